What follows belongs to an exercise in optimizing a design on an open flow for small area, a short achievable clock period and few clock cycles per item; a production flow would make more cautious choices.
At most, simulation tests tie the RTL to the original design; equivalence was not proved.
Runs are listed by start time; runs that overlapped did not see each other's results, and the first one shown may already differ from the original design.
Some runs may be left out. An edit can pass the tests and still lose a function that they never use.
For runs 9, 12 to 17, 19 to 22, 26, 35, 43, 45, 46, 50, 53, 54, 56 and 57, only the layout was checked, not whether the RTL still works.

**design/flow/design.v**
```verilog
module Mul (input clk,
            input reset,
            input signed [10:0] A,
            input signed [10:0] B,
            output signed [20:0] out);
    assign out = A * B;
endmodule
module CrossProduct (input clk,
                     input reset,
                     input start_flg,
                     input signed [10:0] Ax,
                     input signed [10:0] Bx,
                     input signed [10:0] Ay,
                     input signed [10:0] By,
                     output cmp_flg,
                     output reg A_bigger_B_flg);
    reg signed [10:0] Mul_A;
    reg signed [10:0] Mul_B;
    reg signed [20:0] tmp;
    wire signed [20:0] Mul_O;
    reg [1:0]timer;
    assign cmp_flg = (timer == 2'd3);
    Mul M0(
    .clk(clk),
    .reset(reset),
    .A(Mul_A),
    .B(Mul_B),
    .out(Mul_O));
    always @(posedge clk or posedge reset) begin
        if (reset) begin
            timer <= 2'd0;
        end
        else if(!start_flg) begin
            timer <= 2'd0;
        end
        else if (start_flg) begin
            timer <= timer + 2'd1;
        end
        else begin
            timer <= 2'd0;
        end
    end
    always @(posedge clk or posedge reset) begin
        if (reset) begin
            Mul_A <= 11'b0;
            Mul_B <= 11'b0;
        end
        else if(!start_flg) begin
            Mul_A <= 11'b0;
            Mul_B <= 11'b0;
        end
        else if (start_flg) begin
            case(timer)
                2'd0: begin
                    Mul_A <= Bx;
                    Mul_B <= Ay;
                end
                2'd1: begin
                    Mul_A <= Ax;
                    Mul_B <= By;
                end
                2'd2: begin
                    Mul_A <= 11'd0;
                    Mul_B <= 11'd0;
                end
                default: begin
                    Mul_A <= 11'd0;
                    Mul_B <= 11'd0;
                end
            endcase
        end
        else begin
            Mul_A <= 11'd0;
            Mul_B <= 11'd0;
        end
    end
    always @(posedge clk or posedge reset) begin
        if (reset) begin
            tmp <= 21'd0;
        end
        else if(!start_flg) begin
            tmp <= 21'd0;
        end
        else if (start_flg) begin
            case(timer)
                2'd0: begin
                    tmp <= 21'd0;
                end
                2'd1: begin
                    tmp <= Mul_O;
                end
                2'd2: begin
                    tmp <= tmp;
                end
                default: begin
                    tmp <= 21'd0;
                end
            endcase
        end
        else begin
            tmp <= 21'd0;
        end
    end
    wire [20:0] div = $signed(tmp) - $signed(Mul_O);
    wire cmp = !div[20];
    always @(posedge clk or posedge reset) begin
        if (reset) begin
            A_bigger_B_flg <= 1'd0;
        end
        else if(!start_flg) begin
            A_bigger_B_flg <= 1'd0;
        end
        else if (start_flg) begin
            if (timer == 2'd2) begin
                A_bigger_B_flg <= cmp;
            end
            else begin
                A_bigger_B_flg <= A_bigger_B_flg;
            end
        end
        else begin
            A_bigger_B_flg <= A_bigger_B_flg;
        end
    end
endmodule
module geofence (clk,
                 reset,
                 X,
                 Y,
                 valid,
                 is_inside);
    input clk;
    input reset;
    input [9:0] X;
    input [9:0] Y;
    output valid;
    output is_inside;
    localparam FALSE = 1'd0;
    localparam TRUE  = !FALSE;
    localparam STORE_NODE      = 3'd0;
    localparam STORE_FENCE     = 3'd1;
    localparam CACULATE_VECTOR = 3'd2;
    localparam FENCE_BUILD     = 3'd3;
    localparam ORDER_CHANGE    = 3'd4;
    localparam CACULATE_NODE   = 3'd5;
    localparam DETECT_NODE     = 3'd6;
    localparam CACULATE_OVER   = 3'd7;
    reg [2:0] cur_state, next_state;
    reg [2:0] node_ptr, node_ptr2;
    reg signed [10:0] cmp_node_x, cmp_node_y;
    reg signed [10:0] fence_node_x [5:0];
    reg signed [10:0] fence_node_y [5:0];
    reg p_n_flg, cross_start_flg;
    wire cross_cmp_flg, A_bigger_B_flg;
    reg signed [10:0] Ax, Bx, Ay, By;
    reg is_inside_tmp;
    integer i;
    assign is_inside = is_inside_tmp;
    assign valid = (cur_state == CACULATE_OVER) ? TRUE : FALSE;
    CrossProduct C0(
    .clk(clk),
    .reset(reset),
    .start_flg(cross_start_flg),
    .Ax(Ax),
    .Bx(Bx),
    .Ay(Ay),
    .By(By),
    .cmp_flg(cross_cmp_flg),
    .A_bigger_B_flg(A_bigger_B_flg));
    wire STORE_FENCE_flg     = (node_ptr == 3'd5) ? TRUE : FALSE;
    wire CACULATE_VECTOR_flg = (node_ptr == 3'd0) ? TRUE : FALSE;
    wire FENCE_BUILD_flg     = (cross_cmp_flg) ? TRUE : FALSE;
    wire ORDER_CHANGE_flg    = (node_ptr == 3'd4 && node_ptr2 == 3'd5) ? TRUE : FALSE;
    wire CACULATE_NODE_flg   = (cross_cmp_flg) ? TRUE : FALSE;
    wire DETECT_NODE_flg     = ((node_ptr != 0 && A_bigger_B_flg != p_n_flg) || (node_ptr == 3'd5)) ? TRUE : FALSE;
    always @(posedge clk or posedge reset) begin
        if (reset) begin
            cur_state <= STORE_NODE;
        end
        else begin
            cur_state <= next_state;
        end
    end
    always @(*) begin
        case(cur_state)
            STORE_NODE : begin
                next_state = STORE_FENCE;
            end
            STORE_FENCE : begin
                next_state = (STORE_FENCE_flg) ? CACULATE_VECTOR : STORE_FENCE;
            end
            CACULATE_VECTOR : begin
                next_state = (CACULATE_VECTOR_flg) ? FENCE_BUILD : CACULATE_VECTOR;
            end
            FENCE_BUILD : begin
                next_state = (FENCE_BUILD_flg) ? ORDER_CHANGE : FENCE_BUILD;
            end
            ORDER_CHANGE : begin
                next_state = (ORDER_CHANGE_flg) ? CACULATE_NODE : FENCE_BUILD;
            end
            CACULATE_NODE : begin
                next_state = (CACULATE_NODE_flg) ? DETECT_NODE : CACULATE_NODE;
            end
            DETECT_NODE : begin
                next_state = (DETECT_NODE_flg) ? CACULATE_OVER : CACULATE_NODE;
            end
            CACULATE_OVER : begin
                next_state = STORE_NODE;
            end
        endcase
    end
    always @(posedge clk or posedge reset) begin
        if (reset) begin
            cmp_node_x <= 11'd0;
            cmp_node_y <= 11'd0;
        end
        else begin
            case(cur_state)
                STORE_NODE : begin
                    cmp_node_x <= $signed({1'b0, X});
                    cmp_node_y <= $signed({1'b0, Y});
                end
                CACULATE_VECTOR : begin
                    if (node_ptr == 3'd5) begin
                        cmp_node_x <= cmp_node_x - $signed({1'b0, fence_node_x[0]});
                        cmp_node_y <= cmp_node_y - $signed({1'b0, fence_node_y[0]});
                    end
                end
                default: begin
                    cmp_node_x <= cmp_node_x;
                    cmp_node_y <= cmp_node_y;
                end
            endcase
        end
    end
    always @(posedge clk or posedge reset) begin
        if (reset) begin
            for(i = 0; i<6; i = i+1) begin
                fence_node_x[i] <= 11'd0;
                fence_node_y[i] <= 11'd0;
            end
        end
        else begin
            case(cur_state)
                STORE_FENCE : begin
                    fence_node_x[node_ptr] <= $signed({1'b0, X});
                    fence_node_y[node_ptr] <= $signed({1'b0, Y});
                end
                CACULATE_VECTOR : begin
                    fence_node_x[node_ptr] <= fence_node_x[node_ptr] - $signed({1'b0, fence_node_x[0]});
                    fence_node_y[node_ptr] <= fence_node_y[node_ptr] - $signed({1'b0, fence_node_y[0]});
                end
                ORDER_CHANGE : begin
                    if (!A_bigger_B_flg) begin  
                        fence_node_x[node_ptr]  <= fence_node_x[node_ptr2];
                        fence_node_x[node_ptr2] <= fence_node_x[node_ptr];
                        fence_node_y[node_ptr]  <= fence_node_y[node_ptr2];
                        fence_node_y[node_ptr2] <= fence_node_y[node_ptr];
                    end
                end
                default: begin
                    for(i = 0; i<6; i = i+1) begin
                        fence_node_x[i] <= fence_node_x[i] ;
                        fence_node_y[i] <= fence_node_y[i] ;
                    end
                end
            endcase
        end
    end
    always @(posedge clk or posedge reset) begin
        if (reset) begin
            node_ptr <= 3'd0;
        end
        else begin
            case(cur_state)
                STORE_NODE : begin
                    node_ptr <= 3'd0;
                end
                STORE_FENCE : begin
                    if (node_ptr == 3'd5) begin
                        node_ptr <= 3'd5;
                    end
                    else begin
                        node_ptr <= node_ptr + 3'd1;
                    end
                end
                CACULATE_VECTOR : begin
                    if (node_ptr == 3'd0) begin
                        node_ptr <= 3'd1;
                    end
                    else begin
                        node_ptr <= node_ptr - 3'd1;
                    end
                end
                ORDER_CHANGE : begin
                    if (node_ptr == 3'd4 && node_ptr2 == 3'd5) begin
                        node_ptr <= 3'd0;
                    end
                    else if (node_ptr2 == 3'd5) begin
                        node_ptr <= node_ptr + 3'd1;
                    end
                    else begin
                        node_ptr <= node_ptr;
                    end
                end
                DETECT_NODE : begin
                    if (node_ptr == 3'd5) begin
                        node_ptr <= 3'd0;
                    end
                    else begin
                        node_ptr <= node_ptr + 3'd1;
                    end
                end
                default: begin
                    node_ptr <= node_ptr;
                end
            endcase
        end
    end
    always @(posedge clk or posedge reset) begin
        if (reset) begin
            node_ptr2 <= 3'd1;
        end
        else begin
            case(cur_state)
                STORE_NODE : begin
                    node_ptr2 <= 3'd1;
                end
                CACULATE_VECTOR : begin
                    node_ptr2 <= 3'd2;
                end
                ORDER_CHANGE : begin
                    if (node_ptr2 == 3'd5 && node_ptr == 3'd4) begin
                        node_ptr2 <= 3'd1;
                    end
                    else if (node_ptr2 == 3'd5) begin
                        node_ptr2 <= node_ptr + 3'd2;
                    end
                    else begin
                        node_ptr2 <= node_ptr2 + 3'd1;
                    end
                end
                DETECT_NODE : begin
                    if (node_ptr2 == 3'd5) begin
                        node_ptr2 <= 3'd0;
                    end
                    else begin
                        node_ptr2 <= node_ptr2 + 3'd1;
                    end
                end
                default: begin
                    node_ptr2 <= node_ptr2;
                end
            endcase
        end
    end
    always @(*) begin
        case(cur_state)
            FENCE_BUILD : begin
                Ax              = fence_node_x[node_ptr];
                Bx              = fence_node_x[node_ptr2];
                Ay              = fence_node_y[node_ptr];
                By              = fence_node_y[node_ptr2];
                cross_start_flg = 1'b1;
            end
            CACULATE_NODE : begin
                Ax              = cmp_node_x - fence_node_x[node_ptr];
                Bx              = fence_node_x[node_ptr] - fence_node_x[node_ptr2];
                Ay              = cmp_node_y - fence_node_y[node_ptr];
                By              = fence_node_y[node_ptr] - fence_node_y[node_ptr2];
                cross_start_flg = 1'b1;
            end
            default: begin
                Ax              = 11'd0;
                Bx              = 11'd0;
                Ay              = 11'd0;
                By              = 11'd0;
                cross_start_flg = 1'd0;
            end
        endcase
    end
    always @(posedge clk or posedge reset) begin
        if (reset) begin
            p_n_flg <= FALSE;
        end
        else begin
            case(cur_state)
                STORE_NODE : begin
                    p_n_flg <= FALSE;
                end
                CACULATE_NODE : begin
                    p_n_flg <= p_n_flg;
                end
                DETECT_NODE : begin
                    if (node_ptr == 3'd0) begin
                        p_n_flg <= A_bigger_B_flg;
                    end
                    else begin
                        p_n_flg <= p_n_flg;
                    end
                end
                default: begin
                    p_n_flg <= FALSE;
                end
            endcase
        end
    end
    always @(posedge clk or posedge reset) begin
        if (reset) begin
            is_inside_tmp <= FALSE;
        end
        else begin
            case(cur_state)
                STORE_NODE : begin
                    is_inside_tmp <= FALSE;
                end
                DETECT_NODE : begin
                    if(node_ptr == 3'd5 && A_bigger_B_flg == p_n_flg) begin
                        is_inside_tmp <= TRUE;
                    end
                    else begin
                        is_inside_tmp <= FALSE;
                    end
                end
                CACULATE_OVER : begin
                    is_inside_tmp <= is_inside_tmp;
                end
                default: begin
                    is_inside_tmp <= FALSE;
                end
            endcase
        end
    end
endmodule
```
**design/flow/run.sh**
```bash
#!/bin/bash
# synth_recipe.tcl (not shown) runs the flow's synth.tcl, then flattens the netlist and writes it again
# the make line also repeats each setting of config.mk as NAME=value (left out here)
make -C /OpenROAD-flow-scripts/flow DESIGN_CONFIG=/design/flow/config.mk WORK_HOME=/design/flow/orfs CLKGATE_MAP_FILE= SYNTH_SCRIPT=/design/flow/synth_recipe.tcl finish
```
**design/flow/config.mk**
```make
export PLATFORM = sky130hd
export DESIGN_NAME = geofence
export DESIGN_NICKNAME = geofence
export VERILOG_FILES = /design/flow/design.v
export SDC_FILE = /design/flow/constraint.sdc
export NUM_CORES = 4
export LEC_CHECK = 0
export CAP_MARGIN = 20
export CORE_MARGIN = 2
export CORE_UTILIZATION = 40
export SLEW_MARGIN = 20
```
**design/flow/constraint.sdc**
```tcl
create_clock -name core_clock -period 7.5 [get_ports {clk}]
set_input_delay 1.5000 -clock core_clock [delete_from_list [all_inputs] [get_ports {clk}]]
set_output_delay 1.5000 -clock core_clock [all_outputs]
set_load 0.01 [all_outputs]
```
==> reports/results.tsv, run 1 <==
metric	value	unit
fin_crit	6590	ps
syn_area	21300	um^2
syn_nets	2902	
gp_congestion	0.926	
avgSynthCellArea	8.18	um^2
cp_top_family	adder cells	
yosysMostFrequentCell	nor2_1	
ys_top_cells_by_count	321 x nor2_1, 250 x nand2_1, 224 x inv_1	
startpoint	C0.Mul_A[4]	
maxCapViolCount	0	
dp_hpwl	51300	um
io_buffers	23	
grt_pass1_wl	117000	um
pin_count	24	
cts_tree	yes	
netlist.area_leader.share	0.247	
die_width	235	um
ys_ff_latch	211	
core	52600	um^2
cts.reportedPaths.clkPinSlew	60	ps
busiest_layer	met2	
n_fill_cell	5171	
ys.flop_type	dfrtp_1	
slew_viol_final	0	
insertion_delay	610	ps
viasPerCell	6.08	
area_growth	8.68	%
grt_max_degree	174	
synth_warnings	4	
clkSinkCount	211	
cp.arrival	7120	ps
path_depth	26	
period_share	0.878	
cts_setup_buffers	0	
critPathMaxStageDelay	600	ps
antenna_found_initial	2	
initial_utilization	0.405	
final_net_count	2844	
clock-root-buffer	clkbuf_16	
grtUsageTotal	0.280	
setup_viol_count_final	0	
cp.required	8030	ps
relSlewSlack	0.287	
grt_util_met2	0.442	
start_kind	flop	
grt_pass1_vias	19500	
syn_inst	2600	
skew	22.2	ps
hold_path.class	flop to flop	
cp_common_cell	fa_1	
ant_nets	0	
cp_num_buf_inv	3	
r2r_start	C0.Mul_A[4]	
layout-drive-gt1-share	0.0714	
met3_usage	0.0435	
die_h	235	um
cts-buffers-inserted	27	
htreeDepth	1	
finalHoldViolCount	0	
ys_seq_area_frac	0.248	
antenna_cells	0	
synth_area_leaders	dfrtp_1 25%, fa_1 11%, ha_1 9.4%	
route.detailed.drc	0	
synthArstFlopShare	1.00	
regArea	5280	um^2
worstMarginPinSlew	1070	ps
synth_edf_count	0	
rr_endpoint	C0.A_bigger_B_flg	
endpoint_kind	flop	
cts_hold_buf	0	
routed_wl	76200	um
rsz0062_at_grt	false	
clockBufferDepth	3	
grt_use_met1	0.375	
synth_top_area_cell	dfrtp_1	
status	no timing/DRC/antenna violations	
wl_per_cell	23.4	um
first_pass_iters	6	
rows	84	
cp-endpoint	C0.A_bigger_B_flg	
worstPathMaxFanout	11	
ys_types	77	
slowest_stage	dfrtp_1	
overflow	0	
multi_input_area	14500	um^2
fin_setup_tns	0	ps
cts-resized-gates	0	
ff2ff_setup_slack	910	ps
crit_type	flop to flop	
num_vias	19800	
max_freq	152	MHz
dr.first_iter.drc_count	2195	
fp.dieArea	55000	um^2
reg2reg_depth	26	
## stage by stage
step	hold WS (ps)	cell area (um^2)	std cells	util	setup WS [ps]
after floorplan	450	21300	2600	-	236
after global routing	506	23100	3251	0.440	301
final	480	23100	3251	0.440	912
after CTS	484	23100	3250	0.439	897
after detailed placement	472	22200	3200	0.422	925
after global placement	464	22200	3200	0.422	970
## metal layers
metal,vias up,part of all wire
met5,-,0
met4,0,0.054
met3,200,0.084
met2,870,0.44
met1,9684,0.42
li1,8997,-
## worst register-to-register path, stage by stage (launching register included)
cell and delay [ps]:
dfrtp_1 600, nand2_1 150, fa_1 490, fa_1 450, fa_1 480, inv_1 50, fa_1 540, inv_1 50
fa_1 470, inv_1 40, ha_1 330, o21ai_0 180, nand2b_1 80, a21oi_1 140, a21oi_1 90, a41o_1 320
o22a_1 210, xnor2_1 140, ha_1 300, o211ai_1 100, nand2_1 70, a21oi_1 60, o21ai_0 220, mux2i_1 220
o22ai_1 120, or4b_1 520, nand3_1 100
## logic make-up (layout without fill, tap and decap cells)
group,after synthesis,count (layout),synth area share
xor+xnor,77,77,0.0317
fa+ha+maj,280,280,0.207
simple gates,778,778,0.161
flops,211,211,0.248
mux,39,39,0.0191
buf+inv,395,358,0.0740
compound gates,820,820,0.258
## flip-flops by register name, indices dropped and copies added, names as in the netlist, 2 cells and up
signal        count
fence_node_x     66
fence_node_y     66
C0.tmp           21
C0.Mul_A         11
C0.Mul_B         11
cmp_node_x       11
cmp_node_y       11
cur_state         3
node_ptr2         3
node_ptr          3
C0.timer          2
## worst min-delay path by stage
| stage | startpoint | endpoint | slack, ps | cells past startpoint |
|---|---|---|---|---|
| floorplan | cmp_node_x[0] | cmp_node_x[0] | 450 | 2 |
| CTS | C0.tmp[0] | C0.tmp[0] | 480 | 2 |
| detailed placement | C0.tmp[0] | C0.tmp[0] | 470 | 2 |
| finish | C0.tmp[0] | C0.tmp[0] | 480 | 2 |
| global route | cmp_node_y[0] | cmp_node_y[0] | 510 | 2 |
| global placement | cmp_node_y[0] | cmp_node_y[0] | 460 | 2 |
## final cells by class
type / count / share of cell area
tap: 688 / 0.0372
timing repair buffer: 77 / 0.0289
inverter: 231 / 0.0378
multi-input combinational: 1994 / 0.628
clock inverter: 16 / 0.00709
clock buffer: 34 / 0.0325
sequential: 211 / 0.229
## layout by cell type, fill, tap and decap left out, drive strengths merged, types with 68 or more instances in the layout
cell type    n
nor2       323
nand2      250
inv        234
o21ai      228
dfrtp      210
a21oi      164
ha         159
fa         121
a31oi      111
a22oi       79
and2        68
Testbench counts, summed over its fixed seeds: cycles 269,580, tests 3,200.
Power of run 1 is left out: the tool's default activity adds up to more than one toggle a clock period on the data nets, which glitch-free logic cannot reach.
==> run 2, diff against run 1 <==
==> design/flow/design.v (replaced) <==
module Mul (input signed [10:0] A,
            input signed [10:0] B,
            output signed [20:0] out);
    assign out = A * B;
endmodule
module CrossProduct (input signed [10:0] ax,
                     input signed [10:0] ay,
                     input signed [10:0] bx,
                     input signed [10:0] by,
                     output pos);
    wire signed [21:0] d = Mul(ay, bx) - Mul(ax, by);
    assign pos = d[21];
    function signed [21:0] Mul(input signed [10:0] a, input signed [10:0] b);
        Mul = a * b;
    endfunction
endmodule
module geofence (clk,
                 reset,
                 X,
                 Y,
                 valid,
                 is_inside);
    input clk;
    input reset;
    input [9:0] X;
    input [9:0] Y;
    output valid;
    output is_inside;
    reg [3:0] cnt;
    reg [9:0] px, py;
    reg signed [10:0] ux, uy, sx, sy, ex, ey;
    reg ins;
    wire cs, ce;
    CrossProduct C0 (.ax(sx), .ay(sy), .bx(ux), .by(uy), .pos(cs));
    CrossProduct C1 (.ax(ex), .ay(ey), .bx(ux), .by(uy), .pos(ce));
    assign valid = (cnt == 4'd8);
    assign is_inside = ins;
    always @(posedge clk or posedge reset) begin
        if (reset)
            cnt <= 4'd0;
        else if (cnt == 4'd8)
            cnt <= 4'd0;
        else
            cnt <= cnt + 4'd1;
    end
    always @(posedge clk) begin
        if (cnt == 4'd0) begin
            px <= X;
            py <= Y;
        end
        ux <= $signed({1'b0, X}) - $signed({1'b0, px});
        uy <= $signed({1'b0, Y}) - $signed({1'b0, py});
        if (cnt == 4'd2 || (cnt >= 4'd3 && cnt <= 4'd7 && !cs && !ce)) begin
            sx <= ux;
            sy <= uy;
        end
        if (cnt == 4'd2 || (cnt >= 4'd3 && cnt <= 4'd7 && cs && ce)) begin
            ex <= ux;
            ey <= uy;
        end
        if (cnt == 4'd2)
            ins <= 1'b0;
        else if (cnt >= 4'd3 && cnt <= 4'd7 && !cs && ce)
            ins <= 1'b1;
    end
endmodule
==> run 2 against run 1 <==
  * First-iteration DRC count fell by 71%
  * Still clean
  * Non-clock buffer count is 15 lower
  * Setup slack lost 570 ps
  * Final area up 0.96%
  * Register-to-register slack worse by 570 ps
  * Worst hold slack got worse by 10 ps
  * Die area grew 3.2%
  * Synthesized cell count down 15%
  * Flip-flop and latch count shrank 120
  * Fmax down 8.0%
==> reports/results.tsv, run 2 <==
metric	value	unit
antenna_cells	0	
pin_count	24	
period_share	0.955	
wl_per_cell	16.8	um
relSlewSlack	0.392	
final_cell_mix	635 x inv_1, 528 x fa_1, 281 x and2_1	
skew	7.59	ps
syn_inst	2202	
n_fill_cell	5269	
num_vias	13700	
clockBufferDepth	2	
syn_area	21900	um^2
initial_utilization	0.406	
io_buffers	23	
synthAdderAreaFrac	0.585	
crit_type	flop to flop	
ys_ff_latch	91	
core	54000	um^2
viasPerCell	4.75	
clock-root-buffer	clkbuf_16	
ant_nets	0	
cts.reportedPaths.clkPinSlew	60	ps
worstPathMaxFanout	22	
ys_seq_area_frac	0.113	
cp.required	7560	ps
synthArstFlopShare	0.0440	
rsz0062_at_grt	false	
ys_types	43	
routed_wl	48600	um
start_kind	flop	
hold_path.class	flop to flop	
fp.dieArea	56800	um^2
endpoint_kind	flop	
final_net_count	2919	
grtUsageTotal	0.186	
cts-buffers-inserted	9	
htreeDepth	3	
clkSinkCount	91	
maxCapViolCount	0	
worstMarginPinSlew	911	ps
grt_pass1_wl	82800	um
syn_nets	2933	
gp_congestion	0.839	
setup_viol_count_final	0	
finalHoldViolCount	0	
synth_compound_area_frac	0.0211	
synth_area_leaders	fa_1 48%, inv_1 11%, ha_1 10%	
synth_top_area_cell	fa_1	
cp.arrival	7220	ps
muxShareOfSynthArea	0.000456	
ys.flop_type	edfxtp_1	
die_width	238	um
max_freq	140	MHz
cts_tree	yes	
rows	85	
layout-drive-gt1-share	0.0264	
yosysMostFrequentCell	inv_1	
synthSimpleGateAreaFrac	0.133	
dr.first_iter.drc_count	631	
fin_setup_tns	0	ps
die_h	238	um
synth_xor_area_frac	0.0227	
fin_crit	7160	ps
cts_hold_buf	0	
synth_top_family_by_area	adder cells	
first_pass_iters	5	
avgSynthCellArea	9.97	um^2
antenna_found_initial	1	
fin_cells	2889	
synth_warnings	2	
dp_cells	2872	
synth_edf_count	64	
area_growth	6.31	%
grt_max_degree	27	
dp_hpwl	40700	um
overflow	0	
status	no timing/DRC/antenna violations	
slew_viol_final	0	
insertion_delay	350	ps
route.detailed.drc	0	
final_common_cell	inv_1	
netlist.area_leader.share	0.483	
grt_pass1_vias	16000	
ys_top_cells_by_count	635 x inv_1, 530 x fa_1, 281 x and2_1	
==> run 2: cell count changes in the layout (fill, tap and decap cells not counted), moves of 40 or more <==
cell      change
nand2_1      -72
a22oi_1      -79
o21ai_0     -154
dfrtp_1     -206
a222oi_1     -43
o211ai_1     -40
nor2_1      -290
and2_1      +214
a31oi_1     -103
fa_1        +407
edfxtp_1     +64
a21oi_1     -151
inv_1       +412
==> run 2: layout make-up <==
type | instances | area (um^2) | area share
Sequential cell | 91 | 2480 | 0.106
Clock buffer | 12 | 236 | 0.0101
Inverter | 636 | 2390 | 0.102
Multi-Input combinational cell | 1388 | 16800 | 0.718
Tap cell | 696 | 871 | 0.0373
Clock inverter | 4 | 42.5 | 0.00182
Timing Repair Buffer | 62 | 548 | 0.0235
==> run 2: what timing repair did <==
item / in CTS / in global routing
setup buffers: 0 / 1
resized for setup: 0 / 4
endpoints found under the setup margin: 0 / 44
==> run 2: through the flow <==
stage	hold slack [ps]	utilization	setup WS [ps]	area (um^2)
detailed placement	459	0.426	154	23000
finish	470	0.432	338	23300
global placement	454	0.426	331	23000
floorplan	454	-	239	21900
CTS	473	0.432	137	23300
global route	502	0.432	31.3	23300
==> run 2: per-layer routing <==
metal,wire [um],global-route usage,vias to the layer above
met3,1970,0.0170,57
li1,-,-,6224
met5,0,0,-
met2,24100,0.320,304
met4,1120,0.0420,0
met1,21400,0.257,7142
==> run 2: path summary, 6_finish.rpt <==
path,depth (start not counted),endpoint,slack [ps],start
max reg2reg,22,sy[2],340,uy[2]
max in group asynchronous,2,cnt[0],6010,reset
min in group asynchronous,2,cnt[3],1340,reset
min,1,ins,470,ins
min reg2reg,1,ins,470,ins
max,22,sy[2],340,uy[2]
==> run 2: worst max-delay path, stage by stage (launching register included) <==
cell      delay [ps]
dfxtp_1          750
buf_4            300
and2_1           170
fa_1             460
fa_1             470
fa_1             510
inv_1             50
fa_1             560
fa_1             450
fa_1             500
inv_1             50
fa_1             480
inv_1             40
ha_1             290
a21o_1           160
a21oi_1          220
o211ai_1         140
a221oi_1         310
o31ai_1          130
xnor2_1          360
nand3b_1         140
nand2_1          140
buf_12           180
Testbench counts for the RTL of run 2, summed over its fixed seeds: cycles 28,800, tests 3,200.
Power of run 2 is left out for the same reason.
==> run 3: too many edits to list; what changed since run 2 <==
design/flow/design.v: 66 -> 760 lines; modules unchanged: 1
  CrossProduct: edited, 11 -> 699 lines, shown in part
  geofence: edited, 50 -> 56 lines
==> module CrossProduct, changes in run 3, first 28 of 709 lines <==
@@ -1,11 +1,699 @@
-module CrossProduct (input signed [10:0] ax,
-                     input signed [10:0] ay,
-                     input signed [10:0] bx,
-                     input signed [10:0] by,
+module CrossProduct (input [10:0] ax,
+                     input [10:0] ay,
+                     input [10:0] bx,
+                     input [10:0] by,
                      output pos);
-    wire signed [21:0] d = Mul(ay, bx) - Mul(ax, by);
-    assign pos = d[21];
-    function signed [21:0] Mul(input signed [10:0] a, input signed [10:0] b);
-        Mul = a * b;
-    endfunction
+    wire [9:0] ma = ax[9:0], mb = by[9:0], mc = ay[9:0], md = bx[9:0];
+    wire n1 = ax[10] ^ by[10];    
+    wire n2 = ay[10] ^ bx[10];    
+    wire gt;
+    assign pos = n1 ? (n2 & ~gt) : (n2 | gt);
+    wire p1, q2, p3, q4, p5, q6, p7, q8, p9, q10, p11, q12, p13, q14, p15, q16;
+    wire p17, q18, p19, q20, p21, q22, p23, q24, p25, q26, p27, q28, p29, q30, p31, q32;
+    wire p33, q34, p35, q36, p37, q38, p39, q40, p41, q42, p43, q44, p45, q46, p47, q48;
+    wire p49, q50, p51, q52, p53, q54, p55, q56, p57, q58, p59, q60, p61, q62, p63, q64;
+    wire p65, q66, p67, q68, p69, q70, p71, q72, p73, q74, p75, q76, p77, q78, p79, q80;
+    wire p81, q82, p83, q84, p85, q86, p87, q88, p89, q90, p91, q92, p93, q94, p95, q96;
+    wire p97, q98, p99, q100, p101, q102, p103, q104, p105, q106, p107, q108, p109, q110, p111, q112;
+    wire p113, q114, p115, q116, p117, q118, p119, q120, p121, q122, p123, q124, p125, q126, p127, q128;
==> module geofence as of run 3 <==
module geofence (clk,
                 reset,
                 X,
                 Y,
                 valid,
                 is_inside);
    input clk;
    input reset;
    input [9:0] X;
    input [9:0] Y;
    output valid;
    output is_inside;
    reg [3:0] cnt;
    reg [9:0] px, py;
    reg [10:0] ux, uy, sx, sy, ex, ey;    
    reg ins, vld;
    wire cs, ce;
    CrossProduct C0 (.ax(sx), .ay(sy), .bx(ux), .by(uy), .pos(cs));
    CrossProduct C1 (.ax(ex), .ay(ey), .bx(ux), .by(uy), .pos(ce));
    assign valid = vld;
    assign is_inside = ins;
    always @(posedge clk or posedge reset) begin
        if (reset) begin
            cnt <= 4'd0;
            vld <= 1'b0;
        end else begin
            cnt <= (cnt == 4'd8) ? 4'd0 : cnt + 4'd1;
            vld <= (cnt == 4'd7);
        end
    end
    wire [10:0] dx = {1'b0, X} - {1'b0, px};
    wire [10:0] dy = {1'b0, Y} - {1'b0, py};
    wire [9:0] nx = px - X;
    wire [9:0] ny = py - Y;
    wire place = cnt >= 4'd3 && cnt <= 4'd7;
    always @(posedge clk) begin
        if (cnt == 4'd0) begin
            px <= X;
            py <= Y;
        end
        ux <= {dx[10], dx[10] ? nx : dx[9:0]};
        uy <= {dy[10], dy[10] ? ny : dy[9:0]};
        if (cnt == 4'd2 || (place && !cs && !ce)) begin
            sx <= ux;
            sy <= uy;
        end
        if (cnt == 4'd2 || (place && cs && ce)) begin
            ex <= ux;
            ey <= uy;
        end
        if (cnt == 4'd2)
            ins <= 1'b0;
        else if (place && !cs && ce)
            ins <= 1'b1;
    end
endmodule
==> run 3 against run 2 <==
  * First-iteration DRC count fell by 5.4%
  * Critical path depth fell by 2
  * Count of clock-buffer cells in the layout fell by 3
  * Via count fell by 23%
==> reports/results.tsv, run 3 <==
metric	value	unit
status	no timing/DRC/antenna violations	
initial_utilization	0.404	
pin_count	24	
dr.first_iter.drc_count	597	
start_kind	flop	
dp_hpwl	29800	um
pre_cts_ws	380	ps
relSlewSlack	0.339	
cts-buffers-inserted	9	
setup_viol_count_final	0	
finalHoldViolCount	0	
area_growth	7.48	%
clkSinkCount	92	
cts_tree	yes	
rsz0062_at_grt	false	
top_layer	met5	
synthArstFlopShare	0.0543	
synth_warnings	1	
final_cell_mix	376 x inv_1, 326 x fa_1, 235 x nand2_1	
clock-root-buffer	clkbuf_16	
synth_area_leaders	fa_1 42%, edfxtp_1 12%, inv_1 9.1%	
cts_hold_buf	0	
worstPathMaxFanout	22	
clockBufferDepth	2	
maxCapViolCount	0	
grt_max_degree	23	
final_net_count	2048	
wl_per_cell	17.8	um
cp.arrival	7150	ps
insertion_delay	350	ps
yosysMostFrequentCell	inv_1	
final_common_cell	inv_1	
wl_met1	16500	um
fin_setup_tns	0	ps
synth_top_area_cell	fa_1	
ys_seq_area_frac	0.161	
ys_ff_latch	92	
design_area	16700	um^2
viasPerCell	4.96	
syn_inst	1637	
cts.reportedPaths.clkPinSlew	70	ps
route.detailed.drc	0	
endpoint_kind	flop	
worst_slack	374	ps
wl_met2	18500	um
rows	72	
cts-resized-gates	0	
worstMarginPinSlew	990	ps
layout-drive-gt1-share	0.0370	
dpl_cell_area	16400	um^2
avgSynthCellArea	9.49	um^2
period_share	0.950	
core	38500	um^2
antenna_found_initial	1	
grt_pass1_wl	62000	um
fp.dieArea	40400	um^2
die_h	201	um
crit_type	flop to flop	
ant_nets	0	
netlist.area_leader.share	0.420	
num_vias	10600	
syn_area	15500	um^2
routed_wl	38000	um
grt_pass1_vias	11400	
ys_top_cells_by_count	376 x inv_1, 326 x fa_1, 235 x nand2_1	
syn_nets	2068	
cp.required	7530	ps
ys.flop_type	edfxtp_1	
fin_crit	7130	ps
die_width	201	um
synth_edf_count	64	
slew_viol_final	0	
grtUsageTotal	0.197	
cts_setup_buffers	0	
skew	11.5	ps
wl_met3	2030	um
ys_types	55	
hold_path.class	flop to flop	
max_freq	140	MHz
overflow	0	
first_pass_iters	5	
htreeDepth	3	
antenna_cells	0	
io_buffers	23	
gp_congestion	0.849	
run 3: changes by cell type in the layout (fill, tap and decap cells not counted), sizes merged, moves of 10 or more:
cell,delta
a21oi,+21
and2,-86
fa,-204
ha,-96
inv,-258
mux2i,+11
nand2,+57
nand2b,-10
nor2b,-12
xnor2,-39
run 3: cell families (layout without fill, tap and decap cells):
kind of cell	Yosys count	in the layout	share of synthesized area
adders and majority gates	414	414	0.490
AOI/OAI and AO/OA	135	135	0.0567
DFF	92	92	0.161
buffers and inverters	463	448	0.112
muxes	14	14	0.00918
xor gates and xnor gates	18	18	0.0102
and+or+nand+nor	501	501	0.160
run 3: metrics by stage:
step	hold WS [ps]	cells	util
after floorplan	444	1637	-
after global placement	473	2124	0.425
after detailed placement	481	2124	0.425
after CTS	490	2140	0.434
after global routing	508	2140	0.434
final	485	2140	0.434
run 3: metal layers:
metal / vias to the layer above / GRT usage
li1: 4818 / -
met1: 5427 / 0.268
met4: 2 / 0.0587
met2: 308 / 0.329
met3: 59 / 0.0276
met5: - / 0
run 3: critical path, cell delays in order (launching register included):
cell and delay, ps:
edfxtp_1 530, and2_1 240, fa_1 510, fa_1 540, fa_1 560, inv_1 60
fa_1 500, fa_1 540, inv_1 50, fa_1 500, fa_1 570, nand2_1 60
maj3_1 360, o211ai_1 90, a21oi_1 80, o2111ai_1 380, a21oi_1 150, mux2i_1 310
inv_1 120, o41ai_4 320, buf_4 330
run 3: final cells by class:
class | instances | area, um^2
well taps | 518 | 648
clock inverters | 7 | 100
repair buffers | 56 | 490
multi-input cells | 1082 | 11300
inverters | 376 | 1410
fillers | 3741 | 21800
flip-flops and latches | 92 | 2510
clock buffers | 9 | 225
run 3: final timing paths:
kind                       cells past startpoint    from  slack (ps)  endpoint
max                                           20   ex[0]         370     ex[0]
min                                            1  cnt[0]         480    cnt[0]
max reg2reg                                   20   ex[0]         370     ex[0]
min reg2reg                                    1  cnt[0]         480    cnt[0]
max in group asynchronous                      2   reset        5980    cnt[1]
min in group asynchronous                      2   reset        1350       vld
Testbench counts for the RTL of run 3, summed over its fixed seeds: cycles 28,800, tests 3,200.
Power of run 3 is left out for the same reason.
--- run 4: outline of the changes from run 3 ---
design/flow/design.v: 760 -> 590 lines; modules unchanged: 1
  FA: new, 4 lines
  HA: new, 4 lines
  CrossProduct: edited, 699 -> 526 lines, shown in part
  removed: Mul
==> module FA as of run 4 <==
module FA (input a, input b, input c, output s, output co);
    assign s = a ^ b ^ c;
    assign co = (a & b) | (c & (a ^ b));
endmodule
==> module HA as of run 4 <==
module HA (input a, input b, output s, output co);
    assign s = a ^ b;
    assign co = a & b;
endmodule
==> module CrossProduct as of run 4, first 24 of 526 lines <==
module CrossProduct (input [10:0] ax,
                     input [10:0] ay,
                     input [10:0] bx,
                     input [10:0] by,
                     output pos);
    wire [9:0] ma = ax[9:0], mb = by[9:0], mc = ay[9:0], md = bx[9:0];
    wire n1 = ax[10] ^ by[10];    
    wire n2 = ay[10] ^ bx[10];    
    wire gt;
    assign pos = n1 ? (n2 & ~gt) : (n2 | gt);
    wire p1, q2, p3, q4, p5, q6, p7, q8, p9, q10, p11, q12, p13, q14, p15, q16;
    wire p17, q18, p19, q20, p21, q22, p23, q24, p25, q26, p27, q28, p29, q30, p31, q32;
    wire p33, q34, p35, q36, p37, q38, p39, q40, p41, q42, p43, q44, p45, q46, p47, q48;
    wire p49, q50, p51, q52, p53, q54, p55, q56, p57, q58, p59, q60, p61, q62, p63, q64;
    wire p65, q66, p67, q68, p69, q70, p71, q72, p73, q74, p75, q76, p77, q78, p79, q80;
    wire p81, q82, p83, q84, p85, q86, p87, q88, p89, q90, p91, q92, p93, q94, p95, q96;
    wire p97, q98, p99, q100, p101, q102, p103, q104, p105, q106, p107, q108, p109, q110, p111, q112;
    wire p113, q114, p115, q116, p117, q118, p119, q120, p121, q122, p123, q124, p125, q126, p127, q128;
    wire p129, q130, p131, q132, p133, q134, p135, q136, p137, q138, p139, q140, p141, q142, p143, q144;
    wire p145, q146, p147, q148, p149, q150, p151, q152, p153, q154, p155, q156, p157, q158, p159, q160;
    wire p161, q162, p163, q164, p165, q166, p167, q168, p169, q170, p171, q172, p173, q174, p175, q176;
    wire p177, q178, p179, q180, p181, q182, p183, q184, p185, q186, p187, q188, p189, q190, p191, q192;
    wire p193, q194, p195, q196, p197, q198, p199, q200, s201, c202, s203, c204, s205, c206, s207, c208;
    wire s209, c210, s211, c212, s213, c214, s215, c216, s217, c218, s219, c220, s221, c222, s223, c224;
--- a/design/flow/config.mk
+++ b/design/flow/config.mk
@@ -9,3 +9,5 @@
 export CORE_MARGIN = 2
 export CORE_UTILIZATION = 40
 export SLEW_MARGIN = 20
+export SYNTH_HIERARCHICAL = 1
+export SYNTH_MINIMUM_KEEP_SIZE = 0
==> run 4 against run 3 <==
  * First-iteration DRC count grew 13%
  * Area after synthesis shrank 7.1%
  * Non-clock buffer count is the same
  * Die area shrank 7.0%
  * Worst hold slack gained 9.0 ps
  * Critical path depth shrank 3
==> reports/results.tsv, run 4 <==
metric	value	unit
synth_edf_count	64	
grtUsageTotal	0.211	
cts_setup_buffers	0	
cts_tree	yes	
fp.dieArea	37600	um^2
syn_nets	1768	
initial_utilization	0.405	
grt_pass1_vias	10700	
area_growth	7.61	%
die_width	194	um
skew	7.51	ps
start_kind	flop	
worstPathMaxFanout	22	
viasPerCell	5.33	
ys_seq_area_frac	0.174	
status	no timing/DRC/antenna violations	
hold_path.class	flop to flop	
clock-root-buffer	clkbuf_16	
synth_top_area_cell	fa_1	
rows	69	
final_cell_mix	326 x fa_1, 215 x nand2_1, 203 x and2_1	
setup_viol_count_final	0	
synthAdderAreaFrac	0.529	
synthSimpleGateAreaFrac	0.160	
avgSynthCellArea	10.8	um^2
cts_hold_buf	0	
syn_area	14400	um^2
cts-resized-gates	0	
finalHoldViolCount	0	
cp.required	7530	ps
cp.arrival	6630	ps
clockBufferDepth	2	
final_common_cell	fa_1	
fin_setup_tns	0	ps
period_share	0.880	
worstMarginPinSlew	866	ps
antenna_found_initial	1	
final_net_count	1780	
insertion_delay	350	ps
cts.reportedPaths.clkPinSlew	70	ps
first_pass_iters	5	
relSlewSlack	0.422	
grt_pass1_wl	60900	um
endpoint_kind	flop	
maxCapViolCount	0	
clkSinkCount	92	
cts-buffers-inserted	9	
rsz0062_at_grt	false	
syn_inst	1337	
synth_warnings	7	
synth_area_leaders	fa_1 45%, edfxtp_1 13%, and2_1 8.8%	
hp-start	cnt[0]	
max_freq	152	MHz
crit_type	flop to flop	
grt_max_degree	23	
io_buffers	23	
synthArstFlopShare	0.0543	
ys.flop_type	edfxtp_1	
pin_count	24	
r2r_start	ux[9]	
synth_compound_area_frac	0.0644	
slew_viol_final	0	
die_h	194	um
ant_nets	0	
yosysMostFrequentCell	fa_1	
num_vias	9666	
dr.first_iter.drc_count	676	
routed_wl	37700	um
htreeDepth	3	
antenna_cells	0	
core	35600	um^2
dp_hpwl	29000	um
ff2ff_setup_slack	900	ps
gp_congestion	0.833	
layout-drive-gt1-share	0.0443	
netlist.area_leader.share	0.453	
ys_types	50	
ys_ff_latch	92	
startpoint	ux[9]	
wl_per_cell	20.7	um
overflow	0	
synth_top_family_by_area	adder cells	
fin_crit	6600	ps
synth_xor_area_frac	0.0128	
ys_top_cells_by_count	326 x fa_1, 215 x nand2_1, 203 x and2_1	
muxShareOfSynthArea	0.0118	
route.detailed.drc	0	
==> run 4: worst paths after layout <==
check | endpoint | depth (start not counted)
worst max-delay path | ex[10] | 17
worst min-delay path | cnt[0] | 1
worst max register to register | ex[10] | 17
worst min register to register | cnt[0] | 1
max in group asynchronous | cnt[1] | 2
min in group asynchronous | cnt[3] | 2
==> run 4: worst max-delay path, cell delays in order, from the launching register on <==
cell and delay (ps):
dfxtp_1 630, nand2_1 140, fa_1 540, fa_1 530, fa_1 530, fa_1 530, fa_1 520, fa_1 530
fa_1 540, a31oi_1 190, nor2_1 70, nor2_1 180, o221ai_1 210, a21oi_2 240, mux2i_1 290, o211ai_1 150
a21oi_2 150, buf_4 300
==> run 4: per-layer routing <==
layer  part of all wire  wire (um)  GRT usage  vias to the layer above
li1                   -          -          -                     4260
met1               0.43      16200      0.296                     5032
met2               0.46      17400      0.336                      308
met3              0.074       2800     0.0390                       66
met4              0.034       1270     0.0648                        0
met5                  0          0          0                        -
==> run 4: layout make-up <==
cell class	count	area (um^2)
clock buffers	9	225
clock inverters	7	57.6
fillers	3345	20100
inverters	119	447
multi-input cells	1071	11200
flip-flops and latches	92	2510
well taps	461	577
repair buffers	56	478
==> run 4: stage by stage <==
step | util | cells | hold WS [ps] | worst slack (ps) | area (um^2)
2_1_floorplan | - | 1337 | 444 | 552 | 14400
3_3_place_gp | 0.428 | 1799 | 470 | 1010 | 15200
3_5_place_dp | 0.428 | 1799 | 477 | 925 | 15200
4_1_cts | 0.436 | 1815 | 493 | 896 | 15500
5_1_grt | 0.436 | 1815 | 536 | 542 | 15500
6_report | 0.436 | 1815 | 494 | 904 | 15500
==> run 4: Yosys stat by module, one instance, submodules excluded <==
module | cells | area [um^2] | flops+latches | copies in the design
geofence | 365 | 4430 | 92 | 1
CrossProduct | 313 | 1620 | 0 | 2
FA | 1 | 20.0 | 0 | 322
HA | 1 | 12.5 | 0 | 24
Testbench counts for the RTL of run 4, summed over its fixed seeds: cycles 28,800, tests 3,200.
Power of run 4 is left out for the same reason.
==> run 5: too many edits to list; what changed since run 4 <==
design/flow/design.v: 590 -> 519 lines; modules unchanged: 2
  BoothEnc: new, 14 lines
  CrossProduct: edited, 526 -> 432 lines, shown in part
  geofence: edited, 56 -> 65 lines
==> module BoothEnc as of run 5 <==
module BoothEnc (input [9:0] m,
                 output [5:0] one,
                 output [5:0] two,
                 output [5:0] neg);
    wire [12:0] b = {2'b00, m, 1'b0};    
    genvar i;
    generate
        for (i = 0; i < 6; i = i + 1) begin : dig
            assign one[i] = b[2*i+1] ^ b[2*i];
            assign two[i] = (b[2*i+2] & ~b[2*i+1] & ~b[2*i]) | (~b[2*i+2] & b[2*i+1] & b[2*i]);
            assign neg[i] = b[2*i+2];
        end
    endgenerate
endmodule
==> module CrossProduct, changes in run 5, first 28 of 932 lines <==
@@ -1,26 +1,32 @@
 module CrossProduct (input [10:0] ax,
                      input [10:0] ay,
-                     input [10:0] bx,
-                     input [10:0] by,
+                     input bx_sign,
+                     input [5:0] bx_one,
+                     input [5:0] bx_two,
+                     input [5:0] bx_neg,
+                     input by_sign,
+                     input [5:0] by_one,
+                     input [5:0] by_two,
+                     input [5:0] by_neg,
                      output pos);
-    wire [9:0] ma = ax[9:0], mb = by[9:0], mc = ay[9:0], md = bx[9:0];
-    wire n1 = ax[10] ^ by[10];    
-    wire n2 = ay[10] ^ bx[10];    
+    wire [9:0] ma = ax[9:0], mc = ay[9:0];
+    wire n1 = ax[10] ^ by_sign;    
+    wire n2 = ay[10] ^ bx_sign;    
     wire gt;
     assign pos = n1 ? (n2 & ~gt) : (n2 | gt);
-    wire p1, q2, p3, q4, p5, q6, p7, q8, p9, q10, p11, q12, p13, q14, p15, q16;
-    wire p17, q18, p19, q20, p21, q22, p23, q24, p25, q26, p27, q28, p29, q30, p31, q32;
-    wire p33, q34, p35, q36, p37, q38, p39, q40, p41, q42, p43, q44, p45, q46, p47, q48;
-    wire p49, q50, p51, q52, p53, q54, p55, q56, p57, q58, p59, q60, p61, q62, p63, q64;
-    wire p65, q66, p67, q68, p69, q70, p71, q72, p73, q74, p75, q76, p77, q78, p79, q80;
-    wire p81, q82, p83, q84, p85, q86, p87, q88, p89, q90, p91, q92, p93, q94, p95, q96;
==> module geofence, changes in run 5 <==
@@ -15,8 +15,17 @@
     reg [10:0] ux, uy, sx, sy, ex, ey;    
     reg ins, vld;
     wire cs, ce;
-    CrossProduct C0 (.ax(sx), .ay(sy), .bx(ux), .by(uy), .pos(cs));
-    CrossProduct C1 (.ax(ex), .ay(ey), .bx(ux), .by(uy), .pos(ce));
+    wire [5:0] ux_one, ux_two, ux_neg, uy_one, uy_two, uy_neg;
+    BoothEnc BX (.m(ux[9:0]), .one(ux_one), .two(ux_two), .neg(ux_neg));
+    BoothEnc BY (.m(uy[9:0]), .one(uy_one), .two(uy_two), .neg(uy_neg));
+    CrossProduct C0 (.ax(sx), .ay(sy),
+                     .bx_sign(ux[10]), .bx_one(ux_one), .bx_two(ux_two), .bx_neg(ux_neg),
+                     .by_sign(uy[10]), .by_one(uy_one), .by_two(uy_two), .by_neg(uy_neg),
+                     .pos(cs));
+    CrossProduct C1 (.ax(ex), .ay(ey),
+                     .bx_sign(ux[10]), .bx_one(ux_one), .bx_two(ux_two), .bx_neg(ux_neg),
+                     .by_sign(uy[10]), .by_one(uy_one), .by_two(uy_two), .by_neg(uy_neg),
+                     .pos(ce));
     assign valid = vld;
     assign is_inside = ins;
     always @(posedge clk or posedge reset) begin
==> run 5 against run 4 <==
  * Critical path depth rose by 1
  * Area after synthesis up 3.5%
  * Global-route usage fell by 0.55 points
  * Setup slack got worse by 360 ps
  * Wire length increased by 0.91%
  * Final cell count up 5.2%
  * Fmax is 5.1% lower
  * Final area rose by 3.0%
  * Critical path type unchanged
  * Largest cell class unchanged
  * Highest routed layer unchanged
==> reports/results.tsv, run 5 <==
metric	value	unit
status	no timing/DRC/antenna violations	
cp_common_cell	fa_1	
core	36700	um^2
hold_path.class	flop to flop	
worstMarginPinSlew	861	ps
regArea	2520	um^2
fin_setup_tns	0	ps
final_common_cell	fa_1	
start_kind	flop	
cp.arrival	6930	ps
cts.reportedPaths.clkPinSlew	70	ps
worstPathMaxFanout	22	
avgSynthCellArea	10.1	um^2
clock-root-buffer	clkbuf_16	
route.detailed.drc	0	
cts-buffers-inserted	9	
maxCapViolCount	0	
die_h	197	um
clkSinkCount	92	
wl_per_cell	19.9	um
relSlewSlack	0.426	
cts_hold_buf	0	
clockBufferDepth	2	
crit_chain	nand2b_1 > o21ai_1 > buf_4 > a22oi_1 > xor2_1 > ha_1 > fa_1 > fa_1 > fa_1 > fa_1 > nor2_1 > or3_4 > or4_4 > a211o_1 > o211ai_1 > nor2_1 > nor3_1 > a21o_1	
critPathMaxStageDelay	730	ps
rsz0062_at_grt	false	
die_width	197	um
antenna_cells	0	
syn_inst	1481	
overflow	0	
area_growth	7.09	%
multi_input_area	11300	um^2
viasPerCell	5.66	
crit_type	flop to flop	
antenna_found_initial	0	
io_buffers	23	
dp_hpwl	29300	um
grt_pass1_wl	62800	um
final_net_count	1775	
syn_area	14900	um^2
rows	70	
syn_nets	1820	
n_fill_cell	3455	
cp_top_family	adder cells	
endpoint_kind	flop	
fin_crit	6950	ps
dr.first_iter.drc_count	916	
cts-resized-gates	0	
grt_max_degree	27	
cts_tree	yes	
grt_pass1_vias	11500	
insertion_delay	360	ps
layout-drive-gt1-share	0.0604	
setup_viol_count_final	0	
ant_nets	0	
routed_wl	38000	um
fp.dieArea	38900	um^2
finalHoldViolCount	0	
period_share	0.927	
cp.required	7480	ps
synth_warnings	7	
skew	8.96	ps
first_pass_iters	7	
slew_viol_final	0	
cts_setup_buffers	0	
htreeDepth	3	
grtUsageTotal	0.206	
initial_utilization	0.407	
pin_count	24	
slowest_stage	a21o_1	
max_freq	144	MHz
gp_congestion	0.857	
cp_num_buf_inv	1	
final_cell_mix	220 x fa_1, 188 x a22oi_1, 184 x xnor2_1	
num_vias	10800	
[run 5: changes by cell type in the layout (fill, tap and decap cells not counted), sizes merged, moves of 8 or more]
| cell | delta |
|---|---|
| a22oi | +184 |
| and2 | -180 |
| xnor2 | +178 |
| nand2 | -138 |
| fa | -106 |
| xor2 | +52 |
| inv | +28 |
| buf | +19 |
| ha | +14 |
| nand2b | +8 |
[run 5: per-layer routing]
layer / track usage / routed length, um
met4: 0.0554 / 831
met1: 0.284 / 16600
met5: 0 / 0
met2: 0.348 / 18500
met3: 0.0179 / 2070
[run 5: final timing paths]
check,start,slack (ps),to,depth (start not counted)
setup reg to reg,ux[5],550,sy[3],18
setup / recovery,ux[5],550,sy[3],18
hold reg to reg,cnt[0],490,cnt[0],1
min in group asynchronous,reset,1350,vld,2
max in group asynchronous,reset,5970,cnt[2],2
hold / removal,cnt[0],490,cnt[0],1
[run 5: per-stage QoR]
stage	utilization	instances	cell area, um^2	hold slack (ps)	setup slack (ps)
floorplan	-	1481	14900	448	729
global placement	0.425	1893	15600	470	799
detailed placement	0.425	1893	15600	479	608
CTS	0.435	1909	16000	490	560
global route	0.435	1909	16000	498	174
finish	0.435	1909	16000	490	547
[run 5: layout make-up]
cell class | instances | area share
Multi-Input combinational cell | 1107 | 0.707
Sequential cell | 92 | 0.157
Timing Repair Buffer | 75 | 0.0396
Tap cell | 468 | 0.0366
Inverter | 151 | 0.0355
Clock buffer | 9 | 0.0141
Clock inverter | 7 | 0.0102
Testbench counts for the RTL of run 5, summed over its fixed seeds: cycles 28,800, tests 3,200.
Power of run 5 is left out for the same reason.
==> run 6, diff against run 5 <==
--- a/design/flow/config.mk
+++ b/design/flow/config.mk
@@ -8,6 +8,7 @@
 export CAP_MARGIN = 20
 export CORE_MARGIN = 2
 export CORE_UTILIZATION = 40
+export SETUP_SLACK_MARGIN = 3.0
 export SLEW_MARGIN = 20
 export SYNTH_HIERARCHICAL = 1
 export SYNTH_MINIMUM_KEEP_SIZE = 0
==> run 6 against run 5 <==
  * Die area is the same
  * Wire length up 5.6%
  * Final area grew 5.5%
  * Final cell count increased by 2.0%
  * Flip-flop and latch count unchanged
  * Worst hold slack improved by 1.3 ps
  * Highest routed layer is now met5
==> reports/results.tsv, run 6 <==
metric	value	unit
hp-start	cnt[0]	
antenna_found_initial	1	
fp.dieArea	38900	um^2
io_buffers	23	
die_width	197	um
num_vias	11200	
ant_nets	0	
slew_viol_final	0	
clkSinkCount	92	
syn_inst	1481	
core	36700	um^2
period_share	0.793	
insertion_delay	340	ps
rsz0062_at_grt	true	
maxCapViolCount	0	
worstPathMaxFanout	22	
worstMarginPinSlew	700	ps
skew	10.3	ps
htreeDepth	3	
startpoint	uy[9]	
fin_setup_tns	0	ps
fin_crit	5950	ps
clockBufferDepth	2	
grt_pass1_wl	65000	um
slowest_stage	fa_2	
final_cell_mix	204 x fa_1, 182 x a22oi_1, 178 x xnor2_1	
crit_type	flop to flop	
cp.arrival	5980	ps
setup_viol_count_final	0	
area_growth	13.0	%
crit_chain	buf_12 > nand3b_1 > o21ai_4 > buf_6 > buf_6 > a22oi_2 > xnor2_1 > fa_1 > fa_2 > fa_2 > fa_2 > fa_1 > nor2_1 > or3_4 > or4_4 > a21oi_2 > o211ai_1 > nor2_2 > o211ai_1 > a21oi_4 > buf_12	
final_common_cell	fa_1	
dp_hpwl	28600	um
route.detailed.drc	0	
grt_pass1_vias	11900	
pin_count	24	
syn_area	14900	um^2
cp.required	7530	ps
finalHoldViolCount	0	
start_kind	flop	
synth_warnings	7	
die_h	197	um
gp_congestion	0.848	
cts_tree	yes	
wl_per_cell	20.6	um
critPathMaxStageDelay	590	ps
routed_wl	40100	um
clock-root-buffer	clkbuf_16	
viasPerCell	5.73	
overflow	0	
cts-buffers-inserted	9	
avgSynthCellArea	10.1	um^2
initial_utilization	0.407	
dr.first_iter.drc_count	1074	
relSlewSlack	0.533	
antenna_cells	0	
rows	70	
grt_max_degree	48	
max_freq	168	MHz
endpoint_kind	flop	
r2r_start	uy[9]	
first_pass_iters	6	
cp_common_cell	fa_2	
cts.reportedPaths.clkPinSlew	70	ps
final_net_count	1813	
syn_nets	1820	
grtUsageTotal	0.214	
hold_path.class	flop to flop	
layout-drive-gt1-share	0.135	
status	no timing/DRC/antenna violations	
## run 6: cell count changes in the layout (fill, tap and decap cells not counted), moves of 5 or more
cell and change:
dfxtp_4 +12, fa_2 +16, nor2_1 -5, a22oi_1 -6
o22ai_1 -5, dfxtp_1 -8, xor2_1 -5, xnor2_1 -6
buf_6 +21, o21ai_1 -5, a22oi_2 +6, xnor2_2 +6
fa_1 -16
## run 6: repair_timing
action	in CTS	in global routing
gates cloned	15	0
endpoints found under the setup margin	45	45
gates resized for setup	105	23
pin swaps	57	21
setup buffers	31	6
hold buffers	0	0
## run 6: layout make-up
class	instances	area [um^2]
Fill cell	3435	19800
Tap cell	468	586
Multi-Input combinational cell	1111	11800
Clock buffer	10	239
Sequential cell	92	2560
Inverter	151	571
Clock inverter	6	63.8
Timing Repair Buffer	109	1060
## run 6: metrics by stage
stage	util	setup WS [ps]	cells	area (um^2)	hold WS [ps]
floorplan	-	1910	1481	15100	448
global placement	0.424	1020	1879	15500	472
detailed placement	0.424	928	1879	15500	476
CTS	0.455	1600	1941	16700	492
global route	0.459	1320	1947	16900	518
finish	0.459	1550	1947	16900	491
## run 6: critical path, delay by kind of cell, from the launching register on
| family | cells | cell delay (ps) |
|---|---|---|
| adders and majority gates | 5 | 2430 |
| and+or+nand+nor | 5 | 1340 |
| AOI/OAI and AO/OA | 6 | 760 |
| buffers and inverters | 4 | 560 |
| DFF | 1 | 350 |
| xor gates and xnor gates | 1 | 210 |
## run 6: final timing paths
check	end	slack (ps)	depth (start not counted)
max in group asynchronous	cnt[2]	5960	2
min in group asynchronous	vld	1360	2
worst max-delay path	ey[8]	1550	21
worst min register to register	cnt[0]	490	1
worst min-delay path	cnt[0]	490	1
worst max register to register	ey[8]	1550	21
## run 6: metal layers
metal	track usage	up-vias	routed length (um)
li1	-	4986	-
met4	0.0699	2	1180
met1	0.287	5633	16400
met2	0.362	472	19400
met3	0.0256	72	3070
met5	0	-	13
Power of run 6 is left out for the same reason.
==> run 7, diff against run 6 <==
==> design/flow/design.v: back to that of run 4 <==
==> run 7 against run 6 <==
  * Still clean on timing, DRC and antenna
  * Count of clock-buffer cells in the layout unchanged
  * Setup slack worse by 210 ps
  * Worst hold slack improved by 11 ps
  * Via count fell by 9.8%
  * Flip-flop and latch count unchanged
  * Critical path depth decreased by 3
  * Non-clock buffer count up 1
  * First-iteration DRC count fell by 47%
  * Clock skew is 2.9 ps lower
  * Global-route usage increased by 0.061 points
  * Wire length fell by 3.7%
  * Register-to-register slack worse by 210 ps
==> reports/results.tsv, run 7 <==
metric	value	unit
skew	7.44	ps
synthAdderAreaFrac	0.529	
synth_top_family_by_area	adder cells	
ys_ff_latch	92	
crit_chain	and2_4 > fa_2 > fa_1 > fa_2 > fa_2 > fa_2 > fa_2 > fa_2 > a31oi_1 > o21ai_1 > a21oi_2 > o31ai_1 > maj3_2 > a21oi_4 > mux2i_2 > o211ai_1 > a21oi_4 > buf_6	
whs	502	ps
grt_pass1_vias	11200	
grtUsageTotal	0.215	
clkSinkCount	92	
start_kind	flop	
overflow	0	
slew_viol_final	0	
muxShareOfSynthArea	0.0118	
yosysMostFrequentCell	fa_1	
synth_warnings	7	
dp_hpwl	28300	um
cts_tree	yes	
ys.flop_type	edfxtp_1	
pin_count	24	
cp.required	7570	ps
grt_pass1_wl	62400	um
grt_util_met2	0.350	
gp_congestion	0.818	
critPathMaxStageDelay	570	ps
synth_xor_area_frac	0.0128	
rsz0062_at_grt	true	
antenna_found_initial	0	
routed_wl	38600	um
fp.dieArea	37600	um^2
avgSynthCellArea	10.8	um^2
grt_use_met1	0.306	
num_vias	10100	
worstMarginPinSlew	735	ps
synthSimpleGateAreaFrac	0.160	
fin_crit	6160	ps
n_fill_cell	3398	
period_share	0.822	
first_pass_iters	5	
cp_num_buf_inv	1	
cts-buffers-inserted	9	
viasPerCell	5.39	
grt_max_degree	23	
final_cell_mix	303 x fa_1, 215 x nand2_1, 200 x and2_1	
ys_seq_area_frac	0.174	
cp_top_family	adder cells	
netlist.area_leader.share	0.453	
insertion_delay	350	ps
final_common_cell	fa_1	
syn_inst	1337	
endpoint_kind	flop	
die_width	194	um
syn_nets	1768	
hold_path.class	flop to flop	
setup_viol_count_final	0	
initial_utilization	0.405	
relSlewSlack	0.508	
rows	69	
wl_per_cell	20.6	um
synth_compound_area_frac	0.0644	
final_net_count	1835	
synth_area_leaders	fa_1 45%, edfxtp_1 13%, and2_1 8.8%	
layout-drive-gt1-share	0.111	
io_buffers	23	
clockBufferDepth	2	
crit_type	flop to flop	
max_freq	162	MHz
worstPathMaxFanout	6	
synth_edf_count	64	
syn_area	14400	um^2
finalHoldViolCount	0	
synthArstFlopShare	0.0543	
maxCapViolCount	0	
cp_common_cell	fa_2	
cts.reportedPaths.clkPinSlew	70	ps
die_h	194	um
ys_top_cells_by_count	326 x fa_1, 215 x nand2_1, 203 x and2_1	
busiest_layer	met2	
status	no timing/DRC/antenna violations	
cp.arrival	6230	ps
fin_setup_tns	0	ps
clock-root-buffer	clkbuf_16	
core	35600	um^2
met3_usage	0.0299	
ant_nets	0	
dr.first_iter.drc_count	571	
htreeDepth	3	
antenna_cells	0	
ys_types	50	
route.detailed.drc	0	
synth_top_area_cell	fa_1	
slowest_stage	fa_2	
area_growth	11.8	%
-- run 7: routing by layer --
layer  routed length (um)  share of wire
met1                17000           0.44
met2                18400           0.48
met3                 2250          0.058
met4                  973          0.025
met5                    0              0
-- run 7: area by class of cell --
cell class,instances,area (um^2),share of cell area
multi-input combinational,1072,11400,0.704
sequential,92,2530,0.157
timing repair buffer,110,911,0.0565
tap,461,577,0.0358
inverter,119,447,0.0277
clock buffer,10,250,0.0155
clock inverter,6,51.3,0.00318
-- run 7: cells by family (layout without fill, tap and decap cells) --
| kind of cell | after synthesis | after routing |
|---|---|---|
| adders and majority gates | 415 | 415 |
| and+or+nand+nor | 468 | 468 |
| DFF | 92 | 92 |
| AOI/OAI and AO/OA | 150 | 151 |
| buffers and inverters | 174 | 245 |
| muxes | 17 | 17 |
| xor gates and xnor gates | 21 | 21 |
-- run 7: worst paths after layout --
path                        start     end  slack (ps)  cells after the start
max                         ex[1]   ex[3]        1340                     18
min                        cnt[0]  cnt[0]         500                      1
max reg2reg                 ex[1]   ex[3]        1340                     18
min reg2reg                cnt[0]  cnt[0]         500                      1
max in group asynchronous   reset  cnt[2]        5910                      2
min in group asynchronous   reset     vld        1400                      2
-- run 7: metrics by stage --
step	cells	util	cell area, um^2	setup slack [ps]
3_5_place_dp	1796	0.430	15300	744
4_1_cts	1860	0.451	16000	1350
3_3_place_gp	1796	0.430	15300	891
6_report	1870	0.453	16100	1340
2_1_floorplan	1337	-	14500	1570
5_1_grt	1870	0.453	16100	1120
-- run 7: per-module statistics from Yosys (local to each module, per instance) --
module	flip-flops and latches	copies in the design
CrossProduct	0	2
FA	0	322
HA	0	24
geofence	92	1
-- run 7: timing repair --
| item | 4_1_cts | 5_1_grt |
|---|---|---|
| buffers inserted | 47 | 10 |
| gates resized for setup | 20 | 4 |
| hold buffers | 0 | 0 |
| setup endpoints to repair | 45 | 45 |
| cloned | 1 | 0 |
| pin swaps | 3 | 4 |
Testbench counts for the RTL of run 7, summed over its fixed seeds: cycles 28,800, tests 3,200.
Power of run 7 is left out for the same reason.
==> run 8, diff against run 7 <==
==> design/flow/design.v: back to that of run 5 <==
--- a/design/flow/config.mk
+++ b/design/flow/config.mk
@@ -5,6 +5,7 @@
 export SDC_FILE = /design/flow/constraint.sdc
 export NUM_CORES = 4
 export LEC_CHECK = 0
+export ABC_CLOCK_PERIOD_IN_PS = 4000
 export CAP_MARGIN = 20
 export CORE_MARGIN = 2
 export CORE_UTILIZATION = 40
==> run 8 against run 7 <==
  * Still clean
  * Register-to-register slack better by 210 ps
  * Non-clock buffer count is 1 lower
  * Area after synthesis is 3.5% higher
  * Clock skew increased by 2.9 ps
  * Via count up 11%
  * Final cell count grew 4.1%
  * Global-route usage down 0.061 points
  * Wire length rose by 3.9%
  * Die area is 3.4% higher
  * Final area grew 4.6%
  * Core utilization increased by 0.62 points
==> reports/results.tsv, run 8 <==
metric	value	unit
status	no timing/DRC/antenna violations	
crit_chain	buf_12 > nand3b_1 > o21ai_4 > buf_6 > buf_6 > a22oi_2 > xnor2_1 > fa_1 > fa_2 > fa_2 > fa_2 > fa_1 > nor2_1 > or3_4 > or4_4 > a21oi_2 > o211ai_1 > nor2_2 > o211ai_1 > a21oi_4 > buf_12	
cp_common_cell	fa_2	
antenna_cells	0	
overflow	0	
rsz0062_at_grt	true	
rr_endpoint	ey[8]	
worstMarginPinSlew	700	ps
reg2reg_depth	21	
syn_nets	1820	
skew	10.3	ps
dr.first_iter.drc_count	1074	
crit_type	flop to flop	
worstPathMaxFanout	22	
start_kind	flop	
syn_inst	1481	
cp.required	7530	ps
whs_endpoint	cnt[0]	
avgSynthCellArea	10.1	um^2
fin_setup_tns	0	ps
synth_warnings	7	
finalHoldViolCount	0	
die_width	197	um
antenna_found_initial	1	
routed_wl	40100	um
top_layer	met5	
num_vias	11200	
cp.arrival	5980	ps
fp.dieArea	38900	um^2
wl_met3	3070	um
wl_per_cell	20.6	um
final_cell_mix	204 x fa_1, 182 x a22oi_1, 178 x xnor2_1	
initial_utilization	0.407	
layout-drive-gt1-share	0.135	
viasPerCell	5.73	
fin_crit	5950	ps
maxCapViolCount	0	
setup_viol_count_final	0	
wl_met2	19400	um
max_freq	168	MHz
htreeDepth	3	
route.detailed.drc	0	
endpoint_kind	flop	
grt_max_degree	48	
clkSinkCount	92	
cts_tree	yes	
ant_nets	0	
grt_pass1_wl	65000	um
hp-start	cnt[0]	
critPathMaxStageDelay	590	ps
insertion_delay	340	ps
fin_cells	1947	
wl_met1	16400	um
dp_hpwl	28600	um
startpoint	uy[9]	
n_fill_cell	3435	
first_pass_iters	6	
pin_count	24	
gp_congestion	0.848	
relSlewSlack	0.533	
core	36700	um^2
final_net_count	1813	
dp_cells	1879	
hold_depth	1	
cts.reportedPaths.clkPinSlew	70	ps
final_common_cell	fa_1	
hold_path.class	flop to flop	
slowest_stage	fa_2	
die_h	197	um
cp_num_buf_inv	4	
clock-root-buffer	clkbuf_16	
grt_pass1_vias	11900	
syn_area	14900	um^2
r2r_start	uy[9]	
period_share	0.793	
clockBufferDepth	2	
io_buffers	23	
grtUsageTotal	0.214	
slew_viol_final	0	
cp_top_family	adder cells	
cts-buffers-inserted	9	
area_growth	13.0	%
rows	70	
ff2ff_setup_slack	1550	ps
## run 8: worst max path at each step
stage,slack [ps],to,cells past startpoint
floorplan,1910,ex[0],18
global placement,1020,sy[0],17
finish,1550,ey[8],21
detailed placement,930,sx[1],17
CTS,1600,ey[8],22
global route,1320,ey[0],19
## run 8: final cells by class
class / instances / area [um^2] / share of cell area
Tap cell: 468 / 586 / 0.0347
Sequential cell: 92 / 2560 / 0.152
Timing Repair Buffer: 109 / 1060 / 0.0631
Clock inverter: 6 / 63.8 / 0.00378
Inverter: 151 / 571 / 0.0338
Multi-Input combinational cell: 1111 / 11800 / 0.699
Clock buffer: 10 / 239 / 0.0142
## run 8: metrics by stage
| stage | worst slack [ps] | utilization | hold WS, ps | cell area, um^2 |
|---|---|---|---|---|
| finish | 1550 | 0.459 | 491 | 16900 |
| global route | 1320 | 0.459 | 518 | 16900 |
| CTS | 1600 | 0.455 | 492 | 16700 |
| detailed placement | 928 | 0.424 | 476 | 15500 |
| global placement | 1020 | 0.424 | 472 | 15500 |
| floorplan | 1910 | - | 448 | 15100 |
## run 8: routing by layer
| metal | track usage | up-vias |
|---|---|---|
| met3 | 0.0256 | 72 |
| met1 | 0.287 | 5633 |
| met5 | 0 | - |
| li1 | - | 4986 |
| met2 | 0.362 | 472 |
| met4 | 0.0699 | 2 |
## run 8: timing repair
item                                    CTS  global route
pin swaps                                57            21
endpoints found under the setup margin   45            45
gates resized for setup                 105            23
hold buffers                              0             0
hold endpoints to repair                  0             0
gates cloned                             15             0
buffers inserted                         31             6
Testbench counts for the RTL of run 8, summed over its fixed seeds: cycles 28,800, tests 3,200.
Power of run 8 is left out for the same reason.
==> run 9, diff against run 8 <==
--- a/design/flow/design.v
+++ b/design/flow/design.v
@@ -469,9 +469,8 @@
     reg [10:0] ux, uy, sx, sy, ex, ey;    
     reg ins, vld;
     wire cs, ce;
-    wire [5:0] ux_one, ux_two, ux_neg, uy_one, uy_two, uy_neg;
-    BoothEnc BX (.m(ux[9:0]), .one(ux_one), .two(ux_two), .neg(ux_neg));
-    BoothEnc BY (.m(uy[9:0]), .one(uy_one), .two(uy_two), .neg(uy_neg));
+    reg [5:0] ux_one, ux_two, ux_neg, uy_one, uy_two, uy_neg;
+    wire [5:0] dx_one, dx_two, dx_neg, dy_one, dy_two, dy_neg;
     CrossProduct C0 (.ax(sx), .ay(sy),
                      .bx_sign(ux[10]), .bx_one(ux_one), .bx_two(ux_two), .bx_neg(ux_neg),
                      .by_sign(uy[10]), .by_one(uy_one), .by_two(uy_two), .by_neg(uy_neg),
@@ -495,14 +494,24 @@
     wire [10:0] dy = {1'b0, Y} - {1'b0, py};
     wire [9:0] nx = px - X;
     wire [9:0] ny = py - Y;
+    wire [9:0] mx = dx[10] ? nx : dx[9:0];
+    wire [9:0] my = dy[10] ? ny : dy[9:0];
     wire place = cnt >= 4'd3 && cnt <= 4'd7;
+    BoothEnc BX (.m(mx), .one(dx_one), .two(dx_two), .neg(dx_neg));
+    BoothEnc BY (.m(my), .one(dy_one), .two(dy_two), .neg(dy_neg));
     always @(posedge clk) begin
         if (cnt == 4'd0) begin
             px <= X;
             py <= Y;
         end
-        ux <= {dx[10], dx[10] ? nx : dx[9:0]};
-        uy <= {dy[10], dy[10] ? ny : dy[9:0]};
+        ux <= {dx[10], mx};
+        uy <= {dy[10], my};
+        ux_one <= dx_one;
+        ux_two <= dx_two;
+        ux_neg <= dx_neg;
+        uy_one <= dy_one;
+        uy_two <= dy_two;
+        uy_neg <= dy_neg;
         if (cnt == 4'd2 || (place && !cs && !ce)) begin
             sx <= ux;
             sy <= uy;
==> run 9 against run 8 <==
  * Synthesized cell count grew 2.2%
  * Die area is 4.2% higher
  * Via count is 5.6% higher
  * Final area grew 9.6%
  * Non-clock buffer count up 64
  * Critical path type unchanged
  * Critical endpoint is now ey[5]
==> reports/results.tsv, run 9 <==
metric	value	unit
grtUsageTotal	0.215	
whs_endpoint	ex[1]	
cts_tree	yes	
hold_path.class	flop to flop	
first_pass_iters	5	
num_vias	11800	
clkSinkCount	124	
slowest_stage	fa_1	
gp_congestion	0.823	
relSlewSlack	0.450	
layout-drive-gt1-share	0.199	
insertion_delay	420	ps
area_growth	18.7	%
max_freq	170	MHz
fin_crit	5900	ps
grt_pass1_vias	12500	
period_share	0.786	
finalHoldViolCount	0	
wl_per_cell	20.4	um
cts.reportedPaths.clkPinSlew	60	ps
slew_viol_final	0	
start_kind	flop	
die_h	201	um
rows	72	
final_net_count	1916	
hp-start	ux[1]	
hold_depth	0	
endpoint_kind	flop	
routed_wl	43100	um
rsz0062_at_grt	true	
rr_endpoint	ey[5]	
io_buffers	23	
antenna_cells	0	
ant_nets	0	
grt_pass1_wl	68300	um
core	38600	um^2
final_common_cell	fa_1	
r2r_start	ex[7]	
die_width	201	um
route.detailed.drc	0	
clockBufferDepth	2	
reg2reg_depth	18	
ff2ff_setup_slack	1600	ps
startpoint	ex[7]	
crit_chain	buf_6 > a22oi_2 > xnor2_1 > fa_1 > fa_2 > fa_1 > fa_1 > fa_1 > nor2_1 > or3_4 > or4_4 > o2111ai_1 > o211ai_1 > nor2_2 > o211ai_1 > buf_4 > a21oi_4 > buf_6	
status	no timing/DRC/antenna violations	
dr.first_iter.drc_count	933	
dp_hpwl	30400	um
worstPathMaxFanout	4	
pin_count	24	
clock-root-buffer	clkbuf_16	
final_cell_mix	198 x fa_1, 177 x xnor2_1, 152 x a22oi_1	
whs	428	ps
avgSynthCellArea	10.3	um^2
maxCapViolCount	0	
cts_hold_buf	0	
overflow	0	
skew	14.6	ps
crit_type	flop to flop	
cp.arrival	6040	ps
cts-buffers-inserted	17	
grt_max_degree	27	
worstMarginPinSlew	802	ps
initial_utilization	0.404	
antenna_found_initial	0	
fp.dieArea	40500	um^2
fin_setup_tns	0	ps
viasPerCell	5.59	
setup_viol_count_final	0	
synth_warnings	7	
htreeDepth	4	
cp.required	7640	ps
critPathMaxStageDelay	580	ps
syn_inst	1513	
syn_nets	1852	
cp_common_cell	fa_1	
syn_area	15600	um^2
## run 9: metal layers
metal | GRT usage | vias to the layer above | part of all wire | wire, um
li1 | - | 5245 | - | -
met5 | 0 | - | 0 | 0
met3 | 0.0431 | 75 | 0.070 | 3030
met2 | 0.355 | 467 | 0.48 | 20600
met1 | 0.288 | 6003 | 0.42 | 18200
met4 | 0.0622 | 0 | 0.030 | 1270
## run 9: worst max-delay path, delay by kind of cell, from the launching register on
| family | cells | cell delay [ps] |
|---|---|---|
| compound gates | 5 | 810 |
| buf+inv | 3 | 570 |
| xor+xnor | 1 | 160 |
| fa+ha+maj | 5 | 2420 |
| flops | 1 | 540 |
| simple gates | 4 | 1130 |
## run 9: worst max-delay path by stage
| stage | endpoint | slack [ps] | cells past startpoint |
|---|---|---|---|
| global placement | ex[9] | 1130 | 15 |
| CTS | ex[9] | 1750 | 17 |
| floorplan | ex[0] | 2090 | 16 |
| finish | ey[5] | 1600 | 18 |
| global route | ey[5] | 1490 | 18 |
| detailed placement | ex[0] | 910 | 15 |
## run 9: final cells by class
type                    instances  area (um^2)
fillers                      3535        20100
multi-input cells            1110        11800
flip-flops and latches        124         3220
repair buffers                173         1620
well taps                     518          648
inverters                     151          586
clock buffers                  17          425
clock inverters                15          163
## run 9: what timing repair did
action | CTS | global route
cloned | 4 | 1
setup buffers | 101 | 18
pin swaps | 25 | 73
endpoints found under the setup margin | 45 | 51
hold endpoints to repair | 0 | 0
gates resized for setup | 78 | 74
## run 9: per-stage QoR
step | setup slack [ps] | area [um^2] | instances | util
floorplan | 2090 | 15800 | 1513 | -
global placement | 1130 | 16200 | 1952 | 0.420
detailed placement | 905 | 16200 | 1952 | 0.420
CTS | 1750 | 17900 | 2089 | 0.465
global route | 1490 | 18500 | 2108 | 0.479
finish | 1600 | 18500 | 2108 | 0.479
Power of run 9 is left out for the same reason.
==> run 10, diff against run 9 <==
==> design/flow/design.v: back to that of run 4 <==
==> design/flow/config.mk (replaced) <==
export PLATFORM = sky130hd
export DESIGN_NAME = geofence
export DESIGN_NICKNAME = geofence
export VERILOG_FILES = /design/flow/design.v
export SDC_FILE = /design/flow/constraint.sdc
export NUM_CORES = 4
export LEC_CHECK = 0
export CAP_MARGIN = 20
export CORE_MARGIN = 2
export CORE_UTILIZATION = 40
export SETUP_SLACK_MARGIN = 2.0
export SLEW_MARGIN = 20
export SYNTH_HIERARCHICAL = 1
export SYNTH_MINIMUM_KEEP_SIZE = 0
==> run 10 against run 9 <==
  * Still clean on timing, DRC and antenna
  * Final cell count down 9.6%
  * Register-to-register slack worse by 260 ps
  * Non-clock buffer count down 28
  * Final area down 11%
  * Critical path type unchanged
==> reports/results.tsv, run 10 <==
metric	value	unit
status	no timing/DRC/antenna violations	
rows	69	
critPathMaxStageDelay	540	ps
area_growth	14.3	%
muxShareOfSynthArea	0.0118	
clockBufferDepth	2	
slowest_stage	fa_2	
n_fill_cell	3317	
endpoint_kind	flop	
ant_nets	0	
worstMarginPinSlew	599	ps
dp_hpwl	28100	um
slew_viol_final	0	
syn_inst	1337	
cts_hold_buf	0	
initial_utilization	0.405	
antenna_found_initial	0	
first_pass_iters	6	
die_width	194	um
relSlewSlack	0.598	
r2r_start	ex[0]	
routed_wl	39400	um
synth_area_leaders	fa_1 45%, edfxtp_1 13%, and2_1 8.8%	
crit_type	flop to flop	
ys_types	50	
skew	12.8	ps
setup_viol_count_final	0	
startpoint	ex[0]	
cp.arrival	6220	ps
grt_pass1_wl	62700	um
yosysMostFrequentCell	fa_1	
synth_edf_count	64	
crit_chain	and2_4 > fa_2 > fa_2 > fa_2 > fa_2 > fa_2 > fa_2 > fa_1 > a31oi_1 > nor2_1 > nor2_1 > o221ai_1 > a21oi_2 > mux2i_1 > o211ai_1 > buf_4 > a21oi_4 > buf_12	
viasPerCell	5.34	
max_freq	162	MHz
ff2ff_setup_slack	1340	ps
cts.reportedPaths.clkPinSlew	70	ps
syn_nets	1768	
wl_per_cell	20.7	um
cts-buffers-inserted	9	
worstPathMaxFanout	11	
start_kind	flop	
die_h	194	um
io_buffers	23	
ys.flop_type	edfxtp_1	
cp_common_cell	fa_2	
route.detailed.drc	0	
ys_top_cells_by_count	326 x fa_1, 215 x nand2_1, 203 x and2_1	
synth_top_area_cell	fa_1	
synthArstFlopShare	0.0543	
hold_path.class	flop to flop	
grt_pass1_vias	11200	
cts_tree	yes	
synth_compound_area_frac	0.0644	
synth_xor_area_frac	0.0128	
maxCapViolCount	0	
final_cell_mix	299 x fa_1, 215 x nand2_1, 196 x and2_1	
netlist.area_leader.share	0.453	
hp-start	cnt[0]	
cp.required	7560	ps
layout-drive-gt1-share	0.136	
fp.dieArea	37600	um^2
ys_seq_area_frac	0.174	
fin_crit	6160	ps
synth_top_family_by_area	adder cells	
avgSynthCellArea	10.8	um^2
synthAdderAreaFrac	0.529	
syn_area	14400	um^2
clock-root-buffer	clkbuf_16	
overflow	0	
clkSinkCount	92	
synthSimpleGateAreaFrac	0.160	
gp_congestion	0.843	
antenna_cells	0	
fin_setup_tns	0	ps
finalHoldViolCount	0	
grtUsageTotal	0.218	
synth_warnings	7	
core	35600	um^2
ys_ff_latch	92	
num_vias	10200	
period_share	0.821	
rsz0062_at_grt	true	
final_common_cell	fa_1	
pin_count	24	
htreeDepth	3	
dr.first_iter.drc_count	661	
insertion_delay	350	ps
final_net_count	1871	
grt_max_degree	23	
-- run 10: kinds of logic after synthesis --
| group | count (synthesis) |
|---|---|
| AO/OA/AOI/OAI | 150 |
| flip-flops | 92 |
| multiplexers | 17 |
| AND/OR/NAND/NOR | 468 |
| adder cells (fa/ha/maj) | 415 |
| buffers and inverters | 174 |
| XOR/XNOR | 21 |
-- run 10: metrics by stage --
step	worst slack [ps]	instance area [um^2]	util	hold WS, ps	instances
global route	1180	16500	0.463	520	1906
CTS	1380	16100	0.454	490	1873
floorplan	1570	14500	-	444	1337
global placement	834	15300	0.429	473	1790
detailed placement	794	15300	0.429	482	1790
finish	1340	16500	0.463	511	1906
-- run 10: repair_timing --
item | CTS | global route
cloned | 1 | 1
endpoints found under the setup margin | 45 | 45
resized for setup | 24 | 15
pin swaps | 9 | 14
buffers inserted | 66 | 32
hold endpoints to repair | 0 | 0
-- run 10: cell type report --
| class | instances | area, um^2 | area share |
|---|---|---|---|
| clock buffers | 10 | 229 | 0.0139 |
| clock inverters | 6 | 63.8 | 0.00387 |
| inverters | 119 | 447 | 0.0271 |
| multi-input cells | 1073 | 11400 | 0.690 |
| flip-flops and latches | 92 | 2530 | 0.154 |
| well taps | 461 | 577 | 0.0350 |
| repair buffers | 145 | 1260 | 0.0765 |
-- run 10: routing by layer --
layer  up-vias  part of all wire  track usage
li1       4457                 -            -
met1      5295              0.42        0.295
met2       355              0.48        0.356
met3        67             0.074       0.0433
met4         0             0.022       0.0648
met5         -                 0            0
-- run 10: worst max-delay path, delay by kind of cell, from the launching register on --
family	cells	cell delay, ps
fa+ha+maj	7	3410
simple gates	3	450
compound gates	5	920
buf+inv	2	330
mux	1	280
flops	1	480
-- run 10: path summary, 6_finish.rpt --
path | to | cells after the start
setup / recovery | ex[8] | 18
hold / removal | cnt[0] | 1
setup reg to reg | ex[8] | 18
hold reg to reg | cnt[0] | 1
max in group asynchronous | cnt[0] | 2
min in group asynchronous | vld | 2
-- run 10: Yosys stat by module, one instance, submodules excluded --
module        cells inside  flops+latches  times used
geofence               365             92           1
HA                       1              0          24
FA                       1              0         322
CrossProduct           313              0           2
Testbench counts for the RTL of run 10, summed over its fixed seeds: cycles 28,800, tests 3,200.
Power of run 10 is left out for the same reason.
==> run 11, diff against run 10 <==
==> design/flow/design.v: back to that of run 5 <==
==> run 11 against run 10 <==
  * First-iteration DRC count rose by 31%
  * Final cell count rose by 1.4%
  * Critical path depth did not move
  * Clock skew fell by 3.7 ps
  * Die area rose by 3.4%
  * Register-to-register slack improved by 80 ps
  * Critical endpoint is now ey[8]
  * Largest cell class unchanged
==> reports/results.tsv, run 11 <==
metric	value	unit
status	no timing/DRC/antenna violations	
reg2reg_depth	18	
cp_common_cell	fa_1	
final_net_count	1798	
pin_count	24	
initial_utilization	0.407	
grt_pass1_wl	62400	um
startpoint	uy[3]	
slew_viol_final	0	
antenna_found_initial	0	
worstPathMaxFanout	22	
grtUsageTotal	0.204	
relSlewSlack	0.523	
gp_congestion	0.833	
grt_max_degree	49	
setup_viol_count_final	0	
slowest_stage	fa_1	
cts.reportedPaths.clkPinSlew	70	ps
io_buffers	23	
clock-root-buffer	clkbuf_16	
wl_met1	16400	um
synth_warnings	7	
wl_per_cell	19.8	um
n_fill_cell	3448	
crit_chain	buf_8 > o22ai_2 > buf_6 > a22oi_1 > xnor2_1 > fa_1 > fa_1 > fa_1 > fa_1 > fa_1 > o22ai_1 > or4_4 > o2111ai_1 > o211ai_1 > nor2_4 > o211ai_1 > a21oi_4 > buf_12	
core	36700	um^2
critPathMaxStageDelay	580	ps
syn_nets	1820	
endpoint_kind	flop	
cp_top_family	adder cells	
syn_area	14900	um^2
path_depth	18	
period_share	0.811	
route.detailed.drc	0	
die_h	197	um
overflow	0	
cts_tree	yes	
final_common_cell	fa_1	
top_layer	met4	
maxCapViolCount	0	
dp_hpwl	29000	um
ff2ff_setup_slack	1420	ps
rr_endpoint	ey[8]	
fin_crit	6080	ps
cp.arrival	6130	ps
cts-buffers-inserted	9	
syn_inst	1481	
htreeDepth	3	
viasPerCell	5.65	
worstMarginPinSlew	705	ps
cp-endpoint	ey[8]	
hold_path.class	flop to flop	
cp.required	7540	ps
final_cell_mix	208 x fa_1, 184 x a22oi_1, 182 x xnor2_1	
clkSinkCount	92	
wl_met2	18600	um
insertion_delay	340	ps
clockBufferDepth	2	
ant_nets	0	
first_pass_iters	6	
cts_hold_buf	0	
fin_setup_tns	0	ps
fp.dieArea	38900	um^2
num_vias	10900	
finalHoldViolCount	0	
routed_wl	38200	um
skew	9.14	ps
layout-drive-gt1-share	0.111	
wl_met3	2450	um
start_kind	flop	
rsz0062_at_grt	true	
avgSynthCellArea	10.1	um^2
dr.first_iter.drc_count	867	
die_width	197	um
area_growth	10.7	%
grt_pass1_vias	11600	
r2r_start	uy[3]	
cp_num_buf_inv	3	
crit_type	flop to flop	
rows	70	
antenna_cells	0	
max_freq	164	MHz
## run 11: metal layers
| metal | global-route usage | vias up |
|---|---|---|
| li1 | - | 4957 |
| met1 | 0.276 | 5532 |
| met2 | 0.343 | 381 |
| met3 | 0.0271 | 46 |
| met4 | 0.0574 | 0 |
| met5 | 0 | - |
## run 11: area by class of cell
cell class                      count  area, um^2  area share
Inverter                          151         571      0.0345
Clock buffer                       10         229      0.0139
Multi-Input combinational cell   1110       11600       0.703
Clock inverter                      6         111     0.00674
Timing Repair Buffer               95         863      0.0523
Tap cell                          468         586      0.0354
Sequential cell                    92        2540       0.154
## run 11: through the flow
step                      instance area [um^2]  instances  setup slack (ps)  utilization  hold slack [ps]
after floorplan                          15100       1481              1910            -              448
after global placement                   15600       1887               844        0.425              470
after detailed placement                 15600       1887               747        0.425              476
after CTS                                16300       1925              1470        0.445              486
after global routing                     16500       1932              1200        0.450              509
final                                    16500       1932              1420        0.450              485
## run 11: worst min-delay path by stage
stage	cells after the start	slack [ps]	to	from
after floorplan	1	450	cnt[0]	cnt[0]
after global placement	1	470	cnt[0]	cnt[0]
after detailed placement	1	480	cnt[0]	cnt[0]
after CTS	1	490	cnt[0]	cnt[0]
after global routing	0	510	ey[4]	uy[4]
final	1	490	cnt[0]	cnt[0]
## run 11: repair_timing
| item | 4_1_cts | 5_1_grt |
|---|---|---|
| setup buffers | 18 | 7 |
| cloned | 4 | 0 |
| endpoints found under the setup margin | 45 | 45 |
| resized for setup | 50 | 31 |
| pin swaps | 26 | 40 |
Testbench counts for the RTL of run 11, summed over its fixed seeds: cycles 28,800, tests 3,200.
Power of run 11 is left out for the same reason.
==> run 12, diff against run 11 <==
--- a/design/flow/design.v
+++ b/design/flow/design.v
@@ -466,17 +466,22 @@
     output is_inside;
     reg [3:0] cnt;
     reg [9:0] px, py;
-    reg [10:0] ux, uy, sx, sy, ex, ey;    
+    reg [10:0] ux, uy, upx, upy, sx, sy, ex, ey;    
+    reg sel_s, sel_e;
     reg ins, vld;
+    wire [10:0] scx = sel_s ? upx : sx;
+    wire [10:0] scy = sel_s ? upy : sy;
+    wire [10:0] ecx = sel_e ? upx : ex;
+    wire [10:0] ecy = sel_e ? upy : ey;
     wire cs, ce;
     wire [5:0] ux_one, ux_two, ux_neg, uy_one, uy_two, uy_neg;
     BoothEnc BX (.m(ux[9:0]), .one(ux_one), .two(ux_two), .neg(ux_neg));
     BoothEnc BY (.m(uy[9:0]), .one(uy_one), .two(uy_two), .neg(uy_neg));
-    CrossProduct C0 (.ax(sx), .ay(sy),
+    CrossProduct C0 (.ax(scx), .ay(scy),
                      .bx_sign(ux[10]), .bx_one(ux_one), .bx_two(ux_two), .bx_neg(ux_neg),
                      .by_sign(uy[10]), .by_one(uy_one), .by_two(uy_two), .by_neg(uy_neg),
                      .pos(cs));
-    CrossProduct C1 (.ax(ex), .ay(ey),
+    CrossProduct C1 (.ax(ecx), .ay(ecy),
                      .bx_sign(ux[10]), .bx_one(ux_one), .bx_two(ux_two), .bx_neg(ux_neg),
                      .by_sign(uy[10]), .by_one(uy_one), .by_two(uy_two), .by_neg(uy_neg),
                      .pos(ce));
@@ -503,14 +508,14 @@
         end
         ux <= {dx[10], dx[10] ? nx : dx[9:0]};
         uy <= {dy[10], dy[10] ? ny : dy[9:0]};
-        if (cnt == 4'd2 || (place && !cs && !ce)) begin
-            sx <= ux;
-            sy <= uy;
-        end
-        if (cnt == 4'd2 || (place && cs && ce)) begin
-            ex <= ux;
-            ey <= uy;
-        end
+        upx <= ux;
+        upy <= uy;
+        sx <= scx;
+        sy <= scy;
+        ex <= ecx;
+        ey <= ecy;
+        sel_s <= cnt == 4'd2 || (place && !cs && !ce);
+        sel_e <= cnt == 4'd2 || (place && cs && ce);
         if (cnt == 4'd2)
             ins <= 1'b0;
         else if (place && !cs && ce)
==> run 12 against run 11 <==
  * Still clean
  * Global-route usage increased by 0.91 points
  * Setup slack improved by 510 ps
  * Final area up 10%
  * First-iteration DRC count is 3.1% higher
  * Sequential share of layout area is 1.2 points lower
  * Fmax grew 9.2%
  * Critical path type unchanged
  * Critical endpoint is now sel_e
==> reports/results.tsv, run 12 <==
metric	value	unit
status	no timing/DRC/antenna violations	
routed_wl	42900	um
maxCapViolCount	0	
final_cell_mix	195 x fa_1, 175 x xnor2_1, 157 x a22oi_1	
dp_hpwl	29600	um
worstPathMaxFanout	6	
slowest_stage	fa_1	
dr.first_iter.drc_count	894	
final_net_count	1920	
synth_warnings	7	
syn_nets	1892	
wl_per_cell	20.3	um
avgSynthCellArea	9.96	um^2
num_vias	11700	
syn_inst	1553	
gp_congestion	0.854	
die_h	201	um
initial_utilization	0.403	
route.detailed.drc	0	
fp.dieArea	40300	um^2
layout-drive-gt1-share	0.200	
cp_common_cell	fa_1	
rsz0062_at_grt	true	
insertion_delay	410	ps
grtUsageTotal	0.213	
core	38400	um^2
antenna_cells	0	
final_common_cell	fa_1	
finalHoldViolCount	0	
ant_nets	0	
clockBufferDepth	2	
cp.arrival	5900	ps
crit_type	flop to flop	
fin_setup_tns	0	ps
viasPerCell	5.52	
grt_pass1_wl	67700	um
io_buffers	23	
skew	7.45	ps
overflow	0	
htreeDepth	4	
area_growth	17.9	%
worstMarginPinSlew	880	ps
rows	72	
slew_viol_final	0	
cp_top_family	adder cells	
critPathMaxStageDelay	580	ps
relSlewSlack	0.404	
first_pass_iters	8	
endpoint_kind	flop	
clkSinkCount	116	
period_share	0.742	
syn_area	15500	um^2
start_kind	flop	
pin_count	24	
hold_path.class	flop to flop	
worst_slack	1930	ps
cts.reportedPaths.clkPinSlew	50	ps
grt_max_degree	48	
max_freq	180	MHz
cp.required	7830	ps
cp_num_buf_inv	3	
pre_cts_ws	1220	ps
die_width	201	um
cts_tree	yes	
clock-root-buffer	clkbuf_16	
grt_pass1_vias	12300	
fin_crit	5570	ps
cts-buffers-inserted	17	
setup_viol_count_final	0	
antenna_found_initial	0	
crit_chain	buf_12 > buf_6 > mux2_4 > buf_4 > a22oi_1 > xnor2_1 > fa_1 > fa_1 > fa_1 > fa_1 > fa_1 > o22ai_1 > or4_4 > a21oi_2 > o211ai_1 > nor2_2 > o211ai_1 > a21oi_1	
[run 12: cell types whose count changed in the layout (fill, tap and decap cells not counted), sizes merged, moves of 3 or more]
cell    change
dfxtp      +68
buf        +46
mux2       +46
edfxtp     -44
clkbuf     +11
clkinv      +4
a21o        -3
[run 12: worst register-to-register path, delay by kind of cell, from the launching register on]
kind | cells | cell delay, ps
adders and majority gates | 5 | 2560
and+or+nand+nor | 2 | 750
buffers and inverters | 3 | 440
AOI/OAI and AO/OA | 6 | 830
xor gates and xnor gates | 1 | 180
DFF | 1 | 370
muxes | 1 | 360
[run 12: worst paths after layout]
check                      startpoint       to  slack (ps)  cells past startpoint
max                             sel_e    sel_e        1930                     18
min                            uy[10]  upy[10]         400                      0
max reg2reg                     sel_e    sel_e        1930                     18
min reg2reg                    uy[10]  upy[10]         400                      0
max in group asynchronous       reset   cnt[3]        6040                      2
min in group asynchronous       reset   cnt[0]        1300                      2
[run 12: layout make-up]
class,count,area [um^2]
Timing Repair Buffer,142,1310
Multi-Input combinational cell,1153,12500
Fill cell,3531,20100
Sequential cell,116,2590
Tap cell,518,648
Inverter,151,567
Clock buffer,20,478
Clock inverter,12,198
[run 12: metrics by stage]
step / cell area, um^2 / utilization / hold WS, ps / std cells
global placement: 16100 / 0.419 / 381 / 1993
global route: 18200 / 0.475 / 409 / 2112
detailed placement: 16100 / 0.419 / 387 / 1993
finish: 18200 / 0.475 / 403 / 2112
floorplan: 15500 / - / 352 / 1553
CTS: 17800 / 0.465 / 397 / 2096
[run 12: metal layers]
layer  track usage  vias up  routed length, um
met5             0        -                  0
met4        0.0587        0                833
met3        0.0300       62               3160
met2         0.364      438              21100
met1         0.283     5879              17900
li1              -     5283                  -
[run 12: timing repair]
| action | 4_1_cts | 5_1_grt |
|---|---|---|
| setup endpoints to repair | 3 | 3 |
| cloned | 5 | 3 |
| gates resized for setup | 113 | 65 |
| hold endpoints to repair | 0 | 0 |
| buffers inserted | 66 | 13 |
| pin swaps | 87 | 63 |
| hold buffers | 0 | 0 |
Power of run 12 is left out for the same reason.
==> run 13, diff against run 12 <==
--- a/design/flow/config.mk
+++ b/design/flow/config.mk
@@ -8,7 +8,7 @@
 export CAP_MARGIN = 20
 export CORE_MARGIN = 2
 export CORE_UTILIZATION = 40
-export SETUP_SLACK_MARGIN = 2.0
+export SETUP_SLACK_MARGIN = 3.0
 export SLEW_MARGIN = 20
 export SYNTH_HIERARCHICAL = 1
 export SYNTH_MINIMUM_KEEP_SIZE = 0
==> run 13 against run 12 <==
  * Still clean on timing, DRC and antenna
  * Sequential share of layout area is 0.18 points higher
  * Flip-flop and latch count unchanged
  * Final cell count is essentially flat
  * Clock skew up 7.5 ps
  * Core utilization is 0.49 points lower
  * Worst hold slack worse by 18 ps
  * Wire length shrank 0.27%
  * Critical path type unchanged
  * Critical endpoint is now ins
==> reports/results.tsv, run 13 <==
metric	value	unit
status	no timing/DRC/antenna violations	
grt_max_degree	48	
antenna_found_initial	0	
syn_area	15500	um^2
pin_count	24	
syn_nets	1892	
max_freq	179	MHz
cts_hold_buf	0	
initial_utilization	0.403	
die_h	201	um
cp_num_buf_inv	2	
overflow	0	
grt_pass1_wl	68300	um
reg2reg_depth	18	
slowest_stage	fa_1	
crit_chain	buf_12 > buf_12 > mux2_4 > a22oi_1 > xor2_1 > fa_1 > fa_1 > fa_1 > fa_1 > fa_1 > o22ai_1 > or4_4 > a211o_1 > o211ai_1 > nor2_2 > nor3_2 > a21oi_1 > nor2_1	
path_depth	18	
grtUsageTotal	0.215	
first_pass_iters	6	
layout-drive-gt1-share	0.191	
worstPathMaxFanout	12	
core	38400	um^2
dr.first_iter.drc_count	1067	
setup_viol_count_final	0	
fp.dieArea	40300	um^2
worstMarginPinSlew	721	ps
relSlewSlack	0.517	
endpoint_kind	flop	
rsz0062_at_grt	true	
hold_depth	0	
period_share	0.745	
wl_per_cell	20.3	um
insertion_delay	420	ps
fin_setup_tns	0	ps
num_vias	11900	
cp.arrival	5950	ps
start_kind	flop	
area_growth	16.7	%
clock-root-buffer	clkbuf_16	
cp.required	7860	ps
cts-buffers-inserted	17	
multi_input_area	12400	um^2
clkSinkCount	116	
cts_tree	yes	
die_width	201	um
maxCapViolCount	0	
final_common_cell	fa_1	
critPathMaxStageDelay	580	ps
dp_hpwl	29900	um
whs	385	ps
skew	14.9	ps
ff2ff_setup_slack	1910	ps
gp_congestion	0.872	
cp_top_family	adder cells	
regArea	2590	um^2
antenna_cells	0	
routed_wl	42800	um
avgSynthCellArea	9.96	um^2
rows	72	
n_fill_cell	3592	
clockBufferDepth	2	
io_buffers	23	
grt_pass1_vias	12600	
route.detailed.drc	0	
finalHoldViolCount	0	
synth_warnings	7	
hold_path.class	flop to flop	
final_cell_mix	199 x fa_1, 178 x xnor2_1, 156 x a22oi_1	
syn_inst	1553	
ant_nets	0	
crit_type	flop to flop	
cts.reportedPaths.clkPinSlew	60	ps
viasPerCell	5.62	
fin_crit	5590	ps
htreeDepth	4	
slew_viol_final	0	
cp_common_cell	fa_1	
final_net_count	1919	
run 13: cell type report:
| type | count | area share |
|---|---|---|
| Clock inverter | 13 | 0.00818 |
| Timing Repair Buffer | 136 | 0.0686 |
| Multi-Input combinational cell | 1158 | 0.687 |
| Inverter | 151 | 0.0314 |
| Sequential cell | 116 | 0.144 |
| Tap cell | 518 | 0.0359 |
| Clock buffer | 19 | 0.0257 |
run 13: worst paths after layout:
check / startpoint / to
max: sel_s / ins
min: uy[8] / upy[8]
max reg2reg: sel_s / ins
min reg2reg: uy[8] / upy[8]
max in group asynchronous: reset / cnt[1]
min in group asynchronous: reset / vld
run 13: layer usage:
layer	track usage	routed length, um
met4	0.0677	1350
met1	0.283	17800
met2	0.357	20700
met3	0.0433	2980
met5	0	0
run 13: repair_timing:
action | 4_1_cts | 5_1_grt
setup buffers | 58 | 16
pin swaps | 41 | 21
gates resized for setup | 87 | 35
gates cloned | 7 | 3
endpoints found under the setup margin | 3 | 3
run 13: per-stage QoR:
| step | cells | util | setup WS, ps | instance area [um^2] |
|---|---|---|---|---|
| after floorplan | 1553 | - | 2250 | 15800 |
| after CTS | 2092 | 0.462 | 2010 | 17700 |
| after detailed placement | 1995 | 0.422 | 1040 | 16200 |
| final | 2111 | 0.470 | 1910 | 18100 |
| after global placement | 1995 | 0.422 | 1160 | 16200 |
| after global routing | 2111 | 0.470 | 1740 | 18100 |
Power of run 13 is left out for the same reason.
==> run 14, diff against run 13 <==
--- a/design/flow/design.v
+++ b/design/flow/design.v
@@ -20,6 +20,22 @@
     assign s = a ^ b;
     assign co = a & b;
 endmodule
+module GPI (input a, input b, output ng, output np);
+    assign ng = ~(a & b);
+    assign np = ~(a | b);
+endmodule
+module MGI (input gh, input ph, input gl, input pl, output g, output p);
+    assign g = ~(gh & (ph | gl));
+    assign p = ~(ph | pl);
+endmodule
+module MGP (input gh, input ph, input gl, input pl, output g, output p);
+    assign g = ~(gh | (ph & gl));
+    assign p = ~(ph & pl);
+endmodule
+module INV2 (input g, input p, output gn, output pn);
+    assign gn = ~g;
+    assign pn = ~p;
+endmodule
 module CrossProduct (input [10:0] ax,
                      input [10:0] ay,
                      input bx_sign,
@@ -67,7 +83,7 @@
     wire g449, t450, g451, t452, g453, t454, g455, t456, g457, t458, g459, t460, g461, t462, g463, t464;
     wire g465, t466, g467, t468, G469, P470, G471, P472, G473, P474, G475, P476, G477, P478, G479, P480;
     wire G481, P482, G483, P484, G485, P486, G487, P488, G489, P490, G491, P492, G493, P494, G495, P496;
-    wire G497, P498, G499, P500, G501, P502, G503, P504, G505, P506;
+    wire G497, P498, G499, P500, G501, P502, G503, P504, G505, P506, G507, P508, G509, P510;
     assign pp1 = ((by_one[0] & ma[0])) ^ by_neg[0];
     assign pp2 = ((by_one[0] & ma[1]) | (by_two[0] & ma[0])) ^ by_neg[0];
     assign pp3 = ((by_one[0] & ma[2]) | (by_two[0] & ma[1])) ^ by_neg[0];
@@ -372,85 +388,49 @@
     FA fs425 (.a(s383), .b(c340), .c(c382), .s(s425), .co(c426));
     assign s427 = ~(s385 ^ c384);
     assign c428 = s385 | c384;
-    assign g429 = s387 & 1'b1;
-    assign t430 = s387 | 1'b1;
-    assign g431 = s389 & c388;
-    assign t432 = s389 | c388;
-    assign g433 = s391 & c390;
-    assign t434 = s391 | c390;
-    assign g435 = s393 & c392;
-    assign t436 = s393 | c392;
-    assign g437 = s395 & c394;
-    assign t438 = s395 | c394;
-    assign g439 = s397 & c396;
-    assign t440 = s397 | c396;
-    assign g441 = s399 & c398;
-    assign t442 = s399 | c398;
-    assign g443 = s401 & c400;
-    assign t444 = s401 | c400;
-    assign g445 = s403 & c402;
-    assign t446 = s403 | c402;
-    assign g447 = s405 & c404;
-    assign t448 = s405 | c404;
-    assign g449 = s407 & c406;
-    assign t450 = s407 | c406;
-    assign g451 = s409 & c408;
-    assign t452 = s409 | c408;
-    assign g453 = s411 & c410;
-    assign t454 = s411 | c410;
-    assign g455 = s413 & c412;
-    assign t456 = s413 | c412;
-    assign g457 = s415 & c414;
-    assign t458 = s415 | c414;
-    assign g459 = s417 & c416;
-    assign t460 = s417 | c416;
-    assign g461 = s419 & c418;
-    assign t462 = s419 | c418;
-    assign g463 = s421 & c420;
-    assign t464 = s421 | c420;
-    assign g465 = s423 & c422;
-    assign t466 = s423 | c422;
-    assign g467 = s425 & c424;
-    assign t468 = s425 | c424;
-    assign G469 = g431 | (t432 & g429);
-    assign P470 = t432 & t430;
-    assign G471 = g433 | (t434 & G469);
-    assign P472 = t434 & P470;
-    assign G473 = g437 | (t438 & g435);
-    assign P474 = t438 & t436;
-    assign G475 = G473 | (P474 & G471);
-    assign P476 = P474 & P472;
-    assign G477 = g441 | (t442 & g439);
-    assign P478 = t442 & t440;
-    assign G479 = g443 | (t444 & G477);
-    assign P480 = t444 & P478;
-    assign G481 = g447 | (t448 & g445);
-    assign P482 = t448 & t446;
-    assign G483 = G481 | (P482 & G479);
-    assign P484 = P482 & P480;
-    assign G485 = G483 | (P484 & G475);
-    assign P486 = P484 & P476;
-    assign G487 = g451 | (t452 & g449);
-    assign P488 = t452 & t450;
-    assign G489 = g453 | (t454 & G487);
-    assign P490 = t454 & P488;
-    assign G491 = g457 | (t458 & g455);
-    assign P492 = t458 & t456;
-    assign G493 = G491 | (P492 & G489);
-    assign P494 = P492 & P490;
-    assign G495 = g461 | (t462 & g459);
-    assign P496 = t462 & t460;
-    assign G497 = g463 | (t464 & G495);
-    assign P498 = t464 & P496;
-    assign G499 = g467 | (t468 & g465);
-    assign P500 = t468 & t466;
-    assign G501 = G499 | (P500 & G497);
-    assign P502 = P500 & P498;
-    assign G503 = G501 | (P502 & G493);
-    assign P504 = P502 & P494;
-    assign G505 = G503 | (P504 & G485);
-    assign P506 = P504 & P486;
-    assign gt = ~(s427 ^ c426 ^ G505);
+    assign g429 = ~s387;
+    assign t430 = 1'b0;
+    GPI ug431 (.a(s389), .b(c388), .ng(g431), .np(t432));
+    GPI ug433 (.a(s391), .b(c390), .ng(g433), .np(t434));
+    GPI ug435 (.a(s393), .b(c392), .ng(g435), .np(t436));
+    GPI ug437 (.a(s395), .b(c394), .ng(g437), .np(t438));
+    GPI ug439 (.a(s397), .b(c396), .ng(g439), .np(t440));
+    GPI ug441 (.a(s399), .b(c398), .ng(g441), .np(t442));
+    GPI ug443 (.a(s401), .b(c400), .ng(g443), .np(t444));
+    GPI ug445 (.a(s403), .b(c402), .ng(g445), .np(t446));
+    GPI ug447 (.a(s405), .b(c404), .ng(g447), .np(t448));
+    GPI ug449 (.a(s407), .b(c406), .ng(g449), .np(t450));
+    GPI ug451 (.a(s409), .b(c408), .ng(g451), .np(t452));
+    GPI ug453 (.a(s411), .b(c410), .ng(g453), .np(t454));
+    GPI ug455 (.a(s413), .b(c412), .ng(g455), .np(t456));
+    GPI ug457 (.a(s415), .b(c414), .ng(g457), .np(t458));
+    GPI ug459 (.a(s417), .b(c416), .ng(g459), .np(t460));
+    GPI ug461 (.a(s419), .b(c418), .ng(g461), .np(t462));
+    GPI ug463 (.a(s421), .b(c420), .ng(g463), .np(t464));
+    GPI ug465 (.a(s423), .b(c422), .ng(g465), .np(t466));
+    GPI ug467 (.a(s425), .b(c424), .ng(g467), .np(t468));
+    MGI mG469 (.gh(g467), .ph(t468), .gl(g465), .pl(t466), .g(G469), .p(P470));
+    MGI mG471 (.gh(g463), .ph(t464), .gl(g461), .pl(t462), .g(G471), .p(P472));
+    MGI mG473 (.gh(g459), .ph(t460), .gl(g457), .pl(t458), .g(G473), .p(P474));
+    MGI mG475 (.gh(g455), .ph(t456), .gl(g453), .pl(t454), .g(G475), .p(P476));
+    MGI mG477 (.gh(g451), .ph(t452), .gl(g449), .pl(t450), .g(G477), .p(P478));
+    MGI mG479 (.gh(g447), .ph(t448), .gl(g445), .pl(t446), .g(G479), .p(P480));
+    MGI mG481 (.gh(g443), .ph(t444), .gl(g441), .pl(t442), .g(G481), .p(P482));
+    MGI mG483 (.gh(g439), .ph(t440), .gl(g437), .pl(t438), .g(G483), .p(P484));
+    MGI mG485 (.gh(g435), .ph(t436), .gl(g433), .pl(t434), .g(G485), .p(P486));
+    MGI mG487 (.gh(g431), .ph(t432), .gl(g429), .pl(t430), .g(G487), .p(P488));
+    MGP mG489 (.gh(G469), .ph(P470), .gl(G471), .pl(P472), .g(G489), .p(P490));
+    MGP mG491 (.gh(G473), .ph(P474), .gl(G475), .pl(P476), .g(G491), .p(P492));
+    MGP mG493 (.gh(G477), .ph(P478), .gl(G479), .pl(P480), .g(G493), .p(P494));
+    MGP mG495 (.gh(G481), .ph(P482), .gl(G483), .pl(P484), .g(G495), .p(P496));
+    MGP mG497 (.gh(G485), .ph(P486), .gl(G487), .pl(P488), .g(G497), .p(P498));
+    MGI mG499 (.gh(G489), .ph(P490), .gl(G491), .pl(P492), .g(G499), .p(P500));
+    MGI mG501 (.gh(G493), .ph(P494), .gl(G495), .pl(P496), .g(G501), .p(P502));
+    INV2 iG503 (.g(G497), .p(P498), .gn(G503), .pn(P504));
+    MGP mG505 (.gh(G499), .ph(P500), .gl(G501), .pl(P502), .g(G505), .p(P506));
+    INV2 iG507 (.g(G503), .p(P504), .gn(G507), .pn(P508));
+    MGI mG509 (.gh(G505), .ph(P506), .gl(G507), .pl(P508), .g(G509), .p(P510));
+    assign gt = ~(s427 ^ c426 ^ G509);
 endmodule
 module geofence (clk,
                  reset,
--- a/design/flow/config.mk
+++ b/design/flow/config.mk
@@ -8,7 +8,7 @@
 export CAP_MARGIN = 20
 export CORE_MARGIN = 2
 export CORE_UTILIZATION = 40
-export SETUP_SLACK_MARGIN = 3.0
+export SETUP_SLACK_MARGIN = 1.0
 export SLEW_MARGIN = 20
 export SYNTH_HIERARCHICAL = 1
 export SYNTH_MINIMUM_KEEP_SIZE = 0
==> run 14 against run 13 <==
  * Still clean
  * Setup slack got worse by 590 ps
  * First-iteration DRC count fell by 33%
  * Final cell count fell by 1.1%
  * Register-to-register slack got worse by 590 ps
  * Flip-flop and latch count did not move
  * Fmax fell by 9.5%
  * Worst hold slack improved by 2.5 ps
  * Largest cell class unchanged
  * Highest routed layer unchanged
==> reports/results.tsv, run 14 <==
metric	value	unit
status	no timing/DRC/antenna violations	
gp_congestion	0.849	
grtUsageTotal	0.199	
final_cell_mix	220 x fa_1, 185 x xnor2_1, 182 x a22oi_1	
r2r_start	ux[5]	
setup_viol_count_final	0	
fin_setup_tns	0	ps
io_buffers	23	
cp.required	7810	ps
htreeDepth	4	
fp.dieArea	41100	um^2
max_freq	162	MHz
final_common_cell	fa_1	
num_vias	11200	
syn_nets	1950	
die_h	203	um
grt_max_degree	28	
reg2reg_depth	23	
clockBufferDepth	2	
core	38800	um^2
finalHoldViolCount	0	
pin_count	24	
syn_inst	1611	
cp.arrival	6490	ps
relSlewSlack	0.476	
fin_crit	6170	ps
grt_pass1_vias	12000	
worstPathMaxFanout	20	
ant_nets	0	
antenna_cells	0	
wl_per_cell	18.6	um
slowest_stage	fa_1	
cp_num_buf_inv	2	
layout-drive-gt1-share	0.108	
maxCapViolCount	0	
cp_top_family	adder cells	
rsz0062_at_grt	true	
critPathMaxStageDelay	570	ps
routed_wl	38800	um
die_width	203	um
synth_warnings	7	
start_kind	flop	
cts_setup_buffers	0	
rows	72	
crit_type	flop to flop	
cts_hold_buf	0	
whs_endpoint	upx[8]	
hold_path.class	flop to flop	
viasPerCell	5.34	
crit_chain	buf_4 > nand3b_1 > o21ai_1 > buf_4 > a22oi_1 > xnor2_1 > ha_1 > fa_1 > fa_1 > fa_1 > fa_1 > nor2_1 > nor2_1 > nand2_1 > nor2_1 > nand2_1 > o21ai_2 > xor2_1 > xnor2_1 > mux2i_1 > nor3_1 > a21oi_1 > nor2_1	
dr.first_iter.drc_count	717	
first_pass_iters	6	
cts.reportedPaths.clkPinSlew	60	ps
cts_tree	yes	
area_growth	6.79	%
rr_endpoint	ins	
hold_depth	0	
ff2ff_setup_slack	1330	ps
route.detailed.drc	0	
syn_area	15800	um^2
final_net_count	1895	
dp_hpwl	29300	um
avgSynthCellArea	9.80	um^2
path_depth	23	
period_share	0.823	
skew	14.0	ps
cts-buffers-inserted	17	
antenna_found_initial	0	
slew_viol_final	0	
worstMarginPinSlew	786	ps
initial_utilization	0.407	
clock-root-buffer	clkbuf_16	
grt_pass1_wl	64600	um
hp-start	ux[8]	
overflow	0	
clkSinkCount	116	
insertion_delay	420	ps
endpoint_kind	flop	
## run 14: repair_timing
item                       in CTS  in global routing
setup endpoints to repair       0                  3
resized for setup               0                 14
hold endpoints to repair        0                  0
## run 14: per-stage QoR
| step | std cells | hold slack [ps] | instance area [um^2] | utilization | setup slack (ps) |
|---|---|---|---|---|---|
| final | 2087 | 387 | 16900 | 0.434 | 1330 |
| after global placement | 2055 | 376 | 16200 | 0.418 | 1070 |
| after detailed placement | 2055 | 381 | 16200 | 0.418 | 1060 |
| after global routing | 2087 | 394 | 16900 | 0.434 | 994 |
| after CTS | 2087 | 389 | 16800 | 0.433 | 1020 |
| after floorplan | 1611 | 352 | 15800 | - | 1820 |
## run 14: how the worst max path moves through the flow
stage                     slack [ps]  start  end
final                           1330  ux[5]  ins
after global routing             990  uy[7]  ins
after CTS                       1020  sel_s  ins
after detailed placement        1060  sel_s  ins
after global placement          1070  sel_s  ins
after floorplan                 1820  sel_s  ins
## run 14: metal layers
layer,vias up,share of wire,wire (um),GRT usage
li1,5167,-,-,-
met1,5583,0.45,17300,0.268
met2,334,0.48,18500,0.328
met3,69,0.047,1810,0.0247
met4,0,0.029,1120,0.0735
met5,-,0,0,0
## run 14: area by class of cell
class | instances | area (um^2)
clock inverters | 13 | 169
clock buffers | 19 | 443
flip-flops and latches | 116 | 2570
repair buffers | 61 | 519
well taps | 518 | 648
fillers | 3728 | 22000
multi-input cells | 1193 | 11900
inverters | 167 | 627
## run 14: worst reg2reg max path, delay by kind of cell (launching register included)
kind / cells / cell delay [ps]
muxes: 1 / 260
buffers and inverters: 2 / 690
xor gates and xnor gates: 3 / 530
and+or+nand+nor: 8 / 970
DFF: 1 / 550
AOI/OAI and AO/OA: 4 / 650
adders and majority gates: 5 / 2420
Power of run 14 is left out for the same reason.
==> run 15, diff against run 14 <==
--- a/design/flow/config.mk
+++ b/design/flow/config.mk
@@ -8,7 +8,6 @@
 export CAP_MARGIN = 20
 export CORE_MARGIN = 2
 export CORE_UTILIZATION = 40
-export SETUP_SLACK_MARGIN = 1.0
 export SLEW_MARGIN = 20
 export SYNTH_HIERARCHICAL = 1
 export SYNTH_MINIMUM_KEEP_SIZE = 0
==> run 15 against run 14 <==
  * Area after synthesis stayed put
  * Synthesized cell count unchanged
  * Die area stayed put
  * Setup slack worse by 370 ps
  * Core utilization down 0.11 points
  * Global-route usage did not move
  * Count of clock-buffer cells in the layout unchanged
  * Final area is 0.24% lower
  * Critical endpoint unchanged
==> reports/results.tsv, run 15 <==
metric	value	unit
status	no timing/DRC/antenna violations	
pin_count	24	
insertion_delay	420	ps
reg2reg_depth	20	
avgSynthCellArea	9.80	um^2
r2r_start	sel_s	
initial_utilization	0.407	
cts-resized-gates	0	
overflow	0	
num_vias	11200	
final_common_cell	fa_1	
syn_area	15800	um^2
rows	72	
final_cell_mix	220 x fa_1, 186 x xnor2_1, 182 x a22oi_1	
routed_wl	38800	um
cts.reportedPaths.clkPinSlew	60	ps
antenna_found_initial	0	
die_h	203	um
grt_max_degree	28	
clock-root-buffer	clkbuf_16	
slew_viol_final	0	
worstMarginPinSlew	938	ps
cts_setup_buffers	0	
core	38800	um^2
relSlewSlack	0.370	
start_kind	flop	
whs_endpoint	upx[8]	
area_growth	6.53	%
cp_common_cell	fa_1	
cts_tree	yes	
first_pass_iters	6	
setup_viol_count_final	0	
syn_inst	1611	
gp_congestion	0.849	
clockBufferDepth	2	
wl_per_cell	18.6	um
n_fill_cell	3730	
grtUsageTotal	0.199	
finalHoldViolCount	0	
layout-drive-gt1-share	0.104	
period_share	0.873	
fin_setup_tns	0	ps
rr_endpoint	ins	
synth_warnings	7	
maxCapViolCount	0	
fp.dieArea	41100	um^2
antenna_cells	0	
max_freq	153	MHz
dp_hpwl	29300	um
htreeDepth	4	
crit_type	flop to flop	
worstPathMaxFanout	17	
grt_pass1_vias	12000	
syn_nets	1950	
slowest_stage	dfxtp_1	
fin_crit	6550	ps
hold_depth	0	
cp.required	7810	ps
route.detailed.drc	0	
critPathMaxStageDelay	840	ps
io_buffers	23	
rsz0062_at_grt	false	
hp-start	ux[8]	
grt_pass1_wl	64600	um
cts-buffers-inserted	17	
endpoint_kind	flop	
cp.arrival	6860	ps
cts_hold_buf	0	
dr.first_iter.drc_count	724	
crit_chain	mux2_2 > a22oi_1 > xnor2_1 > fa_1 > fa_1 > fa_1 > fa_1 > fa_1 > nor2_1 > nor2_1 > nand2_1 > nor2_1 > nand2_1 > o21ai_2 > xor2_1 > xnor2_1 > mux2i_1 > nor3_1 > a21oi_1 > nor2_1	
hold_path.class	flop to flop	
ff2ff_setup_slack	950	ps
die_width	203	um
clkSinkCount	116	
final_net_count	1895	
skew	13.5	ps
viasPerCell	5.34	
ant_nets	0	
==> run 15: cell type report <==
cell class,count,area (um^2),share of cell area
Multi-Input combinational cell,1193,11900,0.705
Sequential cell,116,2550,0.152
Tap cell,518,648,0.0385
Inverter,167,627,0.0373
Timing Repair Buffer,61,515,0.0306
Clock buffer,19,443,0.0263
Clock inverter,13,169,0.0100
==> run 15: critical path, delay by kind of cell, from the launching register on <==
kind / cells / cell delay [ps]
multiplexers: 2 / 800
adder cells (fa/ha/maj): 5 / 2630
flip-flops: 1 / 840
AO/OA/AOI/OAI: 3 / 720
AND/OR/NAND/NOR: 7 / 890
XOR/XNOR: 3 / 550
==> run 15: metrics by stage <==
step / instances / area (um^2) / utilization / hold slack, ps / setup slack, ps
6_report: 2087 / 16800 / 0.433 / 387 / 953
4_1_cts: 2087 / 16800 / 0.433 / 389 / 1020
3_3_place_gp: 2055 / 16200 / 0.418 / 376 / 1070
3_5_place_dp: 2055 / 16200 / 0.418 / 381 / 1060
2_1_floorplan: 1611 / 15800 / - / 352 / 1820
5_1_grt: 2087 / 16800 / 0.433 / 394 / 585
==> run 15: metal layers <==
| metal | part of all wire | global-route usage |
|---|---|---|
| met3 | 0.053 | 0.0247 |
| met5 | 0 | 0 |
| met1 | 0.44 | 0.268 |
| met2 | 0.47 | 0.328 |
| met4 | 0.032 | 0.0735 |
==> run 15: worst max path at each step <==
stage / startpoint / to / cells past startpoint
after floorplan: sel_s / ins / 22
after global placement: sel_s / ins / 20
after detailed placement: sel_s / ins / 20
after CTS: sel_s / ins / 20
after global routing: ux[9] / ins / 21
final: sel_s / ins / 20
Power of run 15 is left out for the same reason.
==> run 16, diff against run 15 <==
--- a/design/flow/config.mk
+++ b/design/flow/config.mk
@@ -8,6 +8,7 @@
 export CAP_MARGIN = 20
 export CORE_MARGIN = 2
 export CORE_UTILIZATION = 40
+export SETUP_SLACK_MARGIN = 3.0
 export SLEW_MARGIN = 20
 export SYNTH_HIERARCHICAL = 1
 export SYNTH_MINIMUM_KEEP_SIZE = 0
==> run 16 against run 15 <==
  * Still clean
  * Non-clock buffer count grew 97
  * Core utilization grew 5.2 points
  * Count of clock-buffer cells in the layout is the same
  * Setup slack gained 830 ps
  * Register-to-register slack gained 830 ps
  * Die area is the same
  * Flip-flop and latch count is the same
  * Wire length grew 9.0%
==> reports/results.tsv, run 16 <==
metric	value	unit
status	no timing/DRC/antenna violations	
antenna_cells	0	
period_share	0.763	
cts_hold_buf	0	
fin_util	0.485	
die_h	203	um
core	38800	um^2
dr.first_iter.drc_count	944	
clkSinkCount	116	
syn_inst	1611	
syn_nets	1950	
setup_viol_count_final	0	
io_buffers	23	
skew	11.6	ps
design_area	18800	um^2
insertion_delay	420	ps
layout-drive-gt1-share	0.238	
grt_pass1_vias	12700	
worstMarginPinSlew	721	ps
viasPerCell	5.44	
dp_cells	2052	
endpoint_kind	flop	
grt_max_degree	45	
routed_wl	42300	um
crit_chain	buf_12 > nand3b_1 > o21ai_4 > buf_6 > a22oi_2 > xor2_1 > fa_1 > fa_1 > fa_1 > fa_1 > fa_1 > nor2_2 > nor2_2 > nand2_2 > nor2_4 > nand2_1 > o21ai_2 > xor2_1 > xnor2_1 > mux2i_1 > nor3_1 > a21oi_1 > nor2_1	
dp_hpwl	29100	um
critPathMaxStageDelay	590	ps
antenna_found_initial	0	
hold_path.class	flop to flop	
pin_count	24	
dpl_cell_area	16600	um^2
avgSynthCellArea	9.80	um^2
grtUsageTotal	0.213	
fin_setup_tns	0	ps
cp_common_cell	fa_1	
fp.dieArea	41100	um^2
ff2ff_setup_slack	1780	ps
final_common_cell	fa_1	
initial_utilization	0.407	
cts.reportedPaths.clkPinSlew	60	ps
route.detailed.drc	0	
crit_type	flop to flop	
ant_nets	0	
synth_warnings	7	
final_net_count	2000	
fin_crit	5720	ps
cp.arrival	6040	ps
slowest_stage	fa_1	
clock-root-buffer	clkbuf_16	
max_freq	175	MHz
cts-buffers-inserted	17	
htreeDepth	4	
cp.required	7820	ps
grt_pass1_wl	68500	um
wl_per_cell	19.3	um
gp_congestion	0.834	
relSlewSlack	0.518	
cp_num_buf_inv	2	
die_width	203	um
overflow	0	
rsz0062_at_grt	true	
cp_top_family	adder cells	
start_kind	flop	
syn_area	15800	um^2
rows	72	
num_vias	11900	
n_fill_cell	3519	
area_growth	19.3	%
cts_tree	yes	
final_cell_mix	198 x fa_1, 177 x xnor2_1, 167 x inv_1	
maxCapViolCount	0	
finalHoldViolCount	0	
fin_cells	2192	
first_pass_iters	5	
slew_viol_final	0	
clockBufferDepth	2	
worstPathMaxFanout	15	
-- run 16: repair_timing --
item                       CTS  global route
setup endpoints to repair    3             3
cloned                      14             1
gates resized for setup     82            29
setup buffers               69            24
pin swaps                   23            21
-- run 16: path summary, 6_finish.rpt --
path                       startpoint       to  cells past startpoint
min reg2reg                    uy[10]  upy[10]                      0
max                             ux[5]      ins                     23
min in group asynchronous       reset      vld                      2
max in group asynchronous       reset   cnt[3]                      2
max reg2reg                     ux[5]      ins                     23
min                            uy[10]  upy[10]                      0
-- run 16: routing by layer --
metal	wire (um)	track usage	vias to the layer above
li1	-	-	5388
met1	17600	0.279	6046
met2	20700	0.358	425
met3	2950	0.0414	64
met4	952	0.0589	0
met5	0	0	-
-- run 16: cell type report --
type | instances | area, um^2 | share of cell area
repair buffers | 158 | 1640 | 0.0870
clock inverters | 13 | 124 | 0.00657
well taps | 518 | 648 | 0.0344
clock buffers | 19 | 454 | 0.0241
multi-input cells | 1201 | 12800 | 0.677
inverters | 167 | 627 | 0.0333
flip-flops and latches | 116 | 2590 | 0.137
-- run 16: worst register-to-register path, delay by kind of cell (launching register included) --
kind            cells  cell delay, ps
simple gates        8             820
fa+ha+maj           5            2560
buf+inv             2             370
flops               1             400
compound gates      4             620
mux                 1             270
xor+xnor            3             580
-- run 16: per-stage QoR --
step | setup WS [ps] | hold WS, ps
floorplan | 2300 | 352
global placement | 1050 | 394
detailed placement | 943 | 393
CTS | 1720 | 403
global route | 1510 | 410
finish | 1780 | 399
Power of run 16 is left out for the same reason.
==> run 17, diff against run 16 <==
--- a/design/flow/config.mk
+++ b/design/flow/config.mk
@@ -8,7 +8,7 @@
 export CAP_MARGIN = 20
 export CORE_MARGIN = 2
 export CORE_UTILIZATION = 40
-export SETUP_SLACK_MARGIN = 3.0
+export SETUP_SLACK_MARGIN = 2.0
 export SLEW_MARGIN = 20
 export SYNTH_HIERARCHICAL = 1
 export SYNTH_MINIMUM_KEEP_SIZE = 0
==> run 17 against run 16 <==
  * Die area unchanged
  * Synthesized cell count unchanged
  * Still clean
  * Worst hold slack worse by 9.3 ps
  * Clock skew up 2.7 ps
  * Core utilization down 1.3 points
  * Final cell count down 0.87%
  * Register-to-register slack worse by 60 ps
  * Critical path depth down 1
  * Final area down 2.7%
  * Count of clock-buffer cells in the layout down 1
  * Area after synthesis unchanged
  * Flip-flop and latch count unchanged
  * Critical path type unchanged
==> reports/results.tsv, run 17 <==
metric	value	unit
clock-root-buffer	clkbuf_16	
setup_viol_count_final	0	
endpoint_kind	flop	
fin_crit	5780	ps
crit_type	flop to flop	
worstPathMaxFanout	7	
viasPerCell	5.49	
first_pass_iters	6	
die_h	203	um
wl_per_cell	19.7	um
relSlewSlack	0.521	
finalHoldViolCount	0	
antenna_found_initial	0	
grt_max_degree	27	
grtUsageTotal	0.209	
final_cell_mix	211 x fa_1, 178 x xnor2_1, 167 x inv_1	
avgSynthCellArea	9.80	um^2
overflow	0	
antenna_cells	0	
die_width	203	um
whs	389	ps
reg2reg_depth	22	
core	38800	um^2
fp.dieArea	41100	um^2
grt_pass1_wl	67200	um
htreeDepth	4	
final_common_cell	fa_1	
max_freq	173	MHz
maxCapViolCount	0	
insertion_delay	420	ps
gp_congestion	0.857	
synth_warnings	7	
whs_endpoint	upy[8]	
wl_met1	18000	um
pin_count	24	
cp.required	7810	ps
fin_util	0.472	
routed_wl	42700	um
initial_utilization	0.407	
status	no timing/DRC/antenna violations	
grt_pass1_vias	12400	
r2r_start	sel_s	
hold_depth	0	
skew	14.3	ps
ff2ff_setup_slack	1720	ps
cts.reportedPaths.clkPinSlew	60	ps
route.detailed.drc	0	
hp-start	uy[8]	
syn_nets	1950	
n_fill_cell	3550	
io_buffers	23	
cp.arrival	6090	ps
rsz0062_at_grt	true	
rr_endpoint	ins	
slew_viol_final	0	
ant_nets	0	
period_share	0.770	
cts_tree	yes	
layout-drive-gt1-share	0.211	
cts-buffers-inserted	17	
regArea	2590	um^2
start_kind	flop	
fin_setup_tns	0	ps
top_layer	met4	
syn_area	15800	um^2
syn_inst	1611	
clkSinkCount	116	
worstMarginPinSlew	717	ps
dr.first_iter.drc_count	1036	
wl_met2	20100	um
multi_input_area	12600	um^2
area_growth	16.1	%
startpoint	sel_s	
num_vias	11900	
dp_hpwl	28600	um
rows	72	
clockBufferDepth	2	
hold_path.class	flop to flop	
wl_met3	3470	um
final_net_count	1981	
run 17: layout make-up:
| type | count | area share |
|---|---|---|
| repair buffers | 139 | 0.0729 |
| clock buffers | 18 | 0.0234 |
| flip-flops and latches | 116 | 0.141 |
| multi-input cells | 1201 | 0.686 |
| inverters | 167 | 0.0342 |
| clock inverters | 14 | 0.00696 |
| well taps | 518 | 0.0353 |
run 17: how the worst max path moves through the flow:
| stage | slack [ps] | depth (start not counted) | end |
|---|---|---|---|
| global route | 1460 | 20 | sel_e |
| detailed placement | 770 | 21 | ins |
| floorplan | 2010 | 21 | sel_e |
| global placement | 680 | 19 | sel_e |
| finish | 1720 | 22 | ins |
| CTS | 1740 | 23 | ins |
run 17: metal layers:
layer  vias up  GRT usage
li1       5356          -
met1      5929      0.274
met2       556      0.342
met3        98     0.0491
met4         0     0.0631
met5         -          0
run 17: critical path, stage by stage (launching register included):
cell and delay, ps:
dfxtp_4 410, buf_6 120, buf_12 130, mux2_4 370, a22oi_1 230, xnor2_1 180
fa_1 500, fa_2 610, fa_2 450, fa_1 470, fa_1 510, nor2_2 160
o21ai_2 70, a21oi_2 130, o21ai_2 70, a21oi_2 190, o21ai_4 120, xor2_2 170
xnor2_2 200, mux2i_2 290, nor3_2 70, a21oi_1 150, nor2_1 50
run 17: timing repair:
item | CTS | global route
pin swaps | 77 | 44
resized for setup | 134 | 50
endpoints found under the setup margin | 3 | 3
gates cloned | 11 | 4
setup buffers | 68 | 6
hold buffers | 0 | 0
run 17: stage by stage:
stage          cell area, um^2  setup slack [ps]  cells
2_1_floorplan            15800              2010   1611
3_3_place_gp             16200               682   2051
3_5_place_dp             16200               772   2052
4_1_cts                  18000              1740   2163
5_1_grt                  18300              1460   2173
6_report                 18300              1720   2173
Power of run 17 is left out for the same reason.
==> run 18, diff against run 17 <==
--- a/design/flow/design.v
+++ b/design/flow/design.v
@@ -36,6 +36,9 @@
     assign gn = ~g;
     assign pn = ~p;
 endmodule
+module CSEL (input s, input a, input b, output y);
+    assign y = s ? a : b;
+endmodule
 module CrossProduct (input [10:0] ax,
                      input [10:0] ay,
                      input bx_sign,
@@ -50,8 +53,9 @@
     wire [9:0] ma = ax[9:0], mc = ay[9:0];
     wire n1 = ax[10] ^ by_sign;    
     wire n2 = ay[10] ^ bx_sign;    
-    wire gt;
-    assign pos = n1 ? (n2 & ~gt) : (n2 | gt);
+    wire x, pa, pb;
+    assign pa = n1 ? (n2 & ~x) : (n2 | x);
+    assign pb = n1 ? (n2 & x) : (n2 | ~x);
     wire pp1, pp2, pp3, pp4, pp5, pp6, pp7, pp8, pp9, pp10, pp11, ns12, nc13, pp14, pp15, pp16;
     wire pp17, pp18, pp19, pp20, pp21, pp22, pp23, pp24, ns25, nc26, pp27, pp28, pp29, pp30, pp31, pp32;
     wire pp33, pp34, pp35, pp36, pp37, ns38, nc39, pp40, pp41, pp42, pp43, pp44, pp45, pp46, pp47, pp48;
@@ -430,7 +434,8 @@
     MGP mG505 (.gh(G499), .ph(P500), .gl(G501), .pl(P502), .g(G505), .p(P506));
     INV2 iG507 (.g(G503), .p(P504), .gn(G507), .pn(P508));
     MGI mG509 (.gh(G505), .ph(P506), .gl(G507), .pl(P508), .g(G509), .p(P510));
-    assign gt = ~(s427 ^ c426 ^ G509);
+    assign x = s427 ^ c426;
+    CSEL usel (.s(G509), .a(pa), .b(pb), .y(pos));
 endmodule
 module geofence (clk,
                  reset,
@@ -446,22 +451,17 @@
     output is_inside;
     reg [3:0] cnt;
     reg [9:0] px, py;
-    reg [10:0] ux, uy, upx, upy, sx, sy, ex, ey;    
-    reg sel_s, sel_e;
+    reg [10:0] ux, uy, sx, sy, ex, ey;    
     reg ins, vld;
-    wire [10:0] scx = sel_s ? upx : sx;
-    wire [10:0] scy = sel_s ? upy : sy;
-    wire [10:0] ecx = sel_e ? upx : ex;
-    wire [10:0] ecy = sel_e ? upy : ey;
     wire cs, ce;
     wire [5:0] ux_one, ux_two, ux_neg, uy_one, uy_two, uy_neg;
     BoothEnc BX (.m(ux[9:0]), .one(ux_one), .two(ux_two), .neg(ux_neg));
     BoothEnc BY (.m(uy[9:0]), .one(uy_one), .two(uy_two), .neg(uy_neg));
-    CrossProduct C0 (.ax(scx), .ay(scy),
+    CrossProduct C0 (.ax(sx), .ay(sy),
                      .bx_sign(ux[10]), .bx_one(ux_one), .bx_two(ux_two), .bx_neg(ux_neg),
                      .by_sign(uy[10]), .by_one(uy_one), .by_two(uy_two), .by_neg(uy_neg),
                      .pos(cs));
-    CrossProduct C1 (.ax(ecx), .ay(ecy),
+    CrossProduct C1 (.ax(ex), .ay(ey),
                      .bx_sign(ux[10]), .bx_one(ux_one), .bx_two(ux_two), .bx_neg(ux_neg),
                      .by_sign(uy[10]), .by_one(uy_one), .by_two(uy_two), .by_neg(uy_neg),
                      .pos(ce));
@@ -488,14 +488,14 @@
         end
         ux <= {dx[10], dx[10] ? nx : dx[9:0]};
         uy <= {dy[10], dy[10] ? ny : dy[9:0]};
-        upx <= ux;
-        upy <= uy;
-        sx <= scx;
-        sy <= scy;
-        ex <= ecx;
-        ey <= ecy;
-        sel_s <= cnt == 4'd2 || (place && !cs && !ce);
-        sel_e <= cnt == 4'd2 || (place && cs && ce);
+        if (cnt == 4'd2 || (place && !cs && !ce)) begin
+            sx <= ux;
+            sy <= uy;
+        end
+        if (cnt == 4'd2 || (place && cs && ce)) begin
+            ex <= ux;
+            ey <= uy;
+        end
         if (cnt == 4'd2)
             ins <= 1'b0;
         else if (place && !cs && ce)
--- a/design/flow/config.mk
+++ b/design/flow/config.mk
@@ -8,7 +8,7 @@
 export CAP_MARGIN = 20
 export CORE_MARGIN = 2
 export CORE_UTILIZATION = 40
-export SETUP_SLACK_MARGIN = 2.0
+export SETUP_SLACK_MARGIN = 1.0
 export SLEW_MARGIN = 20
 export SYNTH_HIERARCHICAL = 1
 export SYNTH_MINIMUM_KEEP_SIZE = 0
==> run 18 against run 17 <==
  * Still clean on timing, DRC and antenna
  * Final cell count down 7.8%
  * Count of clock-buffer cells in the layout down 6
  * Clock skew down 2.9 ps
  * Die area down 3.2%
  * Core utilization down 4.3 points
  * Register-to-register slack worse by 460 ps
  * First-iteration DRC count down 22%
  * Synthesized cell count down 4.5%
  * Flip-flop and latch count down 24
  * Setup slack worse by 460 ps
  * Critical path type unchanged
  * Largest cell class unchanged
==> reports/results.tsv, run 18 <==
metric	value	unit
worstPathMaxFanout	22	
grt_max_degree	49	
crit_chain	buf_6 > nand3b_1 > o21ai_4 > buf_4 > a22oi_1 > xnor2_1 > fa_1 > fa_1 > fa_1 > fa_1 > fa_1 > nor2_1 > nor2_1 > nand2_1 > nor2_1 > nand2_1 > o21ai_2 > mux2_4 > o211ai_1 > a21oi_2 > buf_4	
avgSynthCellArea	9.93	um^2
wl_met2	18500	um
final_common_cell	fa_1	
insertion_delay	340	ps
grtUsageTotal	0.199	
route.detailed.drc	0	
dr.first_iter.drc_count	803	
fin_crit	6240	ps
cp_num_buf_inv	3	
clockBufferDepth	2	
ant_nets	0	
slowest_stage	fa_1	
viasPerCell	5.41	
pin_count	24	
wl_met1	15800	um
gp_congestion	0.856	
setup_viol_count_final	0	
critPathMaxStageDelay	590	ps
syn_area	15300	um^2
status	no timing/DRC/antenna violations	
period_share	0.831	
relSlewSlack	0.524	
syn_nets	1878	
first_pass_iters	5	
dpl_cell_area	15700	um^2
cts_tree	yes	
clock-root-buffer	clkbuf_16	
cp_top_family	adder cells	
layout-drive-gt1-share	0.0837	
core	37700	um^2
area_growth	5.85	%
reg2reg_depth	21	
design_area	16200	um^2
wl_per_cell	18.8	um
path_depth	21	
skew	11.4	ps
cts_hold_buf	0	
clkSinkCount	92	
final_cell_mix	220 x fa_1, 182 x xnor2_1, 182 x a22oi_1	
endpoint_kind	flop	
hold_path.class	flop to flop	
rsz0062_at_grt	false	
antenna_cells	0	
cp.arrival	6250	ps
syn_inst	1539	
overflow	0	
slew_viol_final	0	
crit_type	flop to flop	
fp.dieArea	39800	um^2
hold_depth	1	
wl_met3	2560	um
die_h	199	um
dp_hpwl	28800	um
rows	71	
die_width	199	um
io_buffers	23	
grt_pass1_vias	11400	
antenna_found_initial	0	
final_net_count	1827	
fin_cells	2004	
maxCapViolCount	0	
htreeDepth	3	
grt_pass1_wl	61200	um
top_layer	met4	
num_vias	10800	
worstMarginPinSlew	713	ps
finalHoldViolCount	0	
max_freq	160	MHz
start_kind	flop	
synth_warnings	7	
fin_setup_tns	0	ps
n_fill_cell	3709	
cp_common_cell	fa_1	
cp.required	7520	ps
routed_wl	37600	um
dp_cells	1982	
cts-buffers-inserted	9	
cts.reportedPaths.clkPinSlew	60	ps
initial_utilization	0.406	
## run 18: routing by layer
layer / global-route usage / vias up
li1: - / 4950
met2: 0.336 / 387
met4: 0.0516 / 0
met5: 0 / -
met3: 0.0295 / 55
met1: 0.267 / 5457
## run 18: worst reg2reg max path: cells and delay by family (launching register included)
kind / cells / cell delay [ps]
fa+ha+maj: 5 / 2710
xor+xnor: 1 / 210
compound gates: 5 / 810
mux: 1 / 240
simple gates: 6 / 770
flops: 1 / 400
buf+inv: 3 / 770
## run 18: repair_timing
item,CTS,global route
resized for setup,6,14
buffers inserted,0,5
setup endpoints to repair,44,44
endpoints found under the hold margin,0,0
## run 18: layout make-up
cell class                      count  area [um^2]  area share
Timing Repair Buffer               69          591      0.0365
Sequential cell                    92         2530       0.156
Inverter                          167          627      0.0388
Clock buffer                       12          258      0.0159
Tap cell                          511          639      0.0395
Multi-Input combinational cell   1149        11500       0.710
Clock inverter                      4         46.3     0.00286
## run 18: per-stage QoR
stage	util	worst slack, ps	hold WS (ps)
finish	0.429	1260	487
global route	0.429	1000	530
CTS	0.426	1020	487
detailed placement	0.418	757	475
global placement	0.418	861	472
floorplan	-	1450	448
## run 18: worst paths after layout
path	startpoint	to	slack, ps
worst max-delay path	uy[5]	ey[3]	1260
worst min register to register	cnt[0]	cnt[0]	490
min in group asynchronous	reset	cnt[1]	1370
max in group asynchronous	reset	cnt[2]	5950
worst max register to register	uy[5]	ey[3]	1260
worst min-delay path	cnt[0]	cnt[0]	490
Testbench counts for the RTL of run 18, summed over its fixed seeds: cycles 28,800, tests 3,200.
Power of run 18 is left out for the same reason.
==> run 19, diff against run 18 <==
--- a/design/flow/design.v
+++ b/design/flow/design.v
@@ -451,17 +451,22 @@
     output is_inside;
     reg [3:0] cnt;
     reg [9:0] px, py;
-    reg [10:0] ux, uy, sx, sy, ex, ey;    
+    reg [10:0] ux, uy, upx, upy, sx, sy, ex, ey;    
+    reg sel_s, sel_e;
     reg ins, vld;
+    wire [10:0] scx = sel_s ? upx : sx;
+    wire [10:0] scy = sel_s ? upy : sy;
+    wire [10:0] ecx = sel_e ? upx : ex;
+    wire [10:0] ecy = sel_e ? upy : ey;
     wire cs, ce;
     wire [5:0] ux_one, ux_two, ux_neg, uy_one, uy_two, uy_neg;
     BoothEnc BX (.m(ux[9:0]), .one(ux_one), .two(ux_two), .neg(ux_neg));
     BoothEnc BY (.m(uy[9:0]), .one(uy_one), .two(uy_two), .neg(uy_neg));
-    CrossProduct C0 (.ax(sx), .ay(sy),
+    CrossProduct C0 (.ax(scx), .ay(scy),
                      .bx_sign(ux[10]), .bx_one(ux_one), .bx_two(ux_two), .bx_neg(ux_neg),
                      .by_sign(uy[10]), .by_one(uy_one), .by_two(uy_two), .by_neg(uy_neg),
                      .pos(cs));
-    CrossProduct C1 (.ax(ex), .ay(ey),
+    CrossProduct C1 (.ax(ecx), .ay(ecy),
                      .bx_sign(ux[10]), .bx_one(ux_one), .bx_two(ux_two), .bx_neg(ux_neg),
                      .by_sign(uy[10]), .by_one(uy_one), .by_two(uy_two), .by_neg(uy_neg),
                      .pos(ce));
@@ -488,14 +493,14 @@
         end
         ux <= {dx[10], dx[10] ? nx : dx[9:0]};
         uy <= {dy[10], dy[10] ? ny : dy[9:0]};
-        if (cnt == 4'd2 || (place && !cs && !ce)) begin
-            sx <= ux;
-            sy <= uy;
-        end
-        if (cnt == 4'd2 || (place && cs && ce)) begin
-            ex <= ux;
-            ey <= uy;
-        end
+        upx <= ux;
+        upy <= uy;
+        sx <= scx;
+        sy <= scy;
+        ex <= ecx;
+        ey <= ecy;
+        sel_s <= cnt == 4'd2 || (place && !cs && !ce);
+        sel_e <= cnt == 4'd2 || (place && cs && ce);
         if (cnt == 4'd2)
             ins <= 1'b0;
         else if (place && !cs && ce)
==> run 19 against run 18 <==
  * Still clean
  * Count of clock-buffer cells in the layout grew 9
  * Worst hold slack lost 90 ps
  * Register-to-register slack gained 90 ps
  * Wire length grew 1.2%
  * Critical path depth is the same
==> reports/results.tsv, run 19 <==
metric	value	unit
status	no timing/DRC/antenna violations	
insertion_delay	420	ps
maxCapViolCount	0	
hold_path.class	flop to flop	
dr.first_iter.drc_count	742	
clock-root-buffer	clkbuf_16	
routed_wl	38100	um
syn_nets	1950	
antenna_found_initial	0	
area_growth	6.36	%
final_common_cell	fa_1	
route.detailed.drc	0	
antenna_cells	0	
r2r_start	uy[7]	
worstPathMaxFanout	20	
cts.reportedPaths.clkPinSlew	60	ps
crit_chain	buf_4 > nand2b_1 > o21ai_1 > buf_4 > a22oi_1 > xnor2_1 > fa_1 > fa_1 > fa_1 > fa_1 > fa_1 > nor2_1 > nor2_1 > nand2_1 > nor2_1 > nand2_1 > o21ai_2 > mux2_4 > nor3_1 > a21oi_1 > nor2_1	
layout-drive-gt1-share	0.108	
start_kind	flop	
pin_count	24	
grt_max_degree	48	
rows	72	
htreeDepth	4	
cp_top_family	adder cells	
rsz0062_at_grt	false	
syn_area	15800	um^2
fp.dieArea	41200	um^2
regArea	2560	um^2
cp-endpoint	ins	
die_h	203	um
dp_hpwl	29600	um
overflow	0	
n_fill_cell	3728	
fin_crit	6140	ps
cp.arrival	6510	ps
gp_congestion	0.856	
syn_inst	1611	
cp.required	7860	ps
grt_pass1_vias	11900	
first_pass_iters	5	
path_depth	21	
crit_type	flop to flop	
cp_common_cell	fa_1	
startpoint	uy[7]	
fin_setup_tns	0	ps
num_vias	11200	
clkSinkCount	116	
endpoint_kind	flop	
wl_per_cell	18.3	um
finalHoldViolCount	0	
cts-resized-gates	1	
worstMarginPinSlew	758	ps
setup_viol_count_final	0	
clockBufferDepth	2	
cp_num_buf_inv	2	
synth_warnings	7	
grtUsageTotal	0.195	
slew_viol_final	0	
skew	7.57	ps
multi_input_area	11900	um^2
final_cell_mix	220 x fa_1, 182 x xnor2_1, 182 x a22oi_1	
initial_utilization	0.408	
critPathMaxStageDelay	600	ps
cts-buffers-inserted	17	
max_freq	163	MHz
slowest_stage	fa_1	
reg2reg_depth	21	
ant_nets	0	
viasPerCell	5.39	
die_width	203	um
cts_hold_buf	0	
core	38800	um^2
relSlewSlack	0.494	
ff2ff_setup_slack	1360	ps
cts_tree	yes	
cts_setup_buffers	0	
grt_pass1_wl	63300	um
avgSynthCellArea	9.83	um^2
rr_endpoint	ins	
period_share	0.819	
io_buffers	23	
final_net_count	1894	
==> run 19: worst min-delay path by stage <==
stage	from	endpoint	slack, ps	cells after the start
2_1_floorplan	ux[0]	upx[0]	350	0
3_3_place_gp	uy[10]	upy[10]	390	0
3_5_place_dp	uy[10]	upy[10]	390	0
4_1_cts	uy[10]	upy[10]	400	0
5_1_grt	uy[10]	upy[10]	410	0
6_report	uy[10]	upy[10]	400	0
==> run 19: layout make-up <==
class | instances | share of cell area
Clock inverter | 11 | 0.00594
Sequential cell | 116 | 0.152
Inverter | 167 | 0.0372
Clock buffer | 21 | 0.0273
Timing Repair Buffer | 60 | 0.0304
Multi-Input combinational cell | 1193 | 0.709
Tap cell | 518 | 0.0385
==> run 19: routing by layer <==
layer,vias up,global-route usage,share of wire
met5,-,0,0
met4,0,0.0558,0.021
met3,60,0.0313,0.052
met2,366,0.325,0.49
met1,5643,0.261,0.44
li1,5167,-,-
==> run 19: stage by stage <==
| step | util | hold slack, ps | setup slack (ps) | cell area [um^2] | instances |
|---|---|---|---|---|---|
| 2_1_floorplan | - | 352 | 2000 | 15800 | 1611 |
| 6_report | 0.434 | 398 | 1360 | 16800 | 2086 |
| 3_5_place_dp | 0.419 | 393 | 973 | 16300 | 2054 |
| 4_1_cts | 0.433 | 399 | 1130 | 16800 | 2086 |
| 3_3_place_gp | 0.418 | 389 | 1070 | 16200 | 2054 |
| 5_1_grt | 0.434 | 412 | 1060 | 16800 | 2086 |
Power of run 19 is left out for the same reason.
==> run 20, diff against run 19 <==
--- a/design/flow/design.v
+++ b/design/flow/design.v
@@ -459,9 +459,8 @@
     wire [10:0] ecx = sel_e ? upx : ex;
     wire [10:0] ecy = sel_e ? upy : ey;
     wire cs, ce;
-    wire [5:0] ux_one, ux_two, ux_neg, uy_one, uy_two, uy_neg;
-    BoothEnc BX (.m(ux[9:0]), .one(ux_one), .two(ux_two), .neg(ux_neg));
-    BoothEnc BY (.m(uy[9:0]), .one(uy_one), .two(uy_two), .neg(uy_neg));
+    reg [5:0] ux_one, ux_two, ux_neg, uy_one, uy_two, uy_neg;
+    wire [5:0] dx_one, dx_two, dx_neg, dy_one, dy_two, dy_neg;
     CrossProduct C0 (.ax(scx), .ay(scy),
                      .bx_sign(ux[10]), .bx_one(ux_one), .bx_two(ux_two), .bx_neg(ux_neg),
                      .by_sign(uy[10]), .by_one(uy_one), .by_two(uy_two), .by_neg(uy_neg),
@@ -485,14 +484,24 @@
     wire [10:0] dy = {1'b0, Y} - {1'b0, py};
     wire [9:0] nx = px - X;
     wire [9:0] ny = py - Y;
+    wire [9:0] mx = dx[10] ? nx : dx[9:0];
+    wire [9:0] my = dy[10] ? ny : dy[9:0];
     wire place = cnt >= 4'd3 && cnt <= 4'd7;
+    BoothEnc BX (.m(mx), .one(dx_one), .two(dx_two), .neg(dx_neg));
+    BoothEnc BY (.m(my), .one(dy_one), .two(dy_two), .neg(dy_neg));
     always @(posedge clk) begin
         if (cnt == 4'd0) begin
             px <= X;
             py <= Y;
         end
-        ux <= {dx[10], dx[10] ? nx : dx[9:0]};
-        uy <= {dy[10], dy[10] ? ny : dy[9:0]};
+        ux <= {dx[10], mx};
+        uy <= {dy[10], my};
+        ux_one <= dx_one;
+        ux_two <= dx_two;
+        ux_neg <= dx_neg;
+        uy_one <= dy_one;
+        uy_two <= dy_two;
+        uy_neg <= dy_neg;
         upx <= ux;
         upy <= uy;
         sx <= scx;
==> run 20 against run 19 <==
  * Synthesized cell count grew 2.0%
  * Clock skew increased by 6.8 ps
  * Wire length increased by 5.4%
  * Count of clock-buffer cells in the layout decreased by 1
  * Critical path type unchanged
  * Global-route usage about the same
  * Core utilization shrank 0.63 points
  * Still clean on timing, DRC and antenna
  * Critical endpoint is now sel_e
  * Sequential share of layout area is 3.1 points higher
  * Via count grew 0.64%
==> reports/results.tsv, run 20 <==
metric	value	unit
antenna_found_initial	0	
dr.first_iter.drc_count	981	
skew	14.4	ps
routed_wl	40200	um
cts_setup_buffers	0	
num_vias	11300	
initial_utilization	0.404	
grt_pass1_vias	11700	
pin_count	24	
finalHoldViolCount	0	
critPathMaxStageDelay	820	ps
die_h	207	um
dpl_cell_area	16800	um^2
worstPathMaxFanout	16	
worstMarginPinSlew	1170	ps
final_common_cell	fa_1	
slew_viol_final	0	
start_kind	flop	
avgSynthCellArea	10.0	um^2
gp_congestion	0.868	
fp.dieArea	42800	um^2
clock-root-buffer	clkbuf_16	
synth_warnings	7	
hp-start	uy[7]	
crit_type	flop to flop	
multi_input_area	11900	um^2
area_growth	5.71	%
status	no timing/DRC/antenna violations	
rsz0062_at_grt	false	
crit_chain	buf_4 > mux2_2 > a22oi_1 > xor2_1 > fa_1 > fa_1 > fa_1 > fa_1 > fa_1 > nor2_1 > nor2_1 > nand2_1 > nor2_1 > nand2_1 > o21ai_2 > mux2_4 > o211ai_1 > a21oi_1	
ff2ff_setup_slack	1360	ps
relSlewSlack	0.222	
max_freq	163	MHz
ant_nets	0	
whs_endpoint	upy[7]	
grt_max_degree	27	
io_buffers	23	
regArea	3190	um^2
viasPerCell	5.35	
final_net_count	1909	
setup_viol_count_final	0	
cts_tree	yes	
cp.arrival	6420	ps
cts-buffers-inserted	17	
syn_area	16500	um^2
antenna_cells	0	
wl_per_cell	19.0	um
fin_crit	6140	ps
die_width	207	um
first_pass_iters	6	
insertion_delay	420	ps
route.detailed.drc	0	
htreeDepth	4	
period_share	0.818	
rr_endpoint	sel_e	
overflow	0	
cp.required	7780	ps
hold_depth	0	
layout-drive-gt1-share	0.0903	
endpoint_kind	flop	
reg2reg_depth	18	
maxCapViolCount	0	
n_fill_cell	3899	
grtUsageTotal	0.195	
fin_setup_tns	0	ps
syn_nets	1982	
cp_common_cell	fa_1	
final_cell_mix	220 x fa_1, 182 x xnor2_1, 182 x a22oi_1	
design_area	17400	um^2
clockBufferDepth	2	
grt_pass1_wl	64200	um
hold_path.class	flop to flop	
core	40700	um^2
slowest_stage	dfxtp_1	
rows	74	
cts.reportedPaths.clkPinSlew	60	ps
dp_hpwl	30100	um
syn_inst	1643	
clkSinkCount	148	
r2r_start	sel_e	
run 20: through the flow:
| stage | worst slack (ps) | hold WS [ps] | utilization | std cells |
|---|---|---|---|---|
| 3_3_place_gp | 1370 | 310 | 0.412 | 2083 |
| 4_1_cts | 1240 | 326 | 0.427 | 2115 |
| 5_1_grt | 1080 | 328 | 0.427 | 2115 |
| 6_report | 1360 | 325 | 0.427 | 2115 |
| 3_5_place_dp | 1260 | 312 | 0.412 | 2083 |
| 2_1_floorplan | 2000 | 310 | - | 1643 |
run 20: cell type report:
class,count,area share
Multi-Input combinational cell,1193,0.684
Sequential cell,148,0.183
Tap cell,532,0.0382
Inverter,167,0.0360
Clock buffer,20,0.0269
Timing Repair Buffer,43,0.0218
Clock inverter,12,0.00956
run 20: worst max path at each step:
| stage | to | depth (start not counted) | start | slack (ps) |
|---|---|---|---|---|
| 5_1_grt | sel_e | 18 | sel_e | 1080 |
| 3_5_place_dp | ins | 18 | sel_s | 1260 |
| 3_3_place_gp | ins | 18 | sel_s | 1370 |
| 4_1_cts | ins | 18 | sel_s | 1240 |
| 6_report | sel_e | 18 | sel_e | 1360 |
| 2_1_floorplan | ins | 20 | sel_s | 2000 |
run 20: routing by layer:
layer	vias to the layer above	part of all wire	GRT usage	wire, um
met5	-	0	0	0
met4	0	0.025	0.0603	1010
met3	59	0.068	0.0272	2720
met2	428	0.47	0.320	19000
met1	5595	0.43	0.266	17400
li1	5226	-	-	-
run 20: timing repair:
action,in CTS,in global routing
resized for setup,0,1
hold endpoints to repair,0,0
hold buffers,0,0
endpoints found under the setup margin,0,2
run 20: worst max-delay path, delay by kind of cell, from the launching register on:
kind / cells / cell delay, ps
and+or+nand+nor: 5 / 630
xor gates and xnor gates: 1 / 220
DFF: 1 / 820
muxes: 2 / 810
AOI/OAI and AO/OA: 4 / 680
buffers and inverters: 1 / 290
adders and majority gates: 5 / 2540
Power of run 20 is left out for the same reason.
==> run 21, diff against run 20 <==
--- a/design/flow/design.v
+++ b/design/flow/design.v
@@ -451,21 +451,16 @@
     output is_inside;
     reg [3:0] cnt;
     reg [9:0] px, py;
-    reg [10:0] ux, uy, upx, upy, sx, sy, ex, ey;    
-    reg sel_s, sel_e;
+    reg [10:0] ux, uy, sx, sy, ex, ey;    
     reg ins, vld;
-    wire [10:0] scx = sel_s ? upx : sx;
-    wire [10:0] scy = sel_s ? upy : sy;
-    wire [10:0] ecx = sel_e ? upx : ex;
-    wire [10:0] ecy = sel_e ? upy : ey;
     wire cs, ce;
     reg [5:0] ux_one, ux_two, ux_neg, uy_one, uy_two, uy_neg;
     wire [5:0] dx_one, dx_two, dx_neg, dy_one, dy_two, dy_neg;
-    CrossProduct C0 (.ax(scx), .ay(scy),
+    CrossProduct C0 (.ax(sx), .ay(sy),
                      .bx_sign(ux[10]), .bx_one(ux_one), .bx_two(ux_two), .bx_neg(ux_neg),
                      .by_sign(uy[10]), .by_one(uy_one), .by_two(uy_two), .by_neg(uy_neg),
                      .pos(cs));
-    CrossProduct C1 (.ax(ecx), .ay(ecy),
+    CrossProduct C1 (.ax(ex), .ay(ey),
                      .bx_sign(ux[10]), .bx_one(ux_one), .bx_two(ux_two), .bx_neg(ux_neg),
                      .by_sign(uy[10]), .by_one(uy_one), .by_two(uy_two), .by_neg(uy_neg),
                      .pos(ce));
@@ -502,14 +497,14 @@
         uy_one <= dy_one;
         uy_two <= dy_two;
         uy_neg <= dy_neg;
-        upx <= ux;
-        upy <= uy;
-        sx <= scx;
-        sy <= scy;
-        ex <= ecx;
-        ey <= ecy;
-        sel_s <= cnt == 4'd2 || (place && !cs && !ce);
-        sel_e <= cnt == 4'd2 || (place && cs && ce);
+        if (cnt == 4'd2 || (place && !cs && !ce)) begin
+            sx <= ux;
+            sy <= uy;
+        end
+        if (cnt == 4'd2 || (place && cs && ce)) begin
+            ex <= ux;
+            ey <= uy;
+        end
         if (cnt == 4'd2)
             ins <= 1'b0;
         else if (place && !cs && ce)
--- a/design/flow/config.mk
+++ b/design/flow/config.mk
@@ -8,7 +8,7 @@
 export CAP_MARGIN = 20
 export CORE_MARGIN = 2
 export CORE_UTILIZATION = 40
-export SETUP_SLACK_MARGIN = 1.0
+export SETUP_SLACK_MARGIN = 2.0
 export SLEW_MARGIN = 20
 export SYNTH_HIERARCHICAL = 1
 export SYNTH_MINIMUM_KEEP_SIZE = 0
==> run 21 against run 20 <==
  * Critical path depth grew 1
  * Count of clock-buffer cells in the layout shrank 3
  * Sequential share of layout area shrank 0.60 points
  * Global-route usage grew 0.17 points
  * Via count grew 1.3%
  * Final area grew 4.5%
  * First-iteration DRC count shrank 15%
  * Final cell count grew 0.99%
  * Non-clock buffer count grew 93
  * Setup slack gained 580 ps
  * Critical path type unchanged
==> reports/results.tsv, run 21 <==
metric	value	unit
first_pass_iters	5	
core	39500	um^2
pin_count	24	
wl_per_cell	18.7	um
grtUsageTotal	0.197	
antenna_cells	0	
slew_viol_final	0	
reg2reg_depth	19	
routed_wl	39800	um
die_width	204	um
syn_nets	1910	
cts_tree	yes	
dr.first_iter.drc_count	835	
setup_viol_count_final	0	
clock-root-buffer	clkbuf_16	
grt_pass1_vias	12000	
grt_pass1_wl	64000	um
final_common_cell	fa_1	
endpoint_kind	flop	
cp.arrival	5730	ps
start_kind	flop	
finalHoldViolCount	0	
crit_chain	buf_6 > a22oi_2 > xnor2_2 > fa_1 > fa_1 > fa_1 > fa_1 > fa_2 > nor2_2 > nor2_2 > nand2_2 > nor2_4 > nand2_2 > o21ai_4 > mux2_4 > o211ai_1 > a21oi_2 > buf_6 > clkbuf_16	
antenna_found_initial	0	
cp_top_family	adder cells	
hold_path.class	flop to flop	
hold_depth	0	
status	no timing/DRC/antenna violations	
insertion_delay	410	ps
clkSinkCount	124	
layout-drive-gt1-share	0.188	
fin_setup_tns	0	ps
ant_nets	0	
fp.dieArea	41400	um^2
path_depth	19	
viasPerCell	5.36	
cts_hold_buf	0	
overflow	0	
cp_num_buf_inv	3	
crit_type	flop to flop	
cp_common_cell	fa_1	
relSlewSlack	0.381	
final_net_count	1937	
syn_inst	1571	
fin_crit	5560	ps
final_cell_mix	213 x fa_1, 175 x xnor2_1, 160 x inv_1	
slowest_stage	fa_2	
max_freq	180	MHz
num_vias	11500	
skew	7.37	ps
grt_max_degree	27	
worstPathMaxFanout	11	
die_h	204	um
syn_area	15900	um^2
synth_warnings	7	
rows	73	
cp.required	7670	ps
period_share	0.741	
avgSynthCellArea	10.1	um^2
initial_utilization	0.403	
critPathMaxStageDelay	580	ps
worstMarginPinSlew	927	ps
io_buffers	23	
area_growth	14.2	%
cts.reportedPaths.clkPinSlew	60	ps
gp_congestion	0.859	
dp_hpwl	29500	um
n_fill_cell	3690	
maxCapViolCount	0	
clockBufferDepth	2	
rsz0062_at_grt	true	
htreeDepth	4	
cts-buffers-inserted	17	
route.detailed.drc	0	
-- run 21: final timing paths --
kind	from	end	slack, ps
worst max-delay path	ex[6]	ey[9]	1940
worst min-delay path	ux[0]	ex[0]	440
worst max register to register	ex[6]	ey[9]	1940
worst min register to register	ux[0]	ex[0]	440
max in group asynchronous	reset	cnt[2]	6060
min in group asynchronous	reset	vld	1280
-- run 21: per-layer routing --
metal,track usage,share of wire,vias to the layer above
met3,0.0313,0.063,50
met1,0.259,0.42,5780
met2,0.342,0.50,392
met4,0.0391,0.017,0
li1,-,-,5231
met5,0,0,-
-- run 21: area by class of cell --
cell class / instances / area, um^2 / share of cell area
Sequential cell: 124 / 3220 / 0.177
Clock buffer: 17 / 425 / 0.0234
Tap cell: 525 / 657 / 0.0361
Multi-Input combinational cell: 1152 / 11800 / 0.651
Inverter: 167 / 649 / 0.0357
Timing Repair Buffer: 136 / 1190 / 0.0652
Clock inverter: 15 / 211 / 0.0116
-- run 21: metrics by stage --
stage | instances | hold WS (ps) | utilization | cell area (um^2) | worst slack (ps)
floorplan | 1571 | 404 | - | 15900 | 2010
global placement | 2014 | 425 | 0.411 | 16300 | 1000
detailed placement | 2014 | 425 | 0.411 | 16300 | 944
CTS | 2112 | 435 | 0.446 | 17600 | 1900
global route | 2136 | 447 | 0.460 | 18200 | 1790
finish | 2136 | 436 | 0.460 | 18200 | 1940
-- run 21: timing repair --
action | CTS | global route
gates cloned | 3 | 1
hold endpoints to repair | 0 | 0
buffers inserted | 63 | 23
pin swaps | 12 | 101
endpoints found under the setup margin | 45 | 45
gates resized for setup | 69 | 83
Power of run 21 is left out for the same reason.
==> run 22, diff against run 21 <==
--- a/design/flow/config.mk
+++ b/design/flow/config.mk
@@ -8,7 +8,7 @@
 export CAP_MARGIN = 20
 export CORE_MARGIN = 2
 export CORE_UTILIZATION = 40
-export SETUP_SLACK_MARGIN = 2.0
+export SETUP_SLACK_MARGIN = 1.0
 export SLEW_MARGIN = 20
 export SYNTH_HIERARCHICAL = 1
 export SYNTH_MINIMUM_KEEP_SIZE = 0
==> run 22 against run 21 <==
  * Still clean on timing, DRC and antenna
  * Sequential share of layout area up 0.90 points
  * Critical path depth down 2
  * Flip-flop and latch count unchanged
  * Die area unchanged
  * First-iteration DRC count up 15%
  * Non-clock buffer count down 91
  * Final cell count down 4.4%
  * Synthesized cell count unchanged
  * Count of clock-buffer cells in the layout up 2
  * Clock skew down 1.4 ps
  * Setup slack worse by 570 ps
  * Via count down 4.8%
  * Largest cell class unchanged
==> reports/results.tsv, run 22 <==
metric	value	unit
worstMarginPinSlew	1080	ps
viasPerCell	5.34	
dp_cells	2010	
fp.dieArea	41400	um^2
rsz0062_at_grt	false	
worst_slack	1380	ps
pin_count	24	
wl_met3	2050	um
cts_hold_buf	0	
die_width	204	um
max_freq	163	MHz
layout-drive-gt1-share	0.0732	
htreeDepth	4	
initial_utilization	0.403	
crit_type	flop to flop	
setup_viol_count_final	0	
worstPathMaxFanout	22	
maxCapViolCount	0	
core	39500	um^2
final_net_count	1843	
clockBufferDepth	2	
fin_cells	2042	
grt_pass1_wl	61600	um
dp_hpwl	29100	um
syn_nets	1910	
io_buffers	23	
skew	5.93	ps
grt_max_degree	27	
start_kind	flop	
n_fill_cell	3773	
wl_met1	16300	um
final_common_cell	fa_1	
dr.first_iter.drc_count	960	
wl_met2	18400	um
clkSinkCount	124	
synth_warnings	7	
first_pass_iters	6	
grtUsageTotal	0.189	
fin_util	0.429	
finalHoldViolCount	0	
rows	73	
cp.arrival	6210	ps
fin_crit	6120	ps
slew_viol_final	0	
clock-root-buffer	clkbuf_16	
overflow	0	
endpoint_kind	flop	
cts.reportedPaths.clkPinSlew	60	ps
num_vias	10900	
pre_cts_ws	964	ps
cts-buffers-inserted	17	
fin_setup_tns	0	ps
status	no timing/DRC/antenna violations	
ant_nets	0	
hold_path.class	flop to flop	
cp.required	7580	ps
avgSynthCellArea	10.1	um^2
insertion_delay	420	ps
routed_wl	37400	um
area_growth	6.58	%
period_share	0.817	
gp_congestion	0.821	
final_cell_mix	220 x fa_1, 182 x xnor2_1, 182 x a22oi_1	
syn_inst	1571	
route.detailed.drc	0	
wl_per_cell	18.3	um
top_layer	met4	
relSlewSlack	0.278	
grt_pass1_vias	11400	
cts_tree	yes	
antenna_found_initial	0	
syn_area	15900	um^2
die_h	204	um
antenna_cells	0	
[run 22: metal layers]
layer  up-vias  global-route usage
met5         -                   0
met4         0              0.0433
met3        51              0.0224
met2       383               0.324
met1      5445               0.257
li1       5027                   -
[run 22: final timing paths]
kind                            from      to  slack, ps  depth (start not counted)
max in group asynchronous      reset  cnt[2]       6050                          2
setup reg to reg           uy_neg[3]  ex[10]       1380                         17
hold / removal                 uy[8]   sy[8]        430                          0
min in group asynchronous      reset     vld       1280                          2
setup / recovery           uy_neg[3]  ex[10]       1380                         17
hold reg to reg                uy[8]   sy[8]        430                          0
[run 22: area by class of cell]
type,count,area (um^2),share of cell area
Clock inverter,13,235,0.0139
Multi-Input combinational cell,1149,11400,0.674
Inverter,167,627,0.0369
Clock buffer,19,464,0.0274
Tap cell,525,657,0.0387
Timing Repair Buffer,45,395,0.0233
Sequential cell,124,3160,0.186
[run 22: metrics by stage]
step                area [um^2]  hold WS [ps]
finish                    17000           426
detailed placement        16300           414
CTS                       17000           427
floorplan                 15900           404
global route              17000           437
global placement          16200           416
[run 22: timing repair]
action,CTS,global route
endpoints found under the setup margin,22,22
endpoints found under the hold margin,0,0
buffers inserted,0,0
gates resized for setup,1,9
[run 22: worst max-delay path: stages (launching register included)]
cell	delay, ps
dfxtp_1	830
buf_4	400
xnor2_1	150
fa_1	590
fa_1	460
fa_1	530
fa_1	520
fa_1	580
nor2_1	70
nor2_1	170
nand2_1	110
nor2_1	180
nand2_1	90
o21ai_2	290
mux2_4	250
o211ai_1	100
a21oi_2	140
buf_4	320
Power of run 22 is left out for the same reason.
==> run 23, diff against run 22 <==
--- a/design/flow/design.v
+++ b/design/flow/design.v
@@ -454,8 +454,9 @@
     reg [10:0] ux, uy, sx, sy, ex, ey;    
     reg ins, vld;
     wire cs, ce;
-    reg [5:0] ux_one, ux_two, ux_neg, uy_one, uy_two, uy_neg;
-    wire [5:0] dx_one, dx_two, dx_neg, dy_one, dy_two, dy_neg;
+    wire [5:0] ux_one, ux_two, ux_neg, uy_one, uy_two, uy_neg;
+    BoothEnc BX (.m(ux[9:0]), .one(ux_one), .two(ux_two), .neg(ux_neg));
+    BoothEnc BY (.m(uy[9:0]), .one(uy_one), .two(uy_two), .neg(uy_neg));
     CrossProduct C0 (.ax(sx), .ay(sy),
                      .bx_sign(ux[10]), .bx_one(ux_one), .bx_two(ux_two), .bx_neg(ux_neg),
                      .by_sign(uy[10]), .by_one(uy_one), .by_two(uy_two), .by_neg(uy_neg),
@@ -479,24 +480,14 @@
     wire [10:0] dy = {1'b0, Y} - {1'b0, py};
     wire [9:0] nx = px - X;
     wire [9:0] ny = py - Y;
-    wire [9:0] mx = dx[10] ? nx : dx[9:0];
-    wire [9:0] my = dy[10] ? ny : dy[9:0];
     wire place = cnt >= 4'd3 && cnt <= 4'd7;
-    BoothEnc BX (.m(mx), .one(dx_one), .two(dx_two), .neg(dx_neg));
-    BoothEnc BY (.m(my), .one(dy_one), .two(dy_two), .neg(dy_neg));
     always @(posedge clk) begin
         if (cnt == 4'd0) begin
             px <= X;
             py <= Y;
         end
-        ux <= {dx[10], mx};
-        uy <= {dy[10], my};
-        ux_one <= dx_one;
-        ux_two <= dx_two;
-        ux_neg <= dx_neg;
-        uy_one <= dy_one;
-        uy_two <= dy_two;
-        uy_neg <= dy_neg;
+        ux <= {dx[10], dx[10] ? nx : dx[9:0]};
+        uy <= {dy[10], dy[10] ? ny : dy[9:0]};
         if (cnt == 4'd2 || (place && !cs && !ce)) begin
             sx <= ux;
             sy <= uy;
--- a/design/flow/config.mk
+++ b/design/flow/config.mk
@@ -8,7 +8,7 @@
 export CAP_MARGIN = 20
 export CORE_MARGIN = 2
 export CORE_UTILIZATION = 40
-export SETUP_SLACK_MARGIN = 1.0
+export SETUP_SLACK_MARGIN = 2.0
 export SLEW_MARGIN = 20
 export SYNTH_HIERARCHICAL = 1
 export SYNTH_MINIMUM_KEEP_SIZE = 0
==> run 23 against run 22 <==
  * Still clean on timing, DRC and antenna
  * Flip-flop and latch count is 32 lower
  * Die area down 3.9%
  * Fmax grew 6.6%
  * Setup slack better by 380 ps
  * Final cell count rose by 0.73%
  * Global-route usage increased by 1.6 points
  * Via count up 2.1%
  * Synthesized cell count shrank 2.0%
  * First-iteration DRC count shrank 9.1%
  * Final area increased by 1.0%
  * Critical path type unchanged
==> reports/results.tsv, run 23 <==
metric	value	unit
rsz0062_at_grt	true	
first_pass_iters	5	
status	no timing/DRC/antenna violations	
insertion_delay	340	ps
synth_warnings	7	
worstPathMaxFanout	6	
relSlewSlack	0.545	
gp_congestion	0.843	
start_kind	flop	
overflow	0	
grtUsageTotal	0.205	
antenna_found_initial	1	
cts-buffers-inserted	9	
worstMarginPinSlew	680	ps
grt_max_degree	49	
rows	71	
fin_crit	5750	ps
syn_area	15300	um^2
design_area	17100	um^2
slew_viol_final	0	
period_share	0.766	
grt_pass1_wl	63000	um
multi_input_area	11900	um^2
antenna_cells	0	
syn_inst	1539	
max_freq	174	MHz
final_net_count	1880	
num_vias	11100	
syn_nets	1878	
final_cell_mix	203 x fa_1, 176 x xnor2_1, 170 x a22oi_1	
grt_pass1_vias	11600	
area_growth	12.2	%
route.detailed.drc	0	
cts.reportedPaths.clkPinSlew	70	ps
clkSinkCount	92	
avgSynthCellArea	9.93	um^2
crit_type	flop to flop	
routed_wl	39000	um
setup_viol_count_final	0	
cp.arrival	5800	ps
skew	7.77	ps
n_fill_cell	3558	
clock-root-buffer	clkbuf_16	
dpl_cell_area	15700	um^2
maxCapViolCount	0	
dp_hpwl	28300	um
fin_util	0.455	
ant_nets	0	
fin_cells	2057	
final_common_cell	fa_1	
viasPerCell	5.41	
die_h	199	um
finalHoldViolCount	0	
die_width	199	um
layout-drive-gt1-share	0.163	
core	37700	um^2
cts_tree	yes	
io_buffers	23	
hold_path.class	flop to flop	
pin_count	24	
fin_setup_tns	0	ps
htreeDepth	3	
dr.first_iter.drc_count	873	
wl_per_cell	19.0	um
clockBufferDepth	2	
dp_cells	1980	
endpoint_kind	flop	
fp.dieArea	39800	um^2
initial_utilization	0.406	
cp.required	7550	ps
regArea	2550	um^2
## run 23: routing by layer
| layer | up-vias | routed length (um) | global-route usage |
|---|---|---|---|
| met5 | - | 0 | 0 |
| met4 | 0 | 912 | 0.0546 |
| met3 | 67 | 2470 | 0.0327 |
| met2 | 396 | 19100 | 0.346 |
| met1 | 5600 | 16500 | 0.274 |
| li1 | 5074 | - | - |
## run 23: worst paths after layout
path | startpoint | end | slack [ps] | depth (start not counted)
setup / recovery | uy[5] | ey[6] | 1750 | 23
min in group asynchronous | reset | cnt[1] | 1360 | 2
hold reg to reg | cnt[0] | cnt[0] | 500 | 1
hold / removal | cnt[0] | cnt[0] | 500 | 1
max in group asynchronous | reset | vld | 5960 | 2
setup reg to reg | uy[5] | ey[6] | 1750 | 23
## run 23: critical path: stages (launching register included)
cell and delay [ps]:
dfxtp_4 360, buf_12 140, buf_4 130, o21ai_4 230, buf_6 170, a22oi_1 80, xnor2_1 180, fa_1 600
fa_2 480, fa_1 560, fa_1 440, fa_1 530, nor2_1 70, nor2_2 150, nand2_1 80, nor2_2 150
buf_4 140, a21oi_4 50, o21ai_4 90, mux2_4 210, o211ai_1 90, buf_4 170, a21oi_4 200, buf_6 160
## run 23: cell type report
type	instances	share of cell area
Timing Repair Buffer	118	0.0657
Sequential cell	92	0.149
Tap cell	511	0.0373
Inverter	167	0.0370
Clock buffer	12	0.0156
Multi-Input combinational cell	1153	0.694
Clock inverter	4	0.00168
## run 23: metrics by stage
stage | setup slack, ps | hold slack, ps
5_1_grt | 1560 | 526
6_report | 1750 | 496
2_1_floorplan | 2090 | 448
3_5_place_dp | 975 | 487
4_1_cts | 1760 | 501
3_3_place_gp | 994 | 468
## run 23: timing repair
action / CTS / global route
setup endpoints to repair: 45 / 45
gates cloned: 11 / 0
setup buffers: 45 / 5
hold buffers: 0 / 0
resized for setup: 107 / 39
pin swaps: 107 / 48
Testbench counts for the RTL of run 23, summed over its fixed seeds: cycles 28,800, tests 3,200.
Power of run 23 is left out for the same reason.
==> run 24, diff against run 23 <==
--- a/design/flow/config.mk
+++ b/design/flow/config.mk
@@ -8,6 +8,7 @@
 export CAP_MARGIN = 20
 export CORE_MARGIN = 2
 export CORE_UTILIZATION = 40
+export PLACE_DENSITY = 0.8
 export SETUP_SLACK_MARGIN = 2.0
 export SLEW_MARGIN = 20
 export SYNTH_HIERARCHICAL = 1
==> run 24 against run 23 <==
  * Register-to-register slack got worse by 200 ps
  * Core utilization rose by 0.52 points
  * Fmax fell by 3.4%
  * Die area did not move
  * Setup slack got worse by 200 ps
  * Synthesized cell count did not move
  * Clock skew rose by 10 ps
  * Non-clock buffer count rose by 13
==> reports/results.tsv, run 24 <==
metric	value	unit
syn_area	15300	um^2
slowest_stage	fa_1	
grt_pass1_wl	63500	um
fp.dieArea	39800	um^2
synth_warnings	7	
skew	17.8	ps
fin_crit	5950	ps
antenna_cells	0	
crit_type	flop to flop	
cp_common_cell	fa_1	
htreeDepth	3	
max_freq	168	MHz
rsz0062_at_grt	true	
worstPathMaxFanout	6	
ant_nets	0	
cp.arrival	6010	ps
final_common_cell	fa_1	
start_kind	flop	
cp.required	7560	ps
cts.reportedPaths.clkPinSlew	70	ps
whs_endpoint	cnt[0]	
clkSinkCount	92	
die_h	199	um
gp_congestion	0.887	
reg2reg_depth	24	
ff2ff_setup_slack	1550	ps
maxCapViolCount	0	
final_cell_mix	198 x fa_1, 174 x xnor2_1, 171 x a22oi_1	
relSlewSlack	0.531	
insertion_delay	350	ps
core	37700	um^2
cp_top_family	adder cells	
rows	71	
dr.first_iter.drc_count	1457	
critPathMaxStageDelay	530	ps
num_vias	11900	
rr_endpoint	ey[5]	
period_share	0.793	
grtUsageTotal	0.203	
layout-drive-gt1-share	0.176	
syn_inst	1539	
syn_nets	1878	
finalHoldViolCount	0	
endpoint_kind	flop	
avgSynthCellArea	9.93	um^2
fin_setup_tns	0	ps
setup_viol_count_final	0	
dp_hpwl	27100	um
clock-root-buffer	clkbuf_16	
pin_count	24	
worstMarginPinSlew	701	ps
hold_path.class	flop to flop	
clockBufferDepth	2	
route.detailed.drc	0	
die_width	199	um
hold_depth	1	
initial_utilization	0.406	
cts-buffers-inserted	9	
grt_pass1_vias	12300	
first_pass_iters	6	
cp_num_buf_inv	6	
wl_per_cell	19.7	um
antenna_found_initial	0	
cts_hold_buf	0	
crit_chain	buf_4 > nand2b_1 > o21ai_4 > buf_6 > buf_4 > a22oi_1 > xnor2_1 > fa_1 > fa_1 > fa_1 > fa_1 > fa_1 > nor2_2 > nor2_2 > buf_4 > a21oi_2 > o21ai_2 > a21oi_2 > o21ai_4 > mux2_4 > o211ai_1 > buf_4 > a21oi_4 > buf_6	
hp-start	cnt[0]	
io_buffers	23	
cts_tree	yes	
routed_wl	40800	um
viasPerCell	5.76	
overflow	0	
final_net_count	1893	
status	no timing/DRC/antenna violations	
grt_max_degree	49	
slew_viol_final	0	
r2r_start	uy[5]	
area_growth	13.5	%
-- run 24: cell count changes in the layout (fill, tap and decap cells not counted), moves of 3 or more --
cell     change
nor2_1       -3
nand2_2      -3
fa_1         -5
buf_4        +5
nor2_2       +4
fa_2         +5
buf_6        +4
nand2_1      +3
-- run 24: layer usage --
metal | share of wire | GRT usage
met5 | 0 | 0
met4 | 0.057 | 0.0914
met3 | 0.11 | 0.0331
met2 | 0.48 | 0.344
met1 | 0.36 | 0.254
-- run 24: stage by stage --
stage | setup WS (ps) | hold WS (ps) | instance area (um^2) | util | cells
3_5_place_dp | 722 | 480 | 15700 | 0.417 | 1975
2_1_floorplan | 2090 | 448 | 15300 | - | 1539
6_report | 1550 | 489 | 17300 | 0.460 | 2070
5_1_grt | 1450 | 506 | 17300 | 0.460 | 2070
3_3_place_gp | 192 | 469 | 15700 | 0.416 | 1974
4_1_cts | 1740 | 493 | 16800 | 0.446 | 2041
-- run 24: worst max path at each step --
stage / start / end / slack (ps) / cells after the start
after CTS: uy[5] / ey[7] / 1740 / 22
after global routing: uy[3] / sx[8] / 1450 / 22
final: uy[5] / ey[5] / 1550 / 24
after global placement: uy[5] / ey[3] / 190 / 18
after floorplan: uy[7] / sx[0] / 2090 / 19
after detailed placement: uy[5] / ex[1] / 720 / 20
-- run 24: what timing repair did --
item / 4_1_cts / 5_1_grt
setup endpoints to repair: 45 / 45
buffers inserted: 36 / 28
cloned: 14 / 1
pin swaps: 82 / 90
hold endpoints to repair: 0 / 0
gates resized for setup: 94 / 73
-- run 24: area by class of cell --
class | count | area [um^2]
clock buffers | 10 | 239
clock inverters | 6 | 70.1
fillers | 3344 | 20300
inverters | 167 | 638
multi-input cells | 1153 | 11900
flip-flops and latches | 92 | 2550
well taps | 511 | 639
repair buffers | 131 | 1270
Power of run 24 is left out for the same reason.
==> run 25, diff against run 24 <==
--- a/design/flow/config.mk
+++ b/design/flow/config.mk
@@ -7,8 +7,7 @@
 export LEC_CHECK = 0
 export CAP_MARGIN = 20
 export CORE_MARGIN = 2
-export CORE_UTILIZATION = 40
-export PLACE_DENSITY = 0.8
+export CORE_UTILIZATION = 60
 export SETUP_SLACK_MARGIN = 2.0
 export SLEW_MARGIN = 20
 export SYNTH_HIERARCHICAL = 1
==> run 25 against run 24 <==
  * Critical path type unchanged
  * Final cell count down 8.3%
  * Non-clock buffer count up 10
  * Worst hold slack worse by 1.2 ps
  * Register-to-register slack better by 180 ps
  * Fmax up 3.1%
  * Critical path depth down 3
  * Via count down 5.5%
  * First-iteration DRC count down 43%
  * Sequential share of layout area up 0.15 points
  * Setup slack better by 180 ps
==> reports/results.tsv, run 25 <==
metric	value	unit
finalHoldViolCount	0	
htreeDepth	3	
first_pass_iters	5	
max_freq	173	MHz
maxCapViolCount	0	
antenna_cells	0	
grt_pass1_vias	11400	
cp_num_buf_inv	3	
grtUsageTotal	0.296	
fin_setup_tns	0	ps
endpoint_kind	flop	
avgSynthCellArea	9.93	um^2
start_kind	flop	
pre_cts_ws	706	ps
startpoint	uy[7]	
syn_inst	1539	
fin_cells	1899	
die_h	164	um
syn_nets	1878	
clock-root-buffer	clkbuf_16	
synth_warnings	7	
rr_endpoint	sx[5]	
layout-drive-gt1-share	0.194	
slew_viol_final	0	
r2r_start	uy[7]	
rows	58	
clockBufferDepth	2	
antenna_found_initial	0	
ff2ff_setup_slack	1730	ps
num_vias	11300	
syn_area	15300	um^2
cts-buffers-inserted	9	
dp_hpwl	27700	um
pin_count	24	
grt_pass1_wl	60700	um
worstMarginPinSlew	699	ps
status	no timing/DRC/antenna violations	
reg2reg_depth	21	
clkSinkCount	92	
die_width	164	um
setup_viol_count_final	0	
crit_chain	nand2b_1 > o21ai_2 > buf_4 > buf_4 > a22oi_2 > xnor2_2 > fa_2 > fa_2 > fa_2 > fa_2 > fa_1 > nor2_2 > nor2_1 > nand2_1 > nor2_2 > nand2_2 > o21ai_4 > mux2_4 > nor3_4 > buf_4 > a21o_4	
dp_cells	1803	
critPathMaxStageDelay	610	ps
gp_congestion	0.895	
n_fill_cell	1913	
route.detailed.drc	0	
slowest_stage	fa_2	
cp.required	7550	ps
final_common_cell	fa_1	
crit_type	flop to flop	
cts.reportedPaths.clkPinSlew	60	ps
overflow	0	
fp.dieArea	26800	um^2
cp_common_cell	fa_2	
cp-endpoint	sx[5]	
cp.arrival	5820	ps
initial_utilization	0.609	
insertion_delay	340	ps
fin_crit	5770	ps
fin_util	0.686	
rsz0062_at_grt	true	
skew	11.2	ps
ant_nets	0	
period_share	0.769	
final_cell_mix	193 x fa_1, 172 x xnor2_1, 165 x inv_1	
worst_slack	1730	ps
viasPerCell	5.93	
core	25100	um^2
area_growth	12.8	%
final_net_count	1903	
routed_wl	38400	um
cp_top_family	adder cells	
dr.first_iter.drc_count	832	
cts_tree	yes	
grt_max_degree	49	
wl_per_cell	20.2	um
relSlewSlack	0.533	
io_buffers	23	
hold_path.class	flop to flop	
worstPathMaxFanout	8	
path_depth	21	
-- run 25: how the worst min path moves through the flow --
stage | startpoint | end | cells past startpoint
after floorplan | cnt[0] | cnt[0] | 1
after global placement | cnt[0] | cnt[0] | 1
after detailed placement | cnt[0] | cnt[0] | 1
after CTS | cnt[0] | cnt[0] | 1
after global routing | ux[4] | sx[4] | 0
final | cnt[0] | cnt[0] | 1
-- run 25: repair_timing --
item,in CTS,in global routing
setup endpoints to repair,45,45
gates cloned,8,0
pin swaps,113,61
hold buffers,0,0
hold endpoints to repair,0,0
gates resized for setup,107,82
buffers inserted,63,9
-- run 25: per-layer routing --
layer | GRT usage | wire, um
met2 | 0.499 | 18900
met4 | 0.0778 | 922
met5 | 0 | 0
met3 | 0.0467 | 3010
met1 | 0.399 | 15600
-- run 25: final cells by class --
class                   count  area, um^2  area share
multi-input cells        1153       12100       0.700
flip-flops and latches     92        2560       0.148
repair buffers            141        1300      0.0753
inverters                 167         634      0.0368
well taps                 330         413      0.0240
clock buffers              12         246      0.0143
clock inverters             4        25.0     0.00145
-- run 25: stage by stage --
stage | hold WS (ps) | area [um^2]
global placement | 472 | 15500
floorplan | 448 | 15300
CTS | 483 | 16800
finish | 488 | 17200
global route | 496 | 17200
detailed placement | 470 | 15500
Power of run 25 is left out for the same reason.
==> run 26, diff against run 25 <==
--- a/design/flow/design.v
+++ b/design/flow/design.v
@@ -478,16 +478,26 @@
     end
     wire [10:0] dx = {1'b0, X} - {1'b0, px};
     wire [10:0] dy = {1'b0, Y} - {1'b0, py};
-    wire [9:0] nx = px - X;
-    wire [9:0] ny = py - Y;
+    wire [9:0] lx, ly;    
+    assign lx[0] = 1'b0;
+    assign ly[0] = 1'b0;
+    genvar j;
+    generate
+        for (j = 1; j < 10; j = j + 1) begin : neg
+            assign lx[j] = lx[j-1] | dx[j-1];
+            assign ly[j] = ly[j-1] | dy[j-1];
+        end
+    endgenerate
+    wire [9:0] mx = dx[9:0] ^ ({10{dx[10]}} & lx);
+    wire [9:0] my = dy[9:0] ^ ({10{dy[10]}} & ly);
     wire place = cnt >= 4'd3 && cnt <= 4'd7;
     always @(posedge clk) begin
         if (cnt == 4'd0) begin
             px <= X;
             py <= Y;
         end
-        ux <= {dx[10], dx[10] ? nx : dx[9:0]};
-        uy <= {dy[10], dy[10] ? ny : dy[9:0]};
+        ux <= {dx[10], mx};
+        uy <= {dy[10], my};
         if (cnt == 4'd2 || (place && !cs && !ce)) begin
             sx <= ux;
             sy <= uy;
--- a/design/flow/config.mk
+++ b/design/flow/config.mk
@@ -7,7 +7,7 @@
 export LEC_CHECK = 0
 export CAP_MARGIN = 20
 export CORE_MARGIN = 2
-export CORE_UTILIZATION = 60
+export CORE_UTILIZATION = 40
 export SETUP_SLACK_MARGIN = 2.0
 export SLEW_MARGIN = 20
 export SYNTH_HIERARCHICAL = 1
==> run 26 against run 25 <==
  * Critical path depth stayed put
  * Worst hold slack better by 3.7 ps
  * Wire length is 0.30% lower
  * Clock skew is 0.50 ps higher
  * Global-route usage is 9.0 points lower
  * Largest cell class unchanged
  * Highest routed layer unchanged
==> reports/results.tsv, run 26 <==
metric	value	unit
cts.reportedPaths.clkPinSlew	70	ps
syn_area	14900	um^2
skew	11.7	ps
dr.first_iter.drc_count	875	
status	no timing/DRC/antenna violations	
cts-buffers-inserted	9	
maxCapViolCount	0	
cp.required	7570	ps
crit_type	flop to flop	
die_width	197	um
final_cell_mix	189 x fa_1, 186 x xnor2_1, 163 x a22oi_1	
rsz0062_at_grt	true	
start_kind	flop	
die_h	197	um
relSlewSlack	0.516	
worstPathMaxFanout	10	
grt_pass1_wl	61800	um
syn_inst	1472	
ff2ff_setup_slack	1700	ps
route.detailed.drc	0	
clock-root-buffer	clkbuf_16	
fin_setup_tns	0	ps
core	36600	um^2
grt_max_degree	49	
dp_hpwl	27100	um
rows	70	
max_freq	173	MHz
final_common_cell	fa_1	
clkSinkCount	92	
wl_met2	18500	um
ant_nets	0	
routed_wl	38300	um
pin_count	24	
setup_viol_count_final	0	
syn_nets	1791	
finalHoldViolCount	0	
pre_cts_ws	488	ps
area_growth	15.6	%
overflow	0	
hold_depth	1	
initial_utilization	0.406	
fin_crit	5800	ps
grt_pass1_vias	11400	
slew_viol_final	0	
endpoint_kind	flop	
hold_path.class	flop to flop	
wl_per_cell	19.3	um
final_net_count	1831	
gp_congestion	0.815	
cts_tree	yes	
wl_met1	15800	um
htreeDepth	3	
reg2reg_depth	21	
insertion_delay	350	ps
cp.arrival	5860	ps
worstMarginPinSlew	725	ps
wl_met3	2730	um
fp.dieArea	38700	um^2
grtUsageTotal	0.206	
antenna_found_initial	0	
layout-drive-gt1-share	0.220	
viasPerCell	5.48	
period_share	0.773	
clockBufferDepth	2	
top_layer	met4	
antenna_cells	0	
worst_slack	1700	ps
avgSynthCellArea	10.1	um^2
num_vias	10900	
synth_warnings	7	
first_pass_iters	6	
io_buffers	23	
-- run 26: path summary, 6_finish.rpt --
check,start,end
max,ux[3],ex[4]
min,cnt[0],cnt[0]
max reg2reg,ux[3],ex[4]
min reg2reg,cnt[0],cnt[0]
max in group asynchronous,reset,cnt[2]
min in group asynchronous,reset,cnt[3]
-- run 26: cell type report --
type / instances / area, um^2
tap: 468 / 586
timing repair buffer: 143 / 1400
sequential: 92 / 2540
multi-input combinational: 1117 / 11800
clock inverter: 7 / 98.8
fill: 3364 / 19400
clock buffer: 9 / 225
inverter: 149 / 571
-- run 26: repair_timing --
action                                  4_1_cts  5_1_grt
hold buffers                                  0        0
gates cloned                                 13        2
gates resized for setup                     136       55
pin swaps                                    94       77
endpoints found under the setup margin       45       45
buffers inserted                             59       10
-- run 26: layer usage --
metal / vias to the layer above / track usage
li1: 4907 / -
met1: 5416 / 0.281
met2: 478 / 0.343
met3: 85 / 0.0279
met4: 0 / 0.0596
met5: - / 0
-- run 26: worst max-delay path, stage by stage (launching register included) --
cell and delay [ps]:
dfxtp_4 430, buf_4 170, xor2_4 250, buf_6 240
a22oi_2 110, xor2_1 180, fa_1 560, fa_2 440
fa_1 560, fa_1 440, fa_1 480, nor2_2 160
nor2_4 60, a21oi_2 180, o21ai_4 100, a21oi_4 180
o21ai_4 100, mux2_4 230, o211ai_1 90, buf_4 180
a21oi_4 210, clkbuf_16 180
-- run 26: stage by stage --
step	std cells	hold WS, ps	util	cell area (um^2)
5_1_grt	1985	517	0.469	17200
2_1_floorplan	1472	448	-	14900
6_report	1985	491	0.469	17200
3_3_place_gp	1885	475	0.419	15400
4_1_cts	1973	494	0.460	16800
3_5_place_dp	1885	483	0.419	15400
Power of run 26 is left out for the same reason.
==> run 27, diff against run 26 <==
--- a/design/flow/design.v
+++ b/design/flow/design.v
@@ -478,26 +478,16 @@
     end
     wire [10:0] dx = {1'b0, X} - {1'b0, px};
     wire [10:0] dy = {1'b0, Y} - {1'b0, py};
-    wire [9:0] lx, ly;    
-    assign lx[0] = 1'b0;
-    assign ly[0] = 1'b0;
-    genvar j;
-    generate
-        for (j = 1; j < 10; j = j + 1) begin : neg
-            assign lx[j] = lx[j-1] | dx[j-1];
-            assign ly[j] = ly[j-1] | dy[j-1];
-        end
-    endgenerate
-    wire [9:0] mx = dx[9:0] ^ ({10{dx[10]}} & lx);
-    wire [9:0] my = dy[9:0] ^ ({10{dy[10]}} & ly);
+    wire [9:0] nx = px - X;
+    wire [9:0] ny = py - Y;
     wire place = cnt >= 4'd3 && cnt <= 4'd7;
     always @(posedge clk) begin
         if (cnt == 4'd0) begin
             px <= X;
             py <= Y;
         end
-        ux <= {dx[10], mx};
-        uy <= {dy[10], my};
+        ux <= {dx[10], dx[10] ? nx : dx[9:0]};
+        uy <= {dy[10], dy[10] ? ny : dy[9:0]};
         if (cnt == 4'd2 || (place && !cs && !ce)) begin
             sx <= ux;
             sy <= uy;
--- a/design/flow/config.mk
+++ b/design/flow/config.mk
@@ -8,6 +8,7 @@
 export CAP_MARGIN = 20
 export CORE_MARGIN = 2
 export CORE_UTILIZATION = 40
+export CTS_BUF_LIST = sky130_fd_sc_hd__clkbuf_4 sky130_fd_sc_hd__clkbuf_8
 export SETUP_SLACK_MARGIN = 2.0
 export SLEW_MARGIN = 20
 export SYNTH_HIERARCHICAL = 1
==> run 27 against run 26 <==
  * Still clean on timing, DRC and antenna
  * Flip-flop and latch count unchanged
  * Final cell count up 3.9%
  * Die area increased by 2.7%
  * Count of clock-buffer cells in the layout is 2 higher
  * Setup slack better by 93 ps
  * Clock skew grew 4.5 ps
  * Via count increased by 2.5%
  * Area after synthesis rose by 2.8%
  * Synthesized cell count rose by 4.6%
  * Fmax grew 1.6%
==> reports/results.tsv, run 27 <==
metric	value	unit
grt_util_met2	0.344	
insertion_delay	360	ps
worstPathMaxFanout	11	
cts_hold_buf	0	
fp.dieArea	39800	um^2
io_buffers	23	
grt_max_degree	49	
die_width	199	um
busiest_layer	met2	
final_cell_mix	204 x fa_1, 177 x xnor2_1, 176 x a22oi_1	
ant_nets	0	
period_share	0.760	
gp_congestion	0.843	
wl_per_cell	19.0	um
cts-buffers-inserted	9	
max_freq	175	MHz
antenna_cells	0	
dp_hpwl	28300	um
core	37700	um^2
dr.first_iter.drc_count	823	
clockBufferDepth	2	
grt_use_met1	0.269	
rsz0062_at_grt	true	
final_net_count	1885	
route.detailed.drc	0	
final_common_cell	fa_1	
skew	16.2	ps
setup_viol_count_final	0	
start_kind	flop	
fin_setup_tns	0	ps
syn_inst	1539	
viasPerCell	5.41	
endpoint_kind	flop	
clock-root-buffer	clkbuf_8	
overflow	0	
syn_nets	1878	
cp.required	7620	ps
layout-drive-gt1-share	0.162	
top_layer	met4	
pin_count	24	
grtUsageTotal	0.206	
synth_warnings	7	
met3_usage	0.0402	
clkSinkCount	92	
area_growth	11.3	%
worstMarginPinSlew	714	ps
grt_pass1_vias	11600	
htreeDepth	3	
fin_crit	5700	ps
wl_met2	19100	um
wl_met1	16100	um
status	no timing/DRC/antenna violations	
grt_pass1_wl	63100	um
syn_area	15300	um^2
slew_viol_final	0	
num_vias	11200	
maxCapViolCount	0	
cts.reportedPaths.clkPinSlew	100	ps
hold_depth	1	
rows	71	
antenna_found_initial	1	
initial_utilization	0.406	
wl_met3	2860	um
cp.arrival	5820	ps
routed_wl	39200	um
reg2reg_depth	22	
crit_type	flop to flop	
die_h	199	um
finalHoldViolCount	0	
relSlewSlack	0.524	
first_pass_iters	6	
hold_path.class	flop to flop	
avgSynthCellArea	9.93	um^2
cts_tree	yes	
-- run 27: final timing paths --
| path | endpoint | startpoint | slack, ps |
|---|---|---|---|
| worst min register to register | cnt[0] | cnt[0] | 500 |
| worst max register to register | ex[4] | uy[5] | 1800 |
| worst min-delay path | cnt[0] | cnt[0] | 500 |
| min in group asynchronous | cnt[1] | reset | 1330 |
| max in group asynchronous | vld | reset | 6000 |
| worst max-delay path | ex[4] | uy[5] | 1800 |
-- run 27: what timing repair did --
action / in CTS / in global routing
cloned: 11 / 0
buffers inserted: 43 / 12
resized for setup: 95 / 44
pin swaps: 101 / 84
hold endpoints to repair: 0 / 0
setup endpoints to repair: 45 / 45
-- run 27: worst max-delay path: stages, from the launching register on --
cell and delay [ps]:
dfxtp_4 370, buf_12 140, buf_4 140, o21ai_4 190, buf_6 170, a22oi_1 80
xnor2_1 180, fa_1 470, fa_1 550, fa_1 580, fa_2 450, fa_1 530
nor2_1 70, nor2_2 150, nand2_1 80, nor2_2 160, nand2_2 80, o21ai_4 220
mux2_4 340, o211ai_1 100, buf_4 170, a21oi_4 60, buf_12 170
-- run 27: metrics by stage --
step / utilization / setup WS, ps / hold slack [ps] / cell area (um^2) / instances
5_1_grt: 0.452 / 1590 / 527 / 17000 / 2062
4_1_cts: 0.445 / 1810 / 506 / 16800 / 2050
2_1_floorplan: - / 2090 / 448 / 15300 / 1539
3_5_place_dp: 0.418 / 975 / 487 / 15700 / 1980
3_3_place_gp: 0.418 / 994 / 468 / 15700 / 1980
6_report: 0.452 / 1800 / 501 / 17000 / 2062
-- run 27: area by class of cell --
| type | count | area [um^2] |
|---|---|---|
| inverters | 167 | 634 |
| multi-input cells | 1153 | 11800 |
| clock inverters | 5 | 58.8 |
| clock buffers | 11 | 145 |
| flip-flops and latches | 92 | 2550 |
| well taps | 511 | 639 |
| repair buffers | 123 | 1130 |
| fillers | 3579 | 20700 |
Testbench counts for the RTL of run 27, summed over its fixed seeds: cycles 28,800, tests 3,200.
Power of run 27 is left out for the same reason.
==> run 28: too many edits to list; what changed since run 27 <==
design/flow/design.v: 504 -> 581 lines; modules unchanged: 7
  CrossProduct: edited, 398 -> 488 lines, shown in part
  geofence: edited, 65 -> 66 lines, not shown
  removed: BoothEnc
==> module CrossProduct, changes in run 28, first 31 of 859 lines <==
@@ -1,33 +1,27 @@
 module CrossProduct (input [10:0] ax,
                      input [10:0] ay,
-                     input bx_sign,
-                     input [5:0] bx_one,
-                     input [5:0] bx_two,
-                     input [5:0] bx_neg,
-                     input by_sign,
-                     input [5:0] by_one,
-                     input [5:0] by_two,
-                     input [5:0] by_neg,
+                     input [10:0] bx,
+                     input [10:0] by,
                      output pos);
-    wire [9:0] ma = ax[9:0], mc = ay[9:0];
-    wire n1 = ax[10] ^ by_sign;    
-    wire n2 = ay[10] ^ bx_sign;    
+    wire [9:0] ma = ax[9:0], mb = by[9:0], mc = ay[9:0], md = bx[9:0];
+    wire n1 = ax[10] ^ by[10];    
+    wire n2 = ay[10] ^ bx[10];    
     wire x, pa, pb;
     assign pa = n1 ? (n2 & ~x) : (n2 | x);
     assign pb = n1 ? (n2 & x) : (n2 | ~x);
-    wire pp1, pp2, pp3, pp4, pp5, pp6, pp7, pp8, pp9, pp10, pp11, ns12, nc13, pp14, pp15, pp16;
-    wire pp17, pp18, pp19, pp20, pp21, pp22, pp23, pp24, ns25, nc26, pp27, pp28, pp29, pp30, pp31, pp32;
-    wire pp33, pp34, pp35, pp36, pp37, ns38, nc39, pp40, pp41, pp42, pp43, pp44, pp45, pp46, pp47, pp48;
-    wire pp49, pp50, ns51, nc52, pp53, pp54, pp55, pp56, pp57, pp58, pp59, pp60, pp61, pp62, pp63, ns64;
-    wire nc65, pp66, pp67, pp68, pp69, pp70, pp71, pp72, pp73, pp74, pp75, pp76, pp77, pp78, pp79, pp80;
-    wire pp81, pp82, pp83, pp84, pp85, pp86, ns87, nc88, pp89, pp90, pp91, pp92, pp93, pp94, pp95, pp96;
-    wire pp97, pp98, pp99, ns100, nc101, pp102, pp103, pp104, pp105, pp106, pp107, pp108, pp109, pp110, pp111, pp112;
-    wire ns113, nc114, pp115, pp116, pp117, pp118, pp119, pp120, pp121, pp122, pp123, pp124, pp125, ns126, nc127, pp128;
--- a/design/flow/config.mk
+++ b/design/flow/config.mk
@@ -8,7 +8,6 @@
 export CAP_MARGIN = 20
 export CORE_MARGIN = 2
 export CORE_UTILIZATION = 40
-export CTS_BUF_LIST = sky130_fd_sc_hd__clkbuf_4 sky130_fd_sc_hd__clkbuf_8
 export SETUP_SLACK_MARGIN = 2.0
 export SLEW_MARGIN = 20
 export SYNTH_HIERARCHICAL = 1
==> run 28 against run 27 <==
  * Still clean
  * Wire length down 6.5%
  * Flip-flop and latch count unchanged
  * Fmax shrank 2.9%
  * Clock skew is 6.7 ps lower
  * Final cell count fell by 8.7%
  * Count of clock-buffer cells in the layout is 2 lower
  * Die area fell by 6.1%
  * Worst hold slack got worse by 2.8 ps
  * Critical endpoint is now ey[1]
==> reports/results.tsv, run 28 <==
metric	value	unit
status	no timing/DRC/antenna violations	
initial_utilization	0.405	
grt_pass1_wl	60100	um
maxCapViolCount	0	
synth_warnings	7	
grt_pass1_vias	10900	
syn_area	14300	um^2
antenna_cells	0	
dp_hpwl	27000	um
final_cell_mix	306 x fa_1, 260 x nand2_1, 196 x and2_1	
viasPerCell	5.13	
r2r_start	ex[1]	
period_share	0.783	
grt_max_degree	23	
route.detailed.drc	0	
ff2ff_setup_slack	1620	ps
routed_wl	36600	um
endpoint_kind	flop	
clkSinkCount	92	
syn_nets	1739	
fin_setup_tns	0	ps
hold_depth	1	
grt_use_met1	0.285	
wl_per_cell	19.5	um
cp.required	7570	ps
die_h	193	um
cts.reportedPaths.clkPinSlew	70	ps
rsz0062_at_grt	true	
finalHoldViolCount	0	
io_buffers	23	
clockBufferDepth	2	
antenna_found_initial	0	
whs_endpoint	cnt[0]	
n_fill_cell	3293	
dr.first_iter.drc_count	559	
rr_endpoint	ey[1]	
max_freq	170	MHz
crit_type	flop to flop	
layout-drive-gt1-share	0.163	
die_width	193	um
busiest_layer	met2	
whs	499	ps
grt_util_met2	0.346	
pin_count	24	
overflow	0	
final_net_count	1828	
cts_hold_buf	0	
avgSynthCellArea	10.8	um^2
cts_tree	yes	
ant_nets	0	
area_growth	12.4	%
rows	69	
final_common_cell	fa_1	
start_kind	flop	
core	35400	um^2
met3_usage	0.0298	
grtUsageTotal	0.209	
first_pass_iters	4	
syn_inst	1328	
setup_viol_count_final	0	
clock-root-buffer	clkbuf_16	
htreeDepth	3	
worstMarginPinSlew	925	ps
num_vias	9658	
hp-start	cnt[0]	
cts-buffers-inserted	9	
worstPathMaxFanout	5	
relSlewSlack	0.382	
skew	9.45	ps
fp.dieArea	37300	um^2
hold_path.class	flop to flop	
cp.arrival	5950	ps
fin_crit	5880	ps
insertion_delay	350	ps
reg2reg_depth	19	
slew_viol_final	0	
gp_congestion	0.795	
==> run 28: repair_timing <==
action	4_1_cts	5_1_grt
cloned	4	0
endpoints found under the setup margin	45	45
gates resized for setup	32	10
setup buffers	65	3
pin swaps	35	11
endpoints found under the hold margin	0	0
==> run 28: per-stage QoR <==
stage	std cells	utilization	instance area [um^2]	setup slack, ps
3_3_place_gp	1795	0.428	15100	1240
6_report	1883	0.455	16100	1620
5_1_grt	1883	0.455	16100	1430
3_5_place_dp	1795	0.428	15100	1010
2_1_floorplan	1328	-	14400	1840
4_1_cts	1880	0.453	16000	1630
==> run 28: final cells by class <==
type	instances	area [um^2]	share of cell area
tap	461	577	0.0358
clock buffer	9	225	0.0140
clock inverter	7	58.8	0.00365
multi-input combinational	1090	11300	0.705
inverter	109	409	0.0254
timing repair buffer	115	956	0.0594
sequential	92	2530	0.157
==> run 28: layer usage <==
layer / wire length, um / up-vias / part of all wire
met5: 0 / - / 0
met1: 15400 / 4945 / 0.42
met3: 2550 / 79 / 0.070
li1: - / 4285 / -
met4: 1280 / 0 / 0.035
met2: 17400 / 349 / 0.48
==> run 28: critical path, cell delays in order, from the launching register on <==
cell and delay, ps:
edfxtp_1 450, and2_4 180, fa_2 560, fa_2 440, fa_2 550, fa_2 440, fa_2 540, fa_1 430
fa_1 490, nor2_2 150, o21ai_2 70, a21oi_2 180, o21ai_2 90, a21oi_2 130, o21ai_2 70, mux2_4 220
o211ai_1 80, buf_4 170, a21oi_4 160, buf_4 180
==> run 28: how the worst max path moves through the flow <==
| stage | slack [ps] | startpoint | to |
|---|---|---|---|
| 2_1_floorplan | 1840 | ex[1] | ex[0] |
| 3_3_place_gp | 1240 | ey[0] | ex[7] |
| 3_5_place_dp | 1010 | uy[3] | ex[4] |
| 4_1_cts | 1630 | ex[1] | ex[3] |
| 5_1_grt | 1430 | ex[1] | ey[1] |
| 6_report | 1620 | ex[1] | ey[1] |
Testbench counts for the RTL of run 28, summed over its fixed seeds: cycles 28,800, tests 3,200.
Power of run 28 is left out for the same reason.
==> run 29, diff against run 28 <==
==> design/flow/design.v: back to that of run 18 <==
--- a/design/flow/config.mk
+++ b/design/flow/config.mk
@@ -8,7 +8,7 @@
 export CAP_MARGIN = 20
 export CORE_MARGIN = 2
 export CORE_UTILIZATION = 40
-export SETUP_SLACK_MARGIN = 2.0
+export SETUP_SLACK_MARGIN = 2.5
 export SLEW_MARGIN = 20
 export SYNTH_HIERARCHICAL = 1
 export SYNTH_MINIMUM_KEEP_SIZE = 0
==> run 29 against run 28 <==
  * Largest cell class unchanged
  * Count of clock-buffer cells in the layout is 3 higher
  * Clock skew shrank 2.3 ps
  * Register-to-register slack improved by 180 ps
  * Flip-flop and latch count unchanged
  * Area after synthesis is 6.7% higher
  * Synthesized cell count is 16% higher
==> reports/results.tsv, run 29 <==
metric	value	unit
grt_pass1_wl	63000	um
rows	71	
reg2reg_depth	22	
cts_tree	yes	
skew	7.15	ps
synth_warnings	7	
grt_pass1_vias	11600	
hold_path.class	flop to flop	
cp_common_cell	fa_1	
area_growth	14.5	%
die_h	199	um
first_pass_iters	6	
clkSinkCount	92	
maxCapViolCount	0	
syn_inst	1539	
cts.reportedPaths.clkPinSlew	60	ps
overflow	0	
avgSynthCellArea	9.93	um^2
setup_viol_count_final	0	
fp.dieArea	39800	um^2
ff2ff_setup_slack	1800	ps
ant_nets	0	
regArea	2560	um^2
r2r_start	uy[8]	
whs_endpoint	cnt[0]	
rsz0062_at_grt	true	
syn_nets	1878	
routed_wl	39200	um
fin_util	0.464	
final_cell_mix	197 x fa_1, 172 x xnor2_1, 166 x inv_1	
hold_depth	1	
num_vias	11100	
grt_max_degree	49	
syn_area	15300	um^2
initial_utilization	0.406	
crit_type	flop to flop	
fin_crit	5700	ps
die_width	199	um
multi_input_area	12000	um^2
slowest_stage	fa_2	
rr_endpoint	ey[0]	
status	no timing/DRC/antenna violations	
core	37700	um^2
clockBufferDepth	2	
dp_hpwl	28300	um
cp.arrival	5810	ps
worstMarginPinSlew	688	ps
grtUsageTotal	0.205	
startpoint	uy[8]	
dr.first_iter.drc_count	863	
fin_setup_tns	0	ps
cts-buffers-inserted	9	
gp_congestion	0.826	
htreeDepth	3	
endpoint_kind	flop	
io_buffers	23	
n_fill_cell	3539	
antenna_found_initial	0	
start_kind	flop	
finalHoldViolCount	0	
max_freq	175	MHz
final_common_cell	fa_1	
cts_hold_buf	0	
viasPerCell	5.35	
critPathMaxStageDelay	600	ps
pin_count	24	
insertion_delay	340	ps
layout-drive-gt1-share	0.185	
hp-start	cnt[0]	
wl_per_cell	19.0	um
cp.required	7610	ps
crit_chain	nand2b_4 > o21ai_4 > buf_12 > buf_6 > a22oi_2 > xnor2_2 > fa_1 > fa_1 > fa_2 > fa_1 > fa_1 > nor2_2 > nor2_1 > nand2_1 > nor2_4 > nand2_2 > o21ai_4 > mux2_4 > o211ai_1 > buf_4 > a21oi_4 > buf_12	
final_net_count	1894	
relSlewSlack	0.541	
clock-root-buffer	clkbuf_16	
worstPathMaxFanout	11	
antenna_cells	0	
slew_viol_final	0	
period_share	0.760	
route.detailed.drc	0	
## run 29: final cells by class
cell class,instances,area share
inverter,167,0.0361
tap,511,0.0366
timing repair buffer,132,0.0760
clock inverter,4,0.00172
clock buffer,12,0.0147
sequential,92,0.146
multi-input combinational,1153,0.689
## run 29: critical path: cells and delay by family (launching register included)
kind            cells  cell delay [ps]
simple gates        6              610
xor+xnor            1              180
mux                 1              340
fa+ha+maj           5             2630
compound gates      5              710
flops               1              370
buf+inv             4              620
## run 29: worst max-delay path by stage
stage | to
after floorplan | ex[0]
after global placement | ex[0]
after detailed placement | ey[5]
after CTS | ey[8]
after global routing | sx[2]
final | ey[0]
## run 29: repair_timing
action / in CTS / in global routing
setup endpoints to repair: 45 / 45
cloned: 12 / 1
gates resized for setup: 99 / 58
buffers inserted: 47 / 15
pin swaps: 53 / 55
endpoints found under the hold margin: 0 / 0
## run 29: routing by layer
metal  GRT usage  vias up  wire length, um
met3      0.0196       46             2250
met4      0.0565        0              784
met1       0.287     5554            17000
met2       0.339      385            19200
li1            -     5101                -
met5           0        -                0
## run 29: stage by stage
| step | worst slack, ps | instance area, um^2 | cells | hold WS (ps) |
|---|---|---|---|---|
| after floorplan | 2300 | 15400 | 1539 | 444 |
| after global placement | 628 | 15800 | 1980 | 468 |
| after detailed placement | 529 | 15800 | 1980 | 484 |
| after CTS | 1840 | 17100 | 2055 | 492 |
| after global routing | 1590 | 17500 | 2071 | 521 |
| final | 1800 | 17500 | 2071 | 485 |
Testbench counts for the RTL of run 29, summed over its fixed seeds: cycles 28,800, tests 3,200.
Power of run 29 is left out for the same reason.
==> run 30, diff against run 29 <==
==> design/flow/design.v: back to that of run 28 <==
--- a/design/flow/config.mk
+++ b/design/flow/config.mk
@@ -8,7 +8,8 @@
 export CAP_MARGIN = 20
 export CORE_MARGIN = 2
 export CORE_UTILIZATION = 40
-export SETUP_SLACK_MARGIN = 2.5
+export CTS_BUF_LIST = sky130_fd_sc_hd__clkbuf_4 sky130_fd_sc_hd__clkbuf_8
+export SETUP_SLACK_MARGIN = 3.0
 export SLEW_MARGIN = 20
 export SYNTH_HIERARCHICAL = 1
 export SYNTH_MINIMUM_KEEP_SIZE = 0
==> run 30 against run 29 <==
  * Fmax shrank 3.4%
  * Still clean on timing, DRC and antenna
  * Sequential share of layout area increased by 1.2 points
  * Critical endpoint is now ey[1]
  * First-iteration DRC count decreased by 29%
  * Worst hold slack improved by 18 ps
==> reports/results.tsv, run 30 <==
metric	value	unit
rows	69	
pin_count	24	
syn_nets	1739	
die_h	193	um
whs_endpoint	ex[9]	
clkSinkCount	92	
antenna_found_initial	0	
num_vias	9708	
ant_nets	0	
slew_viol_final	0	
period_share	0.786	
dr.first_iter.drc_count	613	
worstPathMaxFanout	11	
start_kind	flop	
maxCapViolCount	0	
viasPerCell	5.14	
rr_endpoint	ey[1]	
crit_type	flop to flop	
hold_depth	0	
synth_warnings	7	
clock-root-buffer	clkbuf_8	
skew	17.8	ps
insertion_delay	390	ps
grt_max_degree	23	
relSlewSlack	0.390	
overflow	0	
fp.dieArea	37300	um^2
ff2ff_setup_slack	1600	ps
avgSynthCellArea	10.8	um^2
clockBufferDepth	2	
dp_hpwl	27200	um
fin_setup_tns	0	ps
final_common_cell	fa_1	
rsz0062_at_grt	true	
fin_crit	5900	ps
final_cell_mix	310 x fa_1, 261 x nand2_1, 196 x and2_1	
status	no timing/DRC/antenna violations	
hp-start	ux[9]	
syn_area	14300	um^2
syn_inst	1328	
grtUsageTotal	0.210	
cts_hold_buf	0	
cts_tree	yes	
htreeDepth	3	
reg2reg_depth	19	
core	35400	um^2
hold_path.class	flop to flop	
grt_pass1_wl	60400	um
layout-drive-gt1-share	0.164	
final_net_count	1835	
antenna_cells	0	
cts.reportedPaths.clkPinSlew	110	ps
area_growth	12.2	%
die_width	193	um
first_pass_iters	5	
endpoint_kind	flop	
worstMarginPinSlew	914	ps
r2r_start	ex[1]	
finalHoldViolCount	0	
routed_wl	36800	um
route.detailed.drc	0	
setup_viol_count_final	0	
cp.arrival	6060	ps
grt_pass1_vias	11000	
gp_congestion	0.802	
wl_per_cell	19.5	um
cp.required	7670	ps
max_freq	170	MHz
cts-buffers-inserted	9	
io_buffers	23	
initial_utilization	0.405	
[run 30: layer usage]
metal | routed length [um] | up-vias | global-route usage
met5 | 0 | - | 0
li1 | - | 4298 | -
met2 | 17700 | 376 | 0.351
met4 | 1230 | 0 | 0.0724
met3 | 2500 | 60 | 0.0356
met1 | 15400 | 4974 | 0.279
[run 30: area by class of cell]
class	instances	area, um^2
fillers	3342	19300
multi-input cells	1090	11300
flip-flops and latches	92	2540
repair buffers	122	1030
well taps	461	577
inverters	109	409
clock buffers	9	124
clock inverters	7	65.1
[run 30: worst max-delay path by stage]
stage / from / to / slack [ps] / cells after the start
floorplan: ex[1] / ex[0] / 1840 / 17
global placement: ux[8] / ey[4] / 1170 / 16
detailed placement: ux[9] / ey[5] / 1120 / 18
CTS: sx[1] / sy[8] / 1620 / 17
global route: sx[1] / sx[6] / 1430 / 18
finish: ex[1] / ey[1] / 1600 / 19
[run 30: critical path, cell delays in order (launching register included)]
cell,delay [ps]
edfxtp_1,460
and2_4,180
fa_2,570
fa_2,450
fa_2,540
fa_2,440
fa_2,540
fa_1,440
fa_1,530
nor2_2,50
nor2_1,120
nand2_1,120
nor2_1,120
nand2_1,70
o21ai_2,170
mux2_4,330
o211ai_1,110
buf_4,190
a21oi_4,70
buf_12,170
[run 30: timing repair]
item | CTS | global route
endpoints found under the setup margin | 45 | 45
gates resized for setup | 31 | 7
setup buffers | 70 | 7
cloned | 4 | 0
pin swaps | 16 | 4
[run 30: metrics by stage]
step	util	instance area [um^2]	hold WS (ps)	worst slack, ps	std cells
after global placement	0.427	15100	482	1170	1793
after CTS	0.452	16000	495	1620	1883
final	0.454	16100	503	1600	1890
after global routing	0.454	16100	513	1430	1890
after floorplan	-	14400	437	1840	1328
after detailed placement	0.427	15100	485	1120	1793
Testbench counts for the RTL of run 30, summed over its fixed seeds: cycles 28,800, tests 3,200.
Power of run 30 is left out for the same reason.
==> run 31, diff against run 30 <==
--- a/design/flow/config.mk
+++ b/design/flow/config.mk
@@ -9,7 +9,7 @@
 export CORE_MARGIN = 2
 export CORE_UTILIZATION = 40
 export CTS_BUF_LIST = sky130_fd_sc_hd__clkbuf_4 sky130_fd_sc_hd__clkbuf_8
-export SETUP_SLACK_MARGIN = 3.0
+export SETUP_SLACK_MARGIN = 2.0
 export SLEW_MARGIN = 20
 export SYNTH_HIERARCHICAL = 1
 export SYNTH_MINIMUM_KEEP_SIZE = 0
==> run 31 against run 30 <==
  * Area after synthesis unchanged
  * Wire length decreased by 0.15%
  * Die area unchanged
  * Final area decreased by 0.24%
  * Fmax increased by 0.29%
  * Core utilization decreased by 0.11 points
  * Synthesized cell count unchanged
  * Critical path depth unchanged
  * Register-to-register slack improved by 20 ps
  * Worst hold slack improved by 3.4 ps
  * Global-route usage decreased by 0.17 points
  * Sequential share of layout area about the same
==> reports/results.tsv, run 31 <==
metric	value	unit
hold_path.class	flop to flop	
ant_nets	0	
syn_nets	1739	
avgSynthCellArea	10.8	um^2
rows	69	
cts.reportedPaths.clkPinSlew	100	ps
layout-drive-gt1-share	0.165	
relSlewSlack	0.366	
gp_congestion	0.795	
overflow	0	
dr.first_iter.drc_count	496	
synth_warnings	7	
regArea	2530	um^2
cp_common_cell	fa_2	
crit_type	flop to flop	
fin_setup_tns	0	ps
cts_tree	yes	
htreeDepth	3	
status	no timing/DRC/antenna violations	
slew_viol_final	0	
multi_input_area	11400	um^2
first_pass_iters	5	
fp.dieArea	37300	um^2
core	35400	um^2
worstMarginPinSlew	950	ps
antenna_cells	0	
cp.required	7620	ps
skew	13.1	ps
n_fill_cell	3302	
fin_crit	5880	ps
route.detailed.drc	0	
maxCapViolCount	0	
grt_pass1_vias	11000	
crit_chain	and2_4 > fa_2 > fa_2 > fa_2 > fa_2 > fa_2 > fa_1 > fa_1 > nor2_2 > o21ai_2 > a21oi_2 > o21ai_2 > a21oi_2 > o21ai_2 > mux2_4 > o211ai_1 > buf_4 > a21oi_4 > buf_6	
final_common_cell	fa_1	
setup_viol_count_final	0	
antenna_found_initial	0	
cts-buffers-inserted	9	
grt_pass1_wl	60100	um
grt_max_degree	23	
syn_area	14300	um^2
pin_count	24	
initial_utilization	0.405	
rsz0062_at_grt	true	
grtUsageTotal	0.209	
routed_wl	36700	um
dp_hpwl	27000	um
period_share	0.784	
clockBufferDepth	2	
area_growth	11.9	%
num_vias	9741	
insertion_delay	390	ps
clkSinkCount	92	
endpoint_kind	flop	
syn_inst	1328	
cp_num_buf_inv	2	
die_width	193	um
wl_per_cell	19.5	um
max_freq	170	MHz
start_kind	flop	
die_h	193	um
cp.arrival	6000	ps
final_net_count	1831	
finalHoldViolCount	0	
viasPerCell	5.16	
worstPathMaxFanout	5	
final_cell_mix	306 x fa_1, 260 x nand2_1, 196 x and2_1	
io_buffers	23	
critPathMaxStageDelay	560	ps
slowest_stage	fa_2	
clock-root-buffer	clkbuf_8	
cp_top_family	adder cells	
-- run 31: changes by cell type in the layout (fill, tap and decap cells not counted), moves of 3 or more --
cell | previous run | this run
buf_4 | 92 | 87
buf_6 | 3 | 6
fa_1 | 310 | 306
fa_2 | 14 | 18
nor2_1 | 78 | 74
nor2_2 | 5 | 9
-- run 31: stage by stage --
stage          setup WS (ps)  area (um^2)  std cells  hold WS [ps]   util
2_1_floorplan           1840        14400       1328           437      -
3_3_place_gp            1240        15100       1795           475  0.428
5_1_grt                 1430        16000       1886           524  0.453
4_1_cts                 1620        16000       1882           501  0.451
3_5_place_dp            1010        15100       1795           488  0.428
6_report                1620        16000       1886           506  0.453
-- run 31: metal layers --
metal | vias up | global-route usage | part of all wire
met5 | - | 0 | 0
li1 | 4296 | - | -
met3 | 77 | 0.0321 | 0.068
met1 | 4996 | 0.283 | 0.42
met4 | 0 | 0.0701 | 0.036
met2 | 372 | 0.343 | 0.47
-- run 31: timing repair --
item | in CTS | in global routing
hold buffers | 0 | 0
endpoints found under the setup margin | 45 | 45
resized for setup | 32 | 13
pin swaps | 35 | 9
cloned | 4 | 0
setup buffers | 67 | 4
-- run 31: worst paths after layout --
check | start | to | slack (ps) | depth (start not counted)
min reg2reg | cnt[0] | cnt[0] | 510 | 1
min | cnt[0] | cnt[0] | 510 | 1
max | ex[1] | ey[1] | 1620 | 19
max in group asynchronous | reset | cnt[1] | 5960 | 2
max reg2reg | ex[1] | ey[1] | 1620 | 19
min in group asynchronous | reset | cnt[3] | 1330 | 2
-- run 31: area by class of cell --
cell class | instances | area share
inverter | 109 | 0.0255
multi-input combinational | 1090 | 0.708
sequential | 92 | 0.158
clock inverter | 7 | 0.00367
timing repair buffer | 118 | 0.0615
clock buffer | 9 | 0.00772
tap | 461 | 0.0360
Power of run 31 is left out for the same reason.
==> run 32, diff against run 31 <==
--- a/design/flow/design.v
+++ b/design/flow/design.v
@@ -29,8 +29,10 @@
                      input [10:0] ay,
                      input [10:0] bx,
                      input [10:0] by,
+                     input [9:0] nax,
+                     input [9:0] nby,
                      output pos);
-    wire [9:0] ma = ax[9:0], mb = by[9:0], mc = ay[9:0], md = bx[9:0];
+    wire [9:0] na = nax, nb = nby, mc = ay[9:0], md = bx[9:0];
     wire n1 = ax[10] ^ by[10];    
     wire n2 = ay[10] ^ bx[10];    
     wire x, pa, pb;
@@ -77,205 +79,205 @@
     wire G609, P610, G611, P612, G613, P614, G615, P616, G617, P618, G619, P620, G621, P622, G623, P624;
     wire G625, P626, G627, P628, G629, P630, G631, P632, G633, P634, G635, P636, G637, P638, G639, P640;
     wire G641, P642, G643, P644, G645, P646;
-    assign p1 = ma[0] & mb[0];
+    assign p1 = ~(na[0] | nb[0]);
     assign q2 = ~(mc[0] & md[0]);
-    assign p3 = ma[0] & mb[1];
+    assign p3 = ~(na[0] | nb[1]);
     assign q4 = ~(mc[0] & md[1]);
-    assign p5 = ma[0] & mb[2];
+    assign p5 = ~(na[0] | nb[2]);
     assign q6 = ~(mc[0] & md[2]);
-    assign p7 = ma[0] & mb[3];
+    assign p7 = ~(na[0] | nb[3]);
     assign q8 = ~(mc[0] & md[3]);
-    assign p9 = ma[0] & mb[4];
+    assign p9 = ~(na[0] | nb[4]);
     assign q10 = ~(mc[0] & md[4]);
-    assign p11 = ma[0] & mb[5];
+    assign p11 = ~(na[0] | nb[5]);
     assign q12 = ~(mc[0] & md[5]);
-    assign p13 = ma[0] & mb[6];
+    assign p13 = ~(na[0] | nb[6]);
     assign q14 = ~(mc[0] & md[6]);
-    assign p15 = ma[0] & mb[7];
+    assign p15 = ~(na[0] | nb[7]);
     assign q16 = ~(mc[0] & md[7]);
-    assign p17 = ma[0] & mb[8];
+    assign p17 = ~(na[0] | nb[8]);
     assign q18 = ~(mc[0] & md[8]);
-    assign p19 = ma[0] & mb[9];
+    assign p19 = ~(na[0] | nb[9]);
     assign q20 = ~(mc[0] & md[9]);
-    assign p21 = ma[1] & mb[0];
+    assign p21 = ~(na[1] | nb[0]);
     assign q22 = ~(mc[1] & md[0]);
-    assign p23 = ma[1] & mb[1];
+    assign p23 = ~(na[1] | nb[1]);
     assign q24 = ~(mc[1] & md[1]);
-    assign p25 = ma[1] & mb[2];
+    assign p25 = ~(na[1] | nb[2]);
     assign q26 = ~(mc[1] & md[2]);
-    assign p27 = ma[1] & mb[3];
+    assign p27 = ~(na[1] | nb[3]);
     assign q28 = ~(mc[1] & md[3]);
-    assign p29 = ma[1] & mb[4];
+    assign p29 = ~(na[1] | nb[4]);
     assign q30 = ~(mc[1] & md[4]);
-    assign p31 = ma[1] & mb[5];
+    assign p31 = ~(na[1] | nb[5]);
     assign q32 = ~(mc[1] & md[5]);
-    assign p33 = ma[1] & mb[6];
+    assign p33 = ~(na[1] | nb[6]);
     assign q34 = ~(mc[1] & md[6]);
-    assign p35 = ma[1] & mb[7];
+    assign p35 = ~(na[1] | nb[7]);
     assign q36 = ~(mc[1] & md[7]);
-    assign p37 = ma[1] & mb[8];
+    assign p37 = ~(na[1] | nb[8]);
     assign q38 = ~(mc[1] & md[8]);
-    assign p39 = ma[1] & mb[9];
+    assign p39 = ~(na[1] | nb[9]);
     assign q40 = ~(mc[1] & md[9]);
-    assign p41 = ma[2] & mb[0];
+    assign p41 = ~(na[2] | nb[0]);
     assign q42 = ~(mc[2] & md[0]);
-    assign p43 = ma[2] & mb[1];
+    assign p43 = ~(na[2] | nb[1]);
     assign q44 = ~(mc[2] & md[1]);
-    assign p45 = ma[2] & mb[2];
+    assign p45 = ~(na[2] | nb[2]);
     assign q46 = ~(mc[2] & md[2]);
-    assign p47 = ma[2] & mb[3];
+    assign p47 = ~(na[2] | nb[3]);
     assign q48 = ~(mc[2] & md[3]);
-    assign p49 = ma[2] & mb[4];
+    assign p49 = ~(na[2] | nb[4]);
     assign q50 = ~(mc[2] & md[4]);
-    assign p51 = ma[2] & mb[5];
+    assign p51 = ~(na[2] | nb[5]);
     assign q52 = ~(mc[2] & md[5]);
-    assign p53 = ma[2] & mb[6];
+    assign p53 = ~(na[2] | nb[6]);
     assign q54 = ~(mc[2] & md[6]);
-    assign p55 = ma[2] & mb[7];
+    assign p55 = ~(na[2] | nb[7]);
     assign q56 = ~(mc[2] & md[7]);
-    assign p57 = ma[2] & mb[8];
+    assign p57 = ~(na[2] | nb[8]);
     assign q58 = ~(mc[2] & md[8]);
-    assign p59 = ma[2] & mb[9];
+    assign p59 = ~(na[2] | nb[9]);
     assign q60 = ~(mc[2] & md[9]);
-    assign p61 = ma[3] & mb[0];
+    assign p61 = ~(na[3] | nb[0]);
     assign q62 = ~(mc[3] & md[0]);
-    assign p63 = ma[3] & mb[1];
+    assign p63 = ~(na[3] | nb[1]);
     assign q64 = ~(mc[3] & md[1]);
-    assign p65 = ma[3] & mb[2];
+    assign p65 = ~(na[3] | nb[2]);
     assign q66 = ~(mc[3] & md[2]);
-    assign p67 = ma[3] & mb[3];
+    assign p67 = ~(na[3] | nb[3]);
     assign q68 = ~(mc[3] & md[3]);
-    assign p69 = ma[3] & mb[4];
+    assign p69 = ~(na[3] | nb[4]);
     assign q70 = ~(mc[3] & md[4]);
-    assign p71 = ma[3] & mb[5];
+    assign p71 = ~(na[3] | nb[5]);
     assign q72 = ~(mc[3] & md[5]);
-    assign p73 = ma[3] & mb[6];
+    assign p73 = ~(na[3] | nb[6]);
     assign q74 = ~(mc[3] & md[6]);
-    assign p75 = ma[3] & mb[7];
+    assign p75 = ~(na[3] | nb[7]);
     assign q76 = ~(mc[3] & md[7]);
-    assign p77 = ma[3] & mb[8];
+    assign p77 = ~(na[3] | nb[8]);
     assign q78 = ~(mc[3] & md[8]);
-    assign p79 = ma[3] & mb[9];
+    assign p79 = ~(na[3] | nb[9]);
     assign q80 = ~(mc[3] & md[9]);
-    assign p81 = ma[4] & mb[0];
+    assign p81 = ~(na[4] | nb[0]);
     assign q82 = ~(mc[4] & md[0]);
-    assign p83 = ma[4] & mb[1];
+    assign p83 = ~(na[4] | nb[1]);
     assign q84 = ~(mc[4] & md[1]);
-    assign p85 = ma[4] & mb[2];
+    assign p85 = ~(na[4] | nb[2]);
     assign q86 = ~(mc[4] & md[2]);
-    assign p87 = ma[4] & mb[3];
+    assign p87 = ~(na[4] | nb[3]);
     assign q88 = ~(mc[4] & md[3]);
-    assign p89 = ma[4] & mb[4];
+    assign p89 = ~(na[4] | nb[4]);
     assign q90 = ~(mc[4] & md[4]);
-    assign p91 = ma[4] & mb[5];
+    assign p91 = ~(na[4] | nb[5]);
     assign q92 = ~(mc[4] & md[5]);
-    assign p93 = ma[4] & mb[6];
+    assign p93 = ~(na[4] | nb[6]);
     assign q94 = ~(mc[4] & md[6]);
-    assign p95 = ma[4] & mb[7];
+    assign p95 = ~(na[4] | nb[7]);
     assign q96 = ~(mc[4] & md[7]);
-    assign p97 = ma[4] & mb[8];
+    assign p97 = ~(na[4] | nb[8]);
     assign q98 = ~(mc[4] & md[8]);
-    assign p99 = ma[4] & mb[9];
+    assign p99 = ~(na[4] | nb[9]);
     assign q100 = ~(mc[4] & md[9]);
-    assign p101 = ma[5] & mb[0];
+    assign p101 = ~(na[5] | nb[0]);
     assign q102 = ~(mc[5] & md[0]);
-    assign p103 = ma[5] & mb[1];
+    assign p103 = ~(na[5] | nb[1]);
     assign q104 = ~(mc[5] & md[1]);
-    assign p105 = ma[5] & mb[2];
+    assign p105 = ~(na[5] | nb[2]);
     assign q106 = ~(mc[5] & md[2]);
-    assign p107 = ma[5] & mb[3];
+    assign p107 = ~(na[5] | nb[3]);
     assign q108 = ~(mc[5] & md[3]);
-    assign p109 = ma[5] & mb[4];
+    assign p109 = ~(na[5] | nb[4]);
     assign q110 = ~(mc[5] & md[4]);
-    assign p111 = ma[5] & mb[5];
+    assign p111 = ~(na[5] | nb[5]);
     assign q112 = ~(mc[5] & md[5]);
-    assign p113 = ma[5] & mb[6];
+    assign p113 = ~(na[5] | nb[6]);
     assign q114 = ~(mc[5] & md[6]);
-    assign p115 = ma[5] & mb[7];
+    assign p115 = ~(na[5] | nb[7]);
     assign q116 = ~(mc[5] & md[7]);
-    assign p117 = ma[5] & mb[8];
+    assign p117 = ~(na[5] | nb[8]);
     assign q118 = ~(mc[5] & md[8]);
-    assign p119 = ma[5] & mb[9];
+    assign p119 = ~(na[5] | nb[9]);
     assign q120 = ~(mc[5] & md[9]);
-    assign p121 = ma[6] & mb[0];
+    assign p121 = ~(na[6] | nb[0]);
     assign q122 = ~(mc[6] & md[0]);
-    assign p123 = ma[6] & mb[1];
+    assign p123 = ~(na[6] | nb[1]);
     assign q124 = ~(mc[6] & md[1]);
-    assign p125 = ma[6] & mb[2];
+    assign p125 = ~(na[6] | nb[2]);
     assign q126 = ~(mc[6] & md[2]);
-    assign p127 = ma[6] & mb[3];
+    assign p127 = ~(na[6] | nb[3]);
     assign q128 = ~(mc[6] & md[3]);
-    assign p129 = ma[6] & mb[4];
+    assign p129 = ~(na[6] | nb[4]);
     assign q130 = ~(mc[6] & md[4]);
-    assign p131 = ma[6] & mb[5];
+    assign p131 = ~(na[6] | nb[5]);
     assign q132 = ~(mc[6] & md[5]);
-    assign p133 = ma[6] & mb[6];
+    assign p133 = ~(na[6] | nb[6]);
     assign q134 = ~(mc[6] & md[6]);
-    assign p135 = ma[6] & mb[7];
+    assign p135 = ~(na[6] | nb[7]);
     assign q136 = ~(mc[6] & md[7]);
-    assign p137 = ma[6] & mb[8];
+    assign p137 = ~(na[6] | nb[8]);
     assign q138 = ~(mc[6] & md[8]);
-    assign p139 = ma[6] & mb[9];
+    assign p139 = ~(na[6] | nb[9]);
     assign q140 = ~(mc[6] & md[9]);
-    assign p141 = ma[7] & mb[0];
+    assign p141 = ~(na[7] | nb[0]);
     assign q142 = ~(mc[7] & md[0]);
-    assign p143 = ma[7] & mb[1];
+    assign p143 = ~(na[7] | nb[1]);
     assign q144 = ~(mc[7] & md[1]);
-    assign p145 = ma[7] & mb[2];
+    assign p145 = ~(na[7] | nb[2]);
     assign q146 = ~(mc[7] & md[2]);
-    assign p147 = ma[7] & mb[3];
+    assign p147 = ~(na[7] | nb[3]);
     assign q148 = ~(mc[7] & md[3]);
-    assign p149 = ma[7] & mb[4];
+    assign p149 = ~(na[7] | nb[4]);
     assign q150 = ~(mc[7] & md[4]);
-    assign p151 = ma[7] & mb[5];
+    assign p151 = ~(na[7] | nb[5]);
     assign q152 = ~(mc[7] & md[5]);
-    assign p153 = ma[7] & mb[6];
+    assign p153 = ~(na[7] | nb[6]);
     assign q154 = ~(mc[7] & md[6]);
-    assign p155 = ma[7] & mb[7];
+    assign p155 = ~(na[7] | nb[7]);
     assign q156 = ~(mc[7] & md[7]);
-    assign p157 = ma[7] & mb[8];
+    assign p157 = ~(na[7] | nb[8]);
     assign q158 = ~(mc[7] & md[8]);
-    assign p159 = ma[7] & mb[9];
+    assign p159 = ~(na[7] | nb[9]);
     assign q160 = ~(mc[7] & md[9]);
-    assign p161 = ma[8] & mb[0];
+    assign p161 = ~(na[8] | nb[0]);
     assign q162 = ~(mc[8] & md[0]);
-    assign p163 = ma[8] & mb[1];
+    assign p163 = ~(na[8] | nb[1]);
     assign q164 = ~(mc[8] & md[1]);
-    assign p165 = ma[8] & mb[2];
+    assign p165 = ~(na[8] | nb[2]);
     assign q166 = ~(mc[8] & md[2]);
-    assign p167 = ma[8] & mb[3];
+    assign p167 = ~(na[8] | nb[3]);
     assign q168 = ~(mc[8] & md[3]);
-    assign p169 = ma[8] & mb[4];
+    assign p169 = ~(na[8] | nb[4]);
     assign q170 = ~(mc[8] & md[4]);
-    assign p171 = ma[8] & mb[5];
+    assign p171 = ~(na[8] | nb[5]);
     assign q172 = ~(mc[8] & md[5]);
-    assign p173 = ma[8] & mb[6];
+    assign p173 = ~(na[8] | nb[6]);
     assign q174 = ~(mc[8] & md[6]);
-    assign p175 = ma[8] & mb[7];
+    assign p175 = ~(na[8] | nb[7]);
     assign q176 = ~(mc[8] & md[7]);
-    assign p177 = ma[8] & mb[8];
+    assign p177 = ~(na[8] | nb[8]);
     assign q178 = ~(mc[8] & md[8]);
-    assign p179 = ma[8] & mb[9];
+    assign p179 = ~(na[8] | nb[9]);
     assign q180 = ~(mc[8] & md[9]);
-    assign p181 = ma[9] & mb[0];
+    assign p181 = ~(na[9] | nb[0]);
     assign q182 = ~(mc[9] & md[0]);
-    assign p183 = ma[9] & mb[1];
+    assign p183 = ~(na[9] | nb[1]);
     assign q184 = ~(mc[9] & md[1]);
-    assign p185 = ma[9] & mb[2];
+    assign p185 = ~(na[9] | nb[2]);
     assign q186 = ~(mc[9] & md[2]);
-    assign p187 = ma[9] & mb[3];
+    assign p187 = ~(na[9] | nb[3]);
     assign q188 = ~(mc[9] & md[3]);
-    assign p189 = ma[9] & mb[4];
+    assign p189 = ~(na[9] | nb[4]);
     assign q190 = ~(mc[9] & md[4]);
-    assign p191 = ma[9] & mb[5];
+    assign p191 = ~(na[9] | nb[5]);
     assign q192 = ~(mc[9] & md[5]);
-    assign p193 = ma[9] & mb[6];
+    assign p193 = ~(na[9] | nb[6]);
     assign q194 = ~(mc[9] & md[6]);
-    assign p195 = ma[9] & mb[7];
+    assign p195 = ~(na[9] | nb[7]);
     assign q196 = ~(mc[9] & md[7]);
-    assign p197 = ma[9] & mb[8];
+    assign p197 = ~(na[9] | nb[8]);
     assign q198 = ~(mc[9] & md[8]);
-    assign p199 = ma[9] & mb[9];
+    assign p199 = ~(na[9] | nb[9]);
     assign q200 = ~(mc[9] & md[9]);
     FA fs201 (.a(p19), .b(q20), .c(p37), .s(s201), .co(c202));
     HA hs203 (.a(p39), .b(q40), .s(s203), .co(c204));
@@ -530,8 +532,9 @@
     reg [10:0] ux, uy, sx, sy, ex, ey;    
     reg ins, vld;
     wire cs, ce;
-    CrossProduct C0 (.ax(sx), .ay(sy), .bx(ux), .by(uy), .pos(cs));
-    CrossProduct C1 (.ax(ex), .ay(ey), .bx(ux), .by(uy), .pos(ce));
+    wire [9:0] nsx = ~sx[9:0], nex = ~ex[9:0], nuy = ~uy[9:0];
+    CrossProduct C0 (.ax(sx), .ay(sy), .bx(ux), .by(uy), .nax(nsx), .nby(nuy), .pos(cs));
+    CrossProduct C1 (.ax(ex), .ay(ey), .bx(ux), .by(uy), .nax(nex), .nby(nuy), .pos(ce));
     assign valid = vld;
     assign is_inside = ins;
     always @(posedge clk or posedge reset) begin
==> run 32 against run 31 <==
  * Wire length down 5.1%
  * Setup slack worse by 45 ps
  * Synthesized cell count up 5.3%
==> reports/results.tsv, run 32 <==
metric	value	unit
grt_max_degree	23	
die_width	193	um
antenna_found_initial	0	
final_net_count	1863	
maxCapViolCount	0	
endpoint_kind	flop	
clkSinkCount	92	
design_area	15800	um^2
grtUsageTotal	0.205	
fin_crit	5930	ps
layout-drive-gt1-share	0.167	
viasPerCell	5.10	
dpl_cell_area	14800	um^2
antenna_cells	0	
clockBufferDepth	2	
initial_utilization	0.404	
area_growth	10.6	%
cts-buffers-inserted	9	
slowest_stage	fa_2	
route.detailed.drc	0	
finalHoldViolCount	0	
die_h	193	um
num_vias	9791	
setup_viol_count_final	0	
critPathMaxStageDelay	550	ps
relSlewSlack	0.558	
cts_hold_buf	0	
cp.arrival	6030	ps
fin_setup_tns	0	ps
ant_nets	0	
reg2reg_depth	21	
hold_path.class	flop to flop	
fp.dieArea	37200	um^2
gp_congestion	0.829	
hp-start	uy[8]	
cp_common_cell	fa_1	
startpoint	uy[8]	
cp_num_buf_inv	4	
cts.reportedPaths.clkPinSlew	100	ps
slew_viol_final	0	
overflow	0	
rr_endpoint	ex[8]	
skew	15.9	ps
syn_area	14300	um^2
cp.required	7600	ps
htreeDepth	3	
syn_nets	1809	
syn_inst	1398	
core	35300	um^2
synth_warnings	7	
start_kind	flop	
crit_type	flop to flop	
worstMarginPinSlew	663	ps
cts_tree	yes	
io_buffers	23	
period_share	0.790	
final_cell_mix	318 x fa_1, 270 x nor2_1, 260 x nand2_1	
ff2ff_setup_slack	1570	ps
insertion_delay	370	ps
whs_endpoint	sy[8]	
status	no timing/DRC/antenna violations	
max_freq	169	MHz
dr.first_iter.drc_count	702	
crit_chain	clkinvlp_4 > buf_6 > nor2_4 > fa_1 > fa_2 > fa_1 > fa_2 > fa_2 > fa_1 > fa_1 > nor2_2 > nor2_1 > nand2_1 > nor2_1 > nand2_1 > o21ai_2 > mux2_4 > o211ai_1 > buf_4 > a21oi_4 > buf_12	
wl_per_cell	18.2	um
dp_hpwl	26400	um
cp_top_family	adder cells	
r2r_start	uy[8]	
path_depth	21	
grt_pass1_wl	57600	um
rsz0062_at_grt	true	
pin_count	24	
routed_wl	34800	um
rows	69	
first_pass_iters	5	
worstPathMaxFanout	6	
grt_pass1_vias	10700	
hold_depth	0	
clock-root-buffer	clkbuf_8	
avgSynthCellArea	10.2	um^2
final_common_cell	fa_1	
[run 32: layer usage]
layer  vias to the layer above  share of wire  track usage
met2                       419           0.48        0.338
met4                         0          0.027       0.0590
met5                         -              0            0
li1                       4359              -            -
met3                        68          0.091       0.0455
met1                      4945           0.40        0.273
[run 32: per-stage QoR]
stage / std cells / hold slack [ps] / worst slack, ps / util
after detailed placement: 1826 / 441 / 1020 / 0.419
after floorplan: 1398 / 426 / 1860 / -
after global routing: 1918 / 479 / 1370 / 0.447
after CTS: 1904 / 468 / 1570 / 0.443
after global placement: 1826 / 431 / 1100 / 0.419
final: 1918 / 478 / 1570 / 0.447
[run 32: final cells by class]
| type | instances | area (um^2) |
|---|---|---|
| clock buffer | 9 | 124 |
| inverter | 139 | 582 |
| tap | 461 | 577 |
| timing repair inverter | 1 | 5.00 |
| fill | 3315 | 19500 |
| sequential | 92 | 2530 |
| timing repair buffer | 119 | 1080 |
| clock inverter | 7 | 51.3 |
| multi-input combinational | 1090 | 10800 |
[run 32: worst max-delay path by stage]
stage	slack (ps)	end
after CTS	1570	ex[0]
final	1570	ex[8]
after detailed placement	1020	ey[7]
after global placement	1100	ey[9]
after floorplan	1860	ex[0]
after global routing	1370	ex[8]
[run 32: what timing repair did]
item / CTS / global route
setup endpoints to repair: 45 / 45
endpoints found under the hold margin: 0 / 0
cloned: 6 / 0
setup buffers: 56 / 14
resized for setup: 38 / 10
pin swaps: 11 / 3
Testbench counts for the RTL of run 32, summed over its fixed seeds: cycles 28,800, tests 3,200.
Power of run 32 is left out for the same reason.
==> run 33, diff against run 32 <==
==> design/flow/design.v: back to that of run 28 <==
--- a/design/flow/config.mk
+++ b/design/flow/config.mk
@@ -13,3 +13,4 @@
 export SLEW_MARGIN = 20
 export SYNTH_HIERARCHICAL = 1
 export SYNTH_MINIMUM_KEEP_SIZE = 0
+export TNS_END_PERCENT = 10
==> run 33 against run 32 <==
  * Still clean
  * Synthesized cell count shrank 5.0%
  * Core utilization grew 0.46 points
  * Final cell count shrank 1.8%
  * Largest cell class unchanged
==> reports/results.tsv, run 33 <==
metric	value	unit
syn_nets	1739	
relSlewSlack	0.432	
antenna_found_initial	0	
maxCapViolCount	0	
final_cell_mix	312 x fa_1, 261 x nand2_1, 196 x and2_1	
grtUsageTotal	0.210	
initial_utilization	0.405	
wl_per_cell	19.7	um
cts_tree	yes	
dp_hpwl	26800	um
final_net_count	1828	
syn_inst	1328	
rr_endpoint	sy[5]	
cp.required	7610	ps
viasPerCell	5.13	
rsz0062_at_grt	true	
fin_setup_tns	0	ps
skew	18.2	ps
worstPathMaxFanout	6	
routed_wl	37100	um
die_h	193	um
grt_pass1_wl	60200	um
num_vias	9651	
worstMarginPinSlew	851	ps
route.detailed.drc	0	
r2r_start	sx[1]	
cts_hold_buf	0	
max_freq	170	MHz
rows	69	
crit_type	flop to flop	
period_share	0.787	
clkSinkCount	92	
cts-buffers-inserted	9	
reg2reg_depth	18	
fp.dieArea	37300	um^2
finalHoldViolCount	0	
pin_count	24	
design_area	16000	um^2
hold_path.class	flop to flop	
cp.arrival	6010	ps
layout-drive-gt1-share	0.158	
htreeDepth	3	
setup_viol_count_final	0	
gp_congestion	0.806	
startpoint	sx[1]	
cp-endpoint	sy[5]	
dr.first_iter.drc_count	566	
slew_viol_final	0	
status	no timing/DRC/antenna violations	
first_pass_iters	5	
insertion_delay	390	ps
overflow	0	
syn_area	14300	um^2
avgSynthCellArea	10.8	um^2
area_growth	11.6	%
grt_max_degree	23	
cts.reportedPaths.clkPinSlew	110	ps
final_common_cell	fa_1	
fin_util	0.452	
endpoint_kind	flop	
core	35400	um^2
synth_warnings	7	
start_kind	flop	
io_buffers	23	
grt_pass1_vias	10900	
clockBufferDepth	2	
dpl_cell_area	15100	um^2
die_width	193	um
ant_nets	0	
clock-root-buffer	clkbuf_8	
ff2ff_setup_slack	1600	ps
fin_crit	5900	ps
antenna_cells	0	
==> run 33: worst min-delay path by stage <==
| stage | slack, ps | depth (start not counted) | from | end |
|---|---|---|---|---|
| floorplan | 440 | 0 | ux[1] | ex[1] |
| global placement | 480 | 1 | cnt[0] | cnt[0] |
| detailed placement | 490 | 1 | cnt[0] | cnt[0] |
| CTS | 510 | 1 | cnt[0] | cnt[0] |
| global route | 540 | 1 | cnt[0] | cnt[0] |
| finish | 510 | 1 | cnt[0] | cnt[0] |
==> run 33: what timing repair did <==
item	CTS	global route
setup buffers	64	8
gates resized for setup	24	4
pin swaps	21	3
endpoints found under the setup margin	45	45
gates cloned	4	0
==> run 33: critical path, cell delays in order, from the launching register on <==
cell	delay, ps
edfxtp_1	460
and2_4	170
fa_1	550
fa_2	440
fa_1	520
fa_2	450
fa_2	540
fa_1	430
fa_1	540
nor2_2	60
nor2_1	120
nand2_1	90
nor2_1	120
nand2_1	80
o21ai_2	200
mux2_4	340
nor3_4	180
buf_4	170
a21o_4	170
==> run 33: through the flow <==
stage | std cells | setup slack (ps) | hold slack [ps]
after global placement | 1791 | 1110 | 476
after floorplan | 1328 | 1840 | 437
after global routing | 1883 | 1410 | 543
after detailed placement | 1791 | 1050 | 490
after CTS | 1875 | 1580 | 507
final | 1883 | 1600 | 512
==> run 33: layout make-up <==
| cell class | instances | area, um^2 |
|---|---|---|
| clock buffers | 9 | 124 |
| clock inverters | 7 | 88.8 |
| fillers | 3307 | 19400 |
| inverters | 109 | 409 |
| multi-input cells | 1090 | 11300 |
| flip-flops and latches | 92 | 2530 |
| well taps | 461 | 577 |
| repair buffers | 115 | 933 |
==> run 33: layer usage <==
metal | vias to the layer above | GRT usage | wire [um]
li1 | 4283 | - | -
met1 | 4970 | 0.279 | 15600
met2 | 340 | 0.354 | 17900
met3 | 58 | 0.0392 | 2570
met4 | 0 | 0.0534 | 913
met5 | - | 0 | 0
Testbench counts for the RTL of run 33, summed over its fixed seeds: cycles 28,800, tests 3,200.
Power of run 33 is left out for the same reason.
==> run 34, diff against run 33 <==
==> design/flow/design.v: back to that of run 32 <==
--- a/design/flow/config.mk
+++ b/design/flow/config.mk
@@ -9,8 +9,7 @@
 export CORE_MARGIN = 2
 export CORE_UTILIZATION = 40
 export CTS_BUF_LIST = sky130_fd_sc_hd__clkbuf_4 sky130_fd_sc_hd__clkbuf_8
-export SETUP_SLACK_MARGIN = 2.0
+export SETUP_SLACK_MARGIN = 1.5
 export SLEW_MARGIN = 20
 export SYNTH_HIERARCHICAL = 1
 export SYNTH_MINIMUM_KEEP_SIZE = 0
-export TNS_END_PERCENT = 10
==> run 34 against run 33 <==
  * Wire length decreased by 7.2%
  * Setup slack got worse by 44 ps
  * Final area decreased by 1.6%
  * Area after synthesis decreased by 0.38%
  * Non-clock buffer count decreased by 3
  * Fmax decreased by 0.75%
  * Die area decreased by 0.38%
  * Global-route usage decreased by 0.76 points
  * Sequential share of layout area increased by 0.21 points
  * Critical path depth increased by 1
  * Worst hold slack got worse by 29 ps
  * First-iteration DRC count increased by 32%
  * Largest cell class unchanged
  * Highest routed layer is now met5
==> reports/results.tsv, run 34 <==
metric	value	unit
initial_utilization	0.404	
clock-root-buffer	clkbuf_8	
wl_per_cell	18.0	um
cp.required	7600	ps
die_width	193	um
layout-drive-gt1-share	0.173	
fin_util	0.446	
cp.arrival	6050	ps
avgSynthCellArea	10.2	um^2
cts-buffers-inserted	9	
finalHoldViolCount	0	
critPathMaxStageDelay	570	ps
slowest_stage	fa_1	
hp-start	uy[2]	
grt_pass1_wl	56900	um
rsz0062_at_grt	true	
r2r_start	ex[4]	
crit_type	flop to flop	
cts_tree	yes	
io_buffers	23	
grt_max_degree	23	
clkSinkCount	92	
relSlewSlack	0.500	
crit_chain	clkinvlp_4 > nor2_2 > fa_1 > fa_1 > fa_1 > fa_1 > fa_1 > fa_1 > nor2_1 > nor2_1 > nand2_1 > nor2_2 > nand2_1 > o21ai_2 > mux2_4 > o211ai_1 > buf_4 > a21oi_4 > clkbuf_16	
start_kind	flop	
grt_util_met2	0.333	
regArea	2530	um^2
cts.reportedPaths.clkPinSlew	110	ps
fin_crit	5940	ps
skew	23.9	ps
multi_input_area	10800	um^2
hold_depth	0	
first_pass_iters	5	
cp_num_buf_inv	3	
antenna_cells	0	
pin_count	24	
worstMarginPinSlew	749	ps
cts_hold_buf	0	
dr.first_iter.drc_count	748	
clockBufferDepth	2	
overflow	0	
antenna_found_initial	1	
status	no timing/DRC/antenna violations	
n_fill_cell	3287	
syn_nets	1809	
ff2ff_setup_slack	1560	ps
cp_top_family	adder cells	
slew_viol_final	0	
die_h	193	um
setup_viol_count_final	0	
num_vias	9709	
reg2reg_depth	19	
gp_congestion	0.855	
fin_setup_tns	0	ps
synth_warnings	7	
worstPathMaxFanout	10	
max_freq	168	MHz
hold_path.class	flop to flop	
grtUsageTotal	0.202	
final_cell_mix	313 x fa_1, 268 x nor2_1, 261 x nand2_1	
pre_cts_ws	844	ps
area_growth	10.3	%
htreeDepth	3	
cp_common_cell	fa_1	
maxCapViolCount	0	
rows	69	
whs_endpoint	sy[2]	
syn_inst	1398	
routed_wl	34400	um
period_share	0.793	
met3_usage	0.0395	
route.detailed.drc	0	
final_net_count	1855	
syn_area	14300	um^2
insertion_delay	380	ps
grt_pass1_vias	10700	
fp.dieArea	37200	um^2
dp_hpwl	26800	um
rr_endpoint	ex[9]	
grt_use_met1	0.269	
core	35300	um^2
final_common_cell	fa_1	
ant_nets	0	
endpoint_kind	flop	
worst_slack	1560	ps
viasPerCell	5.08	
busiest_layer	met2	
==> run 34: cell type report <==
cell class | instances | area share
multi-input cells | 1090 | 0.689
flip-flops and latches | 92 | 0.161
repair buffers | 112 | 0.0639
inverters | 139 | 0.0382
well taps | 461 | 0.0367
clock buffers | 10 | 0.00835
clock inverters | 6 | 0.00294
==> run 34: worst register-to-register path: stages (launching register included) <==
cell and delay (ps):
edfxtp_1 380, clkinvlp_4 280, nor2_2 240, fa_1 460, fa_1 540, fa_1 530, fa_1 530, fa_1 520
fa_1 570, nor2_1 60, nor2_1 110, nand2_1 110, nor2_2 190, nand2_1 90, o21ai_2 180, mux2_4 190
o211ai_1 110, buf_4 180, a21oi_4 200, clkbuf_16 190
==> run 34: worst max-delay path by stage <==
stage | startpoint | to | cells past startpoint
after floorplan | uy[9] | sx[0] | 19
after global placement | ux[9] | sy[6] | 17
after detailed placement | ux[9] | sx[7] | 17
after CTS | uy[8] | ex[2] | 20
after global routing | uy[8] | ey[0] | 21
final | ex[4] | ex[9] | 19
==> run 34: metal layers <==
metal | share of wire | up-vias
li1 | - | 4348
met1 | 0.41 | 4907
met2 | 0.47 | 380
met3 | 0.081 | 72
met4 | 0.031 | 2
met5 | 0.00032 | -
==> run 34: per-stage QoR <==
stage | instances | hold slack [ps] | instance area [um^2]
detailed placement | 1827 | 435 | 14700
floorplan | 1398 | 426 | 14300
finish | 1910 | 483 | 15700
CTS | 1899 | 481 | 15600
global route | 1910 | 487 | 15700
global placement | 1827 | 432 | 14700
==> run 34: timing repair <==
item | 4_1_cts | 5_1_grt
gates resized for setup | 53 | 29
gates cloned | 5 | 0
pin swaps | 33 | 21
endpoints found under the setup margin | 45 | 45
setup buffers | 51 | 11
Testbench counts for the RTL of run 34, summed over its fixed seeds: cycles 28,800, tests 3,200.
Power of run 34 is left out for the same reason.
==> run 35, diff against run 34 <==
--- a/design/flow/design.v
+++ b/design/flow/design.v
@@ -25,16 +25,18 @@
 module CSEL (input s, input a, input b, output y);
     assign y = s ? a : b;
 endmodule
-module CrossProduct (input [10:0] ax,
-                     input [10:0] ay,
-                     input [10:0] bx,
-                     input [10:0] by,
+module CrossProduct (input ax_sign,
                      input [9:0] nax,
+                     input ay_sign,
+                     input [9:0] ay,
+                     input bx_sign,
+                     input [9:0] bx,
+                     input by_sign,
                      input [9:0] nby,
                      output pos);
-    wire [9:0] na = nax, nb = nby, mc = ay[9:0], md = bx[9:0];
-    wire n1 = ax[10] ^ by[10];    
-    wire n2 = ay[10] ^ bx[10];    
+    wire [9:0] na = nax, nb = nby, mc = ay, md = bx;
+    wire n1 = ax_sign ^ by_sign;    
+    wire n2 = ay_sign ^ bx_sign;    
     wire x, pa, pb;
     assign pa = n1 ? (n2 & ~x) : (n2 | x);
     assign pb = n1 ? (n2 & x) : (n2 | ~x);
@@ -529,12 +531,17 @@
     output is_inside;
     reg [3:0] cnt;
     reg [9:0] px, py;
-    reg [10:0] ux, uy, sx, sy, ex, ey;    
+    reg ux_s, uy_s, sx_s, sy_s, ex_s, ey_s;    
+    reg [9:0] ux_m, uy_n;                      
+    reg [9:0] sx_n, sy_m, ex_n, ey_m;          
     reg ins, vld;
     wire cs, ce;
-    wire [9:0] nsx = ~sx[9:0], nex = ~ex[9:0], nuy = ~uy[9:0];
-    CrossProduct C0 (.ax(sx), .ay(sy), .bx(ux), .by(uy), .nax(nsx), .nby(nuy), .pos(cs));
-    CrossProduct C1 (.ax(ex), .ay(ey), .bx(ux), .by(uy), .nax(nex), .nby(nuy), .pos(ce));
+    CrossProduct C0 (.ax_sign(sx_s), .nax(sx_n), .ay_sign(sy_s), .ay(sy_m),
+                     .bx_sign(ux_s), .bx(ux_m), .by_sign(uy_s), .nby(uy_n),
+                     .pos(cs));
+    CrossProduct C1 (.ax_sign(ex_s), .nax(ex_n), .ay_sign(ey_s), .ay(ey_m),
+                     .bx_sign(ux_s), .bx(ux_m), .by_sign(uy_s), .nby(uy_n),
+                     .pos(ce));
     assign valid = vld;
     assign is_inside = ins;
     always @(posedge clk or posedge reset) begin
@@ -566,15 +573,21 @@
             px <= X;
             py <= Y;
         end
-        ux <= {dx[10], mx};
-        uy <= {dy[10], my};
+        ux_s <= dx[10];
+        uy_s <= dy[10];
+        ux_m <= mx;
+        uy_n <= ~my;
         if (cnt == 4'd2 || (place && !cs && !ce)) begin
-            sx <= ux;
-            sy <= uy;
+            sx_s <= ux_s;
+            sy_s <= uy_s;
+            sx_n <= ~ux_m;
+            sy_m <= ~uy_n;
         end
         if (cnt == 4'd2 || (place && cs && ce)) begin
-            ex <= ux;
-            ey <= uy;
+            ex_s <= ux_s;
+            ey_s <= uy_s;
+            ex_n <= ~ux_m;
+            ey_m <= ~uy_n;
         end
         if (cnt == 4'd2)
             ins <= 1'b0;
--- a/design/flow/config.mk
+++ b/design/flow/config.mk
@@ -9,7 +9,7 @@
 export CORE_MARGIN = 2
 export CORE_UTILIZATION = 40
 export CTS_BUF_LIST = sky130_fd_sc_hd__clkbuf_4 sky130_fd_sc_hd__clkbuf_8
-export SETUP_SLACK_MARGIN = 1.5
+export SETUP_SLACK_MARGIN = 2.5
 export SLEW_MARGIN = 20
 export SYNTH_HIERARCHICAL = 1
 export SYNTH_MINIMUM_KEEP_SIZE = 0
==> run 35 against run 34 <==
  * Still clean on timing, DRC and antenna
  * Setup slack got worse by 270 ps
  * Synthesized cell count up 1.6%
  * Final cell count up 0.26%
  * Final area down 0.57%
  * Clock skew shrank 8.8 ps
  * Fmax down 4.3%
  * Count of clock-buffer cells in the layout is the same
  * Flip-flop and latch count unchanged
  * Worst hold slack gained 8.2 ps
  * Critical path depth down 1
  * Global-route usage is essentially flat
  * Critical path type unchanged
  * Largest cell class unchanged
==> reports/results.tsv, run 35 <==
metric	value	unit
status	no timing/DRC/antenna violations	
cts-buffers-inserted	9	
cts_tree	yes	
multi_input_area	10900	um^2
antenna_cells	0	
slowest_stage	edfxtp_1	
skew	15.1	ps
final_net_count	1860	
area_growth	8.95	%
hold_depth	1	
rows	69	
clkSinkCount	92	
route.detailed.drc	0	
rsz0062_at_grt	true	
layout-drive-gt1-share	0.135	
cp_top_family	adder cells	
hold_path.class	flop to flop	
cp_num_buf_inv	2	
insertion_delay	380	ps
syn_nets	1832	
syn_inst	1421	
slew_viol_final	0	
crit_chain	nor2_1 > fa_1 > fa_1 > fa_1 > fa_1 > fa_1 > fa_1 > nand2_1 > o21ai_2 > a21oi_2 > o21ai_2 > a21oi_2 > o21ai_2 > mux2_4 > or3_4 > a21oi_4 > buf_4 > buf_12	
critPathMaxStageDelay	740	ps
fin_cells	1915	
first_pass_iters	5	
worstMarginPinSlew	782	ps
cp_common_cell	fa_1	
wl_per_cell	18.9	um
viasPerCell	5.20	
initial_utilization	0.405	
maxCapViolCount	0	
max_freq	161	MHz
worstPathMaxFanout	11	
grt_max_degree	23	
htreeDepth	3	
ff2ff_setup_slack	1290	ps
reg2reg_depth	18	
crit_type	flop to flop	
dp_hpwl	28500	um
syn_area	14400	um^2
die_h	193	um
setup_viol_count_final	0	
dr.first_iter.drc_count	745	
cts_hold_buf	0	
clock-root-buffer	clkbuf_8	
synth_warnings	7	
die_width	193	um
core	35500	um^2
clockBufferDepth	2	
start_kind	flop	
fp.dieArea	37400	um^2
final_cell_mix	309 x fa_1, 261 x nor2_1, 257 x nand2_1	
path_depth	18	
cts.reportedPaths.clkPinSlew	100	ps
period_share	0.828	
fin_setup_tns	0	ps
cp.required	7600	ps
gp_congestion	0.865	
io_buffers	23	
finalHoldViolCount	0	
endpoint_kind	flop	
fin_crit	6210	ps
final_common_cell	fa_1	
grt_pass1_wl	58400	um
relSlewSlack	0.478	
antenna_found_initial	0	
num_vias	9955	
grtUsageTotal	0.202	
regArea	2530	um^2
n_fill_cell	3353	
dp_cells	1853	
grt_pass1_vias	11000	
pin_count	24	
avgSynthCellArea	10.1	um^2
routed_wl	36100	um
cp.arrival	6310	ps
ant_nets	0	
overflow	0	
[run 35: final cells by class]
cell class / count / share of cell area
Clock buffer: 10 / 0.00880
Tap cell: 461 / 0.0369
Timing Repair Buffer: 102 / 0.0594
Clock inverter: 6 / 0.00448
Sequential cell: 92 / 0.162
Inverter: 132 / 0.0317
Multi-Input combinational cell: 1112 / 0.697
[run 35: metrics by stage]
step                       util  hold WS [ps]  instance area [um^2]  setup slack, ps
final                     0.441           491                 15600             1290
after global routing      0.441           529                 15600             1170
after CTS                 0.436           498                 15500             1320
after detailed placement  0.421           477                 14900             1050
after global placement    0.421           473                 14900             1090
after floorplan               -           448                 14500             1490
[run 35: per-layer routing]
metal  vias to the layer above  share of wire  track usage
li1                       4431              -            -
met1                      5046           0.40        0.262
met2                       396           0.48        0.339
met3                        82          0.076       0.0375
met4                         0          0.038       0.0735
met5                         -              0            0
[run 35: worst reg2reg max path: stages (launching register included)]
cell,delay [ps]
edfxtp_1,740
nor2_1,150
fa_1,580
fa_1,450
fa_1,540
fa_1,520
fa_1,530
fa_1,570
nand2_1,80
o21ai_2,190
a21oi_2,80
o21ai_2,230
a21oi_2,60
o21ai_2,90
mux2_4,320
or3_4,400
a21oi_4,140
buf_4,150
buf_12,130
[run 35: worst paths after layout]
check | start | to
worst max register to register | sx_n[6] | sx_n[9]
worst min register to register | cnt[0] | cnt[0]
worst max-delay path | sx_n[6] | sx_n[9]
worst min-delay path | cnt[0] | cnt[0]
max in group asynchronous | reset | cnt[2]
min in group asynchronous | reset | cnt[1]
[run 35: repair_timing]
action	in CTS	in global routing
pin swaps	0	3
gates resized for setup	32	8
endpoints found under the setup margin	45	45
cloned	3	0
setup buffers	22	21
Power of run 35 is left out for the same reason.
==> run 36, diff against run 35 <==
==> design/flow/design.v: back to that of run 32 <==
==> run 36 against run 35 <==
  * Die area down 0.61%
  * Highest routed layer unchanged
  * Final area up 0.30%
  * Non-clock buffer count unchanged
  * Final cell count down 0.73%
  * Count of clock-buffer cells in the layout down 1
  * Global-route usage up 0.65 points
  * Register-to-register slack better by 270 ps
  * Still clean
  * Via count down 1.1%
  * Synthesized cell count down 1.6%
  * Area after synthesis down 0.62%
  * Core utilization up 0.35 points
  * Fmax up 4.5%
  * Critical endpoint is now ey[1]
==> reports/results.tsv, run 36 <==
metric	value	unit
dp_hpwl	26700	um
rsz0062_at_grt	true	
rows	69	
die_width	193	um
insertion_delay	380	ps
gp_congestion	0.848	
clock-root-buffer	clkbuf_8	
busiest_layer	met2	
area_growth	9.96	%
endpoint_kind	flop	
viasPerCell	5.18	
skew	16.1	ps
route.detailed.drc	0	
fp.dieArea	37200	um^2
fin_setup_tns	0	ps
maxCapViolCount	0	
worstMarginPinSlew	765	ps
syn_nets	1809	
cts-buffers-inserted	9	
grtUsageTotal	0.208	
grt_pass1_vias	10900	
avgSynthCellArea	10.2	um^2
finalHoldViolCount	0	
period_share	0.793	
antenna_cells	0	
fin_crit	5940	ps
n_fill_cell	3323	
clockBufferDepth	2	
hold_path.class	flop to flop	
grt_pass1_wl	58200	um
relSlewSlack	0.489	
routed_wl	35500	um
cp.arrival	6060	ps
initial_utilization	0.404	
final_net_count	1846	
max_freq	168	MHz
grt_max_degree	23	
fin_util	0.444	
slew_viol_final	0	
whs	478	ps
syn_inst	1398	
crit_type	flop to flop	
num_vias	9845	
die_h	193	um
ff2ff_setup_slack	1560	ps
status	no timing/DRC/antenna violations	
cp.required	7610	ps
overflow	0	
syn_area	14300	um^2
final_cell_mix	310 x fa_1, 263 x nor2_1, 260 x nand2_1	
htreeDepth	3	
worstPathMaxFanout	5	
grt_use_met1	0.276	
ant_nets	0	
met3_usage	0.0509	
setup_viol_count_final	0	
wl_per_cell	18.7	um
io_buffers	23	
antenna_found_initial	0	
start_kind	flop	
first_pass_iters	5	
clkSinkCount	92	
dr.first_iter.drc_count	748	
grt_util_met2	0.333	
core	35300	um^2
layout-drive-gt1-share	0.166	
multi_input_area	10900	um^2
cts.reportedPaths.clkPinSlew	100	ps
cts_tree	yes	
pin_count	24	
regArea	2530	um^2
synth_warnings	7	
final_common_cell	fa_1	
-- run 36: changes by cell type in the layout (fill, tap and decap cells not counted), moves of 5 or more --
cell and delta:
clkinvlp_4 +14, nor2b_1 -5, o21a_1 -7, a21oi_1 -11, inv_1 -8, o21ai_0 -7
nor2_2 +8, a21oi_2 +7
-- run 36: cell type report --
type                       count  area share
multi-input combinational   1090       0.693
sequential                    92       0.161
timing repair buffer         102      0.0591
tap                          461      0.0368
inverter                     139      0.0366
clock buffer                   9     0.00789
clock inverter                 7     0.00510
timing repair inverter         1    0.000319
-- run 36: worst paths after layout --
kind,start,to,cells after the start
setup reg to reg,uy[9],ey[1],21
max in group asynchronous,reset,cnt[2],2
min in group asynchronous,reset,cnt[1],2
hold reg to reg,uy[8],ey[8],0
setup / recovery,uy[9],ey[1],21
hold / removal,uy[8],ey[8],0
-- run 36: timing repair --
| action | in CTS | in global routing |
|---|---|---|
| pin swaps | 31 | 5 |
| endpoints found under the setup margin | 45 | 45 |
| resized for setup | 50 | 11 |
| hold buffers | 0 | 0 |
| cloned | 5 | 1 |
| buffers inserted | 46 | 7 |
-- run 36: metal layers --
metal	part of all wire	wire, um
met4	0.031	1090
met3	0.088	3140
met1	0.41	14600
met5	0	0
met2	0.47	16700
-- run 36: critical path, cell delays in order, from the launching register on --
cell and delay, ps:
dfxtp_4 370, clkinvlp_4 180, buf_12 190, nor2_4 80, fa_2 440, fa_2 550
fa_1 420, fa_2 540, fa_2 440, fa_2 550, fa_1 440, nor2_2 130
o21ai_2 70, a21oi_2 120, o21ai_2 70, a21oi_2 130, o21ai_2 90, mux2_4 230
o211ai_1 90, buf_4 180, a21oi_4 190, clkbuf_16 180
-- run 36: stage by stage --
step,cell area [um^2],setup WS [ps],instances
2_1_floorplan,14300,1860,1398
3_3_place_gp,14800,1090,1826
3_5_place_dp,14800,985,1826
4_1_cts,15600,1600,1893
5_1_grt,15700,1380,1901
6_report,15700,1560,1901
Testbench counts for the RTL of run 36, summed over its fixed seeds: cycles 28,800, tests 3,200.
Power of run 36 is left out for the same reason.
==> run 37, diff against run 36 <==
==> design/flow/flow/run.sh (new file) <==
#!/bin/bash
# The standard layout (standard.sh), with one change: the input and output
# ports are buffered with sky130_fd_sc_hd__buf_1 instead of the default port
# buffer cell. standard.sh's full output goes to flow.log; ORFS keeps each
# step's own log under orfs/logs/.
set -o pipefail
export BUFFER_PORTS_ARGS="-buffer_cell sky130_fd_sc_hd__buf_1"
bash standard.sh > flow.log 2>&1
==> design/flow/standard.sh (new file) <==
#!/bin/bash
# synth_recipe.tcl (not shown) runs the flow's synth.tcl, then flattens the netlist and writes it again
# the make line also repeats each setting of config.mk as NAME=value (left out here)
make -C /OpenROAD-flow-scripts/flow DESIGN_CONFIG=/design/flow/config.mk WORK_HOME=/design/flow/orfs CLKGATE_MAP_FILE= SYNTH_SCRIPT=/design/flow/synth_recipe.tcl "${@:-finish}"
removed: design/flow/run.sh
==> run 37 against run 36 <==
  * Still clean on timing, DRC and antenna
  * Area after synthesis did not move
  * Fmax barely moved
  * Final area fell by 0.67%
  * Via count fell by 0.46%
  * Critical path depth fell by 2
  * Die area did not move
  * Worst hold slack improved by 3.6 ps
  * First-iteration DRC count fell by 11%
  * Synthesized cell count did not move
  * Clock skew fell by 2.6 ps
  * Highest routed layer unchanged
==> reports/results.tsv, run 37 <==
metric	value	unit
status	no timing/DRC/antenna violations	
slowest_stage	fa_1	
die_h	193	um
grt_max_degree	23	
cts_tree	yes	
grt_pass1_vias	10800	
antenna_cells	0	
final_cell_mix	311 x fa_1, 265 x nor2_1, 260 x nand2_1	
core	35300	um^2
syn_nets	1809	
htreeDepth	3	
relSlewSlack	0.465	
insertion_delay	380	ps
grt_pass1_wl	57900	um
final_common_cell	fa_1	
route.detailed.drc	0	
n_fill_cell	3274	
pin_count	24	
worstMarginPinSlew	801	ps
first_pass_iters	5	
cts-buffers-inserted	9	
rsz0062_at_grt	true	
dpl_cell_area	14600	um^2
area_growth	9.22	%
avgSynthCellArea	10.2	um^2
antenna_found_initial	0	
cp_common_cell	fa_1	
startpoint	ex[4]	
hp-start	uy[5]	
dr.first_iter.drc_count	663	
endpoint_kind	flop	
setup_viol_count_final	0	
die_width	193	um
cp.arrival	6080	ps
hold_path.class	flop to flop	
clock-root-buffer	clkbuf_8	
fp.dieArea	37200	um^2
fin_crit	5940	ps
slew_viol_final	0	
routed_wl	35000	um
fin_cells	1910	
final_net_count	1855	
start_kind	flop	
worstPathMaxFanout	11	
max_freq	168	MHz
grtUsageTotal	0.206	
maxCapViolCount	0	
critPathMaxStageDelay	560	ps
num_vias	9800	
crit_chain	inv_1 > nor2_1 > fa_1 > fa_1 > fa_1 > fa_1 > fa_1 > fa_1 > nor2_1 > nor2_1 > nand2_1 > nor2_2 > nand2_1 > o21ai_2 > mux2_4 > o211ai_1 > buf_4 > a21oi_4 > buf_12	
wl_per_cell	18.3	um
layout-drive-gt1-share	0.169	
crit_type	flop to flop	
clockBufferDepth	2	
synth_warnings	7	
ant_nets	0	
syn_inst	1398	
cts.reportedPaths.clkPinSlew	100	ps
rows	69	
initial_utilization	0.404	
gp_congestion	0.826	
dp_cells	1828	
clkSinkCount	92	
cp.required	7640	ps
skew	13.5	ps
design_area	15600	um^2
r2r_start	ex[4]	
viasPerCell	5.13	
overflow	0	
period_share	0.792	
fin_setup_tns	0	ps
io_buffers	23	
finalHoldViolCount	0	
dp_hpwl	26600	um
syn_area	14300	um^2
-- run 37: cell count changes in the layout (fill, tap and decap cells not counted), sizes merged --
cell,delta
buf,+33
clkdlybuf4s50,-23
inv,-4
clkinvlp,+3
clkinv,+2
bufinv,-1
clkbuf,-1
-- run 37: final timing paths --
path,slack (ps),end,cells past startpoint
worst max-delay path,1560,ey[9],19
worst min-delay path,480,ey[5],0
worst max register to register,1560,ey[9],19
worst min register to register,480,ey[5],0
max in group asynchronous,6340,cnt[2],2
min in group asynchronous,990,cnt[0],2
-- run 37: final cells by class --
type | instances | area [um^2] | share of cell area
inverters | 139 | 582 | 0.0373
multi-input cells | 1090 | 10900 | 0.697
repair buffers | 111 | 852 | 0.0547
repair inverters | 1 | 5.00 | 0.000321
well taps | 461 | 577 | 0.0370
clock buffers | 9 | 124 | 0.00795
clock inverters | 7 | 57.6 | 0.00369
flip-flops and latches | 92 | 2520 | 0.162
-- run 37: through the flow --
stage                     hold slack [ps]  setup slack (ps)   util
after detailed placement              442              1040  0.415
after floorplan                       426              1860      -
after global placement                431              1080  0.415
after CTS                             488              1620  0.437
final                                 482              1560  0.441
after global routing                  498              1350  0.441
-- run 37: critical path, delay by kind of cell (launching register included) --
family	cells	cell delay, ps
adders and majority gates	6	3210
buffers and inverters	3	740
muxes	1	330
DFF	1	390
and+or+nand+nor	6	650
AOI/OAI and AO/OA	3	360
-- run 37: per-layer routing --
| layer | GRT usage | up-vias | routed length (um) | part of all wire |
|---|---|---|---|---|
| met5 | 0 | - | 0 | 0 |
| met4 | 0.0584 | 0 | 890 | 0.025 |
| li1 | - | 4344 | - | - |
| met2 | 0.343 | 420 | 16900 | 0.48 |
| met3 | 0.0324 | 69 | 2890 | 0.083 |
| met1 | 0.280 | 4967 | 14300 | 0.41 |
-- run 37: what timing repair did --
action | 4_1_cts | 5_1_grt
hold endpoints to repair | 0 | 0
hold buffers | 0 | 0
setup endpoints to repair | 45 | 45
pin swaps | 14 | 7
buffers inserted | 48 | 13
cloned | 5 | 0
gates resized for setup | 43 | 18
Power of run 37 is left out for the same reason.
## Run 38: large edit since run 37, in outline
design/flow/design.v: 584 -> 584 lines; modules unchanged: 8
  CrossProduct: edited, 490 -> 490 lines, shown in part
==> module CrossProduct as of run 38, first 26 of 490 lines <==
module CrossProduct (input [10:0] ax,
                     input [10:0] ay,
                     input [10:0] bx,
                     input [10:0] by,
                     input [9:0] nax,
                     input [9:0] nby,
                     output pos);
    wire [9:0] na = nax, nb = nby, mc = ay[9:0], md = bx[9:0];
    wire n1 = ax[10] ^ by[10];    
    wire n2 = ay[10] ^ bx[10];    
    wire x, pa, pb;
    assign pa = n1 ? (n2 & ~x) : (n2 | x);
    assign pb = n1 ? (n2 & x) : (n2 | ~x);
    wire p1, q2, p3, q4, p5, q6, p7, q8, p9, q10, p11, q12, p13, q14, p15, q16;
    wire p17, q18, p19, q20, p21, q22, p23, q24, p25, q26, p27, q28, p29, q30, p31, q32;
    wire p33, q34, p35, q36, p37, q38, p39, q40, p41, q42, p43, q44, p45, q46, p47, q48;
    wire p49, q50, p51, q52, p53, q54, p55, q56, p57, q58, p59, q60, p61, q62, p63, q64;
    wire p65, q66, p67, q68, p69, q70, p71, q72, p73, q74, p75, q76, p77, q78, p79, q80;
    wire p81, q82, p83, q84, p85, q86, p87, q88, p89, q90, p91, q92, p93, q94, p95, q96;
    wire p97, q98, p99, q100, p101, q102, p103, q104, p105, q106, p107, q108, p109, q110, p111, q112;
    wire p113, q114, p115, q116, p117, q118, p119, q120, p121, q122, p123, q124, p125, q126, p127, q128;
    wire p129, q130, p131, q132, p133, q134, p135, q136, p137, q138, p139, q140, p141, q142, p143, q144;
    wire p145, q146, p147, q148, p149, q150, p151, q152, p153, q154, p155, q156, p157, q158, p159, q160;
    wire p161, q162, p163, q164, p165, q166, p167, q168, p169, q170, p171, q172, p173, q174, p175, q176;
    wire p177, q178, p179, q180, p181, q182, p183, q184, p185, q186, p187, q188, p189, q190, p191, q192;
    wire p193, q194, p195, q196, p197, q198, p199, q200, s201, c202, s203, c204, s205, c206, s207, c208;
removed: design/flow/flow/run.sh
removed: design/flow/standard.sh
==> design/flow/run.sh (new file) <==
#!/bin/bash
# synth_recipe.tcl (not shown) runs the flow's synth.tcl, then flattens the netlist and writes it again
# the make line also repeats each setting of config.mk as NAME=value (left out here)
make -C /OpenROAD-flow-scripts/flow DESIGN_CONFIG=/design/flow/config.mk WORK_HOME=/design/flow/orfs CLKGATE_MAP_FILE= SYNTH_SCRIPT=/design/flow/synth_recipe.tcl finish
==> run 38 against run 37 <==
  * Non-clock buffer count grew 85
  * Area after synthesis is 1.5% lower
  * Wire length up 9.8%
  * Sequential share of layout area decreased by 0.95 points
  * Global-route usage up 1.9 points
  * Final cell count up 2.4%
  * Register-to-register slack improved by 470 ps
  * Worst hold slack better by 7.7 ps
  * Final area is 8.1% higher
  * Critical path depth rose by 1
  * Setup slack better by 470 ps
  * Die area is 1.5% lower
==> reports/results.tsv, run 38 <==
metric	value	unit
cp.required	7650	ps
cp.arrival	5610	ps
cts.reportedPaths.clkPinSlew	110	ps
wl_per_cell	19.6	um
dp_hpwl	25700	um
grt_max_degree	23	
antenna_cells	0	
finalHoldViolCount	0	
viasPerCell	5.14	
r2r_start	uy[3]	
ant_nets	0	
worstMarginPinSlew	657	ps
area_growth	19.9	%
syn_nets	1763	
final_net_count	1901	
clockBufferDepth	2	
fin_setup_tns	0	ps
layout-drive-gt1-share	0.272	
fin_crit	5460	ps
startpoint	uy[3]	
dr.first_iter.drc_count	822	
period_share	0.729	
core	34500	um^2
slew_viol_final	0	
crit_type	flop to flop	
whs	490	ps
grt_pass1_wl	61700	um
route.detailed.drc	0	
rows	68	
clock-root-buffer	clkbuf_8	
final_common_cell	fa_1	
io_buffers	23	
routed_wl	38400	um
worst_slack	2040	ps
setup_viol_count_final	0	
relSlewSlack	0.562	
cts-buffers-inserted	9	
gp_congestion	0.837	
cts_tree	yes	
cts_hold_buf	0	
synth_warnings	7	
grtUsageTotal	0.225	
fp.dieArea	36600	um^2
hold_path.class	flop to flop	
final_cell_mix	297 x fa_1, 240 x nor2_1, 228 x nand2_1	
avgSynthCellArea	10.3	um^2
pin_count	24	
max_freq	183	MHz
clkSinkCount	92	
hp-start	cnt[0]	
maxCapViolCount	0	
n_fill_cell	3125	
die_h	191	um
rsz0062_at_grt	true	
overflow	0	
skew	16.7	ps
worstPathMaxFanout	11	
pre_cts_ws	1500	ps
die_width	191	um
status	no timing/DRC/antenna violations	
syn_inst	1358	
endpoint_kind	flop	
syn_area	14100	um^2
start_kind	flop	
insertion_delay	390	ps
first_pass_iters	7	
htreeDepth	3	
antenna_found_initial	2	
num_vias	10100	
grt_pass1_vias	11100	
initial_utilization	0.407	
[run 38: cell types whose count changed in the layout (fill, tap and decap cells not counted), sizes merged, moves of 17 or more]
cell	previous run	this run
nand2	265	243
inv	126	75
buf	111	173
and2	4	34
clkinvlp	18	35
clkdlybuf4s50	0	23
[run 38: what timing repair did]
| action | 4_1_cts | 5_1_grt |
|---|---|---|
| buffers inserted | 134 | 34 |
| setup endpoints to repair | 45 | 45 |
| pin swaps | 12 | 32 |
| cloned | 12 | 0 |
| gates resized for setup | 81 | 53 |
[run 38: path summary, 6_finish.rpt]
check,endpoint,cells past startpoint,slack (ps)
min in group asynchronous,vld,2,1300
min,cnt[0],1,490
max,ey[5],20,2040
min reg2reg,cnt[0],1,490
max in group asynchronous,cnt[1],2,6030
max reg2reg,ey[5],20,2040
[run 38: per-layer routing]
| metal | vias up | GRT usage | wire length, um |
|---|---|---|---|
| li1 | 4449 | - | - |
| met1 | 5145 | 0.293 | 15600 |
| met2 | 402 | 0.372 | 18500 |
| met3 | 64 | 0.0587 | 3000 |
| met4 | 0 | 0.0615 | 1190 |
| met5 | - | 0 | 0 |
[run 38: layout make-up]
class	instances	area, um^2	area share
timing repair inverter	8	55.1	0.00327
sequential	92	2570	0.152
clock inverter	7	56.3	0.00334
tap	455	569	0.0338
timing repair buffer	196	1880	0.112
multi-input combinational	1092	11100	0.661
inverter	97	462	0.0274
clock buffer	9	124	0.00735
[run 38: through the flow]
stage | instance area, um^2 | std cells | util
floorplan | 14400 | 1358 | -
global placement | 14600 | 1760 | 0.422
detailed placement | 14600 | 1760 | 0.422
CTS | 16400 | 1922 | 0.474
global route | 16800 | 1956 | 0.488
finish | 16800 | 1956 | 0.488
[run 38: worst max-delay path: stages, from the launching register on]
cell and delay [ps]:
dfxtp_4 400, clkinvlp_4 120, buf_4 170, nor2_4 100, fa_1 460, fa_2 410, fa_1 490, fa_1 520
fa_2 440, fa_1 520, nor2_1 50, nor2_1 100, nand2_1 100, nor2_4 130, nand2_1 80, o21ai_2 180
mux2_4 340, o211ai_1 170, buf_4 190, a21oi_4 60, buf_12 190
Testbench counts for the RTL of run 38, summed over its fixed seeds: cycles 28,800, tests 3,200.
Power of run 38 is left out for the same reason.
==> run 39, diff against run 38 <==
--- a/design/flow/config.mk
+++ b/design/flow/config.mk
@@ -9,7 +9,7 @@
 export CORE_MARGIN = 2
 export CORE_UTILIZATION = 40
 export CTS_BUF_LIST = sky130_fd_sc_hd__clkbuf_4 sky130_fd_sc_hd__clkbuf_8
-export SETUP_SLACK_MARGIN = 2.5
+export SETUP_SLACK_MARGIN = 2.0
 export SLEW_MARGIN = 20
 export SYNTH_HIERARCHICAL = 1
 export SYNTH_MINIMUM_KEEP_SIZE = 0
==> run 39 against run 38 <==
  * Still clean
  * Largest cell class unchanged
  * Count of clock-buffer cells in the layout unchanged
  * Flip-flop and latch count unchanged
  * Synthesized cell count unchanged
==> reports/results.tsv, run 39 <==
metric	value	unit
status	no timing/DRC/antenna violations	
ant_nets	0	
syn_nets	1763	
fp.dieArea	36600	um^2
start_kind	flop	
die_width	191	um
whs_endpoint	sy[8]	
route.detailed.drc	0	
cts.reportedPaths.clkPinSlew	90	ps
grt_pass1_vias	10800	
met3_usage	0.0338	
hold_depth	0	
max_freq	179	MHz
viasPerCell	5.14	
r2r_start	uy[5]	
final_cell_mix	319 x fa_1, 255 x nor2_1, 235 x nand2_1	
cts_hold_buf	0	
clkSinkCount	92	
layout-drive-gt1-share	0.214	
reg2reg_depth	20	
rows	68	
synth_warnings	7	
dp_hpwl	25800	um
cts_tree	yes	
rr_endpoint	sy[1]	
routed_wl	34900	um
avgSynthCellArea	10.3	um^2
dr.first_iter.drc_count	525	
initial_utilization	0.407	
crit_type	flop to flop	
endpoint_kind	flop	
insertion_delay	370	ps
clock-root-buffer	clkbuf_8	
finalHoldViolCount	0	
worstPathMaxFanout	6	
htreeDepth	3	
cts-buffers-inserted	9	
worstMarginPinSlew	485	ps
grt_util_met2	0.334	
hold_path.class	flop to flop	
setup_viol_count_final	0	
ff2ff_setup_slack	1910	ps
core	34500	um^2
gp_congestion	0.847	
hp-start	uy[8]	
final_common_cell	fa_1	
fin_crit	5590	ps
maxCapViolCount	0	
num_vias	9799	
area_growth	15.0	%
period_share	0.745	
first_pass_iters	5	
wl_per_cell	18.3	um
n_fill_cell	3279	
final_net_count	1850	
io_buffers	23	
relSlewSlack	0.675	
antenna_found_initial	0	
rsz0062_at_grt	true	
syn_area	14100	um^2
skew	16.1	ps
grt_use_met1	0.271	
pin_count	24	
slew_viol_final	0	
regArea	2560	um^2
grt_pass1_wl	56900	um
clockBufferDepth	2	
fin_setup_tns	0	ps
die_h	191	um
busiest_layer	met2	
grt_max_degree	23	
multi_input_area	11000	um^2
cp.required	7580	ps
grtUsageTotal	0.202	
overflow	0	
cp.arrival	5670	ps
antenna_cells	0	
syn_inst	1358	
-- run 39: area by class of cell --
class / instances / share of cell area
well taps: 455 / 0.0352
flip-flops and latches: 92 / 0.158
clock buffers: 9 / 0.00767
clock inverters: 7 / 0.00465
multi-input cells: 1091 / 0.678
inverters: 97 / 0.0288
repair buffers: 154 / 0.0873
-- run 39: layer usage --
layer | part of all wire | wire [um] | vias up
met4 | 0.022 | 753 | 0
met2 | 0.50 | 17400 | 341
met1 | 0.41 | 14400 | 5063
met5 | 0 | 0 | -
li1 | - | - | 4340
met3 | 0.066 | 2300 | 55
-- run 39: how the worst max path moves through the flow --
stage	cells after the start	start	slack [ps]	to
after floorplan	17	ux[9]	2120	ex[0]
after global placement	17	ux[6]	1310	sy[0]
after detailed placement	17	ux[6]	1250	sy[0]
after CTS	20	uy[5]	2000	ey[9]
after global routing	18	uy[5]	1760	sy[1]
final	20	uy[5]	1910	sy[1]
-- run 39: what timing repair did --
action,CTS,global route
buffers inserted,68,39
gates cloned,2,4
pin swaps,7,27
hold endpoints to repair,0,0
endpoints found under the setup margin,45,45
gates resized for setup,64,77
-- run 39: per-stage QoR --
step | cell area, um^2 | util | worst slack (ps) | cells | hold slack, ps
3_5_place_dp | 14600 | 0.422 | 1250 | 1776 | 443
4_1_cts | 15500 | 0.449 | 2000 | 1862 | 467
2_1_floorplan | 14100 | - | 2120 | 1358 | 426
5_1_grt | 16200 | 0.468 | 1760 | 1905 | 480
6_report | 16200 | 0.468 | 1910 | 1905 | 468
3_3_place_gp | 14600 | 0.422 | 1310 | 1776 | 440
-- run 39: critical path, stage by stage (launching register included) --
cell and delay [ps]:
dfxtp_4 380, clkinvlp_4 140, buf_8 180, buf_4 140, buf_4 150, nor2_1 110
ha_1 260, fa_1 480, fa_1 520, fa_1 400, fa_1 450, fa_1 510
nor2_1 70, nor2_1 170, nand2_2 90, nor2_2 80, nand2_1 70, o21ai_2 210
mux2_4 350, nor3_4 310, a21o_4 230
Power of run 39 is left out for the same reason.
==> run 40, diff against run 39 <==
--- a/design/flow/config.mk
+++ b/design/flow/config.mk
@@ -9,7 +9,7 @@
 export CORE_MARGIN = 2
 export CORE_UTILIZATION = 40
 export CTS_BUF_LIST = sky130_fd_sc_hd__clkbuf_4 sky130_fd_sc_hd__clkbuf_8
-export SETUP_SLACK_MARGIN = 2.0
+export SETUP_SLACK_MARGIN = 1.0
 export SLEW_MARGIN = 20
 export SYNTH_HIERARCHICAL = 1
 export SYNTH_MINIMUM_KEEP_SIZE = 0
==> run 40 against run 39 <==
  * Global-route usage shrank 1.2 points
  * Sequential share of layout area grew 1.2 points
  * Critical path depth shrank 1
  * Flip-flop and latch count is the same
  * Count of clock-buffer cells in the layout grew 1
  * Register-to-register slack lost 590 ps
  * Wire length shrank 9.8%
  * Core utilization shrank 4.0 points
  * Fmax shrank 9.5%
  * Clock skew shrank 1.6 ps
  * Final area shrank 8.5%
==> reports/results.tsv, run 40 <==
metric	value	unit
grtUsageTotal	0.189	
ant_nets	0	
setup_viol_count_final	0	
finalHoldViolCount	0	
worstPathMaxFanout	22	
syn_nets	1763	
max_freq	162	MHz
regArea	2510	um^2
cts_hold_buf	0	
core	34500	um^2
clkSinkCount	92	
maxCapViolCount	0	
grt_pass1_wl	53300	um
worstMarginPinSlew	944	ps
antenna_cells	0	
final_cell_mix	328 x fa_1, 285 x nor2_1, 239 x nand2_1	
pin_count	24	
n_fill_cell	3334	
fin_crit	6170	ps
layout-drive-gt1-share	0.0861	
clockBufferDepth	2	
start_kind	flop	
syn_inst	1358	
final_net_count	1735	
die_h	191	um
gp_congestion	0.815	
cp.required	7540	ps
antenna_found_initial	0	
viasPerCell	5.08	
fin_util	0.428	
synth_warnings	7	
fin_setup_tns	0	ps
grt_max_degree	23	
die_width	191	um
slew_viol_final	0	
skew	14.4	ps
routed_wl	31500	um
initial_utilization	0.407	
multi_input_area	10700	um^2
num_vias	9092	
grt_pass1_vias	10100	
area_growth	5.24	%
endpoint_kind	flop	
cts_tree	yes	
overflow	0	
syn_area	14100	um^2
dp_hpwl	25300	um
relSlewSlack	0.370	
fp.dieArea	36600	um^2
crit_type	flop to flop	
hold_path.class	flop to flop	
cp.arrival	6210	ps
htreeDepth	3	
fin_cells	1790	
io_buffers	23	
cts.reportedPaths.clkPinSlew	90	ps
final_common_cell	fa_1	
dr.first_iter.drc_count	694	
status	no timing/DRC/antenna violations	
insertion_delay	370	ps
first_pass_iters	5	
dp_cells	1774	
rows	68	
period_share	0.823	
avgSynthCellArea	10.3	um^2
route.detailed.drc	0	
rsz0062_at_grt	false	
clock-root-buffer	clkbuf_8	
cts-buffers-inserted	9	
wl_per_cell	17.6	um
[run 40: area by class of cell]
| class | count | share of cell area |
|---|---|---|
| well taps | 455 | 0.0385 |
| flip-flops and latches | 92 | 0.170 |
| repair buffers | 42 | 0.0252 |
| clock buffers | 10 | 0.00931 |
| clock inverters | 6 | 0.00626 |
| multi-input cells | 1088 | 0.726 |
| inverters | 97 | 0.0249 |
[run 40: through the flow]
stage	cell area (um^2)	hold WS [ps]	setup WS, ps
floorplan	14100	426	1650
global placement	14500	428	1280
detailed placement	14500	440	1200
CTS	14800	460	1180
global route	14800	478	1010
finish	14800	466	1330
[run 40: path summary, 6_finish.rpt]
check	end	cells past startpoint	slack [ps]	from
worst min-delay path	ey[9]	0	470	uy[9]
worst min register to register	ey[9]	0	470	uy[9]
worst max-delay path	sy[0]	19	1330	uy[7]
max in group asynchronous	cnt[2]	2	6010	reset
worst max register to register	sy[0]	19	1330	uy[7]
min in group asynchronous	vld	2	1320	reset
[run 40: critical path: stages, from the launching register on]
cell and delay (ps):
dfxtp_1 340, inv_1 380, buf_4 300, nor2_1 90, fa_1 500, fa_1 540, fa_1 430, fa_1 400
fa_1 450, fa_1 520, nor2_1 70, nor2_1 170, nand2_1 100, nor2_1 180, nand2_1 90, o21ai_2 250
mux2_4 340, nor3_1 250, a21o_1 160, buf_4 290
[run 40: per-layer routing]
| metal | vias to the layer above | share of wire | wire (um) | global-route usage |
|---|---|---|---|---|
| met1 | 4651 | 0.42 | 13300 | 0.258 |
| met5 | - | 0 | 0 | 0 |
| li1 | 4096 | - | - | - |
| met4 | 0 | 0.011 | 332 | 0.0343 |
| met2 | 322 | 0.50 | 15600 | 0.324 |
| met3 | 23 | 0.071 | 2230 | 0.0274 |
[run 40: repair_timing]
item                                    CTS  global route
setup buffers                             0             0
endpoints found under the setup margin    0            44
resized for setup                         0             6
Power of run 40 is left out for the same reason.
==> run 41, diff against run 40 <==
--- a/design/flow/config.mk
+++ b/design/flow/config.mk
@@ -9,7 +9,7 @@
 export CORE_MARGIN = 2
 export CORE_UTILIZATION = 40
 export CTS_BUF_LIST = sky130_fd_sc_hd__clkbuf_4 sky130_fd_sc_hd__clkbuf_8
-export SETUP_SLACK_MARGIN = 1.0
+export SETUP_SLACK_MARGIN = 1.75
 export SLEW_MARGIN = 20
 export SYNTH_HIERARCHICAL = 1
 export SYNTH_MINIMUM_KEEP_SIZE = 0
==> run 41 against run 40 <==
  * Setup slack better by 590 ps
  * Sequential share of layout area down 0.73 points
  * Critical path depth down 1
  * Clock skew about the same
  * Flip-flop and latch count unchanged
  * Count of clock-buffer cells in the layout up 1
  * Synthesized cell count unchanged
  * Fmax up 11%
  * Critical path type unchanged
  * Critical endpoint is now sy[10]
==> reports/results.tsv, run 41 <==
metric	value	unit
ff2ff_setup_slack	1920	ps
grt_pass1_wl	54800	um
max_freq	179	MHz
reg2reg_depth	18	
worstMarginPinSlew	506	ps
final_cell_mix	326 x fa_1, 274 x nor2_1, 238 x nand2_1	
cts-buffers-inserted	9	
initial_utilization	0.407	
cts_tree	yes	
fin_setup_tns	0	ps
gp_congestion	0.809	
fp.dieArea	36600	um^2
clockBufferDepth	2	
first_pass_iters	5	
slowest_stage	fa_1	
cp.arrival	5670	ps
whs_endpoint	ey[8]	
rows	68	
viasPerCell	5.15	
fin_util	0.454	
synth_warnings	7	
slew_viol_final	0	
crit_type	flop to flop	
syn_area	14100	um^2
ant_nets	0	
clock-root-buffer	clkbuf_8	
rr_endpoint	sy[10]	
cp.required	7590	ps
top_layer	met4	
critPathMaxStageDelay	570	ps
syn_inst	1358	
hp-start	uy[8]	
area_growth	11.6	%
r2r_start	sy[6]	
htreeDepth	3	
hold_path.class	flop to flop	
status	no timing/DRC/antenna violations	
final_common_cell	fa_1	
wl_met2	16600	um
maxCapViolCount	0	
start_kind	flop	
syn_nets	1763	
wl_met1	14000	um
skew	14.7	ps
dp_hpwl	25700	um
setup_viol_count_final	0	
antenna_cells	0	
core	34500	um^2
grt_max_degree	23	
num_vias	9578	
period_share	0.744	
endpoint_kind	flop	
wl_per_cell	18.1	um
fin_crit	5580	ps
clkSinkCount	92	
die_h	191	um
avgSynthCellArea	10.3	um^2
antenna_found_initial	0	
io_buffers	23	
crit_chain	buf_4 > nand2_1 > fa_1 > fa_1 > fa_1 > fa_1 > fa_1 > fa_1 > nor2_1 > nor2_1 > nand2_1 > nor2_2 > nand2_1 > o21ai_4 > mux2_4 > nor3_4 > a21o_4 > clkbuf_16	
die_width	191	um
insertion_delay	370	ps
whs	482	ps
wl_met3	2210	um
rsz0062_at_grt	true	
relSlewSlack	0.660	
grtUsageTotal	0.195	
hold_depth	0	
final_net_count	1806	
worstPathMaxFanout	6	
cp_common_cell	fa_1	
dr.first_iter.drc_count	560	
overflow	0	
routed_wl	33600	um
pin_count	24	
cts_hold_buf	0	
route.detailed.drc	0	
cts.reportedPaths.clkPinSlew	90	ps
grt_pass1_vias	10500	
finalHoldViolCount	0	
layout-drive-gt1-share	0.164	
## run 41: cell type report
cell class	instances	area [um^2]
repair inverters	2	15.0
clock inverters	5	82.6
fillers	3289	18900
flip-flops and latches	92	2550
repair buffers	111	1080
clock buffers	11	145
well taps	455	569
inverters	97	439
multi-input cells	1088	10800
## run 41: worst max-delay path: cells and delay by family, from the launching register on
kind                       cells  cell delay (ps)
and+or+nand+nor                7              690
AOI/OAI and AO/OA              2              420
adders and majority gates      6             3040
muxes                          1              340
DFF                            1              460
buffers and inverters          2              340
## run 41: worst max path at each step
| stage | startpoint | end | slack [ps] |
|---|---|---|---|
| final | sy[6] | sy[10] | 1920 |
| after global routing | sy[5] | sy[0] | 1720 |
| after CTS | ux[5] | sy[0] | 1750 |
| after detailed placement | ux[7] | sx[1] | 1240 |
| after global placement | ux[4] | sx[5] | 1300 |
| after floorplan | ux[9] | sx[0] | 1990 |
## run 41: metal layers
metal / GRT usage / vias up
li1: - / 4245
met1: 0.255 / 4950
met2: 0.329 / 333
met3: 0.0387 / 50
met4: 0.0553 / 0
met5: 0 / -
## run 41: per-stage QoR
step	instances	instance area, um^2	setup slack, ps
4_1_cts	1814	15100	1750
6_report	1861	15700	1920
3_5_place_dp	1774	14500	1240
3_3_place_gp	1774	14500	1300
2_1_floorplan	1358	14100	1990
5_1_grt	1861	15700	1720
## run 41: repair_timing
| action | CTS | global route |
|---|---|---|
| cloned | 2 | 3 |
| setup buffers | 22 | 44 |
| endpoints found under the setup margin | 45 | 44 |
| resized for setup | 38 | 49 |
| pin swaps | 0 | 5 |
Power of run 41 is left out for the same reason.
==> run 42, diff against run 41 <==
--- a/design/flow/config.mk
+++ b/design/flow/config.mk
@@ -9,7 +9,7 @@
 export CORE_MARGIN = 2
 export CORE_UTILIZATION = 40
 export CTS_BUF_LIST = sky130_fd_sc_hd__clkbuf_4 sky130_fd_sc_hd__clkbuf_8
-export SETUP_SLACK_MARGIN = 1.75
+export SETUP_SLACK_MARGIN = 1.5
 export SLEW_MARGIN = 20
 export SYNTH_HIERARCHICAL = 1
 export SYNTH_MINIMUM_KEEP_SIZE = 0
==> run 42 against run 41 <==
  * Worst hold slack gained 10 ps
  * Global-route usage fell by 0.29 points
  * Clock skew grew 0.77 ps
  * Synthesized cell count unchanged
  * Sequential share of layout area increased by 0.51 points
  * Register-to-register slack lost 150 ps
  * Wire length shrank 3.9%
  * Final area shrank 3.8%
  * Fmax decreased by 2.6%
  * Count of clock-buffer cells in the layout fell by 1
  * Setup slack got worse by 150 ps
  * First-iteration DRC count rose by 7.7%
  * Largest cell class unchanged
==> reports/results.tsv, run 42 <==
metric	value	unit
initial_utilization	0.407	
num_vias	9288	
reg2reg_depth	19	
rr_endpoint	sy[0]	
cp.arrival	5790	ps
clock-root-buffer	clkbuf_8	
insertion_delay	370	ps
antenna_cells	0	
hold_path.class	flop to flop	
fp.dieArea	36600	um^2
fin_setup_tns	0	ps
pin_count	24	
cp.required	7560	ps
syn_area	14100	um^2
area_growth	7.36	%
clkSinkCount	92	
maxCapViolCount	0	
cp_num_buf_inv	4	
startpoint	uy[8]	
synth_warnings	7	
cts-buffers-inserted	9	
grt_pass1_vias	10200	
dp_hpwl	25300	um
crit_type	flop to flop	
clockBufferDepth	2	
grt_max_degree	23	
relSlewSlack	0.584	
final_common_cell	fa_1	
cts.reportedPaths.clkPinSlew	90	ps
setup_viol_count_final	0	
die_width	191	um
finalHoldViolCount	0	
antenna_found_initial	0	
endpoint_kind	flop	
wl_per_cell	17.8	um
rows	68	
slew_viol_final	0	
cp_top_family	adder cells	
rsz0062_at_grt	false	
start_kind	flop	
skew	15.4	ps
design_area	15100	um^2
layout-drive-gt1-share	0.118	
status	no timing/DRC/antenna violations	
grt_pass1_wl	53900	um
dpl_cell_area	14500	um^2
r2r_start	uy[8]	
met3_usage	0.0288	
dr.first_iter.drc_count	603	
crit_chain	clkinvlp_4 > buf_4 > nor2_1 > fa_1 > fa_1 > fa_1 > fa_1 > fa_1 > fa_1 > nor2_1 > nor2_1 > nand2_1 > nor2_2 > nand2_1 > o21ai_2 > mux2_4 > inv_1 > a21o_1 > buf_8	
avgSynthCellArea	10.3	um^2
overflow	0	
final_cell_mix	328 x fa_1, 283 x nor2_1, 239 x nand2_1	
syn_nets	1763	
grtUsageTotal	0.192	
cp_common_cell	fa_1	
final_net_count	1762	
io_buffers	23	
slowest_stage	fa_1	
viasPerCell	5.11	
fin_util	0.437	
busiest_layer	met2	
first_pass_iters	4	
die_h	191	um
ant_nets	0	
path_depth	19	
cp-endpoint	sy[0]	
htreeDepth	3	
critPathMaxStageDelay	540	ps
period_share	0.763	
gp_congestion	0.815	
route.detailed.drc	0	
core	34500	um^2
worstPathMaxFanout	22	
ff2ff_setup_slack	1780	ps
worstMarginPinSlew	620	ps
fin_crit	5720	ps
cts_tree	yes	
grt_use_met1	0.261	
grt_util_met2	0.325	
syn_inst	1358	
max_freq	175	MHz
routed_wl	32300	um
## run 42: area by class of cell
cell class | instances | area (um^2)
Tap cell | 455 | 569
Sequential cell | 92 | 2530
Fill cell | 3311 | 19500
Timing Repair Buffer | 66 | 581
Multi-Input combinational cell | 1088 | 10800
Clock inverter | 6 | 92.6
Clock buffer | 10 | 138
Inverter | 97 | 405
Timing Repair inverter | 3 | 17.5
## run 42: worst register-to-register path: stages, from the launching register on
cell and delay [ps]:
dfxtp_2 420, clkinvlp_4 230, buf_4 250, nor2_1 190, fa_1 450, fa_1 540
fa_1 430, fa_1 390, fa_1 450, fa_1 520, nor2_1 80, nor2_1 170
nand2_1 120, nor2_2 170, nand2_1 80, o21ai_2 210, mux2_4 340, inv_1 70
a21o_1 130, buf_8 210
## run 42: routing by layer
| metal | vias up | routed length [um] | share of wire |
|---|---|---|---|
| met5 | - | 0 | 0 |
| met4 | 0 | 618 | 0.019 |
| met3 | 41 | 2220 | 0.069 |
| li1 | 4151 | - | - |
| met2 | 339 | 15800 | 0.49 |
| met1 | 4757 | 13700 | 0.42 |
## run 42: worst min path at each step
stage | start | end | cells past startpoint
floorplan | uy[0] | ey[0] | 0
global placement | uy[4] | ey[4] | 0
detailed placement | uy[5] | sy[5] | 0
CTS | uy[8] | ey[8] | 0
global route | uy[7] | ey[7] | 0
finish | uy[7] | ey[7] | 0
## run 42: what timing repair did
| action | in CTS | in global routing |
|---|---|---|
| gates cloned | 2 | 1 |
| hold buffers | 0 | 0 |
| buffers inserted | 9 | 15 |
| endpoints found under the setup margin | 44 | 44 |
| gates resized for setup | 15 | 20 |
| hold endpoints to repair | 0 | 0 |
| pin swaps | 0 | 0 |
## run 42: per-stage QoR
step                      setup WS, ps  cells  hold WS [ps]
after floorplan                   1650   1358           426
after global placement            1280   1774           428
after detailed placement          1200   1774           440
after CTS                         1500   1801           466
after global routing              1470   1817           502
final                             1780   1817           492
Power of run 42 is left out for the same reason.
## Run 43: large edit since run 42, in outline
design/flow/design.v: 584 -> 514 lines; modules unchanged: 7
  BoothEnc: new, 14 lines
  CrossProduct: edited, 490 -> 398 lines, shown in part
  geofence: edited, 67 -> 75 lines, not shown
==> module BoothEnc as of run 43 <==
module BoothEnc (input [9:0] m,
                 output [5:0] one,
                 output [5:0] two,
                 output [5:0] neg);
    wire [12:0] b = {2'b00, m, 1'b0};    
    genvar i;
    generate
        for (i = 0; i < 6; i = i + 1) begin : dig
            assign one[i] = b[2*i+1] ^ b[2*i];
            assign two[i] = (b[2*i+2] & ~b[2*i+1] & ~b[2*i]) | (~b[2*i+2] & b[2*i+1] & b[2*i]);
            assign neg[i] = b[2*i+2];
        end
    endgenerate
endmodule
==> module CrossProduct, changes in run 43, first 33 of 863 lines <==
@@ -1,29 +1,33 @@
 module CrossProduct (input [10:0] ax,
                      input [10:0] ay,
-                     input [10:0] bx,
-                     input [10:0] by,
-                     input [9:0] nax,
-                     input [9:0] nby,
+                     input bx_sign,
+                     input [5:0] bx_one,
+                     input [5:0] bx_two,
+                     input [5:0] bx_neg,
+                     input by_sign,
+                     input [5:0] by_one,
+                     input [5:0] by_two,
+                     input [5:0] by_neg,
                      output pos);
-    wire [9:0] na = nax, nb = nby, mc = ay[9:0], md = bx[9:0];
-    wire n1 = ax[10] ^ by[10];    
-    wire n2 = ay[10] ^ bx[10];    
+    wire [9:0] ma = ax[9:0], mc = ay[9:0];
+    wire n1 = ax[10] ^ by_sign;    
+    wire n2 = ay[10] ^ bx_sign;    
     wire x, pa, pb;
     assign pa = n1 ? (n2 & ~x) : (n2 | x);
     assign pb = n1 ? (n2 & x) : (n2 | ~x);
-    wire p1, q2, p3, q4, p5, q6, p7, q8, p9, q10, p11, q12, p13, q14, p15, q16;
-    wire p17, q18, p19, q20, p21, q22, p23, q24, p25, q26, p27, q28, p29, q30, p31, q32;
-    wire p33, q34, p35, q36, p37, q38, p39, q40, p41, q42, p43, q44, p45, q46, p47, q48;
-    wire p49, q50, p51, q52, p53, q54, p55, q56, p57, q58, p59, q60, p61, q62, p63, q64;
-    wire p65, q66, p67, q68, p69, q70, p71, q72, p73, q74, p75, q76, p77, q78, p79, q80;
-    wire p81, q82, p83, q84, p85, q86, p87, q88, p89, q90, p91, q92, p93, q94, p95, q96;
-    wire p97, q98, p99, q100, p101, q102, p103, q104, p105, q106, p107, q108, p109, q110, p111, q112;
-    wire p113, q114, p115, q116, p117, q118, p119, q120, p121, q122, p123, q124, p125, q126, p127, q128;
==> run 43 against run 42 <==
  * Global-route usage up 0.097 points
  * Non-clock buffer count up 46
  * Worst hold slack about the same
  * Synthesized cell count up 4.3%
  * Wire length up 20%
  * Setup slack worse by 38 ps
  * Critical path type unchanged
  * Largest cell class unchanged
==> reports/results.tsv, run 43 <==
metric	value	unit
status	no timing/DRC/antenna violations	
pre_cts_ws	875	ps
relSlewSlack	0.399	
grt_pass1_vias	11100	
antenna_found_initial	0	
grt_use_met1	0.260	
fp.dieArea	41600	um^2
num_vias	10400	
endpoint_kind	flop	
rows	73	
viasPerCell	5.33	
fin_setup_tns	0	ps
setup_viol_count_final	0	
hp-start	cnt[0]	
dp_hpwl	29500	um
final_common_cell	fa_1	
pin_count	24	
fin_cells	1952	
startpoint	uy[1]	
route.detailed.drc	0	
dr.first_iter.drc_count	596	
avgSynthCellArea	11.3	um^2
routed_wl	38700	um
overflow	0	
antenna_cells	0	
period_share	0.768	
die_h	204	um
cp.arrival	5810	ps
worstPathMaxFanout	21	
insertion_delay	350	ps
grt_pass1_wl	61900	um
io_buffers	23	
initial_utilization	0.404	
core	39600	um^2
syn_inst	1416	
rsz0062_at_grt	false	
crit_type	flop to flop	
slew_viol_final	0	
cts_hold_buf	0	
busiest_layer	met2	
clkSinkCount	92	
cts-buffers-inserted	9	
dp_cells	1883	
cp.required	7550	ps
maxCapViolCount	0	
wl_per_cell	19.8	um
syn_area	16000	um^2
syn_nets	1731	
cts_tree	yes	
fin_crit	5760	ps
hold_path.class	flop to flop	
ant_nets	0	
final_cell_mix	224 x fa_1, 213 x xnor2_1, 176 x a22oi_2	
first_pass_iters	5	
max_freq	174	MHz
skew	5.30	ps
clock-root-buffer	clkbuf_8	
gp_congestion	0.871	
finalHoldViolCount	0	
met3_usage	0.0263	
area_growth	7.11	%
start_kind	flop	
cts.reportedPaths.clkPinSlew	80	ps
grt_max_degree	29	
htreeDepth	3	
synth_warnings	7	
layout-drive-gt1-share	0.282	
die_width	204	um
r2r_start	uy[1]	
grt_util_met2	0.320	
worst_slack	1740	ps
clockBufferDepth	2	
worstMarginPinSlew	901	ps
final_net_count	1737	
grtUsageTotal	0.193	
## run 43: stage by stage
step	cell area, um^2	hold slack, ps	utilization
6_report	17100	492	0.432
3_5_place_dp	16200	480	0.408
3_3_place_gp	16200	473	0.408
5_1_grt	17100	537	0.432
2_1_floorplan	16000	448	-
4_1_cts	16800	497	0.425
## run 43: path summary, 6_finish.rpt
check,to,slack [ps],cells after the start
worst max-delay path,sy[3],1740,20
worst min-delay path,cnt[0],490,1
worst max register to register,sy[3],1740,20
worst min register to register,cnt[0],490,1
max in group asynchronous,cnt[3],5980,2
min in group asynchronous,vld,1350,2
## run 43: critical path, cell delays in order (launching register included)
cell	delay [ps]
dfxtp_4	440
buf_12	210
nor2b_4	250
buf_6	200
nand2_1	120
xnor2_2	190
fa_1	520
fa_1	510
fa_1	390
fa_1	450
fa_1	510
nor2_1	70
nor2_1	160
nand2_1	100
nor2_1	220
nand2_1	100
o21ai_2	220
mux2_4	350
inv_1	60
a21o_1	150
buf_6	210
## run 43: layout make-up
class | instances | area [um^2]
clock buffer | 11 | 139
clock inverter | 5 | 52.6
fill | 3840 | 22500
inverter | 93 | 353
multi-input combinational | 1114 | 12400
sequential | 92 | 2540
tap | 525 | 657
timing repair buffer | 112 | 1030
## run 43: what timing repair did
item                                    4_1_cts  5_1_grt
buffers inserted                             30       23
endpoints found under the setup margin       45       44
gates resized for setup                      29       26
pin swaps                                     9        4
## run 43: per-layer routing
metal / share of wire / wire length [um]
met5: 0 / 0
met4: 0.036 / 1400
met3: 0.052 / 2020
met2: 0.48 / 18500
met1: 0.43 / 16800
Power of run 43 is left out for the same reason.
## Run 44: large edit since run 43, in outline
design/flow/design.v: 514 -> 588 lines; modules unchanged: 7
  CrossProduct: edited, 398 -> 490 lines, shown in part
  geofence: edited, 75 -> 71 lines, not shown
  removed: BoothEnc
==> module CrossProduct, changes in run 44, first 32 of 863 lines <==
@@ -1,33 +1,29 @@
 module CrossProduct (input [10:0] ax,
                      input [10:0] ay,
-                     input bx_sign,
-                     input [5:0] bx_one,
-                     input [5:0] bx_two,
-                     input [5:0] bx_neg,
-                     input by_sign,
-                     input [5:0] by_one,
-                     input [5:0] by_two,
-                     input [5:0] by_neg,
+                     input [10:0] bx,
+                     input [10:0] by,
+                     input [9:0] nax,
+                     input [9:0] nby,
                      output pos);
-    wire [9:0] ma = ax[9:0], mc = ay[9:0];
-    wire n1 = ax[10] ^ by_sign;    
-    wire n2 = ay[10] ^ bx_sign;    
+    wire [9:0] na = nax, nb = nby, mc = ay[9:0], md = bx[9:0];
+    wire n1 = ax[10] ^ by[10];    
+    wire n2 = ay[10] ^ bx[10];    
     wire x, pa, pb;
     assign pa = n1 ? (n2 & ~x) : (n2 | x);
     assign pb = n1 ? (n2 & x) : (n2 | ~x);
-    wire pp1, pp2, pp3, pp4, pp5, pp6, pp7, pp8, pp9, pp10, pp11, ns12, nc13, pp14, pp15, pp16;
-    wire pp17, pp18, pp19, pp20, pp21, pp22, pp23, pp24, ns25, nc26, pp27, pp28, pp29, pp30, pp31, pp32;
-    wire pp33, pp34, pp35, pp36, pp37, ns38, nc39, pp40, pp41, pp42, pp43, pp44, pp45, pp46, pp47, pp48;
-    wire pp49, pp50, ns51, nc52, pp53, pp54, pp55, pp56, pp57, pp58, pp59, pp60, pp61, pp62, pp63, ns64;
-    wire nc65, pp66, pp67, pp68, pp69, pp70, pp71, pp72, pp73, pp74, pp75, pp76, pp77, pp78, pp79, pp80;
-    wire pp81, pp82, pp83, pp84, pp85, pp86, ns87, nc88, pp89, pp90, pp91, pp92, pp93, pp94, pp95, pp96;
-    wire pp97, pp98, pp99, ns100, nc101, pp102, pp103, pp104, pp105, pp106, pp107, pp108, pp109, pp110, pp111, pp112;
--- a/design/flow/config.mk
+++ b/design/flow/config.mk
@@ -9,7 +9,7 @@
 export CORE_MARGIN = 2
 export CORE_UTILIZATION = 40
 export CTS_BUF_LIST = sky130_fd_sc_hd__clkbuf_4 sky130_fd_sc_hd__clkbuf_8
-export SETUP_SLACK_MARGIN = 1.5
+export SETUP_SLACK_MARGIN = 1.75
 export SLEW_MARGIN = 20
 export SYNTH_HIERARCHICAL = 1
 export SYNTH_MINIMUM_KEEP_SIZE = 0
==> run 44 against run 43 <==
  * Clock skew is 6.5 ps higher
  * Worst hold slack better by 7.4 ps
  * Largest cell class unchanged
  * Die area is 12% lower
  * Final cell count is 3.1% lower
  * Area after synthesis is 12% lower
  * Non-clock buffer count is 5 higher
  * Register-to-register slack better by 190 ps
==> reports/results.tsv, run 44 <==
metric	value	unit
start_kind	flop	
num_vias	9731	
fin_setup_tns	0	ps
cts_hold_buf	0	
final_cell_mix	326 x fa_1, 279 x nor2_1, 244 x nand2_1	
overflow	0	
dp_hpwl	26100	um
status	no timing/DRC/antenna violations	
relSlewSlack	0.418	
rsz0062_at_grt	true	
finalHoldViolCount	0	
syn_nets	1791	
gp_congestion	0.852	
cp.required	7540	ps
fin_crit	5570	ps
worstPathMaxFanout	9	
grt_pass1_wl	54600	um
crit_type	flop to flop	
antenna_cells	0	
dr.first_iter.drc_count	563	
area_growth	10.8	%
cts-buffers-inserted	9	
grt_pass1_vias	10500	
worstMarginPinSlew	872	ps
endpoint_kind	flop	
max_freq	179	MHz
die_width	192	um
cts_tree	yes	
clockBufferDepth	2	
regArea	2560	um^2
clkSinkCount	92	
synth_warnings	7	
initial_utilization	0.408	
pin_count	24	
period_share	0.743	
maxCapViolCount	0	
clock-root-buffer	clkbuf_8	
final_common_cell	fa_1	
cts.reportedPaths.clkPinSlew	90	ps
htreeDepth	3	
antenna_found_initial	0	
viasPerCell	5.15	
skew	11.8	ps
slew_viol_final	0	
grtUsageTotal	0.193	
rows	68	
io_buffers	23	
die_h	192	um
n_fill_cell	3226	
avgSynthCellArea	10.2	um^2
syn_inst	1386	
ant_nets	0	
cp.arrival	5610	ps
final_net_count	1836	
first_pass_iters	5	
fp.dieArea	36800	um^2
routed_wl	33500	um
layout-drive-gt1-share	0.142	
setup_viol_count_final	0	
wl_per_cell	17.7	um
multi_input_area	10900	um^2
core	34600	um^2
route.detailed.drc	0	
grt_max_degree	23	
insertion_delay	360	ps
syn_area	14100	um^2
hold_path.class	flop to flop	
==> run 44: cell count changes in the layout (fill, tap and decap cells not counted), sizes merged, moves of 15 or more <==
cell      previous run  this run
nand2              133       244
fa                 224       327
nor2                85       284
xnor2              224        23
a22oi              180         0
clkinvlp             1        16
xor2                45        14
and2                20        36
==> run 44: layout make-up <==
class                           instances  area share
Multi-Input combinational cell       1119       0.696
Tap cell                              455      0.0364
Timing Repair Buffer                  117      0.0652
Clock inverter                          3     0.00168
Inverter                               92      0.0259
Sequential cell                        92       0.164
Clock buffer                           13      0.0110
==> run 44: worst paths after layout <==
kind	start	to	slack [ps]	cells past startpoint
worst max-delay path	uyn[3]	sy[4]	1930	18
worst min-delay path	cnt[0]	cnt[0]	500	1
worst max register to register	uyn[3]	sy[4]	1930	18
worst min register to register	cnt[0]	cnt[0]	500	1
max in group asynchronous	reset	cnt[2]	5950	2
min in group asynchronous	reset	cnt[3]	1370	2
==> run 44: critical path, stage by stage (launching register included) <==
cell and delay [ps]:
dfxtp_2 550, buf_4 230, nor2_1 70, fa_1 370
fa_1 470, fa_1 530, fa_1 390, fa_1 500
fa_1 530, nor2_1 80, nor2_2 140, nand2_1 90
nor2_1 120, nand2_1 100, o21ai_4 230, mux2_4 350
nor3_4 190, nand2b_4 150, o21ai_4 150
==> run 44: metal layers <==
metal | GRT usage | routed length [um]
met1 | 0.252 | 13800
met2 | 0.332 | 17000
met3 | 0.0356 | 2180
met4 | 0.0473 | 613
met5 | 0 | 0
==> run 44: stage by stage <==
step / setup WS [ps] / std cells / utilization / hold WS (ps) / area (um^2)
2_1_floorplan: 2120 / 1386 / - / 437 / 14100
3_3_place_gp: 1170 / 1802 / 0.422 / 477 / 14600
3_5_place_dp: 1050 / 1802 / 0.422 / 482 / 14600
4_1_cts: 1750 / 1832 / 0.434 / 496 / 15000
5_1_grt: 1730 / 1891 / 0.452 / 523 / 15600
6_report: 1930 / 1891 / 0.452 / 499 / 15600
==> run 44: timing repair <==
action	4_1_cts	5_1_grt
resized for setup	34	34
buffers inserted	11	59
setup endpoints to repair	45	44
pin swaps	0	2
cloned	3	0
Testbench counts for the RTL of run 44, summed over its fixed seeds: cycles 28,800, tests 3,200.
Power of run 44 is left out for the same reason.
==> run 45, diff against run 44 <==
--- a/design/flow/design.v
+++ b/design/flow/design.v
@@ -22,8 +22,8 @@
     assign gn = ~g;
     assign pn = ~p;
 endmodule
-module CSEL (input s, input a, input b, output y);
-    assign y = s ? a : b;
+module CSELN (input s, input a, input b, output yn);
+    assign yn = ~(s ? a : b);
 endmodule
 module CrossProduct (input [10:0] ax,
                      input [10:0] ay,
@@ -31,7 +31,7 @@
                      input [10:0] by,
                      input [9:0] nax,
                      input [9:0] nby,
-                     output pos);
+                     output npos);
     wire [9:0] na = nax, nb = nby, mc = ay[9:0], md = bx[9:0];
     wire n1 = ax[10] ^ by[10];    
     wire n2 = ay[10] ^ bx[10];    
@@ -513,7 +513,7 @@
     INV2 iG643 (.g(G639), .p(P640), .gn(G643), .pn(P644));
     MGI mG645 (.gh(G641), .ph(P642), .gl(G643), .pl(P644), .g(G645), .p(P646));
     assign x = 1'b1;
-    CSEL usel (.s(G645), .a(pa), .b(pb), .y(pos));
+    CSELN usel (.s(G645), .a(pa), .b(pb), .yn(npos));
 endmodule
 module geofence (clk,
                  reset,
@@ -534,10 +534,11 @@
     reg [9:0] uyn;                        
     wire [10:0] uy = {uys, ~uyn};
     reg ins, vld;
-    wire cs, ce;
+    wire ncs, nce;
+    wire cs = ~ncs, ce = ~nce;
     wire [9:0] nsx = ~sx[9:0], nex = ~ex[9:0], nuy = uyn;
-    CrossProduct C0 (.ax(sx), .ay(sy), .bx(ux), .by(uy), .nax(nsx), .nby(nuy), .pos(cs));
-    CrossProduct C1 (.ax(ex), .ay(ey), .bx(ux), .by(uy), .nax(nex), .nby(nuy), .pos(ce));
+    CrossProduct C0 (.ax(sx), .ay(sy), .bx(ux), .by(uy), .nax(nsx), .nby(nuy), .npos(ncs));
+    CrossProduct C1 (.ax(ex), .ay(ey), .bx(ux), .by(uy), .nax(nex), .nby(nuy), .npos(nce));
     assign valid = vld;
     assign is_inside = ins;
     always @(posedge clk or posedge reset) begin
--- a/design/flow/config.mk
+++ b/design/flow/config.mk
@@ -9,7 +9,7 @@
 export CORE_MARGIN = 2
 export CORE_UTILIZATION = 40
 export CTS_BUF_LIST = sky130_fd_sc_hd__clkbuf_4 sky130_fd_sc_hd__clkbuf_8
-export SETUP_SLACK_MARGIN = 1.75
+export SETUP_SLACK_MARGIN = 1.25
 export SLEW_MARGIN = 20
 export SYNTH_HIERARCHICAL = 1
 export SYNTH_MINIMUM_KEEP_SIZE = 0
==> run 45 against run 44 <==
  * Worst hold slack got worse by 5.9 ps
  * Register-to-register slack got worse by 370 ps
  * Setup slack got worse by 370 ps
  * Still clean on timing, DRC and antenna
  * Non-clock buffer count fell by 71
  * Global-route usage barely moved
  * Final area fell by 4.0%
  * Wire length fell by 2.7%
  * Final cell count fell by 3.3%
  * Via count fell by 3.7%
  * Flip-flop and latch count did not move
  * Sequential share of layout area rose by 0.51 points
==> reports/results.tsv, run 45 <==
metric	value	unit
first_pass_iters	5	
worstPathMaxFanout	22	
fin_crit	5950	ps
num_vias	9373	
clkSinkCount	92	
max_freq	168	MHz
die_width	193	um
whs	493	ps
final_cell_mix	327 x fa_1, 278 x nor2_1, 242 x nand2_1	
dr.first_iter.drc_count	631	
fp.dieArea	37100	um^2
wl_met3	1670	um
area_growth	5.58	%
skew	18.2	ps
wl_per_cell	17.8	um
top_layer	met4	
avgSynthCellArea	10.2	um^2
antenna_found_initial	0	
layout-drive-gt1-share	0.0811	
finalHoldViolCount	0	
route.detailed.drc	0	
ff2ff_setup_slack	1550	ps
antenna_cells	0	
routed_wl	32600	um
cp.required	7560	ps
synth_warnings	7	
wl_met2	16300	um
start_kind	flop	
hold_path.class	flop to flop	
cts_tree	yes	
worstMarginPinSlew	903	ps
overflow	0	
initial_utilization	0.403	
syn_area	14200	um^2
slew_viol_final	0	
cts-buffers-inserted	9	
cts_hold_buf	0	
dp_hpwl	25800	um
final_net_count	1768	
status	no timing/DRC/antenna violations	
grtUsageTotal	0.193	
grt_pass1_wl	54600	um
insertion_delay	380	ps
ant_nets	0	
grt_pass1_vias	10300	
pin_count	24	
die_h	193	um
wl_met1	14100	um
fin_setup_tns	0	ps
clockBufferDepth	2	
crit_type	flop to flop	
clock-root-buffer	clkbuf_8	
rows	69	
relSlewSlack	0.398	
cts.reportedPaths.clkPinSlew	100	ps
final_common_cell	fa_1	
grt_max_degree	25	
cp.arrival	6010	ps
viasPerCell	5.12	
core	35300	um^2
maxCapViolCount	0	
gp_congestion	0.826	
syn_inst	1392	
endpoint_kind	flop	
syn_nets	1797	
setup_viol_count_final	0	
io_buffers	23	
rsz0062_at_grt	false	
htreeDepth	3	
period_share	0.793	
[run 45: cell count changes in the layout (fill, tap and decap cells not counted), sizes merged, moves of 5 or more]
cell	previous run	this run
buf	94	23
inv	78	97
clkinvlp	16	4
a21oi	32	25
nor3	1	7
o21a	0	5
[run 45: critical path, stage by stage, from the launching register on]
cell	delay (ps)
dfxtp_2	690
buf_4	270
nor2_1	80
fa_1	490
fa_1	510
fa_1	420
fa_1	390
fa_1	460
fa_1	520
nor2_1	70
nor2_1	190
nand2_1	110
nor2_1	140
nand2_1	80
o21ai_2	290
mux2i_1	210
nor3_1	220
a21oi_1	70
nor2_2	100
buf_4	310
[run 45: area by class of cell]
class                           count  area [um^2]
Fill cell                        3369        20300
Clock inverter                      6          105
Sequential cell                    92         2530
Timing Repair Buffer               46          410
Inverter                           98          383
Multi-Input combinational cell   1116        10900
Tap cell                          461          577
Clock buffer                       10          138
[run 45: path summary, 6_finish.rpt]
check	from	cells after the start	end
setup / recovery	uyn[4]	19	ex[0]
hold / removal	cnt[0]	1	cnt[0]
setup reg to reg	uyn[4]	19	ex[0]
hold reg to reg	cnt[0]	1	cnt[0]
max in group asynchronous	reset	2	cnt[2]
min in group asynchronous	reset	2	cnt[1]
[run 45: layer usage]
| layer | GRT usage | up-vias |
|---|---|---|
| li1 | - | 4258 |
| met1 | 0.262 | 4822 |
| met2 | 0.328 | 260 |
| met3 | 0.0276 | 33 |
| met4 | 0.0440 | 0 |
| met5 | 0 | - |
[run 45: repair_timing]
| action | in CTS | in global routing |
|---|---|---|
| buffers inserted | 0 | 5 |
| resized for setup | 7 | 17 |
| setup endpoints to repair | 22 | 44 |
| pin swaps | 0 | 0 |
[run 45: through the flow]
stage | setup WS, ps | instance area [um^2] | util | instances
after floorplan | 1760 | 14200 | - | 1392
after global placement | 1240 | 14700 | 0.416 | 1808
after detailed placement | 1210 | 14700 | 0.416 | 1808
after CTS | 1300 | 14900 | 0.423 | 1824
after global routing | 1250 | 15000 | 0.425 | 1829
final | 1550 | 15000 | 0.425 | 1829
Power of run 45 is left out for the same reason.
==> run 46, diff against run 45 <==
--- a/design/flow/config.mk
+++ b/design/flow/config.mk
@@ -9,7 +9,7 @@
 export CORE_MARGIN = 2
 export CORE_UTILIZATION = 40
 export CTS_BUF_LIST = sky130_fd_sc_hd__clkbuf_4 sky130_fd_sc_hd__clkbuf_8
-export SETUP_SLACK_MARGIN = 1.25
+export SETUP_SLACK_MARGIN = 1.5
 export SLEW_MARGIN = 20
 export SYNTH_HIERARCHICAL = 1
 export SYNTH_MINIMUM_KEEP_SIZE = 0
==> run 46 against run 45 <==
  * Largest cell class unchanged
  * Critical endpoint is now sy[1]
  * Area after synthesis did not move
  * Synthesized cell count stayed put
  * Via count increased by 1.6%
==> reports/results.tsv, run 46 <==
metric	value	unit
fin_cells	1863	
syn_nets	1797	
clockBufferDepth	2	
r2r_start	sy[4]	
cp_top_family	adder cells	
final_common_cell	fa_1	
endpoint_kind	flop	
wl_per_cell	17.7	um
n_fill_cell	3343	
grtUsageTotal	0.193	
antenna_cells	0	
rows	69	
cp.required	7580	ps
dr.first_iter.drc_count	627	
die_h	193	um
clkSinkCount	92	
slowest_stage	edfxtp_1	
crit_type	flop to flop	
cts_hold_buf	0	
viasPerCell	5.11	
grt_pass1_wl	54600	um
worstMarginPinSlew	906	ps
whs_endpoint	cnt[0]	
htreeDepth	3	
fin_setup_tns	0	ps
cts.reportedPaths.clkPinSlew	100	ps
pin_count	24	
final_cell_mix	327 x fa_1, 277 x nor2_1, 242 x nand2_1	
regArea	2540	um^2
routed_wl	33000	um
finalHoldViolCount	0	
dp_hpwl	25800	um
hp-start	cnt[0]	
multi_input_area	10900	um^2
relSlewSlack	0.396	
area_growth	7.78	%
syn_area	14200	um^2
initial_utilization	0.403	
setup_viol_count_final	0	
gp_congestion	0.826	
avgSynthCellArea	10.2	um^2
reg2reg_depth	17	
synth_warnings	7	
fp.dieArea	37100	um^2
hold_depth	1	
grt_max_degree	25	
route.detailed.drc	0	
insertion_delay	380	ps
cp.arrival	5790	ps
clock-root-buffer	clkbuf_8	
worstPathMaxFanout	22	
cts-buffers-inserted	9	
grt_pass1_vias	10300	
fin_crit	5710	ps
final_net_count	1802	
cts_tree	yes	
period_share	0.762	
cp_common_cell	fa_1	
hold_path.class	flop to flop	
skew	18.7	ps
cp_num_buf_inv	1	
io_buffers	23	
ff2ff_setup_slack	1790	ps
overflow	0	
status	no timing/DRC/antenna violations	
critPathMaxStageDelay	650	ps
ant_nets	0	
start_kind	flop	
die_width	193	um
num_vias	9519	
antenna_found_initial	0	
layout-drive-gt1-share	0.109	
first_pass_iters	5	
dp_cells	1808	
slew_viol_final	0	
maxCapViolCount	0	
rr_endpoint	sy[1]	
crit_chain	nand2_1 > fa_1 > fa_1 > fa_1 > fa_1 > fa_1 > fa_1 > nor2_1 > nor2_1 > nand2_1 > nor2_1 > nand2_1 > o21ai_2 > mux2i_1 > nor3b_2 > a22o_1 > buf_6	
rsz0062_at_grt	false	
syn_inst	1392	
max_freq	175	MHz
core	35300	um^2
[run 46: routing by layer]
metal	GRT usage	up-vias	share of wire
met3	0.0276	34	0.054
met2	0.328	272	0.50
met4	0.0440	0	0.016
met1	0.262	4885	0.43
li1	-	4328	-
met5	0	-	0
[run 46: what timing repair did]
item                       in CTS  in global routing
setup endpoints to repair      44                 44
resized for setup              14                 26
gates cloned                    0                  0
setup buffers                   0                 39
pin swaps                       0                  0
[run 46: how the worst max path moves through the flow]
stage                      start    end  slack (ps)  cells past startpoint
after floorplan            ux[9]  ex[0]        1760                     18
after global placement    uyn[4]  ex[4]        1240                     19
after global routing       ux[2]  sy[0]        1480                     18
after CTS                 uyn[2]  ex[3]        1510                     18
final                      sy[4]  sy[1]        1790                     17
after detailed placement  uyn[4]  ex[4]        1210                     19
[run 46: metrics by stage]
stage	setup slack, ps	utilization	cell area [um^2]	hold slack, ps
finish	1790	0.434	15300	494
global placement	1240	0.416	14700	474
CTS	1510	0.423	14900	494
floorplan	1760	-	14200	437
global route	1480	0.434	15300	534
detailed placement	1210	0.416	14700	478
[run 46: cell type report]
cell class,instances,area share
Tap cell,461,0.0376
Clock buffer,10,0.00898
Timing Repair Buffer,80,0.0444
Clock inverter,6,0.00686
Multi-Input combinational cell,1116,0.710
Sequential cell,92,0.166
Inverter,98,0.0260
[run 46: worst reg2reg max path: stages (launching register included)]
cell      delay (ps)
edfxtp_1         650
nand2_1          140
fa_1             400
fa_1             530
fa_1             450
fa_1             560
fa_1             450
fa_1             520
nor2_1            70
nor2_1           180
nand2_1          120
nor2_1           180
nand2_1           90
o21ai_2          210
mux2i_1          240
nor3b_2          220
a22o_1           170
buf_6            220
Power of run 46 is left out for the same reason.
==> run 47, diff against run 46 <==
--- a/design/flow/design.v
+++ b/design/flow/design.v
@@ -22,8 +22,8 @@
     assign gn = ~g;
     assign pn = ~p;
 endmodule
-module CSELN (input s, input a, input b, output yn);
-    assign yn = ~(s ? a : b);
+module CSEL (input s, input a, input b, output y);
+    assign y = s ? a : b;
 endmodule
 module CrossProduct (input [10:0] ax,
                      input [10:0] ay,
@@ -31,7 +31,7 @@
                      input [10:0] by,
                      input [9:0] nax,
                      input [9:0] nby,
-                     output npos);
+                     output pos);
     wire [9:0] na = nax, nb = nby, mc = ay[9:0], md = bx[9:0];
     wire n1 = ax[10] ^ by[10];    
     wire n2 = ay[10] ^ bx[10];    
@@ -513,7 +513,7 @@
     INV2 iG643 (.g(G639), .p(P640), .gn(G643), .pn(P644));
     MGI mG645 (.gh(G641), .ph(P642), .gl(G643), .pl(P644), .g(G645), .p(P646));
     assign x = 1'b1;
-    CSELN usel (.s(G645), .a(pa), .b(pb), .yn(npos));
+    CSEL usel (.s(G645), .a(pa), .b(pb), .y(pos));
 endmodule
 module geofence (clk,
                  reset,
@@ -534,11 +534,10 @@
     reg [9:0] uyn;                        
     wire [10:0] uy = {uys, ~uyn};
     reg ins, vld;
-    wire ncs, nce;
-    wire cs = ~ncs, ce = ~nce;
+    wire cs, ce;
     wire [9:0] nsx = ~sx[9:0], nex = ~ex[9:0], nuy = uyn;
-    CrossProduct C0 (.ax(sx), .ay(sy), .bx(ux), .by(uy), .nax(nsx), .nby(nuy), .npos(ncs));
-    CrossProduct C1 (.ax(ex), .ay(ey), .bx(ux), .by(uy), .nax(nex), .nby(nuy), .npos(nce));
+    CrossProduct C0 (.ax(sx), .ay(sy), .bx(ux), .by(uy), .nax(nsx), .nby(nuy), .pos(cs));
+    CrossProduct C1 (.ax(ex), .ay(ey), .bx(ux), .by(uy), .nax(nex), .nby(nuy), .pos(ce));
     assign valid = vld;
     assign is_inside = ins;
     always @(posedge clk or posedge reset) begin
==> run 47 against run 46 <==
  * Final cell count decreased by 1.5%
  * Count of clock-buffer cells in the layout increased by 2
  * Global-route usage decreased by 0.098 points
  * Still clean on timing, DRC and antenna
  * Non-clock buffer count decreased by 19
  * Critical path type unchanged
  * Worst hold slack got worse by 2.3 ps
==> reports/results.tsv, run 47 <==
metric	value	unit
final_cell_mix	327 x fa_1, 284 x nor2_1, 244 x nand2_1	
antenna_cells	0	
htreeDepth	3	
wl_per_cell	17.8	um
worstPathMaxFanout	10	
area_growth	6.54	%
grtUsageTotal	0.192	
cts-buffers-inserted	9	
status	no timing/DRC/antenna violations	
cts.reportedPaths.clkPinSlew	90	ps
worstMarginPinSlew	879	ps
cp.arrival	5750	ps
maxCapViolCount	0	
ant_nets	0	
dp_hpwl	25700	um
antenna_found_initial	0	
hold_path.class	flop to flop	
pin_count	24	
rsz0062_at_grt	false	
final_net_count	1780	
first_pass_iters	7	
insertion_delay	360	ps
grt_pass1_wl	54400	um
synth_warnings	7	
start_kind	flop	
avgSynthCellArea	10.2	um^2
clkSinkCount	92	
layout-drive-gt1-share	0.0942	
grt_max_degree	23	
routed_wl	32700	um
final_common_cell	fa_1	
syn_inst	1386	
initial_utilization	0.408	
route.detailed.drc	0	
core	34600	um^2
setup_viol_count_final	0	
clock-root-buffer	clkbuf_8	
cts_tree	yes	
dr.first_iter.drc_count	627	
cp.required	7530	ps
gp_congestion	0.858	
grt_pass1_vias	10400	
syn_area	14100	um^2
rows	68	
period_share	0.763	
slew_viol_final	0	
num_vias	9549	
max_freq	175	MHz
relSlewSlack	0.414	
fin_crit	5720	ps
finalHoldViolCount	0	
io_buffers	23	
cts_hold_buf	0	
endpoint_kind	flop	
crit_type	flop to flop	
syn_nets	1791	
clockBufferDepth	2	
fin_setup_tns	0	ps
die_width	192	um
viasPerCell	5.20	
skew	14.5	ps
die_h	192	um
overflow	0	
fp.dieArea	36800	um^2
n_fill_cell	3273	
[run 47: critical path, stage by stage, from the launching register on]
cell and delay (ps):
edfxtp_1 380, inv_1 400, nor2_1 120, fa_1 510, fa_1 530, fa_1 420
fa_1 390, fa_1 460, fa_1 510, nor2_1 70, nor2_1 160, nand2_1 100
nor2_1 230, nand2_1 100, o21ai_2 200, mux2_4 340, nand2b_1 140, buf_4 170
o21ai_2 130
[run 47: final cells by class]
cell class,count,area (um^2),share of cell area
Timing Repair Buffer,61,539,0.0359
Clock inverter,4,32.5,0.00216
Tap cell,455,569,0.0379
Sequential cell,92,2540,0.169
Inverter,92,368,0.0245
Multi-Input combinational cell,1119,10800,0.720
Clock buffer,12,153,0.0102
[run 47: path summary, 6_finish.rpt]
kind / cells after the start / endpoint / slack [ps] / start
worst max-delay path: 18 / sx[9] / 1780 / ex[3]
worst min-delay path: 1 / cnt[0] / 490 / cnt[0]
worst max register to register: 18 / sx[9] / 1780 / ex[3]
worst min register to register: 1 / cnt[0] / 490 / cnt[0]
max in group asynchronous: 2 / cnt[2] / 5960 / reset
min in group asynchronous: 2 / cnt[0] / 1350 / reset
[run 47: repair_timing]
item                                    in CTS  in global routing
buffers inserted                             0                 16
endpoints found under the setup margin      44                 44
gates cloned                                 0                  3
pin swaps                                    0                  0
resized for setup                           13                 22
[run 47: through the flow]
stage	worst slack (ps)	instance area, um^2	std cells	utilization	hold slack (ps)
floorplan	1650	14100	1386	-	437
global placement	1230	14600	1800	0.421	474
detailed placement	1100	14600	1800	0.421	476
CTS	1510	14800	1816	0.428	494
global route	1490	15000	1835	0.434	544
finish	1780	15000	1835	0.434	491
[run 47: layer usage]
| metal | global-route usage | up-vias | part of all wire |
|---|---|---|---|
| li1 | - | 4266 | - |
| met1 | 0.259 | 4918 | 0.42 |
| met2 | 0.326 | 321 | 0.50 |
| met3 | 0.0291 | 44 | 0.064 |
| met4 | 0.0441 | 0 | 0.018 |
| met5 | 0 | - | 0 |
Testbench counts for the RTL of run 47, summed over its fixed seeds: cycles 28,800, tests 3,200.
Power of run 47 is left out for the same reason.
==> run 48, diff against run 47 <==
--- a/design/flow/config.mk
+++ b/design/flow/config.mk
@@ -9,7 +9,7 @@
 export CORE_MARGIN = 2
 export CORE_UTILIZATION = 40
 export CTS_BUF_LIST = sky130_fd_sc_hd__clkbuf_4 sky130_fd_sc_hd__clkbuf_8
-export SETUP_SLACK_MARGIN = 1.5
+export SETUP_SLACK_MARGIN = 1.4
 export SLEW_MARGIN = 20
 export SYNTH_HIERARCHICAL = 1
 export SYNTH_MINIMUM_KEEP_SIZE = 0
==> run 48 against run 47 <==
  * Still clean
  * Sequential share of layout area hardly changed
  * Critical path depth stayed put
  * Core utilization hardly changed
  * Die area stayed put
  * Clock skew is 1.1 ps lower
  * Via count is 0.18% higher
  * Area after synthesis stayed put
  * Setup slack worse by 97 ps
  * Wire length is 0.27% lower
  * Final cell count stayed put
  * Worst hold slack worse by 0.73 ps
  * Non-clock buffer count stayed put
  * Critical endpoint is now sy[6]
  * Largest cell class unchanged
  * Highest routed layer unchanged
==> reports/results.tsv, run 48 <==
metric	value	unit
status	no timing/DRC/antenna violations	
setup_viol_count_final	0	
whs	491	ps
first_pass_iters	5	
routed_wl	32600	um
dp_cells	1800	
syn_inst	1386	
clock-root-buffer	clkbuf_8	
cp.required	7540	ps
fin_cells	1835	
area_growth	6.45	%
hp-start	cnt[0]	
pre_cts_ws	1100	ps
cts.reportedPaths.clkPinSlew	90	ps
rsz0062_at_grt	false	
clkSinkCount	92	
insertion_delay	360	ps
finalHoldViolCount	0	
grt_max_degree	23	
die_width	192	um
hold_path.class	flop to flop	
overflow	0	
layout-drive-gt1-share	0.0928	
relSlewSlack	0.412	
maxCapViolCount	0	
antenna_found_initial	0	
gp_congestion	0.858	
worstPathMaxFanout	14	
route.detailed.drc	0	
max_freq	172	MHz
syn_nets	1791	
period_share	0.776	
hold_depth	1	
rr_endpoint	sy[6]	
grtUsageTotal	0.192	
die_h	192	um
dr.first_iter.drc_count	606	
clockBufferDepth	2	
final_common_cell	fa_1	
core	34600	um^2
final_cell_mix	327 x fa_1, 284 x nor2_1, 244 x nand2_1	
fin_setup_tns	0	ps
ant_nets	0	
startpoint	ux[2]	
viasPerCell	5.21	
synth_warnings	7	
endpoint_kind	flop	
cts_hold_buf	0	
final_net_count	1780	
syn_area	14100	um^2
crit_type	flop to flop	
cts-buffers-inserted	9	
rows	68	
io_buffers	23	
num_vias	9566	
worstMarginPinSlew	882	ps
whs_endpoint	cnt[0]	
cp.arrival	5860	ps
grt_pass1_vias	10400	
grt_pass1_wl	54400	um
dp_hpwl	25700	um
antenna_cells	0	
worst_slack	1680	ps
pin_count	24	
start_kind	flop	
wl_per_cell	17.8	um
avgSynthCellArea	10.2	um^2
fin_crit	5820	ps
skew	13.4	ps
ff2ff_setup_slack	1680	ps
slew_viol_final	0	
htreeDepth	3	
initial_utilization	0.408	
cts_tree	yes	
r2r_start	ux[2]	
fp.dieArea	36800	um^2
reg2reg_depth	18	
[run 48: repair_timing]
action	CTS	global route
endpoints found under the setup margin	44	44
gates cloned	0	3
resized for setup	12	19
setup buffers	0	16
[run 48: how the worst max path moves through the flow]
| stage | end | slack, ps | depth (start not counted) |
|---|---|---|---|
| 2_1_floorplan | ex[0] | 1650 | 17 |
| 3_3_place_gp | sy[1] | 1230 | 17 |
| 3_5_place_dp | sy[0] | 1100 | 17 |
| 4_1_cts | sy[0] | 1480 | 18 |
| 5_1_grt | sy[7] | 1410 | 19 |
| 6_report | sy[6] | 1680 | 18 |
[run 48: routing by layer]
layer  vias to the layer above  share of wire  GRT usage
met5                         -              0          0
met4                         0          0.018     0.0441
met3                        45          0.062     0.0291
met2                       335           0.50      0.326
met1                      4923           0.42      0.259
li1                       4263              -          -
[run 48: area by class of cell]
class | count | area, um^2
clock buffer | 12 | 153
clock inverter | 4 | 32.5
inverter | 92 | 368
fill | 3277 | 19600
tap | 455 | 569
sequential | 92 | 2540
timing repair buffer | 61 | 536
multi-input combinational | 1119 | 10800
[run 48: stage by stage]
step,instance area [um^2],utilization
after floorplan,14100,-
after global placement,14600,0.421
after detailed placement,14600,0.421
after CTS,14800,0.427
after global routing,15000,0.434
final,15000,0.434
[run 48: critical path, cell delays in order, from the launching register on]
cell      delay (ps)
dfxtp_2          540
buf_4            290
nand2_1          100
fa_1             540
fa_1             570
fa_1             420
fa_1             390
fa_1             460
fa_1             510
nor2_1            70
nor2_1           160
nand2_1          100
nor2_1           230
nand2_1          100
o21ai_2          190
mux2_4           340
nand2b_1         140
buf_4            170
o21ai_2          140
Power of run 48 is left out for the same reason.
==> run 49, diff against run 48 <==
--- a/design/flow/config.mk
+++ b/design/flow/config.mk
@@ -9,7 +9,7 @@
 export CORE_MARGIN = 2
 export CORE_UTILIZATION = 40
 export CTS_BUF_LIST = sky130_fd_sc_hd__clkbuf_4 sky130_fd_sc_hd__clkbuf_8
-export SETUP_SLACK_MARGIN = 1.4
+export SETUP_SLACK_MARGIN = 1.6
 export SLEW_MARGIN = 20
 export SYNTH_HIERARCHICAL = 1
 export SYNTH_MINIMUM_KEEP_SIZE = 0
==> run 49 against run 48 <==
  * Still clean on timing, DRC and antenna
  * Count of clock-buffer cells in the layout is the same
  * Non-clock buffer count increased by 24
  * Via count grew 0.31%
  * Area after synthesis is the same
  * Fmax rose by 2.8%
  * Die area stayed put
  * Largest cell class unchanged
==> reports/results.tsv, run 49 <==
metric	value	unit
status	no timing/DRC/antenna violations	
die_width	192	um
rsz0062_at_grt	false	
worstPathMaxFanout	14	
worstMarginPinSlew	879	ps
grt_pass1_wl	54400	um
finalHoldViolCount	0	
area_growth	8.36	%
grt_pass1_vias	10400	
initial_utilization	0.408	
maxCapViolCount	0	
layout-drive-gt1-share	0.115	
rows	68	
crit_type	flop to flop	
skew	12.1	ps
antenna_cells	0	
hold_path.class	flop to flop	
antenna_found_initial	0	
syn_nets	1791	
dp_hpwl	25700	um
syn_inst	1386	
route.detailed.drc	0	
start_kind	flop	
routed_wl	32800	um
io_buffers	23	
fin_crit	5660	ps
cts_hold_buf	0	
pin_count	24	
grtUsageTotal	0.192	
core	34600	um^2
slew_viol_final	0	
endpoint_kind	flop	
cts.reportedPaths.clkPinSlew	90	ps
ant_nets	0	
overflow	0	
dr.first_iter.drc_count	677	
final_net_count	1804	
max_freq	177	MHz
period_share	0.755	
first_pass_iters	5	
clkSinkCount	92	
clockBufferDepth	2	
clock-root-buffer	clkbuf_8	
die_h	192	um
fin_setup_tns	0	ps
num_vias	9596	
fp.dieArea	36800	um^2
cp.arrival	5700	ps
setup_viol_count_final	0	
cp.required	7540	ps
htreeDepth	3	
viasPerCell	5.16	
grt_max_degree	23	
cts_tree	yes	
relSlewSlack	0.414	
ff2ff_setup_slack	1840	ps
gp_congestion	0.858	
final_common_cell	fa_1	
cts-buffers-inserted	9	
dpl_cell_area	14600	um^2
synth_warnings	7	
wl_per_cell	17.6	um
design_area	15300	um^2
final_cell_mix	327 x fa_1, 283 x nor2_1, 244 x nand2_1	
syn_area	14100	um^2
insertion_delay	360	ps
avgSynthCellArea	10.2	um^2
==> run 49: layout make-up <==
| cell class | instances | area (um^2) |
|---|---|---|
| clock buffers | 12 | 153 |
| clock inverters | 4 | 32.5 |
| fillers | 3242 | 19300 |
| inverters | 92 | 387 |
| multi-input cells | 1119 | 10800 |
| flip-flops and latches | 92 | 2550 |
| well taps | 455 | 569 |
| repair buffers | 85 | 764 |
==> run 49: critical path, cell delays in order, from the launching register on <==
cell and delay, ps:
dfxtp_4 470, buf_4 260, nand2_1 100, fa_1 530, fa_1 560, fa_1 420, fa_1 390, fa_1 460
fa_1 510, nor2_1 70, nor2_1 160, nand2_1 120, nor2_2 190, nand2_1 80, o21ai_2 190, mux2_4 340
nand2b_2 270, o21ai_2 170
==> run 49: repair_timing <==
item                       in CTS  in global routing
setup endpoints to repair      44                 44
resized for setup              22                 25
cloned                          0                  3
setup buffers                  10                 30
==> run 49: final timing paths <==
| check | startpoint | endpoint | cells after the start |
|---|---|---|---|
| min in group asynchronous | reset | cnt[0] | 2 |
| min | cnt[0] | cnt[0] | 1 |
| max | ux[2] | sy[7] | 17 |
| max reg2reg | ux[2] | sy[7] | 17 |
| max in group asynchronous | reset | cnt[2] | 2 |
| min reg2reg | cnt[0] | cnt[0] | 1 |
==> run 49: layer usage <==
metal,global-route usage,vias up,share of wire
met1,0.260,4919,0.42
met4,0.0429,0,0.017
met2,0.326,326,0.50
met5,0,-,0
li1,-,4306,-
met3,0.0287,45,0.060
==> run 49: stage by stage <==
step           cells  utilization  setup slack, ps  hold slack [ps]
2_1_floorplan   1386            -             1650              437
3_3_place_gp    1800        0.421             1230              474
3_5_place_dp    1800        0.421             1100              476
4_1_cts         1826        0.431             1620              494
5_1_grt         1859        0.442             1580              544
6_report        1859        0.442             1840              491
Power of run 49 is left out for the same reason.
==> run 50, diff against run 49 <==
--- a/design/flow/design.v
+++ b/design/flow/design.v
@@ -29,10 +29,8 @@
                      input [10:0] ay,
                      input [10:0] bx,
                      input [10:0] by,
-                     input [9:0] nax,
-                     input [9:0] nby,
                      output pos);
-    wire [9:0] na = nax, nb = nby, mc = ay[9:0], md = bx[9:0];
+    wire [9:0] na = ax[9:0], nb = by[9:0], mc = ay[9:0], md = bx[9:0];
     wire n1 = ax[10] ^ by[10];    
     wire n2 = ay[10] ^ bx[10];    
     wire x, pa, pb;
@@ -529,15 +527,14 @@
     output is_inside;
     reg [3:0] cnt;
     reg [9:0] px, py;
-    reg [10:0] ux, sx, sy, ex, ey;        
-    reg uys;                              
-    reg [9:0] uyn;                        
-    wire [10:0] uy = {uys, ~uyn};
+    reg [10:0] ux, sx, ex;                
+    reg [10:0] uy, sy, ey;                
     reg ins, vld;
     wire cs, ce;
-    wire [9:0] nsx = ~sx[9:0], nex = ~ex[9:0], nuy = uyn;
-    CrossProduct C0 (.ax(sx), .ay(sy), .bx(ux), .by(uy), .nax(nsx), .nby(nuy), .pos(cs));
-    CrossProduct C1 (.ax(ex), .ay(ey), .bx(ux), .by(uy), .nax(nex), .nby(nuy), .pos(ce));
+    wire [10:0] nsx = {sx[10], ~sx[9:0]}, nex = {ex[10], ~ex[9:0]};
+    wire [10:0] psy = {sy[10], ~sy[9:0]}, pey = {ey[10], ~ey[9:0]};
+    CrossProduct C0 (.ax(nsx), .ay(psy), .bx(ux), .by(uy), .pos(cs));
+    CrossProduct C1 (.ax(nex), .ay(pey), .bx(ux), .by(uy), .pos(ce));
     assign valid = vld;
     assign is_inside = ins;
     always @(posedge clk or posedge reset) begin
@@ -570,8 +567,7 @@
             py <= Y;
         end
         ux <= {dx[10], mx};
-        uys <= dy[10];
-        uyn <= ~my;
+        uy <= {dy[10], ~my};
         if (cnt == 4'd2 || (place && !cs && !ce)) begin
             sx <= ux;
             sy <= uy;
--- a/design/flow/config.mk
+++ b/design/flow/config.mk
@@ -9,7 +9,7 @@
 export CORE_MARGIN = 2
 export CORE_UTILIZATION = 40
 export CTS_BUF_LIST = sky130_fd_sc_hd__clkbuf_4 sky130_fd_sc_hd__clkbuf_8
-export SETUP_SLACK_MARGIN = 1.6
+export SETUP_SLACK_MARGIN = 1.5
 export SLEW_MARGIN = 20
 export SYNTH_HIERARCHICAL = 1
 export SYNTH_MINIMUM_KEEP_SIZE = 0
==> run 50 against run 49 <==
  * Wire length up 7.8%
  * Core utilization up 1.4 points
  * Clock skew up 3.1 ps
  * Worst hold slack about the same
  * Die area up 1.0%
  * Via count up 4.1%
  * Sequential share of layout area down 0.73 points
  * Count of clock-buffer cells in the layout down 2
  * Synthesized cell count up 1.0%
==> reports/results.tsv, run 50 <==
metric	value	unit
clockBufferDepth	2	
rows	69	
num_vias	9990	
grt_pass1_vias	10400	
start_kind	flop	
area_growth	12.8	%
pin_count	24	
cts.reportedPaths.clkPinSlew	100	ps
rsz0062_at_grt	false	
skew	15.2	ps
cts-buffers-inserted	9	
htreeDepth	3	
fin_setup_tns	0	ps
whs	492	ps
syn_nets	1805	
fp.dieArea	37200	um^2
syn_inst	1400	
endpoint_kind	flop	
die_h	193	um
synth_warnings	7	
relSlewSlack	0.502	
grt_pass1_wl	56200	um
routed_wl	35300	um
worstPathMaxFanout	6	
antenna_found_initial	0	
maxCapViolCount	0	
clkSinkCount	92	
dr.first_iter.drc_count	594	
layout-drive-gt1-share	0.185	
max_freq	170	MHz
crit_type	flop to flop	
period_share	0.783	
overflow	0	
status	no timing/DRC/antenna violations	
final_common_cell	fa_1	
dpl_cell_area	14800	um^2
clock-root-buffer	clkbuf_8	
grtUsageTotal	0.198	
final_net_count	1883	
dp_hpwl	27100	um
fin_crit	5870	ps
first_pass_iters	5	
syn_area	14300	um^2
gp_congestion	0.865	
setup_viol_count_final	0	
io_buffers	23	
insertion_delay	370	ps
finalHoldViolCount	0	
cp.required	7600	ps
wl_per_cell	18.2	um
avgSynthCellArea	10.2	um^2
viasPerCell	5.14	
antenna_cells	0	
n_fill_cell	3258	
initial_utilization	0.404	
cts_tree	yes	
slew_viol_final	0	
core	35300	um^2
design_area	16100	um^2
ant_nets	0	
cts_hold_buf	0	
worstMarginPinSlew	746	ps
grt_max_degree	23	
hold_path.class	flop to flop	
route.detailed.drc	0	
final_cell_mix	317 x fa_1, 266 x nor2_1, 232 x nand2_1	
cp.arrival	5980	ps
die_width	193	um
run 50: metrics by stage:
stage | util | setup WS (ps) | std cells
CTS | 0.426 | 1520 | 1842
detailed placement | 0.418 | 1110 | 1826
global route | 0.456 | 1450 | 1944
global placement | 0.418 | 1180 | 1826
floorplan | - | 1640 | 1400
finish | 0.456 | 1630 | 1944
run 50: worst max-delay path, cell delays in order, from the launching register on:
cell	delay (ps)
edfxtp_1	420
clkinvlp_4	220
buf_4	190
nand2_1	90
fa_2	440
fa_1	400
fa_1	490
fa_1	570
fa_1	430
fa_1	510
nor2_1	50
nor2_1	90
nand2_1	90
nor2_4	140
nand2_2	80
o21ai_4	210
mux2_4	330
or3_4	400
a21oi_4	240
clkbuf_16	200
run 50: per-layer routing:
layer  vias up  wire, um  track usage
li1       4483         -            -
met1      5151     15400        0.275
met2       294     17400        0.335
met3        62      1630       0.0200
met4         0       872       0.0505
met5         -         0            0
run 50: path summary, 6_finish.rpt:
kind | start | endpoint | slack, ps | cells after the start
max reg2reg | sy[5] | sx[3] | 1630 | 19
max in group asynchronous | reset | cnt[2] | 6020 | 2
min reg2reg | cnt[0] | cnt[0] | 490 | 1
max | sy[5] | sx[3] | 1630 | 19
min | cnt[0] | cnt[0] | 490 | 1
min in group asynchronous | reset | cnt[0] | 1310 | 2
run 50: what timing repair did:
item | CTS | global route
buffers inserted | 0 | 99
setup endpoints to repair | 44 | 44
gates resized for setup | 31 | 76
pin swaps | 0 | 23
cloned | 0 | 3
run 50: cell type report:
cell class,count,area (um^2),area share
Clock buffer,10,138,0.00856
Clock inverter,6,68.8,0.00428
Inverter,110,541,0.0336
Multi-Input combinational cell,1113,10900,0.679
Sequential cell,92,2560,0.159
Tap cell,461,577,0.0359
Timing Repair Buffer,151,1270,0.0789
Timing Repair inverter,1,7.51,0.000467
Power of run 50 is left out for the same reason.
==> run 51, diff against run 50 <==
--- a/design/flow/design.v
+++ b/design/flow/design.v
@@ -29,8 +29,10 @@
                      input [10:0] ay,
                      input [10:0] bx,
                      input [10:0] by,
+                     input [9:0] nax,
+                     input [9:0] nby,
                      output pos);
-    wire [9:0] na = ax[9:0], nb = by[9:0], mc = ay[9:0], md = bx[9:0];
+    wire [9:0] na = nax, nb = nby, mc = ay[9:0], md = bx[9:0];
     wire n1 = ax[10] ^ by[10];    
     wire n2 = ay[10] ^ bx[10];    
     wire x, pa, pb;
@@ -527,14 +529,15 @@
     output is_inside;
     reg [3:0] cnt;
     reg [9:0] px, py;
-    reg [10:0] ux, sx, ex;                
-    reg [10:0] uy, sy, ey;                
+    reg [10:0] ux, sx, sy, ex, ey;        
+    reg uys;                              
+    reg [9:0] uyn;                        
+    wire [10:0] uy = {uys, ~uyn};
     reg ins, vld;
     wire cs, ce;
-    wire [10:0] nsx = {sx[10], ~sx[9:0]}, nex = {ex[10], ~ex[9:0]};
-    wire [10:0] psy = {sy[10], ~sy[9:0]}, pey = {ey[10], ~ey[9:0]};
-    CrossProduct C0 (.ax(nsx), .ay(psy), .bx(ux), .by(uy), .pos(cs));
-    CrossProduct C1 (.ax(nex), .ay(pey), .bx(ux), .by(uy), .pos(ce));
+    wire [9:0] nsx = ~sx[9:0], nex = ~ex[9:0], nuy = uyn;
+    CrossProduct C0 (.ax(sx), .ay(sy), .bx(ux), .by(uy), .nax(nsx), .nby(nuy), .pos(cs));
+    CrossProduct C1 (.ax(ex), .ay(ey), .bx(ux), .by(uy), .nax(nex), .nby(nuy), .pos(ce));
     assign valid = vld;
     assign is_inside = ins;
     always @(posedge clk or posedge reset) begin
@@ -567,7 +570,8 @@
             py <= Y;
         end
         ux <= {dx[10], mx};
-        uy <= {dy[10], ~my};
+        uys <= dy[10];
+        uyn <= ~my;
         if (cnt == 4'd2 || (place && !cs && !ce)) begin
             sx <= ux;
             sy <= uy;
--- a/design/flow/config.mk
+++ b/design/flow/config.mk
@@ -9,6 +9,7 @@
 export CORE_MARGIN = 2
 export CORE_UTILIZATION = 40
 export CTS_BUF_LIST = sky130_fd_sc_hd__clkbuf_4 sky130_fd_sc_hd__clkbuf_8
+export PLACE_DENSITY = 0.7
 export SETUP_SLACK_MARGIN = 1.5
 export SLEW_MARGIN = 20
 export SYNTH_HIERARCHICAL = 1
==> run 51 against run 50 <==
  * Final cell count shrank 5.3%
  * Area after synthesis down 1.1%
  * Fmax increased by 1.8%
  * Critical endpoint is now ex[1]
==> reports/results.tsv, run 51 <==
metric	value	unit
slew_viol_final	0	
reg2reg_depth	18	
grt_use_met1	0.239	
grt_pass1_wl	53300	um
ff2ff_setup_slack	1730	ps
design_area	15100	um^2
core	34600	um^2
dp_hpwl	25200	um
insertion_delay	370	ps
grtUsageTotal	0.187	
cts_hold_buf	0	
fin_cells	1841	
initial_utilization	0.408	
clkSinkCount	92	
worstMarginPinSlew	859	ps
whs	520	ps
hold_path.class	flop to flop	
antenna_found_initial	1	
max_freq	173	MHz
skew	16.3	ps
maxCapViolCount	0	
final_common_cell	fa_1	
ant_nets	0	
num_vias	9717	
wl_per_cell	17.4	um
grt_pass1_vias	10600	
htreeDepth	3	
dp_cells	1798	
final_cell_mix	327 x fa_1, 284 x nor2_1, 244 x nand2_1	
cts_tree	yes	
syn_area	14100	um^2
syn_inst	1386	
cts-buffers-inserted	9	
worstPathMaxFanout	22	
clock-root-buffer	clkbuf_8	
avgSynthCellArea	10.2	um^2
route.detailed.drc	0	
routed_wl	32100	um
first_pass_iters	5	
crit_type	flop to flop	
cp-endpoint	ex[1]	
final_net_count	1786	
relSlewSlack	0.428	
clockBufferDepth	2	
met3_usage	0.0338	
synth_warnings	7	
overflow	0	
n_fill_cell	3202	
startpoint	uyn[7]	
syn_nets	1791	
die_width	192	um
fin_setup_tns	0	ps
busiest_layer	met2	
viasPerCell	5.28	
fin_crit	5770	ps
io_buffers	23	
grt_max_degree	25	
pin_count	24	
antenna_cells	0	
cts.reportedPaths.clkPinSlew	90	ps
cp.arrival	5810	ps
area_growth	7.14	%
layout-drive-gt1-share	0.0967	
start_kind	flop	
finalHoldViolCount	0	
rsz0062_at_grt	false	
gp_congestion	0.871	
rows	68	
grt_util_met2	0.322	
endpoint_kind	flop	
dr.first_iter.drc_count	709	
fp.dieArea	36800	um^2
cp.required	7540	ps
r2r_start	uyn[7]	
setup_viol_count_final	0	
status	no timing/DRC/antenna violations	
rr_endpoint	ex[1]	
dpl_cell_area	14600	um^2
period_share	0.769	
die_h	192	um
-- run 51: changes by cell type in the layout (fill, tap and decap cells not counted), moves of 8 or more --
cell        previous run  this run
buf_4                118        38
clkinvlp_4            36         6
nor2_1               266       284
nand2_1              232       244
inv_1                 75        86
fa_1                 317       327
fa_2                  10         0
dfxtp_4               14         6
-- run 51: critical path, cell delays in order, from the launching register on --
cell and delay [ps]:
dfxtp_2 530, buf_4 290, nor2_1 100, fa_1 510, fa_1 560, fa_1 460, fa_1 420, fa_1 430
fa_1 550, nor2_1 80, nor2_1 160, nand2_1 100, nor2_1 160, nand2_1 90, o21ai_2 210, mux2_4 210
o211ai_1 100, a21oi_2 160, buf_4 310
-- run 51: timing repair --
action / 4_1_cts / 5_1_grt
resized for setup: 12 / 21
setup buffers: 0 / 24
gates cloned: 0 / 3
setup endpoints to repair: 44 / 44
-- run 51: final cells by class --
| cell class | count | area, um^2 | share of cell area |
|---|---|---|---|
| Timing Repair Buffer | 67 | 609 | 0.0403 |
| Sequential cell | 92 | 2540 | 0.168 |
| Multi-Input combinational cell | 1119 | 10800 | 0.716 |
| Inverter | 92 | 368 | 0.0243 |
| Tap cell | 455 | 569 | 0.0377 |
| Clock inverter | 7 | 82.6 | 0.00546 |
| Clock buffer | 9 | 124 | 0.00819 |
-- run 51: metrics by stage --
stage,util,setup WS [ps]
floorplan,-,1650
global placement,0.421,1360
detailed placement,0.421,1140
CTS,0.428,1510
global route,0.437,1530
finish,0.437,1730
-- run 51: worst min-delay path by stage --
| stage | startpoint | end | cells after the start |
|---|---|---|---|
| floorplan | ux[0] | ex[0] | 0 |
| global placement | cnt[0] | cnt[0] | 1 |
| detailed placement | cnt[0] | cnt[0] | 1 |
| CTS | cnt[0] | cnt[0] | 1 |
| global route | ins | ins | 2 |
| finish | cnt[0] | cnt[0] | 1 |
-- run 51: routing by layer --
| layer | wire length, um | part of all wire |
|---|---|---|
| met4 | 891 | 0.028 |
| met3 | 2750 | 0.086 |
| met1 | 12400 | 0.39 |
| met5 | 12 | 0.00037 |
| met2 | 16000 | 0.50 |
Testbench counts for the RTL of run 51, summed over its fixed seeds: cycles 28,800, tests 3,200.
Power of run 51 is left out for the same reason.
==> run 52, diff against run 51 <==
--- a/design/flow/config.mk
+++ b/design/flow/config.mk
@@ -7,9 +7,8 @@
 export LEC_CHECK = 0
 export CAP_MARGIN = 20
 export CORE_MARGIN = 2
-export CORE_UTILIZATION = 40
+export CORE_UTILIZATION = 50
 export CTS_BUF_LIST = sky130_fd_sc_hd__clkbuf_4 sky130_fd_sc_hd__clkbuf_8
-export PLACE_DENSITY = 0.7
 export SETUP_SLACK_MARGIN = 1.5
 export SLEW_MARGIN = 20
 export SYNTH_HIERARCHICAL = 1
==> run 52 against run 51 <==
  * Still clean
  * Worst hold slack worse by 28 ps
  * Count of clock-buffer cells in the layout stayed put
  * Die area is 20% lower
  * Register-to-register slack hardly changed
  * Non-clock buffer count is 15 lower
  * Setup slack worse by 6.8 ps
  * Critical endpoint is now sy[5]
  * Clock skew is 4.7 ps higher
  * First-iteration DRC count is 5.2% lower
  * Synthesized cell count stayed put
  * Via count is 2.9% lower
  * Largest cell class unchanged
==> reports/results.tsv, run 52 <==
metric	value	unit
wl_per_cell	18.8	um
worstMarginPinSlew	859	ps
area_growth	5.30	%
endpoint_kind	flop	
rsz0062_at_grt	false	
cp_num_buf_inv	1	
pre_cts_ws	1150	ps
regArea	2540	um^2
hp-start	cnt[0]	
insertion_delay	370	ps
syn_nets	1791	
hold_depth	1	
fin_crit	5780	ps
final_common_cell	fa_1	
antenna_found_initial	0	
clockBufferDepth	2	
reg2reg_depth	18	
syn_area	14100	um^2
cts-buffers-inserted	9	
cts_tree	yes	
routed_wl	32900	um
cp.required	7530	ps
route.detailed.drc	0	
overflow	0	
pin_count	24	
initial_utilization	0.508	
cp_top_family	adder cells	
r2r_start	sx[3]	
skew	21.0	ps
core	27800	um^2
critPathMaxStageDelay	530	ps
grt_max_degree	24	
die_width	172	um
max_freq	173	MHz
slew_viol_final	0	
viasPerCell	5.40	
htreeDepth	3	
die_h	172	um
final_cell_mix	327 x fa_1, 283 x nor2_1, 244 x nand2_1	
ant_nets	0	
final_net_count	1771	
setup_viol_count_final	0	
clkSinkCount	92	
multi_input_area	10800	um^2
antenna_cells	0	
fin_setup_tns	0	ps
relSlewSlack	0.427	
first_pass_iters	5	
slowest_stage	fa_1	
n_fill_cell	2535	
avgSynthCellArea	10.2	um^2
ff2ff_setup_slack	1720	ps
period_share	0.770	
maxCapViolCount	0	
clock-root-buffer	clkbuf_8	
cp_common_cell	fa_1	
synth_warnings	7	
grtUsageTotal	0.246	
fp.dieArea	29600	um^2
rows	61	
crit_chain	inv_1 > nor2_1 > fa_1 > fa_1 > fa_1 > fa_1 > fa_1 > fa_1 > nor2_1 > nor2_1 > nand2_1 > nor2_1 > nand2_1 > o21ai_2 > mux2_4 > nor3_4 > nand2b_4 > o21ai_2	
dp_hpwl	26200	um
num_vias	9440	
cp.arrival	5810	ps
hold_path.class	flop to flop	
finalHoldViolCount	0	
grt_pass1_wl	55000	um
start_kind	flop	
status	no timing/DRC/antenna violations	
io_buffers	23	
whs_endpoint	cnt[0]	
worstPathMaxFanout	10	
rr_endpoint	sy[5]	
layout-drive-gt1-share	0.0853	
syn_inst	1386	
cts.reportedPaths.clkPinSlew	110	ps
crit_type	flop to flop	
worst_slack	1720	ps
grt_pass1_vias	10600	
dr.first_iter.drc_count	672	
gp_congestion	0.841	
==> run 52: final cells by class <==
type / count / share of cell area
repair buffers: 52 / 0.0315
inverters: 92 / 0.0237
flip-flops and latches: 92 / 0.171
clock buffers: 9 / 0.00834
well taps: 378 / 0.0318
multi-input cells: 1119 / 0.730
clock inverters: 7 / 0.00379
==> run 52: how the worst max path moves through the flow <==
stage | start | end | slack (ps) | depth (start not counted)
floorplan | ux[9] | ex[0] | 1650 | 17
global placement | ux[2] | sy[0] | 1290 | 18
detailed placement | ux[2] | sx[1] | 1150 | 18
CTS | ux[2] | sy[5] | 1520 | 18
global route | uyn[4] | sx[4] | 1470 | 18
finish | sx[3] | sy[5] | 1720 | 18
==> run 52: routing by layer <==
metal	wire length (um)	GRT usage	part of all wire
met1	13500	0.321	0.41
met4	809	0.0687	0.025
met2	16900	0.435	0.51
met5	0	0	0
met3	1640	0.0284	0.050
==> run 52: timing repair <==
action,in CTS,in global routing
setup endpoints to repair,24,44
hold buffers,0,0
hold endpoints to repair,0,0
cloned,1,2
buffers inserted,0,4
resized for setup,16,19
==> run 52: stage by stage <==
| stage | cell area (um^2) | hold WS [ps] | instances | util |
|---|---|---|---|---|
| after CTS | 14700 | 493 | 1743 | 0.531 |
| after global routing | 14900 | 528 | 1749 | 0.535 |
| final | 14900 | 492 | 1749 | 0.535 |
| after detailed placement | 14500 | 473 | 1726 | 0.523 |
| after floorplan | 14100 | 437 | 1386 | - |
| after global placement | 14500 | 477 | 1726 | 0.523 |
Power of run 52 is left out for the same reason.
==> run 53, diff against run 52 <==
--- a/design/flow/design.v
+++ b/design/flow/design.v
@@ -22,8 +22,8 @@
     assign gn = ~g;
     assign pn = ~p;
 endmodule
-module CSEL (input s, input a, input b, output y);
-    assign y = s ? a : b;
+module CSELN (input s, input a, input b, output yn);
+    assign yn = ~(s ? a : b);
 endmodule
 module CrossProduct (input [10:0] ax,
                      input [10:0] ay,
@@ -31,7 +31,7 @@
                      input [10:0] by,
                      input [9:0] nax,
                      input [9:0] nby,
-                     output pos);
+                     output npos);
     wire [9:0] na = nax, nb = nby, mc = ay[9:0], md = bx[9:0];
     wire n1 = ax[10] ^ by[10];    
     wire n2 = ay[10] ^ bx[10];    
@@ -513,7 +513,7 @@
     INV2 iG643 (.g(G639), .p(P640), .gn(G643), .pn(P644));
     MGI mG645 (.gh(G641), .ph(P642), .gl(G643), .pl(P644), .g(G645), .p(P646));
     assign x = 1'b1;
-    CSEL usel (.s(G645), .a(pa), .b(pb), .y(pos));
+    CSELN usel (.s(G645), .a(pa), .b(pb), .yn(npos));
 endmodule
 module geofence (clk,
                  reset,
@@ -534,10 +534,11 @@
     reg [9:0] uyn;                        
     wire [10:0] uy = {uys, ~uyn};
     reg ins, vld;
-    wire cs, ce;
+    wire ncs, nce;
+    wire cs = ~ncs, ce = ~nce;
     wire [9:0] nsx = ~sx[9:0], nex = ~ex[9:0], nuy = uyn;
-    CrossProduct C0 (.ax(sx), .ay(sy), .bx(ux), .by(uy), .nax(nsx), .nby(nuy), .pos(cs));
-    CrossProduct C1 (.ax(ex), .ay(ey), .bx(ux), .by(uy), .nax(nex), .nby(nuy), .pos(ce));
+    CrossProduct C0 (.ax(sx), .ay(sy), .bx(ux), .by(uy), .nax(nsx), .nby(nuy), .npos(ncs));
+    CrossProduct C1 (.ax(ex), .ay(ey), .bx(ux), .by(uy), .nax(nex), .nby(nuy), .npos(nce));
     assign valid = vld;
     assign is_inside = ins;
     always @(posedge clk or posedge reset) begin
--- a/design/flow/config.mk
+++ b/design/flow/config.mk
@@ -7,9 +7,9 @@
 export LEC_CHECK = 0
 export CAP_MARGIN = 20
 export CORE_MARGIN = 2
-export CORE_UTILIZATION = 50
+export CORE_UTILIZATION = 40
 export CTS_BUF_LIST = sky130_fd_sc_hd__clkbuf_4 sky130_fd_sc_hd__clkbuf_8
-export SETUP_SLACK_MARGIN = 1.5
+export SETUP_SLACK_MARGIN = 1.6
 export SLEW_MARGIN = 20
 export SYNTH_HIERARCHICAL = 1
 export SYNTH_MINIMUM_KEEP_SIZE = 0
==> run 53 against run 52 <==
  * Still clean
  * Final area increased by 4.8%
  * Count of clock-buffer cells in the layout increased by 1
  * Via count grew 1.8%
  * Fmax up 1.9%
  * Non-clock buffer count up 54
  * Clock skew is 2.1 ps lower
  * Core utilization down 9.4 points
  * Synthesized cell count up 0.43%
  * Register-to-register slack improved by 110 ps
  * Die area up 25%
  * Global-route usage is 5.3 points lower
==> reports/results.tsv, run 53 <==
metric	value	unit
reg2reg_depth	17	
dr.first_iter.drc_count	579	
worstPathMaxFanout	22	
grt_pass1_wl	54700	um
synth_warnings	7	
rsz0062_at_grt	false	
fin_cells	1889	
cts-buffers-inserted	9	
grt_max_degree	25	
area_growth	9.52	%
finalHoldViolCount	0	
htreeDepth	3	
overflow	0	
fp.dieArea	37100	um^2
ant_nets	0	
status	no timing/DRC/antenna violations	
hold_path.class	flop to flop	
crit_type	flop to flop	
worstMarginPinSlew	906	ps
final_common_cell	fa_1	
die_width	193	um
routed_wl	33100	um
slowest_stage	edfxtp_1	
slew_viol_final	0	
syn_nets	1797	
skew	18.9	ps
fin_util	0.441	
num_vias	9610	
gp_congestion	0.826	
maxCapViolCount	0	
grtUsageTotal	0.193	
rows	69	
cts.reportedPaths.clkPinSlew	100	ps
max_freq	176	MHz
layout-drive-gt1-share	0.130	
cp.arrival	5760	ps
syn_inst	1392	
n_fill_cell	3327	
io_buffers	23	
endpoint_kind	flop	
fin_setup_tns	0	ps
cp.required	7590	ps
syn_area	14200	um^2
dp_cells	1808	
ff2ff_setup_slack	1830	ps
initial_utilization	0.403	
r2r_start	sy[7]	
wl_per_cell	17.5	um
period_share	0.756	
clockBufferDepth	2	
route.detailed.drc	0	
fin_crit	5670	ps
critPathMaxStageDelay	650	ps
final_cell_mix	327 x fa_1, 276 x nor2_1, 242 x nand2_1	
relSlewSlack	0.396	
insertion_delay	380	ps
die_h	193	um
final_net_count	1828	
first_pass_iters	5	
whs	494	ps
startpoint	sy[7]	
cts_hold_buf	0	
grt_pass1_vias	10300	
setup_viol_count_final	0	
dp_hpwl	25800	um
pin_count	24	
start_kind	flop	
core	35300	um^2
avgSynthCellArea	10.2	um^2
cp_common_cell	fa_1	
viasPerCell	5.09	
clkSinkCount	92	
antenna_cells	0	
cts_tree	yes	
cp-endpoint	sy[1]	
rr_endpoint	sy[1]	
crit_chain	nand2_1 > fa_1 > fa_1 > fa_1 > fa_1 > fa_1 > fa_1 > nor2_1 > nor2_1 > nand2_1 > nor2_1 > nand2_1 > o21ai_2 > mux2i_1 > nor3b_2 > a22o_1 > buf_8	
clock-root-buffer	clkbuf_8	
antenna_found_initial	0	
==> run 53: worst min-delay path by stage <==
stage | startpoint | to | slack, ps | cells after the start
CTS | cnt[0] | cnt[0] | 490 | 1
floorplan | ux[0] | ex[0] | 440 | 0
finish | cnt[0] | cnt[0] | 490 | 1
global placement | cnt[0] | cnt[0] | 470 | 1
global route | cnt[0] | cnt[0] | 530 | 1
detailed placement | cnt[0] | cnt[0] | 480 | 1
==> run 53: cell type report <==
| cell class | count | area (um^2) | share of cell area |
|---|---|---|---|
| timing repair buffer | 106 | 892 | 0.0573 |
| clock buffer | 10 | 138 | 0.00884 |
| sequential | 92 | 2550 | 0.164 |
| tap | 461 | 577 | 0.0370 |
| multi-input combinational | 1116 | 10900 | 0.700 |
| inverter | 98 | 420 | 0.0270 |
| clock inverter | 6 | 105 | 0.00675 |
==> run 53: metrics by stage <==
step                      instance area [um^2]  setup slack [ps]
after CTS                                15100              1610
after detailed placement                 14700              1210
after floorplan                          14200              1760
after global routing                     15600              1590
final                                    15600              1830
after global placement                   14700              1240
==> run 53: routing by layer <==
layer	wire, um	up-vias	GRT usage
li1	-	4377	-
met1	14200	4942	0.262
met2	16500	254	0.328
met3	1730	37	0.0280
met4	573	0	0.0440
met5	0	-	0
==> run 53: what timing repair did <==
| action | 4_1_cts | 5_1_grt |
|---|---|---|
| setup endpoints to repair | 44 | 44 |
| gates cloned | 0 | 0 |
| gates resized for setup | 25 | 28 |
| setup buffers | 11 | 54 |
==> run 53: critical path: cells and delay by family (launching register included) <==
| kind | cells | cell delay, ps |
|---|---|---|
| fa+ha+maj | 6 | 3040 |
| flops | 1 | 650 |
| buf+inv | 1 | 200 |
| simple gates | 7 | 840 |
| compound gates | 2 | 400 |
| mux | 1 | 240 |
Power of run 53 is left out for the same reason.
==> run 54, diff against run 53 <==
--- a/design/flow/config.mk
+++ b/design/flow/config.mk
@@ -9,7 +9,7 @@
 export CORE_MARGIN = 2
 export CORE_UTILIZATION = 40
 export CTS_BUF_LIST = sky130_fd_sc_hd__clkbuf_4 sky130_fd_sc_hd__clkbuf_8
-export SETUP_SLACK_MARGIN = 1.6
+export SETUP_SLACK_MARGIN = 1.75
 export SLEW_MARGIN = 20
 export SYNTH_HIERARCHICAL = 1
 export SYNTH_MINIMUM_KEEP_SIZE = 0
==> run 54 against run 53 <==
  * Setup slack better by 120 ps
  * Critical path depth is 3 higher
  * Sequential share of layout area shrank 0.47 points
  * Via count up 3.6%
  * Still clean on timing, DRC and antenna
  * Global-route usage barely moved
  * Register-to-register slack gained 120 ps
  * First-iteration DRC count is 8.5% lower
  * Flip-flop and latch count unchanged
==> reports/results.tsv, run 54 <==
metric	value	unit
die_h	193	um
hold_path.class	flop to flop	
cts-buffers-inserted	9	
syn_area	14200	um^2
rows	69	
pre_cts_ws	1210	ps
dp_hpwl	25800	um
syn_nets	1797	
worst_slack	1950	ps
cp.arrival	5700	ps
crit_type	flop to flop	
antenna_cells	0	
cts_tree	yes	
insertion_delay	390	ps
clkSinkCount	92	
route.detailed.drc	0	
rsz0062_at_grt	true	
finalHoldViolCount	0	
antenna_found_initial	0	
grtUsageTotal	0.193	
fin_util	0.459	
fin_crit	5550	ps
cp.required	7650	ps
layout-drive-gt1-share	0.179	
ant_nets	0	
synth_warnings	7	
dr.first_iter.drc_count	530	
start_kind	flop	
grt_use_met1	0.260	
viasPerCell	5.15	
grt_max_degree	25	
endpoint_kind	flop	
met3_usage	0.0291	
first_pass_iters	5	
busiest_layer	met2	
cp-endpoint	ey[9]	
final_cell_mix	313 x fa_1, 270 x nor2_1, 237 x nand2_1	
clockBufferDepth	2	
final_common_cell	fa_1	
status	no timing/DRC/antenna violations	
slew_viol_final	0	
r2r_start	ey[4]	
whs	494	ps
grt_pass1_wl	54800	um
startpoint	ey[4]	
syn_inst	1392	
core	35300	um^2
pin_count	24	
max_freq	180	MHz
period_share	0.739	
htreeDepth	3	
fp.dieArea	37100	um^2
clock-root-buffer	clkbuf_8	
reg2reg_depth	20	
cts.reportedPaths.clkPinSlew	100	ps
ff2ff_setup_slack	1950	ps
final_net_count	1871	
grt_util_met2	0.328	
grt_pass1_vias	10400	
area_growth	14.0	%
gp_congestion	0.826	
avgSynthCellArea	10.2	um^2
num_vias	9954	
cts_hold_buf	0	
skew	19.8	ps
worstMarginPinSlew	905	ps
io_buffers	23	
relSlewSlack	0.397	
routed_wl	34900	um
n_fill_cell	3264	
worstPathMaxFanout	11	
initial_utilization	0.403	
setup_viol_count_final	0	
die_width	193	um
fin_setup_tns	0	ps
wl_per_cell	18.0	um
overflow	0	
rr_endpoint	ey[9]	
maxCapViolCount	0	
## run 54: routing by layer
layer  share of wire  vias up
li1                -     4473
met5               0        -
met2            0.49      337
met1            0.42     5089
met3           0.065       55
met4           0.022        0
## run 54: worst max-delay path, cell delays in order, from the launching register on
cell and delay (ps):
edfxtp_1 370, buf_4 170, nand2_1 80, fa_1 420
fa_1 510, fa_1 440, fa_1 580, fa_1 440
fa_1 530, nor2_2 70, nor2_2 170, nand2_2 90
nor2_2 140, nand2_2 80, o21ai_4 280, mux2i_4 320
nor3_1 80, a21oi_1 140, nor2_2 50, buf_4 160
clkbuf_16 170
## run 54: how the worst min path moves through the flow
stage / start / slack (ps) / cells after the start / to
global route: cnt[0] / 530 / 1 / cnt[0]
CTS: cnt[0] / 490 / 1 / cnt[0]
detailed placement: cnt[0] / 480 / 1 / cnt[0]
global placement: cnt[0] / 470 / 1 / cnt[0]
finish: cnt[0] / 490 / 1 / cnt[0]
floorplan: ux[0] / 440 / 0 / ex[0]
## run 54: timing repair
item,4_1_cts,5_1_grt
resized for setup,38,71
buffers inserted,25,78
cloned,0,5
setup endpoints to repair,45,44
pin swaps,0,11
## run 54: final cells by class
type                    instances  area, um^2  area share
multi-input cells            1116       11000       0.677
flip-flops and latches         92        2570       0.159
repair buffers                149        1410      0.0871
well taps                     461         577      0.0356
inverters                      98         435      0.0269
clock buffers                  10         138     0.00850
clock inverters                 6         105     0.00649
## run 54: per-stage QoR
stage	instance area, um^2	cells
3_5_place_dp	14700	1808
5_1_grt	16200	1932
4_1_cts	15200	1849
2_1_floorplan	14200	1392
3_3_place_gp	14700	1808
6_report	16200	1932
Power of run 54 is left out for the same reason.
==> run 55, diff against run 54 <==
--- a/design/flow/design.v
+++ b/design/flow/design.v
@@ -22,8 +22,8 @@
     assign gn = ~g;
     assign pn = ~p;
 endmodule
-module CSELN (input s, input a, input b, output yn);
-    assign yn = ~(s ? a : b);
+module CSEL (input s, input a, input b, output y);
+    assign y = s ? a : b;
 endmodule
 module CrossProduct (input [10:0] ax,
                      input [10:0] ay,
@@ -31,7 +31,7 @@
                      input [10:0] by,
                      input [9:0] nax,
                      input [9:0] nby,
-                     output npos);
+                     output pos);
     wire [9:0] na = nax, nb = nby, mc = ay[9:0], md = bx[9:0];
     wire n1 = ax[10] ^ by[10];    
     wire n2 = ay[10] ^ bx[10];    
@@ -513,7 +513,7 @@
     INV2 iG643 (.g(G639), .p(P640), .gn(G643), .pn(P644));
     MGI mG645 (.gh(G641), .ph(P642), .gl(G643), .pl(P644), .g(G645), .p(P646));
     assign x = 1'b1;
-    CSELN usel (.s(G645), .a(pa), .b(pb), .yn(npos));
+    CSEL usel (.s(G645), .a(pa), .b(pb), .y(pos));
 endmodule
 module geofence (clk,
                  reset,
@@ -534,11 +534,10 @@
     reg [9:0] uyn;                        
     wire [10:0] uy = {uys, ~uyn};
     reg ins, vld;
-    wire ncs, nce;
-    wire cs = ~ncs, ce = ~nce;
+    wire cs, ce;
     wire [9:0] nsx = ~sx[9:0], nex = ~ex[9:0], nuy = uyn;
-    CrossProduct C0 (.ax(sx), .ay(sy), .bx(ux), .by(uy), .nax(nsx), .nby(nuy), .npos(ncs));
-    CrossProduct C1 (.ax(ex), .ay(ey), .bx(ux), .by(uy), .nax(nex), .nby(nuy), .npos(nce));
+    CrossProduct C0 (.ax(sx), .ay(sy), .bx(ux), .by(uy), .nax(nsx), .nby(nuy), .pos(cs));
+    CrossProduct C1 (.ax(ex), .ay(ey), .bx(ux), .by(uy), .nax(nex), .nby(nuy), .pos(ce));
     assign valid = vld;
     assign is_inside = ins;
     always @(posedge clk or posedge reset) begin
==> design/flow/flow/run.sh (new file) <==
#!/bin/bash
# The standard layout (standard.sh), with one change: the input and output
# ports are buffered with sky130_fd_sc_hd__buf_1 instead of the default port
# buffer cell. standard.sh's full output goes to flow.log; ORFS keeps each
# step's own log under orfs/logs/.
set -o pipefail
export BUFFER_PORTS_ARGS="-buffer_cell sky130_fd_sc_hd__buf_1"
bash standard.sh > flow.log 2>&1
==> design/flow/standard.sh (new file) <==
#!/bin/bash
# synth_recipe.tcl (not shown) runs the flow's synth.tcl, then flattens the netlist and writes it again
# the make line also repeats each setting of config.mk as NAME=value (left out here)
make -C /OpenROAD-flow-scripts/flow DESIGN_CONFIG=/design/flow/config.mk WORK_HOME=/design/flow/orfs CLKGATE_MAP_FILE= SYNTH_SCRIPT=/design/flow/synth_recipe.tcl "${@:-finish}"
--- a/design/flow/config.mk
+++ b/design/flow/config.mk
@@ -9,7 +9,7 @@
 export CORE_MARGIN = 2
 export CORE_UTILIZATION = 40
 export CTS_BUF_LIST = sky130_fd_sc_hd__clkbuf_4 sky130_fd_sc_hd__clkbuf_8
-export SETUP_SLACK_MARGIN = 1.75
+export SETUP_SLACK_MARGIN = 1.5
 export SLEW_MARGIN = 20
 export SYNTH_HIERARCHICAL = 1
 export SYNTH_MINIMUM_KEEP_SIZE = 0
removed: design/flow/run.sh
==> run 55 against run 54 <==
  * Still clean on timing, DRC and antenna
  * Register-to-register slack got worse by 210 ps
  * Synthesized cell count fell by 0.43%
  * Critical path depth fell by 2
  * Final cell count fell by 4.6%
  * Core utilization fell by 2.5 points
  * Count of clock-buffer cells in the layout rose by 1
  * First-iteration DRC count rose by 11%
  * Non-clock buffer count fell by 79
  * Wire length fell by 5.7%
  * Area after synthesis fell by 0.72%
==> reports/results.tsv, run 55 <==
metric	value	unit
final_cell_mix	327 x fa_1, 283 x nor2_1, 244 x nand2_1	
crit_chain	clkinvlp_4 > nor2_1 > fa_1 > fa_1 > fa_1 > fa_1 > fa_1 > fa_1 > nor2_1 > nor2_1 > nand2_1 > nor2_1 > nand2_1 > o21ai_4 > mux2_4 > nor3_2 > nand2b_2 > o21ai_2	
period_share	0.767	
syn_nets	1791	
cp_common_cell	fa_1	
clockBufferDepth	2	
relSlewSlack	0.423	
critPathMaxStageDelay	530	ps
fin_crit	5750	ps
antenna_cells	0	
cp_num_buf_inv	1	
antenna_found_initial	0	
slowest_stage	fa_1	
ant_nets	0	
cts-buffers-inserted	9	
area_growth	6.42	%
endpoint_kind	flop	
wl_per_cell	17.8	um
viasPerCell	5.17	
skew	8.58	ps
crit_type	flop to flop	
rows	68	
clock-root-buffer	clkbuf_8	
cts_hold_buf	0	
syn_area	14100	um^2
final_net_count	1789	
setup_viol_count_final	0	
grtUsageTotal	0.194	
hold_path.class	flop to flop	
layout-drive-gt1-share	0.102	
core	34600	um^2
clkSinkCount	92	
die_h	192	um
cts.reportedPaths.clkPinSlew	90	ps
cp.required	7540	ps
first_pass_iters	6	
insertion_delay	360	ps
routed_wl	32900	um
cp.arrival	5790	ps
die_width	192	um
grt_pass1_vias	10400	
maxCapViolCount	0	
avgSynthCellArea	10.2	um^2
final_common_cell	fa_1	
cts_tree	yes	
regArea	2550	um^2
fp.dieArea	36800	um^2
rsz0062_at_grt	false	
overflow	0	
start_kind	flop	
worstPathMaxFanout	10	
syn_inst	1386	
dr.first_iter.drc_count	590	
initial_utilization	0.408	
worstMarginPinSlew	866	ps
grt_max_degree	23	
max_freq	174	MHz
cp_top_family	adder cells	
num_vias	9533	
finalHoldViolCount	0	
htreeDepth	3	
multi_input_area	10800	um^2
fin_setup_tns	0	ps
io_buffers	23	
dp_hpwl	26200	um
n_fill_cell	3292	
gp_congestion	0.844	
route.detailed.drc	0	
pin_count	24	
status	no timing/DRC/antenna violations	
synth_warnings	7	
grt_pass1_wl	54600	um
slew_viol_final	0	
[run 55: path summary, 6_finish.rpt]
path,from,to,slack [ps],cells after the start
setup / recovery,sx[2],sx[10],1750,18
hold / removal,cnt[0],cnt[0],490,1
setup reg to reg,sx[2],sx[10],1750,18
hold reg to reg,cnt[0],cnt[0],490,1
max in group asynchronous,reset,cnt[1],6280,2
min in group asynchronous,reset,vld,1020,2
[run 55: metrics by stage]
| step | instances | util | worst slack, ps | instance area (um^2) | hold slack [ps] |
|---|---|---|---|---|---|
| CTS | 1818 | 0.425 | 1510 | 14700 | 489 |
| finish | 1844 | 0.434 | 1750 | 15000 | 493 |
| global placement | 1802 | 0.418 | 1140 | 14500 | 474 |
| floorplan | 1386 | - | 1650 | 14100 | 437 |
| detailed placement | 1802 | 0.418 | 1090 | 14500 | 476 |
| global route | 1844 | 0.434 | 1480 | 15000 | 528 |
[run 55: area by class of cell]
class,instances,share of cell area
clock buffer,11,0.00966
inverter,92,0.0245
clock inverter,5,0.00550
sequential,92,0.170
multi-input combinational,1119,0.722
timing repair buffer,70,0.0311
tap,455,0.0379
[run 55: what timing repair did]
| action | in CTS | in global routing |
|---|---|---|
| endpoints found under the setup margin | 44 | 44 |
| gates resized for setup | 15 | 26 |
| buffers inserted | 0 | 23 |
| gates cloned | 0 | 3 |
[run 55: metal layers]
| metal | up-vias | wire (um) | part of all wire | GRT usage |
|---|---|---|---|---|
| met5 | - | 0 | 0 | 0 |
| met3 | 37 | 2190 | 0.067 | 0.0311 |
| li1 | 4275 | - | - | - |
| met4 | 0 | 531 | 0.016 | 0.0432 |
| met1 | 4879 | 13600 | 0.41 | 0.258 |
| met2 | 342 | 16600 | 0.50 | 0.333 |
Testbench counts for the RTL of run 55, summed over its fixed seeds: cycles 28,800, tests 3,200.
Power of run 55 is left out for the same reason.
==> run 56, diff against run 55 <==
--- a/design/flow/design.v
+++ b/design/flow/design.v
@@ -529,15 +529,24 @@
     output is_inside;
     reg [3:0] cnt;
     reg [9:0] px, py;
-    reg [10:0] ux, sx, sy, ex, ey;        
-    reg uys;                              
-    reg [9:0] uyn;                        
-    wire [10:0] uy = {uys, ~uyn};
+    reg ux_s, uy_s, upx_s, upy_s, sx_s, sy_s, ex_s, ey_s;
+    reg [9:0] ux_m, upx_m, sx_m, ex_m;    
+    reg [9:0] uy_n, upy_n, sy_n, ey_n;    
+    reg sel_s, sel_e;
     reg ins, vld;
+    wire scx_s = sel_s ? upx_s : sx_s;
+    wire scy_s = sel_s ? upy_s : sy_s;
+    wire ecx_s = sel_e ? upx_s : ex_s;
+    wire ecy_s = sel_e ? upy_s : ey_s;
+    wire [9:0] scx_n = ~(sel_s ? upx_m : sx_m);
+    wire [9:0] scy_m = ~(sel_s ? upy_n : sy_n);
+    wire [9:0] ecx_n = ~(sel_e ? upx_m : ex_m);
+    wire [9:0] ecy_m = ~(sel_e ? upy_n : ey_n);
     wire cs, ce;
-    wire [9:0] nsx = ~sx[9:0], nex = ~ex[9:0], nuy = uyn;
-    CrossProduct C0 (.ax(sx), .ay(sy), .bx(ux), .by(uy), .nax(nsx), .nby(nuy), .pos(cs));
-    CrossProduct C1 (.ax(ex), .ay(ey), .bx(ux), .by(uy), .nax(nex), .nby(nuy), .pos(ce));
+    CrossProduct C0 (.ax({scx_s, 10'd0}), .ay({scy_s, scy_m}), .bx({ux_s, ux_m}), .by({uy_s, 10'd0}),
+                     .nax(scx_n), .nby(uy_n), .pos(cs));
+    CrossProduct C1 (.ax({ecx_s, 10'd0}), .ay({ecy_s, ecy_m}), .bx({ux_s, ux_m}), .by({uy_s, 10'd0}),
+                     .nax(ecx_n), .nby(uy_n), .pos(ce));
     assign valid = vld;
     assign is_inside = ins;
     always @(posedge clk or posedge reset) begin
@@ -569,17 +578,28 @@
             px <= X;
             py <= Y;
         end
-        ux <= {dx[10], mx};
-        uys <= dy[10];
-        uyn <= ~my;
-        if (cnt == 4'd2 || (place && !cs && !ce)) begin
-            sx <= ux;
-            sy <= uy;
+        ux_s <= dx[10];
+        ux_m <= mx;
+        uy_s <= dy[10];
+        uy_n <= ~my;
+        upx_s <= ux_s;
+        upx_m <= ux_m;
+        upy_s <= uy_s;
+        upy_n <= uy_n;
+        if (sel_s) begin
+            sx_s <= upx_s;
+            sx_m <= upx_m;
+            sy_s <= upy_s;
+            sy_n <= upy_n;
         end
-        if (cnt == 4'd2 || (place && cs && ce)) begin
-            ex <= ux;
-            ey <= uy;
+        if (sel_e) begin
+            ex_s <= upx_s;
+            ex_m <= upx_m;
+            ey_s <= upy_s;
+            ey_n <= upy_n;
         end
+        sel_s <= cnt == 4'd2 || (place && !cs && !ce);
+        sel_e <= cnt == 4'd2 || (place && cs && ce);
         if (cnt == 4'd2)
             ins <= 1'b0;
         else if (place && !cs && ce)
==> design/flow/run.sh (new file) <==
#!/bin/bash
# synth_recipe.tcl (not shown) runs the flow's synth.tcl, then flattens the netlist and writes it again
# the make line also repeats each setting of config.mk as NAME=value (left out here)
make -C /OpenROAD-flow-scripts/flow DESIGN_CONFIG=/design/flow/config.mk WORK_HOME=/design/flow/orfs CLKGATE_MAP_FILE= SYNTH_SCRIPT=/design/flow/synth_recipe.tcl finish
removed: design/flow/flow/run.sh
removed: design/flow/standard.sh
==> run 56 against run 55 <==
  * Fmax is 1.6% lower
  * Count of clock-buffer cells in the layout is 7 higher
  * Synthesized cell count is 6.3% higher
  * Largest cell class unchanged
==> reports/results.tsv, run 56 <==
metric	value	unit
num_vias	10300	
cts_hold_buf	0	
dpl_cell_area	15500	um^2
maxCapViolCount	0	
r2r_start	sel_s	
io_buffers	23	
worstPathMaxFanout	9	
grt_max_degree	22	
ant_nets	0	
grt_pass1_vias	11600	
hold_depth	0	
avgSynthCellArea	9.98	um^2
period_share	0.779	
worstMarginPinSlew	818	ps
whs_endpoint	upx_s	
syn_area	14700	um^2
reg2reg_depth	19	
cts-buffers-inserted	17	
relSlewSlack	0.454	
overflow	0	
n_fill_cell	3492	
layout-drive-gt1-share	0.125	
final_common_cell	fa_1	
fp.dieArea	38300	um^2
endpoint_kind	flop	
rr_endpoint	sel_s	
htreeDepth	4	
area_growth	10.3	%
synth_warnings	7	
die_h	196	um
ff2ff_setup_slack	1650	ps
critPathMaxStageDelay	560	ps
clock-root-buffer	clkbuf_8	
viasPerCell	5.15	
final_cell_mix	327 x fa_1, 273 x nor2_1, 236 x nand2_1	
max_freq	171	MHz
first_pass_iters	6	
fin_cells	1995	
start_kind	flop	
initial_utilization	0.404	
route.detailed.drc	0	
dp_hpwl	28000	um
skew	19.2	ps
slew_viol_final	0	
hold_path.class	flop to flop	
slowest_stage	fa_1	
wl_per_cell	17.7	um
rsz0062_at_grt	false	
cp.arrival	6200	ps
design_area	16200	um^2
fin_crit	5850	ps
cp_common_cell	fa_1	
grtUsageTotal	0.200	
grt_pass1_wl	59600	um
gp_congestion	0.851	
hp-start	ux_s	
crit_type	flop to flop	
cp.required	7850	ps
rows	70	
fin_util	0.445	
syn_nets	1879	
insertion_delay	450	ps
finalHoldViolCount	0	
dp_cells	1939	
status	no timing/DRC/antenna violations	
antenna_cells	0	
routed_wl	35400	um
clockBufferDepth	2	
dr.first_iter.drc_count	507	
syn_inst	1474	
final_net_count	1919	
pin_count	24	
setup_viol_count_final	0	
cts.reportedPaths.clkPinSlew	80	ps
die_width	196	um
cts_tree	yes	
core	36400	um^2
fin_setup_tns	0	ps
antenna_found_initial	0	
clkSinkCount	116	
crit_chain	buf_4 > mux2i_1 > buf_4 > nand2_1 > fa_1 > fa_1 > fa_1 > fa_1 > fa_1 > fa_1 > nor2_1 > nor2_1 > nand2_1 > nor2_2 > nand2_1 > o21ai_4 > mux2_4 > or3_1 > a21oi_1	
[run 56: layout make-up]
type                            instances  area [um^2]  area share
Clock buffer                           18          241      0.0149
Clock inverter                         14          145     0.00894
Inverter                              110          413      0.0254
Multi-Input combinational cell       1157        11300       0.698
Sequential cell                       116         2560       0.158
Tap cell                              468          586      0.0361
Timing Repair Buffer                  112          950      0.0585
[run 56: worst max path at each step]
stage	end	slack, ps	startpoint	cells past startpoint
global route	sel_s	1460	sel_s	19
CTS	ins	1500	uy_n[5]	18
global placement	ins	1050	sel_e	19
finish	sel_s	1650	sel_s	19
detailed placement	ins	970	sel_e	19
floorplan	sel_s	1720	sel_s	20
[run 56: per-layer routing]
metal / global-route usage / part of all wire
met1: 0.251 / 0.41
met2: 0.355 / 0.51
met3: 0.0316 / 0.061
met4: 0.0592 / 0.026
met5: 0 / 0
[run 56: through the flow]
step | setup slack [ps] | hold slack (ps)
floorplan | 1720 | 341
global placement | 1050 | 394
detailed placement | 975 | 394
CTS | 1500 | 399
global route | 1460 | 417
finish | 1650 | 398
[run 56: worst max-delay path: cells and delay by family (launching register included)]
family / cells / cell delay (ps)
AOI/OAI and AO/OA: 2 / 340
buffers and inverters: 2 / 380
and+or+nand+nor: 7 / 1110
DFF: 1 / 430
adders and majority gates: 6 / 2950
muxes: 2 / 540
[run 56: timing repair]
action                                  4_1_cts  5_1_grt
buffers inserted                              0       23
pin swaps                                     0        2
cloned                                        0        1
gates resized for setup                       8       20
endpoints found under the setup margin        3        3
Power of run 56 is left out for the same reason.
==> run 57, diff against run 56 <==
--- a/design/flow/config.mk
+++ b/design/flow/config.mk
@@ -9,7 +9,7 @@
 export CORE_MARGIN = 2
 export CORE_UTILIZATION = 40
 export CTS_BUF_LIST = sky130_fd_sc_hd__clkbuf_4 sky130_fd_sc_hd__clkbuf_8
-export SETUP_SLACK_MARGIN = 1.5
+export SETUP_SLACK_MARGIN = 1.75
 export SLEW_MARGIN = 20
 export SYNTH_HIERARCHICAL = 1
 export SYNTH_MINIMUM_KEEP_SIZE = 0
==> run 57 against run 56 <==
  * Wire length grew 2.0%
  * Count of clock-buffer cells in the layout shrank 1
  * Final area grew 1.8%
  * Clock skew grew 6.4 ps
  * Critical path type unchanged
  * Critical path depth grew 1
  * Sequential share of layout area shrank 0.24 points
  * Flip-flop and latch count is the same
  * Synthesized cell count is the same
  * Register-to-register slack gained 110 ps
  * Final cell count grew 1.1%
  * Still clean
==> reports/results.tsv, run 57 <==
metric	value	unit
status	no timing/DRC/antenna violations	
area_growth	12.2	%
rows	70	
cp.arrival	6090	ps
critPathMaxStageDelay	540	ps
whs_endpoint	upy_s	
cts.reportedPaths.clkPinSlew	80	ps
cp_num_buf_inv	3	
antenna_cells	0	
viasPerCell	5.15	
hold_path.class	flop to flop	
gp_congestion	0.856	
start_kind	flop	
skew	25.6	ps
syn_inst	1474	
initial_utilization	0.404	
relSlewSlack	0.455	
ff2ff_setup_slack	1760	ps
num_vias	10400	
wl_per_cell	17.9	um
hp-start	uy_s	
rr_endpoint	sel_s	
grt_max_degree	22	
layout-drive-gt1-share	0.155	
final_cell_mix	319 x fa_1, 266 x nor2_1, 233 x nand2_1	
grt_pass1_wl	60200	um
final_net_count	1940	
path_depth	20	
cp_top_family	adder cells	
cp_common_cell	fa_1	
crit_chain	buf_6 > mux2i_2 > buf_4 > buf_6 > nand2_1 > fa_1 > fa_1 > fa_1 > fa_1 > fa_1 > fa_1 > nor2_1 > nor2_1 > nand2_1 > nor2_4 > nand2_2 > o21ai_4 > mux2_4 > or3_1 > a21oi_1	
maxCapViolCount	0	
period_share	0.765	
core	36400	um^2
routed_wl	36000	um
syn_area	14700	um^2
r2r_start	sel_e	
whs	402	ps
ant_nets	0	
fin_setup_tns	0	ps
dp_cells	1938	
endpoint_kind	flop	
insertion_delay	450	ps
slowest_stage	fa_1	
route.detailed.drc	0	
clockBufferDepth	2	
grt_pass1_vias	11700	
setup_viol_count_final	0	
dp_hpwl	28000	um
hold_depth	0	
cts_tree	yes	
overflow	0	
slew_viol_final	0	
avgSynthCellArea	9.98	um^2
max_freq	174	MHz
final_common_cell	fa_1	
pin_count	24	
clkSinkCount	116	
dpl_cell_area	15500	um^2
first_pass_iters	5	
clock-root-buffer	clkbuf_8	
rsz0062_at_grt	true	
die_width	196	um
io_buffers	23	
htreeDepth	4	
synth_warnings	7	
fp.dieArea	38300	um^2
worstMarginPinSlew	816	ps
fin_cells	2016	
n_fill_cell	3492	
antenna_found_initial	0	
die_h	196	um
grtUsageTotal	0.202	
reg2reg_depth	20	
fin_crit	5740	ps
cp.required	7850	ps
dr.first_iter.drc_count	522	
syn_nets	1879	
crit_type	flop to flop	
cts-buffers-inserted	17	
cts_hold_buf	0	
worstPathMaxFanout	6	
finalHoldViolCount	0	
design_area	16500	um^2
run 57: what timing repair did:
action / in CTS / in global routing
pin swaps: 26 / 7
hold endpoints to repair: 0 / 0
gates resized for setup: 49 / 16
setup buffers: 36 / 10
endpoints found under the setup margin: 3 / 3
run 57: worst max path at each step:
stage	from	end
after global routing	sel_e	ins
after global placement	sel_e	ins
after CTS	sel_s	sel_s
after detailed placement	sel_e	ins
final	sel_e	sel_s
after floorplan	sel_s	sel_s
run 57: layer usage:
layer  GRT usage  vias to the layer above  part of all wire
li1            -                     4685                 -
met1       0.251                     5246              0.40
met2       0.345                      366              0.50
met3      0.0389                       81             0.065
met4      0.0842                        0             0.039
met5           0                        -                 0
run 57: layout make-up:
cell class / count / area [um^2] / share of cell area
clock inverters: 15 / 179 / 0.0108
flip-flops and latches: 116 / 2570 / 0.155
multi-input cells: 1157 / 11400 / 0.692
repair buffers: 133 / 1110 / 0.0670
inverters: 110 / 413 / 0.0250
clock buffers: 17 / 234 / 0.0142
well taps: 468 / 586 / 0.0355
run 57: metrics by stage:
stage | setup slack (ps) | util
detailed placement | 835 | 0.426
floorplan | 1790 | -
CTS | 1750 | 0.449
finish | 1760 | 0.453
global route | 1580 | 0.453
global placement | 859 | 0.426
Power of run 57 is left out for the same reason.
==> run 58, diff against run 57 <==
==> design/flow/design.v: back to that of run 44 <==
--- a/design/flow/config.mk
+++ b/design/flow/config.mk
@@ -8,8 +8,8 @@
 export CAP_MARGIN = 20
 export CORE_MARGIN = 2
 export CORE_UTILIZATION = 40
-export CTS_BUF_LIST = sky130_fd_sc_hd__clkbuf_4 sky130_fd_sc_hd__clkbuf_8
-export SETUP_SLACK_MARGIN = 1.75
+export CTS_BUF_LIST = sky130_fd_sc_hd__clkbuf_2 sky130_fd_sc_hd__clkbuf_4 sky130_fd_sc_hd__clkbuf_8
+export SETUP_SLACK_MARGIN = 1.5
 export SLEW_MARGIN = 20
 export SYNTH_HIERARCHICAL = 1
 export SYNTH_MINIMUM_KEEP_SIZE = 0
==> run 58 against run 57 <==
  * Final cell count down 9.0%
  * Setup slack better by 17 ps
  * Critical endpoint is now sx[9]
  * Area after synthesis down 4.1%
  * Critical path type unchanged
  * Still clean on timing, DRC and antenna
  * Clock skew down 11 ps
  * Critical path depth down 2
  * Final area down 9.0%
==> reports/results.tsv, run 58 <==
metric	value	unit
cp_num_buf_inv	2	
reg2reg_depth	18	
final_net_count	1780	
setup_viol_count_final	0	
route.detailed.drc	0	
slew_viol_final	0	
routed_wl	32700	um
initial_utilization	0.408	
num_vias	9549	
cts_hold_buf	0	
relSlewSlack	0.414	
syn_nets	1791	
path_depth	18	
area_growth	6.54	%
dp_hpwl	25700	um
cts-buffers-inserted	9	
dr.first_iter.drc_count	627	
crit_type	flop to flop	
slowest_stage	fa_1	
die_width	192	um
finalHoldViolCount	0	
fin_setup_tns	0	ps
core	34600	um^2
viasPerCell	5.20	
grt_pass1_wl	54400	um
rows	68	
final_cell_mix	327 x fa_1, 284 x nor2_1, 244 x nand2_1	
antenna_cells	0	
endpoint_kind	flop	
antenna_found_initial	0	
ff2ff_setup_slack	1780	ps
syn_area	14100	um^2
rsz0062_at_grt	false	
layout-drive-gt1-share	0.0942	
grt_pass1_vias	10400	
io_buffers	23	
worstMarginPinSlew	879	ps
fp.dieArea	36800	um^2
period_share	0.763	
start_kind	flop	
grtUsageTotal	0.192	
rr_endpoint	sx[9]	
max_freq	175	MHz
cp_common_cell	fa_1	
synth_warnings	7	
overflow	0	
htreeDepth	3	
grt_max_degree	23	
startpoint	ex[3]	
syn_inst	1386	
die_h	192	um
worstPathMaxFanout	10	
cp.arrival	5750	ps
cts.reportedPaths.clkPinSlew	90	ps
hold_path.class	flop to flop	
insertion_delay	360	ps
status	no timing/DRC/antenna violations	
pin_count	24	
avgSynthCellArea	10.2	um^2
cp_top_family	adder cells	
maxCapViolCount	0	
cts_tree	yes	
final_common_cell	fa_1	
r2r_start	ex[3]	
first_pass_iters	7	
clockBufferDepth	2	
n_fill_cell	3273	
gp_congestion	0.858	
cp-endpoint	sx[9]	
skew	14.5	ps
crit_chain	inv_1 > nor2_1 > fa_1 > fa_1 > fa_1 > fa_1 > fa_1 > fa_1 > nor2_1 > nor2_1 > nand2_1 > nor2_1 > nand2_1 > o21ai_2 > mux2_4 > nand2b_1 > buf_4 > o21ai_2	
clkSinkCount	92	
cp.required	7530	ps
fin_crit	5720	ps
critPathMaxStageDelay	530	ps
wl_per_cell	17.8	um
clock-root-buffer	clkbuf_8	
ant_nets	0	
## run 58: worst min-delay path by stage
stage,start,end,slack (ps),cells after the start
2_1_floorplan,ux[0],ex[0],440,0
3_3_place_gp,cnt[0],cnt[0],470,1
3_5_place_dp,cnt[0],cnt[0],480,1
4_1_cts,cnt[0],cnt[0],490,1
5_1_grt,ux[10],ex[10],540,0
6_report,cnt[0],cnt[0],490,1
## run 58: repair_timing
action / in CTS / in global routing
endpoints found under the setup margin: 44 / 44
resized for setup: 13 / 22
gates cloned: 0 / 3
buffers inserted: 0 / 16
## run 58: per-stage QoR
step | cells | setup slack (ps) | instance area (um^2) | util | hold WS, ps
2_1_floorplan | 1386 | 1650 | 14100 | - | 437
3_3_place_gp | 1800 | 1230 | 14600 | 0.421 | 474
3_5_place_dp | 1800 | 1100 | 14600 | 0.421 | 476
4_1_cts | 1816 | 1510 | 14800 | 0.428 | 494
5_1_grt | 1835 | 1490 | 15000 | 0.434 | 544
6_report | 1835 | 1780 | 15000 | 0.434 | 491
## run 58: layer usage
layer,track usage,vias to the layer above,wire (um)
met1,0.259,4918,13700
met5,0,-,0
met2,0.326,321,16300
met4,0.0441,0,601
li1,-,4266,-
met3,0.0291,44,2100
## run 58: area by class of cell
| type | count | area, um^2 | area share |
|---|---|---|---|
| clock buffer | 12 | 153 | 0.0102 |
| clock inverter | 4 | 32.5 | 0.00216 |
| inverter | 92 | 368 | 0.0245 |
| multi-input combinational | 1119 | 10800 | 0.720 |
| sequential | 92 | 2540 | 0.169 |
| tap | 455 | 569 | 0.0379 |
| timing repair buffer | 61 | 539 | 0.0359 |
Testbench counts for the RTL of run 58, summed over its fixed seeds: cycles 28,800, tests 3,200.
Power of run 58 is left out for the same reason.
==> run 59, diff against run 58 <==
==> design/flow/config.mk (replaced) <==
export PLATFORM = sky130hd
export DESIGN_NAME = geofence
export DESIGN_NICKNAME = geofence
export VERILOG_FILES = /design/flow/design.v
export SDC_FILE = /design/flow/constraint.sdc
export NUM_CORES = 4
export LEC_CHECK = 0
export CAP_MARGIN = 0
export CORE_MARGIN = 2
export CORE_UTILIZATION = 40
export CTS_BUF_LIST = sky130_fd_sc_hd__clkbuf_4 sky130_fd_sc_hd__clkbuf_8
export SETUP_SLACK_MARGIN = 1.5
export SLEW_MARGIN = 0
export SYNTH_HIERARCHICAL = 1
export SYNTH_MINIMUM_KEEP_SIZE = 0
==> run 59 against run 58 <==
  * Highest routed layer unchanged
  * Via count unchanged
  * Area after synthesis unchanged
  * Worst hold slack unchanged
  * Count of clock-buffer cells in the layout unchanged
  * Die area unchanged
  * Still clean on timing, DRC and antenna
==> reports/results.tsv, run 59 <==
metric	value	unit
worstPathMaxFanout	10	
grt_max_degree	23	
num_vias	9549	
syn_nets	1791	
clkSinkCount	92	
relSlewSlack	0.414	
route.detailed.drc	0	
slew_viol_final	0	
layout-drive-gt1-share	0.0942	
pin_count	24	
whs	491	ps
dr.first_iter.drc_count	627	
skew	14.5	ps
initial_utilization	0.408	
cts_hold_buf	0	
max_freq	175	MHz
die_h	192	um
ff2ff_setup_slack	1780	ps
fp.dieArea	36800	um^2
clock-root-buffer	clkbuf_8	
start_kind	flop	
cts-buffers-inserted	9	
htreeDepth	3	
avgSynthCellArea	10.2	um^2
ant_nets	0	
antenna_found_initial	0	
syn_area	14100	um^2
overflow	0	
worstMarginPinSlew	879	ps
first_pass_iters	7	
finalHoldViolCount	0	
viasPerCell	5.20	
syn_inst	1386	
hold_path.class	flop to flop	
routed_wl	32700	um
io_buffers	23	
cts.reportedPaths.clkPinSlew	90	ps
grt_pass1_wl	54400	um
maxCapViolCount	0	
setup_viol_count_final	0	
period_share	0.763	
grtUsageTotal	0.192	
die_width	192	um
cts_tree	yes	
final_common_cell	fa_1	
worst_slack	1780	ps
wl_per_cell	17.8	um
rsz0062_at_grt	false	
synth_warnings	7	
fin_crit	5720	ps
fin_setup_tns	0	ps
grt_pass1_vias	10400	
status	no timing/DRC/antenna violations	
antenna_cells	0	
cp.required	7530	ps
rows	68	
crit_type	flop to flop	
final_cell_mix	327 x fa_1, 284 x nor2_1, 244 x nand2_1	
endpoint_kind	flop	
clockBufferDepth	2	
dp_hpwl	25700	um
core	34600	um^2
insertion_delay	360	ps
area_growth	6.54	%
cp.arrival	5750	ps
final_net_count	1780	
pre_cts_ws	1100	ps
gp_congestion	0.858	
-- run 59: area by class of cell --
class	count	area [um^2]
sequential	92	2540
timing repair buffer	61	539
clock buffer	12	153
fill	3273	19600
tap	455	569
multi-input combinational	1119	10800
clock inverter	4	32.5
inverter	92	368
-- run 59: critical path, stage by stage, from the launching register on --
cell      delay (ps)
edfxtp_1         380
inv_1            400
nor2_1           120
fa_1             510
fa_1             530
fa_1             420
fa_1             390
fa_1             460
fa_1             510
nor2_1            70
nor2_1           160
nand2_1          100
nor2_1           230
nand2_1          100
o21ai_2          200
mux2_4           340
nand2b_1         140
buf_4            170
o21ai_2          130
-- run 59: final timing paths --
| path | from | depth (start not counted) | endpoint |
|---|---|---|---|
| min in group asynchronous | reset | 2 | cnt[0] |
| hold / removal | cnt[0] | 1 | cnt[0] |
| setup / recovery | ex[3] | 18 | sx[9] |
| max in group asynchronous | reset | 2 | cnt[2] |
| setup reg to reg | ex[3] | 18 | sx[9] |
| hold reg to reg | cnt[0] | 1 | cnt[0] |
-- run 59: routing by layer --
layer | up-vias | part of all wire | global-route usage
li1 | 4266 | - | -
met1 | 4918 | 0.42 | 0.259
met2 | 321 | 0.50 | 0.326
met3 | 44 | 0.064 | 0.0291
met4 | 0 | 0.018 | 0.0441
met5 | - | 0 | 0
-- run 59: timing repair --
action | in CTS | in global routing
setup buffers | 0 | 16
cloned | 0 | 3
gates resized for setup | 13 | 22
hold endpoints to repair | 0 | 0
endpoints found under the setup margin | 44 | 44
-- run 59: stage by stage --
stage,area [um^2],cells,util
global placement,14600,1800,0.421
detailed placement,14600,1800,0.421
floorplan,14100,1386,-
CTS,14800,1816,0.428
global route,15000,1835,0.434
finish,15000,1835,0.434
Power of run 59 is left out for the same reason.

## what the ideal ports hide
Ports are ideal in the flow. The routed layouts listed here were re-timed in OpenROAD. Step 1 sets driving cells, clkbuf_16 on the clock port and buf_2 on the other inputs (assumed; they add their load-dependent delay and slew). Step 2 moves the port delays by t, midway between the first and last clock arrival at a register: inputs arrive t later, outputs are due t later. That takes back most of the time a late clock gives input paths. Slacks: no drivers / after step 1 / after step 2; pairs: no drivers / after step 1.
run	t, ns	setup WS [ns]	hold slack, ns	worst setup path at the end
run 1	0.651	0.912 / 0.912 / 0.912	0.480 / 0.480 / 0.480	register to register
run 2	0.383	0.338 / 0.338 / 0.338	0.470 / 0.470 / 0.470	register to register
run 3	0.386	0.374 / 0.374 / 0.374	0.485 / 0.485 / 0.485	register to register
run 4	0.389	0.904 / 0.904 / 0.904	0.494 / 0.494 / 0.494	register to register
run 5	0.394	0.547 / 0.547 / 0.547	0.490 / 0.490 / 0.490	register to register
run 6	0.373	1.553 / 1.553 / 1.553	0.491 / 0.491 / 0.491	register to register
run 7	0.386	1.339 / 1.339 / 1.339	0.502 / 0.502 / 0.502	register to register
run 8	0.373	1.553 / 1.553 / 1.553	0.491 / 0.491 / 0.491	register to register
run 9	0.458	1.603 / 1.603 / 1.603	0.428 / 0.428 / 0.428	register to register
run 10	0.390	1.340 / 1.340 / 1.340	0.511 / 0.511 / 0.511	register to register
run 11	0.379	1.418 / 1.418 / 1.418	0.485 / 0.485 / 0.485	register to register
run 12	0.453	1.931 / 1.931 / 1.931	0.403 / 0.403 / 0.403	register to register
run 13	0.459	1.913 / 1.913 / 1.913	0.385 / 0.385 / 0.385	register to register
run 14	0.460	1.326 / 1.326 / 1.326	0.387 / 0.387 / 0.387	register to register
run 15	0.457	0.953 / 0.953 / 0.953	0.387 / 0.387 / 0.387	register to register
run 16	0.465	1.779 / 1.779 / 1.779	0.399 / 0.399 / 0.399	register to register
run 17	0.462	1.722 / 1.722 / 1.722	0.389 / 0.389 / 0.389	register to register
run 18	0.369	1.264 / 1.264 / 1.264	0.487 / 0.487 / 0.487	register to register
run 19	0.463	1.355 / 1.355 / 1.355	0.398 / 0.398 / 0.398	register to register
run 20	0.454	1.364 / 1.364 / 1.364	0.325 / 0.325 / 0.325	register to register
run 21	0.448	1.945 / 1.945 / 1.945	0.436 / 0.436 / 0.436	register to register
run 22	0.453	1.376 / 1.376 / 1.376	0.426 / 0.426 / 0.426	register to register
run 23	0.376	1.753 / 1.753 / 1.753	0.496 / 0.496 / 0.496	register to register
run 24	0.383	1.551 / 1.551 / 1.551	0.489 / 0.489 / 0.489	register to register
run 25	0.378	1.730 / 1.730 / 1.730	0.488 / 0.488 / 0.488	register to register
run 26	0.384	1.704 / 1.704 / 1.704	0.491 / 0.491 / 0.491	register to register
run 27	0.389	1.797 / 1.797 / 1.797	0.501 / 0.501 / 0.501	register to register
run 28	0.390	1.624 / 1.624 / 1.624	0.499 / 0.499 / 0.499	register to register
run 29	0.378	1.800 / 1.800 / 1.800	0.485 / 0.485 / 0.485	register to register
run 30	0.415	1.601 / 1.601 / 1.601	0.503 / 0.503 / 0.503	register to register
run 31	0.420	1.618 / 1.618 / 1.618	0.506 / 0.506 / 0.506	register to register
run 32	0.398	1.573 / 1.573 / 1.573	0.478 / 0.478 / 0.478	register to register
run 33	0.420	1.601 / 1.601 / 1.601	0.512 / 0.512 / 0.512	register to register
run 34	0.403	1.556 / 1.556 / 1.556	0.483 / 0.483 / 0.483	register to register
run 35	0.418	1.287 / 1.287 / 1.287	0.491 / 0.491 / 0.491	register to register
run 36	0.404	1.556 / 1.556 / 1.556	0.478 / 0.478 / 0.478	register to register
run 37	0.404	1.561 / 1.561 / 1.561	0.482 / 0.482 / 0.482	register to register
run 38	0.419	2.035 / 2.035 / 2.035	0.490 / 0.490 / 0.490	register to register
run 39	0.397	1.915 / 1.915 / 1.915	0.468 / 0.468 / 0.468	register to register
run 40	0.399	1.328 / 1.328 / 1.328	0.466 / 0.466 / 0.466	register to register
run 41	0.403	1.922 / 1.922 / 1.922	0.482 / 0.482 / 0.482	register to register
run 42	0.402	1.775 / 1.775 / 1.775	0.492 / 0.492 / 0.492	register to register
run 43	0.377	1.737 / 1.737 / 1.737	0.492 / 0.492 / 0.492	register to register
run 44	0.398	1.925 / 1.925 / 1.925	0.499 / 0.499 / 0.499	register to register
run 45	0.409	1.553 / 1.553 / 1.553	0.493 / 0.493 / 0.493	register to register
run 46	0.413	1.789 / 1.789 / 1.789	0.494 / 0.494 / 0.494	register to register
run 47	0.395	1.779 / 1.779 / 1.779	0.491 / 0.491 / 0.491	register to register
run 48	0.396	1.682 / 1.682 / 1.682	0.491 / 0.491 / 0.491	register to register
run 49	0.397	1.839 / 1.839 / 1.839	0.491 / 0.491 / 0.491	register to register
run 50	0.399	1.626 / 1.626 / 1.626	0.492 / 0.492 / 0.492	register to register
run 51	0.399	1.729 / 1.729 / 1.729	0.520 / 0.520 / 0.520	register to register
run 52	0.395	1.722 / 1.722 / 1.722	0.492 / 0.492 / 0.492	register to register
run 53	0.409	1.831 / 1.831 / 1.831	0.494 / 0.494 / 0.494	register to register
run 54	0.416	1.955 / 1.955 / 1.955	0.494 / 0.494 / 0.494	register to register
run 55	0.397	1.747 / 1.747 / 1.747	0.493 / 0.493 / 0.493	register to register
run 56	0.480	1.655 / 1.655 / 1.655	0.398 / 0.398 / 0.398	register to register
run 57	0.478	1.762 / 1.762 / 1.762	0.402 / 0.402 / 0.402	register to register
run 58	0.395	1.779 / 1.779 / 1.779	0.491 / 0.491 / 0.491	register to register
run 59	0.395	1.779 / 1.779 / 1.779	0.491 / 0.491 / 0.491	register to register
After both steps every run listed still meets setup and hold.
